What follows belongs to an exercise in optimizing a design on an open flow for small area, a short achievable clock period and few clock cycles; a production flow would make more cautious choices. At most, simulation tests tie the RTL to the original design; equivalence was not proved. The runs stand in the order in which they began. Some may have run side by side, so a run need not build on the results above it, and the first need not be the original design. Some runs may be left out. An edit can pass the tests and still lose a function that they never use. For runs 2 to 9, only the layout was checked, not whether the RTL still works. No driver is modelled on the clock port, so clock power and skew are understated where the tree is cut down; a real chip needs a root buffer or a tree. Power and IR drop assume default switching activity.

==> flow/design.v <==
`default_nettype none
module seq_gcd (
        clk,
        rst_n,        
	la_write_a,
	la_write_b,
        a_i,
        b_i,
        gcd_o,
	rdata,        
	ready
);
        input wire clk;
        input wire rst_n;        
	input wire [31:0] la_write_a;
	input wire [31:0] la_write_b;
        input wire [31:0] a_i;
        input wire [31:0] b_i;
        output reg [31:0] gcd_o;
	output reg [31:0] rdata;        
	output reg ready;
        reg [31:0] a_q;
        reg [31:0] b_q;
        wire [31:0] a_muxed;
        wire [31:0] b_muxed;
	wire la_load;
	reg done_o;
        reg CS;
        reg NS;
        reg load_int;		
        always @(posedge clk or negedge rst_n) begin : proc_seq
                if (~rst_n) begin
                        a_q <= 0;
                        b_q <= 0;
			gcd_o <= 0;
			rdata <= 0;
			ready <= 0;
                end
                else begin
                        a_q <= a_muxed;
                        b_q <= b_muxed;
			if (done_o) gcd_o <= a_q;
			ready <= done_o;  
                end
        end
	assign la_load = (&la_write_a)&(&la_write_b);
        assign a_muxed = (load_int ? a_i : b_q);
        assign b_muxed = (load_int ? b_i : a_q % b_q);		
        always @(posedge clk or negedge rst_n) begin : proc_update_state
                if (~rst_n)
                        CS <= 1'd0;
                else
                        CS <= NS;				
        end
        always @(*) begin : proc_compute_NS
                load_int = 1'b0;
                done_o = 1'b0;
                case (CS)
                        1'd0: begin
                                done_o = 1'b0;
                                load_int = la_load;
                                if (la_load)
                                        NS = 1'd1;
                                else
                                        NS = 1'd0;
                        end
                        1'd1: begin
                                load_int = 1'b0;
                                done_o = b_q == 0;
                                if (b_q == 0)
                                        NS = 1'd0;
                                else
                                        NS = 1'd1;
                        end
                endcase
        end
endmodule   
`default_nettype wire
==> flow/run.sh <==
#!/bin/bash
# synth_recipe.tcl (not shown) runs the flow's synth.tcl, then flattens the netlist and writes it again
# the make line also repeats each setting of config.mk as NAME=value (left out here)
make -C /OpenROAD-flow-scripts/flow DESIGN_CONFIG=/design/flow/config.mk WORK_HOME=/design/flow/orfs CLKGATE_MAP_FILE= SYNTH_SCRIPT=/design/flow/synth_recipe.tcl finish
==> flow/config.mk <==
export PLATFORM = sky130hd
export DESIGN_NAME = seq_gcd
export DESIGN_NICKNAME = seq_gcd
export VERILOG_FILES = /design/flow/design.v
export SDC_FILE = /design/flow/constraint.sdc
export NUM_CORES = 4
export LEC_CHECK = 0
export CAP_MARGIN = 20
export CORE_MARGIN = 2
export CORE_UTILIZATION = 40
export PLACE_DENSITY = 0.6
export SLEW_MARGIN = 20
==> flow/constraint.sdc <==
create_clock -name core_clock -period 70.0 [get_ports {clk}]
set_input_delay 14.0000 -clock core_clock [delete_from_list [all_inputs] [get_ports {clk}]]
set_output_delay 14.0000 -clock core_clock [all_outputs]
set_load 0.01 [all_outputs]
==> run notes, run 1 <==
# TYPE chip_impl_metric gauge
chip_impl_metric{name="yosysWarningCount",unit=""} 1
chip_impl_metric{name="via_count",unit=""} 43700
chip_impl_metric{name="grt_overflow_total",unit=""} 0
chip_impl_metric{name="final_report_setup_violation_count",unit=""} 0
chip_impl_metric{name="dp_hpwl",unit="µm"} 136000
chip_impl_metric{name="critical_path_arrival",unit="ns"} 67.14
chip_impl_metric{name="area_fraction_of_the_dominant_cell_type_after_synthesis",unit=""} 0.187
chip_impl_metric{name="floorplan.die.width",unit="µm"} 301
chip_impl_metric{name="track_usage",unit=""} 0.358
chip_impl_info{name="worstHoldStart",value="gcd_o[10]$_DFFE_PN0P_"} 1
chip_impl_metric{name="maxCapViolCount",unit=""} 0
chip_impl_metric{name="number_of_antenna_violations_at_the_first_check_in_global_routing",unit=""} 4
chip_impl_info{name="path_common_cell",value="sky130_fd_sc_hd__ha_1"} 1
chip_impl_metric{name="vias_in_the_first_global_route",unit=""} 40500
chip_impl_info{name="worstReg2RegStart",value="b_q[8]$_DFF_PN0_"} 1
chip_impl_info{name="setup.worst_path.start_class",value="flop"} 1
chip_impl_metric{name="cts_hold_repair.buffers",unit=""} 0
chip_impl_metric{name="clock_sink_count",unit=""} 98
chip_impl_metric{name="finish.net_count",unit=""} 6618
chip_impl_info{name="kind_of_cell_adding_the_most_delay_to_the_critical_path",value="compound AO/OA/AOI/OAI gates"} 1
chip_impl_metric{name="rrSetupSlack",unit="ns"} 3.14
chip_impl_metric{name="total_die_area",unit="mm²"} 0.0908
chip_impl_metric{name="worstSkewPairLatency",unit="ns"} 0.44
chip_impl_metric{name="post_synth_instance_area",unit="mm²"} 0.0354
chip_impl_metric{name="ys_ff_latch",unit=""} 98
chip_impl_metric{name="grt_start_max_net_pins",unit=""} 82
chip_impl_info{name="cts_root_buffer",value="sky130_fd_sc_hd__clkbuf_16"} 1
chip_impl_metric{name="remaining_drc_errors",unit=""} 0
chip_impl_metric{name="routabilityCongestion",unit=""} 1.08
chip_impl_metric{name="required",unit="ns"} 70.28
chip_impl_metric{name="synth_enable_flop_cells",unit=""} 0
chip_impl_metric{name="timing.slew.headroom",unit=""} 0.198
chip_impl_metric{name="cp.buffers_inverters",unit=""} 28
chip_impl_metric{name="core-area",unit="mm²"} 0.0880
chip_impl_metric{name="layout.filler_cells",unit=""} 8727
chip_impl_metric{name="dr.pass1.iters",unit=""} 6
chip_impl_metric{name="post-route-period-util",unit=""} 0.955
chip_impl_metric{name="routed_wirelength",unit="µm"} 169000
chip_impl_metric{name="cts.htree.levels",unit=""} 3
chip_impl_metric{name="max_slew_violation_count",unit=""} 0
chip_impl_metric{name="drt_iter0_drc",unit=""} 4421
chip_impl_info{name="top_cells_by_count_synth",value="sky130_fd_sc_hd__nand2_1 (588), sky130_fd_sc_hd__ha_1 (529), sky130_fd_sc_hd__a21oi_1 (441), sky130_fd_sc_hd__nor2_1 (439), sky130_fd_sc_hd__o21ai_0 (306)"} 1
chip_impl_info{name="tritoncts",value="yes"} 1
chip_impl_info{name="cp-startpoint",value="b_q[8]$_DFF_PN0_"} 1
chip_impl_info{name="critPathCaptureType",value="flop"} 1
chip_impl_metric{name="cts-buffers-inserted",unit=""} 9
chip_impl_info{name="critical_path_class",value="reg2reg"} 1
chip_impl_info{name="cells_taking_the_most_area_after_synthesis",value="sky130_fd_sc_hd__ha_1 (19%), sky130_fd_sc_hd__dfrtp_1 (6.9%), sky130_fd_sc_hd__a21oi_1 (6.2%)"} 1
chip_impl_metric{name="worst-path-max-fanout",unit=""} 17
chip_impl_metric{name="preCtsSetupSlack",unit="ns"} -2.82
chip_impl_metric{name="syn_inst",unit=""} 5012
chip_impl_metric{name="period_needed",unit="ns"} 66.86
chip_impl_info{name="run_status",value="complete, no violations"} 1
chip_impl_metric{name="wire_per_inst",unit="µm"} 23.7
chip_impl_metric{name="hold_violations",unit=""} 0
chip_impl_metric{name="layout-drive-gt1-share",unit=""} 0.225
chip_impl_metric{name="cpPeakStageDelay",unit="ns"} 0.67
chip_impl_metric{name="share_of_the_yosys_chip_area_belonging_to_registers",unit=""} 0.0694
chip_impl_info{name="synth_top_flop_cell",value="sky130_fd_sc_hd__dfrtp_1"} 1
chip_impl_info{name="critPathSlowestCell",value="sky130_fd_sc_hd__or4b_2"} 1
chip_impl_metric{name="cts_max_path_buffers",unit=""} 2
chip_impl_info{name="holdCritPathClass",value="reg2reg"} 1
chip_impl_metric{name="grt_first_pass_wirelength",unit="µm"} 250000
chip_impl_metric{name="post_synth.cell_area_avg",unit="µm²"} 7.05
chip_impl_metric{name="finClkSkew",unit="ns"} 0.0303
chip_impl_metric{name="synth.lib_cells_used.distinct",unit=""} 128
chip_impl_metric{name="timing.fmax",unit="MHz"} 15.0
chip_impl_info{name="synth_top_cell_by_area",value="sky130_fd_sc_hd__ha_1"} 1
chip_impl_metric{name="asyncSetResetFlopFracSynth",unit=""} 1.00
chip_impl_info{name="synthMostInstantiatedCell",value="sky130_fd_sc_hd__nand2_1"} 1
chip_impl_metric{name="worst_slack",unit="ns"} 3.14
chip_impl_metric{name="worst_setup_hold_path_clk_slew",unit="ns"} 0.11
chip_impl_metric{name="floorplan.rows",unit=""} 109
chip_impl_metric{name="flow.area_growth_from_synthesis",unit="%"} 30.0
chip_impl_metric{name="routed_via_density",unit=""} 6.12
chip_impl_metric{name="place.port_buffers",unit=""} 162
chip_impl_metric{name="ioPinCount",unit=""} 195
chip_impl_metric{name="die_height",unit="µm"} 301
chip_impl_metric{name="antenna_violating_nets_post_route",unit=""} 0
chip_impl_metric{name="start_util",unit=""} 0.402
chip_impl_metric{name="slew_at_the_pin_closest_to_its_max_slew_limit",unit="ns"} 1.19
## path summary, 6_finish.rpt
kind,endpoint,cells after the start
max in group asynchronous,a_q[14]$_DFF_PN0_,2
hold / removal,gcd_o[10]$_DFFE_PN0P_,2
setup reg to reg,b_q[15]$_DFF_PN0_,291
setup / recovery,b_q[15]$_DFF_PN0_,291
hold reg to reg,gcd_o[10]$_DFFE_PN0P_,2
min in group asynchronous,gcd_o[25]$_DFFE_PN0P_,1
## flip-flops by register name, indices dropped and copies added (netlist names)
| name | cells |
|---|---|
| CS | 1 |
| gcd_o | 32 |
| ready | 1 |
| b_q | 32 |
| a_q | 32 |
## per-stage QoR
step | instance area, µm² | hold slack (ns) | setup TNS [ns] | instances | util
after floorplan | 35500 | 0.495 | 0 | 5043 | -
after global placement | 44500 | 0.467 | -56.71 | 7077 | 0.506
after detailed placement | 44500 | 0.476 | -83.15 | 7077 | 0.506
after CTS | 44900 | 0.495 | 0 | 7099 | 0.511
after global routing | 46000 | 0.515 | -5.60 | 7128 | 0.523
final | 46000 | 0.487 | 0 | 7129 | 0.523
## cell usage in the layout (no fill, tap or decap), types with 35 or more instances in the layout
master,instances
sky130_fd_sc_hd__buf_4,916
sky130_fd_sc_hd__nand2_1,577
sky130_fd_sc_hd__ha_1,528
sky130_fd_sc_hd__nor2_1,430
sky130_fd_sc_hd__a21oi_1,412
sky130_fd_sc_hd__o21ai_0,280
sky130_fd_sc_hd__xnor2_1,208
sky130_fd_sc_hd__inv_1,206
sky130_fd_sc_hd__a21o_1,163
sky130_fd_sc_hd__clkdlybuf4s50_1,161
sky130_fd_sc_hd__o21a_1,144
sky130_fd_sc_hd__xor2_1,143
sky130_fd_sc_hd__nor3_1,135
sky130_fd_sc_hd__nand3_1,116
sky130_fd_sc_hd__dfrtp_1,96
sky130_fd_sc_hd__nand4_1,86
sky130_fd_sc_hd__o211ai_1,72
sky130_fd_sc_hd__a31oi_1,62
sky130_fd_sc_hd__mux2_2,61
sky130_fd_sc_hd__or3_1,60
sky130_fd_sc_hd__and3_1,59
sky130_fd_sc_hd__a211oi_1,51
sky130_fd_sc_hd__nor2b_1,45
sky130_fd_sc_hd__nand2b_1,45
sky130_fd_sc_hd__o21bai_1,44
sky130_fd_sc_hd__or2_2,39
sky130_fd_sc_hd__o31ai_1,38
sky130_fd_sc_hd__and2_1,37
sky130_fd_sc_hd__o21ai_1,35
## layer usage
metal	vias up	global-route usage	wire length [µm]
met5	-	0	0
li1	20600	-	-
met3	372	0.0589	15400
met2	2075	0.551	72100
met4	0	0.137	7370
met1	20600	0.497	73900
## cells by family after synthesis
kind of cell	synth area share
AND/OR/NAND/NOR	0.246
AO/OA/AOI/OAI	0.333
adder cells (fa/ha/maj)	0.188
buffers and inverters	0.0479
XOR/XNOR	0.0869
flip-flops	0.0694
multiplexers	0.0288
other	0.000106
## what timing repair did
action,CTS,global route
pin swaps,5,36
gates resized for setup,28,188
endpoints found under the setup margin,32,32
buffers inserted,6,29
## worst register-to-register path, delay by kind of cell (launching register included)
kind	cells	cell delay (ns)
compound gates	135	30.95
xor+xnor	1	0.27
fa+ha+maj	31	9.48
buf+inv	28	4.77
flops	1	0.53
mux	6	2.15
simple gates	90	18.58
## final cells by class
cell class | instances | area [µm²] | share of cell area
timing repair buffer | 1087 | 8660 | 0.188
sequential | 98 | 2450 | 0.0534
antenna | 1 | 2.50 | 0.0000544
tap | 1165 | 1460 | 0.0317
inverter | 216 | 811 | 0.0176
multi-input combinational | 4546 | 32300 | 0.702
clock inverter | 7 | 81.3 | 0.00177
clock buffer | 9 | 225 | 0.00490
Testbench counts, summed over its fixed seeds: cycles 37,963.
Power of run 1 is not shown: the default activity estimate is doubtful for this run.
==> run 2, diff against run 1 <==
==> flow/design.v (replaced) <==
`default_nettype none
module seq_gcd (
	input  wire        clk,
	input  wire        rst_n,
	input  wire [31:0] la_write_a,
	input  wire [31:0] la_write_b,
	input  wire [31:0] a_i,
	input  wire [31:0] b_i,
	output wire [31:0] gcd_o,
	output wire [31:0] rdata,
	output reg         ready
);
	reg [31:0] a_q;
	reg [31:0] b_q;
	reg        busy;
	wire la_load = (&la_write_a) & (&la_write_b);
	function [4:0] tz32;
		input [31:0] v;
		integer i;
		begin
			tz32 = 5'd0;
			for (i = 31; i >= 0; i = i - 1)
				if (v[i]) tz32 = i[4:0];
		end
	endfunction
	wire [31:0] ab   = a_q | b_q;
	wire [31:0] low  = ab & (~ab + 32'd1);
	wire [4:0]  k    = tz32(ab);
	wire        a_lo = |(a_q & low);
	wire        b_lo = |(b_q & low);
	wire        a_z  = ~|a_q;
	wire        b_z  = ~|b_q;
	wire        pre_a = ~a_lo;           
	wire        pre_b = ~b_lo;
	wire [32:0] diff = {1'b0, a_q} - {1'b0, b_q};
	wire        lt   = diff[32];
	wire [31:0] mn   = lt ? a_q : b_q;
	wire [31:0] dd   = lt ? (b_q - a_q) : diff[31:0];
	wire        c4   = |((a_q ^ b_q) & {low[30:0], 1'b0});
	wire [32:0] sum  = {1'b0, a_q} + {1'b0, b_q};
	wire [32:0] s    = c4 ? sum : {1'b0, dd};
	wire [32:0] v    = pre_a ? {1'b0, a_q} : pre_b ? {1'b0, b_q} : s;
	wire [5:0]  tzv  = v[31:0] == 32'd0 ? 6'd32 : {1'b0, tz32(v[31:0])};
	wire [5:0]  amt  = tzv - {1'b0, k};
	wire [32:0] n    = v >> amt;
	wire        step_done = (dd == 32'd0) | (n[31:0] == mn);
	always @(posedge clk or negedge rst_n) begin
		if (~rst_n) begin
			busy  <= 1'b0;
			ready <= 1'b0;
		end else begin
			if (~busy) begin
				busy  <= la_load;
				ready <= 1'b0;
			end else if (a_z | b_z) begin
				busy  <= 1'b0;
				ready <= 1'b1;
			end else if (pre_a | pre_b) begin
				ready <= 1'b0;
			end else begin
				busy  <= ~step_done;
				ready <= step_done;
			end
		end
	end
	always @(posedge clk) begin
		if (~busy) begin
			a_q <= a_i;
			b_q <= b_i;
		end else if (a_z | b_z) begin
			a_q <= ab;
		end else if (pre_a) begin
			a_q <= n[31:0];
		end else if (pre_b) begin
			b_q <= n[31:0];
		end else begin
			a_q <= mn;
			b_q <= n[31:0];
		end
	end
	assign gcd_o = a_q;
	assign rdata = 32'd0;
endmodule
`default_nettype wire
--- a/flow/config.mk
+++ b/flow/config.mk
@@ -7,6 +7,7 @@
 export LEC_CHECK = 0
+export ABC_AREA = 1
 export CAP_MARGIN = 20
 export CORE_MARGIN = 2
-export CORE_UTILIZATION = 40
-export PLACE_DENSITY = 0.6
+export CORE_UTILIZATION = 50
+export PLACE_DENSITY = 0.7
 export SLEW_MARGIN = 20
==> run 2 against run 1 <==
  * Highest routed layer unchanged
  * Area after synthesis fell by 54%
  * Utilization is 4.1 points higher
  * Still clean
  * Cell count is 53% lower
  * Clock skew down 0.024 ns
  * Worst setup slack improved by 51 ns
  * Critical path depth fell by 290
  * Maximum frequency increased to 4.3 times the previous value
  * Via count down 52%
  * Clock-buffer cell count is the same
==> run notes, run 2 <==
# TYPE chip_impl_metric gauge
chip_impl_info{name="cells_taking_the_most_area_after_synthesis",value="sky130_fd_sc_hd__nand2_1 (20%), sky130_fd_sc_hd__edfxtp_1 (12%), sky130_fd_sc_hd__ha_1 (10%)"} 1
chip_impl_info{name="worstReg2RegStart",value="b_q[0]$_DFFE_PP_"} 1
chip_impl_metric{name="syn_inst",unit=""} 2854
chip_impl_metric{name="maxCapViolCount",unit=""} 0
chip_impl_metric{name="cp.buffers_inverters",unit=""} 1
chip_impl_metric{name="final_report_setup_violation_count",unit=""} 0
chip_impl_metric{name="core-area",unit="mm²"} 0.0324
chip_impl_info{name="synth_top_cell_by_area",value="sky130_fd_sc_hd__nand2_1"} 1
chip_impl_metric{name="slew_at_the_pin_closest_to_its_max_slew_limit",unit="ns"} 1.01
chip_impl_metric{name="cts.repair_timing.setup_buffer_count",unit=""} 0
chip_impl_metric{name="cts-buffers-inserted",unit=""} 9
chip_impl_metric{name="grt_overflow_total",unit=""} 0
chip_impl_metric{name="cts_hold_repair.buffers",unit=""} 0
chip_impl_metric{name="place.port_buffers",unit=""} 162
chip_impl_metric{name="post-route-period-util",unit=""} 0.224
chip_impl_metric{name="dp_hpwl",unit="µm"} 64300
chip_impl_info{name="top_cells_by_count_synth",value="sky130_fd_sc_hd__nand2_1 (876), sky130_fd_sc_hd__inv_1 (272), sky130_fd_sc_hd__nand3_1 (235), sky130_fd_sc_hd__nor2_1 (235), sky130_fd_sc_hd__o21ai_0 (199)"} 1
chip_impl_info{name="critical_path_class",value="reg2out"} 1
chip_impl_metric{name="synth.lib_cells_used.distinct",unit=""} 60
chip_impl_metric{name="timing.setup.tns",unit="ns"} 0
chip_impl_metric{name="required",unit="ns"} 56.00
chip_impl_metric{name="placedInstanceArea",unit="mm²"} 0.0179
chip_impl_metric{name="flow.area_growth_from_synthesis",unit="%"} 11.6
chip_impl_metric{name="hold-path-cell-count",unit=""} 3
chip_impl_metric{name="worst-r2r-cell-count",unit=""} 69
chip_impl_info{name="most-common-layout-cells",value="sky130_fd_sc_hd__nand2_1 (876), sky130_fd_sc_hd__inv_1 (272), sky130_fd_sc_hd__nor2_1 (235), sky130_fd_sc_hd__nand3_1 (234), sky130_fd_sc_hd__o21ai_0 (198)"} 1
chip_impl_metric{name="finClkSkew",unit="ns"} 0.00620
chip_impl_info{name="tritoncts",value="yes"} 1
chip_impl_metric{name="cts_max_path_buffers",unit=""} 2
chip_impl_metric{name="period_needed",unit="ns"} 15.66
chip_impl_metric{name="ioPinCount",unit=""} 195
chip_impl_metric{name="max_slew_violation_count",unit=""} 0
chip_impl_metric{name="routed_via_density",unit=""} 6.24
chip_impl_info{name="cts_root_buffer",value="sky130_fd_sc_hd__clkbuf_16"} 1
chip_impl_info{name="biggestRegsByFlops",value="a_q x32, b_q x32"} 1
chip_impl_metric{name="floorplan.rows",unit=""} 66
chip_impl_metric{name="clock_sink_count",unit=""} 66
chip_impl_metric{name="remaining_drc_errors",unit=""} 0
chip_impl_metric{name="post_synth.cell_area_avg",unit="µm²"} 5.73
chip_impl_metric{name="dr.pass1.iters",unit=""} 9
chip_impl_metric{name="ys_ff_latch",unit=""} 66
chip_impl_metric{name="start_util",unit=""} 0.505
chip_impl_metric{name="cts.htree.levels",unit=""} 3
chip_impl_metric{name="share_of_the_yosys_chip_area_belonging_to_registers",unit=""} 0.121
chip_impl_metric{name="globalRouteMet2Util",unit=""} 0.702
chip_impl_metric{name="finish.net_count",unit=""} 3198
chip_impl_info{name="mostFrequentLayoutCell",value="sky130_fd_sc_hd__nand2_1"} 1
chip_impl_metric{name="timing.fmax",unit="MHz"} 63.8
chip_impl_info{name="rsz0062_at_grt",value="false"} 1
chip_impl_metric{name="timing.slew.headroom",unit=""} 0.324
chip_impl_metric{name="floorplan.die.width",unit="µm"} 185
chip_impl_info{name="critPathSlowestCell",value="sky130_fd_sc_hd__edfxtp_1"} 1
chip_impl_metric{name="critical_path_arrival",unit="ns"} 1.66
chip_impl_metric{name="total_die_area",unit="mm²"} 0.0341
chip_impl_metric{name="via_count",unit=""} 21000
chip_impl_metric{name="wire_per_inst",unit="µm"} 23.4
chip_impl_info{name="crit_path_cell_trace",value="clkdlybuf4s50_1"} 1
chip_impl_metric{name="routed_wirelength",unit="µm"} 78900
chip_impl_metric{name="hold_violations",unit=""} 0
chip_impl_metric{name="synth_enable_flop_cells",unit=""} 64
chip_impl_metric{name="finalInstanceArea",unit="mm²"} 0.0182
chip_impl_metric{name="met3_usage",unit=""} 0.0952
chip_impl_info{name="kind_of_cell_adding_the_most_delay_to_the_critical_path",value="flip-flops"} 1
chip_impl_metric{name="cpPeakStageDelay",unit="ns"} 0.67
chip_impl_metric{name="track_usage",unit=""} 0.455
chip_impl_metric{name="yosysWarningCount",unit=""} 1
chip_impl_metric{name="routabilityCongestion",unit=""} 1.13
chip_impl_info{name="globalRoute.busiestLayer",value="met2"} 1
chip_impl_metric{name="hold_slack",unit="ns"} 0.832
chip_impl_metric{name="layout.filler_cells",unit=""} 3354
chip_impl_metric{name="postCtsResizedCells",unit=""} 0
chip_impl_metric{name="die_height",unit="µm"} 185
chip_impl_info{name="critPathCaptureType",value="output pin"} 1
chip_impl_metric{name="worst-path-max-fanout",unit=""} 7
chip_impl_info{name="synthMostInstantiatedCell",value="sky130_fd_sc_hd__nand2_1"} 1
chip_impl_metric{name="worstSkewPairLatency",unit="ns"} 0.35
chip_impl_metric{name="worst_setup_hold_path_clk_slew",unit="ns"} 0.06
chip_impl_info{name="setup.worst_path.start_class",value="flop"} 1
chip_impl_info{name="worstHoldStart",value="busy$_DFF_PN0_"} 1
chip_impl_metric{name="vias_in_the_first_global_route",unit=""} 19600
chip_impl_info{name="run_status",value="complete, no violations"} 1
chip_impl_info{name="worst_hold_path_ep",value="busy$_DFF_PN0_"} 1
chip_impl_metric{name="grt.met1_usage",unit=""} 0.573
chip_impl_metric{name="layout-drive-gt1-share",unit=""} 0.0566
chip_impl_metric{name="area_fraction_of_the_dominant_cell_type_after_synthesis",unit=""} 0.201
chip_impl_info{name="critical_path.reg2reg.endpoint",value="busy$_DFF_PN0_"} 1
chip_impl_metric{name="number_of_antenna_violations_at_the_first_check_in_global_routing",unit=""} 0
chip_impl_metric{name="rrSetupSlack",unit="ns"} 59.34
chip_impl_info{name="synth_top_flop_cell",value="sky130_fd_sc_hd__edfxtp_1"} 1
chip_impl_metric{name="grt_first_pass_wirelength",unit="µm"} 116000
chip_impl_info{name="holdCritPathClass",value="reg2reg"} 1
chip_impl_metric{name="drt_iter0_drc",unit=""} 3148
chip_impl_metric{name="num_antenna_cells",unit=""} 0
chip_impl_metric{name="grt_start_max_net_pins",unit=""} 83
chip_impl_metric{name="asyncSetResetFlopFracSynth",unit=""} 0.0303
chip_impl_metric{name="post_synth_instance_area",unit="mm²"} 0.0163
chip_impl_metric{name="antenna_violating_nets_post_route",unit=""} 0
[run 2: worst max path at each step]
stage,startpoint,cells after the start,to
after floorplan,la_write_b[6],5,busy$_DFF_PN0_
after global placement,la_write_b[23],6,busy$_DFF_PN0_
after detailed placement,la_write_b[18],6,busy$_DFF_PN0_
after CTS,a_q[20]$_DFFE_PP_,1,gcd_o[20]
after global routing,a_q[1]$_DFFE_PP_,1,gcd_o[1]
final,a_q[15]$_DFFE_PP_,1,gcd_o[15]
[run 2: per-stage QoR]
stage	cells	setup WS, ns	util
2_1_floorplan	2885	55.17	-
3_3_place_gp	3358	54.10	0.554
3_5_place_dp	3358	54.13	0.554
4_1_cts	3374	54.38	0.563
5_1_grt	3375	54.36	0.563
6_report	3375	54.34	0.563
[run 2: cell families after synthesis]
logic type | synth area share
AND/OR/NAND/NOR | 0.420
AO/OA/AOI/OAI | 0.194
buffers and inverters | 0.125
adder cells (fa/ha/maj) | 0.109
flip-flops | 0.121
XOR/XNOR | 0.0289
multiplexers | 0.00245
other | 0.000229
[run 2: final cells by class]
type / count / area (µm²) / share of cell area
clock inverter: 7 / 68.8 / 0.00377
sequential: 66 / 1970 / 0.108
timing repair buffer: 180 / 1760 / 0.0965
clock buffer: 9 / 225 / 0.0123
inverter: 314 / 1180 / 0.0648
tap: 442 / 553 / 0.0303
multi-input combinational: 2357 / 12500 / 0.684
[run 2: metal layers]
layer | routed length [µm] | vias up | part of all wire
li1 | - | 9553 | -
met1 | 29800 | 9622 | 0.38
met2 | 33400 | 1550 | 0.42
met3 | 9390 | 322 | 0.12
met4 | 6330 | 0 | 0.080
met5 | 0 | - | 0
Power of run 2 is left out: the tool's default activity adds up to more than one toggle a clock period on the data nets, which glitch-free logic cannot reach.
==> run 3, diff against run 2 <==
==> flow/design.v (replaced) <==
`default_nettype none
module seq_gcd (
	input  wire        clk,
	input  wire        rst_n,
	input  wire [31:0] la_write_a,
	input  wire [31:0] la_write_b,
	input  wire [31:0] a_i,
	input  wire [31:0] b_i,
	output wire [31:0] gcd_o,
	output wire [31:0] rdata,
	output reg         ready
);
	localparam L = 3;   
	reg [31:0] a_q;
	reg [31:0] b_q;
	reg        busy;
	wire la_load = (&la_write_a) & (&la_write_b);
	function [4:0] enc;
		input [31:0] t;
		integer i;
		begin
			enc = 5'd0;
			for (i = 1; i < 32; i = i + 1)
				if (!t[i]) enc = i[4:0];
		end
	endfunction
	wire [31:0] ab = a_q | b_q;
	wire [31:0] hk;
	genvar g;
	assign hk[0] = 1'b0;
	generate for (g = 1; g < 32; g = g + 1) begin : g_hk
		assign hk[g] = hk[g-1] | ab[g-1];
	end endgenerate
	wire [31:0] low    = ab & ~hk;
	wire [4:0]  k      = enc(hk);
	wire        a_lo   = |(a_q & low);
	wire        b_lo   = |(b_q & low);
	wire        a_zero = ~|a_q;
	wire        pre    = ~(a_lo & b_lo);
	wire        sel_b = a_lo | a_zero;
	wire [31:0] x     = a_q & ~{32{pre & sel_b}};
	wire [31:0] y     = b_q & ~{32{pre & ~sel_b}};
	wire [32:0] c;
	wire [32:0] v;
	assign c[0] = 1'b1;
	generate for (g = 0; g < 32; g = g + 1) begin : g_sub
		assign v[g]   = x[g] ^ ~y[g] ^ c[g];
		assign c[g+1] = (x[g] & ~y[g]) | ((x[g] ^ ~y[g]) & c[g]);
	end endgenerate
	assign v[32] = ~c[32];
	wire        neg   = v[32];
	wire [33:0] hv;    
	assign hv[0] = 1'b0;
	generate for (g = 1; g < 34; g = g + 1) begin : g_hv
		assign hv[g] = hv[g-1] | v[g-1];
	end endgenerate
	wire        vzero = ~hv[33];
	wire [31:0] u     = v[31:0] ^ (hv[31:0] & {32{neg}});
	wire [4:0]  tzv   = enc(hv[31:0]);
	wire [4:0]  amt   = tzv - k;
	wire [L-1:0] sh   = (|amt[4:L]) ? {L{1'b1}} : amt[L-1:0];
	wire [31:0] n     = u >> sh;
	wire to_a  = pre ? ~a_lo : ~neg & ~vzero;
	wire done  = pre ? (vzero | a_zero) : vzero;
	always @(posedge clk or negedge rst_n) begin
		if (~rst_n) begin
			busy  <= 1'b0;
			ready <= 1'b0;
		end else begin
			busy  <= busy ? ~done : la_load;
			ready <= busy & done;
		end
	end
	always @(posedge clk) begin
		if (~busy | to_a)  a_q <= busy ? n : a_i;
		if (~busy | ~to_a) b_q <= busy ? n : b_i;
	end
	assign gcd_o = a_q;
	assign rdata = 32'd0;
endmodule
`default_nettype wire
==> run 3 against run 2 <==
  * Critical path depth rose by 86
  * Still clean
  * Clock-buffer cell count is 1 higher
  * Worst hold slack gained 0.14 ns
  * Sequential share of layout area increased by 10 points
  * Critical path type is now reg2reg
  * Global-route usage decreased by 17 points
==> run notes, run 3 <==
# TYPE chip_impl_metric gauge
chip_impl_metric{name="post_synth.cell_area_avg",unit="µm²"} 7.07
chip_impl_metric{name="pwr_density_cell",unit="mW/mm²"} 20.8
chip_impl_metric{name="grt_first_pass_wirelength",unit="µm"} 36100
chip_impl_metric{name="ioPinCount",unit=""} 195
chip_impl_metric{name="cts.htree.levels",unit=""} 3
chip_impl_metric{name="dp_hpwl",unit="µm"} 17500
chip_impl_metric{name="area_fraction_of_the_dominant_cell_type_after_synthesis",unit=""} 0.260
chip_impl_metric{name="fin_total_pwr",unit="µW"} 194
chip_impl_metric{name="flow.area_growth_from_synthesis",unit="%"} 26.1
chip_impl_metric{name="cts-buffers-inserted",unit=""} 9
chip_impl_metric{name="cts.repair_timing.setup_buffer_count",unit=""} 0
chip_impl_metric{name="ys_ff_latch",unit=""} 66
chip_impl_metric{name="asyncSetResetFlopFracSynth",unit=""} 0.0303
chip_impl_metric{name="routabilityCongestion",unit=""} 0.922
chip_impl_metric{name="worst-path-max-fanout",unit=""} 23
chip_impl_info{name="critPathSlowestCell",value="sky130_fd_sc_hd__inv_1"} 1
chip_impl_info{name="synthMostInstantiatedCell",value="sky130_fd_sc_hd__nand2_1"} 1
chip_impl_metric{name="maxCapViolCount",unit=""} 0
chip_impl_metric{name="core-area",unit="mm²"} 0.0145
chip_impl_metric{name="dr.pass1.iters",unit=""} 5
chip_impl_metric{name="number_of_antenna_violations_at_the_first_check_in_global_routing",unit=""} 0
chip_impl_metric{name="layout.filler_cells",unit=""} 1394
chip_impl_metric{name="required",unit="ns"} 70.21
chip_impl_info{name="critPathCaptureType",value="flop"} 1
chip_impl_metric{name="synth_enable_flop_cells",unit=""} 64
chip_impl_metric{name="syn_inst",unit=""} 1045
chip_impl_metric{name="clock_sink_count",unit=""} 66
chip_impl_metric{name="floorplan.rows",unit=""} 44
chip_impl_metric{name="period_needed",unit="ns"} 18.46
chip_impl_metric{name="cpPeakStageDelay",unit="ns"} 0.79
chip_impl_metric{name="antenna_violating_nets_post_route",unit=""} 0
chip_impl_metric{name="worst_setup_hold_path_clk_slew",unit="ns"} 0.06
chip_impl_metric{name="routed_via_density",unit=""} 5.45
chip_impl_metric{name="final_report_setup_violation_count",unit=""} 0
chip_impl_metric{name="ir_worst_vdd",unit="mV"} 0.0165
chip_impl_metric{name="die_height",unit="µm"} 126
chip_impl_metric{name="critical_path_arrival",unit="ns"} 18.68
chip_impl_metric{name="worstSkewPairLatency",unit="ns"} 0.35
chip_impl_info{name="critical_path_class",value="reg2reg"} 1
chip_impl_metric{name="via_count",unit=""} 7529
chip_impl_metric{name="floorplan.die.width",unit="µm"} 126
chip_impl_info{name="synth_top_flop_cell",value="sky130_fd_sc_hd__edfxtp_1"} 1
chip_impl_metric{name="total_leakage_power",unit="nW"} 4.37
chip_impl_metric{name="grt_overflow_total",unit=""} 0
chip_impl_metric{name="slew_at_the_pin_closest_to_its_max_slew_limit",unit="ns"} 0.944
chip_impl_info{name="holdCritPathClass",value="reg2reg"} 1
chip_impl_metric{name="timing.fmax",unit="MHz"} 54.2
chip_impl_info{name="kind_of_cell_adding_the_most_delay_to_the_critical_path",value="adder cells"} 1
chip_impl_metric{name="finish.net_count",unit=""} 1360
chip_impl_metric{name="total_die_area",unit="mm²"} 0.0158
chip_impl_metric{name="remaining_drc_errors",unit=""} 0
chip_impl_metric{name="post-route-period-util",unit=""} 0.264
chip_impl_info{name="cts_root_buffer",value="sky130_fd_sc_hd__clkbuf_16"} 1
chip_impl_info{name="mostFrequentLayoutCell",value="sky130_fd_sc_hd__nand2_1"} 1
chip_impl_metric{name="yosysWarningCount",unit=""} 1
chip_impl_metric{name="drt_iter0_drc",unit=""} 732
chip_impl_metric{name="post_synth_instance_area",unit="mm²"} 0.00739
chip_impl_metric{name="max_slew_violation_count",unit=""} 0
chip_impl_metric{name="finClkSkew",unit="ns"} 0.00660
chip_impl_info{name="biggestRegsByFlops",value="a_q x32, b_q x32"} 1
chip_impl_metric{name="share_of_the_yosys_chip_area_belonging_to_registers",unit=""} 0.267
chip_impl_metric{name="postCtsResizedCells",unit=""} 0
chip_impl_info{name="setup.worst_path.start_class",value="flop"} 1
chip_impl_info{name="cells_taking_the_most_area_after_synthesis",value="sky130_fd_sc_hd__edfxtp_1 (26%), sky130_fd_sc_hd__nand2_1 (15%), sky130_fd_sc_hd__fa_1 (8.7%)"} 1
chip_impl_metric{name="track_usage",unit=""} 0.288
chip_impl_metric{name="cts_max_path_buffers",unit=""} 2
chip_impl_info{name="tritoncts",value="yes"} 1
chip_impl_metric{name="wire_per_inst",unit="µm"} 16.3
chip_impl_info{name="rsz0062_at_grt",value="false"} 1
chip_impl_metric{name="timing.setup.tns",unit="ns"} 0
chip_impl_metric{name="layout-drive-gt1-share",unit=""} 0.0643
chip_impl_metric{name="cts_hold_repair.buffers",unit=""} 0
chip_impl_metric{name="place.port_buffers",unit=""} 162
chip_impl_metric{name="timing.slew.headroom",unit=""} 0.370
chip_impl_metric{name="routed_wirelength",unit="µm"} 22500
chip_impl_metric{name="num_antenna_cells",unit=""} 0
chip_impl_info{name="path_common_cell",value="sky130_fd_sc_hd__fa_1"} 1
chip_impl_info{name="top_cells_by_count_synth",value="sky130_fd_sc_hd__nand2_1 (295), sky130_fd_sc_hd__inv_1 (135), sky130_fd_sc_hd__nand3_1 (122), sky130_fd_sc_hd__nor2_1 (93), sky130_fd_sc_hd__edfxtp_1 (64)"} 1
chip_impl_info{name="synth_top_cell_by_area",value="sky130_fd_sc_hd__edfxtp_1"} 1
chip_impl_metric{name="cp.buffers_inverters",unit=""} 24
chip_impl_metric{name="synth.lib_cells_used.distinct",unit=""} 45
chip_impl_metric{name="vias_in_the_first_global_route",unit=""} 7237
chip_impl_info{name="run_status",value="complete, no violations"} 1
chip_impl_metric{name="start_util",unit=""} 0.511
chip_impl_info{name="most-common-layout-cells",value="sky130_fd_sc_hd__nand2_1 (295), sky130_fd_sc_hd__clkdlybuf4s50_1 (162), sky130_fd_sc_hd__inv_1 (134), sky130_fd_sc_hd__nand3_1 (122), sky130_fd_sc_hd__nor2_1 (92)"} 1
chip_impl_metric{name="hold_violations",unit=""} 0
chip_impl_metric{name="grt_start_max_net_pins",unit=""} 67
==> run 3: cell types whose count changed after synthesis, moves of 42 or more <==
| cell | change |
|---|---|
| sky130_fd_sc_hd__nor2_1 | -142 |
| sky130_fd_sc_hd__ha_1 | -131 |
| sky130_fd_sc_hd__o21ai_0 | -152 |
| sky130_fd_sc_hd__o21ai_1 | -42 |
| sky130_fd_sc_hd__a21oi_1 | -155 |
| sky130_fd_sc_hd__nand4_1 | -60 |
| sky130_fd_sc_hd__nand3_1 | -113 |
| sky130_fd_sc_hd__nand2_1 | -581 |
| sky130_fd_sc_hd__inv_1 | -137 |
==> run 3: cell type report <==
type                    count  area [µm²]  area share
clock buffers              10         229      0.0246
repair buffers            170        1680       0.180
inverters                 138         519      0.0557
clock inverters             6        57.6     0.00617
well taps                 184         230      0.0247
flip-flops and latches     66        1970       0.212
multi-input cells         808        4630       0.497
==> run 3: final timing paths <==
| kind | start | endpoint | slack [ns] | cells past startpoint |
|---|---|---|---|---|
| min | busy$_DFF_PN0_ | b_q[2]$_DFFE_PP_ | 0.97 | 2 |
| max | b_q[0]$_DFFE_PP_ | b_q[23]$_DFFE_PP_ | 51.54 | 87 |
| min reg2reg | busy$_DFF_PN0_ | b_q[2]$_DFFE_PP_ | 0.97 | 2 |
| min in group asynchronous | rst_n | ready$_DFF_PN0_ | 13.82 | 1 |
| max reg2reg | b_q[0]$_DFFE_PP_ | b_q[23]$_DFFE_PP_ | 51.54 | 87 |
| max in group asynchronous | rst_n | busy$_DFF_PN0_ | 56.04 | 1 |
==> run 3: logic make-up (layout without fill, tap and decap cells) <==
kind of cell / after synthesis / in the layout / synth area share
mux: 4 / 4 / 0.00542
flops: 66 / 66 / 0.267
buf+inv: 202 / 324 / 0.123
simple gates: 604 / 604 / 0.394
xor+xnor: 31 / 31 / 0.0367
fa+ha+maj: 37 / 37 / 0.0951
other cells: 1 / 32 / 0.000507
compound gates: 100 / 100 / 0.0792
==> run 3: where the power goes <==
group	leakage [nW]	switching, mW	internal, mW
logic	3.53	0.0652	0.0354
clock network	0.134	0.0180	0.0272
registers	0.706	0.00252	0.0454
total	4.37	0.0857	0.108
==> run 3: layer usage <==
metal | share of wire | routed length, µm | GRT usage | up-vias
met5 | 0 | 0 | 0 | -
met4 | 0.030 | 679 | 0.121 | 0
met3 | 0.076 | 1710 | 0.0458 | 46
met2 | 0.47 | 10600 | 0.463 | 334
met1 | 0.42 | 9540 | 0.387 | 3481
li1 | - | - | - | 3668
==> run 3: stage by stage <==
step | util | cell area, µm² | std cells | hold slack [ns] | setup slack [ns]
finish | 0.644 | 9320 | 1382 | 0.972 | 51.54
global route | 0.644 | 9320 | 1382 | 1.03 | 50.30
CTS | 0.644 | 9320 | 1382 | 0.987 | 51.61
detailed placement | 0.624 | 9030 | 1366 | 0.967 | 51.66
global placement | 0.624 | 9030 | 1366 | 0.951 | 52.07
floorplan | - | 7510 | 1076 | 0.780 | 53.59
==> run 3: worst min-delay path: cells and delay by family (launching register included) <==
| kind | cells | cell delay (ns) |
|---|---|---|
| and+or+nand+nor | 1 | 0.07 |
| DFF | 1 | 0.40 |
| buffers and inverters | 1 | 0.28 |
==> run 4, diff against run 3 <==
==> flow/flow/run.sh (new file) <==
#!/bin/bash
# The standard layout, with the port buffers made from the smallest buffer
# cell (buf_1) instead of buffer_ports' default choice.
set -euo pipefail
export BUFFER_PORTS_ARGS="-buffer_cell sky130_fd_sc_hd__buf_1"
bash standard.sh > flow.log 2>&1
==> flow/standard.sh (new file) <==
#!/bin/bash
# synth_recipe.tcl (not shown) runs the flow's synth.tcl, then flattens the netlist and writes it again
# the make line also repeats each setting of config.mk as NAME=value (left out here)
make -C /OpenROAD-flow-scripts/flow DESIGN_CONFIG=/design/flow/config.mk WORK_HOME=/design/flow/orfs CLKGATE_MAP_FILE= SYNTH_SCRIPT=/design/flow/synth_recipe.tcl "${@:-finish}"
removed: flow/run.sh
==> run 4 against run 3 <==
  * Still clean
  * First-iteration DRC count is 3.8% lower
  * Clock power increased by 5.8%
  * Sequential power about the same
  * Total power shrank 2.6%
  * Combinational power is 8% lower
  * Design area is 11% lower
  * Synthesized cell count unchanged
  * Non-clock buffer count unchanged
  * Sequential cell count is the same
  * Cell count about the same
  * Via count down 1.1%
  * Critical path type unchanged
  * Critical endpoint is now b_q[19]$_DFFE_PP_
==> run notes, run 4 <==
# TYPE chip_impl_metric gauge
chip_impl_metric{name="layout.filler_cells",unit=""} 1440
chip_impl_info{name="tritoncts",value="yes"} 1
chip_impl_metric{name="clock_sink_count",unit=""} 66
chip_impl_metric{name="via_count",unit=""} 7446
chip_impl_metric{name="die_height",unit="µm"} 126
chip_impl_metric{name="flow.area_growth_from_synthesis",unit="%"} 12.6
chip_impl_info{name="path_common_cell",value="sky130_fd_sc_hd__fa_1"} 1
chip_impl_metric{name="required",unit="ns"} 70.21
chip_impl_metric{name="layout-drive-gt1-share",unit=""} 0.0627
chip_impl_metric{name="max_slew_violation_count",unit=""} 0
chip_impl_metric{name="post_synth.cell_area_avg",unit="µm²"} 7.07
chip_impl_info{name="synthMostInstantiatedCell",value="sky130_fd_sc_hd__nand2_1"} 1
chip_impl_metric{name="ys_ff_latch",unit=""} 66
chip_impl_metric{name="cts.htree.levels",unit=""} 3
chip_impl_metric{name="hold_slack",unit="ns"} 0.926
chip_impl_metric{name="placedCellCount",unit=""} 1366
chip_impl_metric{name="timing.setup.tns",unit="ns"} 0
chip_impl_info{name="holdCritPathClass",value="reg2reg"} 1
chip_impl_metric{name="critical_path_arrival",unit="ns"} 18.57
chip_impl_metric{name="worst-path-max-fanout",unit=""} 32
chip_impl_info{name="run_status",value="complete, no violations"} 1
chip_impl_metric{name="period_needed",unit="ns"} 18.36
chip_impl_metric{name="synth_enable_flop_cells",unit=""} 64
chip_impl_metric{name="wire_per_inst",unit="µm"} 15.9
chip_impl_metric{name="total_leakage_power",unit="nW"} 3.94
chip_impl_metric{name="yosysWarningCount",unit=""} 1
chip_impl_info{name="cells_taking_the_most_area_after_synthesis",value="sky130_fd_sc_hd__edfxtp_1 (26%), sky130_fd_sc_hd__nand2_1 (15%), sky130_fd_sc_hd__fa_1 (8.7%)"} 1
chip_impl_metric{name="place.port_buffers",unit=""} 162
chip_impl_metric{name="timing.fmax",unit="MHz"} 54.5
chip_impl_metric{name="syn_inst",unit=""} 1045
chip_impl_metric{name="antenna_violating_nets_post_route",unit=""} 0
chip_impl_metric{name="asyncSetResetFlopFracSynth",unit=""} 0.0303
chip_impl_metric{name="timing.slew.headroom",unit=""} 0.375
chip_impl_metric{name="track_usage",unit=""} 0.283
chip_impl_metric{name="routed_wirelength",unit="µm"} 22000
chip_impl_metric{name="pwr_density_cell",unit="mW/mm²"} 22.7
chip_impl_metric{name="clockPowerShare",unit=""} 0.253
chip_impl_info{name="top_cells_by_count_synth",value="sky130_fd_sc_hd__nand2_1 (295), sky130_fd_sc_hd__inv_1 (135), sky130_fd_sc_hd__nand3_1 (122), sky130_fd_sc_hd__nor2_1 (93), sky130_fd_sc_hd__edfxtp_1 (64)"} 1
chip_impl_metric{name="finClkSkew",unit="ns"} 0.00513
chip_impl_metric{name="cpPeakStageDelay",unit="ns"} 0.78
chip_impl_info{name="setup.worst_path.start_class",value="flop"} 1
chip_impl_metric{name="slew_at_the_pin_closest_to_its_max_slew_limit",unit="ns"} 0.936
chip_impl_info{name="critical_path_class",value="reg2reg"} 1
chip_impl_metric{name="vias_in_the_first_global_route",unit=""} 6976
chip_impl_metric{name="share_of_the_yosys_chip_area_belonging_to_registers",unit=""} 0.267
chip_impl_info{name="synth_top_flop_cell",value="sky130_fd_sc_hd__edfxtp_1"} 1
chip_impl_metric{name="drt_iter0_drc",unit=""} 704
chip_impl_metric{name="grt_first_pass_wirelength",unit="µm"} 35300
chip_impl_metric{name="dp_hpwl",unit="µm"} 16700
chip_impl_metric{name="cts.repair_timing.setup_buffer_count",unit=""} 0
chip_impl_metric{name="floorplan.die.width",unit="µm"} 126
chip_impl_info{name="mostFrequentLayoutCell",value="sky130_fd_sc_hd__nand2_1"} 1
chip_impl_metric{name="finish.net_count",unit=""} 1360
chip_impl_metric{name="cts_max_path_buffers",unit=""} 2
chip_impl_metric{name="post_synth_instance_area",unit="mm²"} 0.00739
chip_impl_metric{name="floorplan.rows",unit=""} 44
chip_impl_metric{name="grt_start_max_net_pins",unit=""} 67
chip_impl_metric{name="synth.lib_cells_used.distinct",unit=""} 45
chip_impl_metric{name="core-area",unit="mm²"} 0.0145
chip_impl_metric{name="routabilityCongestion",unit=""} 0.907
chip_impl_metric{name="grt_overflow_total",unit=""} 0
chip_impl_metric{name="start_util",unit=""} 0.511
chip_impl_metric{name="worstSkewPairLatency",unit="ns"} 0.35
chip_impl_metric{name="dr.pass1.iters",unit=""} 6
chip_impl_info{name="critPathCaptureType",value="flop"} 1
chip_impl_metric{name="number_of_antenna_violations_at_the_first_check_in_global_routing",unit=""} 0
chip_impl_metric{name="ioPinCount",unit=""} 195
chip_impl_metric{name="intPower",unit="µW"} 106
chip_impl_info{name="synth_top_cell_by_area",value="sky130_fd_sc_hd__edfxtp_1"} 1
chip_impl_metric{name="cts_hold_repair.buffers",unit=""} 0
chip_impl_metric{name="remaining_drc_errors",unit=""} 0
chip_impl_metric{name="area_fraction_of_the_dominant_cell_type_after_synthesis",unit=""} 0.260
chip_impl_metric{name="hold_violations",unit=""} 0
chip_impl_metric{name="post-route-period-util",unit=""} 0.262
chip_impl_metric{name="postCtsResizedCells",unit=""} 0
chip_impl_metric{name="power.share.sequential",unit=""} 0.253
chip_impl_metric{name="ir_worst_vdd",unit="mV"} 0.0187
chip_impl_info{name="rsz0062_at_grt",value="false"} 1
chip_impl_metric{name="maxCapViolCount",unit=""} 0
chip_impl_metric{name="num_antenna_cells",unit=""} 0
chip_impl_info{name="most-common-layout-cells",value="sky130_fd_sc_hd__nand2_1 (295), sky130_fd_sc_hd__buf_1 (162), sky130_fd_sc_hd__inv_1 (134), sky130_fd_sc_hd__nand3_1 (122), sky130_fd_sc_hd__nor2_1 (92)"} 1
chip_impl_info{name="critPathSlowestCell",value="sky130_fd_sc_hd__inv_1"} 1
chip_impl_metric{name="power_frac_comb",unit=""} 0.493
chip_impl_metric{name="switching_share",unit=""} 0.439
chip_impl_metric{name="routed_via_density",unit=""} 5.39
chip_impl_info{name="cts_root_buffer",value="sky130_fd_sc_hd__clkbuf_16"} 1
chip_impl_metric{name="total_die_area",unit="mm²"} 0.0158
chip_impl_metric{name="final_report_setup_violation_count",unit=""} 0
chip_impl_metric{name="cts-buffers-inserted",unit=""} 9
chip_impl_metric{name="worst_setup_hold_path_clk_slew",unit="ns"} 0.05
chip_impl_metric{name="switchingPower",unit="µW"} 83.0
chip_impl_info{name="biggestRegsByFlops",value="a_q x32, b_q x32"} 1
chip_impl_metric{name="fin_cells",unit=""} 1381
==> run 4: cell counts after synthesis <==
Identical to the previous run, type by type.
==> run 4: critical path, delay by kind of cell, from the launching register on <==
kind | cells | cell delay (ns)
AOI/OAI and AO/OA | 4 | 0.73
and+or+nand+nor | 25 | 3.77
xor gates and xnor gates | 1 | 0.18
adders and majority gates | 33 | 10.32
buffers and inverters | 25 | 2.76
DFF | 1 | 0.46
==> run 4: path summary, 6_finish.rpt <==
kind / end / depth (start not counted) / startpoint / slack [ns]
max in group asynchronous: busy$_DFF_PN0_ / 1 / rst_n / 56.40
worst max-delay path: b_q[19]$_DFFE_PP_ / 88 / a_q[0]$_DFFE_PP_ / 51.64
worst min-delay path: ready$_DFF_PN0_ / 5 / b_q[31]$_DFFE_PP_ / 0.93
min in group asynchronous: busy$_DFF_PN0_ / 1 / rst_n / 13.45
worst max register to register: b_q[19]$_DFFE_PP_ / 88 / a_q[0]$_DFFE_PP_ / 51.64
worst min register to register: ready$_DFF_PN0_ / 5 / b_q[31]$_DFFE_PP_ / 0.93
==> run 4: layout make-up <==
| type | count | area, µm² | area share |
|---|---|---|---|
| Clock buffer | 11 | 233 | 0.0280 |
| Clock inverter | 4 | 67.6 | 0.00812 |
| Inverter | 138 | 519 | 0.0624 |
| Multi-Input combinational cell | 808 | 4630 | 0.557 |
| Sequential cell | 66 | 1970 | 0.237 |
| Tap cell | 184 | 230 | 0.0277 |
| Timing Repair Buffer | 170 | 668 | 0.0803 |
==> run 4: layer usage <==
metal / global-route usage / up-vias / part of all wire
met5: 0 / - / 0
met4: 0.112 / 0 / 0.028
met3: 0.0496 / 41 / 0.076
met2: 0.446 / 364 / 0.46
met1: 0.390 / 3374 / 0.44
li1: - / 3667 / -
==> run 4: per-stage QoR <==
| stage | total power [mW] | utilization | cell area (µm²) | setup WS, ns |
|---|---|---|---|---|
| after floorplan | 0.119 | - | 7510 | 53.59 |
| after global placement | 0.140 | 0.554 | 8020 | 52.18 |
| after detailed placement | 0.140 | 0.554 | 8020 | 51.70 |
| after CTS | 0.188 | 0.575 | 8320 | 51.65 |
| after global routing | 0.203 | 0.575 | 8320 | 50.33 |
| final | 0.189 | 0.575 | 8320 | 51.64 |
==> run 4: cells by family after synthesis <==
group,share of synthesized area
xor+xnor,0.0367
fa+ha+maj,0.0951
buf+inv,0.123
other cells,0.000507
mux,0.00542
flops,0.267
simple gates,0.394
compound gates,0.0792
==> run 4: power groups by stage <==
| stage | Sequential, mW | Clock (mW) | Combinational (mW) |
|---|---|---|---|
| 6_report | 0.0478 | 0.0478 | 0.0931 |
| 5_1_grt | 0.0481 | 0.0502 | 0.105 |
| 4_1_cts | 0.0478 | 0.0482 | 0.0921 |
| 3_5_place_dp | 0.0485 | 0 | 0.0912 |
| 3_3_place_gp | 0.0486 | 0 | 0.0919 |
| 2_1_floorplan | 0.0482 | 0 | 0.0706 |
==> run 5, diff against run 4 <==
==> flow/design.v (replaced) <==
`default_nettype none
module seq_gcd (
	input  wire        clk,
	input  wire        rst_n,
	input  wire [31:0] la_write_a,
	input  wire [31:0] la_write_b,
	input  wire [31:0] a_i,
	input  wire [31:0] b_i,
	output wire [31:0] gcd_o,
	output wire [31:0] rdata,
	output reg         ready
);
	reg [31:0] a_q;
	reg [31:0] b_q;
	reg        busy;
	wire la_load = (&la_write_a) & (&la_write_b);
	genvar g;
	function [4:0] enc;
		input [31:0] t;
		integer i;
		begin
			enc = 5'd0;
			for (i = 1; i < 32; i = i + 1)
				if (!t[i]) enc = i[4:0];
		end
	endfunction
	wire [31:0] ab = a_q | b_q;
	wire [32:0] hk;
	wire [31:0] hk_s0 = ab[31:0];
	wire [31:0] hk_s1 = {hk_s0[31] | hk_s0[30], hk_s0[30], hk_s0[29] | hk_s0[28], hk_s0[28], hk_s0[27] | hk_s0[26], hk_s0[26], hk_s0[25] | hk_s0[24], hk_s0[24], hk_s0[23] | hk_s0[22], hk_s0[22], hk_s0[21] | hk_s0[20], hk_s0[20], hk_s0[19] | hk_s0[18], hk_s0[18], hk_s0[17] | hk_s0[16], hk_s0[16], hk_s0[15] | hk_s0[14], hk_s0[14], hk_s0[13] | hk_s0[12], hk_s0[12], hk_s0[11] | hk_s0[10], hk_s0[10], hk_s0[9] | hk_s0[8], hk_s0[8], hk_s0[7] | hk_s0[6], hk_s0[6], hk_s0[5] | hk_s0[4], hk_s0[4], hk_s0[3] | hk_s0[2], hk_s0[2], hk_s0[1] | hk_s0[0], hk_s0[0]};
	wire [31:0] hk_s2 = {hk_s1[31] | hk_s1[29], hk_s1[30] | hk_s1[29], hk_s1[29], hk_s1[28], hk_s1[27] | hk_s1[25], hk_s1[26] | hk_s1[25], hk_s1[25], hk_s1[24], hk_s1[23] | hk_s1[21], hk_s1[22] | hk_s1[21], hk_s1[21], hk_s1[20], hk_s1[19] | hk_s1[17], hk_s1[18] | hk_s1[17], hk_s1[17], hk_s1[16], hk_s1[15] | hk_s1[13], hk_s1[14] | hk_s1[13], hk_s1[13], hk_s1[12], hk_s1[11] | hk_s1[9], hk_s1[10] | hk_s1[9], hk_s1[9], hk_s1[8], hk_s1[7] | hk_s1[5], hk_s1[6] | hk_s1[5], hk_s1[5], hk_s1[4], hk_s1[3] | hk_s1[1], hk_s1[2] | hk_s1[1], hk_s1[1], hk_s1[0]};
	wire [31:0] hk_s3 = {hk_s2[31] | hk_s2[27], hk_s2[30] | hk_s2[27], hk_s2[29] | hk_s2[27], hk_s2[28] | hk_s2[27], hk_s2[27], hk_s2[26], hk_s2[25], hk_s2[24], hk_s2[23] | hk_s2[19], hk_s2[22] | hk_s2[19], hk_s2[21] | hk_s2[19], hk_s2[20] | hk_s2[19], hk_s2[19], hk_s2[18], hk_s2[17], hk_s2[16], hk_s2[15] | hk_s2[11], hk_s2[14] | hk_s2[11], hk_s2[13] | hk_s2[11], hk_s2[12] | hk_s2[11], hk_s2[11], hk_s2[10], hk_s2[9], hk_s2[8], hk_s2[7] | hk_s2[3], hk_s2[6] | hk_s2[3], hk_s2[5] | hk_s2[3], hk_s2[4] | hk_s2[3], hk_s2[3], hk_s2[2], hk_s2[1], hk_s2[0]};
	wire [31:0] hk_s4 = {hk_s3[31] | hk_s3[23], hk_s3[30] | hk_s3[23], hk_s3[29] | hk_s3[23], hk_s3[28] | hk_s3[23], hk_s3[27] | hk_s3[23], hk_s3[26] | hk_s3[23], hk_s3[25] | hk_s3[23], hk_s3[24] | hk_s3[23], hk_s3[23], hk_s3[22], hk_s3[21], hk_s3[20], hk_s3[19], hk_s3[18], hk_s3[17], hk_s3[16], hk_s3[15] | hk_s3[7], hk_s3[14] | hk_s3[7], hk_s3[13] | hk_s3[7], hk_s3[12] | hk_s3[7], hk_s3[11] | hk_s3[7], hk_s3[10] | hk_s3[7], hk_s3[9] | hk_s3[7], hk_s3[8] | hk_s3[7], hk_s3[7], hk_s3[6], hk_s3[5], hk_s3[4], hk_s3[3], hk_s3[2], hk_s3[1], hk_s3[0]};
	wire [31:0] hk_s5 = {hk_s4[31] | hk_s4[15], hk_s4[30] | hk_s4[15], hk_s4[29] | hk_s4[15], hk_s4[28] | hk_s4[15], hk_s4[27] | hk_s4[15], hk_s4[26] | hk_s4[15], hk_s4[25] | hk_s4[15], hk_s4[24] | hk_s4[15], hk_s4[23] | hk_s4[15], hk_s4[22] | hk_s4[15], hk_s4[21] | hk_s4[15], hk_s4[20] | hk_s4[15], hk_s4[19] | hk_s4[15], hk_s4[18] | hk_s4[15], hk_s4[17] | hk_s4[15], hk_s4[16] | hk_s4[15], hk_s4[15], hk_s4[14], hk_s4[13], hk_s4[12], hk_s4[11], hk_s4[10], hk_s4[9], hk_s4[8], hk_s4[7], hk_s4[6], hk_s4[5], hk_s4[4], hk_s4[3], hk_s4[2], hk_s4[1], hk_s4[0]};
	assign hk = {hk_s5, 1'b0};
	wire [31:0] low    = ab & ~hk[31:0];
	wire [4:0]  k      = enc(hk[31:0]);
	wire        a_lo   = |(a_q & low);
	wire        b_lo   = |(b_q & low);
	wire        a_zero = ~|a_q;
	wire        pre    = ~(a_lo & b_lo);
	wire        sel_b = a_lo | a_zero;
	wire [31:0] x0    = a_q & ~{32{pre & sel_b}};
	wire [31:0] y0    = b_q & ~{32{pre & ~sel_b}};
	wire [32:0] s0_v;
	wire [16:0] s0_c0;
	assign s0_c0[0] = 1'b1;
	generate for (g = 0; g < 16; g = g + 1) begin : g_s0_b0
		assign s0_v[g] = x0[g] ^ ~y0[g] ^ s0_c0[g];
		assign s0_c0[g+1] = (x0[g] & ~y0[g]) | ((x0[g] ^ ~y0[g]) & s0_c0[g]);
	end endgenerate
	wire s0_co0 = s0_c0[16];
	wire [16:0] s0_b1_0_c;
	wire [15:0] s0_b1_0_s;
	assign s0_b1_0_c[0] = 1'b0;
	generate for (g = 0; g < 16; g = g + 1) begin : g_s0_b1_0
		assign s0_b1_0_s[g] = x0[16+g] ^ ~y0[16+g] ^ s0_b1_0_c[g];
		assign s0_b1_0_c[g+1] = (x0[16+g] & ~y0[16+g]) | ((x0[16+g] ^ ~y0[16+g]) & s0_b1_0_c[g]);
	end endgenerate
	wire [16:0] s0_b1_1_c;
	wire [15:0] s0_b1_1_s;
	assign s0_b1_1_c[0] = 1'b1;
	generate for (g = 0; g < 16; g = g + 1) begin : g_s0_b1_1
		assign s0_b1_1_s[g] = x0[16+g] ^ ~y0[16+g] ^ s0_b1_1_c[g];
		assign s0_b1_1_c[g+1] = (x0[16+g] & ~y0[16+g]) | ((x0[16+g] ^ ~y0[16+g]) & s0_b1_1_c[g]);
	end endgenerate
	assign s0_v[31:16] = s0_co0 ? s0_b1_1_s : s0_b1_0_s;
	wire s0_co1 = s0_co0 ? s0_b1_1_c[16] : s0_b1_0_c[16];
	assign s0_v[32] = ~s0_co1;
	wire s0_neg = s0_v[32];
	wire [33:0] s0_h;
	wire [32:0] s0_h_s0 = s0_v[32:0];
	wire [32:0] s0_h_s1 = {s0_h_s0[32], s0_h_s0[31] | s0_h_s0[30], s0_h_s0[30], s0_h_s0[29] | s0_h_s0[28], s0_h_s0[28], s0_h_s0[27] | s0_h_s0[26], s0_h_s0[26], s0_h_s0[25] | s0_h_s0[24], s0_h_s0[24], s0_h_s0[23] | s0_h_s0[22], s0_h_s0[22], s0_h_s0[21] | s0_h_s0[20], s0_h_s0[20], s0_h_s0[19] | s0_h_s0[18], s0_h_s0[18], s0_h_s0[17] | s0_h_s0[16], s0_h_s0[16], s0_h_s0[15] | s0_h_s0[14], s0_h_s0[14], s0_h_s0[13] | s0_h_s0[12], s0_h_s0[12], s0_h_s0[11] | s0_h_s0[10], s0_h_s0[10], s0_h_s0[9] | s0_h_s0[8], s0_h_s0[8], s0_h_s0[7] | s0_h_s0[6], s0_h_s0[6], s0_h_s0[5] | s0_h_s0[4], s0_h_s0[4], s0_h_s0[3] | s0_h_s0[2], s0_h_s0[2], s0_h_s0[1] | s0_h_s0[0], s0_h_s0[0]};
	wire [32:0] s0_h_s2 = {s0_h_s1[32], s0_h_s1[31] | s0_h_s1[29], s0_h_s1[30] | s0_h_s1[29], s0_h_s1[29], s0_h_s1[28], s0_h_s1[27] | s0_h_s1[25], s0_h_s1[26] | s0_h_s1[25], s0_h_s1[25], s0_h_s1[24], s0_h_s1[23] | s0_h_s1[21], s0_h_s1[22] | s0_h_s1[21], s0_h_s1[21], s0_h_s1[20], s0_h_s1[19] | s0_h_s1[17], s0_h_s1[18] | s0_h_s1[17], s0_h_s1[17], s0_h_s1[16], s0_h_s1[15] | s0_h_s1[13], s0_h_s1[14] | s0_h_s1[13], s0_h_s1[13], s0_h_s1[12], s0_h_s1[11] | s0_h_s1[9], s0_h_s1[10] | s0_h_s1[9], s0_h_s1[9], s0_h_s1[8], s0_h_s1[7] | s0_h_s1[5], s0_h_s1[6] | s0_h_s1[5], s0_h_s1[5], s0_h_s1[4], s0_h_s1[3] | s0_h_s1[1], s0_h_s1[2] | s0_h_s1[1], s0_h_s1[1], s0_h_s1[0]};
	wire [32:0] s0_h_s3 = {s0_h_s2[32], s0_h_s2[31] | s0_h_s2[27], s0_h_s2[30] | s0_h_s2[27], s0_h_s2[29] | s0_h_s2[27], s0_h_s2[28] | s0_h_s2[27], s0_h_s2[27], s0_h_s2[26], s0_h_s2[25], s0_h_s2[24], s0_h_s2[23] | s0_h_s2[19], s0_h_s2[22] | s0_h_s2[19], s0_h_s2[21] | s0_h_s2[19], s0_h_s2[20] | s0_h_s2[19], s0_h_s2[19], s0_h_s2[18], s0_h_s2[17], s0_h_s2[16], s0_h_s2[15] | s0_h_s2[11], s0_h_s2[14] | s0_h_s2[11], s0_h_s2[13] | s0_h_s2[11], s0_h_s2[12] | s0_h_s2[11], s0_h_s2[11], s0_h_s2[10], s0_h_s2[9], s0_h_s2[8], s0_h_s2[7] | s0_h_s2[3], s0_h_s2[6] | s0_h_s2[3], s0_h_s2[5] | s0_h_s2[3], s0_h_s2[4] | s0_h_s2[3], s0_h_s2[3], s0_h_s2[2], s0_h_s2[1], s0_h_s2[0]};
	wire [32:0] s0_h_s4 = {s0_h_s3[32], s0_h_s3[31] | s0_h_s3[23], s0_h_s3[30] | s0_h_s3[23], s0_h_s3[29] | s0_h_s3[23], s0_h_s3[28] | s0_h_s3[23], s0_h_s3[27] | s0_h_s3[23], s0_h_s3[26] | s0_h_s3[23], s0_h_s3[25] | s0_h_s3[23], s0_h_s3[24] | s0_h_s3[23], s0_h_s3[23], s0_h_s3[22], s0_h_s3[21], s0_h_s3[20], s0_h_s3[19], s0_h_s3[18], s0_h_s3[17], s0_h_s3[16], s0_h_s3[15] | s0_h_s3[7], s0_h_s3[14] | s0_h_s3[7], s0_h_s3[13] | s0_h_s3[7], s0_h_s3[12] | s0_h_s3[7], s0_h_s3[11] | s0_h_s3[7], s0_h_s3[10] | s0_h_s3[7], s0_h_s3[9] | s0_h_s3[7], s0_h_s3[8] | s0_h_s3[7], s0_h_s3[7], s0_h_s3[6], s0_h_s3[5], s0_h_s3[4], s0_h_s3[3], s0_h_s3[2], s0_h_s3[1], s0_h_s3[0]};
	wire [32:0] s0_h_s5 = {s0_h_s4[32], s0_h_s4[31] | s0_h_s4[15], s0_h_s4[30] | s0_h_s4[15], s0_h_s4[29] | s0_h_s4[15], s0_h_s4[28] | s0_h_s4[15], s0_h_s4[27] | s0_h_s4[15], s0_h_s4[26] | s0_h_s4[15], s0_h_s4[25] | s0_h_s4[15], s0_h_s4[24] | s0_h_s4[15], s0_h_s4[23] | s0_h_s4[15], s0_h_s4[22] | s0_h_s4[15], s0_h_s4[21] | s0_h_s4[15], s0_h_s4[20] | s0_h_s4[15], s0_h_s4[19] | s0_h_s4[15], s0_h_s4[18] | s0_h_s4[15], s0_h_s4[17] | s0_h_s4[15], s0_h_s4[16] | s0_h_s4[15], s0_h_s4[15], s0_h_s4[14], s0_h_s4[13], s0_h_s4[12], s0_h_s4[11], s0_h_s4[10], s0_h_s4[9], s0_h_s4[8], s0_h_s4[7], s0_h_s4[6], s0_h_s4[5], s0_h_s4[4], s0_h_s4[3], s0_h_s4[2], s0_h_s4[1], s0_h_s4[0]};
	wire [32:0] s0_h_s6 = {s0_h_s5[32] | s0_h_s5[31], s0_h_s5[31], s0_h_s5[30], s0_h_s5[29], s0_h_s5[28], s0_h_s5[27], s0_h_s5[26], s0_h_s5[25], s0_h_s5[24], s0_h_s5[23], s0_h_s5[22], s0_h_s5[21], s0_h_s5[20], s0_h_s5[19], s0_h_s5[18], s0_h_s5[17], s0_h_s5[16], s0_h_s5[15], s0_h_s5[14], s0_h_s5[13], s0_h_s5[12], s0_h_s5[11], s0_h_s5[10], s0_h_s5[9], s0_h_s5[8], s0_h_s5[7], s0_h_s5[6], s0_h_s5[5], s0_h_s5[4], s0_h_s5[3], s0_h_s5[2], s0_h_s5[1], s0_h_s5[0]};
	assign s0_h = {s0_h_s6, 1'b0};
	wire        s0_zero = ~s0_h[33];
	wire [31:0] s0_u   = s0_v[31:0] ^ (s0_h[31:0] & {32{s0_neg}});
	wire [4:0]  s0_amt = enc(s0_h[31:0]) - k;
	wire [2:0]  s0_sh  = (|s0_amt[4:3]) ? {3{1'b1}} : s0_amt[2:0];
	wire [31:0] s0_n   = s0_u >> s0_sh;
	wire        s0_to_a = pre ? ~a_lo : ~s0_neg & ~s0_zero;
	wire        s0_done = pre ? (s0_zero | a_zero) : s0_zero;
	wire        act1    = ~s0_done;
	wire done = s0_done;
	always @(posedge clk) begin
		if (~busy | s0_to_a)  a_q <= busy ? s0_n : a_i;
		if (~busy | ~s0_to_a) b_q <= busy ? s0_n : b_i;
	end
	always @(posedge clk or negedge rst_n) begin
		if (~rst_n) begin
			busy  <= 1'b0;
			ready <= 1'b0;
		end else begin
			busy  <= busy ? ~done : la_load;
			ready <= busy & done;
		end
	end
	assign gcd_o = a_q;
	assign rdata = 32'd0;
endmodule
`default_nettype wire
==> run 5 against run 4 <==
  * Cell count is 1.6% higher
  * Synthesized cell count is 2.5% higher
  * Combinational power is 13% higher
  * Clock power is 12% lower
  * Sequential power hardly changed
  * Global-route usage is 2.6 points higher
  * Utilization is 0.28 points lower
  * Design area is 0.11% lower
  * Area after synthesis is 0.86% higher
  * Clock-buffer cell count stayed put
  * Worst setup slack worse by 2.4 ns
  * Sequential cell count stayed put
==> run notes, run 5 <==
# TYPE chip_impl_metric gauge
chip_impl_metric{name="total_die_area",unit="mm²"} 0.0159
chip_impl_metric{name="start_util",unit=""} 0.513
chip_impl_info{name="holdCritPathClass",value="reg2reg"} 1
chip_impl_info{name="mostFrequentLayoutCell",value="sky130_fd_sc_hd__nand2_1"} 1
chip_impl_info{name="critical_path_class",value="reg2reg"} 1
chip_impl_info{name="synthMostInstantiatedCell",value="sky130_fd_sc_hd__nand2_1"} 1
chip_impl_info{name="critical_path.reg2reg.endpoint",value="a_q[21]$_DFFE_PP_"} 1
chip_impl_info{name="rsz0062_at_grt",value="false"} 1
chip_impl_metric{name="area_fraction_of_the_dominant_cell_type_after_synthesis",unit=""} 0.258
chip_impl_metric{name="routed_wirelength",unit="µm"} 24800
chip_impl_metric{name="clock_sink_count",unit=""} 66
chip_impl_info{name="top_cells_by_count_synth",value="sky130_fd_sc_hd__nand2_1 (288), sky130_fd_sc_hd__nand3_1 (201), sky130_fd_sc_hd__inv_1 (104), sky130_fd_sc_hd__edfxtp_1 (64), sky130_fd_sc_hd__nor2_1 (58)"} 1
chip_impl_metric{name="finClkSkew",unit="ns"} 0.00723
chip_impl_info{name="critical_path.endpoint",value="a_q[21]$_DFFE_PP_"} 1
chip_impl_info{name="path_common_cell",value="sky130_fd_sc_hd__fa_1"} 1
chip_impl_metric{name="ys_ff_latch",unit=""} 66
chip_impl_metric{name="post-route-period-util",unit=""} 0.296
chip_impl_metric{name="cp.buffers_inverters",unit=""} 3
chip_impl_metric{name="final_report_setup_violation_count",unit=""} 0
chip_impl_metric{name="number_of_antenna_violations_at_the_first_check_in_global_routing",unit=""} 1
chip_impl_metric{name="grt_first_pass_wirelength",unit="µm"} 38200
chip_impl_metric{name="core-area",unit="mm²"} 0.0145
chip_impl_metric{name="rrSetupSlack",unit="ns"} 49.26
chip_impl_metric{name="worst-path-max-fanout",unit=""} 63
chip_impl_metric{name="cts.htree.levels",unit=""} 3
chip_impl_info{name="critPathSlowestCell",value="sky130_fd_sc_hd__inv_2"} 1
chip_impl_metric{name="ir_worst_vdd",unit="mV"} 0.0116
chip_impl_metric{name="timing.setup.tns",unit="ns"} 0
chip_impl_info{name="worstReg2RegStart",value="a_q[0]$_DFFE_PP_"} 1
chip_impl_metric{name="ioPinCount",unit=""} 195
chip_impl_metric{name="required",unit="ns"} 70.09
chip_impl_metric{name="fin_cells",unit=""} 1403
chip_impl_metric{name="hold_violations",unit=""} 0
chip_impl_metric{name="finish.net_count",unit=""} 1381
chip_impl_metric{name="place.port_buffers",unit=""} 162
chip_impl_metric{name="remaining_drc_errors",unit=""} 0
chip_impl_metric{name="postCtsResizedCells",unit=""} 0
chip_impl_metric{name="share_of_the_yosys_chip_area_belonging_to_registers",unit=""} 0.264
chip_impl_metric{name="finalInstanceArea",unit="mm²"} 0.00831
chip_impl_metric{name="cts-buffers-inserted",unit=""} 9
chip_impl_info{name="cp-startpoint",value="a_q[0]$_DFFE_PP_"} 1
chip_impl_metric{name="layout-drive-gt1-share",unit=""} 0.0542
chip_impl_info{name="synth_top_flop_cell",value="sky130_fd_sc_hd__edfxtp_1"} 1
chip_impl_metric{name="synth.lib_cells_used.distinct",unit=""} 50
chip_impl_info{name="synth_top_cell_by_area",value="sky130_fd_sc_hd__edfxtp_1"} 1
chip_impl_info{name="globalRoute.busiestLayer",value="met2"} 1
chip_impl_metric{name="synth_enable_flop_cells",unit=""} 64
chip_impl_metric{name="floorplan.rows",unit=""} 44
chip_impl_metric{name="yosysWarningCount",unit=""} 1
chip_impl_metric{name="grt_overflow_total",unit=""} 0
chip_impl_metric{name="post_synth_instance_area",unit="mm²"} 0.00746
chip_impl_metric{name="asyncSetResetFlopFracSynth",unit=""} 0.0303
chip_impl_metric{name="routed_via_density",unit=""} 5.76
chip_impl_metric{name="track_usage",unit=""} 0.309
chip_impl_metric{name="drt_iter0_drc",unit=""} 801
chip_impl_info{name="kind_of_cell_adding_the_most_delay_to_the_critical_path",value="adder cells"} 1
chip_impl_metric{name="period_needed",unit="ns"} 20.74
chip_impl_metric{name="pwr_density_cell",unit="mW/mm²"} 23.5
chip_impl_info{name="setup.worst_path.start_class",value="flop"} 1
chip_impl_metric{name="cpPeakStageDelay",unit="ns"} 0.57
chip_impl_metric{name="die_height",unit="µm"} 126
chip_impl_metric{name="timing.fmax",unit="MHz"} 48.2
chip_impl_metric{name="grt.met1_usage",unit=""} 0.414
chip_impl_metric{name="antenna_violating_nets_post_route",unit=""} 0
chip_impl_info{name="most-common-layout-cells",value="sky130_fd_sc_hd__nand2_1 (288), sky130_fd_sc_hd__nand3_1 (201), sky130_fd_sc_hd__buf_1 (162), sky130_fd_sc_hd__inv_1 (103), sky130_fd_sc_hd__edfxtp_1 (64)"} 1
chip_impl_metric{name="placedCellCount",unit=""} 1386
chip_impl_metric{name="worstSkewPairLatency",unit="ns"} 0.34
chip_impl_metric{name="syn_inst",unit=""} 1071
chip_impl_metric{name="slew_at_the_pin_closest_to_its_max_slew_limit",unit="ns"} 1.07
chip_impl_metric{name="worst-r2r-cell-count",unit=""} 65
chip_impl_metric{name="cts.repair_timing.setup_buffer_count",unit=""} 0
chip_impl_metric{name="maxCapViolCount",unit=""} 0
chip_impl_metric{name="total_leakage_power",unit="nW"} 3.68
chip_impl_metric{name="cts_max_path_buffers",unit=""} 2
chip_impl_metric{name="placedInstanceArea",unit="mm²"} 0.00805
chip_impl_metric{name="globalRouteMet2Util",unit=""} 0.500
chip_impl_metric{name="vias_in_the_first_global_route",unit=""} 7437
chip_impl_info{name="biggestRegsByFlops",value="a_q x32, b_q x32"} 1
chip_impl_metric{name="worst_setup_hold_path_clk_slew",unit="ns"} 0.06
chip_impl_info{name="tritoncts",value="yes"} 1
chip_impl_metric{name="grt_start_max_net_pins",unit=""} 68
chip_impl_metric{name="dp_hpwl",unit="µm"} 19800
chip_impl_metric{name="critical_path_cell_count",unit=""} 65
chip_impl_metric{name="routabilityCongestion",unit=""} 0.958
chip_impl_metric{name="critical_path_arrival",unit="ns"} 20.82
chip_impl_metric{name="timing.slew.headroom",unit=""} 0.285
chip_impl_metric{name="cts_hold_repair.buffers",unit=""} 0
chip_impl_metric{name="post_synth.cell_area_avg",unit="µm²"} 6.96
chip_impl_info{name="cts_root_buffer",value="sky130_fd_sc_hd__clkbuf_16"} 1
chip_impl_metric{name="floorplan.die.width",unit="µm"} 126
chip_impl_metric{name="max_slew_violation_count",unit=""} 0
chip_impl_metric{name="wire_per_inst",unit="µm"} 17.6
chip_impl_metric{name="post_layout_utilization_of_the_core",unit=""} 0.572
chip_impl_metric{name="fin_total_pwr",unit="µW"} 196
chip_impl_metric{name="via_count",unit=""} 8081
chip_impl_metric{name="flow.area_growth_from_synthesis",unit="%"} 11.5
chip_impl_metric{name="dr.pass1.iters",unit=""} 6
chip_impl_metric{name="met3_usage",unit=""} 0.0722
chip_impl_metric{name="layout.filler_cells",unit=""} 1485
chip_impl_info{name="run_status",value="complete, no violations"} 1
chip_impl_info{name="cells_taking_the_most_area_after_synthesis",value="sky130_fd_sc_hd__edfxtp_1 (26%), sky130_fd_sc_hd__nand2_1 (14%), sky130_fd_sc_hd__nand3_1 (13%)"} 1
chip_impl_info{name="critPathCaptureType",value="flop"} 1
[run 5: changes by cell type after synthesis, sizes merged, moves of 13 or more]
cell	change
nand3	+79
inv	-22
nor2	-42
a21oi	+22
buf	+18
clkbuf	-13
o21ai	-18
[run 5: cell families (layout without fill, tap and decap cells)]
| family | count (synthesis) | after routing | synth area share |
|---|---|---|---|
| buffers and inverters | 183 | 299 | 0.114 |
| flip-flops | 66 | 66 | 0.264 |
| adder cells (fa/ha/maj) | 38 | 38 | 0.0950 |
| AO/OA/AOI/OAI | 112 | 112 | 0.0873 |
| XOR/XNOR | 34 | 34 | 0.0409 |
| other | 1 | 33 | 0.000503 |
| AND/OR/NAND/NOR | 637 | 637 | 0.398 |
[run 5: layer usage]
layer	share of wire	wire length [µm]
met1	0.39	9760
met2	0.46	11500
met3	0.12	2960
met4	0.022	556
met5	0	0
[run 5: final cells by class]
class	count	area, µm²	share of cell area
Clock inverter	5	31.3	0.00376
Clock buffer	11	233	0.0280
Timing Repair Buffer	169	661	0.0795
Sequential cell	66	1970	0.237
Inverter	114	429	0.0516
Antenna cell	1	2.50	0.000301
Multi-Input combinational cell	853	4750	0.572
Tap cell	184	230	0.0277
[run 5: worst min-delay path by stage]
stage | cells past startpoint | startpoint | to | slack (ns)
floorplan | 2 | busy$_DFF_PN0_ | a_q[26]$_DFFE_PP_ | 0.67
global placement | 2 | busy$_DFF_PN0_ | a_q[26]$_DFFE_PP_ | 0.85
detailed placement | 2 | busy$_DFF_PN0_ | b_q[26]$_DFFE_PP_ | 0.86
CTS | 2 | busy$_DFF_PN0_ | b_q[26]$_DFFE_PP_ | 0.88
global route | 2 | busy$_DFF_PN0_ | b_q[26]$_DFFE_PP_ | 0.90
finish | 2 | busy$_DFF_PN0_ | b_q[26]$_DFFE_PP_ | 0.88
[run 5: where the power goes]
part | internal [mW] | switching, mW | leakage (nW)
logic | 0.0331 | 0.0722 | 2.85
registers | 0.0454 | 0.00271 | 0.706
clock network | 0.0239 | 0.0183 | 0.129
[run 5: worst min-delay path, delay by kind of cell, from the launching register on]
family        cells  cell delay [ns]
simple gates      2             0.28
flops             1             0.49
[run 5: per-stage QoR]
stage	hold WS [ns]	setup WS, ns
final	0.878	49.26
after global routing	0.900	48.32
after CTS	0.879	49.34
after detailed placement	0.865	49.33
after global placement	0.852	49.70
after floorplan	0.674	51.48
==> run 6, diff against run 5 <==
--- a/flow/design.v
+++ b/flow/design.v
@@ -45,29 +45,124 @@
 	wire [32:0] s0_v;
-	wire [16:0] s0_c0;
-	assign s0_c0[0] = 1'b1;
-	generate for (g = 0; g < 16; g = g + 1) begin : g_s0_b0
-		assign s0_v[g] = x0[g] ^ ~y0[g] ^ s0_c0[g];
-		assign s0_c0[g+1] = (x0[g] & ~y0[g]) | ((x0[g] ^ ~y0[g]) & s0_c0[g]);
-	end endgenerate
-	wire s0_co0 = s0_c0[16];
-	wire [16:0] s0_b1_0_c;
-	wire [15:0] s0_b1_0_s;
-	assign s0_b1_0_c[0] = 1'b0;
-	generate for (g = 0; g < 16; g = g + 1) begin : g_s0_b1_0
-		assign s0_b1_0_s[g] = x0[16+g] ^ ~y0[16+g] ^ s0_b1_0_c[g];
-		assign s0_b1_0_c[g+1] = (x0[16+g] & ~y0[16+g]) | ((x0[16+g] ^ ~y0[16+g]) & s0_b1_0_c[g]);
-	end endgenerate
-	wire [16:0] s0_b1_1_c;
-	wire [15:0] s0_b1_1_s;
-	assign s0_b1_1_c[0] = 1'b1;
-	generate for (g = 0; g < 16; g = g + 1) begin : g_s0_b1_1
-		assign s0_b1_1_s[g] = x0[16+g] ^ ~y0[16+g] ^ s0_b1_1_c[g];
-		assign s0_b1_1_c[g+1] = (x0[16+g] & ~y0[16+g]) | ((x0[16+g] ^ ~y0[16+g]) & s0_b1_1_c[g]);
-	end endgenerate
-	assign s0_v[31:16] = s0_co0 ? s0_b1_1_s : s0_b1_0_s;
-	wire s0_co1 = s0_co0 ? s0_b1_1_c[16] : s0_b1_0_c[16];
-	assign s0_v[32] = ~s0_co1;
+	wire [31:0] s0_p = x0 ^ ~y0;
+	wire [31:0] s0_g0 = x0 & ~y0;
+	wire s0_G1_0 = s0_g0[1] | (s0_p[1] & (x0[0] | ~y0[0]));
+	wire s0_G3_2 = s0_g0[3] | (s0_p[3] & s0_g0[2]);
+	wire s0_P3_2 = s0_p[3] & s0_p[2];
+	wire s0_G5_4 = s0_g0[5] | (s0_p[5] & s0_g0[4]);
+	wire s0_P5_4 = s0_p[5] & s0_p[4];
+	wire s0_G7_6 = s0_g0[7] | (s0_p[7] & s0_g0[6]);
+	wire s0_P7_6 = s0_p[7] & s0_p[6];
+	wire s0_G9_8 = s0_g0[9] | (s0_p[9] & s0_g0[8]);
+	wire s0_P9_8 = s0_p[9] & s0_p[8];
+	wire s0_G11_10 = s0_g0[11] | (s0_p[11] & s0_g0[10]);
+	wire s0_P11_10 = s0_p[11] & s0_p[10];
+	wire s0_G13_12 = s0_g0[13] | (s0_p[13] & s0_g0[12]);
+	wire s0_P13_12 = s0_p[13] & s0_p[12];
+	wire s0_G15_14 = s0_g0[15] | (s0_p[15] & s0_g0[14]);
+	wire s0_P15_14 = s0_p[15] & s0_p[14];
+	wire s0_G17_16 = s0_g0[17] | (s0_p[17] & s0_g0[16]);
+	wire s0_P17_16 = s0_p[17] & s0_p[16];
+	wire s0_G19_18 = s0_g0[19] | (s0_p[19] & s0_g0[18]);
+	wire s0_P19_18 = s0_p[19] & s0_p[18];
+	wire s0_G21_20 = s0_g0[21] | (s0_p[21] & s0_g0[20]);
+	wire s0_P21_20 = s0_p[21] & s0_p[20];
+	wire s0_G23_22 = s0_g0[23] | (s0_p[23] & s0_g0[22]);
+	wire s0_P23_22 = s0_p[23] & s0_p[22];
+	wire s0_G25_24 = s0_g0[25] | (s0_p[25] & s0_g0[24]);
+	wire s0_P25_24 = s0_p[25] & s0_p[24];
+	wire s0_G27_26 = s0_g0[27] | (s0_p[27] & s0_g0[26]);
+	wire s0_P27_26 = s0_p[27] & s0_p[26];
+	wire s0_G29_28 = s0_g0[29] | (s0_p[29] & s0_g0[28]);
+	wire s0_P29_28 = s0_p[29] & s0_p[28];
+	wire s0_G31_30 = s0_g0[31] | (s0_p[31] & s0_g0[30]);
+	wire s0_P31_30 = s0_p[31] & s0_p[30];
+	wire s0_G3_0 = s0_G3_2 | (s0_P3_2 & s0_G1_0);
+	wire s0_G7_4 = s0_G7_6 | (s0_P7_6 & s0_G5_4);
+	wire s0_P7_4 = s0_P7_6 & s0_P5_4;
+	wire s0_G11_8 = s0_G11_10 | (s0_P11_10 & s0_G9_8);
+	wire s0_P11_8 = s0_P11_10 & s0_P9_8;
+	wire s0_G15_12 = s0_G15_14 | (s0_P15_14 & s0_G13_12);
+	wire s0_P15_12 = s0_P15_14 & s0_P13_12;
+	wire s0_G19_16 = s0_G19_18 | (s0_P19_18 & s0_G17_16);
+	wire s0_P19_16 = s0_P19_18 & s0_P17_16;
+	wire s0_G23_20 = s0_G23_22 | (s0_P23_22 & s0_G21_20);
+	wire s0_P23_20 = s0_P23_22 & s0_P21_20;
+	wire s0_G27_24 = s0_G27_26 | (s0_P27_26 & s0_G25_24);
+	wire s0_P27_24 = s0_P27_26 & s0_P25_24;
+	wire s0_G31_28 = s0_G31_30 | (s0_P31_30 & s0_G29_28);
+	wire s0_P31_28 = s0_P31_30 & s0_P29_28;
+	wire s0_G7_0 = s0_G7_4 | (s0_P7_4 & s0_G3_0);
+	wire s0_G15_8 = s0_G15_12 | (s0_P15_12 & s0_G11_8);
+	wire s0_P15_8 = s0_P15_12 & s0_P11_8;
+	wire s0_G23_16 = s0_G23_20 | (s0_P23_20 & s0_G19_16);
+	wire s0_P23_16 = s0_P23_20 & s0_P19_16;
+	wire s0_G31_24 = s0_G31_28 | (s0_P31_28 & s0_G27_24);
+	wire s0_P31_24 = s0_P31_28 & s0_P27_24;
+	wire s0_G15_0 = s0_G15_8 | (s0_P15_8 & s0_G7_0);
+	wire s0_G31_16 = s0_G31_24 | (s0_P31_24 & s0_G23_16);
+	wire s0_P31_16 = s0_P31_24 & s0_P23_16;
+	wire s0_G31_0 = s0_G31_16 | (s0_P31_16 & s0_G15_0);
+	wire s0_G23_0 = s0_G23_16 | (s0_P23_16 & s0_G15_0);
+	wire s0_G11_0 = s0_G11_8 | (s0_P11_8 & s0_G7_0);
+	wire s0_G19_0 = s0_G19_16 | (s0_P19_16 & s0_G15_0);
+	wire s0_G27_0 = s0_G27_24 | (s0_P27_24 & s0_G23_0);
+	wire s0_G5_0 = s0_G5_4 | (s0_P5_4 & s0_G3_0);
+	wire s0_G9_0 = s0_G9_8 | (s0_P9_8 & s0_G7_0);
+	wire s0_G13_0 = s0_G13_12 | (s0_P13_12 & s0_G11_0);
+	wire s0_G17_0 = s0_G17_16 | (s0_P17_16 & s0_G15_0);
+	wire s0_G21_0 = s0_G21_20 | (s0_P21_20 & s0_G19_0);
+	wire s0_G25_0 = s0_G25_24 | (s0_P25_24 & s0_G23_0);
+	wire s0_G29_0 = s0_G29_28 | (s0_P29_28 & s0_G27_0);
+	wire s0_G2_0 = s0_g0[2] | (s0_p[2] & s0_G1_0);
+	wire s0_G4_0 = s0_g0[4] | (s0_p[4] & s0_G3_0);
+	wire s0_G6_0 = s0_g0[6] | (s0_p[6] & s0_G5_0);
+	wire s0_G8_0 = s0_g0[8] | (s0_p[8] & s0_G7_0);
+	wire s0_G10_0 = s0_g0[10] | (s0_p[10] & s0_G9_0);
+	wire s0_G12_0 = s0_g0[12] | (s0_p[12] & s0_G11_0);
+	wire s0_G14_0 = s0_g0[14] | (s0_p[14] & s0_G13_0);
+	wire s0_G16_0 = s0_g0[16] | (s0_p[16] & s0_G15_0);
+	wire s0_G18_0 = s0_g0[18] | (s0_p[18] & s0_G17_0);
+	wire s0_G20_0 = s0_g0[20] | (s0_p[20] & s0_G19_0);
+	wire s0_G22_0 = s0_g0[22] | (s0_p[22] & s0_G21_0);
+	wire s0_G24_0 = s0_g0[24] | (s0_p[24] & s0_G23_0);
+	wire s0_G26_0 = s0_g0[26] | (s0_p[26] & s0_G25_0);
+	wire s0_G28_0 = s0_g0[28] | (s0_p[28] & s0_G27_0);
+	wire s0_G30_0 = s0_g0[30] | (s0_p[30] & s0_G29_0);
+	assign s0_v[0] = s0_p[0] ^ 1'b1;
+	assign s0_v[1] = s0_p[1] ^ (x0[0] | ~y0[0]);
+	assign s0_v[2] = s0_p[2] ^ s0_G1_0;
+	assign s0_v[3] = s0_p[3] ^ s0_G2_0;
+	assign s0_v[4] = s0_p[4] ^ s0_G3_0;
+	assign s0_v[5] = s0_p[5] ^ s0_G4_0;
+	assign s0_v[6] = s0_p[6] ^ s0_G5_0;
+	assign s0_v[7] = s0_p[7] ^ s0_G6_0;
+	assign s0_v[8] = s0_p[8] ^ s0_G7_0;
+	assign s0_v[9] = s0_p[9] ^ s0_G8_0;
+	assign s0_v[10] = s0_p[10] ^ s0_G9_0;
+	assign s0_v[11] = s0_p[11] ^ s0_G10_0;
+	assign s0_v[12] = s0_p[12] ^ s0_G11_0;
+	assign s0_v[13] = s0_p[13] ^ s0_G12_0;
+	assign s0_v[14] = s0_p[14] ^ s0_G13_0;
+	assign s0_v[15] = s0_p[15] ^ s0_G14_0;
+	assign s0_v[16] = s0_p[16] ^ s0_G15_0;
+	assign s0_v[17] = s0_p[17] ^ s0_G16_0;
+	assign s0_v[18] = s0_p[18] ^ s0_G17_0;
+	assign s0_v[19] = s0_p[19] ^ s0_G18_0;
+	assign s0_v[20] = s0_p[20] ^ s0_G19_0;
+	assign s0_v[21] = s0_p[21] ^ s0_G20_0;
+	assign s0_v[22] = s0_p[22] ^ s0_G21_0;
+	assign s0_v[23] = s0_p[23] ^ s0_G22_0;
+	assign s0_v[24] = s0_p[24] ^ s0_G23_0;
+	assign s0_v[25] = s0_p[25] ^ s0_G24_0;
+	assign s0_v[26] = s0_p[26] ^ s0_G25_0;
+	assign s0_v[27] = s0_p[27] ^ s0_G26_0;
+	assign s0_v[28] = s0_p[28] ^ s0_G27_0;
+	assign s0_v[29] = s0_p[29] ^ s0_G28_0;
+	assign s0_v[30] = s0_p[30] ^ s0_G29_0;
+	assign s0_v[31] = s0_p[31] ^ s0_G30_0;
+	assign s0_v[32] = ~s0_G31_0;
 	wire s0_neg = s0_v[32];
+	wire [32:0] s0_xy = {1'b0, x0 ^ y0};
 	wire [33:0] s0_h;
-	wire [32:0] s0_h_s0 = s0_v[32:0];
+	wire [32:0] s0_h_s0 = s0_xy[32:0];
 	wire [32:0] s0_h_s1 = {s0_h_s0[32], s0_h_s0[31] | s0_h_s0[30], s0_h_s0[30], s0_h_s0[29] | s0_h_s0[28], s0_h_s0[28], s0_h_s0[27] | s0_h_s0[26], s0_h_s0[26], s0_h_s0[25] | s0_h_s0[24], s0_h_s0[24], s0_h_s0[23] | s0_h_s0[22], s0_h_s0[22], s0_h_s0[21] | s0_h_s0[20], s0_h_s0[20], s0_h_s0[19] | s0_h_s0[18], s0_h_s0[18], s0_h_s0[17] | s0_h_s0[16], s0_h_s0[16], s0_h_s0[15] | s0_h_s0[14], s0_h_s0[14], s0_h_s0[13] | s0_h_s0[12], s0_h_s0[12], s0_h_s0[11] | s0_h_s0[10], s0_h_s0[10], s0_h_s0[9] | s0_h_s0[8], s0_h_s0[8], s0_h_s0[7] | s0_h_s0[6], s0_h_s0[6], s0_h_s0[5] | s0_h_s0[4], s0_h_s0[4], s0_h_s0[3] | s0_h_s0[2], s0_h_s0[2], s0_h_s0[1] | s0_h_s0[0], s0_h_s0[0]};
@@ -84,9 +179,148 @@
 	wire [31:0] s0_n   = s0_u >> s0_sh;
-	wire        s0_to_a = pre ? ~a_lo : ~s0_neg & ~s0_zero;
+	wire [31:0] x1 = (pre ? a_lo : s0_neg) ? a_q : b_q;
+	wire [31:0] y1 = s0_n;
 	wire        s0_done = pre ? (s0_zero | a_zero) : s0_zero;
-	wire        act1    = ~s0_done;
-	wire done = s0_done;
+	wire [32:0] s1_v;
+	wire [31:0] s1_p = x1 ^ ~y1;
+	wire [31:0] s1_g0 = x1 & ~y1;
+	wire s1_G1_0 = s1_g0[1] | (s1_p[1] & (x1[0] | ~y1[0]));
+	wire s1_G3_2 = s1_g0[3] | (s1_p[3] & s1_g0[2]);
+	wire s1_P3_2 = s1_p[3] & s1_p[2];
+	wire s1_G5_4 = s1_g0[5] | (s1_p[5] & s1_g0[4]);
+	wire s1_P5_4 = s1_p[5] & s1_p[4];
+	wire s1_G7_6 = s1_g0[7] | (s1_p[7] & s1_g0[6]);
+	wire s1_P7_6 = s1_p[7] & s1_p[6];
+	wire s1_G9_8 = s1_g0[9] | (s1_p[9] & s1_g0[8]);
+	wire s1_P9_8 = s1_p[9] & s1_p[8];
+	wire s1_G11_10 = s1_g0[11] | (s1_p[11] & s1_g0[10]);
+	wire s1_P11_10 = s1_p[11] & s1_p[10];
+	wire s1_G13_12 = s1_g0[13] | (s1_p[13] & s1_g0[12]);
+	wire s1_P13_12 = s1_p[13] & s1_p[12];
+	wire s1_G15_14 = s1_g0[15] | (s1_p[15] & s1_g0[14]);
+	wire s1_P15_14 = s1_p[15] & s1_p[14];
+	wire s1_G17_16 = s1_g0[17] | (s1_p[17] & s1_g0[16]);
+	wire s1_P17_16 = s1_p[17] & s1_p[16];
+	wire s1_G19_18 = s1_g0[19] | (s1_p[19] & s1_g0[18]);
+	wire s1_P19_18 = s1_p[19] & s1_p[18];
+	wire s1_G21_20 = s1_g0[21] | (s1_p[21] & s1_g0[20]);
+	wire s1_P21_20 = s1_p[21] & s1_p[20];
+	wire s1_G23_22 = s1_g0[23] | (s1_p[23] & s1_g0[22]);
+	wire s1_P23_22 = s1_p[23] & s1_p[22];
+	wire s1_G25_24 = s1_g0[25] | (s1_p[25] & s1_g0[24]);
+	wire s1_P25_24 = s1_p[25] & s1_p[24];
+	wire s1_G27_26 = s1_g0[27] | (s1_p[27] & s1_g0[26]);
+	wire s1_P27_26 = s1_p[27] & s1_p[26];
+	wire s1_G29_28 = s1_g0[29] | (s1_p[29] & s1_g0[28]);
+	wire s1_P29_28 = s1_p[29] & s1_p[28];
+	wire s1_G31_30 = s1_g0[31] | (s1_p[31] & s1_g0[30]);
+	wire s1_P31_30 = s1_p[31] & s1_p[30];
+	wire s1_G3_0 = s1_G3_2 | (s1_P3_2 & s1_G1_0);
+	wire s1_G7_4 = s1_G7_6 | (s1_P7_6 & s1_G5_4);
+	wire s1_P7_4 = s1_P7_6 & s1_P5_4;
+	wire s1_G11_8 = s1_G11_10 | (s1_P11_10 & s1_G9_8);
+	wire s1_P11_8 = s1_P11_10 & s1_P9_8;
+	wire s1_G15_12 = s1_G15_14 | (s1_P15_14 & s1_G13_12);
+	wire s1_P15_12 = s1_P15_14 & s1_P13_12;
+	wire s1_G19_16 = s1_G19_18 | (s1_P19_18 & s1_G17_16);
+	wire s1_P19_16 = s1_P19_18 & s1_P17_16;
+	wire s1_G23_20 = s1_G23_22 | (s1_P23_22 & s1_G21_20);
+	wire s1_P23_20 = s1_P23_22 & s1_P21_20;
+	wire s1_G27_24 = s1_G27_26 | (s1_P27_26 & s1_G25_24);
+	wire s1_P27_24 = s1_P27_26 & s1_P25_24;
+	wire s1_G31_28 = s1_G31_30 | (s1_P31_30 & s1_G29_28);
+	wire s1_P31_28 = s1_P31_30 & s1_P29_28;
+	wire s1_G7_0 = s1_G7_4 | (s1_P7_4 & s1_G3_0);
+	wire s1_G15_8 = s1_G15_12 | (s1_P15_12 & s1_G11_8);
+	wire s1_P15_8 = s1_P15_12 & s1_P11_8;
+	wire s1_G23_16 = s1_G23_20 | (s1_P23_20 & s1_G19_16);
+	wire s1_P23_16 = s1_P23_20 & s1_P19_16;
+	wire s1_G31_24 = s1_G31_28 | (s1_P31_28 & s1_G27_24);
+	wire s1_P31_24 = s1_P31_28 & s1_P27_24;
+	wire s1_G15_0 = s1_G15_8 | (s1_P15_8 & s1_G7_0);
+	wire s1_G31_16 = s1_G31_24 | (s1_P31_24 & s1_G23_16);
+	wire s1_P31_16 = s1_P31_24 & s1_P23_16;
+	wire s1_G31_0 = s1_G31_16 | (s1_P31_16 & s1_G15_0);
+	wire s1_G23_0 = s1_G23_16 | (s1_P23_16 & s1_G15_0);
+	wire s1_G11_0 = s1_G11_8 | (s1_P11_8 & s1_G7_0);
+	wire s1_G19_0 = s1_G19_16 | (s1_P19_16 & s1_G15_0);
+	wire s1_G27_0 = s1_G27_24 | (s1_P27_24 & s1_G23_0);
+	wire s1_G5_0 = s1_G5_4 | (s1_P5_4 & s1_G3_0);
+	wire s1_G9_0 = s1_G9_8 | (s1_P9_8 & s1_G7_0);
+	wire s1_G13_0 = s1_G13_12 | (s1_P13_12 & s1_G11_0);
+	wire s1_G17_0 = s1_G17_16 | (s1_P17_16 & s1_G15_0);
+	wire s1_G21_0 = s1_G21_20 | (s1_P21_20 & s1_G19_0);
+	wire s1_G25_0 = s1_G25_24 | (s1_P25_24 & s1_G23_0);
+	wire s1_G29_0 = s1_G29_28 | (s1_P29_28 & s1_G27_0);
+	wire s1_G2_0 = s1_g0[2] | (s1_p[2] & s1_G1_0);
+	wire s1_G4_0 = s1_g0[4] | (s1_p[4] & s1_G3_0);
+	wire s1_G6_0 = s1_g0[6] | (s1_p[6] & s1_G5_0);
+	wire s1_G8_0 = s1_g0[8] | (s1_p[8] & s1_G7_0);
+	wire s1_G10_0 = s1_g0[10] | (s1_p[10] & s1_G9_0);
+	wire s1_G12_0 = s1_g0[12] | (s1_p[12] & s1_G11_0);
+	wire s1_G14_0 = s1_g0[14] | (s1_p[14] & s1_G13_0);
+	wire s1_G16_0 = s1_g0[16] | (s1_p[16] & s1_G15_0);
+	wire s1_G18_0 = s1_g0[18] | (s1_p[18] & s1_G17_0);
+	wire s1_G20_0 = s1_g0[20] | (s1_p[20] & s1_G19_0);
+	wire s1_G22_0 = s1_g0[22] | (s1_p[22] & s1_G21_0);
+	wire s1_G24_0 = s1_g0[24] | (s1_p[24] & s1_G23_0);
+	wire s1_G26_0 = s1_g0[26] | (s1_p[26] & s1_G25_0);
+	wire s1_G28_0 = s1_g0[28] | (s1_p[28] & s1_G27_0);
+	wire s1_G30_0 = s1_g0[30] | (s1_p[30] & s1_G29_0);
+	assign s1_v[0] = s1_p[0] ^ 1'b1;
+	assign s1_v[1] = s1_p[1] ^ (x1[0] | ~y1[0]);
+	assign s1_v[2] = s1_p[2] ^ s1_G1_0;
+	assign s1_v[3] = s1_p[3] ^ s1_G2_0;
+	assign s1_v[4] = s1_p[4] ^ s1_G3_0;
+	assign s1_v[5] = s1_p[5] ^ s1_G4_0;
+	assign s1_v[6] = s1_p[6] ^ s1_G5_0;
+	assign s1_v[7] = s1_p[7] ^ s1_G6_0;
+	assign s1_v[8] = s1_p[8] ^ s1_G7_0;
+	assign s1_v[9] = s1_p[9] ^ s1_G8_0;
+	assign s1_v[10] = s1_p[10] ^ s1_G9_0;
+	assign s1_v[11] = s1_p[11] ^ s1_G10_0;
+	assign s1_v[12] = s1_p[12] ^ s1_G11_0;
+	assign s1_v[13] = s1_p[13] ^ s1_G12_0;
+	assign s1_v[14] = s1_p[14] ^ s1_G13_0;
+	assign s1_v[15] = s1_p[15] ^ s1_G14_0;
+	assign s1_v[16] = s1_p[16] ^ s1_G15_0;
+	assign s1_v[17] = s1_p[17] ^ s1_G16_0;
+	assign s1_v[18] = s1_p[18] ^ s1_G17_0;
+	assign s1_v[19] = s1_p[19] ^ s1_G18_0;
+	assign s1_v[20] = s1_p[20] ^ s1_G19_0;
+	assign s1_v[21] = s1_p[21] ^ s1_G20_0;
+	assign s1_v[22] = s1_p[22] ^ s1_G21_0;
+	assign s1_v[23] = s1_p[23] ^ s1_G22_0;
+	assign s1_v[24] = s1_p[24] ^ s1_G23_0;
+	assign s1_v[25] = s1_p[25] ^ s1_G24_0;
+	assign s1_v[26] = s1_p[26] ^ s1_G25_0;
+	assign s1_v[27] = s1_p[27] ^ s1_G26_0;
+	assign s1_v[28] = s1_p[28] ^ s1_G27_0;
+	assign s1_v[29] = s1_p[29] ^ s1_G28_0;
+	assign s1_v[30] = s1_p[30] ^ s1_G29_0;
+	assign s1_v[31] = s1_p[31] ^ s1_G30_0;
+	assign s1_v[32] = ~s1_G31_0;
+	wire s1_neg = s1_v[32];
+	wire [32:0] s1_xy = {1'b0, x1 ^ y1};
+	wire [33:0] s1_h;
+	wire [32:0] s1_h_s0 = s1_xy[32:0];
+	wire [32:0] s1_h_s1 = {s1_h_s0[32], s1_h_s0[31] | s1_h_s0[30], s1_h_s0[30], s1_h_s0[29] | s1_h_s0[28], s1_h_s0[28], s1_h_s0[27] | s1_h_s0[26], s1_h_s0[26], s1_h_s0[25] | s1_h_s0[24], s1_h_s0[24], s1_h_s0[23] | s1_h_s0[22], s1_h_s0[22], s1_h_s0[21] | s1_h_s0[20], s1_h_s0[20], s1_h_s0[19] | s1_h_s0[18], s1_h_s0[18], s1_h_s0[17] | s1_h_s0[16], s1_h_s0[16], s1_h_s0[15] | s1_h_s0[14], s1_h_s0[14], s1_h_s0[13] | s1_h_s0[12], s1_h_s0[12], s1_h_s0[11] | s1_h_s0[10], s1_h_s0[10], s1_h_s0[9] | s1_h_s0[8], s1_h_s0[8], s1_h_s0[7] | s1_h_s0[6], s1_h_s0[6], s1_h_s0[5] | s1_h_s0[4], s1_h_s0[4], s1_h_s0[3] | s1_h_s0[2], s1_h_s0[2], s1_h_s0[1] | s1_h_s0[0], s1_h_s0[0]};
+	wire [32:0] s1_h_s2 = {s1_h_s1[32], s1_h_s1[31] | s1_h_s1[29], s1_h_s1[30] | s1_h_s1[29], s1_h_s1[29], s1_h_s1[28], s1_h_s1[27] | s1_h_s1[25], s1_h_s1[26] | s1_h_s1[25], s1_h_s1[25], s1_h_s1[24], s1_h_s1[23] | s1_h_s1[21], s1_h_s1[22] | s1_h_s1[21], s1_h_s1[21], s1_h_s1[20], s1_h_s1[19] | s1_h_s1[17], s1_h_s1[18] | s1_h_s1[17], s1_h_s1[17], s1_h_s1[16], s1_h_s1[15] | s1_h_s1[13], s1_h_s1[14] | s1_h_s1[13], s1_h_s1[13], s1_h_s1[12], s1_h_s1[11] | s1_h_s1[9], s1_h_s1[10] | s1_h_s1[9], s1_h_s1[9], s1_h_s1[8], s1_h_s1[7] | s1_h_s1[5], s1_h_s1[6] | s1_h_s1[5], s1_h_s1[5], s1_h_s1[4], s1_h_s1[3] | s1_h_s1[1], s1_h_s1[2] | s1_h_s1[1], s1_h_s1[1], s1_h_s1[0]};
+	wire [32:0] s1_h_s3 = {s1_h_s2[32], s1_h_s2[31] | s1_h_s2[27], s1_h_s2[30] | s1_h_s2[27], s1_h_s2[29] | s1_h_s2[27], s1_h_s2[28] | s1_h_s2[27], s1_h_s2[27], s1_h_s2[26], s1_h_s2[25], s1_h_s2[24], s1_h_s2[23] | s1_h_s2[19], s1_h_s2[22] | s1_h_s2[19], s1_h_s2[21] | s1_h_s2[19], s1_h_s2[20] | s1_h_s2[19], s1_h_s2[19], s1_h_s2[18], s1_h_s2[17], s1_h_s2[16], s1_h_s2[15] | s1_h_s2[11], s1_h_s2[14] | s1_h_s2[11], s1_h_s2[13] | s1_h_s2[11], s1_h_s2[12] | s1_h_s2[11], s1_h_s2[11], s1_h_s2[10], s1_h_s2[9], s1_h_s2[8], s1_h_s2[7] | s1_h_s2[3], s1_h_s2[6] | s1_h_s2[3], s1_h_s2[5] | s1_h_s2[3], s1_h_s2[4] | s1_h_s2[3], s1_h_s2[3], s1_h_s2[2], s1_h_s2[1], s1_h_s2[0]};
+	wire [32:0] s1_h_s4 = {s1_h_s3[32], s1_h_s3[31] | s1_h_s3[23], s1_h_s3[30] | s1_h_s3[23], s1_h_s3[29] | s1_h_s3[23], s1_h_s3[28] | s1_h_s3[23], s1_h_s3[27] | s1_h_s3[23], s1_h_s3[26] | s1_h_s3[23], s1_h_s3[25] | s1_h_s3[23], s1_h_s3[24] | s1_h_s3[23], s1_h_s3[23], s1_h_s3[22], s1_h_s3[21], s1_h_s3[20], s1_h_s3[19], s1_h_s3[18], s1_h_s3[17], s1_h_s3[16], s1_h_s3[15] | s1_h_s3[7], s1_h_s3[14] | s1_h_s3[7], s1_h_s3[13] | s1_h_s3[7], s1_h_s3[12] | s1_h_s3[7], s1_h_s3[11] | s1_h_s3[7], s1_h_s3[10] | s1_h_s3[7], s1_h_s3[9] | s1_h_s3[7], s1_h_s3[8] | s1_h_s3[7], s1_h_s3[7], s1_h_s3[6], s1_h_s3[5], s1_h_s3[4], s1_h_s3[3], s1_h_s3[2], s1_h_s3[1], s1_h_s3[0]};
+	wire [32:0] s1_h_s5 = {s1_h_s4[32], s1_h_s4[31] | s1_h_s4[15], s1_h_s4[30] | s1_h_s4[15], s1_h_s4[29] | s1_h_s4[15], s1_h_s4[28] | s1_h_s4[15], s1_h_s4[27] | s1_h_s4[15], s1_h_s4[26] | s1_h_s4[15], s1_h_s4[25] | s1_h_s4[15], s1_h_s4[24] | s1_h_s4[15], s1_h_s4[23] | s1_h_s4[15], s1_h_s4[22] | s1_h_s4[15], s1_h_s4[21] | s1_h_s4[15], s1_h_s4[20] | s1_h_s4[15], s1_h_s4[19] | s1_h_s4[15], s1_h_s4[18] | s1_h_s4[15], s1_h_s4[17] | s1_h_s4[15], s1_h_s4[16] | s1_h_s4[15], s1_h_s4[15], s1_h_s4[14], s1_h_s4[13], s1_h_s4[12], s1_h_s4[11], s1_h_s4[10], s1_h_s4[9], s1_h_s4[8], s1_h_s4[7], s1_h_s4[6], s1_h_s4[5], s1_h_s4[4], s1_h_s4[3], s1_h_s4[2], s1_h_s4[1], s1_h_s4[0]};
+	wire [32:0] s1_h_s6 = {s1_h_s5[32] | s1_h_s5[31], s1_h_s5[31], s1_h_s5[30], s1_h_s5[29], s1_h_s5[28], s1_h_s5[27], s1_h_s5[26], s1_h_s5[25], s1_h_s5[24], s1_h_s5[23], s1_h_s5[22], s1_h_s5[21], s1_h_s5[20], s1_h_s5[19], s1_h_s5[18], s1_h_s5[17], s1_h_s5[16], s1_h_s5[15], s1_h_s5[14], s1_h_s5[13], s1_h_s5[12], s1_h_s5[11], s1_h_s5[10], s1_h_s5[9], s1_h_s5[8], s1_h_s5[7], s1_h_s5[6], s1_h_s5[5], s1_h_s5[4], s1_h_s5[3], s1_h_s5[2], s1_h_s5[1], s1_h_s5[0]};
+	assign s1_h = {s1_h_s6, 1'b0};
+	wire        s1_zero = ~s1_h[33];
+	wire [31:0] s1_u   = s1_v[31:0] ^ (s1_h[31:0] & {32{s1_neg}});
+	wire [4:0]  s1_amt = enc(s1_h[31:0]) - k;
+	wire [2:0]  s1_sh  = (|s1_amt[4:3]) ? {3{1'b1}} : s1_amt[2:0];
+	wire [31:0] s1_n   = s1_u >> s1_sh;
+	wire [31:0] x2 = s1_neg ? x1 : y1;
+	wire [31:0] y2 = s1_n;
+	wire        s1_done = s1_zero;
+	wire done = s0_done | s1_done;
+	wire [31:0] res = s0_done ? x1 : (x2);
 	always @(posedge clk) begin
-		if (~busy | s0_to_a)  a_q <= busy ? s0_n : a_i;
-		if (~busy | ~s0_to_a) b_q <= busy ? s0_n : b_i;
+		a_q <= busy ? res : a_i;
+		b_q <= busy ? y2 : b_i;
 	end
==> flow/flow/run.sh (replaced) <==
#!/bin/bash
# The standard layout with two changes: port buffers use the smallest buffer
# cell (buf_1) instead of buffer_ports' default choice, and clock tree
# synthesis adds no dummy loads.
set -euo pipefail
export BUFFER_PORTS_ARGS="-buffer_cell sky130_fd_sc_hd__buf_1"
export CTS_ARGS="-sink_clustering_enable -repair_clock_nets -dont_use_dummy_load"
bash standard.sh > flow.log 2>&1
==> run 6 against run 5 <==
  * Still clean
  * Total power rose to 3.2 times the previous value
  * Sequential share of layout area down 14 points
  * Area after synthesis up 66%
  * Synthesized cell count up 100%
  * Non-clock buffer count up 1
  * Register-to-register slack better by 5.7 ns
  * Critical path depth down 64
  * Clock skew up 0.0030 ns
  * Highest routed layer unchanged
==> run notes, run 6 <==
# TYPE chip_impl_metric gauge
chip_impl_metric{name="met2RoutedLength",unit="µm"} 17600
chip_impl_metric{name="core-area",unit="mm²"} 0.0243
chip_impl_info{name="setup.worst_path.start_class",value="flop"} 1
chip_impl_metric{name="routed_via_density",unit=""} 5.80
chip_impl_metric{name="asyncSetResetFlopFracSynth",unit=""} 0.0303
chip_impl_info{name="synthMostInstantiatedCell",value="sky130_fd_sc_hd__nand2_1"} 1
chip_impl_metric{name="vias_in_the_first_global_route",unit=""} 13100
chip_impl_metric{name="synth.lib_cells_used.distinct",unit=""} 53
chip_impl_metric{name="clock_sink_count",unit=""} 66
chip_impl_metric{name="power.share.sequential",unit=""} 0.070
chip_impl_metric{name="post_synth.cell_area_avg",unit="µm²"} 5.75
chip_impl_metric{name="syn_inst",unit=""} 2157
chip_impl_metric{name="cp.buffers_inverters",unit=""} 1
chip_impl_metric{name="via_count",unit=""} 14900
chip_impl_metric{name="routed_wirelength",unit="µm"} 42600
chip_impl_metric{name="remaining_drc_errors",unit=""} 0
chip_impl_metric{name="post_synth_instance_area",unit="mm²"} 0.0124
chip_impl_metric{name="grt_start_max_net_pins",unit=""} 68
chip_impl_metric{name="cpPeakStageDelay",unit="ns"} 0.43
chip_impl_metric{name="synth_mux_area_frac",unit=""} 0
chip_impl_metric{name="detail_route.wirelength.met1",unit="µm"} 19300
chip_impl_metric{name="total_die_area",unit="mm²"} 0.0261
chip_impl_metric{name="worst_setup_hold_path_clk_slew",unit="ns"} 0.06
chip_impl_info{name="cts_root_buffer",value="sky130_fd_sc_hd__clkbuf_16"} 1
chip_impl_metric{name="switchingPower",unit="µW"} 382
chip_impl_metric{name="synth-compound-area-share",unit=""} 0.0693
chip_impl_metric{name="postCtsResizedCells",unit=""} 0
chip_impl_metric{name="dp_hpwl",unit="µm"} 34500
chip_impl_info{name="highest_layer",value="met4"} 1
chip_impl_metric{name="worstSkewPairLatency",unit="ns"} 0.35
chip_impl_metric{name="number_of_antenna_violations_at_the_first_check_in_global_routing",unit=""} 0
chip_impl_metric{name="cts.htree.levels",unit=""} 3
chip_impl_metric{name="synth_xor_area_frac",unit=""} 0.0246
chip_impl_info{name="holdCritPathClass",value="reg2reg"} 1
chip_impl_metric{name="wire_per_inst",unit="µm"} 16.6
chip_impl_info{name="combinational_family_with_the_most_area_after_synthesis",value="simple AND/OR/NAND/NOR gates"} 1
chip_impl_metric{name="total_leakage_power",unit="nW"} 6.62
chip_impl_metric{name="area_fraction_of_the_dominant_cell_type_after_synthesis",unit=""} 0.201
chip_impl_info{name="synth_top_flop_cell",value="sky130_fd_sc_hd__dfxtp_1"} 1
chip_impl_metric{name="share_of_the_yosys_chip_area_belonging_to_registers",unit=""} 0.107
chip_impl_info{name="cells_taking_the_most_area_after_synthesis",value="sky130_fd_sc_hd__nand2_1 (20%), sky130_fd_sc_hd__nand3_1 (20%), sky130_fd_sc_hd__dfxtp_1 (10%)"} 1
chip_impl_info{name="critPathCaptureType",value="output pin"} 1
chip_impl_metric{name="die_height",unit="µm"} 161
chip_impl_info{name="critPathSlowestCell",value="sky130_fd_sc_hd__dfxtp_1"} 1
chip_impl_metric{name="num_antenna_cells",unit=""} 0
chip_impl_metric{name="grt_overflow_total",unit=""} 0
chip_impl_metric{name="track_usage",unit=""} 0.319
chip_impl_metric{name="yosysWarningCount",unit=""} 1
chip_impl_metric{name="cts-buffers-inserted",unit=""} 9
chip_impl_info{name="run_status",value="complete, no violations"} 1
chip_impl_metric{name="period_needed",unit="ns"} 15.06
chip_impl_metric{name="finClkSkew",unit="ns"} 0.0103
chip_impl_info{name="most-common-layout-cells",value="sky130_fd_sc_hd__nand2_1 (664), sky130_fd_sc_hd__nand3_1 (488), sky130_fd_sc_hd__inv_1 (189), sky130_fd_sc_hd__buf_1 (162), sky130_fd_sc_hd__nor2_1 (120)"} 1
chip_impl_metric{name="ir_worst_vdd",unit="mV"} 0.0813
chip_impl_metric{name="ioPinCount",unit=""} 195
chip_impl_metric{name="critical_path_arrival",unit="ns"} 1.06
chip_impl_metric{name="hold_slack",unit="ns"} 0.716
chip_impl_metric{name="timing.setup.tns",unit="ns"} 0
chip_impl_info{name="rsz0062_at_grt",value="false"} 1
chip_impl_metric{name="switching_share",unit=""} 0.610
chip_impl_metric{name="power_frac_comb",unit=""} 0.868
chip_impl_metric{name="synth_enable_flop_cells",unit=""} 0
chip_impl_metric{name="simple_gate_share_of_the_synthesized_area",unit=""} 0.548
chip_impl_info{name="mostFrequentLayoutCell",value="sky130_fd_sc_hd__nand2_1"} 1
chip_impl_metric{name="routabilityCongestion",unit=""} 0.966
chip_impl_metric{name="hold_violations",unit=""} 0
chip_impl_metric{name="grt_first_pass_wirelength",unit="µm"} 67100
chip_impl_metric{name="pwr_density_cell",unit="mW/mm²"} 47.8
chip_impl_metric{name="finish.net_count",unit=""} 2491
chip_impl_metric{name="maxCapViolCount",unit=""} 0
chip_impl_metric{name="placedCellCount",unit=""} 2562
chip_impl_info{name="crit_path_cell_trace",value="buf_1"} 1
chip_impl_metric{name="met3_wirelength",unit="µm"} 4990
chip_impl_metric{name="adder_cell_share_of_the_synthesized_area",unit=""} 0.134
chip_impl_metric{name="antenna_violating_nets_post_route",unit=""} 0
chip_impl_info{name="synth_top_cell_by_area",value="sky130_fd_sc_hd__nand2_1"} 1
chip_impl_info{name="top_cells_by_count_synth",value="sky130_fd_sc_hd__nand2_1 (664), sky130_fd_sc_hd__nand3_1 (488), sky130_fd_sc_hd__inv_1 (190), sky130_fd_sc_hd__nor2_1 (121), sky130_fd_sc_hd__nand4_1 (86)"} 1
chip_impl_metric{name="cts_hold_repair.buffers",unit=""} 0
chip_impl_metric{name="drt_iter0_drc",unit=""} 1792
chip_impl_metric{name="floorplan.die.width",unit="µm"} 161
chip_impl_metric{name="cts_max_path_buffers",unit=""} 2
chip_impl_metric{name="timing.slew.headroom",unit=""} 0.297
chip_impl_metric{name="worst-path-max-fanout",unit=""} 5
chip_impl_metric{name="post_layout_utilization_of_the_core",unit=""} 0.540
chip_impl_info{name="biggestRegsByFlops",value="a_q x32, b_q x32"} 1
chip_impl_metric{name="clockPowerShare",unit=""} 0.063
chip_impl_metric{name="cts.repair_timing.setup_buffer_count",unit=""} 0
chip_impl_metric{name="fin_cells",unit=""} 2571
chip_impl_metric{name="layout-drive-gt1-share",unit=""} 0.0365
chip_impl_info{name="tritoncts",value="yes"} 1
chip_impl_metric{name="slew_at_the_pin_closest_to_its_max_slew_limit",unit="ns"} 1.05
chip_impl_metric{name="max_slew_violation_count",unit=""} 0
chip_impl_metric{name="start_util",unit=""} 0.510
chip_impl_metric{name="post-route-period-util",unit=""} 0.215
chip_impl_metric{name="flow.area_growth_from_synthesis",unit="%"} 6.01
chip_impl_metric{name="dr.pass1.iters",unit=""} 6
chip_impl_metric{name="final_report_setup_violation_count",unit=""} 0
chip_impl_metric{name="floorplan.rows",unit=""} 57
chip_impl_metric{name="fin_total_pwr",unit="µW"} 627
chip_impl_metric{name="required",unit="ns"} 56.00
chip_impl_metric{name="ys_ff_latch",unit=""} 66
chip_impl_info{name="kind_of_cell_adding_the_most_delay_to_the_critical_path",value="flip-flops"} 1
chip_impl_info{name="critical_path_class",value="reg2out"} 1
chip_impl_metric{name="intPower",unit="µW"} 245
chip_impl_metric{name="timing.fmax",unit="MHz"} 66.4
chip_impl_metric{name="place.port_buffers",unit=""} 162
==> run 6: changes by cell type in the layout (fill, tap and decap cells not counted), moves of 14 or more <==
cell,before,now
sky130_fd_sc_hd__and2_1,1,26
sky130_fd_sc_hd__dfxtp_1,0,64
sky130_fd_sc_hd__ha_1,7,78
sky130_fd_sc_hd__nand3b_1,0,30
sky130_fd_sc_hd__nor2_1,57,120
sky130_fd_sc_hd__nand3_1,201,488
sky130_fd_sc_hd__o21ai_0,26,48
sky130_fd_sc_hd__nand4_1,29,86
sky130_fd_sc_hd__inv_1,103,189
sky130_fd_sc_hd__o22ai_1,14,0
sky130_fd_sc_hd__edfxtp_1,64,0
sky130_fd_sc_hd__nand2_1,288,664
==> run 6: worst paths after layout <==
kind | startpoint | end | slack (ns) | cells past startpoint
setup reg to reg | b_q[2]$_DFF_P_ | b_q[27]$_DFF_P_ | 54.94 | 74
hold reg to reg | a_q[28]$_DFF_P_ | a_q[28]$_DFF_P_ | 0.72 | 4
min in group asynchronous | rst_n | busy$_DFF_PN0_ | 13.43 | 1
setup / recovery | a_q[12]$_DFF_P_ | gcd_o[12] | 54.94 | 1
max in group asynchronous | rst_n | busy$_DFF_PN0_ | 56.44 | 1
hold / removal | a_q[28]$_DFF_P_ | a_q[28]$_DFF_P_ | 0.72 | 4
==> run 6: kinds of logic after synthesis <==
logic type	after synthesis
and+or+nand+nor	1477
buffers and inverters	321
AOI/OAI and AO/OA	146
adders and majority gates	112
DFF	66
xor gates and xnor gates	34
other	1
==> run 6: layout make-up <==
cell class,count,area (µm²)
timing repair buffer,170,668
inverter,201,754
sequential,66,1330
tap,324,405
fill,2611,11200
multi-input combinational,1801,9750
clock buffer,9,225
==> run 6: power by group through the flow <==
stage / registers, mW / clock network [mW] / logic [mW]
finish: 0.0437 / 0.0393 / 0.544
detailed placement: 0.0441 / 0 / 0.529
CTS: 0.0433 / 0.0394 / 0.533
global placement: 0.0440 / 0 / 0.522
global route: 0.0437 / 0.0409 / 0.617
floorplan: 0.0427 / 0 / 0.435
==> run 6: through the flow <==
| step | setup WS (ns) | area [µm²] |
|---|---|---|
| 6_report | 54.94 | 13100 |
| 5_1_grt | 53.68 | 13100 |
| 4_1_cts | 54.97 | 13100 |
| 3_5_place_dp | 55.09 | 12900 |
| 3_3_place_gp | 55.12 | 12900 |
| 2_1_floorplan | 55.35 | 12500 |
==> run 6: metal layers <==
layer	vias to the layer above	GRT usage
li1	7311	-
met1	6715	0.484
met2	830	0.466
met3	59	0.0583
met4	0	0.0714
met5	-	0
==> run 7, diff against run 6 <==
--- a/flow/design.v
+++ b/flow/design.v
@@ -18,8 +18,10 @@
 	function [4:0] enc;
-		input [31:0] t;
-		integer i;
+		input [31:0] oh;
+		integer i, j;
 		begin
-			enc = 5'd0;
-			for (i = 1; i < 32; i = i + 1)
-				if (!t[i]) enc = i[4:0];
+			for (j = 0; j < 5; j = j + 1) begin
+				enc[j] = 1'b0;
+				for (i = 0; i < 32; i = i + 1)
+					if ((i >> j) & 1) enc[j] = enc[j] | oh[i];
+			end
 		end
@@ -36,3 +38,3 @@
 	wire [31:0] low    = ab & ~hk[31:0];
-	wire [4:0]  k      = enc(hk[31:0]);
+	wire [4:0]  k      = enc(low);
 	wire        a_lo   = |(a_q & low);
@@ -176,3 +178,3 @@
 	wire [31:0] s0_u   = s0_v[31:0] ^ (s0_h[31:0] & {32{s0_neg}});
-	wire [4:0]  s0_amt = enc(s0_h[31:0]) - k;
+	wire [4:0]  s0_amt = enc(s0_xy[31:0] & ~s0_h[31:0]) - k;
 	wire [2:0]  s0_sh  = (|s0_amt[4:3]) ? {3{1'b1}} : s0_amt[2:0];
@@ -314,3 +316,3 @@
 	wire [31:0] s1_u   = s1_v[31:0] ^ (s1_h[31:0] & {32{s1_neg}});
-	wire [4:0]  s1_amt = enc(s1_h[31:0]) - k;
+	wire [4:0]  s1_amt = enc(s1_xy[31:0] & ~s1_h[31:0]) - k;
 	wire [2:0]  s1_sh  = (|s1_amt[4:3]) ? {3{1'b1}} : s1_amt[2:0];
==> flow/flow/run.sh (replaced) <==
#!/bin/bash
# The standard layout with two changes: port buffers use the smallest buffer
# cell (buf_1) instead of buffer_ports' default choice, and clock tree
# synthesis uses small clock buffers and adds no dummy loads.
set -euo pipefail
export BUFFER_PORTS_ARGS="-buffer_cell sky130_fd_sc_hd__buf_1"
export CTS_ARGS="-sink_clustering_enable -repair_clock_nets -dont_use_dummy_load -buf_list sky130_fd_sc_hd__clkbuf_4 -root_buf sky130_fd_sc_hd__clkbuf_8"
bash standard.sh > flow.log 2>&1
==> run 7 against run 6 <==
  * Still clean on timing, DRC and antenna
  * Design area fell by 1.3%
  * Cell count fell by 3.3%
  * Critical path depth increased by 67
  * Register-to-register slack got worse by 0.37 ns
  * Critical path type is now reg2reg
  * Critical endpoint is now b_q[22]$_DFF_P_
==> run notes, run 7 <==
# TYPE chip_impl_metric gauge
chip_impl_metric{name="ys_ff_latch",unit=""} 66
chip_impl_metric{name="routed_wirelength",unit="µm"} 47100
chip_impl_info{name="mostFrequentLayoutCell",value="sky130_fd_sc_hd__nand2_1"} 1
chip_impl_metric{name="cts.htree.levels",unit=""} 3
chip_impl_metric{name="cts.repair_timing.setup_buffer_count",unit=""} 0
chip_impl_info{name="rsz0062_at_grt",value="false"} 1
chip_impl_metric{name="timing.fmax",unit="MHz"} 64.8
chip_impl_metric{name="via_count",unit=""} 14600
chip_impl_metric{name="final_report_setup_violation_count",unit=""} 0
chip_impl_metric{name="post_synth.cell_area_avg",unit="µm²"} 5.97
chip_impl_metric{name="finish.net_count",unit=""} 2407
chip_impl_metric{name="die_height",unit="µm"} 161
chip_impl_info{name="critPathSlowestCell",value="sky130_fd_sc_hd__inv_2"} 1
chip_impl_metric{name="finClkSkew",unit="ns"} 0.0194
chip_impl_info{name="critical_path_class",value="reg2reg"} 1
chip_impl_metric{name="layout-drive-gt1-share",unit=""} 0.0356
chip_impl_metric{name="syn_inst",unit=""} 2070
chip_impl_metric{name="required",unit="ns"} 70.23
chip_impl_metric{name="asyncSetResetFlopFracSynth",unit=""} 0.0303
chip_impl_metric{name="grt_overflow_total",unit=""} 0
chip_impl_metric{name="timing.slew.headroom",unit=""} 0.291
chip_impl_info{name="critPathCaptureType",value="flop"} 1
chip_impl_metric{name="cts_max_path_buffers",unit=""} 2
chip_impl_metric{name="num_antenna_cells",unit=""} 0
chip_impl_metric{name="routabilityCongestion",unit=""} 0.995
chip_impl_metric{name="drt_iter0_drc",unit=""} 1464
chip_impl_metric{name="core-area",unit="mm²"} 0.0243
chip_impl_metric{name="worst_setup_hold_path_clk_slew",unit="ns"} 0.07
chip_impl_metric{name="total_die_area",unit="mm²"} 0.0260
chip_impl_metric{name="layout.filler_cells",unit=""} 2628
chip_impl_metric{name="share_of_the_yosys_chip_area_belonging_to_registers",unit=""} 0.108
chip_impl_metric{name="area_fraction_of_the_dominant_cell_type_after_synthesis",unit=""} 0.172
chip_impl_metric{name="dp_hpwl",unit="µm"} 38600
chip_impl_info{name="synth_top_cell_by_area",value="sky130_fd_sc_hd__nand3_1"} 1
chip_impl_metric{name="clock_sink_count",unit=""} 66
chip_impl_metric{name="number_of_antenna_violations_at_the_first_check_in_global_routing",unit=""} 0
chip_impl_metric{name="worst-path-max-fanout",unit=""} 34
chip_impl_info{name="highest_layer",value="met4"} 1
chip_impl_metric{name="timing.setup.tns",unit="ns"} 0
chip_impl_info{name="synth_top_flop_cell",value="sky130_fd_sc_hd__dfxtp_1"} 1
chip_impl_metric{name="maxCapViolCount",unit=""} 0
chip_impl_info{name="holdCritPathClass",value="reg2reg"} 1
chip_impl_metric{name="detail_route.wirelength.met1",unit="µm"} 21800
chip_impl_metric{name="grt_first_pass_wirelength",unit="µm"} 72500
chip_impl_info{name="cts_root_buffer",value="sky130_fd_sc_hd__clkbuf_8"} 1
chip_impl_info{name="biggestRegsByFlops",value="a_q x32, b_q x32"} 1
chip_impl_metric{name="start_util",unit=""} 0.508
chip_impl_metric{name="cpPeakStageDelay",unit="ns"} 0.66
chip_impl_metric{name="post_synth_instance_area",unit="mm²"} 0.0124
chip_impl_metric{name="slew_at_the_pin_closest_to_its_max_slew_limit",unit="ns"} 1.06
chip_impl_metric{name="grt_start_max_net_pins",unit=""} 42
chip_impl_metric{name="hold_violations",unit=""} 0
chip_impl_metric{name="met3_wirelength",unit="µm"} 4390
chip_impl_info{name="most-common-layout-cells",value="sky130_fd_sc_hd__nand2_1 (499), sky130_fd_sc_hd__nand3_1 (426), sky130_fd_sc_hd__inv_1 (210), sky130_fd_sc_hd__nor2_1 (169), sky130_fd_sc_hd__buf_1 (162)"} 1
chip_impl_metric{name="floorplan.rows",unit=""} 57
chip_impl_metric{name="track_usage",unit=""} 0.354
chip_impl_metric{name="place.port_buffers",unit=""} 162
chip_impl_info{name="setup.worst_path.start_class",value="flop"} 1
chip_impl_metric{name="period_needed",unit="ns"} 15.43
chip_impl_metric{name="ioPinCount",unit=""} 195
chip_impl_info{name="cells_taking_the_most_area_after_synthesis",value="sky130_fd_sc_hd__nand3_1 (17%), sky130_fd_sc_hd__nand2_1 (15%), sky130_fd_sc_hd__dfxtp_1 (10%)"} 1
chip_impl_metric{name="synth.lib_cells_used.distinct",unit=""} 62
chip_impl_metric{name="synth_enable_flop_cells",unit=""} 0
chip_impl_metric{name="post-route-period-util",unit=""} 0.220
chip_impl_metric{name="antenna_violating_nets_post_route",unit=""} 0
chip_impl_info{name="run_status",value="complete, no violations"} 1
chip_impl_metric{name="remaining_drc_errors",unit=""} 0
chip_impl_metric{name="flow.area_growth_from_synthesis",unit="%"} 4.91
chip_impl_metric{name="dr.pass1.iters",unit=""} 9
chip_impl_metric{name="cts_hold_repair.buffers",unit=""} 0
chip_impl_metric{name="postCtsResizedCells",unit=""} 0
chip_impl_metric{name="critical_path_arrival",unit="ns"} 15.66
chip_impl_metric{name="met2RoutedLength",unit="µm"} 19700
chip_impl_metric{name="wire_per_inst",unit="µm"} 18.9
chip_impl_metric{name="cts-buffers-inserted",unit=""} 9
chip_impl_metric{name="routed_via_density",unit=""} 5.88
chip_impl_metric{name="max_slew_violation_count",unit=""} 0
chip_impl_info{name="synthMostInstantiatedCell",value="sky130_fd_sc_hd__nand2_1"} 1
chip_impl_metric{name="yosysWarningCount",unit=""} 1
chip_impl_metric{name="vias_in_the_first_global_route",unit=""} 13100
chip_impl_info{name="tritoncts",value="yes"} 1
chip_impl_metric{name="worstSkewPairLatency",unit="ns"} 0.36
chip_impl_metric{name="floorplan.die.width",unit="µm"} 161
chip_impl_info{name="top_cells_by_count_synth",value="sky130_fd_sc_hd__nand2_1 (499), sky130_fd_sc_hd__nand3_1 (426), sky130_fd_sc_hd__inv_1 (210), sky130_fd_sc_hd__nor2_1 (169), sky130_fd_sc_hd__nand4_1 (81)"} 1
## run 7: layout make-up
type                    count  area, µm²  share of cell area
flip-flops and latches     66       1330               0.103
clock buffers               9        124             0.00955
repair buffers            171        676              0.0521
multi-input cells        1696       9600               0.740
inverters                 221        833              0.0643
well taps                 324        405              0.0313
## run 7: worst paths after layout
| kind | end | from | cells past startpoint | slack [ns] |
|---|---|---|---|---|
| worst max-delay path | b_q[22]$_DFF_P_ | b_q[4]$_DFF_P_ | 68 | 54.57 |
| worst min-delay path | ready$_DFF_PN0_ | busy$_DFF_PN0_ | 3 | 0.80 |
| worst max register to register | b_q[22]$_DFF_P_ | b_q[4]$_DFF_P_ | 68 | 54.57 |
| worst min register to register | ready$_DFF_PN0_ | busy$_DFF_PN0_ | 3 | 0.80 |
| max in group asynchronous | busy$_DFF_PN0_ | rst_n | 1 | 56.45 |
| min in group asynchronous | ready$_DFF_PN0_ | rst_n | 1 | 13.43 |
## run 7: worst max-delay path: cells and delay by family, from the launching register on
kind                       cells  cell delay [ns]
DFF                            1             0.41
buffers and inverters         10             2.81
AOI/OAI and AO/OA              4             0.39
adders and majority gates      6             2.24
and+or+nand+nor               48             9.35
## run 7: metal layers
metal / track usage / vias to the layer above
met3: 0.0537 / 59
li1: - / 7071
met1: 0.526 / 6786
met5: 0 / -
met4: 0.0998 / 0
met2: 0.527 / 702
## run 7: cells by family (layout without fill, tap and decap cells)
logic type	count (synthesis)	in the layout	share of synthesized area
flip-flops	66	66	0.108
XOR/XNOR	94	94	0.0666
AO/OA/AOI/OAI	165	165	0.0806
buffers and inverters	339	401	0.125
adder cells (fa/ha/maj)	112	112	0.134
other	1	32	0.000303
AND/OR/NAND/NOR	1293	1293	0.486
## run 7: metrics by stage
stage               worst slack, ns  instances   util  area (µm²)  hold WS (ns)
floorplan                     55.35       2101      -       12500         0.610
global placement              55.01       2478  0.528       12800         0.777
detailed placement            54.90       2478  0.528       12800         0.785
CTS                           54.81       2487  0.533       13000         0.775
global route                  53.27       2487  0.533       13000         0.840
finish                        54.57       2487  0.533       13000         0.804
Power of run 7 is not shown: the default activity estimate is doubtful for this run.
==> run 8, diff against run 7 <==
--- a/flow/config.mk
+++ b/flow/config.mk
@@ -10,4 +10,5 @@
 export CORE_MARGIN = 2
-export CORE_UTILIZATION = 50
-export PLACE_DENSITY = 0.7
+export CORE_UTILIZATION = 60
+export GPL_TIMING_DRIVEN = 1
+export PLACE_DENSITY = 0.75
 export SLEW_MARGIN = 20
==> run 8 against run 7 <==
  * Via count grew 3.6%
  * Area after synthesis is the same
  * Non-clock buffer count is 3 lower
  * Wire length fell by 3.3%
  * Register-to-register slack worse by 0.08 ns
  * Clock-buffer cell count is the same
  * Sequential share of layout area grew 0.066 points
  * First-iteration DRC count up 27%
  * Largest cell class unchanged
==> run notes, run 8 <==
# TYPE chip_impl_metric gauge
chip_impl_metric{name="dp_hpwl",unit="µm"} 36700
chip_impl_metric{name="hold_violations",unit=""} 0
chip_impl_metric{name="slew_at_the_pin_closest_to_its_max_slew_limit",unit="ns"} 1.05
chip_impl_metric{name="postCtsResizedCells",unit=""} 0
chip_impl_info{name="top_cells_by_count_synth",value="sky130_fd_sc_hd__nand2_1 (499), sky130_fd_sc_hd__nand3_1 (426), sky130_fd_sc_hd__inv_1 (210), sky130_fd_sc_hd__nor2_1 (169), sky130_fd_sc_hd__nand4_1 (81)"} 1
chip_impl_metric{name="post_synth_instance_area",unit="mm²"} 0.0124
chip_impl_metric{name="hold_slack",unit="ns"} 0.726
chip_impl_metric{name="required",unit="ns"} 70.20
chip_impl_metric{name="grt_start_max_net_pins",unit=""} 69
chip_impl_metric{name="timing.fmax",unit="MHz"} 64.5
chip_impl_metric{name="floorplan.die.width",unit="µm"} 148
chip_impl_metric{name="rrSetupSlack",unit="ns"} 54.49
chip_impl_metric{name="grt_first_pass_wirelength",unit="µm"} 70600
chip_impl_metric{name="via_count",unit=""} 15100
chip_impl_info{name="holdCritPathClass",value="reg2reg"} 1
chip_impl_metric{name="cts_max_path_buffers",unit=""} 2
chip_impl_info{name="critical_path.endpoint",value="b_q[6]$_DFF_P_"} 1
chip_impl_info{name="synth_top_cell_by_area",value="sky130_fd_sc_hd__nand3_1"} 1
chip_impl_metric{name="cts.repair_timing.setup_buffer_count",unit=""} 0
chip_impl_metric{name="num_antenna_cells",unit=""} 0
chip_impl_metric{name="area_fraction_of_the_dominant_cell_type_after_synthesis",unit=""} 0.172
chip_impl_metric{name="timing.slew.headroom",unit=""} 0.293
chip_impl_metric{name="core-area",unit="mm²"} 0.0202
chip_impl_metric{name="yosysWarningCount",unit=""} 1
chip_impl_metric{name="die_height",unit="µm"} 148
chip_impl_metric{name="grt_overflow_total",unit=""} 0
chip_impl_metric{name="floorplan.rows",unit=""} 52
chip_impl_info{name="cells_taking_the_most_area_after_synthesis",value="sky130_fd_sc_hd__nand3_1 (17%), sky130_fd_sc_hd__nand2_1 (15%), sky130_fd_sc_hd__dfxtp_1 (10%)"} 1
chip_impl_info{name="worstReg2RegStart",value="a_q[0]$_DFF_P_"} 1
chip_impl_info{name="critPathCaptureType",value="flop"} 1
chip_impl_metric{name="dr.pass1.iters",unit=""} 8
chip_impl_info{name="biggestRegsByFlops",value="a_q x32, b_q x32"} 1
chip_impl_metric{name="met3_wirelength",unit="µm"} 6250
chip_impl_metric{name="final_report_setup_violation_count",unit=""} 0
chip_impl_metric{name="max_slew_violation_count",unit=""} 0
chip_impl_metric{name="ys_ff_latch",unit=""} 66
chip_impl_metric{name="maxCapViolCount",unit=""} 0
chip_impl_metric{name="clock_sink_count",unit=""} 66
chip_impl_metric{name="flow.area_growth_from_synthesis",unit="%"} 4.24
chip_impl_info{name="synth_top_flop_cell",value="sky130_fd_sc_hd__dfxtp_1"} 1
chip_impl_metric{name="synth.lib_cells_used.distinct",unit=""} 62
chip_impl_metric{name="asyncSetResetFlopFracSynth",unit=""} 0.0303
chip_impl_metric{name="finClkSkew",unit="ns"} 0.0297
chip_impl_metric{name="period_needed",unit="ns"} 15.51
chip_impl_metric{name="track_usage",unit=""} 0.406
chip_impl_info{name="critical_path_class",value="reg2reg"} 1
chip_impl_info{name="mostFrequentLayoutCell",value="sky130_fd_sc_hd__nand2_1"} 1
chip_impl_metric{name="start_util",unit=""} 0.611
chip_impl_metric{name="worst-r2r-cell-count",unit=""} 76
chip_impl_metric{name="cts_hold_repair.buffers",unit=""} 0
chip_impl_info{name="critPathSlowestCell",value="sky130_fd_sc_hd__inv_2"} 1
chip_impl_metric{name="met2RoutedLength",unit="µm"} 19100
chip_impl_info{name="rsz0062_at_grt",value="false"} 1
chip_impl_metric{name="cpPeakStageDelay",unit="ns"} 0.67
chip_impl_info{name="setup.worst_path.start_class",value="flop"} 1
chip_impl_metric{name="antenna_violating_nets_post_route",unit=""} 0
chip_impl_metric{name="layout-drive-gt1-share",unit=""} 0.0347
chip_impl_metric{name="number_of_antenna_violations_at_the_first_check_in_global_routing",unit=""} 0
chip_impl_metric{name="timing.setup.tns",unit="ns"} 0
chip_impl_info{name="most-common-layout-cells",value="sky130_fd_sc_hd__nand2_1 (498), sky130_fd_sc_hd__nand3_1 (426), sky130_fd_sc_hd__inv_1 (210), sky130_fd_sc_hd__nor2_1 (169), sky130_fd_sc_hd__buf_1 (162)"} 1
chip_impl_metric{name="routabilityCongestion",unit=""} 1.04
chip_impl_metric{name="post_synth.cell_area_avg",unit="µm²"} 5.97
chip_impl_info{name="run_status",value="complete, no violations"} 1
chip_impl_metric{name="detail_route.wirelength.met1",unit="µm"} 18600
chip_impl_metric{name="total_die_area",unit="mm²"} 0.0218
chip_impl_info{name="highest_layer",value="met4"} 1
chip_impl_metric{name="place.port_buffers",unit=""} 162
chip_impl_metric{name="ioPinCount",unit=""} 195
chip_impl_metric{name="worst-path-max-fanout",unit=""} 34
chip_impl_metric{name="finish.net_count",unit=""} 2404
chip_impl_info{name="path_common_cell",value="sky130_fd_sc_hd__nor2_2"} 1
chip_impl_metric{name="critical_path_arrival",unit="ns"} 15.71
chip_impl_metric{name="routed_wirelength",unit="µm"} 45500
chip_impl_metric{name="share_of_the_yosys_chip_area_belonging_to_registers",unit=""} 0.108
chip_impl_info{name="cts_root_buffer",value="sky130_fd_sc_hd__clkbuf_8"} 1
chip_impl_metric{name="routed_via_density",unit=""} 6.23
chip_impl_metric{name="post-route-period-util",unit=""} 0.222
chip_impl_metric{name="layout.filler_cells",unit=""} 2045
chip_impl_info{name="synthMostInstantiatedCell",value="sky130_fd_sc_hd__nand2_1"} 1
chip_impl_metric{name="cts-buffers-inserted",unit=""} 9
chip_impl_metric{name="wire_per_inst",unit="µm"} 18.7
chip_impl_metric{name="remaining_drc_errors",unit=""} 0
chip_impl_metric{name="vias_in_the_first_global_route",unit=""} 13300
chip_impl_metric{name="cts.htree.levels",unit=""} 3
chip_impl_info{name="tritoncts",value="yes"} 1
chip_impl_metric{name="worst_setup_hold_path_clk_slew",unit="ns"} 0.08
chip_impl_metric{name="drt_iter0_drc",unit=""} 1854
chip_impl_info{name="critical_path.reg2reg.endpoint",value="b_q[6]$_DFF_P_"} 1
chip_impl_metric{name="synth_enable_flop_cells",unit=""} 0
chip_impl_metric{name="syn_inst",unit=""} 2070
chip_impl_info{name="cp-startpoint",value="a_q[0]$_DFF_P_"} 1
chip_impl_metric{name="worstSkewPairLatency",unit="ns"} 0.39
[run 8: cell counts after synthesis]
No cell type changed its count.
[run 8: layout make-up]
cell class	count	area, µm²	area share
Tap cell	270	338	0.0262
Timing Repair Buffer	168	653	0.0507
Sequential cell	66	1330	0.103
Multi-Input combinational cell	1696	9610	0.745
Clock buffer	9	124	0.00961
Inverter	221	833	0.0647
[run 8: kinds of logic after synthesis]
logic type	after synthesis	share of synthesized area
buffers and inverters	339	0.125
adder cells (fa/ha/maj)	112	0.134
AO/OA/AOI/OAI	165	0.0806
XOR/XNOR	94	0.0666
flip-flops	66	0.108
AND/OR/NAND/NOR	1293	0.486
other	1	0.000303
[run 8: layer usage]
metal  vias to the layer above  GRT usage
met5                         -          0
li1                       7070          -
met3                       121     0.0753
met1                      6858      0.588
met2                      1090      0.613
met4                         0      0.124
[run 8: worst max-delay path: cells and delay by family, from the launching register on]
kind / cells / cell delay, ns
adder cells (fa/ha/maj): 4 / 1.58
AO/OA/AOI/OAI: 5 / 0.55
flip-flops: 1 / 0.43
buffers and inverters: 11 / 2.84
AND/OR/NAND/NOR: 56 / 9.86
[run 8: worst min path at each step]
| stage | from | end | slack (ns) | cells after the start |
|---|---|---|---|---|
| floorplan | b_q[29]$_DFF_P_ | a_q[29]$_DFF_P_ | 0.61 | 4 |
| global placement | b_q[29]$_DFF_P_ | a_q[29]$_DFF_P_ | 0.70 | 4 |
| detailed placement | b_q[29]$_DFF_P_ | a_q[29]$_DFF_P_ | 0.71 | 4 |
| CTS | b_q[29]$_DFF_P_ | a_q[29]$_DFF_P_ | 0.70 | 4 |
| global route | b_q[29]$_DFF_P_ | a_q[29]$_DFF_P_ | 0.76 | 4 |
| finish | b_q[29]$_DFF_P_ | a_q[29]$_DFF_P_ | 0.73 | 4 |
[run 8: per-stage QoR]
step	instance area [µm²]	worst slack (ns)	utilization	cells
finish	12900	54.49	0.637	2430
global placement	12800	55.08	0.630	2421
detailed placement	12800	55.01	0.631	2421
CTS	12900	54.84	0.637	2430
global route	12900	53.28	0.637	2430
floorplan	12500	55.35	-	2101
Power of run 8 is not shown: the default activity estimate is doubtful for this run.
==> run 9, diff against run 8 <==
--- a/flow/config.mk
+++ b/flow/config.mk
@@ -10,5 +10,4 @@
 export CORE_MARGIN = 2
-export CORE_UTILIZATION = 60
-export GPL_TIMING_DRIVEN = 1
-export PLACE_DENSITY = 0.75
+export CORE_UTILIZATION = 70
+export PLACE_DENSITY = 0.85
 export SLEW_MARGIN = 20
==> run 9 against run 8 <==
  * Clock-buffer cell count unchanged
  * Non-clock buffer count is 1 higher
  * Highest routed layer unchanged
  * Worst setup slack improved by 0.081 ns
  * Largest cell class unchanged
  * Via count down 0.46%
  * Critical path depth shrank 3
  * Worst hold slack gained 0.047 ns
  * Utilization increased by 11 points
  * Register-to-register slack gained 0.08 ns
==> run notes, run 9 <==
# TYPE chip_impl_metric gauge
chip_impl_metric{name="asyncSetResetFlopFracSynth",unit=""} 0.0303
chip_impl_metric{name="cts.repair_timing.setup_buffer_count",unit=""} 0
chip_impl_info{name="synth_top_flop_cell",value="sky130_fd_sc_hd__dfxtp_1"} 1
chip_impl_info{name="holdCritPathClass",value="reg2reg"} 1
chip_impl_metric{name="layout.filler_cells",unit=""} 1538
chip_impl_metric{name="hold_violations",unit=""} 0
chip_impl_metric{name="core-area",unit="mm²"} 0.0173
chip_impl_metric{name="layout-drive-gt1-share",unit=""} 0.0347
chip_impl_metric{name="wire_per_inst",unit="µm"} 17.8
chip_impl_metric{name="floorplan.rows",unit=""} 48
chip_impl_metric{name="grt_overflow_total",unit=""} 0
chip_impl_metric{name="vias_in_the_first_global_route",unit=""} 13200
chip_impl_info{name="most-common-layout-cells",value="sky130_fd_sc_hd__nand2_1 (499), sky130_fd_sc_hd__nand3_1 (426), sky130_fd_sc_hd__inv_1 (210), sky130_fd_sc_hd__nor2_1 (169), sky130_fd_sc_hd__buf_1 (162)"} 1
chip_impl_metric{name="cpPeakStageDelay",unit="ns"} 0.68
chip_impl_info{name="biggestRegsByFlops",value="a_q x32, b_q x32"} 1
chip_impl_info{name="synth_top_cell_by_area",value="sky130_fd_sc_hd__nand3_1"} 1
chip_impl_metric{name="routed_wirelength",unit="µm"} 42500
chip_impl_metric{name="post_synth.cell_area_avg",unit="µm²"} 5.97
chip_impl_metric{name="number_of_antenna_violations_at_the_first_check_in_global_routing",unit=""} 0
chip_impl_metric{name="dp_hpwl",unit="µm"} 34300
chip_impl_metric{name="timing.fmax",unit="MHz"} 64.8
chip_impl_metric{name="ys_ff_latch",unit=""} 66
chip_impl_metric{name="timing.setup.tns",unit="ns"} 0
chip_impl_metric{name="synth_enable_flop_cells",unit=""} 0
chip_impl_metric{name="syn_inst",unit=""} 2070
chip_impl_metric{name="antenna_violating_nets_post_route",unit=""} 0
chip_impl_metric{name="cts-buffers-inserted",unit=""} 9
chip_impl_metric{name="clock_sink_count",unit=""} 66
chip_impl_metric{name="finClkSkew",unit="ns"} 0.0179
chip_impl_metric{name="max_slew_violation_count",unit=""} 0
chip_impl_metric{name="dr.pass1.iters",unit=""} 12
chip_impl_info{name="cp-startpoint",value="b_q[6]$_DFF_P_"} 1
chip_impl_info{name="synthMostInstantiatedCell",value="sky130_fd_sc_hd__nand2_1"} 1
chip_impl_metric{name="final_report_setup_violation_count",unit=""} 0
chip_impl_metric{name="num_antenna_cells",unit=""} 0
chip_impl_metric{name="worstSkewPairLatency",unit="ns"} 0.37
chip_impl_metric{name="postCtsResizedCells",unit=""} 0
chip_impl_info{name="worstReg2RegStart",value="b_q[6]$_DFF_P_"} 1
chip_impl_metric{name="floorplan.die.width",unit="µm"} 137
chip_impl_info{name="critical_path_class",value="reg2reg"} 1
chip_impl_metric{name="place.port_buffers",unit=""} 162
chip_impl_metric{name="cts_max_path_buffers",unit=""} 2
chip_impl_metric{name="drt_iter0_drc",unit=""} 1812
chip_impl_metric{name="track_usage",unit=""} 0.448
chip_impl_metric{name="required",unit="ns"} 70.21
chip_impl_metric{name="routed_via_density",unit=""} 6.32
chip_impl_info{name="tritoncts",value="yes"} 1
chip_impl_metric{name="critical_path_cell_count",unit=""} 73
chip_impl_metric{name="via_count",unit=""} 15100
chip_impl_info{name="top_cells_by_count_synth",value="sky130_fd_sc_hd__nand2_1 (499), sky130_fd_sc_hd__nand3_1 (426), sky130_fd_sc_hd__inv_1 (210), sky130_fd_sc_hd__nor2_1 (169), sky130_fd_sc_hd__nand4_1 (81)"} 1
chip_impl_metric{name="share_of_the_yosys_chip_area_belonging_to_registers",unit=""} 0.108
chip_impl_info{name="critPathCaptureType",value="flop"} 1
chip_impl_info{name="cells_taking_the_most_area_after_synthesis",value="sky130_fd_sc_hd__nand3_1 (17%), sky130_fd_sc_hd__nand2_1 (15%), sky130_fd_sc_hd__dfxtp_1 (10%)"} 1
chip_impl_metric{name="finish.net_count",unit=""} 2405
chip_impl_info{name="critPathSlowestCell",value="sky130_fd_sc_hd__inv_2"} 1
chip_impl_metric{name="critical_path_arrival",unit="ns"} 15.64
chip_impl_info{name="rsz0062_at_grt",value="false"} 1
chip_impl_metric{name="preCtsSetupSlack",unit="ns"} 55.12
chip_impl_metric{name="post_synth_instance_area",unit="mm²"} 0.0124
chip_impl_metric{name="yosysWarningCount",unit=""} 1
chip_impl_metric{name="die_height",unit="µm"} 137
chip_impl_metric{name="routabilityCongestion",unit=""} 1.10
chip_impl_metric{name="start_util",unit=""} 0.715
chip_impl_metric{name="cp.buffers_inverters",unit=""} 9
chip_impl_metric{name="hold_slack",unit="ns"} 0.773
chip_impl_metric{name="total_die_area",unit="mm²"} 0.0187
chip_impl_metric{name="worst_slack",unit="ns"} 54.57
chip_impl_metric{name="slew_at_the_pin_closest_to_its_max_slew_limit",unit="ns"} 1.05
chip_impl_metric{name="cts_hold_repair.buffers",unit=""} 0
chip_impl_metric{name="hold-path-cell-count",unit=""} 6
chip_impl_info{name="kind_of_cell_adding_the_most_delay_to_the_critical_path",value="simple AND/OR/NAND/NOR gates"} 1
chip_impl_metric{name="worst_setup_hold_path_clk_slew",unit="ns"} 0.08
chip_impl_metric{name="cts.htree.levels",unit=""} 3
chip_impl_metric{name="area_fraction_of_the_dominant_cell_type_after_synthesis",unit=""} 0.172
chip_impl_info{name="worstHoldStart",value="b_q[19]$_DFF_P_"} 1
chip_impl_metric{name="flow.area_growth_from_synthesis",unit="%"} 3.89
chip_impl_metric{name="remaining_drc_errors",unit=""} 0
chip_impl_metric{name="grt_start_max_net_pins",unit=""} 70
chip_impl_metric{name="grt_first_pass_wirelength",unit="µm"} 66300
chip_impl_metric{name="post-route-period-util",unit=""} 0.220
chip_impl_metric{name="maxCapViolCount",unit=""} 0
chip_impl_metric{name="ioPinCount",unit=""} 195
chip_impl_metric{name="period_needed",unit="ns"} 15.43
chip_impl_info{name="run_status",value="complete, no violations"} 1
chip_impl_info{name="cts_root_buffer",value="sky130_fd_sc_hd__clkbuf_8"} 1
chip_impl_info{name="mostFrequentLayoutCell",value="sky130_fd_sc_hd__nand2_1"} 1
chip_impl_metric{name="synth.lib_cells_used.distinct",unit=""} 62
chip_impl_info{name="setup.worst_path.start_class",value="flop"} 1
chip_impl_metric{name="timing.slew.headroom",unit=""} 0.303
chip_impl_metric{name="worst-path-max-fanout",unit=""} 33
chip_impl_metric{name="worst-r2r-cell-count",unit=""} 73
run 9: tightest hold or removal path: stages, from the launching register on:
cell                      delay, ns
sky130_fd_sc_hd__dfxtp_1       0.37
sky130_fd_sc_hd__nand2_1       0.11
sky130_fd_sc_hd__nand3_1       0.07
sky130_fd_sc_hd__nand2_1       0.06
sky130_fd_sc_hd__inv_1         0.03
sky130_fd_sc_hd__nand2_1       0.05
sky130_fd_sc_hd__nand2_1       0.04
run 9: through the flow:
stage / util / std cells / area, µm²
2_1_floorplan: - / 2101 / 12500
3_3_place_gp: 0.734 / 2375 / 12700
3_5_place_dp: 0.735 / 2377 / 12700
4_1_cts: 0.742 / 2386 / 12800
5_1_grt: 0.742 / 2386 / 12800
6_report: 0.742 / 2386 / 12800
run 9: final cells by class:
type                            instances  area (µm²)  area share
Inverter                              221         833      0.0649
Multi-Input combinational cell       1696        9600       0.748
Clock buffer                            9         124     0.00965
Timing Repair Buffer                  169         668      0.0520
Tap cell                              225         282      0.0219
Sequential cell                        66        1330       0.104
run 9: per-layer routing:
| layer | vias up | GRT usage | share of wire |
|---|---|---|---|
| met5 | - | 0 | 0 |
| met4 | 0 | 0.179 | 0.043 |
| met3 | 158 | 0.106 | 0.15 |
| met2 | 1180 | 0.681 | 0.42 |
| met1 | 6668 | 0.610 | 0.39 |
| li1 | 7064 | - | - |
run 9: logic make-up after synthesis:
family,share of synthesized area
other,0.000303
DFF,0.108
adders and majority gates,0.134
buffers and inverters,0.125
and+or+nand+nor,0.486
AOI/OAI and AO/OA,0.0806
xor gates and xnor gates,0.0666
run 9: path summary, 6_finish.rpt:
path	end	slack, ns
setup reg to reg	b_q[19]$_DFF_P_	54.57
max in group asynchronous	busy$_DFF_PN0_	56.44
hold reg to reg	a_q[19]$_DFF_P_	0.77
hold / removal	a_q[19]$_DFF_P_	0.77
setup / recovery	b_q[19]$_DFF_P_	54.57
min in group asynchronous	ready$_DFF_PN0_	13.41
Power of run 9 is not shown: the default activity estimate is doubtful for this run.
==> run 10, diff against run 9 <==
==> flow/design.v (replaced) <==
`default_nettype none
module seq_gcd (
	input  wire        clk,
	input  wire        rst_n,
	input  wire [31:0] la_write_a,
	input  wire [31:0] la_write_b,
	input  wire [31:0] a_i,
	input  wire [31:0] b_i,
	output wire [31:0] gcd_o,
	output wire [31:0] rdata,
	output reg         ready
);
	reg [31:0] a_q;
	reg [31:0] b_q;
	reg        busy;
	wire la_load = (&la_write_a) & (&la_write_b);
	function [4:0] enc;
		input [31:0] oh;
		integer i, j;
		begin
			for (j = 0; j < 5; j = j + 1) begin
				enc[j] = 1'b0;
				for (i = 0; i < 32; i = i + 1)
					if ((i >> j) & 1) enc[j] = enc[j] | oh[i];
			end
		end
	endfunction
	wire [31:0] ab = a_q | b_q;
	wire [32:0] hk;
	wire [31:0] hk_s0 = ab[31:0];
	wire [31:0] hk_s1 = {hk_s0[31] | hk_s0[30], hk_s0[30], hk_s0[29] | hk_s0[28], hk_s0[28], hk_s0[27] | hk_s0[26], hk_s0[26], hk_s0[25] | hk_s0[24], hk_s0[24], hk_s0[23] | hk_s0[22], hk_s0[22], hk_s0[21] | hk_s0[20], hk_s0[20], hk_s0[19] | hk_s0[18], hk_s0[18], hk_s0[17] | hk_s0[16], hk_s0[16], hk_s0[15] | hk_s0[14], hk_s0[14], hk_s0[13] | hk_s0[12], hk_s0[12], hk_s0[11] | hk_s0[10], hk_s0[10], hk_s0[9] | hk_s0[8], hk_s0[8], hk_s0[7] | hk_s0[6], hk_s0[6], hk_s0[5] | hk_s0[4], hk_s0[4], hk_s0[3] | hk_s0[2], hk_s0[2], hk_s0[1] | hk_s0[0], hk_s0[0]};
	wire [31:0] hk_s2 = {hk_s1[31] | hk_s1[29], hk_s1[30] | hk_s1[29], hk_s1[29], hk_s1[28], hk_s1[27] | hk_s1[25], hk_s1[26] | hk_s1[25], hk_s1[25], hk_s1[24], hk_s1[23] | hk_s1[21], hk_s1[22] | hk_s1[21], hk_s1[21], hk_s1[20], hk_s1[19] | hk_s1[17], hk_s1[18] | hk_s1[17], hk_s1[17], hk_s1[16], hk_s1[15] | hk_s1[13], hk_s1[14] | hk_s1[13], hk_s1[13], hk_s1[12], hk_s1[11] | hk_s1[9], hk_s1[10] | hk_s1[9], hk_s1[9], hk_s1[8], hk_s1[7] | hk_s1[5], hk_s1[6] | hk_s1[5], hk_s1[5], hk_s1[4], hk_s1[3] | hk_s1[1], hk_s1[2] | hk_s1[1], hk_s1[1], hk_s1[0]};
	wire [31:0] hk_s3 = {hk_s2[31] | hk_s2[27], hk_s2[30] | hk_s2[27], hk_s2[29] | hk_s2[27], hk_s2[28] | hk_s2[27], hk_s2[27], hk_s2[26], hk_s2[25], hk_s2[24], hk_s2[23] | hk_s2[19], hk_s2[22] | hk_s2[19], hk_s2[21] | hk_s2[19], hk_s2[20] | hk_s2[19], hk_s2[19], hk_s2[18], hk_s2[17], hk_s2[16], hk_s2[15] | hk_s2[11], hk_s2[14] | hk_s2[11], hk_s2[13] | hk_s2[11], hk_s2[12] | hk_s2[11], hk_s2[11], hk_s2[10], hk_s2[9], hk_s2[8], hk_s2[7] | hk_s2[3], hk_s2[6] | hk_s2[3], hk_s2[5] | hk_s2[3], hk_s2[4] | hk_s2[3], hk_s2[3], hk_s2[2], hk_s2[1], hk_s2[0]};
	wire [31:0] hk_s4 = {hk_s3[31] | hk_s3[23], hk_s3[30] | hk_s3[23], hk_s3[29] | hk_s3[23], hk_s3[28] | hk_s3[23], hk_s3[27] | hk_s3[23], hk_s3[26] | hk_s3[23], hk_s3[25] | hk_s3[23], hk_s3[24] | hk_s3[23], hk_s3[23], hk_s3[22], hk_s3[21], hk_s3[20], hk_s3[19], hk_s3[18], hk_s3[17], hk_s3[16], hk_s3[15] | hk_s3[7], hk_s3[14] | hk_s3[7], hk_s3[13] | hk_s3[7], hk_s3[12] | hk_s3[7], hk_s3[11] | hk_s3[7], hk_s3[10] | hk_s3[7], hk_s3[9] | hk_s3[7], hk_s3[8] | hk_s3[7], hk_s3[7], hk_s3[6], hk_s3[5], hk_s3[4], hk_s3[3], hk_s3[2], hk_s3[1], hk_s3[0]};
	wire [31:0] hk_s5 = {hk_s4[31] | hk_s4[15], hk_s4[30] | hk_s4[15], hk_s4[29] | hk_s4[15], hk_s4[28] | hk_s4[15], hk_s4[27] | hk_s4[15], hk_s4[26] | hk_s4[15], hk_s4[25] | hk_s4[15], hk_s4[24] | hk_s4[15], hk_s4[23] | hk_s4[15], hk_s4[22] | hk_s4[15], hk_s4[21] | hk_s4[15], hk_s4[20] | hk_s4[15], hk_s4[19] | hk_s4[15], hk_s4[18] | hk_s4[15], hk_s4[17] | hk_s4[15], hk_s4[16] | hk_s4[15], hk_s4[15], hk_s4[14], hk_s4[13], hk_s4[12], hk_s4[11], hk_s4[10], hk_s4[9], hk_s4[8], hk_s4[7], hk_s4[6], hk_s4[5], hk_s4[4], hk_s4[3], hk_s4[2], hk_s4[1], hk_s4[0]};
	assign hk = {hk_s5, 1'b0};
	wire [31:0] low    = ab & ~hk[31:0];
	wire [4:0]  k      = enc(low);
	wire        a_lo   = |(a_q & low);
	wire        b_lo   = |(b_q & low);
	wire        zop    = ~|a_q | ~|b_q;    
	wire [32:0] s0_v;
	wire [31:0] s0_p = a_q ^ ~b_q;
	wire [31:0] s0_g = a_q & ~b_q;
	wire s0_G1_0 = s0_g[1] | (s0_p[1] & (a_q[0] | ~b_q[0]));
	wire s0_G3_2 = s0_g[3] | (s0_p[3] & s0_g[2]);
	wire s0_P3_2 = s0_p[3] & s0_p[2];
	wire s0_G5_4 = s0_g[5] | (s0_p[5] & s0_g[4]);
	wire s0_P5_4 = s0_p[5] & s0_p[4];
	wire s0_G7_6 = s0_g[7] | (s0_p[7] & s0_g[6]);
	wire s0_P7_6 = s0_p[7] & s0_p[6];
	wire s0_G9_8 = s0_g[9] | (s0_p[9] & s0_g[8]);
	wire s0_P9_8 = s0_p[9] & s0_p[8];
	wire s0_G11_10 = s0_g[11] | (s0_p[11] & s0_g[10]);
	wire s0_P11_10 = s0_p[11] & s0_p[10];
	wire s0_G13_12 = s0_g[13] | (s0_p[13] & s0_g[12]);
	wire s0_P13_12 = s0_p[13] & s0_p[12];
	wire s0_G15_14 = s0_g[15] | (s0_p[15] & s0_g[14]);
	wire s0_P15_14 = s0_p[15] & s0_p[14];
	wire s0_G17_16 = s0_g[17] | (s0_p[17] & s0_g[16]);
	wire s0_P17_16 = s0_p[17] & s0_p[16];
	wire s0_G19_18 = s0_g[19] | (s0_p[19] & s0_g[18]);
	wire s0_P19_18 = s0_p[19] & s0_p[18];
	wire s0_G21_20 = s0_g[21] | (s0_p[21] & s0_g[20]);
	wire s0_P21_20 = s0_p[21] & s0_p[20];
	wire s0_G23_22 = s0_g[23] | (s0_p[23] & s0_g[22]);
	wire s0_P23_22 = s0_p[23] & s0_p[22];
	wire s0_G25_24 = s0_g[25] | (s0_p[25] & s0_g[24]);
	wire s0_P25_24 = s0_p[25] & s0_p[24];
	wire s0_G27_26 = s0_g[27] | (s0_p[27] & s0_g[26]);
	wire s0_P27_26 = s0_p[27] & s0_p[26];
	wire s0_G29_28 = s0_g[29] | (s0_p[29] & s0_g[28]);
	wire s0_P29_28 = s0_p[29] & s0_p[28];
	wire s0_G31_30 = s0_g[31] | (s0_p[31] & s0_g[30]);
	wire s0_P31_30 = s0_p[31] & s0_p[30];
	wire s0_G3_0 = s0_G3_2 | (s0_P3_2 & s0_G1_0);
	wire s0_G7_4 = s0_G7_6 | (s0_P7_6 & s0_G5_4);
	wire s0_P7_4 = s0_P7_6 & s0_P5_4;
	wire s0_G11_8 = s0_G11_10 | (s0_P11_10 & s0_G9_8);
	wire s0_P11_8 = s0_P11_10 & s0_P9_8;
	wire s0_G15_12 = s0_G15_14 | (s0_P15_14 & s0_G13_12);
	wire s0_P15_12 = s0_P15_14 & s0_P13_12;
	wire s0_G19_16 = s0_G19_18 | (s0_P19_18 & s0_G17_16);
	wire s0_P19_16 = s0_P19_18 & s0_P17_16;
	wire s0_G23_20 = s0_G23_22 | (s0_P23_22 & s0_G21_20);
	wire s0_P23_20 = s0_P23_22 & s0_P21_20;
	wire s0_G27_24 = s0_G27_26 | (s0_P27_26 & s0_G25_24);
	wire s0_P27_24 = s0_P27_26 & s0_P25_24;
	wire s0_G31_28 = s0_G31_30 | (s0_P31_30 & s0_G29_28);
	wire s0_P31_28 = s0_P31_30 & s0_P29_28;
	wire s0_G7_0 = s0_G7_4 | (s0_P7_4 & s0_G3_0);
	wire s0_G15_8 = s0_G15_12 | (s0_P15_12 & s0_G11_8);
	wire s0_P15_8 = s0_P15_12 & s0_P11_8;
	wire s0_G23_16 = s0_G23_20 | (s0_P23_20 & s0_G19_16);
	wire s0_P23_16 = s0_P23_20 & s0_P19_16;
	wire s0_G31_24 = s0_G31_28 | (s0_P31_28 & s0_G27_24);
	wire s0_P31_24 = s0_P31_28 & s0_P27_24;
	wire s0_G15_0 = s0_G15_8 | (s0_P15_8 & s0_G7_0);
	wire s0_G31_16 = s0_G31_24 | (s0_P31_24 & s0_G23_16);
	wire s0_P31_16 = s0_P31_24 & s0_P23_16;
	wire s0_G31_0 = s0_G31_16 | (s0_P31_16 & s0_G15_0);
	wire s0_G23_0 = s0_G23_16 | (s0_P23_16 & s0_G15_0);
	wire s0_G11_0 = s0_G11_8 | (s0_P11_8 & s0_G7_0);
	wire s0_G19_0 = s0_G19_16 | (s0_P19_16 & s0_G15_0);
	wire s0_G27_0 = s0_G27_24 | (s0_P27_24 & s0_G23_0);
	wire s0_G5_0 = s0_G5_4 | (s0_P5_4 & s0_G3_0);
	wire s0_G9_0 = s0_G9_8 | (s0_P9_8 & s0_G7_0);
	wire s0_G13_0 = s0_G13_12 | (s0_P13_12 & s0_G11_0);
	wire s0_G17_0 = s0_G17_16 | (s0_P17_16 & s0_G15_0);
	wire s0_G21_0 = s0_G21_20 | (s0_P21_20 & s0_G19_0);
	wire s0_G25_0 = s0_G25_24 | (s0_P25_24 & s0_G23_0);
	wire s0_G29_0 = s0_G29_28 | (s0_P29_28 & s0_G27_0);
	wire s0_G2_0 = s0_g[2] | (s0_p[2] & s0_G1_0);
	wire s0_G4_0 = s0_g[4] | (s0_p[4] & s0_G3_0);
	wire s0_G6_0 = s0_g[6] | (s0_p[6] & s0_G5_0);
	wire s0_G8_0 = s0_g[8] | (s0_p[8] & s0_G7_0);
	wire s0_G10_0 = s0_g[10] | (s0_p[10] & s0_G9_0);
	wire s0_G12_0 = s0_g[12] | (s0_p[12] & s0_G11_0);
	wire s0_G14_0 = s0_g[14] | (s0_p[14] & s0_G13_0);
	wire s0_G16_0 = s0_g[16] | (s0_p[16] & s0_G15_0);
	wire s0_G18_0 = s0_g[18] | (s0_p[18] & s0_G17_0);
	wire s0_G20_0 = s0_g[20] | (s0_p[20] & s0_G19_0);
	wire s0_G22_0 = s0_g[22] | (s0_p[22] & s0_G21_0);
	wire s0_G24_0 = s0_g[24] | (s0_p[24] & s0_G23_0);
	wire s0_G26_0 = s0_g[26] | (s0_p[26] & s0_G25_0);
	wire s0_G28_0 = s0_g[28] | (s0_p[28] & s0_G27_0);
	wire s0_G30_0 = s0_g[30] | (s0_p[30] & s0_G29_0);
	assign s0_v[0] = s0_p[0] ^ 1'b1;
	assign s0_v[1] = s0_p[1] ^ (a_q[0] | ~b_q[0]);
	assign s0_v[2] = s0_p[2] ^ s0_G1_0;
	assign s0_v[3] = s0_p[3] ^ s0_G2_0;
	assign s0_v[4] = s0_p[4] ^ s0_G3_0;
	assign s0_v[5] = s0_p[5] ^ s0_G4_0;
	assign s0_v[6] = s0_p[6] ^ s0_G5_0;
	assign s0_v[7] = s0_p[7] ^ s0_G6_0;
	assign s0_v[8] = s0_p[8] ^ s0_G7_0;
	assign s0_v[9] = s0_p[9] ^ s0_G8_0;
	assign s0_v[10] = s0_p[10] ^ s0_G9_0;
	assign s0_v[11] = s0_p[11] ^ s0_G10_0;
	assign s0_v[12] = s0_p[12] ^ s0_G11_0;
	assign s0_v[13] = s0_p[13] ^ s0_G12_0;
	assign s0_v[14] = s0_p[14] ^ s0_G13_0;
	assign s0_v[15] = s0_p[15] ^ s0_G14_0;
	assign s0_v[16] = s0_p[16] ^ s0_G15_0;
	assign s0_v[17] = s0_p[17] ^ s0_G16_0;
	assign s0_v[18] = s0_p[18] ^ s0_G17_0;
	assign s0_v[19] = s0_p[19] ^ s0_G18_0;
	assign s0_v[20] = s0_p[20] ^ s0_G19_0;
	assign s0_v[21] = s0_p[21] ^ s0_G20_0;
	assign s0_v[22] = s0_p[22] ^ s0_G21_0;
	assign s0_v[23] = s0_p[23] ^ s0_G22_0;
	assign s0_v[24] = s0_p[24] ^ s0_G23_0;
	assign s0_v[25] = s0_p[25] ^ s0_G24_0;
	assign s0_v[26] = s0_p[26] ^ s0_G25_0;
	assign s0_v[27] = s0_p[27] ^ s0_G26_0;
	assign s0_v[28] = s0_p[28] ^ s0_G27_0;
	assign s0_v[29] = s0_p[29] ^ s0_G28_0;
	assign s0_v[30] = s0_p[30] ^ s0_G29_0;
	assign s0_v[31] = s0_p[31] ^ s0_G30_0;
	assign s0_v[32] = ~s0_G31_0;
	wire        s0_neg  = s0_v[32];
	wire [31:0] s0_xy   = a_q ^ b_q;
	wire [32:0] s0_h;
	wire [31:0] s0_h_s0 = s0_xy[31:0];
	wire [31:0] s0_h_s1 = {s0_h_s0[31] | s0_h_s0[30], s0_h_s0[30], s0_h_s0[29] | s0_h_s0[28], s0_h_s0[28], s0_h_s0[27] | s0_h_s0[26], s0_h_s0[26], s0_h_s0[25] | s0_h_s0[24], s0_h_s0[24], s0_h_s0[23] | s0_h_s0[22], s0_h_s0[22], s0_h_s0[21] | s0_h_s0[20], s0_h_s0[20], s0_h_s0[19] | s0_h_s0[18], s0_h_s0[18], s0_h_s0[17] | s0_h_s0[16], s0_h_s0[16], s0_h_s0[15] | s0_h_s0[14], s0_h_s0[14], s0_h_s0[13] | s0_h_s0[12], s0_h_s0[12], s0_h_s0[11] | s0_h_s0[10], s0_h_s0[10], s0_h_s0[9] | s0_h_s0[8], s0_h_s0[8], s0_h_s0[7] | s0_h_s0[6], s0_h_s0[6], s0_h_s0[5] | s0_h_s0[4], s0_h_s0[4], s0_h_s0[3] | s0_h_s0[2], s0_h_s0[2], s0_h_s0[1] | s0_h_s0[0], s0_h_s0[0]};
	wire [31:0] s0_h_s2 = {s0_h_s1[31] | s0_h_s1[29], s0_h_s1[30] | s0_h_s1[29], s0_h_s1[29], s0_h_s1[28], s0_h_s1[27] | s0_h_s1[25], s0_h_s1[26] | s0_h_s1[25], s0_h_s1[25], s0_h_s1[24], s0_h_s1[23] | s0_h_s1[21], s0_h_s1[22] | s0_h_s1[21], s0_h_s1[21], s0_h_s1[20], s0_h_s1[19] | s0_h_s1[17], s0_h_s1[18] | s0_h_s1[17], s0_h_s1[17], s0_h_s1[16], s0_h_s1[15] | s0_h_s1[13], s0_h_s1[14] | s0_h_s1[13], s0_h_s1[13], s0_h_s1[12], s0_h_s1[11] | s0_h_s1[9], s0_h_s1[10] | s0_h_s1[9], s0_h_s1[9], s0_h_s1[8], s0_h_s1[7] | s0_h_s1[5], s0_h_s1[6] | s0_h_s1[5], s0_h_s1[5], s0_h_s1[4], s0_h_s1[3] | s0_h_s1[1], s0_h_s1[2] | s0_h_s1[1], s0_h_s1[1], s0_h_s1[0]};
	wire [31:0] s0_h_s3 = {s0_h_s2[31] | s0_h_s2[27], s0_h_s2[30] | s0_h_s2[27], s0_h_s2[29] | s0_h_s2[27], s0_h_s2[28] | s0_h_s2[27], s0_h_s2[27], s0_h_s2[26], s0_h_s2[25], s0_h_s2[24], s0_h_s2[23] | s0_h_s2[19], s0_h_s2[22] | s0_h_s2[19], s0_h_s2[21] | s0_h_s2[19], s0_h_s2[20] | s0_h_s2[19], s0_h_s2[19], s0_h_s2[18], s0_h_s2[17], s0_h_s2[16], s0_h_s2[15] | s0_h_s2[11], s0_h_s2[14] | s0_h_s2[11], s0_h_s2[13] | s0_h_s2[11], s0_h_s2[12] | s0_h_s2[11], s0_h_s2[11], s0_h_s2[10], s0_h_s2[9], s0_h_s2[8], s0_h_s2[7] | s0_h_s2[3], s0_h_s2[6] | s0_h_s2[3], s0_h_s2[5] | s0_h_s2[3], s0_h_s2[4] | s0_h_s2[3], s0_h_s2[3], s0_h_s2[2], s0_h_s2[1], s0_h_s2[0]};
	wire [31:0] s0_h_s4 = {s0_h_s3[31] | s0_h_s3[23], s0_h_s3[30] | s0_h_s3[23], s0_h_s3[29] | s0_h_s3[23], s0_h_s3[28] | s0_h_s3[23], s0_h_s3[27] | s0_h_s3[23], s0_h_s3[26] | s0_h_s3[23], s0_h_s3[25] | s0_h_s3[23], s0_h_s3[24] | s0_h_s3[23], s0_h_s3[23], s0_h_s3[22], s0_h_s3[21], s0_h_s3[20], s0_h_s3[19], s0_h_s3[18], s0_h_s3[17], s0_h_s3[16], s0_h_s3[15] | s0_h_s3[7], s0_h_s3[14] | s0_h_s3[7], s0_h_s3[13] | s0_h_s3[7], s0_h_s3[12] | s0_h_s3[7], s0_h_s3[11] | s0_h_s3[7], s0_h_s3[10] | s0_h_s3[7], s0_h_s3[9] | s0_h_s3[7], s0_h_s3[8] | s0_h_s3[7], s0_h_s3[7], s0_h_s3[6], s0_h_s3[5], s0_h_s3[4], s0_h_s3[3], s0_h_s3[2], s0_h_s3[1], s0_h_s3[0]};
	wire [31:0] s0_h_s5 = {s0_h_s4[31] | s0_h_s4[15], s0_h_s4[30] | s0_h_s4[15], s0_h_s4[29] | s0_h_s4[15], s0_h_s4[28] | s0_h_s4[15], s0_h_s4[27] | s0_h_s4[15], s0_h_s4[26] | s0_h_s4[15], s0_h_s4[25] | s0_h_s4[15], s0_h_s4[24] | s0_h_s4[15], s0_h_s4[23] | s0_h_s4[15], s0_h_s4[22] | s0_h_s4[15], s0_h_s4[21] | s0_h_s4[15], s0_h_s4[20] | s0_h_s4[15], s0_h_s4[19] | s0_h_s4[15], s0_h_s4[18] | s0_h_s4[15], s0_h_s4[17] | s0_h_s4[15], s0_h_s4[16] | s0_h_s4[15], s0_h_s4[15], s0_h_s4[14], s0_h_s4[13], s0_h_s4[12], s0_h_s4[11], s0_h_s4[10], s0_h_s4[9], s0_h_s4[8], s0_h_s4[7], s0_h_s4[6], s0_h_s4[5], s0_h_s4[4], s0_h_s4[3], s0_h_s4[2], s0_h_s4[1], s0_h_s4[0]};
	assign s0_h = {s0_h_s5, 1'b0};
	wire        s0_zero = ~s0_h[32];
	wire [31:0] s0_u    = s0_v[31:0] ^ (s0_h[31:0] & {32{s0_neg}});
	wire [4:0]  s0_amt  = enc(s0_xy & ~s0_h[31:0]) - k;
	wire [2:0]  s0_sh   = (|s0_amt[4:3]) ? {3{1'b1}} : s0_amt[2:0];
	wire [31:0] s0_n    = s0_u >> s0_sh;
	wire [31:0] x1   = s0_neg ? a_q : b_q;         
	wire        pre1 = s0_neg ? ~a_lo : ~b_lo;    
	wire [31:0] y1   = s0_n & ~{32{pre1}};
	wire [32:0] s1_v;
	wire [31:0] s1_p = x1 ^ ~y1;
	wire [31:0] s1_g = x1 & ~y1;
	wire s1_G1_0 = s1_g[1] | (s1_p[1] & (x1[0] | ~y1[0]));
	wire s1_G3_2 = s1_g[3] | (s1_p[3] & s1_g[2]);
	wire s1_P3_2 = s1_p[3] & s1_p[2];
	wire s1_G5_4 = s1_g[5] | (s1_p[5] & s1_g[4]);
	wire s1_P5_4 = s1_p[5] & s1_p[4];
	wire s1_G7_6 = s1_g[7] | (s1_p[7] & s1_g[6]);
	wire s1_P7_6 = s1_p[7] & s1_p[6];
	wire s1_G9_8 = s1_g[9] | (s1_p[9] & s1_g[8]);
	wire s1_P9_8 = s1_p[9] & s1_p[8];
	wire s1_G11_10 = s1_g[11] | (s1_p[11] & s1_g[10]);
	wire s1_P11_10 = s1_p[11] & s1_p[10];
	wire s1_G13_12 = s1_g[13] | (s1_p[13] & s1_g[12]);
	wire s1_P13_12 = s1_p[13] & s1_p[12];
	wire s1_G15_14 = s1_g[15] | (s1_p[15] & s1_g[14]);
	wire s1_P15_14 = s1_p[15] & s1_p[14];
	wire s1_G17_16 = s1_g[17] | (s1_p[17] & s1_g[16]);
	wire s1_P17_16 = s1_p[17] & s1_p[16];
	wire s1_G19_18 = s1_g[19] | (s1_p[19] & s1_g[18]);
	wire s1_P19_18 = s1_p[19] & s1_p[18];
	wire s1_G21_20 = s1_g[21] | (s1_p[21] & s1_g[20]);
	wire s1_P21_20 = s1_p[21] & s1_p[20];
	wire s1_G23_22 = s1_g[23] | (s1_p[23] & s1_g[22]);
	wire s1_P23_22 = s1_p[23] & s1_p[22];
	wire s1_G25_24 = s1_g[25] | (s1_p[25] & s1_g[24]);
	wire s1_P25_24 = s1_p[25] & s1_p[24];
	wire s1_G27_26 = s1_g[27] | (s1_p[27] & s1_g[26]);
	wire s1_P27_26 = s1_p[27] & s1_p[26];
	wire s1_G29_28 = s1_g[29] | (s1_p[29] & s1_g[28]);
	wire s1_P29_28 = s1_p[29] & s1_p[28];
	wire s1_G31_30 = s1_g[31] | (s1_p[31] & s1_g[30]);
	wire s1_P31_30 = s1_p[31] & s1_p[30];
	wire s1_G3_0 = s1_G3_2 | (s1_P3_2 & s1_G1_0);
	wire s1_G7_4 = s1_G7_6 | (s1_P7_6 & s1_G5_4);
	wire s1_P7_4 = s1_P7_6 & s1_P5_4;
	wire s1_G11_8 = s1_G11_10 | (s1_P11_10 & s1_G9_8);
	wire s1_P11_8 = s1_P11_10 & s1_P9_8;
	wire s1_G15_12 = s1_G15_14 | (s1_P15_14 & s1_G13_12);
	wire s1_P15_12 = s1_P15_14 & s1_P13_12;
	wire s1_G19_16 = s1_G19_18 | (s1_P19_18 & s1_G17_16);
	wire s1_P19_16 = s1_P19_18 & s1_P17_16;
	wire s1_G23_20 = s1_G23_22 | (s1_P23_22 & s1_G21_20);
	wire s1_P23_20 = s1_P23_22 & s1_P21_20;
	wire s1_G27_24 = s1_G27_26 | (s1_P27_26 & s1_G25_24);
	wire s1_P27_24 = s1_P27_26 & s1_P25_24;
	wire s1_G31_28 = s1_G31_30 | (s1_P31_30 & s1_G29_28);
	wire s1_P31_28 = s1_P31_30 & s1_P29_28;
	wire s1_G7_0 = s1_G7_4 | (s1_P7_4 & s1_G3_0);
	wire s1_G15_8 = s1_G15_12 | (s1_P15_12 & s1_G11_8);
	wire s1_P15_8 = s1_P15_12 & s1_P11_8;
	wire s1_G23_16 = s1_G23_20 | (s1_P23_20 & s1_G19_16);
	wire s1_P23_16 = s1_P23_20 & s1_P19_16;
	wire s1_G31_24 = s1_G31_28 | (s1_P31_28 & s1_G27_24);
	wire s1_P31_24 = s1_P31_28 & s1_P27_24;
	wire s1_G15_0 = s1_G15_8 | (s1_P15_8 & s1_G7_0);
	wire s1_G31_16 = s1_G31_24 | (s1_P31_24 & s1_G23_16);
	wire s1_P31_16 = s1_P31_24 & s1_P23_16;
	wire s1_G31_0 = s1_G31_16 | (s1_P31_16 & s1_G15_0);
	wire s1_G23_0 = s1_G23_16 | (s1_P23_16 & s1_G15_0);
	wire s1_G11_0 = s1_G11_8 | (s1_P11_8 & s1_G7_0);
	wire s1_G19_0 = s1_G19_16 | (s1_P19_16 & s1_G15_0);
	wire s1_G27_0 = s1_G27_24 | (s1_P27_24 & s1_G23_0);
	wire s1_G5_0 = s1_G5_4 | (s1_P5_4 & s1_G3_0);
	wire s1_G9_0 = s1_G9_8 | (s1_P9_8 & s1_G7_0);
	wire s1_G13_0 = s1_G13_12 | (s1_P13_12 & s1_G11_0);
	wire s1_G17_0 = s1_G17_16 | (s1_P17_16 & s1_G15_0);
	wire s1_G21_0 = s1_G21_20 | (s1_P21_20 & s1_G19_0);
	wire s1_G25_0 = s1_G25_24 | (s1_P25_24 & s1_G23_0);
	wire s1_G29_0 = s1_G29_28 | (s1_P29_28 & s1_G27_0);
	wire s1_G2_0 = s1_g[2] | (s1_p[2] & s1_G1_0);
	wire s1_G4_0 = s1_g[4] | (s1_p[4] & s1_G3_0);
	wire s1_G6_0 = s1_g[6] | (s1_p[6] & s1_G5_0);
	wire s1_G8_0 = s1_g[8] | (s1_p[8] & s1_G7_0);
	wire s1_G10_0 = s1_g[10] | (s1_p[10] & s1_G9_0);
	wire s1_G12_0 = s1_g[12] | (s1_p[12] & s1_G11_0);
	wire s1_G14_0 = s1_g[14] | (s1_p[14] & s1_G13_0);
	wire s1_G16_0 = s1_g[16] | (s1_p[16] & s1_G15_0);
	wire s1_G18_0 = s1_g[18] | (s1_p[18] & s1_G17_0);
	wire s1_G20_0 = s1_g[20] | (s1_p[20] & s1_G19_0);
	wire s1_G22_0 = s1_g[22] | (s1_p[22] & s1_G21_0);
	wire s1_G24_0 = s1_g[24] | (s1_p[24] & s1_G23_0);
	wire s1_G26_0 = s1_g[26] | (s1_p[26] & s1_G25_0);
	wire s1_G28_0 = s1_g[28] | (s1_p[28] & s1_G27_0);
	wire s1_G30_0 = s1_g[30] | (s1_p[30] & s1_G29_0);
	assign s1_v[0] = s1_p[0] ^ 1'b1;
	assign s1_v[1] = s1_p[1] ^ (x1[0] | ~y1[0]);
	assign s1_v[2] = s1_p[2] ^ s1_G1_0;
	assign s1_v[3] = s1_p[3] ^ s1_G2_0;
	assign s1_v[4] = s1_p[4] ^ s1_G3_0;
	assign s1_v[5] = s1_p[5] ^ s1_G4_0;
	assign s1_v[6] = s1_p[6] ^ s1_G5_0;
	assign s1_v[7] = s1_p[7] ^ s1_G6_0;
	assign s1_v[8] = s1_p[8] ^ s1_G7_0;
	assign s1_v[9] = s1_p[9] ^ s1_G8_0;
	assign s1_v[10] = s1_p[10] ^ s1_G9_0;
	assign s1_v[11] = s1_p[11] ^ s1_G10_0;
	assign s1_v[12] = s1_p[12] ^ s1_G11_0;
	assign s1_v[13] = s1_p[13] ^ s1_G12_0;
	assign s1_v[14] = s1_p[14] ^ s1_G13_0;
	assign s1_v[15] = s1_p[15] ^ s1_G14_0;
	assign s1_v[16] = s1_p[16] ^ s1_G15_0;
	assign s1_v[17] = s1_p[17] ^ s1_G16_0;
	assign s1_v[18] = s1_p[18] ^ s1_G17_0;
	assign s1_v[19] = s1_p[19] ^ s1_G18_0;
	assign s1_v[20] = s1_p[20] ^ s1_G19_0;
	assign s1_v[21] = s1_p[21] ^ s1_G20_0;
	assign s1_v[22] = s1_p[22] ^ s1_G21_0;
	assign s1_v[23] = s1_p[23] ^ s1_G22_0;
	assign s1_v[24] = s1_p[24] ^ s1_G23_0;
	assign s1_v[25] = s1_p[25] ^ s1_G24_0;
	assign s1_v[26] = s1_p[26] ^ s1_G25_0;
	assign s1_v[27] = s1_p[27] ^ s1_G26_0;
	assign s1_v[28] = s1_p[28] ^ s1_G27_0;
	assign s1_v[29] = s1_p[29] ^ s1_G28_0;
	assign s1_v[30] = s1_p[30] ^ s1_G29_0;
	assign s1_v[31] = s1_p[31] ^ s1_G30_0;
	assign s1_v[32] = ~s1_G31_0;
	wire        s1_neg  = s1_v[32];
	wire [31:0] s1_xy   = x1 ^ y1;
	wire [32:0] s1_h;
	wire [31:0] s1_h_s0 = s1_xy[31:0];
	wire [31:0] s1_h_s1 = {s1_h_s0[31] | s1_h_s0[30], s1_h_s0[30], s1_h_s0[29] | s1_h_s0[28], s1_h_s0[28], s1_h_s0[27] | s1_h_s0[26], s1_h_s0[26], s1_h_s0[25] | s1_h_s0[24], s1_h_s0[24], s1_h_s0[23] | s1_h_s0[22], s1_h_s0[22], s1_h_s0[21] | s1_h_s0[20], s1_h_s0[20], s1_h_s0[19] | s1_h_s0[18], s1_h_s0[18], s1_h_s0[17] | s1_h_s0[16], s1_h_s0[16], s1_h_s0[15] | s1_h_s0[14], s1_h_s0[14], s1_h_s0[13] | s1_h_s0[12], s1_h_s0[12], s1_h_s0[11] | s1_h_s0[10], s1_h_s0[10], s1_h_s0[9] | s1_h_s0[8], s1_h_s0[8], s1_h_s0[7] | s1_h_s0[6], s1_h_s0[6], s1_h_s0[5] | s1_h_s0[4], s1_h_s0[4], s1_h_s0[3] | s1_h_s0[2], s1_h_s0[2], s1_h_s0[1] | s1_h_s0[0], s1_h_s0[0]};
	wire [31:0] s1_h_s2 = {s1_h_s1[31] | s1_h_s1[29], s1_h_s1[30] | s1_h_s1[29], s1_h_s1[29], s1_h_s1[28], s1_h_s1[27] | s1_h_s1[25], s1_h_s1[26] | s1_h_s1[25], s1_h_s1[25], s1_h_s1[24], s1_h_s1[23] | s1_h_s1[21], s1_h_s1[22] | s1_h_s1[21], s1_h_s1[21], s1_h_s1[20], s1_h_s1[19] | s1_h_s1[17], s1_h_s1[18] | s1_h_s1[17], s1_h_s1[17], s1_h_s1[16], s1_h_s1[15] | s1_h_s1[13], s1_h_s1[14] | s1_h_s1[13], s1_h_s1[13], s1_h_s1[12], s1_h_s1[11] | s1_h_s1[9], s1_h_s1[10] | s1_h_s1[9], s1_h_s1[9], s1_h_s1[8], s1_h_s1[7] | s1_h_s1[5], s1_h_s1[6] | s1_h_s1[5], s1_h_s1[5], s1_h_s1[4], s1_h_s1[3] | s1_h_s1[1], s1_h_s1[2] | s1_h_s1[1], s1_h_s1[1], s1_h_s1[0]};
	wire [31:0] s1_h_s3 = {s1_h_s2[31] | s1_h_s2[27], s1_h_s2[30] | s1_h_s2[27], s1_h_s2[29] | s1_h_s2[27], s1_h_s2[28] | s1_h_s2[27], s1_h_s2[27], s1_h_s2[26], s1_h_s2[25], s1_h_s2[24], s1_h_s2[23] | s1_h_s2[19], s1_h_s2[22] | s1_h_s2[19], s1_h_s2[21] | s1_h_s2[19], s1_h_s2[20] | s1_h_s2[19], s1_h_s2[19], s1_h_s2[18], s1_h_s2[17], s1_h_s2[16], s1_h_s2[15] | s1_h_s2[11], s1_h_s2[14] | s1_h_s2[11], s1_h_s2[13] | s1_h_s2[11], s1_h_s2[12] | s1_h_s2[11], s1_h_s2[11], s1_h_s2[10], s1_h_s2[9], s1_h_s2[8], s1_h_s2[7] | s1_h_s2[3], s1_h_s2[6] | s1_h_s2[3], s1_h_s2[5] | s1_h_s2[3], s1_h_s2[4] | s1_h_s2[3], s1_h_s2[3], s1_h_s2[2], s1_h_s2[1], s1_h_s2[0]};
	wire [31:0] s1_h_s4 = {s1_h_s3[31] | s1_h_s3[23], s1_h_s3[30] | s1_h_s3[23], s1_h_s3[29] | s1_h_s3[23], s1_h_s3[28] | s1_h_s3[23], s1_h_s3[27] | s1_h_s3[23], s1_h_s3[26] | s1_h_s3[23], s1_h_s3[25] | s1_h_s3[23], s1_h_s3[24] | s1_h_s3[23], s1_h_s3[23], s1_h_s3[22], s1_h_s3[21], s1_h_s3[20], s1_h_s3[19], s1_h_s3[18], s1_h_s3[17], s1_h_s3[16], s1_h_s3[15] | s1_h_s3[7], s1_h_s3[14] | s1_h_s3[7], s1_h_s3[13] | s1_h_s3[7], s1_h_s3[12] | s1_h_s3[7], s1_h_s3[11] | s1_h_s3[7], s1_h_s3[10] | s1_h_s3[7], s1_h_s3[9] | s1_h_s3[7], s1_h_s3[8] | s1_h_s3[7], s1_h_s3[7], s1_h_s3[6], s1_h_s3[5], s1_h_s3[4], s1_h_s3[3], s1_h_s3[2], s1_h_s3[1], s1_h_s3[0]};
	wire [31:0] s1_h_s5 = {s1_h_s4[31] | s1_h_s4[15], s1_h_s4[30] | s1_h_s4[15], s1_h_s4[29] | s1_h_s4[15], s1_h_s4[28] | s1_h_s4[15], s1_h_s4[27] | s1_h_s4[15], s1_h_s4[26] | s1_h_s4[15], s1_h_s4[25] | s1_h_s4[15], s1_h_s4[24] | s1_h_s4[15], s1_h_s4[23] | s1_h_s4[15], s1_h_s4[22] | s1_h_s4[15], s1_h_s4[21] | s1_h_s4[15], s1_h_s4[20] | s1_h_s4[15], s1_h_s4[19] | s1_h_s4[15], s1_h_s4[18] | s1_h_s4[15], s1_h_s4[17] | s1_h_s4[15], s1_h_s4[16] | s1_h_s4[15], s1_h_s4[15], s1_h_s4[14], s1_h_s4[13], s1_h_s4[12], s1_h_s4[11], s1_h_s4[10], s1_h_s4[9], s1_h_s4[8], s1_h_s4[7], s1_h_s4[6], s1_h_s4[5], s1_h_s4[4], s1_h_s4[3], s1_h_s4[2], s1_h_s4[1], s1_h_s4[0]};
	assign s1_h = {s1_h_s5, 1'b0};
	wire        s1_zero = ~s1_h[32];
	wire [31:0] s1_u    = s1_v[31:0] ^ (s1_h[31:0] & {32{s1_neg}});
	wire [4:0]  s1_amt  = enc(s1_xy & ~s1_h[31:0]) - k;
	wire [2:0]  s1_sh   = (|s1_amt[4:3]) ? {3{1'b1}} : s1_amt[2:0];
	wire [31:0] s1_n    = s1_u >> s1_sh;
	wire        to_n0 = zop | pre1 | ~(s0_zero | s1_zero | s1_neg);
	wire [31:0] a_nx  = to_n0 ? s0_n : x1;
	wire [31:0] b_nx  = s1_n;
	wire        done  = zop | s0_zero | s1_zero;
	always @(posedge clk) begin
		a_q <= busy ? a_nx : a_i;
		b_q <= busy ? b_nx : b_i;
	end
	always @(posedge clk or negedge rst_n) begin
		if (~rst_n) begin
			busy  <= 1'b0;
			ready <= 1'b0;
		end else begin
			busy  <= busy ? ~done : la_load;
			ready <= busy & done;
		end
	end
	assign gcd_o = a_q;
	assign rdata = 32'd0;
endmodule
`default_nettype wire
--- a/flow/config.mk
+++ b/flow/config.mk
@@ -10,4 +10,4 @@
 export CORE_MARGIN = 2
-export CORE_UTILIZATION = 70
-export PLACE_DENSITY = 0.85
+export CORE_UTILIZATION = 50
+export PLACE_DENSITY = 0.7
 export SLEW_MARGIN = 20
==> run 10 against run 9 <==
  * Area after synthesis increased by 1.2%
  * Sequential cell count stayed put
  * Clock-buffer cell count stayed put
  * Utilization is 20 points lower
  * Critical endpoint is now gcd_o[8]
  * Cell count grew 4.2%
  * Non-clock buffer count grew 5
  * Still clean on timing, DRC and antenna
  * Largest cell class unchanged
  * Worst hold slack got worse by 0.16 ns
  * Clock skew down 0.0018 ns
  * Die area increased by 40%
==> run notes, run 10 <==
# TYPE chip_impl_metric gauge
chip_impl_metric{name="max_slew_violation_count",unit=""} 0
chip_impl_metric{name="placedCellCount",unit=""} 2477
chip_impl_metric{name="area_fraction_of_the_dominant_cell_type_after_synthesis",unit=""} 0.158
chip_impl_info{name="critPathCaptureType",value="output pin"} 1
chip_impl_metric{name="drt_iter0_drc",unit=""} 1790
chip_impl_metric{name="floorplan.die.width",unit="µm"} 162
chip_impl_metric{name="place.port_buffers",unit=""} 162
chip_impl_metric{name="clockPowerShare",unit=""} 0.061
chip_impl_info{name="crit_path_cell_trace",value="buf_1"} 1
chip_impl_metric{name="total_die_area",unit="mm²"} 0.0263
chip_impl_metric{name="cts_max_path_buffers",unit=""} 2
chip_impl_metric{name="hold_slack",unit="ns"} 0.609
chip_impl_metric{name="final_report_setup_violation_count",unit=""} 0
chip_impl_metric{name="hold_violations",unit=""} 0
chip_impl_metric{name="cpPeakStageDelay",unit="ns"} 0.53
chip_impl_info{name="holdCritPathClass",value="reg2reg"} 1
chip_impl_info{name="cts_root_buffer",value="sky130_fd_sc_hd__clkbuf_8"} 1
chip_impl_info{name="synthMostInstantiatedCell",value="sky130_fd_sc_hd__nand2_1"} 1
chip_impl_metric{name="start_util",unit=""} 0.511
chip_impl_metric{name="timing.slew.headroom",unit=""} 0.287
chip_impl_metric{name="syn_inst",unit=""} 2057
chip_impl_metric{name="yosysWarningCount",unit=""} 1
chip_impl_info{name="most-common-layout-cells",value="sky130_fd_sc_hd__nand2_1 (475), sky130_fd_sc_hd__nand3_1 (394), sky130_fd_sc_hd__inv_1 (230), sky130_fd_sc_hd__nor2_1 (168), sky130_fd_sc_hd__buf_1 (162)"} 1
chip_impl_metric{name="power.share.sequential",unit=""} 0.093
chip_impl_metric{name="period_needed",unit="ns"} 15.10
chip_impl_metric{name="cp.buffers_inverters",unit=""} 1
chip_impl_metric{name="finClkSkew",unit="ns"} 0.0161
chip_impl_metric{name="timing.fmax",unit="MHz"} 66.2
chip_impl_metric{name="grt_first_pass_wirelength",unit="µm"} 71100
chip_impl_info{name="critical_path_class",value="reg2out"} 1
chip_impl_metric{name="fin_total_pwr",unit="µW"} 460
chip_impl_metric{name="flow.area_growth_from_synthesis",unit="%"} 5.58
chip_impl_metric{name="maxCapViolCount",unit=""} 0
chip_impl_metric{name="vias_in_the_first_global_route",unit=""} 13100
chip_impl_metric{name="num_antenna_cells",unit=""} 0
chip_impl_metric{name="critical_path_arrival",unit="ns"} 1.10
chip_impl_info{name="kind_of_cell_adding_the_most_delay_to_the_critical_path",value="flip-flops"} 1
chip_impl_metric{name="post-route-period-util",unit=""} 0.216
chip_impl_metric{name="synth.lib_cells_used.distinct",unit=""} 60
chip_impl_metric{name="routabilityCongestion",unit=""} 0.966
chip_impl_metric{name="total_leakage_power",unit="nW"} 6.53
chip_impl_metric{name="share_of_the_yosys_chip_area_belonging_to_registers",unit=""} 0.106
chip_impl_metric{name="switching_share",unit=""} 0.612
chip_impl_metric{name="via_count",unit=""} 14400
chip_impl_info{name="biggestRegsByFlops",value="a_q x32, b_q x32"} 1
chip_impl_metric{name="cts.repair_timing.setup_buffer_count",unit=""} 0
chip_impl_metric{name="remaining_drc_errors",unit=""} 0
chip_impl_metric{name="timing.setup.tns",unit="ns"} 0
chip_impl_metric{name="track_usage",unit=""} 0.345
chip_impl_metric{name="ir_worst_vdd",unit="mV"} 0.0531
chip_impl_info{name="run_status",value="complete, no violations"} 1
chip_impl_info{name="mostFrequentLayoutCell",value="sky130_fd_sc_hd__nand2_1"} 1
chip_impl_metric{name="finish.net_count",unit=""} 2431
chip_impl_metric{name="grt_start_max_net_pins",unit=""} 85
chip_impl_info{name="synth_top_flop_cell",value="sky130_fd_sc_hd__dfxtp_1"} 1
chip_impl_metric{name="ys_ff_latch",unit=""} 66
chip_impl_info{name="synth_top_cell_by_area",value="sky130_fd_sc_hd__nand3_1"} 1
chip_impl_metric{name="layout.filler_cells",unit=""} 2625
chip_impl_metric{name="cts.htree.levels",unit=""} 3
chip_impl_metric{name="ioPinCount",unit=""} 195
chip_impl_metric{name="grt_overflow_total",unit=""} 0
chip_impl_info{name="critPathSlowestCell",value="sky130_fd_sc_hd__dfxtp_1"} 1
chip_impl_metric{name="worst_setup_hold_path_clk_slew",unit="ns"} 0.08
chip_impl_metric{name="wire_per_inst",unit="µm"} 18.4
chip_impl_info{name="cells_taking_the_most_area_after_synthesis",value="sky130_fd_sc_hd__nand3_1 (16%), sky130_fd_sc_hd__nand2_1 (14%), sky130_fd_sc_hd__ha_1 (10%)"} 1
chip_impl_metric{name="dr.pass1.iters",unit=""} 9
chip_impl_metric{name="number_of_antenna_violations_at_the_first_check_in_global_routing",unit=""} 0
chip_impl_metric{name="floorplan.rows",unit=""} 57
chip_impl_metric{name="intPower",unit="µW"} 178
chip_impl_metric{name="switchingPower",unit="µW"} 281
chip_impl_metric{name="die_height",unit="µm"} 162
chip_impl_metric{name="synth_enable_flop_cells",unit=""} 0
chip_impl_info{name="setup.worst_path.start_class",value="flop"} 1
chip_impl_info{name="rsz0062_at_grt",value="false"} 1
chip_impl_metric{name="postCtsResizedCells",unit=""} 0
chip_impl_info{name="top_cells_by_count_synth",value="sky130_fd_sc_hd__nand2_1 (475), sky130_fd_sc_hd__nand3_1 (394), sky130_fd_sc_hd__inv_1 (230), sky130_fd_sc_hd__nor2_1 (168), sky130_fd_sc_hd__ha_1 (103)"} 1
chip_impl_info{name="tritoncts",value="yes"} 1
chip_impl_metric{name="worstSkewPairLatency",unit="ns"} 0.38
chip_impl_metric{name="dp_hpwl",unit="µm"} 37600
chip_impl_metric{name="core-area",unit="mm²"} 0.0245
chip_impl_metric{name="clock_sink_count",unit=""} 66
chip_impl_metric{name="cts_hold_repair.buffers",unit=""} 0
chip_impl_metric{name="cts-buffers-inserted",unit=""} 9
chip_impl_metric{name="post_synth.cell_area_avg",unit="µm²"} 6.08
chip_impl_metric{name="required",unit="ns"} 56.00
chip_impl_metric{name="antenna_violating_nets_post_route",unit=""} 0
chip_impl_metric{name="asyncSetResetFlopFracSynth",unit=""} 0.0303
chip_impl_metric{name="routed_wirelength",unit="µm"} 45800
chip_impl_metric{name="worst-path-max-fanout",unit=""} 6
chip_impl_metric{name="layout-drive-gt1-share",unit=""} 0.0416
chip_impl_metric{name="power_frac_comb",unit=""} 0.846
chip_impl_metric{name="post_synth_instance_area",unit="mm²"} 0.0125
chip_impl_metric{name="fin_cells",unit=""} 2486
chip_impl_metric{name="pwr_density_cell",unit="mW/mm²"} 34.8
chip_impl_metric{name="routed_via_density",unit=""} 5.81
chip_impl_metric{name="slew_at_the_pin_closest_to_its_max_slew_limit",unit="ns"} 1.07
-- run 10: changes by cell type after synthesis, sizes merged, moves of 11 or more --
cell	previous run	this run
nand3	430	397
inv	218	247
buf	91	75
nand2	507	488
ha	78	103
and2	26	2
nand4	85	59
o21ai	49	62
a31oi	3	15
nor3	20	31
-- run 10: area by class of cell --
class,count,area [µm²],area share
flip-flops and latches,66,1330,0.101
repair buffers,174,698,0.0529
multi-input cells,1666,9710,0.736
inverters,247,932,0.0706
clock buffers,9,124,0.00938
well taps,324,405,0.0307
-- run 10: power by group through the flow --
stage	registers, mW	logic, mW	clock network, mW
finish	0.0430	0.389	0.0278
global route	0.0431	0.434	0.0286
floorplan	0.0426	0.312	0
CTS	0.0427	0.381	0.0281
detailed placement	0.0436	0.377	0
global placement	0.0435	0.376	0
-- run 10: path summary, 6_finish.rpt --
path                           startpoint               to  slack [ns]  cells past startpoint
setup / recovery           a_q[8]$_DFF_P_         gcd_o[8]       54.90                      1
hold / removal             busy$_DFF_PN0_  a_q[29]$_DFF_P_        0.61                      2
setup reg to reg           b_q[5]$_DFF_P_  b_q[22]$_DFF_P_       58.98                     60
hold reg to reg            busy$_DFF_PN0_  a_q[29]$_DFF_P_        0.61                      2
max in group asynchronous           rst_n   busy$_DFF_PN0_       56.47                      1
min in group asynchronous           rst_n  ready$_DFF_PN0_       13.40                      1
-- run 10: cell families (layout without fill, tap and decap cells) --
logic type | Yosys count | in the layout | synth area share
simple gates | 1210 | 1210 | 0.448
buf+inv | 356 | 430 | 0.126
compound gates | 191 | 191 | 0.0938
fa+ha+maj | 137 | 137 | 0.157
xor+xnor | 96 | 96 | 0.0672
flops | 66 | 66 | 0.106
other cells | 1 | 32 | 0.000300
-- run 10: metal layers --
layer  vias up  global-route usage  part of all wire
met2       740               0.515              0.42
met5         -                   0                 0
li1       7004                   -                 -
met3        58              0.0490              0.10
met1      6631               0.520              0.46
met4         0              0.0857             0.020
-- run 10: metrics by stage --
stage / setup slack, ns / instance area [µm²] / util
finish: 54.90 / 13200 / 0.540
global route: 54.87 / 13200 / 0.540
CTS: 54.88 / 13200 / 0.540
detailed placement: 55.07 / 13100 / 0.535
global placement: 55.06 / 13100 / 0.535
floorplan: 55.35 / 12600 / -
Testbench counts for the RTL of run 10, summed over its fixed seeds: cycles 24,209.
==> run 11, diff against run 10 <==
--- a/flow/design.v
+++ b/flow/design.v
@@ -29,9 +29,35 @@
 	wire [32:0] hk;
-	wire [31:0] hk_s0 = ab[31:0];
-	wire [31:0] hk_s1 = {hk_s0[31] | hk_s0[30], hk_s0[30], hk_s0[29] | hk_s0[28], hk_s0[28], hk_s0[27] | hk_s0[26], hk_s0[26], hk_s0[25] | hk_s0[24], hk_s0[24], hk_s0[23] | hk_s0[22], hk_s0[22], hk_s0[21] | hk_s0[20], hk_s0[20], hk_s0[19] | hk_s0[18], hk_s0[18], hk_s0[17] | hk_s0[16], hk_s0[16], hk_s0[15] | hk_s0[14], hk_s0[14], hk_s0[13] | hk_s0[12], hk_s0[12], hk_s0[11] | hk_s0[10], hk_s0[10], hk_s0[9] | hk_s0[8], hk_s0[8], hk_s0[7] | hk_s0[6], hk_s0[6], hk_s0[5] | hk_s0[4], hk_s0[4], hk_s0[3] | hk_s0[2], hk_s0[2], hk_s0[1] | hk_s0[0], hk_s0[0]};
-	wire [31:0] hk_s2 = {hk_s1[31] | hk_s1[29], hk_s1[30] | hk_s1[29], hk_s1[29], hk_s1[28], hk_s1[27] | hk_s1[25], hk_s1[26] | hk_s1[25], hk_s1[25], hk_s1[24], hk_s1[23] | hk_s1[21], hk_s1[22] | hk_s1[21], hk_s1[21], hk_s1[20], hk_s1[19] | hk_s1[17], hk_s1[18] | hk_s1[17], hk_s1[17], hk_s1[16], hk_s1[15] | hk_s1[13], hk_s1[14] | hk_s1[13], hk_s1[13], hk_s1[12], hk_s1[11] | hk_s1[9], hk_s1[10] | hk_s1[9], hk_s1[9], hk_s1[8], hk_s1[7] | hk_s1[5], hk_s1[6] | hk_s1[5], hk_s1[5], hk_s1[4], hk_s1[3] | hk_s1[1], hk_s1[2] | hk_s1[1], hk_s1[1], hk_s1[0]};
-	wire [31:0] hk_s3 = {hk_s2[31] | hk_s2[27], hk_s2[30] | hk_s2[27], hk_s2[29] | hk_s2[27], hk_s2[28] | hk_s2[27], hk_s2[27], hk_s2[26], hk_s2[25], hk_s2[24], hk_s2[23] | hk_s2[19], hk_s2[22] | hk_s2[19], hk_s2[21] | hk_s2[19], hk_s2[20] | hk_s2[19], hk_s2[19], hk_s2[18], hk_s2[17], hk_s2[16], hk_s2[15] | hk_s2[11], hk_s2[14] | hk_s2[11], hk_s2[13] | hk_s2[11], hk_s2[12] | hk_s2[11], hk_s2[11], hk_s2[10], hk_s2[9], hk_s2[8], hk_s2[7] | hk_s2[3], hk_s2[6] | hk_s2[3], hk_s2[5] | hk_s2[3], hk_s2[4] | hk_s2[3], hk_s2[3], hk_s2[2], hk_s2[1], hk_s2[0]};
-	wire [31:0] hk_s4 = {hk_s3[31] | hk_s3[23], hk_s3[30] | hk_s3[23], hk_s3[29] | hk_s3[23], hk_s3[28] | hk_s3[23], hk_s3[27] | hk_s3[23], hk_s3[26] | hk_s3[23], hk_s3[25] | hk_s3[23], hk_s3[24] | hk_s3[23], hk_s3[23], hk_s3[22], hk_s3[21], hk_s3[20], hk_s3[19], hk_s3[18], hk_s3[17], hk_s3[16], hk_s3[15] | hk_s3[7], hk_s3[14] | hk_s3[7], hk_s3[13] | hk_s3[7], hk_s3[12] | hk_s3[7], hk_s3[11] | hk_s3[7], hk_s3[10] | hk_s3[7], hk_s3[9] | hk_s3[7], hk_s3[8] | hk_s3[7], hk_s3[7], hk_s3[6], hk_s3[5], hk_s3[4], hk_s3[3], hk_s3[2], hk_s3[1], hk_s3[0]};
-	wire [31:0] hk_s5 = {hk_s4[31] | hk_s4[15], hk_s4[30] | hk_s4[15], hk_s4[29] | hk_s4[15], hk_s4[28] | hk_s4[15], hk_s4[27] | hk_s4[15], hk_s4[26] | hk_s4[15], hk_s4[25] | hk_s4[15], hk_s4[24] | hk_s4[15], hk_s4[23] | hk_s4[15], hk_s4[22] | hk_s4[15], hk_s4[21] | hk_s4[15], hk_s4[20] | hk_s4[15], hk_s4[19] | hk_s4[15], hk_s4[18] | hk_s4[15], hk_s4[17] | hk_s4[15], hk_s4[16] | hk_s4[15], hk_s4[15], hk_s4[14], hk_s4[13], hk_s4[12], hk_s4[11], hk_s4[10], hk_s4[9], hk_s4[8], hk_s4[7], hk_s4[6], hk_s4[5], hk_s4[4], hk_s4[3], hk_s4[2], hk_s4[1], hk_s4[0]};
-	assign hk = {hk_s5, 1'b0};
+	assign hk[0] = 1'b0;
+	assign hk[1] = hk[0] | ab[0];
+	assign hk[2] = hk[1] | ab[1];
+	assign hk[3] = hk[2] | ab[2];
+	assign hk[4] = hk[3] | ab[3];
+	assign hk[5] = hk[4] | ab[4];
+	assign hk[6] = hk[5] | ab[5];
+	assign hk[7] = hk[6] | ab[6];
+	assign hk[8] = hk[7] | ab[7];
+	assign hk[9] = hk[8] | ab[8];
+	assign hk[10] = hk[9] | ab[9];
+	assign hk[11] = hk[10] | ab[10];
+	assign hk[12] = hk[11] | ab[11];
+	assign hk[13] = hk[12] | ab[12];
+	assign hk[14] = hk[13] | ab[13];
+	assign hk[15] = hk[14] | ab[14];
+	assign hk[16] = hk[15] | ab[15];
+	assign hk[17] = hk[16] | ab[16];
+	assign hk[18] = hk[17] | ab[17];
+	assign hk[19] = hk[18] | ab[18];
+	assign hk[20] = hk[19] | ab[19];
+	assign hk[21] = hk[20] | ab[20];
+	assign hk[22] = hk[21] | ab[21];
+	assign hk[23] = hk[22] | ab[22];
+	assign hk[24] = hk[23] | ab[23];
+	assign hk[25] = hk[24] | ab[24];
+	assign hk[26] = hk[25] | ab[25];
+	assign hk[27] = hk[26] | ab[26];
+	assign hk[28] = hk[27] | ab[27];
+	assign hk[29] = hk[28] | ab[28];
+	assign hk[30] = hk[29] | ab[29];
+	assign hk[31] = hk[30] | ab[30];
+	assign hk[32] = hk[31] | ab[31];
 	wire [31:0] low    = ab & ~hk[31:0];
@@ -163,9 +189,92 @@
 	wire [32:0] s0_h;
-	wire [31:0] s0_h_s0 = s0_xy[31:0];
-	wire [31:0] s0_h_s1 = {s0_h_s0[31] | s0_h_s0[30], s0_h_s0[30], s0_h_s0[29] | s0_h_s0[28], s0_h_s0[28], s0_h_s0[27] | s0_h_s0[26], s0_h_s0[26], s0_h_s0[25] | s0_h_s0[24], s0_h_s0[24], s0_h_s0[23] | s0_h_s0[22], s0_h_s0[22], s0_h_s0[21] | s0_h_s0[20], s0_h_s0[20], s0_h_s0[19] | s0_h_s0[18], s0_h_s0[18], s0_h_s0[17] | s0_h_s0[16], s0_h_s0[16], s0_h_s0[15] | s0_h_s0[14], s0_h_s0[14], s0_h_s0[13] | s0_h_s0[12], s0_h_s0[12], s0_h_s0[11] | s0_h_s0[10], s0_h_s0[10], s0_h_s0[9] | s0_h_s0[8], s0_h_s0[8], s0_h_s0[7] | s0_h_s0[6], s0_h_s0[6], s0_h_s0[5] | s0_h_s0[4], s0_h_s0[4], s0_h_s0[3] | s0_h_s0[2], s0_h_s0[2], s0_h_s0[1] | s0_h_s0[0], s0_h_s0[0]};
-	wire [31:0] s0_h_s2 = {s0_h_s1[31] | s0_h_s1[29], s0_h_s1[30] | s0_h_s1[29], s0_h_s1[29], s0_h_s1[28], s0_h_s1[27] | s0_h_s1[25], s0_h_s1[26] | s0_h_s1[25], s0_h_s1[25], s0_h_s1[24], s0_h_s1[23] | s0_h_s1[21], s0_h_s1[22] | s0_h_s1[21], s0_h_s1[21], s0_h_s1[20], s0_h_s1[19] | s0_h_s1[17], s0_h_s1[18] | s0_h_s1[17], s0_h_s1[17], s0_h_s1[16], s0_h_s1[15] | s0_h_s1[13], s0_h_s1[14] | s0_h_s1[13], s0_h_s1[13], s0_h_s1[12], s0_h_s1[11] | s0_h_s1[9], s0_h_s1[10] | s0_h_s1[9], s0_h_s1[9], s0_h_s1[8], s0_h_s1[7] | s0_h_s1[5], s0_h_s1[6] | s0_h_s1[5], s0_h_s1[5], s0_h_s1[4], s0_h_s1[3] | s0_h_s1[1], s0_h_s1[2] | s0_h_s1[1], s0_h_s1[1], s0_h_s1[0]};
-	wire [31:0] s0_h_s3 = {s0_h_s2[31] | s0_h_s2[27], s0_h_s2[30] | s0_h_s2[27], s0_h_s2[29] | s0_h_s2[27], s0_h_s2[28] | s0_h_s2[27], s0_h_s2[27], s0_h_s2[26], s0_h_s2[25], s0_h_s2[24], s0_h_s2[23] | s0_h_s2[19], s0_h_s2[22] | s0_h_s2[19], s0_h_s2[21] | s0_h_s2[19], s0_h_s2[20] | s0_h_s2[19], s0_h_s2[19], s0_h_s2[18], s0_h_s2[17], s0_h_s2[16], s0_h_s2[15] | s0_h_s2[11], s0_h_s2[14] | s0_h_s2[11], s0_h_s2[13] | s0_h_s2[11], s0_h_s2[12] | s0_h_s2[11], s0_h_s2[11], s0_h_s2[10], s0_h_s2[9], s0_h_s2[8], s0_h_s2[7] | s0_h_s2[3], s0_h_s2[6] | s0_h_s2[3], s0_h_s2[5] | s0_h_s2[3], s0_h_s2[4] | s0_h_s2[3], s0_h_s2[3], s0_h_s2[2], s0_h_s2[1], s0_h_s2[0]};
-	wire [31:0] s0_h_s4 = {s0_h_s3[31] | s0_h_s3[23], s0_h_s3[30] | s0_h_s3[23], s0_h_s3[29] | s0_h_s3[23], s0_h_s3[28] | s0_h_s3[23], s0_h_s3[27] | s0_h_s3[23], s0_h_s3[26] | s0_h_s3[23], s0_h_s3[25] | s0_h_s3[23], s0_h_s3[24] | s0_h_s3[23], s0_h_s3[23], s0_h_s3[22], s0_h_s3[21], s0_h_s3[20], s0_h_s3[19], s0_h_s3[18], s0_h_s3[17], s0_h_s3[16], s0_h_s3[15] | s0_h_s3[7], s0_h_s3[14] | s0_h_s3[7], s0_h_s3[13] | s0_h_s3[7], s0_h_s3[12] | s0_h_s3[7], s0_h_s3[11] | s0_h_s3[7], s0_h_s3[10] | s0_h_s3[7], s0_h_s3[9] | s0_h_s3[7], s0_h_s3[8] | s0_h_s3[7], s0_h_s3[7], s0_h_s3[6], s0_h_s3[5], s0_h_s3[4], s0_h_s3[3], s0_h_s3[2], s0_h_s3[1], s0_h_s3[0]};
-	wire [31:0] s0_h_s5 = {s0_h_s4[31] | s0_h_s4[15], s0_h_s4[30] | s0_h_s4[15], s0_h_s4[29] | s0_h_s4[15], s0_h_s4[28] | s0_h_s4[15], s0_h_s4[27] | s0_h_s4[15], s0_h_s4[26] | s0_h_s4[15], s0_h_s4[25] | s0_h_s4[15], s0_h_s4[24] | s0_h_s4[15], s0_h_s4[23] | s0_h_s4[15], s0_h_s4[22] | s0_h_s4[15], s0_h_s4[21] | s0_h_s4[15], s0_h_s4[20] | s0_h_s4[15], s0_h_s4[19] | s0_h_s4[15], s0_h_s4[18] | s0_h_s4[15], s0_h_s4[17] | s0_h_s4[15], s0_h_s4[16] | s0_h_s4[15], s0_h_s4[15], s0_h_s4[14], s0_h_s4[13], s0_h_s4[12], s0_h_s4[11], s0_h_s4[10], s0_h_s4[9], s0_h_s4[8], s0_h_s4[7], s0_h_s4[6], s0_h_s4[5], s0_h_s4[4], s0_h_s4[3], s0_h_s4[2], s0_h_s4[1], s0_h_s4[0]};
-	assign s0_h = {s0_h_s5, 1'b0};
+	wire s0_h_1_0 = s0_xy[1] | s0_xy[0];
+	wire s0_h_3_2 = s0_xy[3] | s0_xy[2];
+	wire s0_h_5_4 = s0_xy[5] | s0_xy[4];
+	wire s0_h_7_6 = s0_xy[7] | s0_xy[6];
+	wire s0_h_9_8 = s0_xy[9] | s0_xy[8];
+	wire s0_h_11_10 = s0_xy[11] | s0_xy[10];
+	wire s0_h_13_12 = s0_xy[13] | s0_xy[12];
+	wire s0_h_15_14 = s0_xy[15] | s0_xy[14];
+	wire s0_h_17_16 = s0_xy[17] | s0_xy[16];
+	wire s0_h_19_18 = s0_xy[19] | s0_xy[18];
+	wire s0_h_21_20 = s0_xy[21] | s0_xy[20];
+	wire s0_h_23_22 = s0_xy[23] | s0_xy[22];
+	wire s0_h_25_24 = s0_xy[25] | s0_xy[24];
+	wire s0_h_27_26 = s0_xy[27] | s0_xy[26];
+	wire s0_h_29_28 = s0_xy[29] | s0_xy[28];
+	wire s0_h_31_30 = s0_xy[31] | s0_xy[30];
+	wire s0_h_3_0 = s0_h_3_2 | s0_h_1_0;
+	wire s0_h_7_4 = s0_h_7_6 | s0_h_5_4;
+	wire s0_h_11_8 = s0_h_11_10 | s0_h_9_8;
+	wire s0_h_15_12 = s0_h_15_14 | s0_h_13_12;
+	wire s0_h_19_16 = s0_h_19_18 | s0_h_17_16;
+	wire s0_h_23_20 = s0_h_23_22 | s0_h_21_20;
+	wire s0_h_27_24 = s0_h_27_26 | s0_h_25_24;
+	wire s0_h_31_28 = s0_h_31_30 | s0_h_29_28;
+	wire s0_h_7_0 = s0_h_7_4 | s0_h_3_0;
+	wire s0_h_15_8 = s0_h_15_12 | s0_h_11_8;
+	wire s0_h_23_16 = s0_h_23_20 | s0_h_19_16;
+	wire s0_h_31_24 = s0_h_31_28 | s0_h_27_24;
+	wire s0_h_15_0 = s0_h_15_8 | s0_h_7_0;
+	wire s0_h_31_16 = s0_h_31_24 | s0_h_23_16;
+	wire s0_h_31_0 = s0_h_31_16 | s0_h_15_0;
+	wire s0_h_23_0 = s0_h_23_16 | s0_h_15_0;
+	wire s0_h_11_0 = s0_h_11_8 | s0_h_7_0;
+	wire s0_h_19_0 = s0_h_19_16 | s0_h_15_0;
+	wire s0_h_27_0 = s0_h_27_24 | s0_h_23_0;
+	wire s0_h_5_0 = s0_h_5_4 | s0_h_3_0;
+	wire s0_h_9_0 = s0_h_9_8 | s0_h_7_0;
+	wire s0_h_13_0 = s0_h_13_12 | s0_h_11_0;
+	wire s0_h_17_0 = s0_h_17_16 | s0_h_15_0;
+	wire s0_h_21_0 = s0_h_21_20 | s0_h_19_0;
+	wire s0_h_25_0 = s0_h_25_24 | s0_h_23_0;
+	wire s0_h_29_0 = s0_h_29_28 | s0_h_27_0;
+	wire s0_h_2_0 = s0_xy[2] | s0_h_1_0;
+	wire s0_h_4_0 = s0_xy[4] | s0_h_3_0;
+	wire s0_h_6_0 = s0_xy[6] | s0_h_5_0;
+	wire s0_h_8_0 = s0_xy[8] | s0_h_7_0;
+	wire s0_h_10_0 = s0_xy[10] | s0_h_9_0;
+	wire s0_h_12_0 = s0_xy[12] | s0_h_11_0;
+	wire s0_h_14_0 = s0_xy[14] | s0_h_13_0;
+	wire s0_h_16_0 = s0_xy[16] | s0_h_15_0;
+	wire s0_h_18_0 = s0_xy[18] | s0_h_17_0;
+	wire s0_h_20_0 = s0_xy[20] | s0_h_19_0;
+	wire s0_h_22_0 = s0_xy[22] | s0_h_21_0;
+	wire s0_h_24_0 = s0_xy[24] | s0_h_23_0;
+	wire s0_h_26_0 = s0_xy[26] | s0_h_25_0;
+	wire s0_h_28_0 = s0_xy[28] | s0_h_27_0;
+	wire s0_h_30_0 = s0_xy[30] | s0_h_29_0;
+	assign s0_h[0] = 1'b0;
+	assign s0_h[1] = s0_xy[0];
+	assign s0_h[2] = s0_h_1_0;
+	assign s0_h[3] = s0_h_2_0;
+	assign s0_h[4] = s0_h_3_0;
+	assign s0_h[5] = s0_h_4_0;
+	assign s0_h[6] = s0_h_5_0;
+	assign s0_h[7] = s0_h_6_0;
+	assign s0_h[8] = s0_h_7_0;
+	assign s0_h[9] = s0_h_8_0;
+	assign s0_h[10] = s0_h_9_0;
+	assign s0_h[11] = s0_h_10_0;
+	assign s0_h[12] = s0_h_11_0;
+	assign s0_h[13] = s0_h_12_0;
+	assign s0_h[14] = s0_h_13_0;
+	assign s0_h[15] = s0_h_14_0;
+	assign s0_h[16] = s0_h_15_0;
+	assign s0_h[17] = s0_h_16_0;
+	assign s0_h[18] = s0_h_17_0;
+	assign s0_h[19] = s0_h_18_0;
+	assign s0_h[20] = s0_h_19_0;
+	assign s0_h[21] = s0_h_20_0;
+	assign s0_h[22] = s0_h_21_0;
+	assign s0_h[23] = s0_h_22_0;
+	assign s0_h[24] = s0_h_23_0;
+	assign s0_h[25] = s0_h_24_0;
+	assign s0_h[26] = s0_h_25_0;
+	assign s0_h[27] = s0_h_26_0;
+	assign s0_h[28] = s0_h_27_0;
+	assign s0_h[29] = s0_h_28_0;
+	assign s0_h[30] = s0_h_29_0;
+	assign s0_h[31] = s0_h_30_0;
+	assign s0_h[32] = s0_h_31_0;
 	wire        s0_zero = ~s0_h[32];
@@ -300,9 +409,92 @@
 	wire [32:0] s1_h;
-	wire [31:0] s1_h_s0 = s1_xy[31:0];
-	wire [31:0] s1_h_s1 = {s1_h_s0[31] | s1_h_s0[30], s1_h_s0[30], s1_h_s0[29] | s1_h_s0[28], s1_h_s0[28], s1_h_s0[27] | s1_h_s0[26], s1_h_s0[26], s1_h_s0[25] | s1_h_s0[24], s1_h_s0[24], s1_h_s0[23] | s1_h_s0[22], s1_h_s0[22], s1_h_s0[21] | s1_h_s0[20], s1_h_s0[20], s1_h_s0[19] | s1_h_s0[18], s1_h_s0[18], s1_h_s0[17] | s1_h_s0[16], s1_h_s0[16], s1_h_s0[15] | s1_h_s0[14], s1_h_s0[14], s1_h_s0[13] | s1_h_s0[12], s1_h_s0[12], s1_h_s0[11] | s1_h_s0[10], s1_h_s0[10], s1_h_s0[9] | s1_h_s0[8], s1_h_s0[8], s1_h_s0[7] | s1_h_s0[6], s1_h_s0[6], s1_h_s0[5] | s1_h_s0[4], s1_h_s0[4], s1_h_s0[3] | s1_h_s0[2], s1_h_s0[2], s1_h_s0[1] | s1_h_s0[0], s1_h_s0[0]};
-	wire [31:0] s1_h_s2 = {s1_h_s1[31] | s1_h_s1[29], s1_h_s1[30] | s1_h_s1[29], s1_h_s1[29], s1_h_s1[28], s1_h_s1[27] | s1_h_s1[25], s1_h_s1[26] | s1_h_s1[25], s1_h_s1[25], s1_h_s1[24], s1_h_s1[23] | s1_h_s1[21], s1_h_s1[22] | s1_h_s1[21], s1_h_s1[21], s1_h_s1[20], s1_h_s1[19] | s1_h_s1[17], s1_h_s1[18] | s1_h_s1[17], s1_h_s1[17], s1_h_s1[16], s1_h_s1[15] | s1_h_s1[13], s1_h_s1[14] | s1_h_s1[13], s1_h_s1[13], s1_h_s1[12], s1_h_s1[11] | s1_h_s1[9], s1_h_s1[10] | s1_h_s1[9], s1_h_s1[9], s1_h_s1[8], s1_h_s1[7] | s1_h_s1[5], s1_h_s1[6] | s1_h_s1[5], s1_h_s1[5], s1_h_s1[4], s1_h_s1[3] | s1_h_s1[1], s1_h_s1[2] | s1_h_s1[1], s1_h_s1[1], s1_h_s1[0]};
-	wire [31:0] s1_h_s3 = {s1_h_s2[31] | s1_h_s2[27], s1_h_s2[30] | s1_h_s2[27], s1_h_s2[29] | s1_h_s2[27], s1_h_s2[28] | s1_h_s2[27], s1_h_s2[27], s1_h_s2[26], s1_h_s2[25], s1_h_s2[24], s1_h_s2[23] | s1_h_s2[19], s1_h_s2[22] | s1_h_s2[19], s1_h_s2[21] | s1_h_s2[19], s1_h_s2[20] | s1_h_s2[19], s1_h_s2[19], s1_h_s2[18], s1_h_s2[17], s1_h_s2[16], s1_h_s2[15] | s1_h_s2[11], s1_h_s2[14] | s1_h_s2[11], s1_h_s2[13] | s1_h_s2[11], s1_h_s2[12] | s1_h_s2[11], s1_h_s2[11], s1_h_s2[10], s1_h_s2[9], s1_h_s2[8], s1_h_s2[7] | s1_h_s2[3], s1_h_s2[6] | s1_h_s2[3], s1_h_s2[5] | s1_h_s2[3], s1_h_s2[4] | s1_h_s2[3], s1_h_s2[3], s1_h_s2[2], s1_h_s2[1], s1_h_s2[0]};
-	wire [31:0] s1_h_s4 = {s1_h_s3[31] | s1_h_s3[23], s1_h_s3[30] | s1_h_s3[23], s1_h_s3[29] | s1_h_s3[23], s1_h_s3[28] | s1_h_s3[23], s1_h_s3[27] | s1_h_s3[23], s1_h_s3[26] | s1_h_s3[23], s1_h_s3[25] | s1_h_s3[23], s1_h_s3[24] | s1_h_s3[23], s1_h_s3[23], s1_h_s3[22], s1_h_s3[21], s1_h_s3[20], s1_h_s3[19], s1_h_s3[18], s1_h_s3[17], s1_h_s3[16], s1_h_s3[15] | s1_h_s3[7], s1_h_s3[14] | s1_h_s3[7], s1_h_s3[13] | s1_h_s3[7], s1_h_s3[12] | s1_h_s3[7], s1_h_s3[11] | s1_h_s3[7], s1_h_s3[10] | s1_h_s3[7], s1_h_s3[9] | s1_h_s3[7], s1_h_s3[8] | s1_h_s3[7], s1_h_s3[7], s1_h_s3[6], s1_h_s3[5], s1_h_s3[4], s1_h_s3[3], s1_h_s3[2], s1_h_s3[1], s1_h_s3[0]};
-	wire [31:0] s1_h_s5 = {s1_h_s4[31] | s1_h_s4[15], s1_h_s4[30] | s1_h_s4[15], s1_h_s4[29] | s1_h_s4[15], s1_h_s4[28] | s1_h_s4[15], s1_h_s4[27] | s1_h_s4[15], s1_h_s4[26] | s1_h_s4[15], s1_h_s4[25] | s1_h_s4[15], s1_h_s4[24] | s1_h_s4[15], s1_h_s4[23] | s1_h_s4[15], s1_h_s4[22] | s1_h_s4[15], s1_h_s4[21] | s1_h_s4[15], s1_h_s4[20] | s1_h_s4[15], s1_h_s4[19] | s1_h_s4[15], s1_h_s4[18] | s1_h_s4[15], s1_h_s4[17] | s1_h_s4[15], s1_h_s4[16] | s1_h_s4[15], s1_h_s4[15], s1_h_s4[14], s1_h_s4[13], s1_h_s4[12], s1_h_s4[11], s1_h_s4[10], s1_h_s4[9], s1_h_s4[8], s1_h_s4[7], s1_h_s4[6], s1_h_s4[5], s1_h_s4[4], s1_h_s4[3], s1_h_s4[2], s1_h_s4[1], s1_h_s4[0]};
-	assign s1_h = {s1_h_s5, 1'b0};
+	wire s1_h_1_0 = s1_xy[1] | s1_xy[0];
+	wire s1_h_3_2 = s1_xy[3] | s1_xy[2];
+	wire s1_h_5_4 = s1_xy[5] | s1_xy[4];
+	wire s1_h_7_6 = s1_xy[7] | s1_xy[6];
+	wire s1_h_9_8 = s1_xy[9] | s1_xy[8];
+	wire s1_h_11_10 = s1_xy[11] | s1_xy[10];
+	wire s1_h_13_12 = s1_xy[13] | s1_xy[12];
+	wire s1_h_15_14 = s1_xy[15] | s1_xy[14];
+	wire s1_h_17_16 = s1_xy[17] | s1_xy[16];
+	wire s1_h_19_18 = s1_xy[19] | s1_xy[18];
+	wire s1_h_21_20 = s1_xy[21] | s1_xy[20];
+	wire s1_h_23_22 = s1_xy[23] | s1_xy[22];
+	wire s1_h_25_24 = s1_xy[25] | s1_xy[24];
+	wire s1_h_27_26 = s1_xy[27] | s1_xy[26];
+	wire s1_h_29_28 = s1_xy[29] | s1_xy[28];
+	wire s1_h_31_30 = s1_xy[31] | s1_xy[30];
+	wire s1_h_3_0 = s1_h_3_2 | s1_h_1_0;
+	wire s1_h_7_4 = s1_h_7_6 | s1_h_5_4;
+	wire s1_h_11_8 = s1_h_11_10 | s1_h_9_8;
+	wire s1_h_15_12 = s1_h_15_14 | s1_h_13_12;
+	wire s1_h_19_16 = s1_h_19_18 | s1_h_17_16;
+	wire s1_h_23_20 = s1_h_23_22 | s1_h_21_20;
+	wire s1_h_27_24 = s1_h_27_26 | s1_h_25_24;
+	wire s1_h_31_28 = s1_h_31_30 | s1_h_29_28;
+	wire s1_h_7_0 = s1_h_7_4 | s1_h_3_0;
+	wire s1_h_15_8 = s1_h_15_12 | s1_h_11_8;
+	wire s1_h_23_16 = s1_h_23_20 | s1_h_19_16;
+	wire s1_h_31_24 = s1_h_31_28 | s1_h_27_24;
+	wire s1_h_15_0 = s1_h_15_8 | s1_h_7_0;
+	wire s1_h_31_16 = s1_h_31_24 | s1_h_23_16;
+	wire s1_h_31_0 = s1_h_31_16 | s1_h_15_0;
+	wire s1_h_23_0 = s1_h_23_16 | s1_h_15_0;
+	wire s1_h_11_0 = s1_h_11_8 | s1_h_7_0;
+	wire s1_h_19_0 = s1_h_19_16 | s1_h_15_0;
+	wire s1_h_27_0 = s1_h_27_24 | s1_h_23_0;
+	wire s1_h_5_0 = s1_h_5_4 | s1_h_3_0;
+	wire s1_h_9_0 = s1_h_9_8 | s1_h_7_0;
+	wire s1_h_13_0 = s1_h_13_12 | s1_h_11_0;
+	wire s1_h_17_0 = s1_h_17_16 | s1_h_15_0;
+	wire s1_h_21_0 = s1_h_21_20 | s1_h_19_0;
+	wire s1_h_25_0 = s1_h_25_24 | s1_h_23_0;
+	wire s1_h_29_0 = s1_h_29_28 | s1_h_27_0;
+	wire s1_h_2_0 = s1_xy[2] | s1_h_1_0;
+	wire s1_h_4_0 = s1_xy[4] | s1_h_3_0;
+	wire s1_h_6_0 = s1_xy[6] | s1_h_5_0;
+	wire s1_h_8_0 = s1_xy[8] | s1_h_7_0;
+	wire s1_h_10_0 = s1_xy[10] | s1_h_9_0;
+	wire s1_h_12_0 = s1_xy[12] | s1_h_11_0;
+	wire s1_h_14_0 = s1_xy[14] | s1_h_13_0;
+	wire s1_h_16_0 = s1_xy[16] | s1_h_15_0;
+	wire s1_h_18_0 = s1_xy[18] | s1_h_17_0;
+	wire s1_h_20_0 = s1_xy[20] | s1_h_19_0;
+	wire s1_h_22_0 = s1_xy[22] | s1_h_21_0;
+	wire s1_h_24_0 = s1_xy[24] | s1_h_23_0;
+	wire s1_h_26_0 = s1_xy[26] | s1_h_25_0;
+	wire s1_h_28_0 = s1_xy[28] | s1_h_27_0;
+	wire s1_h_30_0 = s1_xy[30] | s1_h_29_0;
+	assign s1_h[0] = 1'b0;
+	assign s1_h[1] = s1_xy[0];
+	assign s1_h[2] = s1_h_1_0;
+	assign s1_h[3] = s1_h_2_0;
+	assign s1_h[4] = s1_h_3_0;
+	assign s1_h[5] = s1_h_4_0;
+	assign s1_h[6] = s1_h_5_0;
+	assign s1_h[7] = s1_h_6_0;
+	assign s1_h[8] = s1_h_7_0;
+	assign s1_h[9] = s1_h_8_0;
+	assign s1_h[10] = s1_h_9_0;
+	assign s1_h[11] = s1_h_10_0;
+	assign s1_h[12] = s1_h_11_0;
+	assign s1_h[13] = s1_h_12_0;
+	assign s1_h[14] = s1_h_13_0;
+	assign s1_h[15] = s1_h_14_0;
+	assign s1_h[16] = s1_h_15_0;
+	assign s1_h[17] = s1_h_16_0;
+	assign s1_h[18] = s1_h_17_0;
+	assign s1_h[19] = s1_h_18_0;
+	assign s1_h[20] = s1_h_19_0;
+	assign s1_h[21] = s1_h_20_0;
+	assign s1_h[22] = s1_h_21_0;
+	assign s1_h[23] = s1_h_22_0;
+	assign s1_h[24] = s1_h_23_0;
+	assign s1_h[25] = s1_h_24_0;
+	assign s1_h[26] = s1_h_25_0;
+	assign s1_h[27] = s1_h_26_0;
+	assign s1_h[28] = s1_h_27_0;
+	assign s1_h[29] = s1_h_28_0;
+	assign s1_h[30] = s1_h_29_0;
+	assign s1_h[31] = s1_h_30_0;
+	assign s1_h[32] = s1_h_31_0;
 	wire        s1_zero = ~s1_h[32];
==> run 11 against run 10 <==
  * Wire length is 1.1% lower
  * Worst hold slack better by 0.034 ns
  * Total power is 2.7% lower
  * Synthesized cell count is 1.9% lower
  * Via count is 2.9% lower
  * Clock skew is 0.0086 ns higher
  * Maximum frequency is 0.16% higher
  * Sequential power hardly changed
  * Die area is 2.9% lower
  * Register-to-register slack worse by 1.6 ns
==> run notes, run 11 <==
# TYPE chip_impl_metric gauge
chip_impl_info{name="most-common-layout-cells",value="sky130_fd_sc_hd__nand2_1 (476), sky130_fd_sc_hd__nand3_1 (342), sky130_fd_sc_hd__inv_1 (221), sky130_fd_sc_hd__nor2_1 (204), sky130_fd_sc_hd__buf_1 (162)"} 1
chip_impl_metric{name="drt_iter0_drc",unit=""} 1630
chip_impl_metric{name="final_report_setup_violation_count",unit=""} 0
chip_impl_metric{name="routed_wirelength",unit="µm"} 45300
chip_impl_metric{name="total_die_area",unit="mm²"} 0.0255
chip_impl_metric{name="floorplan.rows",unit=""} 56
chip_impl_metric{name="syn_inst",unit=""} 2018
chip_impl_metric{name="worstSkewPairLatency",unit="ns"} 0.38
chip_impl_metric{name="required",unit="ns"} 56.00
chip_impl_info{name="synth_top_flop_cell",value="sky130_fd_sc_hd__dfxtp_1"} 1
chip_impl_metric{name="die_height",unit="µm"} 160
chip_impl_metric{name="finClkSkew",unit="ns"} 0.0247
chip_impl_metric{name="grt_start_max_net_pins",unit=""} 99
chip_impl_metric{name="core-area",unit="mm²"} 0.0236
chip_impl_metric{name="floorplan.die.width",unit="µm"} 160
chip_impl_metric{name="antenna_violating_nets_post_route",unit=""} 0
chip_impl_metric{name="timing.slew.headroom",unit=""} 0.306
chip_impl_metric{name="cts.repair_timing.setup_buffer_count",unit=""} 0
chip_impl_metric{name="start_util",unit=""} 0.514
chip_impl_metric{name="post_synth_instance_area",unit="mm²"} 0.0121
chip_impl_metric{name="ir_worst_vdd",unit="mV"} 0.0578
chip_impl_metric{name="pwr_density_cell",unit="mW/mm²"} 35.0
chip_impl_metric{name="share_of_the_yosys_chip_area_belonging_to_registers",unit=""} 0.110
chip_impl_metric{name="wire_per_inst",unit="µm"} 18.6
chip_impl_info{name="cts_root_buffer",value="sky130_fd_sc_hd__clkbuf_8"} 1
chip_impl_metric{name="critical_path_arrival",unit="ns"} 1.08
chip_impl_metric{name="flow.area_growth_from_synthesis",unit="%"} 5.56
chip_impl_metric{name="period_needed",unit="ns"} 15.08
chip_impl_metric{name="asyncSetResetFlopFracSynth",unit=""} 0.0303
chip_impl_metric{name="clock_sink_count",unit=""} 66
chip_impl_metric{name="timing.fmax",unit="MHz"} 66.3
chip_impl_info{name="rsz0062_at_grt",value="false"} 1
chip_impl_metric{name="cp.buffers_inverters",unit=""} 1
chip_impl_metric{name="synth_mux_area_frac",unit=""} 0
chip_impl_info{name="synthMostInstantiatedCell",value="sky130_fd_sc_hd__nand2_1"} 1
chip_impl_metric{name="maxCapViolCount",unit=""} 0
chip_impl_metric{name="grt_first_pass_wirelength",unit="µm"} 69500
chip_impl_metric{name="place.port_buffers",unit=""} 162
chip_impl_info{name="cells_taking_the_most_area_after_synthesis",value="sky130_fd_sc_hd__nand2_1 (15%), sky130_fd_sc_hd__nand3_1 (14%), sky130_fd_sc_hd__ha_1 (11%)"} 1
chip_impl_metric{name="cts-buffers-inserted",unit=""} 9
chip_impl_metric{name="synth-compound-area-share",unit=""} 0.0777
chip_impl_metric{name="adder_cell_share_of_the_synthesized_area",unit=""} 0.159
chip_impl_info{name="crit_path_cell_trace",value="buf_1"} 1
chip_impl_metric{name="fin_total_pwr",unit="µW"} 447
chip_impl_metric{name="hold_violations",unit=""} 0
chip_impl_metric{name="layout-drive-gt1-share",unit=""} 0.0392
chip_impl_metric{name="max_slew_violation_count",unit=""} 0
chip_impl_metric{name="worst-path-max-fanout",unit=""} 6
chip_impl_info{name="critical_path_class",value="reg2out"} 1
chip_impl_info{name="critPathCaptureType",value="output pin"} 1
chip_impl_info{name="kind_of_cell_adding_the_most_delay_to_the_critical_path",value="flip-flops"} 1
chip_impl_metric{name="ys_ff_latch",unit=""} 66
chip_impl_metric{name="vias_in_the_first_global_route",unit=""} 12600
chip_impl_metric{name="via_count",unit=""} 14000
chip_impl_info{name="setup.worst_path.start_class",value="flop"} 1
chip_impl_info{name="critPathSlowestCell",value="sky130_fd_sc_hd__dfxtp_1"} 1
chip_impl_metric{name="cts.htree.levels",unit=""} 3
chip_impl_metric{name="hold_slack",unit="ns"} 0.643
chip_impl_metric{name="routed_via_density",unit=""} 5.75
chip_impl_metric{name="number_of_antenna_violations_at_the_first_check_in_global_routing",unit=""} 0
chip_impl_info{name="mostFrequentLayoutCell",value="sky130_fd_sc_hd__nand2_1"} 1
chip_impl_metric{name="num_antenna_cells",unit=""} 0
chip_impl_metric{name="synth_xor_area_frac",unit=""} 0.0693
chip_impl_metric{name="slew_at_the_pin_closest_to_its_max_slew_limit",unit="ns"} 1.04
chip_impl_info{name="biggestRegsByFlops",value="a_q x32, b_q x32"} 1
chip_impl_info{name="top_cells_by_count_synth",value="sky130_fd_sc_hd__nand2_1 (478), sky130_fd_sc_hd__nand3_1 (342), sky130_fd_sc_hd__inv_1 (221), sky130_fd_sc_hd__nor2_1 (204), sky130_fd_sc_hd__ha_1 (103)"} 1
chip_impl_metric{name="simple_gate_share_of_the_synthesized_area",unit=""} 0.458
chip_impl_metric{name="synth_enable_flop_cells",unit=""} 0
chip_impl_metric{name="timing.setup.tns",unit="ns"} 0
chip_impl_metric{name="ioPinCount",unit=""} 195
chip_impl_metric{name="worst_setup_hold_path_clk_slew",unit="ns"} 0.08
chip_impl_metric{name="post_synth.cell_area_avg",unit="µm²"} 6.01
chip_impl_metric{name="dr.pass1.iters",unit=""} 7
chip_impl_metric{name="post-route-period-util",unit=""} 0.215
chip_impl_info{name="synth_top_cell_by_area",value="sky130_fd_sc_hd__nand2_1"} 1
chip_impl_info{name="tritoncts",value="yes"} 1
chip_impl_info{name="combinational_family_with_the_most_area_after_synthesis",value="simple AND/OR/NAND/NOR gates"} 1
chip_impl_info{name="run_status",value="complete, no violations"} 1
chip_impl_metric{name="area_fraction_of_the_dominant_cell_type_after_synthesis",unit=""} 0.148
chip_impl_metric{name="dp_hpwl",unit="µm"} 37100
chip_impl_metric{name="finish.net_count",unit=""} 2385
chip_impl_metric{name="total_leakage_power",unit="nW"} 6.36
chip_impl_metric{name="grt_overflow_total",unit=""} 0
chip_impl_metric{name="synth.lib_cells_used.distinct",unit=""} 57
chip_impl_info{name="holdCritPathClass",value="reg2reg"} 1
chip_impl_metric{name="yosysWarningCount",unit=""} 1
chip_impl_metric{name="cpPeakStageDelay",unit="ns"} 0.51
chip_impl_metric{name="cts_max_path_buffers",unit=""} 2
chip_impl_metric{name="remaining_drc_errors",unit=""} 0
chip_impl_metric{name="routabilityCongestion",unit=""} 0.991
chip_impl_metric{name="postCtsResizedCells",unit=""} 0
chip_impl_metric{name="track_usage",unit=""} 0.344
chip_impl_metric{name="cts_hold_repair.buffers",unit=""} 0
run 11: changes by cell type in the layout (fill, tap and decap cells not counted), sizes merged, moves of 4 or more:
cell,before,now
a21oi,50,43
inv,247,236
nand4,59,90
a21o,6,2
o22ai,22,9
buf,174,168
a31oi,15,4
nor3,31,21
nand3,397,346
or2,2,7
nor2,189,225
xor2,51,60
xnor2,45,36
run 11: power breakdown:
group	internal (mW)	total, mW	switching (mW)
Combinational	0.119	0.377	0.258
Sequential	0.0396	0.0430	0.00346
Clock	0.0115	0.0274	0.0159
run 11: cells by family after synthesis:
kind of cell,count (synthesis)
simple gates,1216
buf+inv,347
compound gates,157
fa+ha+maj,135
xor+xnor,96
flops,66
other cells,1
run 11: stage by stage:
step	cell area (µm²)	std cells	util	worst slack [ns]
after CTS	12800	2437	0.542	54.90
after floorplan	12200	2049	-	55.35
after global placement	12700	2428	0.537	55.09
after detailed placement	12700	2428	0.537	55.10
after global routing	12800	2437	0.542	54.86
final	12800	2437	0.542	54.92
run 11: path summary, 6_finish.rpt:
| path | cells after the start | to | slack (ns) | start |
|---|---|---|---|---|
| worst max-delay path | 1 | gcd_o[10] | 54.92 | a_q[10]$_DFF_P_ |
| worst min-delay path | 2 | b_q[27]$_DFF_P_ | 0.64 | busy$_DFF_PN0_ |
| worst max register to register | 64 | b_q[17]$_DFF_P_ | 57.40 | a_q[4]$_DFF_P_ |
| worst min register to register | 2 | b_q[27]$_DFF_P_ | 0.64 | busy$_DFF_PN0_ |
| max in group asynchronous | 1 | busy$_DFF_PN0_ | 56.48 | rst_n |
| min in group asynchronous | 1 | ready$_DFF_PN0_ | 13.40 | rst_n |
run 11: layout make-up:
class / count / area (µm²)
timing repair buffer: 168 / 653
fill: 2566 / 10800
clock buffer: 9 / 124
multi-input combinational: 1636 / 9390
tap: 319 / 399
sequential: 66 / 1330
inverter: 239 / 901
run 11: per-layer routing:
layer	share of wire	wire length, µm	GRT usage
met2	0.42	18800	0.500
met1	0.45	20200	0.510
met3	0.12	5420	0.0829
met4	0.019	871	0.0798
met5	0	0	0
Testbench counts for the RTL of run 11, summed over its fixed seeds: cycles 24,209.
==> run 12, diff against run 11 <==
--- a/flow/flow/run.sh
+++ b/flow/flow/run.sh
@@ -6,3 +6,3 @@
 export BUFFER_PORTS_ARGS="-buffer_cell sky130_fd_sc_hd__buf_1"
-export CTS_ARGS="-sink_clustering_enable -repair_clock_nets -dont_use_dummy_load -buf_list sky130_fd_sc_hd__clkbuf_4 -root_buf sky130_fd_sc_hd__clkbuf_8"
+export CTS_ARGS="-sink_clustering_enable -sink_clustering_size 80 -sink_clustering_max_diameter 400 -repair_clock_nets -dont_use_dummy_load -buf_list sky130_fd_sc_hd__clkbuf_8 -root_buf sky130_fd_sc_hd__clkbuf_16"
 bash standard.sh > flow.log 2>&1
==> run 12 against run 11 <==
  * Still clean
  * Maximum frequency is 0.20% higher
  * Via count grew 0.36%
  * Total power increased by 2.8%
  * Cell count is the same
  * Register-to-register slack better by 0.09 ns
  * Sequential power is essentially flat
  * Design area is 0.79% higher
  * Combinational power is essentially flat
  * Critical endpoint unchanged
==> run notes, run 12 <==
# TYPE chip_impl_metric gauge
chip_impl_info{name="run_status",value="complete, no violations"} 1
chip_impl_metric{name="cpPeakStageDelay",unit="ns"} 0.51
chip_impl_metric{name="total_die_area",unit="mm²"} 0.0255
chip_impl_info{name="worstReg2RegStart",value="a_q[4]$_DFF_P_"} 1
chip_impl_metric{name="layout-drive-gt1-share",unit=""} 0.0392
chip_impl_metric{name="finish.net_count",unit=""} 2385
chip_impl_metric{name="globalRouteMet2Util",unit=""} 0.501
chip_impl_metric{name="cts.htree.levels",unit=""} 3
chip_impl_metric{name="wire_per_inst",unit="µm"} 18.6
chip_impl_metric{name="hold_violations",unit=""} 0
chip_impl_metric{name="timing.fmax",unit="MHz"} 66.4
chip_impl_metric{name="worst_setup_hold_path_clk_slew",unit="ns"} 0.06
chip_impl_metric{name="ys_ff_latch",unit=""} 66
chip_impl_info{name="tritoncts",value="yes"} 1
chip_impl_metric{name="syn_inst",unit=""} 2018
chip_impl_info{name="worstHoldStart",value="busy$_DFF_PN0_"} 1
chip_impl_info{name="most-common-layout-cells",value="sky130_fd_sc_hd__nand2_1 (476), sky130_fd_sc_hd__nand3_1 (342), sky130_fd_sc_hd__inv_1 (221), sky130_fd_sc_hd__nor2_1 (204), sky130_fd_sc_hd__buf_1 (162)"} 1
chip_impl_info{name="critical_path_class",value="reg2out"} 1
chip_impl_metric{name="via_count",unit=""} 14100
chip_impl_metric{name="routabilityCongestion",unit=""} 0.991
chip_impl_info{name="rsz0062_at_grt",value="false"} 1
chip_impl_metric{name="synth.lib_cells_used.distinct",unit=""} 57
chip_impl_info{name="critPathCaptureType",value="output pin"} 1
chip_impl_metric{name="post_synth_instance_area",unit="mm²"} 0.0121
chip_impl_metric{name="postCtsResizedCells",unit=""} 0
chip_impl_metric{name="yosysWarningCount",unit=""} 1
chip_impl_metric{name="pwr_density_cell",unit="mW/mm²"} 35.6
chip_impl_metric{name="num_antenna_cells",unit=""} 0
chip_impl_metric{name="grt.met1_usage",unit=""} 0.512
chip_impl_metric{name="track_usage",unit=""} 0.344
chip_impl_metric{name="routed_via_density",unit=""} 5.77
chip_impl_info{name="synthMostInstantiatedCell",value="sky130_fd_sc_hd__nand2_1"} 1
chip_impl_metric{name="met3_usage",unit=""} 0.0805
chip_impl_metric{name="final_report_setup_violation_count",unit=""} 0
chip_impl_metric{name="flow.area_growth_from_synthesis",unit="%"} 6.40
chip_impl_metric{name="clock_sink_count",unit=""} 66
chip_impl_metric{name="cts_hold_repair.buffers",unit=""} 0
chip_impl_metric{name="maxCapViolCount",unit=""} 0
chip_impl_info{name="mostFrequentLayoutCell",value="sky130_fd_sc_hd__nand2_1"} 1
chip_impl_metric{name="layout.filler_cells",unit=""} 2550
chip_impl_metric{name="post-route-period-util",unit=""} 0.215
chip_impl_metric{name="ioPinCount",unit=""} 195
chip_impl_metric{name="period_needed",unit="ns"} 15.05
chip_impl_metric{name="grt_overflow_total",unit=""} 0
chip_impl_metric{name="floorplan.die.width",unit="µm"} 160
chip_impl_metric{name="start_util",unit=""} 0.514
chip_impl_info{name="holdCritPathClass",value="reg2reg"} 1
chip_impl_metric{name="number_of_antenna_violations_at_the_first_check_in_global_routing",unit=""} 0
chip_impl_metric{name="core-area",unit="mm²"} 0.0236
chip_impl_metric{name="timing.slew.headroom",unit=""} 0.300
chip_impl_metric{name="vias_in_the_first_global_route",unit=""} 12600
chip_impl_metric{name="area_fraction_of_the_dominant_cell_type_after_synthesis",unit=""} 0.148
chip_impl_metric{name="cts-buffers-inserted",unit=""} 9
chip_impl_metric{name="ir_worst_vdd",unit="mV"} 0.0571
chip_impl_info{name="cp-startpoint",value="a_q[10]$_DFF_P_"} 1
chip_impl_metric{name="worstSkewPairLatency",unit="ns"} 0.35
chip_impl_metric{name="asyncSetResetFlopFracSynth",unit=""} 0.0303
chip_impl_info{name="kind_of_cell_adding_the_most_delay_to_the_critical_path",value="flip-flops"} 1
chip_impl_metric{name="die_height",unit="µm"} 160
chip_impl_metric{name="grt_first_pass_wirelength",unit="µm"} 69600
chip_impl_metric{name="antenna_violating_nets_post_route",unit=""} 0
chip_impl_metric{name="cts_max_path_buffers",unit=""} 2
chip_impl_metric{name="timing.setup.tns",unit="ns"} 0
chip_impl_metric{name="share_of_the_yosys_chip_area_belonging_to_registers",unit=""} 0.110
chip_impl_metric{name="cp.buffers_inverters",unit=""} 1
chip_impl_metric{name="remaining_drc_errors",unit=""} 0
chip_impl_info{name="synth_top_flop_cell",value="sky130_fd_sc_hd__dfxtp_1"} 1
chip_impl_metric{name="max_slew_violation_count",unit=""} 0
chip_impl_metric{name="post_layout_utilization_of_the_core",unit=""} 0.546
chip_impl_metric{name="post_synth.cell_area_avg",unit="µm²"} 6.01
chip_impl_info{name="cells_taking_the_most_area_after_synthesis",value="sky130_fd_sc_hd__nand2_1 (15%), sky130_fd_sc_hd__nand3_1 (14%), sky130_fd_sc_hd__ha_1 (11%)"} 1
chip_impl_metric{name="grt_start_max_net_pins",unit=""} 99
chip_impl_metric{name="floorplan.rows",unit=""} 56
chip_impl_info{name="critPathSlowestCell",value="sky130_fd_sc_hd__dfxtp_1"} 1
chip_impl_info{name="top_cells_by_count_synth",value="sky130_fd_sc_hd__nand2_1 (478), sky130_fd_sc_hd__nand3_1 (342), sky130_fd_sc_hd__inv_1 (221), sky130_fd_sc_hd__nor2_1 (204), sky130_fd_sc_hd__ha_1 (103)"} 1
chip_impl_metric{name="finClkSkew",unit="ns"} 0.0188
chip_impl_metric{name="place.port_buffers",unit=""} 162
chip_impl_info{name="crit_path_cell_trace",value="buf_1"} 1
chip_impl_metric{name="total_leakage_power",unit="nW"} 6.41
chip_impl_info{name="cts_root_buffer",value="sky130_fd_sc_hd__clkbuf_16"} 1
chip_impl_metric{name="dp_hpwl",unit="µm"} 37100
chip_impl_metric{name="critical_path_arrival",unit="ns"} 1.05
chip_impl_info{name="globalRoute.busiestLayer",value="met1"} 1
chip_impl_metric{name="slew_at_the_pin_closest_to_its_max_slew_limit",unit="ns"} 1.05
chip_impl_metric{name="dr.pass1.iters",unit=""} 6
chip_impl_info{name="biggestRegsByFlops",value="a_q x32, b_q x32"} 1
chip_impl_metric{name="cts.repair_timing.setup_buffer_count",unit=""} 0
chip_impl_metric{name="worst-path-max-fanout",unit=""} 6
chip_impl_info{name="synth_top_cell_by_area",value="sky130_fd_sc_hd__nand2_1"} 1
chip_impl_metric{name="drt_iter0_drc",unit=""} 1597
chip_impl_metric{name="routed_wirelength",unit="µm"} 45300
chip_impl_info{name="setup.worst_path.start_class",value="flop"} 1
chip_impl_metric{name="required",unit="ns"} 56.00
chip_impl_metric{name="synth_enable_flop_cells",unit=""} 0
[run 12: per-layer routing]
metal / wire [µm] / up-vias
met5: 0 / -
met4: 885 / 0
met3: 5250 / 66
met2: 18900 / 732
met1: 20300 / 6439
li1: - / 6826
[run 12: final timing paths]
check / to / slack, ns / depth (start not counted)
hold reg to reg: b_q[27]$_DFF_P_ / 0.64 / 2
hold / removal: b_q[27]$_DFF_P_ / 0.64 / 2
max in group asynchronous: busy$_DFF_PN0_ / 56.44 / 1
setup / recovery: gcd_o[10] / 54.95 / 1
setup reg to reg: b_q[19]$_DFF_P_ / 57.49 / 63
min in group asynchronous: busy$_DFF_PN0_ / 13.43 / 1
[run 12: layout make-up]
| type | instances | area (µm²) | share of cell area |
|---|---|---|---|
| multi-input combinational | 1636 | 9390 | 0.728 |
| tap | 319 | 399 | 0.0309 |
| clock buffer | 9 | 225 | 0.0175 |
| inverter | 239 | 901 | 0.0698 |
| sequential | 66 | 1330 | 0.103 |
| timing repair buffer | 168 | 653 | 0.0506 |
[run 12: through the flow]
stage	hold WS (ns)	worst slack (ns)	power (mW)	instance area [µm²]	std cells
after global routing	0.688	54.91	0.505	12900	2437
after global placement	0.611	55.09	0.409	12700	2428
after CTS	0.628	54.95	0.452	12900	2437
final	0.642	54.95	0.460	12900	2437
after detailed placement	0.613	55.10	0.409	12700	2428
after floorplan	0.520	55.35	0.344	12200	2049
[run 12: cell families (layout without fill, tap and decap cells)]
| group | after synthesis | after routing | synth area share |
|---|---|---|---|
| AND/OR/NAND/NOR | 1216 | 1216 | 0.458 |
| buffers and inverters | 347 | 416 | 0.126 |
| flip-flops | 66 | 66 | 0.110 |
| other | 1 | 32 | 0.000309 |
| XOR/XNOR | 96 | 96 | 0.0693 |
| AO/OA/AOI/OAI | 157 | 157 | 0.0777 |
| adder cells (fa/ha/maj) | 135 | 135 | 0.159 |
[run 12: power by group]
| group | leakage [nW] | internal, mW | switching, mW | total, mW |
|---|---|---|---|---|
| clock | 0.111 | 0.0226 | 0.0169 | 0.0395 |
| combinational | 5.73 | 0.119 | 0.258 | 0.377 |
| sequential | 0.568 | 0.0396 | 0.00346 | 0.0431 |
==> run 13, diff against run 12 <==
--- a/flow/design.v
+++ b/flow/design.v
@@ -66,3 +66,3 @@
 	wire        b_lo   = |(b_q & low);
-	wire        zop    = ~|a_q | ~|b_q;    
+	wire        zop    = 1'b0;
 	wire [32:0] s0_v;
==> flow/flow/run.sh (replaced) <==
#!/bin/bash
# The standard layout with two changes: port buffers use the smallest buffer
# cell (buf_1) instead of buffer_ports' default choice, and clock tree
# synthesis uses small clock buffers and adds no dummy loads.
set -euo pipefail
export BUFFER_PORTS_ARGS="-buffer_cell sky130_fd_sc_hd__buf_1"
export CTS_ARGS="-sink_clustering_enable -repair_clock_nets -dont_use_dummy_load -buf_list sky130_fd_sc_hd__clkbuf_4 -root_buf sky130_fd_sc_hd__clkbuf_8"
bash standard.sh > flow.log 2>&1
==> run 13 against run 12 <==
  * Still clean
  * Register-to-register slack worse by 0.31 ns
  * Design area fell by 1.8%
  * Synthesized cell count fell by 1.1%
  * Clock skew increased by 0.0027 ns
  * Area after synthesis is 1.2% lower
  * Clock power is 28% lower
  * Wire length down 7.2%
  * Non-clock buffer count is 2 lower
  * Sequential power decreased by 1%
  * Critical endpoint unchanged
  * Largest cell class unchanged
  * Largest power group unchanged
  * Highest routed layer unchanged
==> run notes, run 13 <==
# TYPE chip_impl_metric gauge
chip_impl_metric{name="area_fraction_of_the_dominant_cell_type_after_synthesis",unit=""} 0.150
chip_impl_metric{name="required",unit="ns"} 56.00
chip_impl_metric{name="asyncSetResetFlopFracSynth",unit=""} 0.0303
chip_impl_metric{name="dr.pass1.iters",unit=""} 6
chip_impl_metric{name="finalInstanceArea",unit="mm²"} 0.0127
chip_impl_metric{name="hold-path-cell-count",unit=""} 2
chip_impl_metric{name="start_util",unit=""} 0.511
chip_impl_info{name="worstReg2RegStart",value="b_q[0]$_DFF_P_"} 1
chip_impl_metric{name="flow.area_growth_from_synthesis",unit="%"} 5.72
chip_impl_metric{name="syn_inst",unit=""} 1995
chip_impl_metric{name="timing.fmax",unit="MHz"} 66.3
chip_impl_metric{name="core-area",unit="mm²"} 0.0235
chip_impl_info{name="critical_path_class",value="reg2out"} 1
chip_impl_metric{name="max_slew_violation_count",unit=""} 0
chip_impl_info{name="setup.worst_path.start_class",value="flop"} 1
chip_impl_metric{name="ys_ff_latch",unit=""} 66
chip_impl_metric{name="vias_in_the_first_global_route",unit=""} 12300
chip_impl_info{name="run_status",value="complete, no violations"} 1
chip_impl_info{name="synth_top_cell_by_area",value="sky130_fd_sc_hd__nand2_1"} 1
chip_impl_metric{name="routabilityCongestion",unit=""} 1.04
chip_impl_metric{name="power.share.sequential",unit=""} 0.096
chip_impl_metric{name="place.port_buffers",unit=""} 162
chip_impl_info{name="mostFrequentLayoutCell",value="sky130_fd_sc_hd__nand2_1"} 1
chip_impl_metric{name="pwr_density_cell",unit="mW/mm²"} 35.1
chip_impl_info{name="crit_path_cell_trace",value="buf_1"} 1
chip_impl_metric{name="cts_max_path_buffers",unit=""} 2
chip_impl_metric{name="yosysWarningCount",unit=""} 1
chip_impl_metric{name="hold_violations",unit=""} 0
chip_impl_metric{name="routed_via_density",unit=""} 5.69
chip_impl_metric{name="routed_wirelength",unit="µm"} 42000
chip_impl_info{name="worst_hold_path_ep",value="b_q[27]$_DFF_P_"} 1
chip_impl_metric{name="post-route-period-util",unit=""} 0.216
chip_impl_metric{name="rrSetupSlack",unit="ns"} 57.18
chip_impl_metric{name="antenna_violating_nets_post_route",unit=""} 0
chip_impl_metric{name="final_report_setup_violation_count",unit=""} 0
chip_impl_info{name="top_cells_by_count_synth",value="sky130_fd_sc_hd__nand2_1 (480), sky130_fd_sc_hd__nand3_1 (313), sky130_fd_sc_hd__inv_1 (240), sky130_fd_sc_hd__nor2_1 (214), sky130_fd_sc_hd__ha_1 (103)"} 1
chip_impl_metric{name="ir_worst_vdd",unit="mV"} 0.0381
chip_impl_info{name="kind_of_cell_adding_the_most_delay_to_the_critical_path",value="flip-flops"} 1
chip_impl_metric{name="switchingPower",unit="µW"} 274
chip_impl_info{name="tritoncts",value="yes"} 1
chip_impl_metric{name="cts-buffers-inserted",unit=""} 9
chip_impl_info{name="critPathSlowestCell",value="sky130_fd_sc_hd__dfxtp_1"} 1
chip_impl_metric{name="die_height",unit="µm"} 159
chip_impl_metric{name="slew_at_the_pin_closest_to_its_max_slew_limit",unit="ns"} 1.08
chip_impl_metric{name="switching_share",unit=""} 0.617
chip_impl_metric{name="grt_start_max_net_pins",unit=""} 81
chip_impl_metric{name="via_count",unit=""} 13800
chip_impl_metric{name="timing.setup.tns",unit="ns"} 0
chip_impl_metric{name="finClkSkew",unit="ns"} 0.0215
chip_impl_metric{name="postCtsResizedCells",unit=""} 0
chip_impl_info{name="critical_path.reg2reg.endpoint",value="b_q[18]$_DFF_P_"} 1
chip_impl_metric{name="clock_sink_count",unit=""} 66
chip_impl_info{name="synth_top_flop_cell",value="sky130_fd_sc_hd__dfxtp_1"} 1
chip_impl_info{name="most-common-layout-cells",value="sky130_fd_sc_hd__nand2_1 (479), sky130_fd_sc_hd__nand3_1 (312), sky130_fd_sc_hd__inv_1 (240), sky130_fd_sc_hd__nor2_1 (214), sky130_fd_sc_hd__buf_1 (162)"} 1
chip_impl_metric{name="worst-path-max-fanout",unit=""} 5
chip_impl_metric{name="total_die_area",unit="mm²"} 0.0252
chip_impl_metric{name="timing.slew.headroom",unit=""} 0.282
chip_impl_metric{name="grt_first_pass_wirelength",unit="µm"} 64600
chip_impl_metric{name="clockPowerShare",unit=""} 0.064
chip_impl_metric{name="dp_hpwl",unit="µm"} 34400
chip_impl_metric{name="floorplan.rows",unit=""} 56
chip_impl_metric{name="total_leakage_power",unit="nW"} 6.30
chip_impl_metric{name="layout-drive-gt1-share",unit=""} 0.0358
chip_impl_info{name="worstHoldStart",value="busy$_DFF_PN0_"} 1
chip_impl_metric{name="power_frac_comb",unit=""} 0.840
chip_impl_info{name="cts_root_buffer",value="sky130_fd_sc_hd__clkbuf_8"} 1
chip_impl_info{name="rsz0062_at_grt",value="false"} 1
chip_impl_metric{name="number_of_antenna_violations_at_the_first_check_in_global_routing",unit=""} 0
chip_impl_info{name="synthMostInstantiatedCell",value="sky130_fd_sc_hd__nand2_1"} 1
chip_impl_metric{name="ioPinCount",unit=""} 195
chip_impl_info{name="biggestRegsByFlops",value="a_q x32, b_q x32"} 1
chip_impl_metric{name="cts.htree.levels",unit=""} 3
chip_impl_metric{name="worst_setup_hold_path_clk_slew",unit="ns"} 0.08
chip_impl_metric{name="wire_per_inst",unit="µm"} 17.4
chip_impl_metric{name="placedInstanceArea",unit="mm²"} 0.0125
chip_impl_metric{name="cts_hold_repair.buffers",unit=""} 0
chip_impl_metric{name="preCtsSetupSlack",unit="ns"} 55.11
chip_impl_metric{name="maxCapViolCount",unit=""} 0
chip_impl_metric{name="post_synth_instance_area",unit="mm²"} 0.0120
chip_impl_metric{name="remaining_drc_errors",unit=""} 0
chip_impl_metric{name="share_of_the_yosys_chip_area_belonging_to_registers",unit=""} 0.111
chip_impl_metric{name="layout.filler_cells",unit=""} 2489
chip_impl_metric{name="grt_overflow_total",unit=""} 0
chip_impl_info{name="cells_taking_the_most_area_after_synthesis",value="sky130_fd_sc_hd__nand2_1 (15%), sky130_fd_sc_hd__nand3_1 (13%), sky130_fd_sc_hd__ha_1 (11%)"} 1
chip_impl_info{name="holdCritPathClass",value="reg2reg"} 1
chip_impl_metric{name="intPower",unit="µW"} 170
chip_impl_metric{name="cts.repair_timing.setup_buffer_count",unit=""} 0
chip_impl_metric{name="worst_slack",unit="ns"} 54.91
chip_impl_metric{name="worst-r2r-cell-count",unit=""} 68
chip_impl_metric{name="num_antenna_cells",unit=""} 0
chip_impl_metric{name="worstSkewPairLatency",unit="ns"} 0.38
chip_impl_metric{name="period_needed",unit="ns"} 15.09
chip_impl_metric{name="post_synth.cell_area_avg",unit="µm²"} 6.01
chip_impl_metric{name="drt_iter0_drc",unit=""} 1604
chip_impl_metric{name="synth.lib_cells_used.distinct",unit=""} 56
chip_impl_metric{name="cp.buffers_inverters",unit=""} 1
chip_impl_metric{name="finish.net_count",unit=""} 2363
chip_impl_metric{name="floorplan.die.width",unit="µm"} 159
chip_impl_metric{name="cpPeakStageDelay",unit="ns"} 0.51
chip_impl_metric{name="critical_path_arrival",unit="ns"} 1.09
chip_impl_metric{name="synth_enable_flop_cells",unit=""} 0
chip_impl_info{name="critPathCaptureType",value="output pin"} 1
chip_impl_metric{name="track_usage",unit=""} 0.320
run 13: changes by cell type after synthesis, sizes merged, moves of 5 or more:
cell	delta
a211oi	+5
inv	+16
nor2	+10
o2111ai	+9
nand3	-30
nor4	-19
nand4	-19
a21oi	+5
run 13: area by class of cell:
cell class,instances,area (µm²),share of cell area
multi-input cells,1602,9230,0.728
inverters,253,951,0.0751
clock buffers,9,124,0.00978
well taps,319,399,0.0315
repair buffers,166,638,0.0504
flip-flops and latches,66,1330,0.105
run 13: worst max path at each step:
stage | from | depth (start not counted) | slack, ns | endpoint
after floorplan | la_write_b[22] | 4 | 55.35 | busy$_DFF_PN0_
after global placement | la_write_a[23] | 5 | 55.12 | busy$_DFF_PN0_
after detailed placement | la_write_a[23] | 5 | 55.11 | busy$_DFF_PN0_
after CTS | a_q[10]$_DFF_P_ | 1 | 54.90 | gcd_o[10]
after global routing | a_q[10]$_DFF_P_ | 1 | 54.87 | gcd_o[10]
final | a_q[10]$_DFF_P_ | 1 | 54.91 | gcd_o[10]
run 13: power by group through the flow:
stage               Sequential, mW  Combinational, mW  Clock, mW
floorplan                   0.0423              0.295          0
global placement            0.0432              0.359          0
detailed placement          0.0433              0.360          0
CTS                         0.0424              0.365     0.0286
global route                0.0428              0.415     0.0298
finish                      0.0426              0.373     0.0283
run 13: cell families after synthesis:
logic type,share of synthesized area
other cells,0.000313
xor+xnor,0.0702
fa+ha+maj,0.161
buf+inv,0.129
compound gates,0.0880
flops,0.111
simple gates,0.440
run 13: through the flow:
| step | util | instances | hold WS, ns | power, mW |
|---|---|---|---|---|
| CTS | 0.540 | 2415 | 0.631 | 0.436 |
| global route | 0.540 | 2415 | 0.703 | 0.488 |
| floorplan | - | 2026 | 0.545 | 0.337 |
| global placement | 0.534 | 2406 | 0.606 | 0.402 |
| detailed placement | 0.534 | 2406 | 0.612 | 0.404 |
| finish | 0.540 | 2415 | 0.625 | 0.444 |
run 13: layer usage:
| metal | vias to the layer above | wire [µm] | part of all wire | global-route usage |
|---|---|---|---|---|
| met5 | - | 0 | 0 | 0 |
| met4 | 0 | 1260 | 0.030 | 0.105 |
| met3 | 80 | 4360 | 0.10 | 0.0423 |
| met2 | 736 | 16900 | 0.40 | 0.457 |
| met1 | 6240 | 19500 | 0.46 | 0.489 |
| li1 | 6697 | - | - | - |
Testbench counts for the RTL of run 13, summed over its fixed seeds: cycles 24,209.
==> run 14, diff against run 13 <==
==> flow/flow/run.sh (replaced) <==
#!/bin/bash
# The standard layout with these changes: port buffers use the smallest
# buffer cell (buf_1) instead of buffer_ports' default choice; clock tree
# synthesis uses small clock buffers and adds no dummy loads; after global
# placement, upsize.tcl gives the a_q flip-flops and gcd_o's output buffers
# the next drive strength.
set -euo pipefail
export BUFFER_PORTS_ARGS="-buffer_cell sky130_fd_sc_hd__buf_1"
export CTS_ARGS="-sink_clustering_enable -repair_clock_nets -dont_use_dummy_load -buf_list sky130_fd_sc_hd__clkbuf_2 -root_buf sky130_fd_sc_hd__clkbuf_8"
export POST_GLOBAL_PLACE_TCL="$(pwd)/flow/upsize.tcl"
bash standard.sh > flow.log 2>&1
==> flow/flow/upsize.tcl (new file) <==
# Sourced after global placement (POST_GLOBAL_PLACE_TCL): gcd_o comes
# straight from the a_q flip-flops through the output buffers, so give those
# flip-flops and buffers the next drive strength (same cell types).
set block [ord::get_db_block]
foreach inst [$block getInsts] {
  set name [$inst getName]
  set master [[$inst getMaster] getName]
  if {[string match {a_q\[*} $name] && $master eq "sky130_fd_sc_hd__dfxtp_1"} {
    replace_cell $name sky130_fd_sc_hd__dfxtp_2
  }
}
foreach port [$block getBTerms] {
  if {![string match {gcd_o*} [$port getName]]} { continue }
  set net [$port getNet]
  foreach iterm [$net getITerms] {
    set inst [$iterm getInst]
    if {[[$inst getMaster] getName] eq "sky130_fd_sc_hd__buf_1"} {
      replace_cell [$inst getName] sky130_fd_sc_hd__buf_2
    }
  }
}
==> run 14 against run 13 <==
  * Design area grew 0.32%
  * Worst hold slack gained 0.0034 ns
  * Sequential share of layout area hardly changed
  * Non-clock buffer count is the same
  * Sequential cell count is the same
  * Wire length down 0.42%
  * Combinational power hardly changed
  * Worst setup slack got worse by 0.0077 ns
  * Clock power barely moved
  * Critical path type unchanged
  * Critical endpoint unchanged
==> run notes, run 14 <==
# TYPE chip_impl_metric gauge
chip_impl_metric{name="clockPowerShare",unit=""} 0.064
chip_impl_metric{name="synth_enable_flop_cells",unit=""} 0
chip_impl_metric{name="grt_first_pass_wirelength",unit="µm"} 64400
chip_impl_metric{name="ys_ff_latch",unit=""} 66
chip_impl_metric{name="cts_max_path_buffers",unit=""} 2
chip_impl_metric{name="share_of_the_yosys_chip_area_belonging_to_registers",unit=""} 0.111
chip_impl_metric{name="total_die_area",unit="mm²"} 0.0252
chip_impl_metric{name="number_of_antenna_violations_at_the_first_check_in_global_routing",unit=""} 0
chip_impl_metric{name="layout-drive-gt1-share",unit=""} 0.0510
chip_impl_metric{name="cts-buffers-inserted",unit=""} 9
chip_impl_metric{name="critical_path_cell_count",unit=""} 1
chip_impl_metric{name="cts.repair_timing.setup_buffer_count",unit=""} 0
chip_impl_info{name="run_status",value="complete, no violations"} 1
chip_impl_metric{name="fin_cells",unit=""} 2415
chip_impl_info{name="holdCritPathClass",value="reg2reg"} 1
chip_impl_metric{name="syn_inst",unit=""} 1995
chip_impl_metric{name="maxCapViolCount",unit=""} 0
chip_impl_info{name="tritoncts",value="yes"} 1
chip_impl_info{name="critPathCaptureType",value="output pin"} 1
chip_impl_metric{name="post_synth_instance_area",unit="mm²"} 0.0120
chip_impl_info{name="kind_of_cell_adding_the_most_delay_to_the_critical_path",value="flip-flops"} 1
chip_impl_metric{name="cp.buffers_inverters",unit=""} 1
chip_impl_metric{name="start_util",unit=""} 0.511
chip_impl_metric{name="layout.filler_cells",unit=""} 2486
chip_impl_info{name="setup.worst_path.start_class",value="flop"} 1
chip_impl_metric{name="cts.htree.levels",unit=""} 3
chip_impl_metric{name="synth.lib_cells_used.distinct",unit=""} 56
chip_impl_metric{name="track_usage",unit=""} 0.319
chip_impl_info{name="critical_path_class",value="reg2out"} 1
chip_impl_metric{name="post_synth.cell_area_avg",unit="µm²"} 6.01
chip_impl_metric{name="grt_overflow_total",unit=""} 0
chip_impl_info{name="critical_path.reg2reg.endpoint",value="b_q[18]$_DFF_P_"} 1
chip_impl_metric{name="ir_worst_vdd",unit="mV"} 0.0335
chip_impl_metric{name="rrSetupSlack",unit="ns"} 57.21
chip_impl_info{name="synthMostInstantiatedCell",value="sky130_fd_sc_hd__nand2_1"} 1
chip_impl_metric{name="intPower",unit="µW"} 170
chip_impl_metric{name="finish.net_count",unit=""} 2363
chip_impl_metric{name="yosysWarningCount",unit=""} 1
chip_impl_metric{name="ioPinCount",unit=""} 195
chip_impl_metric{name="worst_setup_hold_path_clk_slew",unit="ns"} 0.09
chip_impl_metric{name="post-route-period-util",unit=""} 0.216
chip_impl_metric{name="power_frac_comb",unit=""} 0.840
chip_impl_info{name="synth_top_cell_by_area",value="sky130_fd_sc_hd__nand2_1"} 1
chip_impl_metric{name="timing.fmax",unit="MHz"} 66.2
chip_impl_metric{name="total_leakage_power",unit="nW"} 6.38
chip_impl_metric{name="via_count",unit=""} 13800
chip_impl_metric{name="clock_sink_count",unit=""} 66
chip_impl_metric{name="dr.pass1.iters",unit=""} 6
chip_impl_metric{name="antenna_violating_nets_post_route",unit=""} 0
chip_impl_metric{name="hold_violations",unit=""} 0
chip_impl_metric{name="hold-path-cell-count",unit=""} 2
chip_impl_metric{name="final_report_setup_violation_count",unit=""} 0
chip_impl_metric{name="cts_hold_repair.buffers",unit=""} 0
chip_impl_metric{name="routed_via_density",unit=""} 5.70
chip_impl_metric{name="routed_wirelength",unit="µm"} 41900
chip_impl_metric{name="switchingPower",unit="µW"} 273
chip_impl_metric{name="switching_share",unit=""} 0.616
chip_impl_info{name="synth_top_flop_cell",value="sky130_fd_sc_hd__dfxtp_1"} 1
chip_impl_info{name="top_cells_by_count_synth",value="sky130_fd_sc_hd__nand2_1 (480), sky130_fd_sc_hd__nand3_1 (313), sky130_fd_sc_hd__inv_1 (240), sky130_fd_sc_hd__nor2_1 (214), sky130_fd_sc_hd__ha_1 (103)"} 1
chip_impl_metric{name="max_slew_violation_count",unit=""} 0
chip_impl_metric{name="floorplan.rows",unit=""} 56
chip_impl_metric{name="worst-path-max-fanout",unit=""} 5
chip_impl_metric{name="period_needed",unit="ns"} 15.10
chip_impl_metric{name="timing.setup.tns",unit="ns"} 0
chip_impl_metric{name="finClkSkew",unit="ns"} 0.0205
chip_impl_info{name="worstReg2RegStart",value="b_q[0]$_DFF_P_"} 1
chip_impl_metric{name="area_fraction_of_the_dominant_cell_type_after_synthesis",unit=""} 0.150
chip_impl_metric{name="critical_path_arrival",unit="ns"} 1.10
chip_impl_metric{name="timing.slew.headroom",unit=""} 0.289
chip_impl_metric{name="core-area",unit="mm²"} 0.0235
chip_impl_metric{name="grt_start_max_net_pins",unit=""} 81
chip_impl_info{name="worstHoldStart",value="busy$_DFF_PN0_"} 1
chip_impl_metric{name="power.share.sequential",unit=""} 0.096
chip_impl_metric{name="floorplan.die.width",unit="µm"} 159
chip_impl_info{name="biggestRegsByFlops",value="a_q x32, b_q x32"} 1
chip_impl_metric{name="dp_hpwl",unit="µm"} 34400
chip_impl_info{name="rsz0062_at_grt",value="false"} 1
chip_impl_metric{name="die_height",unit="µm"} 159
chip_impl_metric{name="fin_total_pwr",unit="µW"} 443
chip_impl_metric{name="remaining_drc_errors",unit=""} 0
chip_impl_info{name="most-common-layout-cells",value="sky130_fd_sc_hd__nand2_1 (479), sky130_fd_sc_hd__nand3_1 (312), sky130_fd_sc_hd__inv_1 (240), sky130_fd_sc_hd__nor2_1 (214), sky130_fd_sc_hd__buf_1 (130)"} 1
chip_impl_metric{name="pwr_density_cell",unit="mW/mm²"} 34.9
chip_impl_info{name="cells_taking_the_most_area_after_synthesis",value="sky130_fd_sc_hd__nand2_1 (15%), sky130_fd_sc_hd__nand3_1 (13%), sky130_fd_sc_hd__ha_1 (11%)"} 1
chip_impl_metric{name="asyncSetResetFlopFracSynth",unit=""} 0.0303
chip_impl_metric{name="place.port_buffers",unit=""} 162
chip_impl_info{name="critPathSlowestCell",value="sky130_fd_sc_hd__dfxtp_1"} 1
chip_impl_info{name="crit_path_cell_trace",value="buf_2"} 1
chip_impl_metric{name="cpPeakStageDelay",unit="ns"} 0.51
chip_impl_metric{name="slew_at_the_pin_closest_to_its_max_slew_limit",unit="ns"} 1.07
chip_impl_info{name="cts_root_buffer",value="sky130_fd_sc_hd__clkbuf_8"} 1
chip_impl_metric{name="vias_in_the_first_global_route",unit=""} 12200
chip_impl_metric{name="worstSkewPairLatency",unit="ns"} 0.38
chip_impl_metric{name="num_antenna_cells",unit=""} 0
chip_impl_metric{name="placedCellCount",unit=""} 2406
chip_impl_info{name="worst_hold_path_ep",value="b_q[27]$_DFF_P_"} 1
chip_impl_metric{name="flow.area_growth_from_synthesis",unit="%"} 6.06
chip_impl_metric{name="required",unit="ns"} 56.00
chip_impl_metric{name="worst-r2r-cell-count",unit=""} 68
chip_impl_metric{name="wire_per_inst",unit="µm"} 17.3
chip_impl_metric{name="postCtsResizedCells",unit=""} 0
chip_impl_metric{name="drt_iter0_drc",unit=""} 1614
chip_impl_info{name="mostFrequentLayoutCell",value="sky130_fd_sc_hd__nand2_1"} 1
-- run 14: power groups by stage --
stage | registers (mW) | clock network (mW) | logic, mW
floorplan | 0.0423 | 0 | 0.295
global placement | 0.0432 | 0 | 0.359
detailed placement | 0.0433 | 0 | 0.360
CTS | 0.0424 | 0.0285 | 0.364
global route | 0.0428 | 0.0295 | 0.414
finish | 0.0426 | 0.0283 | 0.372
-- run 14: area by class of cell --
type / instances / area [µm²] / share of cell area
Clock buffer: 9 / 124 / 0.00975
Inverter: 253 / 951 / 0.0748
Timing Repair Buffer: 166 / 678 / 0.0534
Multi-Input combinational cell: 1602 / 9230 / 0.726
Sequential cell: 66 / 1330 / 0.105
Tap cell: 319 / 399 / 0.0314
-- run 14: worst reg2reg max path: cells and delay by family, from the launching register on --
kind / cells / cell delay, ns
and+or+nand+nor: 48 / 8.02
buffers and inverters: 13 / 2.58
adders and majority gates: 5 / 1.40
DFF: 1 / 0.45
AOI/OAI and AO/OA: 2 / 0.28
-- run 14: cells by family (layout without fill, tap and decap cells) --
logic type	count (synthesis)	after routing	share of synthesized area
adders and majority gates	135	135	0.161
and+or+nand+nor	1167	1167	0.440
AOI/OAI and AO/OA	172	172	0.0880
other	1	32	0.000313
buffers and inverters	358	428	0.129
DFF	66	66	0.111
xor gates and xnor gates	96	96	0.0702
-- run 14: worst max-delay path by stage --
| stage | startpoint | endpoint |
|---|---|---|
| after floorplan | la_write_b[22] | busy$_DFF_PN0_ |
| after global placement | la_write_a[23] | busy$_DFF_PN0_ |
| after detailed placement | la_write_a[23] | busy$_DFF_PN0_ |
| after CTS | a_q[10]$_DFF_P_ | gcd_o[10] |
| after global routing | a_q[10]$_DFF_P_ | gcd_o[10] |
| final | a_q[10]$_DFF_P_ | gcd_o[10] |
-- run 14: through the flow --
stage	hold slack (ns)	utilization	setup WS, ns	area [µm²]
floorplan	0.545	-	55.35	12100
global placement	0.606	0.534	55.12	12500
detailed placement	0.613	0.536	55.13	12600
CTS	0.632	0.541	54.90	12700
global route	0.700	0.541	54.86	12700
finish	0.628	0.541	54.90	12700
-- run 14: routing by layer --
metal	track usage	vias to the layer above	wire length (µm)
met1	0.474	6243	19000
li1	-	6688	-
met2	0.464	768	17100
met4	0.102	0	1190
met3	0.0538	78	4610
met5	0	-	0
==> run 15, diff against run 14 <==
==> flow/flow/run.sh (replaced) <==
#!/bin/bash
# The standard layout with two changes: port buffers use the smallest buffer
# cell (buf_1) instead of buffer_ports' default choice, and clock tree
# synthesis uses small clock buffers and adds no dummy loads.
set -euo pipefail
export BUFFER_PORTS_ARGS="-buffer_cell sky130_fd_sc_hd__buf_1"
export CTS_ARGS="-sink_clustering_enable -repair_clock_nets -dont_use_dummy_load -buf_list sky130_fd_sc_hd__clkbuf_4 -root_buf sky130_fd_sc_hd__clkbuf_8"
bash standard.sh > flow.log 2>&1
--- a/flow/config.mk
+++ b/flow/config.mk
@@ -8,3 +8,3 @@
 export ABC_AREA = 1
-export CAP_MARGIN = 20
+export CAP_MARGIN = 0
 export CORE_MARGIN = 2
@@ -12,2 +12,2 @@
 export PLACE_DENSITY = 0.7
-export SLEW_MARGIN = 20
+export SLEW_MARGIN = 0
removed: flow/flow/upsize.tcl
==> run 15 against run 14 <==
  * Register-to-register slack about the same
  * First-iteration DRC count decreased by 0.37%
  * Sequential power about the same
  * Critical path type unchanged
  * Worst setup slack improved by 0.0055 ns
  * Worst hold slack got worse by 0.0032 ns
  * Highest routed layer unchanged
  * Utilization decreased by 0.19 points
  * Critical endpoint unchanged
  * Total power increased by 0.29%
  * Global-route usage increased by 0.12 points
  * Largest cell class unchanged
  * Sequential cell count unchanged
==> run notes, run 15 <==
# TYPE chip_impl_metric gauge
chip_impl_info{name="run_status",value="complete, no violations"} 1
chip_impl_metric{name="yosysWarningCount",unit=""} 1
chip_impl_metric{name="asyncSetResetFlopFracSynth",unit=""} 0.0303
chip_impl_metric{name="post-route-period-util",unit=""} 0.216
chip_impl_metric{name="hold_violations",unit=""} 0
chip_impl_info{name="critPathSlowestCell",value="sky130_fd_sc_hd__dfxtp_1"} 1
chip_impl_metric{name="pwr_density_cell",unit="mW/mm²"} 35.1
chip_impl_info{name="synth_top_flop_cell",value="sky130_fd_sc_hd__dfxtp_1"} 1
chip_impl_metric{name="cts.repair_timing.setup_buffer_count",unit=""} 0
chip_impl_metric{name="num_antenna_cells",unit=""} 0
chip_impl_metric{name="final_report_setup_violation_count",unit=""} 0
chip_impl_metric{name="routed_via_density",unit=""} 5.70
chip_impl_info{name="critical_path_class",value="reg2out"} 1
chip_impl_metric{name="post_synth_instance_area",unit="mm²"} 0.0120
chip_impl_metric{name="ys_ff_latch",unit=""} 66
chip_impl_metric{name="grt_overflow_total",unit=""} 0
chip_impl_metric{name="layout.filler_cells",unit=""} 2489
chip_impl_info{name="cells_taking_the_most_area_after_synthesis",value="sky130_fd_sc_hd__nand2_1 (15%), sky130_fd_sc_hd__nand3_1 (13%), sky130_fd_sc_hd__ha_1 (11%)"} 1
chip_impl_metric{name="critical_path_arrival",unit="ns"} 1.09
chip_impl_metric{name="grt_first_pass_wirelength",unit="µm"} 64600
chip_impl_metric{name="place.port_buffers",unit=""} 162
chip_impl_metric{name="max_slew_violation_count",unit=""} 0
chip_impl_metric{name="cts.htree.levels",unit=""} 3
chip_impl_metric{name="routed_wirelength",unit="µm"} 42100
chip_impl_info{name="setup.worst_path.start_class",value="flop"} 1
chip_impl_metric{name="ir_worst_vdd",unit="mV"} 0.0383
chip_impl_metric{name="dp_hpwl",unit="µm"} 34400
chip_impl_metric{name="worst-path-max-fanout",unit=""} 5
chip_impl_metric{name="timing.fmax",unit="MHz"} 66.3
chip_impl_info{name="critPathCaptureType",value="output pin"} 1
chip_impl_metric{name="total_leakage_power",unit="nW"} 6.29
chip_impl_metric{name="antenna_violating_nets_post_route",unit=""} 0
chip_impl_info{name="crit_path_cell_trace",value="buf_1"} 1
chip_impl_metric{name="period_needed",unit="ns"} 15.09
chip_impl_info{name="synthMostInstantiatedCell",value="sky130_fd_sc_hd__nand2_1"} 1
chip_impl_metric{name="share_of_the_yosys_chip_area_belonging_to_registers",unit=""} 0.111
chip_impl_metric{name="layout-drive-gt1-share",unit=""} 0.0353
chip_impl_metric{name="grt_start_max_net_pins",unit=""} 81
chip_impl_metric{name="synth-compound-area-share",unit=""} 0.0880
chip_impl_metric{name="post_synth.cell_area_avg",unit="µm²"} 6.01
chip_impl_metric{name="routabilityCongestion",unit=""} 1.04
chip_impl_info{name="holdCritPathClass",value="reg2reg"} 1
chip_impl_metric{name="placedInstanceArea",unit="mm²"} 0.0125
chip_impl_info{name="mostFrequentLayoutCell",value="sky130_fd_sc_hd__nand2_1"} 1
chip_impl_metric{name="multiInputGateArea",unit="mm²"} 0.00922
chip_impl_info{name="kind_of_cell_adding_the_most_delay_to_the_critical_path",value="flip-flops"} 1
chip_impl_info{name="top_cells_by_count_synth",value="sky130_fd_sc_hd__nand2_1 (480), sky130_fd_sc_hd__nand3_1 (313), sky130_fd_sc_hd__inv_1 (240), sky130_fd_sc_hd__nor2_1 (214), sky130_fd_sc_hd__ha_1 (103)"} 1
chip_impl_metric{name="required",unit="ns"} 56.00
chip_impl_info{name="rsz0062_at_grt",value="false"} 1
chip_impl_metric{name="timing.setup.tns",unit="ns"} 0
chip_impl_metric{name="finalInstanceArea",unit="mm²"} 0.0127
chip_impl_metric{name="vias_in_the_first_global_route",unit=""} 12300
chip_impl_metric{name="drt_iter0_drc",unit=""} 1608
chip_impl_metric{name="cpPeakStageDelay",unit="ns"} 0.51
chip_impl_metric{name="finClkSkew",unit="ns"} 0.0214
chip_impl_metric{name="wire_per_inst",unit="µm"} 17.4
chip_impl_metric{name="cts_hold_repair.buffers",unit=""} 0
chip_impl_metric{name="maxCapViolCount",unit=""} 0
chip_impl_metric{name="start_util",unit=""} 0.511
chip_impl_info{name="tritoncts",value="yes"} 1
chip_impl_metric{name="floorplan.rows",unit=""} 56
chip_impl_metric{name="timing.slew.headroom",unit=""} 0.184
chip_impl_metric{name="clock_sink_count",unit=""} 66
chip_impl_metric{name="area_fraction_of_the_dominant_cell_type_after_synthesis",unit=""} 0.150
chip_impl_metric{name="syn_inst",unit=""} 1995
chip_impl_metric{name="core-area",unit="mm²"} 0.0235
chip_impl_metric{name="simple_gate_share_of_the_synthesized_area",unit=""} 0.440
chip_impl_info{name="most-common-layout-cells",value="sky130_fd_sc_hd__nand2_1 (479), sky130_fd_sc_hd__nand3_1 (313), sky130_fd_sc_hd__inv_1 (240), sky130_fd_sc_hd__nor2_1 (214), sky130_fd_sc_hd__buf_1 (162)"} 1
chip_impl_info{name="cts_root_buffer",value="sky130_fd_sc_hd__clkbuf_8"} 1
chip_impl_metric{name="area.sequential",unit="mm²"} 0.00133
chip_impl_metric{name="cts_max_path_buffers",unit=""} 2
chip_impl_metric{name="synth_xor_area_frac",unit=""} 0.0702
chip_impl_metric{name="synth_enable_flop_cells",unit=""} 0
chip_impl_metric{name="track_usage",unit=""} 0.320
chip_impl_metric{name="slew_at_the_pin_closest_to_its_max_slew_limit",unit="ns"} 1.22
chip_impl_metric{name="synth_mux_area_frac",unit=""} 0
chip_impl_metric{name="worst_setup_hold_path_clk_slew",unit="ns"} 0.08
chip_impl_metric{name="dr.pass1.iters",unit=""} 6
chip_impl_metric{name="via_count",unit=""} 13800
chip_impl_metric{name="die_height",unit="µm"} 159
chip_impl_metric{name="cts-buffers-inserted",unit=""} 9
chip_impl_metric{name="worstSkewPairLatency",unit="ns"} 0.39
chip_impl_metric{name="adder_cell_share_of_the_synthesized_area",unit=""} 0.161
chip_impl_info{name="synth_top_cell_by_area",value="sky130_fd_sc_hd__nand2_1"} 1
chip_impl_metric{name="cp.buffers_inverters",unit=""} 1
chip_impl_metric{name="ioPinCount",unit=""} 195
chip_impl_metric{name="flow.area_growth_from_synthesis",unit="%"} 5.68
chip_impl_info{name="biggestRegsByFlops",value="a_q x32, b_q x32"} 1
chip_impl_metric{name="finish.net_count",unit=""} 2363
chip_impl_metric{name="number_of_antenna_violations_at_the_first_check_in_global_routing",unit=""} 0
chip_impl_metric{name="remaining_drc_errors",unit=""} 0
chip_impl_metric{name="total_die_area",unit="mm²"} 0.0252
chip_impl_metric{name="floorplan.die.width",unit="µm"} 159
chip_impl_metric{name="postCtsResizedCells",unit=""} 0
chip_impl_metric{name="synth.lib_cells_used.distinct",unit=""} 56
chip_impl_info{name="combinational_family_with_the_most_area_after_synthesis",value="simple AND/OR/NAND/NOR gates"} 1
## run 15: cell counts after synthesis
Identical to the previous run, type by type.
## run 15: metal layers
metal  global-route usage  share of wire
met5                    0              0
met3               0.0423           0.10
met4                0.105          0.030
met1                0.489           0.46
met2                0.457           0.40
## run 15: area by class of cell
cell class	count	share of cell area
multi-input combinational	1602	0.728
inverter	253	0.0751
timing repair buffer	166	0.0504
tap	319	0.0315
clock buffer	9	0.00978
sequential	66	0.105
## run 15: power by group
part           switching [mW]  internal, mW  total (mW)
Sequential            0.00309        0.0395      0.0426
Clock                  0.0169        0.0115      0.0284
Combinational           0.254         0.119       0.373
Total                   0.274         0.170       0.444
## run 15: cells by family (layout without fill, tap and decap cells)
family	Yosys count	in the layout
AND/OR/NAND/NOR	1167	1167
buffers and inverters	358	428
AO/OA/AOI/OAI	172	172
adder cells (fa/ha/maj)	135	135
XOR/XNOR	96	96
flip-flops	66	66
other	1	32
## run 15: worst paths after layout
check / slack, ns / start / end / depth (start not counted)
worst max-delay path: 54.91 / a_q[10]$_DFF_P_ / gcd_o[10] / 1
worst min-delay path: 0.62 / busy$_DFF_PN0_ / b_q[27]$_DFF_P_ / 2
worst max register to register: 57.21 / b_q[0]$_DFF_P_ / b_q[18]$_DFF_P_ / 68
worst min register to register: 0.62 / busy$_DFF_PN0_ / b_q[27]$_DFF_P_ / 2
max in group asynchronous: 56.48 / rst_n / busy$_DFF_PN0_ / 1
min in group asynchronous: 13.40 / rst_n / ready$_DFF_PN0_ / 1
## run 15: stage by stage
step	power (mW)	hold WS, ns	util	cells	setup WS [ns]
after floorplan	0.337	0.545	-	2026	55.35
after global placement	0.402	0.606	0.534	2406	55.12
after detailed placement	0.404	0.612	0.534	2406	55.11
after CTS	0.436	0.631	0.540	2415	54.90
after global routing	0.488	0.703	0.540	2415	54.87
final	0.444	0.625	0.540	2415	54.91
==> run 16, diff against run 15 <==
==> flow/flow/run.sh (replaced) <==
#!/bin/bash
# The standard layout with these changes: port buffers use the smallest
# buffer cell (buf_1) instead of buffer_ports' default choice; clock tree
# synthesis adds no dummy loads; after global placement, upsize.tcl gives
# the a_q flip-flops, which drive gcd_o, the next drive strength.
set -euo pipefail
export BUFFER_PORTS_ARGS="-buffer_cell sky130_fd_sc_hd__buf_1"
export CTS_ARGS="-sink_clustering_enable -repair_clock_nets -dont_use_dummy_load -buf_list sky130_fd_sc_hd__clkbuf_4 -root_buf sky130_fd_sc_hd__clkbuf_8"
export POST_GLOBAL_PLACE_TCL="$(pwd)/flow/upsize.tcl"
bash standard.sh > flow.log 2>&1
==> flow/flow/upsize.tcl (new file) <==
# Sourced after global placement (POST_GLOBAL_PLACE_TCL): gcd_o comes
# straight from the a_q flip-flops through the output buffers, so give those
# flip-flops the next drive strength (same cell type).
set block [ord::get_db_block]
set n 0
foreach inst [$block getInsts] {
  set name [$inst getName]
  set master [[$inst getMaster] getName]
  if {[string match {a_q*} $name] && $master eq "sky130_fd_sc_hd__dfxtp_1"} {
    $inst swapMaster [[ord::get_db] findMaster sky130_fd_sc_hd__dfxtp_2]
    incr n
  }
}
puts "upsize.tcl: $n flip-flops upsized"
--- a/flow/config.mk
+++ b/flow/config.mk
@@ -8,3 +8,3 @@
 export ABC_AREA = 1
-export CAP_MARGIN = 0
+export CAP_MARGIN = 20
 export CORE_MARGIN = 2
@@ -12,2 +12,2 @@
 export PLACE_DENSITY = 0.7
-export SLEW_MARGIN = 0
+export SLEW_MARGIN = 20
==> run 16 against run 15 <==
  * Still clean
  * Worst setup slack better by 0.084 ns
  * Cell count is the same
  * Worst hold slack got worse by 0.013 ns
  * Largest cell class unchanged
  * Largest power group unchanged
==> run notes, run 16 <==
# TYPE chip_impl_metric gauge
chip_impl_info{name="critical_path_class",value="reg2out"} 1
chip_impl_metric{name="worst-r2r-cell-count",unit=""} 68
chip_impl_metric{name="asyncSetResetFlopFracSynth",unit=""} 0.0303
chip_impl_metric{name="ys_ff_latch",unit=""} 66
chip_impl_metric{name="pwr_density_cell",unit="mW/mm²"} 34.9
chip_impl_info{name="setup.worst_path.start_class",value="flop"} 1
chip_impl_metric{name="area_fraction_of_the_dominant_cell_type_after_synthesis",unit=""} 0.150
chip_impl_metric{name="worstSkewPairLatency",unit="ns"} 0.39
chip_impl_info{name="cp-startpoint",value="a_q[10]$_DFF_P_"} 1
chip_impl_metric{name="hold_violations",unit=""} 0
chip_impl_info{name="kind_of_cell_adding_the_most_delay_to_the_critical_path",value="flip-flops"} 1
chip_impl_metric{name="globalRouteMet2Util",unit=""} 0.454
chip_impl_metric{name="fin_total_pwr",unit="µW"} 444
chip_impl_metric{name="ioPinCount",unit=""} 195
chip_impl_info{name="synthMostInstantiatedCell",value="sky130_fd_sc_hd__nand2_1"} 1
chip_impl_info{name="cts_root_buffer",value="sky130_fd_sc_hd__clkbuf_8"} 1
chip_impl_metric{name="met3_usage",unit=""} 0.0619
chip_impl_metric{name="routed_via_density",unit=""} 5.66
chip_impl_info{name="critical_path.endpoint",value="gcd_o[10]"} 1
chip_impl_metric{name="period_needed",unit="ns"} 15.01
chip_impl_info{name="biggestRegsByFlops",value="a_q x32, b_q x32"} 1
chip_impl_info{name="critical_path.reg2reg.endpoint",value="b_q[18]$_DFF_P_"} 1
chip_impl_metric{name="floorplan.rows",unit=""} 56
chip_impl_metric{name="yosysWarningCount",unit=""} 1
chip_impl_info{name="synth_top_flop_cell",value="sky130_fd_sc_hd__dfxtp_1"} 1
chip_impl_info{name="mostFrequentLayoutCell",value="sky130_fd_sc_hd__nand2_1"} 1
chip_impl_metric{name="post_synth.cell_area_avg",unit="µm²"} 6.01
chip_impl_metric{name="cts_max_path_buffers",unit=""} 2
chip_impl_metric{name="dp_hpwl",unit="µm"} 34400
chip_impl_info{name="tritoncts",value="yes"} 1
chip_impl_metric{name="worst-path-max-fanout",unit=""} 5
chip_impl_info{name="most-common-layout-cells",value="sky130_fd_sc_hd__nand2_1 (479), sky130_fd_sc_hd__nand3_1 (312), sky130_fd_sc_hd__inv_1 (240), sky130_fd_sc_hd__nor2_1 (214), sky130_fd_sc_hd__buf_1 (162)"} 1
chip_impl_metric{name="clock_sink_count",unit=""} 66
chip_impl_metric{name="timing.setup.tns",unit="ns"} 0
chip_impl_info{name="run_status",value="complete, no violations"} 1
chip_impl_metric{name="antenna_violating_nets_post_route",unit=""} 0
chip_impl_metric{name="grt_first_pass_wirelength",unit="µm"} 64400
chip_impl_metric{name="finish.net_count",unit=""} 2363
chip_impl_metric{name="grt_overflow_total",unit=""} 0
chip_impl_metric{name="via_count",unit=""} 13700
chip_impl_metric{name="number_of_antenna_violations_at_the_first_check_in_global_routing",unit=""} 1
chip_impl_metric{name="rrSetupSlack",unit="ns"} 57.21
chip_impl_metric{name="grt.met1_usage",unit=""} 0.477
chip_impl_metric{name="cts-buffers-inserted",unit=""} 9
chip_impl_info{name="synth_top_cell_by_area",value="sky130_fd_sc_hd__nand2_1"} 1
chip_impl_metric{name="final_report_setup_violation_count",unit=""} 0
chip_impl_metric{name="place.port_buffers",unit=""} 162
chip_impl_metric{name="track_usage",unit=""} 0.320
chip_impl_metric{name="flow.area_growth_from_synthesis",unit="%"} 6.06
chip_impl_metric{name="total_die_area",unit="mm²"} 0.0252
chip_impl_metric{name="postCtsResizedCells",unit=""} 0
chip_impl_metric{name="routed_wirelength",unit="µm"} 41800
chip_impl_metric{name="max_slew_violation_count",unit=""} 0
chip_impl_metric{name="syn_inst",unit=""} 1995
chip_impl_metric{name="cts_hold_repair.buffers",unit=""} 0
chip_impl_info{name="critPathSlowestCell",value="sky130_fd_sc_hd__dfxtp_2"} 1
chip_impl_metric{name="synth.lib_cells_used.distinct",unit=""} 56
chip_impl_metric{name="slew_at_the_pin_closest_to_its_max_slew_limit",unit="ns"} 1.05
chip_impl_metric{name="share_of_the_yosys_chip_area_belonging_to_registers",unit=""} 0.111
chip_impl_metric{name="cpPeakStageDelay",unit="ns"} 0.43
chip_impl_metric{name="post-route-period-util",unit=""} 0.214
chip_impl_info{name="worstReg2RegStart",value="b_q[0]$_DFF_P_"} 1
chip_impl_info{name="top_cells_by_count_synth",value="sky130_fd_sc_hd__nand2_1 (480), sky130_fd_sc_hd__nand3_1 (313), sky130_fd_sc_hd__inv_1 (240), sky130_fd_sc_hd__nor2_1 (214), sky130_fd_sc_hd__ha_1 (103)"} 1
chip_impl_info{name="critPathCaptureType",value="output pin"} 1
chip_impl_info{name="crit_path_cell_trace",value="buf_1"} 1
chip_impl_metric{name="die_height",unit="µm"} 159
chip_impl_metric{name="dr.pass1.iters",unit=""} 7
chip_impl_metric{name="critical_path_cell_count",unit=""} 1
chip_impl_metric{name="required",unit="ns"} 56.00
chip_impl_metric{name="synth_enable_flop_cells",unit=""} 0
chip_impl_metric{name="maxCapViolCount",unit=""} 0
chip_impl_metric{name="drt_iter0_drc",unit=""} 1372
chip_impl_info{name="cells_taking_the_most_area_after_synthesis",value="sky130_fd_sc_hd__nand2_1 (15%), sky130_fd_sc_hd__nand3_1 (13%), sky130_fd_sc_hd__ha_1 (11%)"} 1
chip_impl_metric{name="ir_worst_vdd",unit="mV"} 0.0313
chip_impl_metric{name="timing.fmax",unit="MHz"} 66.6
chip_impl_metric{name="post_synth_instance_area",unit="mm²"} 0.0120
chip_impl_metric{name="finClkSkew",unit="ns"} 0.0292
chip_impl_metric{name="total_leakage_power",unit="nW"} 6.30
chip_impl_info{name="holdCritPathClass",value="reg2reg"} 1
chip_impl_metric{name="finalInstanceArea",unit="mm²"} 0.0127
chip_impl_metric{name="critical_path_arrival",unit="ns"} 1.01
chip_impl_metric{name="grt_start_max_net_pins",unit=""} 81
chip_impl_metric{name="num_antenna_cells",unit=""} 0
chip_impl_metric{name="remaining_drc_errors",unit=""} 0
chip_impl_metric{name="cp.buffers_inverters",unit=""} 1
chip_impl_metric{name="timing.slew.headroom",unit=""} 0.299
chip_impl_metric{name="layout-drive-gt1-share",unit=""} 0.0510
chip_impl_metric{name="worst_setup_hold_path_clk_slew",unit="ns"} 0.08
chip_impl_info{name="rsz0062_at_grt",value="false"} 1
chip_impl_metric{name="wire_per_inst",unit="µm"} 17.3
chip_impl_info{name="globalRoute.busiestLayer",value="met1"} 1
chip_impl_metric{name="cts.htree.levels",unit=""} 3
chip_impl_metric{name="start_util",unit=""} 0.511
chip_impl_metric{name="floorplan.die.width",unit="µm"} 159
chip_impl_metric{name="placedInstanceArea",unit="mm²"} 0.0126
chip_impl_metric{name="vias_in_the_first_global_route",unit=""} 12300
chip_impl_metric{name="core-area",unit="mm²"} 0.0235
chip_impl_metric{name="hold-path-cell-count",unit=""} 2
chip_impl_metric{name="cts.repair_timing.setup_buffer_count",unit=""} 0
## run 16: cell counts after synthesis
No cell type changed its count.
## run 16: metal layers
metal | vias to the layer above | share of wire
met4 | 0 | 0.029
li1 | 6689 | -
met3 | 75 | 0.12
met1 | 6183 | 0.45
met5 | - | 0
met2 | 721 | 0.40
## run 16: report_power, final
part	switching, mW	internal (mW)	total (mW)
registers	0.00307	0.0398	0.0428
clock network	0.0168	0.0115	0.0283
logic	0.254	0.119	0.373
## run 16: per-stage QoR
step	cells	hold WS (ns)	setup slack [ns]	util
finish	2415	0.612	54.99	0.541
global route	2415	0.681	54.97	0.541
CTS	2415	0.620	54.98	0.541
detailed placement	2406	0.603	55.13	0.536
global placement	2406	0.606	55.12	0.534
floorplan	2026	0.545	55.35	-
## run 16: final cells by class
type	instances	area, µm²
fill	2495	10800
inverter	253	951
sequential	66	1370
timing repair buffer	166	638
clock buffer	9	124
multi-input combinational	1602	9230
tap	319	399
## run 16: cells by family (layout without fill, tap and decap cells)
family	after synthesis	in the layout	share of synthesized area
simple gates	1167	1167	0.440
buf+inv	358	428	0.129
compound gates	172	172	0.0880
fa+ha+maj	135	135	0.161
xor+xnor	96	96	0.0702
flops	66	66	0.111
other cells	1	32	0.000313
## run 16: how the worst min path moves through the flow
stage | slack, ns | startpoint | endpoint
floorplan | 0.54 | busy$_DFF_PN0_ | b_q[27]$_DFF_P_
global placement | 0.61 | busy$_DFF_PN0_ | b_q[27]$_DFF_P_
detailed placement | 0.60 | busy$_DFF_PN0_ | b_q[27]$_DFF_P_
CTS | 0.62 | busy$_DFF_PN0_ | b_q[27]$_DFF_P_
global route | 0.68 | busy$_DFF_PN0_ | b_q[27]$_DFF_P_
finish | 0.61 | busy$_DFF_PN0_ | b_q[27]$_DFF_P_
## run 16: worst reg2reg max path: cells and delay by family (launching register included)
kind / cells / cell delay [ns]
adders and majority gates: 5 / 1.41
and+or+nand+nor: 48 / 7.93
AOI/OAI and AO/OA: 2 / 0.31
DFF: 1 / 0.45
buffers and inverters: 13 / 2.56
==> run 17, diff against run 16 <==
--- a/flow/config.mk
+++ b/flow/config.mk
@@ -10,4 +10,4 @@
 export CORE_MARGIN = 2
-export CORE_UTILIZATION = 50
-export PLACE_DENSITY = 0.7
+export CORE_UTILIZATION = 65
+export PLACE_DENSITY = 0.8
 export SLEW_MARGIN = 20
==> run 17 against run 16 <==
  * Sequential share of layout area is 0.088 points higher
  * Cell count is 3.6% lower
  * Critical path depth stayed put
  * Combinational power is 2% higher
  * Total power is 1.4% higher
  * Maximum frequency hardly changed
  * Still clean
  * Register-to-register slack hardly changed
  * Sequential cell count stayed put
==> run notes, run 17 <==
# TYPE chip_impl_metric gauge
chip_impl_metric{name="share_of_the_yosys_chip_area_belonging_to_registers",unit=""} 0.111
chip_impl_info{name="critPathSlowestCell",value="sky130_fd_sc_hd__dfxtp_2"} 1
chip_impl_metric{name="finClkSkew",unit="ns"} 0.0298
chip_impl_metric{name="total_die_area",unit="mm²"} 0.0195
chip_impl_metric{name="area_fraction_of_the_dominant_cell_type_after_synthesis",unit=""} 0.150
chip_impl_info{name="most-common-layout-cells",value="sky130_fd_sc_hd__nand2_1 (479), sky130_fd_sc_hd__nand3_1 (313), sky130_fd_sc_hd__inv_1 (240), sky130_fd_sc_hd__nor2_1 (214), sky130_fd_sc_hd__buf_1 (162)"} 1
chip_impl_metric{name="grt_first_pass_wirelength",unit="µm"} 64400
chip_impl_metric{name="cts.htree.levels",unit=""} 3
chip_impl_metric{name="dr.pass1.iters",unit=""} 11
chip_impl_info{name="cp-startpoint",value="a_q[6]$_DFF_P_"} 1
chip_impl_metric{name="maxCapViolCount",unit=""} 0
chip_impl_info{name="critical_path_class",value="reg2out"} 1
chip_impl_info{name="rsz0062_at_grt",value="false"} 1
chip_impl_metric{name="floorplan.rows",unit=""} 49
chip_impl_info{name="critical_path.reg2reg.endpoint",value="b_q[19]$_DFF_P_"} 1
chip_impl_info{name="kind_of_cell_adding_the_most_delay_to_the_critical_path",value="flip-flops"} 1
chip_impl_metric{name="grt_overflow_total",unit=""} 0
chip_impl_metric{name="cp.buffers_inverters",unit=""} 1
chip_impl_metric{name="multiInputGateArea",unit="mm²"} 0.00922
chip_impl_metric{name="wire_per_inst",unit="µm"} 18.1
chip_impl_metric{name="hold-path-cell-count",unit=""} 2
chip_impl_metric{name="asyncSetResetFlopFracSynth",unit=""} 0.0303
chip_impl_metric{name="ir_worst_vdd",unit="mV"} 0.0594
chip_impl_metric{name="start_util",unit=""} 0.665
chip_impl_metric{name="synth.lib_cells_used.distinct",unit=""} 56
chip_impl_metric{name="pwr_density_cell",unit="mW/mm²"} 35.7
chip_impl_metric{name="post_synth_instance_area",unit="mm²"} 0.0120
chip_impl_metric{name="fin_cells",unit=""} 2327
chip_impl_metric{name="placedCellCount",unit=""} 2318
chip_impl_metric{name="synth_enable_flop_cells",unit=""} 0
chip_impl_metric{name="finalInstanceArea",unit="mm²"} 0.0126
chip_impl_metric{name="required",unit="ns"} 56.00
chip_impl_info{name="cells_taking_the_most_area_after_synthesis",value="sky130_fd_sc_hd__nand2_1 (15%), sky130_fd_sc_hd__nand3_1 (13%), sky130_fd_sc_hd__ha_1 (11%)"} 1
chip_impl_info{name="worstHoldStart",value="busy$_DFF_PN0_"} 1
chip_impl_metric{name="max_slew_violation_count",unit=""} 0
chip_impl_info{name="synth_top_flop_cell",value="sky130_fd_sc_hd__dfxtp_1"} 1
chip_impl_metric{name="timing.fmax",unit="MHz"} 66.7
chip_impl_metric{name="vias_in_the_first_global_route",unit=""} 12500
chip_impl_metric{name="grt_start_max_net_pins",unit=""} 83
chip_impl_metric{name="cts_max_path_buffers",unit=""} 2
chip_impl_metric{name="placedInstanceArea",unit="mm²"} 0.0125
chip_impl_metric{name="timing.setup.tns",unit="ns"} 0
chip_impl_metric{name="routed_wirelength",unit="µm"} 42100
chip_impl_info{name="tritoncts",value="yes"} 1
chip_impl_metric{name="worstSkewPairLatency",unit="ns"} 0.40
chip_impl_info{name="biggestRegsByFlops",value="a_q x32, b_q x32"} 1
chip_impl_metric{name="core-area",unit="mm²"} 0.0180
chip_impl_info{name="crit_path_cell_trace",value="buf_1"} 1
chip_impl_metric{name="remaining_drc_errors",unit=""} 0
chip_impl_metric{name="num_antenna_cells",unit=""} 0
chip_impl_metric{name="ioPinCount",unit=""} 195
chip_impl_metric{name="place.port_buffers",unit=""} 162
chip_impl_metric{name="cts_hold_repair.buffers",unit=""} 0
chip_impl_info{name="worst_hold_path_ep",value="b_q[27]$_DFF_P_"} 1
chip_impl_info{name="worstReg2RegStart",value="a_q[0]$_DFF_P_"} 1
chip_impl_metric{name="critical_path_arrival",unit="ns"} 1.00
chip_impl_metric{name="ys_ff_latch",unit=""} 66
chip_impl_metric{name="drt_iter0_drc",unit=""} 2128
chip_impl_metric{name="clock_sink_count",unit=""} 66
chip_impl_metric{name="yosysWarningCount",unit=""} 1
chip_impl_metric{name="timing.slew.headroom",unit=""} 0.292
chip_impl_metric{name="routed_via_density",unit=""} 6.15
chip_impl_metric{name="total_leakage_power",unit="nW"} 6.30
chip_impl_metric{name="syn_inst",unit=""} 1995
chip_impl_metric{name="area.sequential",unit="mm²"} 0.00137
chip_impl_metric{name="layout.filler_cells",unit=""} 1683
chip_impl_metric{name="final_report_setup_violation_count",unit=""} 0
chip_impl_metric{name="worst_setup_hold_path_clk_slew",unit="ns"} 0.10
chip_impl_metric{name="floorplan.die.width",unit="µm"} 140
chip_impl_metric{name="rrSetupSlack",unit="ns"} 57.21
chip_impl_metric{name="hold_violations",unit=""} 0
chip_impl_info{name="run_status",value="complete, no violations"} 1
chip_impl_info{name="top_cells_by_count_synth",value="sky130_fd_sc_hd__nand2_1 (480), sky130_fd_sc_hd__nand3_1 (313), sky130_fd_sc_hd__inv_1 (240), sky130_fd_sc_hd__nor2_1 (214), sky130_fd_sc_hd__ha_1 (103)"} 1
chip_impl_info{name="synthMostInstantiatedCell",value="sky130_fd_sc_hd__nand2_1"} 1
chip_impl_metric{name="slew_at_the_pin_closest_to_its_max_slew_limit",unit="ns"} 1.06
chip_impl_metric{name="worst-r2r-cell-count",unit=""} 70
chip_impl_metric{name="flow.area_growth_from_synthesis",unit="%"} 5.20
chip_impl_metric{name="fin_total_pwr",unit="µW"} 450
chip_impl_metric{name="cts-buffers-inserted",unit=""} 9
chip_impl_metric{name="hold_slack",unit="ns"} 0.675
chip_impl_metric{name="cpPeakStageDelay",unit="ns"} 0.42
chip_impl_metric{name="post-route-period-util",unit=""} 0.214
chip_impl_metric{name="post_synth.cell_area_avg",unit="µm²"} 6.01
chip_impl_metric{name="number_of_antenna_violations_at_the_first_check_in_global_routing",unit=""} 1
chip_impl_info{name="synth_top_cell_by_area",value="sky130_fd_sc_hd__nand2_1"} 1
chip_impl_metric{name="period_needed",unit="ns"} 15.00
chip_impl_info{name="holdCritPathClass",value="reg2reg"} 1
chip_impl_metric{name="worst-path-max-fanout",unit=""} 5
chip_impl_metric{name="postCtsResizedCells",unit=""} 0
chip_impl_metric{name="cts.repair_timing.setup_buffer_count",unit=""} 0
chip_impl_metric{name="finish.net_count",unit=""} 2365
chip_impl_metric{name="die_height",unit="µm"} 140
chip_impl_info{name="critPathCaptureType",value="output pin"} 1
chip_impl_info{name="setup.worst_path.start_class",value="flop"} 1
chip_impl_info{name="cts_root_buffer",value="sky130_fd_sc_hd__clkbuf_8"} 1
chip_impl_metric{name="via_count",unit=""} 14300
chip_impl_metric{name="layout-drive-gt1-share",unit=""} 0.0515
chip_impl_metric{name="track_usage",unit=""} 0.413
chip_impl_metric{name="dp_hpwl",unit="µm"} 34100
chip_impl_info{name="mostFrequentLayoutCell",value="sky130_fd_sc_hd__nand2_1"} 1
chip_impl_metric{name="antenna_violating_nets_post_route",unit=""} 0
==> run 17: cell count changes in the layout (fill, tap and decap cells not counted), sizes merged <==
cell  delta
buf      +2
==> run 17: final cells by class <==
| cell class | instances | area share |
|---|---|---|
| multi-input cells | 1602 | 0.731 |
| flip-flops and latches | 66 | 0.109 |
| inverters | 253 | 0.0754 |
| repair buffers | 168 | 0.0518 |
| well taps | 229 | 0.0227 |
| clock buffers | 9 | 0.00983 |
==> run 17: worst max path at each step <==
stage,to,slack [ns],cells past startpoint
3_5_place_dp,busy$_DFF_PN0_,55.05,5
6_report,gcd_o[6],55.00,1
3_3_place_gp,busy$_DFF_PN0_,55.07,5
2_1_floorplan,busy$_DFF_PN0_,55.35,4
5_1_grt,gcd_o[6],54.99,1
4_1_cts,gcd_o[6],55.01,1
==> run 17: where the power goes <==
group / total, mW / internal (mW) / switching [mW]
Combinational: 0.380 / 0.119 / 0.261
Clock: 0.0280 / 0.0115 / 0.0165
Sequential: 0.0426 / 0.0398 / 0.00287
==> run 17: cells by family (layout without fill, tap and decap cells) <==
logic type	Yosys count	in the layout	share of synthesized area
compound gates	172	172	0.0880
xor+xnor	96	96	0.0702
fa+ha+maj	135	135	0.161
buf+inv	358	430	0.129
flops	66	66	0.111
other cells	1	32	0.000313
simple gates	1167	1167	0.440
==> run 17: per-layer routing <==
layer | GRT usage | vias to the layer above | share of wire
li1 | - | 6694 | -
met1 | 0.584 | 6378 | 0.40
met2 | 0.613 | 1113 | 0.41
met3 | 0.113 | 116 | 0.16
met4 | 0.124 | 2 | 0.031
met5 | 0 | - | 0.00040
==> run 17: metrics by stage <==
step / worst slack, ns / util
after detailed placement: 55.05 / 0.693
after floorplan: 55.35 / -
after global routing: 54.99 / 0.699
after CTS: 55.01 / 0.699
final: 55.00 / 0.699
after global placement: 55.07 / 0.690
==> run 18, diff against run 17 <==
==> flow/flow/run.sh (replaced) <==
#!/bin/bash
# The standard layout with these changes: port buffers use the smallest
# buffer cell (buf_1) instead of buffer_ports' default choice; clock tree
# synthesis uses clkbuf_16 buffers and adds no dummy loads; after global placement, upsize.tcl gives
# the a_q flip-flops, which drive gcd_o, the next drive strength.
set -euo pipefail
export BUFFER_PORTS_ARGS="-buffer_cell sky130_fd_sc_hd__buf_1"
export CTS_ARGS="-sink_clustering_enable -repair_clock_nets -dont_use_dummy_load -buf_list sky130_fd_sc_hd__clkbuf_16 -root_buf sky130_fd_sc_hd__clkbuf_16"
export POST_GLOBAL_PLACE_TCL="$(pwd)/flow/upsize.tcl"
bash standard.sh > flow.log 2>&1
--- a/flow/config.mk
+++ b/flow/config.mk
@@ -10,4 +10,4 @@
 export CORE_MARGIN = 2
-export CORE_UTILIZATION = 65
-export PLACE_DENSITY = 0.8
+export CORE_UTILIZATION = 50
+export PLACE_DENSITY = 0.7
 export SLEW_MARGIN = 20
==> run 18 against run 17 <==
  * Clock-buffer cell count unchanged
  * Worst setup slack better by 0.035 ns
  * First-iteration DRC count down 34%
  * Worst hold slack worse by 0.066 ns
  * Area after synthesis unchanged
  * Synthesized cell count unchanged
  * Maximum frequency up 0.24%
  * Register-to-register slack about the same
  * Utilization down 15 points
  * Combinational power down 2%
  * Global-route usage down 9.2 points
  * Critical path type unchanged
  * Highest routed layer is now met4
==> run notes, run 18 <==
# TYPE chip_impl_metric gauge
chip_impl_metric{name="pwr_density_cell",unit="mW/mm²"} 35.6
chip_impl_info{name="cts_root_buffer",value="sky130_fd_sc_hd__clkbuf_16"} 1
chip_impl_metric{name="num_antenna_cells",unit=""} 0
chip_impl_metric{name="post_synth_instance_area",unit="mm²"} 0.0120
chip_impl_metric{name="finish.net_count",unit=""} 2363
chip_impl_metric{name="cts.repair_timing.setup_buffer_count",unit=""} 0
chip_impl_metric{name="cts_hold_repair.buffers",unit=""} 0
chip_impl_metric{name="wire_per_inst",unit="µm"} 17.3
chip_impl_metric{name="timing.setup.tns",unit="ns"} 0
chip_impl_info{name="most-common-layout-cells",value="sky130_fd_sc_hd__nand2_1 (479), sky130_fd_sc_hd__nand3_1 (312), sky130_fd_sc_hd__inv_1 (240), sky130_fd_sc_hd__nor2_1 (214), sky130_fd_sc_hd__buf_1 (162)"} 1
chip_impl_metric{name="total_leakage_power",unit="nW"} 6.34
chip_impl_info{name="synthMostInstantiatedCell",value="sky130_fd_sc_hd__nand2_1"} 1
chip_impl_metric{name="post-route-period-util",unit=""} 0.214
chip_impl_metric{name="number_of_antenna_violations_at_the_first_check_in_global_routing",unit=""} 1
chip_impl_metric{name="syn_inst",unit=""} 1995
chip_impl_metric{name="flow.area_growth_from_synthesis",unit="%"} 6.90
chip_impl_metric{name="post_synth.cell_area_avg",unit="µm²"} 6.01
chip_impl_metric{name="routed_wirelength",unit="µm"} 41800
chip_impl_metric{name="period_needed",unit="ns"} 14.96
chip_impl_metric{name="hold_violations",unit=""} 0
chip_impl_info{name="worst_hold_path_ep",value="b_q[27]$_DFF_P_"} 1
chip_impl_info{name="critPathCaptureType",value="output pin"} 1
chip_impl_metric{name="total_die_area",unit="mm²"} 0.0252
chip_impl_metric{name="worst-path-max-fanout",unit=""} 5
chip_impl_metric{name="ys_ff_latch",unit=""} 66
chip_impl_info{name="worstReg2RegStart",value="b_q[0]$_DFF_P_"} 1
chip_impl_metric{name="grt_start_max_net_pins",unit=""} 81
chip_impl_metric{name="postCtsResizedCells",unit=""} 0
chip_impl_info{name="setup.worst_path.start_class",value="flop"} 1
chip_impl_metric{name="cts.htree.levels",unit=""} 3
chip_impl_metric{name="worst_setup_hold_path_clk_slew",unit="ns"} 0.06
chip_impl_metric{name="dr.pass1.iters",unit=""} 8
chip_impl_metric{name="layout.filler_cells",unit=""} 2476
chip_impl_info{name="synth_top_cell_by_area",value="sky130_fd_sc_hd__nand2_1"} 1
chip_impl_metric{name="preCtsSetupSlack",unit="ns"} 55.13
chip_impl_metric{name="synth.lib_cells_used.distinct",unit=""} 56
chip_impl_info{name="cells_taking_the_most_area_after_synthesis",value="sky130_fd_sc_hd__nand2_1 (15%), sky130_fd_sc_hd__nand3_1 (13%), sky130_fd_sc_hd__ha_1 (11%)"} 1
chip_impl_metric{name="asyncSetResetFlopFracSynth",unit=""} 0.0303
chip_impl_metric{name="grt_overflow_total",unit=""} 0
chip_impl_metric{name="start_util",unit=""} 0.511
chip_impl_metric{name="placedCellCount",unit=""} 2406
chip_impl_info{name="critical_path_class",value="reg2out"} 1
chip_impl_metric{name="max_slew_violation_count",unit=""} 0
chip_impl_metric{name="hold_slack",unit="ns"} 0.609
chip_impl_metric{name="antenna_violating_nets_post_route",unit=""} 0
chip_impl_metric{name="place.port_buffers",unit=""} 162
chip_impl_metric{name="cp.buffers_inverters",unit=""} 1
chip_impl_metric{name="ir_worst_vdd",unit="mV"} 0.0309
chip_impl_info{name="kind_of_cell_adding_the_most_delay_to_the_critical_path",value="flip-flops"} 1
chip_impl_info{name="mostFrequentLayoutCell",value="sky130_fd_sc_hd__nand2_1"} 1
chip_impl_metric{name="rrSetupSlack",unit="ns"} 57.21
chip_impl_metric{name="area_fraction_of_the_dominant_cell_type_after_synthesis",unit=""} 0.150
chip_impl_info{name="top_cells_by_count_synth",value="sky130_fd_sc_hd__nand2_1 (480), sky130_fd_sc_hd__nand3_1 (313), sky130_fd_sc_hd__inv_1 (240), sky130_fd_sc_hd__nor2_1 (214), sky130_fd_sc_hd__ha_1 (103)"} 1
chip_impl_metric{name="timing.fmax",unit="MHz"} 66.8
chip_impl_metric{name="track_usage",unit=""} 0.321
chip_impl_metric{name="cts-buffers-inserted",unit=""} 9
chip_impl_metric{name="synth_enable_flop_cells",unit=""} 0
chip_impl_info{name="run_status",value="complete, no violations"} 1
chip_impl_metric{name="required",unit="ns"} 56.00
chip_impl_metric{name="critical_path_cell_count",unit=""} 1
chip_impl_metric{name="slew_at_the_pin_closest_to_its_max_slew_limit",unit="ns"} 1.05
chip_impl_info{name="tritoncts",value="yes"} 1
chip_impl_metric{name="post_layout_utilization_of_the_core",unit=""} 0.546
chip_impl_metric{name="clock_sink_count",unit=""} 66
chip_impl_metric{name="placedInstanceArea",unit="mm²"} 0.0126
chip_impl_metric{name="fin_cells",unit=""} 2415
chip_impl_metric{name="yosysWarningCount",unit=""} 1
chip_impl_metric{name="share_of_the_yosys_chip_area_belonging_to_registers",unit=""} 0.111
chip_impl_info{name="biggestRegsByFlops",value="a_q x32, b_q x32"} 1
chip_impl_metric{name="remaining_drc_errors",unit=""} 0
chip_impl_metric{name="vias_in_the_first_global_route",unit=""} 12300
chip_impl_metric{name="final_report_setup_violation_count",unit=""} 0
chip_impl_metric{name="finalInstanceArea",unit="mm²"} 0.0128
chip_impl_info{name="worstHoldStart",value="busy$_DFF_PN0_"} 1
chip_impl_metric{name="core-area",unit="mm²"} 0.0235
chip_impl_info{name="critical_path.reg2reg.endpoint",value="b_q[19]$_DFF_P_"} 1
chip_impl_metric{name="worst-r2r-cell-count",unit=""} 68
chip_impl_metric{name="cpPeakStageDelay",unit="ns"} 0.42
chip_impl_metric{name="via_count",unit=""} 13700
chip_impl_metric{name="routed_via_density",unit=""} 5.65
chip_impl_metric{name="ioPinCount",unit=""} 195
chip_impl_metric{name="fin_total_pwr",unit="µW"} 456
chip_impl_metric{name="worstSkewPairLatency",unit="ns"} 0.36
chip_impl_metric{name="hold-path-cell-count",unit=""} 2
chip_impl_metric{name="critical_path_arrival",unit="ns"} 0.96
chip_impl_metric{name="timing.slew.headroom",unit=""} 0.299
chip_impl_metric{name="cts_max_path_buffers",unit=""} 2
chip_impl_metric{name="maxCapViolCount",unit=""} 0
chip_impl_info{name="holdCritPathClass",value="reg2reg"} 1
chip_impl_metric{name="layout-drive-gt1-share",unit=""} 0.0510
chip_impl_metric{name="grt_first_pass_wirelength",unit="µm"} 64500
chip_impl_info{name="critPathSlowestCell",value="sky130_fd_sc_hd__dfxtp_2"} 1
chip_impl_info{name="crit_path_cell_trace",value="buf_1"} 1
chip_impl_metric{name="drt_iter0_drc",unit=""} 1395
chip_impl_metric{name="floorplan.die.width",unit="µm"} 159
chip_impl_metric{name="dp_hpwl",unit="µm"} 34400
chip_impl_info{name="rsz0062_at_grt",value="false"} 1
chip_impl_metric{name="floorplan.rows",unit=""} 56
chip_impl_metric{name="finClkSkew",unit="ns"} 0.0243
chip_impl_info{name="synth_top_flop_cell",value="sky130_fd_sc_hd__dfxtp_1"} 1
chip_impl_metric{name="die_height",unit="µm"} 159
chip_impl_metric{name="worst_slack",unit="ns"} 55.04
==> run 18: cells by family after synthesis <==
family / after synthesis / share of synthesized area
AND/OR/NAND/NOR: 1167 / 0.440
buffers and inverters: 358 / 0.129
XOR/XNOR: 96 / 0.0702
adder cells (fa/ha/maj): 135 / 0.161
flip-flops: 66 / 0.111
other: 1 / 0.000313
AO/OA/AOI/OAI: 172 / 0.0880
==> run 18: layout make-up <==
class                           instances  area, µm²  area share
Clock buffer                            9        225      0.0176
Sequential cell                        66       1370       0.107
Multi-Input combinational cell       1602       9230       0.720
Tap cell                              319        399      0.0312
Timing Repair Buffer                  166        638      0.0498
Inverter                              253        951      0.0742
==> run 18: how the worst max path moves through the flow <==
stage	from	slack (ns)	endpoint
3_3_place_gp	la_write_a[23]	55.12	busy$_DFF_PN0_
5_1_grt	a_q[10]$_DFF_P_	55.01	gcd_o[10]
2_1_floorplan	la_write_b[22]	55.35	busy$_DFF_PN0_
3_5_place_dp	la_write_a[31]	55.13	busy$_DFF_PN0_
6_report	a_q[10]$_DFF_P_	55.04	gcd_o[10]
4_1_cts	a_q[10]$_DFF_P_	55.03	gcd_o[10]
==> run 18: layer usage <==
metal	routed length [µm]	GRT usage	up-vias
li1	-	-	6696
met3	4930	0.0643	74
met4	1230	0.101	0
met5	0	0	-
met2	16900	0.455	737
met1	18800	0.480	6144
==> run 18: power by group <==
part | switching [mW] | internal (mW) | leakage [nW]
logic | 0.254 | 0.119 | 5.66
clock network | 0.0182 | 0.0226 | 0.111
registers | 0.00307 | 0.0398 | 0.568
total | 0.275 | 0.181 | 6.34
==> run 19, diff against run 18 <==
==> flow/flow/run.sh (replaced) <==
#!/bin/bash
# The standard layout with these changes: port buffers use the smallest
# buffer cell (buf_1) instead of buffer_ports' default choice; after global
# placement, upsize.tcl gives the a_q flip-flops, which drive gcd_o, the next
# drive strength; after clock tree synthesis, clk4.tcl makes the clock tree
# one level of four clkbuf_16 buffers on the clock port.
set -euo pipefail
export BUFFER_PORTS_ARGS="-buffer_cell sky130_fd_sc_hd__buf_1"
export CTS_ARGS="-sink_clustering_enable -repair_clock_nets -dont_use_dummy_load -buf_list sky130_fd_sc_hd__clkbuf_4 -root_buf sky130_fd_sc_hd__clkbuf_8"
export POST_GLOBAL_PLACE_TCL="$(pwd)/flow/upsize.tcl"
export POST_CTS_TCL="$(pwd)/flow/clk4.tcl"
bash standard.sh > flow.log 2>&1
==> flow/flow/clk4.tcl (new file) <==
# Sourced at the end of clock tree synthesis (POST_CTS_TCL). The design has
# only 66 flip-flops. CTS builds a root buffer driving eight leaf buffers;
# this makes the tree one level: the eight leaves are merged pairwise (by
# distance) into four clkbuf_16 buffers, which the clock port drives
# directly (the port feeds four cells), and the root buffer is removed.
# Every register still gets its clock through one buffer, as its neighbours.
set block [ord::get_db_block]
set db [ord::get_db]
set clk_net [$block findNet clk]
set root ""
foreach it [$clk_net getITerms] { set root [$it getInst] }
if {$root eq ""} { error "clk4.tcl: no clock root buffer" }
set root_out [[$root findITerm X] getNet]
set leaves {}
foreach it [$root_out getITerms] {
  set inst [$it getInst]
  if {$inst eq $root} { continue }
  if {![string match "sky130_fd_sc_hd__clkbuf_*" [[$inst getMaster] getName]]} {
    error "clk4.tcl: the root buffer drives [$inst getName], not a clock buffer"
  }
  lappend leaves $inst
}
if {[llength $leaves] != 8} { error "clk4.tcl: expected 8 leaf buffers, found [llength $leaves]" }
proc loc {inst} { return [$inst getLocation] }
proc dist {a b} {
  lassign [loc $a] ax ay
  lassign [loc $b] bx by
  return [expr {abs($ax - $bx) + abs($ay - $by)}]
}
# greedy pairing: repeatedly take the closest remaining pair
set left $leaves
set pairs {}
while {[llength $left] > 1} {
  set best ""
  set bd 1e18
  foreach a $left {
    foreach b $left {
      if {$a eq $b} { continue }
      set d [dist $a $b]
      if {$d < $bd} { set bd $d; set best [list $a $b] }
    }
  }
  lappend pairs $best
  set left [lsearch -all -inline -not -exact $left [lindex $best 0]]
  set left [lsearch -all -inline -not -exact $left [lindex $best 1]]
}
set big [$db findMaster sky130_fd_sc_hd__clkbuf_16]
set moved 0
foreach p $pairs {
  lassign $p keep drop
  set knet [[$keep findITerm X] getNet]
  set dnet [[$drop findITerm X] getNet]
  foreach it [$dnet getITerms] {
    if {[$it getInst] eq $drop} { continue }
    $it disconnect
    $it connect $knet
    incr moved
  }
  [$drop findITerm A] disconnect
  [$drop findITerm X] disconnect
  odb::dbInst_destroy $drop
  odb::dbNet_destroy $dnet
  $keep swapMaster $big
  set ka [$keep findITerm A]
  $ka disconnect
  $ka connect $clk_net
}
[$root findITerm A] disconnect
[$root findITerm X] disconnect
odb::dbInst_destroy $root
odb::dbNet_destroy $root_out
puts "clk4.tcl: [llength $pairs] leaf buffers on the clock port, $moved sinks moved"
detailed_placement
check_placement -verbose
estimate_parasitics -placement
report_clock_skew
==> run 19 against run 18 <==
  * Largest power group unchanged
  * Total power is 3.8% lower
  * Clock power shrank 43%
  * Critical path depth did not move
  * Combinational power is essentially flat
  * Clock-buffer cell count down 5
  * First-iteration DRC count is 2.9% higher
  * Design area shrank 0.98%
  * Cell count shrank 0.21%
  * Register-to-register slack improved by 0.06 ns
  * Maximum frequency grew 1.3%
  * Sequential power barely moved
==> run notes, run 19 <==
# TYPE chip_impl_metric gauge
chip_impl_metric{name="slew_at_the_pin_closest_to_its_max_slew_limit",unit="ns"} 1.06
chip_impl_metric{name="drt_iter0_drc",unit=""} 1435
chip_impl_info{name="critical_path.reg2reg.endpoint",value="b_q[19]$_DFF_P_"} 1
chip_impl_metric{name="grt_overflow_total",unit=""} 0
chip_impl_metric{name="switchingPower",unit="µW"} 270
chip_impl_metric{name="worstSkewPairLatency",unit="ns"} 0.16
chip_impl_metric{name="critical_path_arrival",unit="ns"} 0.77
chip_impl_metric{name="ys_ff_latch",unit=""} 66
chip_impl_metric{name="cp.buffers_inverters",unit=""} 1
chip_impl_metric{name="switching_share",unit=""} 0.614
chip_impl_metric{name="rrSetupSlack",unit="ns"} 57.27
chip_impl_info{name="critPathCaptureType",value="output pin"} 1
chip_impl_info{name="most-common-layout-cells",value="sky130_fd_sc_hd__nand2_1 (479), sky130_fd_sc_hd__nand3_1 (312), sky130_fd_sc_hd__inv_1 (240), sky130_fd_sc_hd__nor2_1 (214), sky130_fd_sc_hd__buf_1 (162)"} 1
chip_impl_metric{name="clockPowerShare",unit=""} 0.053
chip_impl_metric{name="remaining_drc_errors",unit=""} 0
chip_impl_metric{name="critical_path_cell_count",unit=""} 1
chip_impl_info{name="synthMostInstantiatedCell",value="sky130_fd_sc_hd__nand2_1"} 1
chip_impl_info{name="top_cells_by_count_synth",value="sky130_fd_sc_hd__nand2_1 (480), sky130_fd_sc_hd__nand3_1 (313), sky130_fd_sc_hd__inv_1 (240), sky130_fd_sc_hd__nor2_1 (214), sky130_fd_sc_hd__ha_1 (103)"} 1
chip_impl_metric{name="met3_wirelength",unit="µm"} 4520
chip_impl_info{name="critPathSlowestCell",value="sky130_fd_sc_hd__dfxtp_2"} 1
chip_impl_metric{name="worst-path-max-fanout",unit=""} 5
chip_impl_metric{name="clock_sink_count",unit=""} 66
chip_impl_info{name="setup.worst_path.start_class",value="flop"} 1
chip_impl_metric{name="timing.fmax",unit="MHz"} 67.7
chip_impl_metric{name="routed_wirelength",unit="µm"} 41700
chip_impl_metric{name="worst_setup_hold_path_clk_slew",unit="ns"} 0.08
chip_impl_metric{name="asyncSetResetFlopFracSynth",unit=""} 0.0303
chip_impl_metric{name="total_leakage_power",unit="nW"} 6.28
chip_impl_metric{name="power_frac_comb",unit=""} 0.850
chip_impl_metric{name="track_usage",unit=""} 0.317
chip_impl_metric{name="maxCapViolCount",unit=""} 0
chip_impl_info{name="synth_top_flop_cell",value="sky130_fd_sc_hd__dfxtp_1"} 1
chip_impl_metric{name="grt_start_max_net_pins",unit=""} 81
chip_impl_metric{name="antenna_violating_nets_post_route",unit=""} 0
chip_impl_info{name="biggestRegsByFlops",value="a_q x32, b_q x32"} 1
chip_impl_info{name="critical_path.endpoint",value="gcd_o[10]"} 1
chip_impl_info{name="holdCritPathClass",value="reg2reg"} 1
chip_impl_metric{name="start_util",unit=""} 0.511
chip_impl_info{name="cells_taking_the_most_area_after_synthesis",value="sky130_fd_sc_hd__nand2_1 (15%), sky130_fd_sc_hd__nand3_1 (13%), sky130_fd_sc_hd__ha_1 (11%)"} 1
chip_impl_metric{name="dp_hpwl",unit="µm"} 34400
chip_impl_metric{name="via_count",unit=""} 13600
chip_impl_metric{name="timing.slew.headroom",unit=""} 0.293
chip_impl_metric{name="die_height",unit="µm"} 159
chip_impl_metric{name="fin_cells",unit=""} 2410
chip_impl_metric{name="power.share.sequential",unit=""} 0.097
chip_impl_metric{name="post_synth.cell_area_avg",unit="µm²"} 6.01
chip_impl_metric{name="hold_slack",unit="ns"} 0.617
chip_impl_metric{name="share_of_the_yosys_chip_area_belonging_to_registers",unit=""} 0.111
chip_impl_metric{name="pwr_density_cell",unit="mW/mm²"} 34.6
chip_impl_metric{name="layout.filler_cells",unit=""} 2498
chip_impl_info{name="crit_path_cell_trace",value="buf_1"} 1
chip_impl_metric{name="flow.area_growth_from_synthesis",unit="%"} 5.86
chip_impl_metric{name="worst_slack",unit="ns"} 55.23
chip_impl_metric{name="floorplan.rows",unit=""} 56
chip_impl_info{name="cp-startpoint",value="a_q[10]$_DFF_P_"} 1
chip_impl_metric{name="timing.setup.tns",unit="ns"} 0
chip_impl_info{name="run_status",value="complete, no violations"} 1
chip_impl_metric{name="place.port_buffers",unit=""} 162
chip_impl_metric{name="floorplan.die.width",unit="µm"} 159
chip_impl_metric{name="ir_worst_vdd",unit="mV"} 0.0303
chip_impl_info{name="rsz0062_at_grt",value="false"} 1
chip_impl_info{name="synth_top_cell_by_area",value="sky130_fd_sc_hd__nand2_1"} 1
chip_impl_info{name="mostFrequentLayoutCell",value="sky130_fd_sc_hd__nand2_1"} 1
chip_impl_metric{name="cpPeakStageDelay",unit="ns"} 0.43
chip_impl_metric{name="wire_per_inst",unit="µm"} 17.3
chip_impl_metric{name="required",unit="ns"} 56.00
chip_impl_metric{name="preCtsSetupSlack",unit="ns"} 55.13
chip_impl_info{name="kind_of_cell_adding_the_most_delay_to_the_critical_path",value="flip-flops"} 1
chip_impl_metric{name="final_report_setup_violation_count",unit=""} 0
chip_impl_metric{name="area.sequential",unit="mm²"} 0.00137
chip_impl_metric{name="syn_inst",unit=""} 1995
chip_impl_metric{name="post-route-period-util",unit=""} 0.211
chip_impl_metric{name="total_die_area",unit="mm²"} 0.0252
chip_impl_metric{name="finish.net_count",unit=""} 2358
chip_impl_info{name="worstReg2RegStart",value="b_q[0]$_DFF_P_"} 1
chip_impl_metric{name="number_of_antenna_violations_at_the_first_check_in_global_routing",unit=""} 0
chip_impl_metric{name="placedCellCount",unit=""} 2406
chip_impl_metric{name="multiInputGateArea",unit="mm²"} 0.00923
chip_impl_metric{name="finClkSkew",unit="ns"} 0.0153
chip_impl_metric{name="synth_enable_flop_cells",unit=""} 0
chip_impl_metric{name="worst-r2r-cell-count",unit=""} 68
chip_impl_metric{name="met2RoutedLength",unit="µm"} 16900
chip_impl_info{name="critical_path_class",value="reg2out"} 1
chip_impl_metric{name="num_antenna_cells",unit=""} 0
chip_impl_metric{name="vias_in_the_first_global_route",unit=""} 12300
chip_impl_info{name="highest_layer",value="met4"} 1
chip_impl_metric{name="detail_route.wirelength.met1",unit="µm"} 19000
chip_impl_metric{name="hold-path-cell-count",unit=""} 2
chip_impl_metric{name="period_needed",unit="ns"} 14.77
chip_impl_metric{name="synth.lib_cells_used.distinct",unit=""} 56
chip_impl_metric{name="ioPinCount",unit=""} 195
chip_impl_metric{name="grt_first_pass_wirelength",unit="µm"} 64200
chip_impl_metric{name="fin_total_pwr",unit="µW"} 439
chip_impl_metric{name="core-area",unit="mm²"} 0.0235
chip_impl_metric{name="max_slew_violation_count",unit=""} 0
chip_impl_metric{name="hold_violations",unit=""} 0
chip_impl_metric{name="dr.pass1.iters",unit=""} 7
chip_impl_metric{name="layout-drive-gt1-share",unit=""} 0.0488
chip_impl_metric{name="area_fraction_of_the_dominant_cell_type_after_synthesis",unit=""} 0.150
chip_impl_metric{name="intPower",unit="µW"} 169
chip_impl_metric{name="routed_via_density",unit=""} 5.63
chip_impl_metric{name="post_synth_instance_area",unit="mm²"} 0.0120
chip_impl_metric{name="yosysWarningCount",unit=""} 1
run 19: cell counts after synthesis:
No cell type changed its count.
run 19: how the worst min path moves through the flow:
| stage | to | start | slack (ns) |
|---|---|---|---|
| final | b_q[27]$_DFF_P_ | busy$_DFF_PN0_ | 0.62 |
| after global routing | b_q[27]$_DFF_P_ | busy$_DFF_PN0_ | 0.68 |
| after detailed placement | b_q[27]$_DFF_P_ | busy$_DFF_PN0_ | 0.60 |
| after global placement | b_q[27]$_DFF_P_ | busy$_DFF_PN0_ | 0.61 |
| after floorplan | b_q[27]$_DFF_P_ | busy$_DFF_PN0_ | 0.54 |
run 19: cell families (layout without fill, tap and decap cells):
logic type / count (synthesis) / after routing / synth area share
and+or+nand+nor: 1167 / 1167 / 0.440
xor gates and xnor gates: 96 / 96 / 0.0702
DFF: 66 / 66 / 0.111
AOI/OAI and AO/OA: 172 / 172 / 0.0880
adders and majority gates: 135 / 135 / 0.161
other: 1 / 32 / 0.000313
buffers and inverters: 358 / 423 / 0.129
run 19: layer usage:
layer / GRT usage / vias to the layer above
met5: 0 / -
met3: 0.0617 / 68
met4: 0.0959 / 0
met1: 0.476 / 6127
li1: - / 6681
met2: 0.452 / 693
run 19: cell type report:
class,count,share of cell area
Timing Repair Buffer,166,0.0503
Inverter,253,0.0750
Multi-Input combinational cell,1602,0.727
Clock buffer,4,0.00789
Tap cell,319,0.0315
Sequential cell,66,0.108
run 19: power groups by stage:
| stage | registers (mW) | clock network, mW | logic, mW |
|---|---|---|---|
| 6_report | 0.0428 | 0.0232 | 0.373 |
| 5_1_grt | 0.0430 | 0.0247 | 0.416 |
| 3_5_place_dp | 0.0435 | 0 | 0.360 |
| 3_3_place_gp | 0.0432 | 0 | 0.359 |
| 2_1_floorplan | 0.0423 | 0 | 0.295 |
run 19: through the flow:
stage | utilization | instance area, µm²
global route | 0.540 | 12700
floorplan | - | 12100
detailed placement | 0.536 | 12600
finish | 0.540 | 12700
global placement | 0.534 | 12500

afterwards: timing with drivers on the ports:
The results above use ideal ports. As a check the final layouts listed here were re-extracted and re-timed, cells and wires unchanged. Step 1 (the two cells are an assumption about what drives the block):
set clk [get_ports {clk}]
set_driving_cell -lib_cell sky130_fd_sc_hd__clkbuf_16 $clk
set_driving_cell -lib_cell sky130_fd_sc_hd__buf_2 [delete_from_list [all_inputs] $clk]
Step 2 times the ports against the registers' clock, not the clock port: input delays grow and output delays shrink by t, the midpoint of the rising clock arrivals with the driver on. a / b / c = ideal ports / drivers / drivers and shift; a / b = the first two.
run	shift t [ns]	setup slack, ns	hold slack, ns	worst setup path after step 2
run 1	0.462	3.139 / 3.139 / 3.139	0.487 / 0.487 / 0.487	register to register
run 2	0.395	54.338 / 54.289 / 54.180	0.832 / 0.832 / 0.832	input to register
run 3	0.390	51.538 / 51.538 / 51.538	0.972 / 0.972 / 0.972	register to register
run 4	0.390	51.637 / 51.637 / 51.637	0.926 / 0.926 / 0.926	register to register
run 5	0.380	49.265 / 49.265 / 49.265	0.878 / 0.878 / 0.878	register to register
run 6	0.395	54.937 / 54.892 / 54.941	0.716 / 0.716 / 0.716	register to register
run 7	0.390	54.569 / 54.569 / 54.569	0.804 / 0.804 / 0.804	register to register
run 8	0.409	54.489 / 54.489 / 54.489	0.726 / 0.726 / 0.726	register to register
run 9	0.396	54.570 / 54.570 / 54.570	0.773 / 0.773 / 0.773	register to register
run 10	0.416	54.896 / 54.850 / 55.008	0.609 / 0.609 / 0.609	input to register
run 11	0.415	54.920 / 54.877 / 55.061	0.643 / 0.643 / 0.643	input to register
run 12	0.392	54.950 / 54.902 / 55.061	0.642 / 0.642 / 0.642	input to register
run 13	0.415	54.911 / 54.869 / 55.111	0.625 / 0.625 / 0.625	input to register
run 14	0.409	54.904 / 54.864 / 55.124	0.628 / 0.628 / 0.628	input to register
run 15	0.417	54.909 / 54.867 / 55.112	0.625 / 0.625 / 0.625	input to register
run 16	0.419	54.993 / 54.953 / 55.113	0.612 / 0.612 / 0.612	input to register
run 17	0.428	55.001 / 54.962 / 55.028	0.675 / 0.675 / 0.675	input to register
run 18	0.393	55.037 / 54.991 / 55.112	0.609 / 0.609 / 0.609	input to register
run 19	0.246	55.229 / 55.136 / 55.117	0.617 / 0.617 / 0.617	input to register
After both steps setup and hold are still met in every run listed. For run 2, which loses most, drivers alone change the setup slack by -0.049 ns; drivers and shift together by -0.158 ns.
